Context: an optimization exercise on an open-source flow, tuned for small area and a short achievable clock period. The choices shown serve that exercise and are no tape-out recipe. At most, simulation tests tie the RTL to the original design; equivalence was not proved. Runs are listed by start time; runs that overlapped did not see each other's results, and the first one shown may already differ from the original design. Not every run is shown, and edits may drop behaviour that the tests do not exercise. No functional check of the RTL was part of runs 3 to 6, 8, 9 and 14 to 17. No driver is modelled on the clock port, so clocking that relies on it looks cheaper here than on a real chip. Power is estimated from default activity; no workload was simulated.

$ cat design/flow/config.mk
export PLATFORM = sky130hd
export DESIGN_NAME = Multiplier_Wrapper
export DESIGN_NICKNAME = Multiplier_Wrapper
export VERILOG_FILES = /design/flow/design.v
export SDC_FILE = /design/flow/constraint.sdc
export NUM_CORES = 4
export LEC_CHECK = 0
export CAP_MARGIN = 20
export CORE_MARGIN = 2
export CORE_UTILIZATION = 40
export SLEW_MARGIN = 20
$ cat design/flow/constraint.sdc
create_clock -name core_clock -period 19.5 [get_ports {clk}]
set_input_delay 3.9000 -clock core_clock [delete_from_list [all_inputs] [get_ports {clk}]]
set_output_delay 3.9000 -clock core_clock [all_outputs]
set_load 0.01 [all_outputs]
$ cat design/flow/design.v
`timescale 1ns / 1ps
module Inter_Prod #(parameter bits = 31)(
    input [bits:0] x, y, z,
    output [bits:0] s, c
    );
    assign s = x ^ y ^ z;
    assign c = (x & y) | (y & z) | (x & z);
endmodule
`timescale 1ns / 1ps
module Multiplier #(parameter N = 32, bits = N-1, prod = 2*bits+1)(
    input [bits:0] a, b,  
    output [prod:0] p  
    );
    wire [bits:0] c [bits:0];  
    wire [bits-1:0] s [bits:0];  
    Inter_Prod #(bits) ip0 (
        b[0] ? a : 0,
        0,
        0,
        {s[0], p[0]},
        c[0]
    );
    genvar i;
    generate
        for(i=1; i<=bits; i=i+1)
            Inter_Prod #(bits) ip (
                b[i] ? a : 0,
                {1'b0, s[i-1]},
                c[i-1],
                {s[i], p[i]},
                c[i]
            );
    endgenerate
    assign p[prod:prod-bits] = s[bits] + c[bits];        
endmodule
`timescale 1ns / 1ps
module Multiplier_Wrapper #(parameter N = 32, bits = N-1, prod = 2*bits+1)(
    input clk, rst,  
    input [bits:0] a_in, b_in,  
    output reg [prod:0] p  
    );
    reg [bits:0] a, b;  
    wire [prod:0] product;  
    always @ (posedge clk) begin 
        if(rst)  
            {a, b} <= {{N{1'b0}}, {N{1'b0}}};
        else begin  
            a <= a_in;
            b <= b_in;
            p <= product;
        end
    end
    Multiplier #(.N(N)) mul (
        .a(a),
        .b(b),
        .p(product)
    );
endmodule
$ cat design/flow/run.sh
#!/bin/bash
# synth_recipe.tcl (not shown) runs the flow's synth.tcl, then flattens the netlist and writes it again
# the make line also repeats each setting of config.mk as NAME=value (left out here)
make -C /OpenROAD-flow-scripts/flow DESIGN_CONFIG=/design/flow/config.mk WORK_HOME=/design/flow/orfs CLKGATE_MAP_FILE= SYNTH_SCRIPT=/design/flow/synth_recipe.tcl finish
==> results of run 1 <==
==> metrics by stage <==
step	hold slack [ps]	instance area, sq um
finish	871	34400
CTS	880	34400
global placement	876	33800
detailed placement	889	33800
floorplan	560	31700
global route	908	34400
==> worst min path at each step <==
stage / start / to / slack, ps / cells past startpoint
5_1_grt: a[0] / p[0] / 910 / 2
2_1_floorplan: a[0] / p[0] / 560 / 1
6_report: a[0] / p[0] / 870 / 2
3_5_place_dp: a[0] / p[0] / 890 / 2
3_3_place_gp: a[0] / p[0] / 880 / 2
4_1_cts: a[0] / p[0] / 880 / 2
==> cells in the mapped netlist (all sizes together) (6+ instances only) <==
master  number
fa         931
and2       919
clkbuf     204
inv        184
nand2      124
nor2b       66
dfxtp       64
edfxtp      64
ha          62
a21oi       33
o21ai       15
xnor2       14
a21o        13
xor2        13
nand3        8
o211ai       7
and3         6
nor2         6
==> repair_timing <==
item                                    4_1_cts  5_1_grt
endpoints found under the setup margin        0       10
gates resized for setup                       0        4
setup buffers                                 0        0
==> final cells by class <==
class,instances,area (sq um)
clock inverters,15,171
inverters,184,691
fillers,7422,44300
repair buffers,162,1540
well taps,1050,1310
clock buffers,17,425
flip-flops and latches,128,3210
multi-input cells,2253,27100
==> worst max-delay path: cells and delay by family, from the launching register on <==
kind,cells,cell delay [ps]
buf+inv,1,280
simple gates,2,270
flops,1,380
compound gates,7,1790
fa+ha+maj,33,15810
==> sequential cells by signal, indices dropped and copies added, names as in the netlist <==
register,cells
a,32
b,32
p,64
==> placed cells by master (no fill, tap or decap), types with 7 or more instances in the layout <==
cell / count
and2_1: 919
dfxtp_1: 60
nand2_1: 124
edfxtp_1: 64
o21ai_0: 7
a21oi_1: 32
xor2_1: 13
buf_4: 34
inv_6: 8
o21ai_1: 8
inv_1: 183
nor2b_1: 66
xnor2_1: 14
a21o_1: 13
nand3_1: 8
fa_1: 931
clkdlybuf4s50_1: 128
clkbuf_16: 17
ha_1: 62
==> logic make-up after synthesis <==
| group | Yosys count |
|---|---|
| flops | 128 |
| fa+ha+maj | 993 |
| buf+inv | 388 |
| xor+xnor | 27 |
| compound gates | 91 |
| simple gates | 1142 |
==> per-layer routing <==
layer  vias to the layer above  wire length (um)  GRT usage (%)
li1                       8210                 -              -
met1                     10200             20800           15.2
met2                       176             29600           26.4
met4                         0               670           3.29
met3                        42              1310           2.03
met5                         -                 0              0
==> results_dict.tcl, run 1 <==
set metrics [dict create \
    gr-total-overflow 0 \
    hp-class "reg2reg" \
    crit_arrival_ps 19040 \
    synth-edff-count 64 \
    synthAdderAreaFrac_pct 61.2 \
    setup.worst_path.start "a[28]" \
    cp-end-kind "flop" \
    synthCells 2769 \
    drt_iter0_drc 374 \
    async_flop_share_pct 0 \
    area_growth_pct 8.48 \
    synth_xor_area_share_pct 0.745 \
    n_antenna_cell 0 \
    synthSimpleGateAreaFrac_pct 21.5 \
    setup_viol 0 \
    ys_seq_area_share_pct 10.1 \
    fin_worst_skew_ps 27.8 \
    period_share_pct 96.5 \
    clock_sinks 128 \
    ys_ff_latch 128 \
    setup_ws_ps 690 \
    start_util_pct 40.3 \
    final_hold_viol_count 0 \
    reg2regPathDepth 43 \
    yosys_warnings 2 \
    worst-path-max-fanout 31 \
    synth_top_area_share_pct 58.7 \
    relSlewSlack_pct 32.4 \
    wire_per_inst_um 13.8 \
    die_h_um 286 \
    final.setup.tns_ps 0 \
    place_inst 3777 \
    postLayoutCoreUtil_pct 43.7 \
    period_needed_ps 18810 \
    grt_pass1_wl_mm 91.8 \
    yosys_most_used_dff "edfxtp_1" \
    dpl.hpwl_mm 47.9 \
    ant_nets 0 \
    htree_levels 4 \
    cpMostUsedCell "fa_1" \
    dpl_worst_slack_ps 166 \
    numPortBuffers 129 \
    antenna_found_initial 1 \
    timing.critical_path.to "p[56]" \
    required_ps 19730 \
    drtPass1Iterations 4 \
    ios 130 \
    path_clk_slew_ps 70 \
    rows 103 \
    cts_tree "yes" \
    syn_area_sq_um 31700 \
    synthTopCellsByArea "fa_1 (59%), and2_1 (18%), edfxtp_1 (6.1%)" \
    r2r-start "a[28]" \
    crit_slowest_cell "fa_1" \
    place.gp.congestion 0.798 \
    core_sq_um 78700 \
    die_w_um 286 \
    fin_nets 3805 \
    netlist-cell-type-count 44 \
    wl_mm 52.5 \
    drcViolationCount 0 \
    avgSynthCellArea_sq_um 11.5 \
    synth.area.mux_share_pct 0 \
    maxCapViolCount 0 \
    grt_max_degree 66 \
    slew_viol_final 0 \
    fmax_mhz 53.2 \
    die-area_sq_um 81600 \
    status "finished clean" \
    r2r_slack_ps 690 \
    insertion_delay_ps 500 \
    grt_usage_pct 13.5 \
    root_buffer "clkbuf_16" \
    yosys.area.top_type "fa_1" \
    layout-drive-gt1-share_pct 2.86 \
    tightest_slew_ps 1010 \
    instances_no_fill 3809 \
    start_kind "flop" \
    via_per_inst 4.89 \
    vias 18600 \
    grt_pass1_vias 21200 \
    synth_compound_area_share_pct 1.95 \
    numCtsBuffers 17 \
    rsz0062_at_grt "no" \
    clock_path_buffers 2 \
    cts_hold_buf 0 \
    reg2reg_to "p[56]" \
    max_stage_delay_ps 590 \
    synth_top_family_by_area "adder cells" \
    critical_path_class "reg2reg" \
]
Power of run 1 is left out: the tool's default activity adds up to more than one toggle a clock period on the data nets, which glitch-free logic cannot reach.
--- run 2: outline of the changes from run 1 ---
design/flow/design.v: 58 -> 4874 lines; modules unchanged: 0
  FA: new, 4 lines
  HA: new, 4 lines
  Multiplier: edited, 26 -> 4844 lines, shown in part
  Multiplier_Wrapper: edited, 22 -> 22 lines
  removed: Inter_Prod
  code outside the modules changed too, not shown
==> module FA as of run 2 <==
module FA (input a, b, ci, output s, co);
    assign s = a ^ b ^ ci;
    assign co = (a & b) | (a & ci) | (b & ci);
endmodule
==> module HA as of run 2 <==
module HA (input a, b, output s, co);
    assign s = a ^ b;
    assign co = a & b;
endmodule
==> module Multiplier, changes in run 2, first 93 of 4870 lines <==
@@ -1,26 +1,4844 @@
-module Multiplier #(parameter N = 32, bits = N-1, prod = 2*bits+1)(
-    input [bits:0] a, b,  
-    output [prod:0] p  
-    );
-    wire [bits:0] c [bits:0];  
-    wire [bits-1:0] s [bits:0];  
-    Inter_Prod #(bits) ip0 (
-        b[0] ? a : 0,
-        0,
-        0,
-        {s[0], p[0]},
-        c[0]
-    );
-    genvar i;
-    generate
-        for(i=1; i<=bits; i=i+1)
-            Inter_Prod #(bits) ip (
-                b[i] ? a : 0,
-                {1'b0, s[i-1]},
-                c[i-1],
-                {s[i], p[i]},
-                c[i]
-            );
-    endgenerate
-    assign p[prod:prod-bits] = s[bits] + c[bits];        
+module Multiplier (input [31:0] a, input [31:0] b, output [63:0] p);
+    wire pp1;
+    wire pp2;
+    wire pp3;
+    wire pp4;
+    wire pp5;
+    wire pp6;
+    wire pp7;
+    wire pp8;
+    wire pp9;
+    wire pp10;
+    wire pp11;
+    wire pp12;
+    wire pp13;
+    wire pp14;
+    wire pp15;
+    wire pp16;
+    wire pp17;
+    wire pp18;
+    wire pp19;
+    wire pp20;
+    wire pp21;
+    wire pp22;
+    wire pp23;
+    wire pp24;
+    wire pp25;
+    wire pp26;
+    wire pp27;
+    wire pp28;
+    wire pp29;
+    wire pp30;
+    wire pp31;
+    wire pp32;
+    wire pp33;
+    wire pp34;
+    wire pp35;
+    wire pp36;
+    wire pp37;
+    wire pp38;
+    wire pp39;
+    wire pp40;
+    wire pp41;
+    wire pp42;
+    wire pp43;
+    wire pp44;
+    wire pp45;
+    wire pp46;
+    wire pp47;
+    wire pp48;
+    wire pp49;
+    wire pp50;
+    wire pp51;
+    wire pp52;
+    wire pp53;
+    wire pp54;
+    wire pp55;
+    wire pp56;
+    wire pp57;
+    wire pp58;
+    wire pp59;
+    wire pp60;
+    wire pp61;
+    wire pp62;
+    wire pp63;
+    wire pp64;
+    wire pp65;
+    wire pp66;
==> module Multiplier_Wrapper as of run 2 <==
module Multiplier_Wrapper #(parameter N = 32, bits = N-1, prod = 2*bits+1)(
    input clk, rst,  
    input [bits:0] a_in, b_in,  
    output reg [prod:0] p  
    );
    reg [bits:0] a, b;  
    wire [prod:0] product;  
    always @ (posedge clk) begin
        if(rst)  
            {a, b} <= {{N{1'b0}}, {N{1'b0}}};
        else begin  
            a <= a_in;
            b <= b_in;
            p <= product;
        end
    end
    Multiplier mul (
        .a(a),
        .b(b),
        .p(product)
    );
endmodule
--- a/design/flow/config.mk
+++ b/design/flow/config.mk
@@ -9,3 +9,5 @@
 export CORE_MARGIN = 2
 export CORE_UTILIZATION = 40
 export SLEW_MARGIN = 20
+export SYNTH_HIERARCHICAL = 1
+export SYNTH_MINIMUM_KEEP_SIZE = 0
==> results_dict.tcl, run 2 <==
set metrics [dict create \
    synth_top_cells_by_count "and2_1 (1024), fa_1 (900), clkbuf_1 (227)" \
    grt_usage_pct 27.4 \
    tightest_slew_ps 1160 \
    dpl_worst_slack_ps 10690 \
    setup_viol 0 \
    fin_nets 3958 \
    cellPowerDensity_nw_per_um2 103 \
    synthTopCellsByArea "fa_1 (54%), and2_1 (19%), edfxtp_1 (5.8%)" \
    async_flop_share_pct 0 \
    dpl.hpwl_mm 77.9 \
    layout-drive-gt1-share_pct 5.43 \
    root_buffer "clkbuf_16" \
    cts_resized 0 \
    ios 130 \
    yosys_most_used_dff "edfxtp_1" \
    insertion_delay_ps 510 \
    worst-path-max-fanout 17 \
    cp-end-kind "flop" \
    setup_ws_ps 10330 \
    rsz0062_at_grt "no" \
    core_sq_um 82100 \
    htree_levels 4 \
    gr-total-overflow 0 \
    yosysMostFrequentCell "and2_1" \
    hp-class "reg2reg" \
    relSlewSlack_pct 21.8 \
    worst_hold_slack_ps 1010 \
    drcViolationCount 0 \
    numCtsBuffers 17 \
    ant_nets 0 \
    synth-edff-count 64 \
    final_common_cell "and2_1" \
    synthCells 2940 \
    yosys_warnings 7 \
    area_growth_pct 8.05 \
    crit_arrival_ps 9410 \
    worst_ir_drop_vdd_v 0.000130 \
    crit_slowest_cell "dfxtp_1" \
    max_stage_delay_ps 970 \
    top_regs "p x64, a x32, b x32" \
    cts_tree "yes" \
    maxCapViolCount 0 \
    cpMostUsedCell "fa_1" \
    via_per_inst 5.81 \
    yosys.area.top_type "fa_1" \
    layout_common_cells "and2_1 (1024), fa_1 (900), clkdlybuf4s50_1 (128)" \
    drtPass1Iterations 5 \
    grt_pass1_vias 27000 \
    clock_sinks 128 \
    final_hold_viol_count 0 \
    wire_per_inst_um 28.3 \
    p_leak_uw 0.0174 \
    ys_ff_latch 128 \
    fin_worst_skew_ps 26.3 \
    status "finished clean" \
    power.total_uw 3710 \
    wl_mm 113 \
    ys_seq_area_share_pct 9.65 \
    postCtsSetupBuffers 0 \
    vias 23200 \
    antenna_found_initial 6 \
    instances_no_fill 3985 \
    required_ps 19730 \
    clock_path_buffers 2 \
    synth_top_area_share_pct 54.3 \
    start_kind "flop" \
    avgSynthCellArea_sq_um 11.3 \
    final.setup.tns_ps 0 \
    place_inst 3950 \
    period_share_pct 47.0 \
    drt_iter0_drc 1994 \
    rows 105 \
    grt_pass1_wl_mm 171 \
    num-fill-cells 7594 \
    die_h_um 292 \
    die-area_sq_um 85300 \
    path_clk_slew_ps 90 \
    grt_max_degree 66 \
    start_util_pct 40.4 \
    syn_area_sq_um 33200 \
    numPortBuffers 129 \
    largest_register_ff_count 64 \
    place.gp.congestion 0.916 \
    top_register "p" \
    fmax_mhz 109 \
    crit_chain "buf_4 -> and2_1 -> fa_1 -> fa_1 -> fa_1 -> fa_1 -> fa_1 -> fa_1 -> fa_1 -> ha_1 -> a21oi_1 -> o21ai_0 -> a221oi_1 -> o31ai_1 -> nor3b_2 -> o21ai_1 -> a311oi_1 -> xnor2_1" \
    netlist-cell-type-count 63 \
    die_w_um 292 \
    cts_hold_buf 0 \
    period_needed_ps 9170 \
    slew_viol_final 0 \
    critical_path_class "reg2reg" \
]
-- run 2: final cells by class --
| cell class | instances | area (sq um) | share of cell area (%) |
|---|---|---|---|
| clock buffers | 18 | 439 | 1.22 |
| clock inverters | 14 | 141 | 0.394 |
| diodes | 3 | 7.51 | 0.0209 |
| inverters | 15 | 57.6 | 0.160 |
| multi-input cells | 2562 | 29000 | 80.9 |
| well taps | 1070 | 1340 | 3.73 |
| repair buffers | 175 | 1630 | 4.56 |
| flip-flops and latches | 128 | 3240 | 9.05 |
-- run 2: final timing paths --
| path | from | endpoint | slack, ps | cells past startpoint |
|---|---|---|---|---|
| hold reg to reg | a[0] | p[0] | 1010 | 2 |
| setup reg to reg | b[10] | p[60] | 10330 | 18 |
| hold / removal | a[0] | p[0] | 1010 | 2 |
| setup / recovery | b[10] | p[60] | 10330 | 18 |
-- run 2: metal layers --
layer	global-route usage, %	wire, um	vias to the layer above
met5	0	13	-
met4	13.5	5920	2
met3	5.09	9250	319
met2	44.4	53500	1309
met1	35.4	44200	12400
li1	-	-	9140
-- run 2: through the flow --
| step | area, sq um | util, % |
|---|---|---|
| final | 35900 | 43.7 |
| after global routing | 35900 | 43.7 |
| after CTS | 35900 | 43.7 |
| after detailed placement | 35300 | 43.0 |
| after global placement | 35300 | 43.0 |
| after floorplan | 33200 | - |
-- run 2: kinds of logic after synthesis --
logic type,synth area share (%)
xor+xnor,1.40
mux,0.0302
fa+ha+maj,57.8
compound gates,4.40
simple gates,23.7
buf+inv,2.98
flops,9.65
-- run 2: critical path, delay by kind of cell, from the launching register on --
| kind | cells | cell delay, ps |
|---|---|---|
| buffers and inverters | 1 | 360 |
| XOR/XNOR | 1 | 130 |
| AND/OR/NAND/NOR | 2 | 910 |
| AO/OA/AOI/OAI | 6 | 2720 |
| adder cells (fa/ha/maj) | 8 | 3780 |
| flip-flops | 1 | 970 |
-- run 2: report_power, final --
group,internal [uW],switching [uW]
clock,183,166
sequential,439,53.4
combinational,1050,1810
total,1670,2030
-- run 2: modules after synthesis (local to each module, per instance) --
module	cells inside	cell area [sq um]	flip-flops and latches
FA	1	20.0	0
HA	1	12.5	0
Multiplier_Wrapper	200	3750	128
Multiplier	1810	11100	0
==> run 3: too many edits to list; what changed since run 2 <==
design/flow/design.v: 4874 -> 2869 lines; modules unchanged: 3
  HAN: new, 4 lines
  BSEL: new, 3 lines
  Multiplier: edited, 4844 -> 2832 lines, shown in part
==> module HAN as of run 3 <==
module HAN (input a, b, output s, co);
    assign s = ~(a ^ b);
    assign co = a | b;
endmodule
==> module BSEL as of run 3 <==
module BSEL (input one, two, neg, x, xl, output pp);
    assign pp = ((one & x) | (two & xl)) ^ neg;
endmodule
==> module Multiplier, changes in run 3, first 102 of 5375 lines <==
@@ -1,7 +1,7 @@
 module Multiplier (input [31:0] a, input [31:0] b, output [63:0] p);
-    wire pp1;
-    wire pp2;
-    wire pp3;
+    wire neg1;
+    wire one2;
+    wire two3;
     wire pp4;
     wire pp5;
     wire pp6;
@@ -35,10 +35,10 @@
     wire pp34;
     wire pp35;
     wire pp36;
-    wire pp37;
-    wire pp38;
-    wire pp39;
-    wire pp40;
+    wire nn37;
+    wire neg38;
+    wire one39;
+    wire two40;
     wire pp41;
     wire pp42;
     wire pp43;
@@ -72,10 +72,10 @@
     wire pp71;
     wire pp72;
     wire pp73;
-    wire pp74;
-    wire pp75;
-    wire pp76;
-    wire pp77;
+    wire nn74;
+    wire neg75;
+    wire one76;
+    wire two77;
     wire pp78;
     wire pp79;
     wire pp80;
@@ -109,10 +109,10 @@
     wire pp108;
     wire pp109;
     wire pp110;
-    wire pp111;
-    wire pp112;
-    wire pp113;
-    wire pp114;
+    wire nn111;
+    wire neg112;
+    wire one113;
+    wire two114;
     wire pp115;
     wire pp116;
     wire pp117;
@@ -146,10 +146,10 @@
     wire pp145;
     wire pp146;
     wire pp147;
-    wire pp148;
-    wire pp149;
-    wire pp150;
-    wire pp151;
+    wire nn148;
+    wire neg149;
+    wire one150;
+    wire two151;
     wire pp152;
     wire pp153;
     wire pp154;
@@ -183,10 +183,10 @@
     wire pp182;
     wire pp183;
     wire pp184;
-    wire pp185;
-    wire pp186;
-    wire pp187;
-    wire pp188;
+    wire nn185;
+    wire neg186;
+    wire one187;
+    wire two188;
     wire pp189;
     wire pp190;
     wire pp191;
@@ -220,10 +220,10 @@
     wire pp219;
     wire pp220;
     wire pp221;
-    wire pp222;
-    wire pp223;
-    wire pp224;
-    wire pp225;
+    wire nn222;
+    wire neg223;
+    wire one224;
+    wire two225;
     wire pp226;
     wire pp227;
     wire pp228;
@@ -257,10 +257,10 @@
removed: design/flow/run.sh
==> design/flow/flow/run.sh (new file) <==
#!/bin/bash
# Standard ORFS layout, with repair_timing aiming for 12 ns of setup slack
# (the clock period and constraints are the design's own).
set -euo pipefail
bash standard.sh SETUP_SLACK_MARGIN=12 finish > standard_flow.log 2>&1
==> design/flow/standard.sh (new file) <==
#!/bin/bash
# synth_recipe.tcl (not shown) runs the flow's synth.tcl, then flattens the netlist and writes it again
# the make line also repeats each setting of config.mk as NAME=value (left out here)
make -C /OpenROAD-flow-scripts/flow DESIGN_CONFIG=/design/flow/config.mk WORK_HOME=/design/flow/orfs CLKGATE_MAP_FILE= SYNTH_SCRIPT=/design/flow/synth_recipe.tcl "${@:-finish}"
==> results_dict.tcl, run 3 <==
set metrics [dict create \
    htree_levels 4 \
    grt_use_met3_pct 5.53 \
    met1_usage_pct 35.1 \
    drcViolationCount 0 \
    grt_use_met2_pct 47.7 \
    required_ps 19730 \
    setup_viol 0 \
    synth_top_area_share_pct 32.4 \
    place.gp.congestion 0.901 \
    r2r-start "b[1]" \
    ant_nets 0 \
    hold_start "b[1]" \
    fmax_mhz 137 \
    rows 99 \
    yosys_warnings 7 \
    path_clk_slew_ps 60 \
    syn_area_sq_um 29600 \
    final_hold_viol_count 0 \
    synth_top_cells_by_count "xnor2_1 (545), a22oi_2 (496), fa_1 (480)" \
    crit_arrival_ps 7520 \
    grt_max_degree 63 \
    cts_tree "yes" \
    die-area_sq_um 76200 \
    grt_pass1_vias 25800 \
    critical_path_class "reg2reg" \
    worst-path-max-fanout 31 \
    rsz0062_at_grt "no" \
    avgSynthCellArea_sq_um 11.8 \
    die_h_um 276 \
    wl_mm 109 \
    grt_usage_pct 28.8 \
    largest_register_ff_count 64 \
    hp-class "reg2reg" \
    synthTopCellsByArea "fa_1 (32%), a22oi_2 (21%), xnor2_1 (16%)" \
    fin_nets 3416 \
    die_w_um 276 \
    fin_worst_skew_ps 15.4 \
    core_sq_um 73100 \
    drtPass1Iterations 19 \
    antenna_found_initial 0 \
    wire_per_inst_um 29.3 \
    ys_seq_area_share_pct 10.8 \
    maxCapViolCount 0 \
    yosys.area.top_type "fa_1" \
    grt_busiest_layer "met2" \
    vias 23400 \
    ys_ff_latch 128 \
    period_share_pct 37.4 \
    layout-drive-gt1-share_pct 29.0 \
    synthCells 2512 \
    final.setup.tns_ps 0 \
    synth-edff-count 64 \
    yosysMostFrequentCell "xnor2_1" \
    dpl_worst_slack_ps 11200 \
    numCtsBuffers 17 \
    insertion_delay_ps 500 \
    async_flop_share_pct 0 \
    period_needed_ps 7290 \
    clock_sinks 128 \
    drt_iter0_drc 1957 \
    netlist-cell-type-count 73 \
    yosys_most_used_dff "edfxtp_1" \
    dpl.hpwl_mm 72.5 \
    tightest_slew_ps 983 \
    final_common_cell "xnor2_1" \
    cts_hold_buf 0 \
    start_kind "flop" \
    status "finished clean" \
    relSlewSlack_pct 34.5 \
    ios 130 \
    setup_ws_ps 12210 \
    setup.worst_path.start "b[1]" \
    place_inst 3639 \
    instances_no_fill 3734 \
    clock_path_buffers 2 \
    cp-end-kind "flop" \
    numPortBuffers 129 \
    area_growth_pct 16.7 \
    grt_pass1_wl_mm 165 \
    gr-total-overflow 0 \
    top_regs "p x64, a x32, b x32" \
    root_buffer "clkbuf_16" \
    top_register "p" \
    via_per_inst 6.27 \
    slew_viol_final 0 \
    layout_common_cells "xnor2_1 (541), a22oi_2 (496), fa_1 (480)" \
    start_util_pct 40.5 \
]
-- run 3: layout make-up --
| cell class | instances | area [sq um] |
|---|---|---|
| Tap cell | 959 | 1200 |
| Multi-Input combinational cell | 2304 | 26600 |
| Fill cell | 6696 | 38500 |
| Sequential cell | 128 | 3290 |
| Antenna cell | 1 | 2.50 |
| Timing Repair Buffer | 269 | 2810 |
| Clock buffer | 18 | 429 |
| Clock inverter | 14 | 113 |
| Inverter | 41 | 158 |
-- run 3: logic make-up after synthesis --
family                   count (synthesis)  share of synthesized area [%]
AND/OR/NAND/NOR                        326                           6.16
buffers and inverters                   95                           1.49
XOR/XNOR                               585                           17.3
adder cells (fa/ha/maj)                589                           37.1
flip-flops                             128                           10.8
other                                    1                         0.0127
AO/OA/AOI/OAI                          788                           27.2
-- run 3: per-stage QoR --
| step | area (sq um) | hold WS (ps) | util (%) |
|---|---|---|---|
| finish | 34600 | 815 | 47.3 |
| global route | 34600 | 840 | 47.3 |
| CTS | 34000 | 738 | 46.6 |
| detailed placement | 33000 | 745 | 45.2 |
| global placement | 33000 | 781 | 45.2 |
| floorplan | 30200 | 941 | - |
-- run 3: timing repair --
item | CTS | global route
setup endpoints to repair | 26 | 18
hold endpoints to repair | 0 | 0
buffers inserted | 19 | 41
gates resized for setup | 32 | 37
cloned | 0 | 2
pin swaps | 3 | 3
-- run 3: critical path, cell delays in order, from the launching register on --
cell,delay [ps]
dfxtp_4,450
buf_12,260
inv_1,170
nor2_4,150
buf_12,260
a22oi_2,90
xnor2_1,200
fa_1,580
fa_1,440
fa_1,400
fa_1,510
fa_1,410
ha_1,420
nand2_1,120
nor4_2,520
o21ai_0,190
a41o_1,330
a21o_1,310
a21oi_2,420
a31oi_1,300
o31ai_1,350
xor2_1,100
-- run 3: routing by layer --
layer,up-vias,share of wire [%],wire length [um]
li1,9634,-,-
met1,12200,39,42100
met2,1196,48,52000
met3,347,7.8,8470
met4,0,6.1,6630
met5,-,0,0
-- run 3: path summary, 6_finish.rpt --
path / cells past startpoint / slack (ps) / end
setup / recovery: 21 / 12210 / p[62]
hold / removal: 2 / 810 / p[0]
setup reg to reg: 21 / 12210 / p[62]
hold reg to reg: 2 / 810 / p[0]
-- run 3: Yosys stat by module, one instance, submodules excluded --
module              copies in the design  cells  cell area (sq um)
FA                                   480      1               20.0
HA                                    46      1               12.5
Multiplier_Wrapper                     1    200               3750
BSEL                                 496      2               21.3
Multiplier                             1    794               5130
Power of run 3 is left out: the tool's default activity adds up to more than one toggle a clock period on the data nets, which glitch-free logic cannot reach.
--- run 4: outline of the changes from run 3 ---
design/flow/design.v: 2869 -> 4878 lines; modules unchanged: 4
  Multiplier: edited, 2832 -> 4844 lines, shown in part
  removed: BSEL
==> module Multiplier, changes in run 4, first 102 of 5376 lines <==
@@ -1,7 +1,7 @@
 module Multiplier (input [31:0] a, input [31:0] b, output [63:0] p);
-    wire neg1;
-    wire one2;
-    wire two3;
+    wire pp1;
+    wire pp2;
+    wire pp3;
     wire pp4;
     wire pp5;
     wire pp6;
@@ -35,10 +35,10 @@
     wire pp34;
     wire pp35;
     wire pp36;
-    wire nn37;
-    wire neg38;
-    wire one39;
-    wire two40;
+    wire pp37;
+    wire pp38;
+    wire pp39;
+    wire pp40;
     wire pp41;
     wire pp42;
     wire pp43;
@@ -72,10 +72,10 @@
     wire pp71;
     wire pp72;
     wire pp73;
-    wire nn74;
-    wire neg75;
-    wire one76;
-    wire two77;
+    wire pp74;
+    wire pp75;
+    wire pp76;
+    wire pp77;
     wire pp78;
     wire pp79;
     wire pp80;
@@ -109,10 +109,10 @@
     wire pp108;
     wire pp109;
     wire pp110;
-    wire nn111;
-    wire neg112;
-    wire one113;
-    wire two114;
+    wire pp111;
+    wire pp112;
+    wire pp113;
+    wire pp114;
     wire pp115;
     wire pp116;
     wire pp117;
@@ -146,10 +146,10 @@
     wire pp145;
     wire pp146;
     wire pp147;
-    wire nn148;
-    wire neg149;
-    wire one150;
-    wire two151;
+    wire pp148;
+    wire pp149;
+    wire pp150;
+    wire pp151;
     wire pp152;
     wire pp153;
     wire pp154;
@@ -183,10 +183,10 @@
     wire pp182;
     wire pp183;
     wire pp184;
-    wire nn185;
-    wire neg186;
-    wire one187;
-    wire two188;
+    wire pp185;
+    wire pp186;
+    wire pp187;
+    wire pp188;
     wire pp189;
     wire pp190;
     wire pp191;
@@ -220,10 +220,10 @@
     wire pp219;
     wire pp220;
     wire pp221;
-    wire nn222;
-    wire neg223;
-    wire one224;
-    wire two225;
+    wire pp222;
+    wire pp223;
+    wire pp224;
+    wire pp225;
     wire pp226;
     wire pp227;
     wire pp228;
@@ -257,10 +257,10 @@
==> results_dict.tcl, run 4 <==
set metrics [dict create \
    status "finished clean" \
    via_per_inst 5.62 \
    grt_usage_pct 26.4 \
    die_w_um 284 \
    yosys_warnings 7 \
    yosysMostFrequentCell "nand2_1" \
    insertion_delay_ps 530 \
    critical_path_class "reg2reg" \
    final_common_cell "nand2_1" \
    r2r_slack_ps 12260 \
    period_needed_ps 7240 \
    clock_path_buffers 2 \
    fin_worst_skew_ps 45.7 \
    layout_common_cells "nand2_1 (1065), fa_1 (900), inv_1 (260)" \
    yosys.area.top_type "fa_1" \
    dpl.hpwl_mm 70.3 \
    postLayoutCoreUtil_pct 44.4 \
    final_hold_viol_count 0 \
    clock_sinks 128 \
    die-area_sq_um 80500 \
    rsz0062_at_grt "yes" \
    syn_area_sq_um 31300 \
    synth_top_area_share_pct 57.5 \
    ant_nets 0 \
    postCtsSetupBuffers 0 \
    fin_area_sq_um 34400 \
    worst_ir_drop_vdd_v 0.000102 \
    grt_pass1_vias 26300 \
    ys_seq_area_share_pct 10.2 \
    layout-drive-gt1-share_pct 5.01 \
    drcViolationCount 0 \
    grt_pass1_wl_mm 159 \
    synthCells 3127 \
    synth-edff-count 64 \
    wire_per_inst_um 24.2 \
    area_growth_pct 9.94 \
    avgSynthCellArea_sq_um 10.0 \
    crit_arrival_ps 7490 \
    cellPowerDensity_nw_per_um2 101 \
    slew_viol_final 0 \
    root_buffer "clkbuf_16" \
    power.total_uw 3490 \
    place_area_sq_um 33500 \
    worst-path-max-fanout 24 \
    p_leak_uw 0.00965 \
    yosys_most_used_dff "edfxtp_1" \
    path_clk_slew_ps 70 \
    n_antenna_cell 0 \
    vias 23500 \
    ys_ff_latch 128 \
    worst_hold_slack_ps 839 \
    setup_viol 0 \
    async_flop_share_pct 0 \
    die_h_um 284 \
    netlist-cell-type-count 61 \
    maxCapViolCount 0 \
    ios 130 \
    place.gp.congestion 0.906 \
    synthTopCellsByArea "fa_1 (58%), nand2_1 (13%), edfxtp_1 (6.1%)" \
    fmax_mhz 138 \
    antenna_found_initial 1 \
    numPortBuffers 129 \
    required_ps 19750 \
    cp-end-kind "flop" \
    synth_top_cells_by_count "nand2_1 (1065), fa_1 (900), inv_1 (261)" \
    core_sq_um 77500 \
    top_register "p" \
    start_kind "flop" \
    period_share_pct 37.1 \
    tightest_slew_ps 974 \
    final.setup.tns_ps 0 \
    largest_register_ff_count 64 \
    fin_nets 4177 \
    gr-total-overflow 0 \
    hp-class "reg2reg" \
    wl_mm 101 \
    cts_tree "yes" \
    drt_iter0_drc 2023 \
    htree_levels 4 \
    rows 102 \
    relSlewSlack_pct 34.5 \
    numCtsBuffers 17 \
    top_regs "p x64, a x32, b x32" \
    start_util_pct 40.4 \
    grt_max_degree 53 \
    drtPass1Iterations 5 \
]
run 4: per-layer routing:
layer | track usage, % | up-vias | wire length [um]
met5 | 0 | - | 30
met4 | 13.9 | 4 | 5850
met3 | 6.31 | 301 | 10000
met2 | 43.0 | 1411 | 48100
met1 | 32.8 | 12300 | 37000
li1 | - | 9456 | -
run 4: Yosys stat by module (local to each module, per instance):
| module | area (sq um) | times used | cells inside |
|---|---|---|---|
| Multiplier_Wrapper | 3750 | 1 | 200 |
| Multiplier | 8710 | 1 | 1873 |
| HAN | 27.5 | 31 | 5 |
| FA | 20.0 | 899 | 1 |
run 4: logic make-up after synthesis:
kind of cell,Yosys count,synth area share [%]
buffers and inverters,485,6.02
adder cells (fa/ha/maj),993,61.3
AO/OA/AOI/OAI,210,4.40
XOR/XNOR,57,1.59
flip-flops,128,10.2
AND/OR/NAND/NOR,1254,16.5
run 4: worst paths after layout:
check / from / to / depth (start not counted)
hold reg to reg: b[0] / p[0] / 2
hold / removal: b[0] / p[0] / 2
setup / recovery: b[3] / p[62] / 20
setup reg to reg: b[3] / p[62] / 20
run 4: cell type report:
class,instances,area [sq um]
timing repair buffer,196,2040
tap,1040,1300
clock buffer,20,472
inverter,261,980
multi-input combinational,2514,26300
fill,7323,43000
clock inverter,12,145
sequential,128,3210
run 4: repair_timing:
| item | CTS | global route |
|---|---|---|
| cloned | 0 | 0 |
| resized for setup | 2 | 80 |
| hold buffers | 0 | 0 |
| setup endpoints to repair | 3 | 18 |
run 4: worst max-delay path, stage by stage, from the launching register on:
cell	delay [ps]
dfxtp_2	420
buf_6	270
nand2_1	120
fa_1	510
fa_1	400
fa_1	420
fa_1	510
fa_1	440
fa_1	390
fa_1	430
fa_1	640
inv_1	70
ha_2	430
nand4_1	150
or3_1	380
or3_1	390
a21oi_2	220
o2111ai_1	230
o211ai_1	270
a31oi_1	140
xnor2_1	140
run 4: where the power goes:
| group | internal [uW] | total (uW) | switching (uW) |
|---|---|---|---|
| registers | 438 | 458 | 19.6 |
| logic | 1030 | 2680 | 1650 |
| clock network | 203 | 357 | 155 |
run 4: stage by stage:
step,setup WS (ps),cells
floorplan,12880,3127
global placement,12060,4139
detailed placement,11920,4139
CTS,12030,4171
global route,12010,4171
finish,12260,4171
==> run 5: changes to the inputs <==
==> design/flow/design.v: back to that of run 3 <==
==> design/flow/flow/run.sh (replaced) <==
#!/bin/bash
# Standard ORFS layout, with repair_timing aiming for 12 ns of setup slack
# (the clock period and constraints are the design's own).
set -euo pipefail
bash standard.sh SETUP_SLACK_MARGIN=12 RECOVER_POWER=100 finish > standard_flow.log 2>&1
==> results_dict.tcl, run 5 <==
set metrics [dict create \
    worst-path-max-fanout 33 \
    rsz0062_at_grt "no" \
    grt_pass1_wl_mm 165 \
    ios 130 \
    top_register "p" \
    top_regs "p x64, a x32, b x32" \
    clock_sinks 128 \
    ys_seq_area_share_pct 10.8 \
    ant_nets 0 \
    core_sq_um 73100 \
    wl_mm 109 \
    insertion_delay_ps 490 \
    crit_slowest_cell "clkbuf_1" \
    synth_top_area_share_pct 32.4 \
    fin_nets 3416 \
    rows 99 \
    maxCapViolCount 3 \
    synth_top_family_by_area "adder cells" \
    die_h_um 276 \
    gr-total-overflow 0 \
    ys_ff_latch 128 \
    numPortBuffers 129 \
    required_ps 19720 \
    vias 23400 \
    place.gp.congestion 0.901 \
    netlist-cell-type-count 73 \
    fin_worst_skew_ps 13.6 \
    avgSynthCellArea_sq_um 11.8 \
    crit_arrival_ps 9150 \
    start_kind "flop" \
    syn_area_sq_um 29600 \
    worst_hold_slack_ps 813 \
    clock_path_buffers 2 \
    wire_per_inst_um 29.3 \
    crit_chain "clkbuf_1 -> a22oi_1 -> xnor2_1 -> fa_1 -> fa_1 -> fa_1 -> fa_1 -> fa_1 -> ha_1 -> nand2_1 -> nor4_1 -> o21ai_0 -> a41o_1 -> a21o_1 -> a21oi_1 -> a31oi_1 -> o31ai_1 -> xor2_1" \
    setup_viol 0 \
    fmax_mhz 112 \
    tightest_slew_ps 3940 \
    hp-class "reg2reg" \
    max_stage_delay_ps 1670 \
    yosysMostFrequentCell "xnor2_1" \
    num-fill-cells 6727 \
    final_common_cell "xnor2_1" \
    synth_compound_area_share_pct 27.2 \
    die-area_sq_um 76200 \
    start_util_pct 40.5 \
    layout-drive-gt1-share_pct 28.0 \
    dpl_worst_slack_ps 11200 \
    synth.area.mux_share_pct 0 \
    n_antenna_cell 0 \
    async_flop_share_pct 0 \
    yosys_warnings 7 \
    period_needed_ps 8930 \
    cts_tree "yes" \
    antenna_found_initial 0 \
    die_w_um 276 \
    setup_ws_ps 10570 \
    final.setup.tns_ps 0 \
    dpl.hpwl_mm 72.5 \
    period_share_pct 45.8 \
    drtPass1Iterations 16 \
    area_growth_pct 16.2 \
    yosys.area.top_type "fa_1" \
    synthCells 2512 \
    synthSimpleGateAreaFrac_pct 6.16 \
    synth_top_cells_by_count "xnor2_1 (545), a22oi_2 (496), fa_1 (480)" \
    postLayoutCoreUtil_pct 47.1 \
    relSlewSlack_pct -162 \
    root_buffer "clkbuf_16" \
    grt_max_degree 63 \
    synthAdderAreaFrac_pct 37.1 \
    check.faults "capacitance limit, slew limit" \
    cpMostUsedCell "fa_1" \
    grt_pass1_vias 25800 \
    numCtsBuffers 17 \
    drt_iter0_drc 1863 \
    largest_register_ff_count 64 \
    grt_usage_pct 28.8 \
    synth-edff-count 64 \
    htree_levels 4 \
    drcViolationCount 0 \
    slew_viol_final 134 \
    yosys_most_used_dff "edfxtp_1" \
    cp-end-kind "flop" \
    synth_xor_area_share_pct 17.3 \
    via_per_inst 6.27 \
    status "failed layout checks" \
    critical_path_class "reg2reg" \
    cts_hold_buf 0 \
    final_hold_viol_count 0 \
    synthTopCellsByArea "fa_1 (32%), a22oi_2 (21%), xnor2_1 (16%)" \
    path_clk_slew_ps 60 \
    layout_common_cells "xnor2_1 (541), a22oi_2 (486), fa_1 (480)" \
]
-- run 5: path summary, 6_finish.rpt --
path	start	endpoint	slack, ps	cells after the start
worst min-delay path	b[1]	p[0]	810	2
worst min register to register	b[1]	p[0]	810	2
worst max register to register	b[0]	p[62]	10570	18
worst max-delay path	b[0]	p[62]	10570	18
-- run 5: repair_timing --
item | CTS | global route
setup buffers | 19 | 41
cloned | 0 | 2
pin swaps | 3 | 3
hold endpoints to repair | 0 | 0
setup endpoints to repair | 26 | 18
resized for setup | 32 | 37
-- run 5: metal layers --
metal  vias to the layer above  track usage (%)  part of all wire (%)
met3                       377             5.53                   7.7
met5                         -                0                     0
met1                     12200             35.1                    39
met4                         0             16.3                   6.2
met2                      1211             47.7                    47
li1                       9639                -                     -
-- run 5: area by class of cell --
class,instances,area (sq um),area share (%)
Multi-Input combinational cell,2304,26400,76.8
Sequential cell,128,3290,9.56
Timing Repair Buffer,269,2790,8.10
Tap cell,959,1200,3.49
Clock buffer,18,429,1.25
Inverter,41,158,0.458
Clock inverter,14,113,0.327
-- run 5: cells by family after synthesis --
kind of cell | count (synthesis)
xor+xnor | 585
simple gates | 326
other cells | 1
flops | 128
buf+inv | 95
compound gates | 788
fa+ha+maj | 589
-- run 5: Yosys stat by module (local to each module, per instance) --
| module | cells inside | flops+latches | area [sq um] |
|---|---|---|---|
| Multiplier_Wrapper | 200 | 128 | 3750 |
| HA | 1 | 0 | 12.5 |
| FA | 1 | 0 | 20.0 |
| BSEL | 2 | 0 | 21.3 |
| Multiplier | 794 | 0 | 5130 |
-- run 5: per-stage QoR --
step | cell area (sq um) | cells
5_1_grt | 34400 | 3733
3_3_place_gp | 33000 | 3639
4_1_cts | 34000 | 3690
3_5_place_dp | 33000 | 3639
6_report | 34400 | 3733
2_1_floorplan | 30200 | 2527
-- run 5: critical path: cells and delay by family, from the launching register on --
family          cells  cell delay, ps
compound gates      7            2590
buf+inv             1            1670
flops               1             480
fa+ha+maj           6            2760
simple gates        2             790
xor+xnor            2             370
Power of run 5 is left out: the tool's default activity adds up to more than one toggle a clock period on the data nets, which glitch-free logic cannot reach.
==> run 6: changes to the inputs <==
==> design/flow/design.v: back to that of run 4 <==
==> design/flow/flow/run.sh (replaced) <==
#!/bin/bash
# Standard ORFS layout, with repair_timing aiming for 14 ns of setup slack
# (the clock period and constraints are the design's own).
set -euo pipefail
bash standard.sh SETUP_SLACK_MARGIN=14 finish > standard_flow.log 2>&1
==> results_dict.tcl, run 6 <==
set metrics [dict create \
    grt_pass1_vias 30000 \
    numPortBuffers 129 \
    syn_area_sq_um 31300 \
    synth-edff-count 64 \
    antenna_found_initial 7 \
    multiInputGateArea_sq_um 27900 \
    layout-drive-gt1-share_pct 27.6 \
    drt_iter0_drc 3283 \
    via_per_inst 5.89 \
    ys_seq_area_share_pct 10.2 \
    start_util_pct 40.4 \
    fin_area_sq_um 42200 \
    switchingPower_uw 2400 \
    tightest_slew_ps 987 \
    switching_share_pct 47.9 \
    worst_hold_path.num_cells 2 \
    insertion_delay_ps 500 \
    synth_top_area_share_pct 57.5 \
    p_int_uw 2610 \
    worst-path-max-fanout 6 \
    path_clk_slew_ps 70 \
    top_regs "p x64, a x32, b x32" \
    core_sq_um 77500 \
    ant_nets 0 \
    cp-end-kind "flop" \
    final_hold_viol_count 0 \
    htree_levels 4 \
    relSlewSlack_pct 34.2 \
    period_needed_ps 6870 \
    vias 27100 \
    yosys_warnings 7 \
    largest_register_ff_count 64 \
    place.gp.congestion 0.906 \
    synth_top_cells_by_count "nand2_1 (1065), fa_1 (900), inv_1 (261)" \
    numCtsBuffers 17 \
    grt_max_degree 64 \
    synthCells 3127 \
    crit_arrival_ps 7120 \
    wl_mm 134 \
    seq_area_sq_um 3420 \
    layout_common_cells "nand2_1 (1037), fa_1 (741), buf_4 (269)" \
    maxCapViolCount 0 \
    async_flop_share_pct 0 \
    dpl.hpwl_mm 70.5 \
    num-fill-cells 6446 \
    start_kind "flop" \
    die-area_sq_um 80500 \
    grt_usage_pct 33.7 \
    fin_worst_skew_ps 20.2 \
    period_share_pct 35.2 \
    drcViolationCount 0 \
    seqPwrFrac_pct 9.4 \
    synthTopCellsByArea "fa_1 (58%), nand2_1 (13%), edfxtp_1 (6.1%)" \
    power.total_uw 5010 \
    top_register "p" \
    rsz0062_at_grt "yes" \
    fmax_mhz 146 \
    final_common_cell "nand2_1" \
    p_leak_uw 0.0131 \
    setup_viol 0 \
    pwr-share-clk_pct 7.3 \
    required_ps 19760 \
    reg2regPathDepth 23 \
    yosysMostFrequentCell "nand2_1" \
    avgSynthCellArea_sq_um 10.0 \
    rows 102 \
    slew_viol_final 0 \
    die_h_um 284 \
    status "finished clean" \
    clock_sinks 128 \
    hp-class "reg2reg" \
    fin_nets 4599 \
    wire_per_inst_um 29.1 \
    worst_ir_drop_vdd_v 0.000179 \
    critical_path_class "reg2reg" \
    gr-total-overflow 0 \
    area_growth_pct 34.7 \
    die_w_um 284 \
    root_buffer "clkbuf_16" \
    place_area_sq_um 33500 \
    yosys.area.top_type "fa_1" \
    yosys_most_used_dff "edfxtp_1" \
    drtPass1Iterations 6 \
    combPwrFrac_pct 83.3 \
    grt_pass1_wl_mm 195 \
    ys_ff_latch 128 \
    clock_path_buffers 2 \
    cellPowerDensity_nw_per_um2 119 \
    ios 130 \
    netlist-cell-type-count 61 \
    final.setup.tns_ps 0 \
    cts_tree "yes" \
]
run 6: path summary, 6_finish.rpt:
kind                            start    end  slack (ps)
worst max-delay path            b[11]  p[62]       12630
worst min-delay path             b[0]   p[0]         950
worst max register to register  b[11]  p[62]       12630
worst min register to register   b[0]   p[0]         950
run 6: timing repair:
action                                 4_1_cts  5_1_grt
cloned                                      54        5
endpoints found under the hold margin        0        0
resized for setup                          558      166
buffers inserted                           316       62
pin swaps                                   95       80
setup endpoints to repair                   49       45
hold buffers                                 0        0
run 6: cell families (layout without fill, tap and decap cells):
family | after synthesis | count (layout) | synth area share (%)
flops | 128 | 128 | 10.2
xor+xnor | 57 | 57 | 1.59
simple gates | 1254 | 1254 | 16.5
buf+inv | 485 | 911 | 6.02
fa+ha+maj | 993 | 993 | 61.3
compound gates | 210 | 210 | 4.40
other cells | 0 | 4 | 0
run 6: final cells by class:
class | instances | share of cell area (%)
diodes | 4 | 0.0237
clock buffers | 22 | 1.23
inverters | 261 | 2.33
clock inverters | 10 | 0.258
flip-flops and latches | 128 | 8.11
multi-input cells | 2514 | 66.1
well taps | 1040 | 3.08
repair buffers | 618 | 18.8
run 6: power groups by stage:
stage / clock network, uW / logic, uW / registers [uW]
2_1_floorplan: 0 / 1830 / 494
3_3_place_gp: 0 / 2650 / 487
3_5_place_dp: 0 / 2650 / 486
4_1_cts: 371 / 3680 / 472
5_1_grt: 379 / 4460 / 478
6_report: 364 / 4180 / 472
run 6: worst max-delay path: stages, from the launching register on:
cell and delay, ps:
dfxtp_4 390, buf_12 160, buf_4 160, nand2_2 80
inv_2 40, ha_4 250, inv_2 40, fa_2 460
fa_2 370, fa_1 520, fa_1 450, fa_2 360
fa_2 450, fa_1 510, inv_2 50, ha_4 350
nand4_1 210, or3_4 420, or3_4 380, a21oi_4 240
o2111ai_4 160, o211ai_1 250, a31oi_1 140, xnor2_1 140
run 6: routing by layer:
layer | wire [um] | GRT usage [%] | part of all wire, %
met2 | 57200 | 49.7 | 43
met5 | 65 | 0.298 | 0.049
met4 | 12300 | 24.2 | 9.2
met3 | 20200 | 15.4 | 15
met1 | 43900 | 38.7 | 33
run 6: per-stage QoR:
stage                     instances  util (%)  setup WS, ps  hold slack, ps
after floorplan                3127         -         13220             548
after global placement         4124      43.3         12090             998
after detailed placement       4124      43.3         12000            1020
after CTS                      4526      52.8         12820             949
after global routing           4594      54.5         12520             964
final                          4597      54.5         12630             951
run 6: modules after synthesis, one instance, submodules excluded:
module              times used  cells  area [sq um]
Multiplier                   1   1873          8710
FA                         899      1          20.0
HAN                         31      5          27.5
Multiplier_Wrapper           1    200          3750
--- run 7: outline of the changes from run 6 ---
design/flow/design.v: 4878 -> 3734 lines; modules unchanged: 2
  BSEL: new, 3 lines
  PG0: new, 4 lines
  BLKP: new, 4 lines
  BLKN: new, 4 lines
  GRYP: new, 3 lines
  GRYN: new, 3 lines
  Multiplier: edited, 4844 -> 3667 lines, shown in part
  Multiplier_Wrapper: edited, 22 -> 38 lines
  removed: HAN
==> module BSEL as of run 7 <==
module BSEL (input one, two, neg, x, xl, output pp);
    assign pp = ((one & x) | (two & xl)) ^ neg;
endmodule
==> module PG0 as of run 7 <==
module PG0 (input x, y, output gn, p);
    assign gn = ~(x & y);
    assign p = x ^ y;
endmodule
==> module BLKP as of run 7 <==
module BLKP (input g, p, gl, pl, output gn, pn);
    assign gn = ~(g | (p & gl));
    assign pn = ~(p & pl);
endmodule
==> module BLKN as of run 7 <==
module BLKN (input gn, pn, gln, pln, output g, p);
    assign g = ~(gn & (pn | gln));
    assign p = ~(pn | pln);
endmodule
==> module GRYP as of run 7 <==
module GRYP (input g, p, gl, output gn);
    assign gn = ~(g | (p & gl));
endmodule
==> module GRYN as of run 7 <==
module GRYN (input gn, pn, gln, output g);
    assign g = ~(gn & (pn | gln));
endmodule
==> module Multiplier as of run 7, first 110 of 3667 lines <==
module Multiplier (input [31:0] a, input [15:0] one, input [15:0] two, input [15:0] neg, output [63:0] p);
    wire pp1;
    wire pp2;
    wire pp4;
    wire pp6;
    wire pp8;
    wire pp10;
    wire pp12;
    wire pp14;
    wire pp16;
    wire pp18;
    wire pp20;
    wire pp22;
    wire pp24;
    wire pp26;
    wire pp28;
    wire pp30;
    wire pp32;
    wire pp34;
    wire pp36;
    wire pp38;
    wire pp40;
    wire pp42;
    wire pp44;
    wire pp46;
    wire pp48;
    wire pp50;
    wire pp52;
    wire pp54;
    wire pp56;
    wire pp58;
    wire pp60;
    wire pp62;
    wire pp64;
    wire nn65;
    wire pp66;
    wire pp67;
    wire pp69;
    wire pp71;
    wire pp73;
    wire pp75;
    wire pp77;
    wire pp79;
    wire pp81;
    wire pp83;
    wire pp85;
    wire pp87;
    wire pp89;
    wire pp91;
    wire pp93;
    wire pp95;
    wire pp97;
    wire pp99;
    wire pp101;
    wire pp103;
    wire pp105;
    wire pp107;
    wire pp109;
    wire pp111;
    wire pp113;
    wire pp115;
    wire pp117;
    wire pp119;
    wire pp121;
    wire pp123;
    wire pp125;
    wire pp127;
    wire pp129;
    wire nn130;
    wire pp131;
    wire pp132;
    wire pp134;
    wire pp136;
    wire pp138;
    wire pp140;
    wire pp142;
    wire pp144;
    wire pp146;
    wire pp148;
    wire pp150;
    wire pp152;
    wire pp154;
    wire pp156;
    wire pp158;
    wire pp160;
    wire pp162;
    wire pp164;
    wire pp166;
    wire pp168;
    wire pp170;
    wire pp172;
    wire pp174;
    wire pp176;
    wire pp178;
    wire pp180;
    wire pp182;
    wire pp184;
    wire pp186;
    wire pp188;
    wire pp190;
    wire pp192;
    wire pp194;
    wire nn195;
    wire pp196;
    wire pp197;
    wire pp199;
    wire pp201;
    wire pp203;
    wire pp205;
    wire pp207;
==> module Multiplier_Wrapper as of run 7 <==
module Multiplier_Wrapper #(parameter N = 32, bits = N-1, prod = 2*bits+1)(
    input clk, rst,  
    input [bits:0] a_in, b_in,  
    output reg [prod:0] p  
    );
    reg [bits:0] a;  
    reg [15:0] one, two, neg;  
    wire [prod:0] product;  
    wire [32:0] bx = {b_in, 1'b0};
    wire [15:0] one_in, two_in, neg_in;
    genvar i;
    generate
        for (i = 0; i < 16; i = i + 1) begin : enc
            assign neg_in[i] = bx[2*i+2];
            assign one_in[i] = bx[2*i+1] ^ bx[2*i];
            assign two_in[i] = (bx[2*i+2] & ~bx[2*i+1] & ~bx[2*i]) | (~bx[2*i+2] & bx[2*i+1] & bx[2*i]);
        end
    endgenerate
    always @ (posedge clk) begin
        if(rst) begin  
            a <= {N{1'b0}};
            {one, two, neg} <= 48'b0;
        end else begin
            a <= a_in;
            one <= one_in;
            two <= two_in;
            neg <= neg_in;
            p <= product;
        end
    end
    Multiplier mul (
        .a(a),
        .one(one),
        .two(two),
        .neg(neg),
        .p(product)
    );
endmodule
==> design/flow/flow/run.sh (replaced) <==
#!/bin/bash
# The standard ORFS layout (standard.sh, unchanged synthesis), with
# repair_timing asked to leave 13 ns of setup slack. The clock period and all
# constraints stay the design's own; the margin only makes the repair work harder.
set -euo pipefail
bash standard.sh SETUP_SLACK_MARGIN=13 finish > standard_flow.log 2>&1
==> results_dict.tcl, run 7 <==
set metrics [dict create \
    status "failed layout checks" \
    start_kind "flop" \
    cts_hold_buf 0 \
    start_util_pct 40.3 \
    final_hold_viol_count 0 \
    hold_start "neg[0]" \
    fmax_mhz 157 \
    grt_max_degree 68 \
    die_h_um 278 \
    drtPass1Iterations 5 \
    dpl.hpwl_mm 68.9 \
    syn_area_sq_um 29900 \
    wl_mm 105 \
    area_growth_pct 14.3 \
    drcViolationCount 0 \
    clock_sinks 144 \
    grt_usage_pct 27.2 \
    rows 100 \
    grt_pass1_vias 24200 \
    reg2reg_to "p[62]" \
    cp-end-kind "flop" \
    fin_nets 3386 \
    antenna_found_initial 0 \
    instances_no_fill 3717 \
    gr-total-overflow 0 \
    die_w_um 278 \
    rsz0062_at_grt "yes" \
    synthCells 2515 \
    vias 22200 \
    cts_tree "yes" \
    ios 130 \
    htree_levels 4 \
    layout-drive-gt1-share_pct 33.1 \
    path_clk_slew_ps 90 \
    final_common_cell "xnor2_1" \
    ant_nets 1 \
    period_share_pct 32.6 \
    setup_viol 0 \
    slew_viol_final 0 \
    top_regs "p x64, a x32" \
    core_sq_um 74300 \
    final.setup.tns_ps 0 \
    required_ps 19790 \
    dpl_worst_slack_ps 12480 \
    numPortBuffers 129 \
    place_inst 3660 \
    whs_endpoint "p[0]" \
    yosys_warnings 7 \
    layout_common_cells "xnor2_1 (545), a22oi_2 (496), fa_1 (469)" \
    critical_path_class "reg2reg" \
    die-area_sq_um 77100 \
    fin_worst_skew_ps 33.2 \
    setup_ws_ps 13140 \
    reg2regPathDepth 18 \
    period_needed_ps 6360 \
    numCtsBuffers 17 \
    avgSynthCellArea_sq_um 11.9 \
    r2r-start "a[22]" \
    tightest_slew_ps 819 \
    check.faults "antenna rules" \
    largest_register_ff_count 64 \
    insertion_delay_ps 520 \
    hp-class "reg2reg" \
    drt_iter0_drc 1871 \
    grt_pass1_wl_mm 155 \
    relSlewSlack_pct 45.4 \
    root_buffer "clkbuf_16" \
    top_register "p" \
    worst-path-max-fanout 33 \
    place.gp.congestion 0.919 \
    worst_hold_path.num_cells 2 \
    crit_arrival_ps 6650 \
    wire_per_inst_um 28.4 \
    r2r_slack_ps 13140 \
    clock_path_buffers 2 \
    via_per_inst 5.98 \
    maxCapViolCount 0 \
]
==> run 7: what timing repair did <==
item                       CTS  global route
resized for setup           37            51
setup endpoints to repair   36            30
gates cloned                 0             0
buffers inserted             4            16
==> run 7: routing by layer <==
metal / GRT usage (%) / share of wire (%) / vias up
met4: 12.8 / 5.0 / 0
met1: 35.2 / 41 / 11500
met2: 43.8 / 46 / 1145
li1: - / - / 9234
met5: 0 / 0 / -
met3: 5.25 / 7.9 / 287
==> run 7: per-stage QoR <==
stage	utilization [%]	cell area, sq um	hold WS, ps
global route	46.0	34200	1220
finish	46.1	34200	1190
detailed placement	44.2	32900	1210
CTS	45.3	33700	1100
global placement	44.2	32900	1210
floorplan	-	30000	1090
==> run 7: worst max-delay path by stage <==
stage	startpoint	end	slack, ps
5_1_grt	a[10]	p[47]	12960
3_5_place_dp	a[28]	p[62]	12480
2_1_floorplan	neg[15]	p[35]	13210
6_report	a[22]	p[62]	13140
4_1_cts	two[8]	p[47]	13000
3_3_place_gp	a[27]	p[63]	12430
==> run 7: worst max-delay path, cell delays in order (launching register included) <==
cell and delay (ps):
dfxtp_2 320, clkbuf_8 400, a22oi_2 100, xnor2_1 170, fa_1 440, fa_1 570, fa_1 490, fa_1 430
fa_1 620, fa_1 450, ha_1 330, inv_1 70, nor2_1 280, nand2_1 180, nor2_1 300, nand2_1 150
o21ai_2 330, a21oi_2 170, xnor2_1 330
==> run 7: area by class of cell <==
type                            count  area (sq um)
Antenna cell                        5          12.5
Clock buffer                       17           425
Clock inverter                     15           185
Fill cell                        6811         40100
Inverter                          178           669
Multi-Input combinational cell   2179         25700
Sequential cell                   144          3680
Tap cell                          969          1210
Timing Repair Buffer              210          2400
Power of run 7 is not shown: default switching activity piles up to over one toggle a cycle in this logic, so the estimate is an artifact.
==> run 8: changes to the inputs <==
--- a/design/flow/design.v
+++ b/design/flow/design.v
@@ -1784,196 +1784,197 @@
     wire pr2827;
     wire gc2829;
     wire ni2830;
-    wire g2831;
-    wire p2832;
-    wire ni2833;
+    wire pc2831;
+    wire g2832;
+    wire p2833;
     wire ni2834;
-    wire g2836;
-    wire p2837;
-    wire ni2838;
+    wire ni2835;
+    wire g2837;
+    wire p2838;
     wire ni2839;
     wire g2841;
     wire p2842;
     wire ni2843;
-    wire ni2844;
-    wire g2846;
-    wire p2847;
-    wire ni2848;
-    wire ni2849;
-    wire g2851;
-    wire p2852;
-    wire ni2853;
-    wire ni2854;
-    wire g2856;
-    wire p2857;
-    wire ni2858;
+    wire g2845;
+    wire p2846;
+    wire ni2847;
+    wire g2849;
+    wire p2850;
+    wire ni2851;
+    wire g2853;
+    wire p2854;
+    wire ni2855;
+    wire g2857;
+    wire p2858;
     wire ni2859;
     wire g2861;
     wire p2862;
     wire ni2863;
-    wire ni2864;
-    wire g2866;
-    wire p2867;
-    wire ni2868;
-    wire ni2869;
-    wire g2871;
-    wire p2872;
-    wire ni2873;
-    wire ni2874;
-    wire g2876;
-    wire p2877;
-    wire ni2878;
+    wire g2865;
+    wire p2866;
+    wire ni2867;
+    wire g2869;
+    wire p2870;
+    wire ni2871;
+    wire g2873;
+    wire p2874;
+    wire ni2875;
+    wire g2877;
+    wire p2878;
     wire ni2879;
     wire g2881;
     wire p2882;
     wire ni2883;
-    wire ni2884;
-    wire g2886;
-    wire p2887;
-    wire ni2888;
-    wire ni2889;
-    wire g2891;
-    wire p2892;
-    wire ni2893;
-    wire ni2894;
-    wire g2896;
-    wire p2897;
-    wire ni2898;
+    wire g2885;
+    wire p2886;
+    wire ni2887;
+    wire g2889;
+    wire p2890;
+    wire ni2891;
+    wire g2893;
+    wire p2894;
+    wire ni2895;
+    wire g2897;
+    wire p2898;
     wire ni2899;
     wire g2901;
     wire p2902;
     wire ni2903;
-    wire ni2904;
-    wire g2906;
-    wire p2907;
-    wire ni2908;
-    wire ni2909;
-    wire g2911;
-    wire p2912;
-    wire ni2913;
-    wire ni2914;
-    wire g2916;
-    wire p2917;
-    wire ni2918;
+    wire g2905;
+    wire p2906;
+    wire ni2907;
+    wire g2909;
+    wire p2910;
+    wire ni2911;
+    wire g2913;
+    wire p2914;
+    wire ni2915;
+    wire g2917;
+    wire p2918;
     wire ni2919;
     wire g2921;
     wire p2922;
     wire ni2923;
-    wire ni2924;
-    wire g2926;
-    wire p2927;
-    wire ni2928;
-    wire ni2929;
-    wire g2931;
-    wire p2932;
-    wire ni2933;
-    wire ni2934;
-    wire g2936;
-    wire p2937;
-    wire ni2938;
+    wire g2925;
+    wire p2926;
+    wire ni2927;
+    wire g2929;
+    wire p2930;
+    wire ni2931;
+    wire g2933;
+    wire p2934;
+    wire ni2935;
+    wire g2937;
+    wire p2938;
     wire ni2939;
     wire g2941;
     wire p2942;
     wire ni2943;
-    wire ni2944;
-    wire g2946;
-    wire p2947;
-    wire ni2948;
-    wire ni2949;
-    wire g2951;
-    wire p2952;
-    wire ni2953;
-    wire ni2954;
-    wire g2956;
-    wire p2957;
-    wire ni2958;
+    wire g2945;
+    wire p2946;
+    wire ni2947;
+    wire g2949;
+    wire p2950;
+    wire ni2951;
+    wire g2953;
+    wire p2954;
+    wire ni2955;
+    wire g2957;
+    wire p2958;
     wire ni2959;
     wire g2961;
     wire p2962;
     wire ni2963;
-    wire ni2964;
-    wire g2966;
-    wire p2967;
-    wire ni2968;
-    wire ni2969;
-    wire g2971;
-    wire p2972;
-    wire ni2973;
-    wire ni2974;
-    wire g2976;
-    wire p2977;
-    wire ni2978;
+    wire g2965;
+    wire p2966;
+    wire ni2967;
+    wire g2969;
+    wire p2970;
+    wire ni2971;
+    wire g2973;
+    wire p2974;
+    wire ni2975;
+    wire g2977;
+    wire p2978;
     wire ni2979;
     wire g2981;
     wire p2982;
     wire ni2983;
-    wire ni2984;
-    wire g2986;
-    wire g2988;
-    wire p2989;
-    wire g2991;
-    wire p2992;
-    wire g2994;
-    wire p2995;
+    wire g2985;
+    wire p2986;
+    wire ni2987;
+    wire g2989;
+    wire p2990;
+    wire ni2991;
+    wire g2993;
+    wire p2994;
+    wire ni2995;
     wire g2997;
     wire p2998;
-    wire g3000;
-    wire p3001;
-    wire g3003;
-    wire p3004;
-    wire g3006;
-    wire p3007;
+    wire ni2999;
+    wire g3001;
+    wire p3002;
+    wire ni3003;
+    wire g3005;
+    wire p3006;
+    wire ni3007;
     wire g3009;
     wire p3010;
-    wire g3012;
-    wire p3013;
-    wire g3015;
-    wire p3016;
-    wire g3018;
-    wire p3019;
+    wire ni3011;
+    wire g3013;
+    wire p3014;
+    wire ni3015;
+    wire g3017;
+    wire p3018;
+    wire ni3019;
     wire g3021;
     wire p3022;
-    wire g3024;
-    wire p3025;
-    wire g3027;
-    wire p3028;
-    wire g3030;
-    wire p3031;
+    wire ni3023;
+    wire g3025;
+    wire p3026;
+    wire ni3027;
+    wire g3029;
+    wire p3030;
+    wire ni3031;
     wire g3033;
     wire p3034;
-    wire g3036;
-    wire p3037;
-    wire g3039;
-    wire p3040;
-    wire g3042;
-    wire p3043;
+    wire ni3035;
+    wire g3037;
+    wire p3038;
+    wire ni3039;
+    wire g3041;
+    wire p3042;
+    wire ni3043;
     wire g3045;
     wire p3046;
-    wire g3048;
-    wire p3049;
-    wire g3051;
-    wire p3052;
-    wire g3054;
-    wire p3055;
+    wire ni3047;
+    wire g3049;
+    wire p3050;
+    wire ni3051;
+    wire g3053;
+    wire p3054;
+    wire ni3055;
     wire g3057;
     wire p3058;
-    wire g3060;
-    wire p3061;
-    wire g3063;
-    wire p3064;
-    wire g3066;
-    wire p3067;
+    wire ni3059;
+    wire g3061;
+    wire p3062;
+    wire ni3063;
+    wire g3065;
+    wire p3066;
+    wire ni3067;
     wire g3069;
     wire p3070;
-    wire g3072;
-    wire p3073;
-    wire g3075;
-    wire p3076;
-    wire g3078;
-    wire ni3079;
-    wire g3081;
-    wire g3083;
-    wire p3084;
+    wire ni3071;
+    wire g3073;
+    wire p3074;
+    wire ni3075;
+    wire g3077;
+    wire ni3078;
+    wire g3080;
+    wire g3082;
+    wire p3083;
+    wire ni3084;
     wire g3086;
     wire p3087;
     wire g3089;
@@ -2029,10 +2030,11 @@
     wire g3164;
     wire p3165;
     wire g3167;
-    wire g3169;
-    wire ni3170;
-    wire g3172;
-    wire g3174;
+    wire p3168;
+    wire g3170;
+    wire p3171;
+    wire g3173;
+    wire p3174;
     wire g3176;
     wire p3177;
     wire g3179;
@@ -2082,106 +2084,362 @@
     wire g3245;
     wire p3246;
     wire g3248;
-    wire g3250;
-    wire g3252;
-    wire ni3253;
-    wire g3255;
-    wire ni3256;
-    wire g3258;
+    wire p3249;
+    wire g3251;
+    wire p3252;
+    wire g3254;
+    wire p3255;
+    wire g3257;
+    wire p3258;
     wire g3260;
-    wire g3262;
-    wire g3264;
-    wire g3266;
-    wire p3267;
-    wire g3269;
-    wire p3270;
-    wire g3272;
-    wire p3273;
-    wire g3275;
-    wire p3276;
-    wire g3278;
-    wire p3279;
-    wire g3281;
-    wire p3282;
-    wire g3284;
-    wire p3285;
-    wire g3287;
-    wire p3288;
-    wire g3290;
-    wire p3291;
-    wire g3293;
-    wire p3294;
-    wire g3296;
-    wire p3297;
-    wire g3299;
-    wire p3300;
-    wire g3302;
-    wire p3303;
-    wire g3305;
-    wire p3306;
-    wire g3308;
-    wire p3309;
-    wire g3311;
-    wire p3312;
-    wire g3314;
-    wire g3316;
+    wire p3261;
+    wire g3263;
+    wire g3265;
+    wire ni3266;
+    wire g3268;
+    wire ni3269;
+    wire g3271;
+    wire g3273;
+    wire p3274;
+    wire g3276;
+    wire p3277;
+    wire g3279;
+    wire p3280;
+    wire g3282;
+    wire p3283;
+    wire g3285;
+    wire p3286;
+    wire g3288;
+    wire p3289;
+    wire g3291;
+    wire p3292;
+    wire g3294;
+    wire p3295;
+    wire g3297;
+    wire p3298;
+    wire g3300;
+    wire p3301;
+    wire g3303;
+    wire p3304;
+    wire g3306;
+    wire p3307;
+    wire g3309;
+    wire p3310;
+    wire g3312;
+    wire p3313;
+    wire g3315;
+    wire p3316;
     wire g3318;
-    wire g3320;
-    wire g3322;
-    wire ni3323;
-    wire g3325;
-    wire ni3326;
-    wire g3328;
-    wire ni3329;
-    wire g3331;
-    wire ni3332;
-    wire g3334;
+    wire p3319;
+    wire g3321;
+    wire p3322;
+    wire g3324;
+    wire p3325;
+    wire g3327;
+    wire p3328;
+    wire g3330;
+    wire p3331;
+    wire g3333;
+    wire p3334;
     wire g3336;
-    wire g3338;
-    wire g3340;
+    wire p3337;
+    wire g3339;
+    wire p3340;
     wire g3342;
-    wire g3344;
-    wire g3346;
+    wire p3343;
+    wire g3345;
+    wire p3346;
     wire g3348;
-    wire g3350;
-    wire g3352;
+    wire p3349;
+    wire g3351;
+    wire p3352;
     wire g3354;
-    wire g3356;
-    wire g3358;
+    wire p3355;
+    wire g3357;
+    wire p3358;
     wire g3360;
-    wire g3362;
-    wire g3364;
+    wire p3361;
+    wire g3363;
+    wire p3364;
     wire g3366;
-    wire ni3367;
+    wire p3367;
     wire g3369;
-    wire ni3370;
+    wire p3370;
     wire g3372;
-    wire ni3373;
+    wire p3373;
     wire g3375;
-    wire ni3376;
+    wire p3376;
     wire g3378;
-    wire ni3379;
+    wire p3379;
     wire g3381;
-    wire ni3382;
+    wire p3382;
     wire g3384;
-    wire ni3385;
+    wire p3385;
     wire g3387;
-    wire ni3388;
+    wire p3388;
     wire g3390;
-    wire g3392;
-    wire g3394;
+    wire p3391;
+    wire g3393;
+    wire p3394;
     wire g3396;
-    wire g3398;
-    wire g3400;
+    wire p3397;
+    wire g3399;
+    wire p3400;
     wire g3402;
-    wire g3404;
-    wire g3406;
+    wire p3403;
+    wire g3405;
+    wire p3406;
     wire g3408;
-    wire g3410;
-    wire g3412;
+    wire p3409;
+    wire g3411;
+    wire p3412;
     wire g3414;
-    wire g3416;
-    wire g3418;
+    wire p3415;
+    wire g3417;
+    wire p3418;
+    wire g3420;
+    wire p3421;
+    wire g3423;
+    wire p3424;
+    wire g3426;
+    wire p3427;
+    wire g3429;
+    wire p3430;
+    wire g3432;
+    wire p3433;
+    wire g3435;
+    wire p3436;
+    wire g3438;
+    wire p3439;
+    wire g3441;
+    wire g3443;
+    wire g3445;
+    wire g3447;
+    wire ni3448;
+    wire g3450;
+    wire g3452;
+    wire g3454;
+    wire g3456;
+    wire g3458;
+    wire p3459;
+    wire g3461;
+    wire p3462;
+    wire g3464;
+    wire p3465;
+    wire g3467;
+    wire p3468;
+    wire g3470;
+    wire p3471;
+    wire g3473;
+    wire p3474;
+    wire g3476;
+    wire p3477;
+    wire g3479;
+    wire p3480;
+    wire g3482;
+    wire p3483;
+    wire g3485;
+    wire p3486;
+    wire g3488;
+    wire p3489;
+    wire g3491;
+    wire p3492;
+    wire g3494;
+    wire p3495;
+    wire g3497;
+    wire p3498;
+    wire g3500;
+    wire p3501;
+    wire g3503;
+    wire p3504;
+    wire g3506;
+    wire p3507;
+    wire g3509;
+    wire p3510;
+    wire g3512;
+    wire p3513;
+    wire g3515;
+    wire p3516;
+    wire g3518;
+    wire p3519;
+    wire g3521;
+    wire p3522;
+    wire g3524;
+    wire p3525;
+    wire g3527;
+    wire p3528;
+    wire g3530;
+    wire p3531;
+    wire g3533;
+    wire p3534;
+    wire g3536;
+    wire p3537;
+    wire g3539;
+    wire p3540;
+    wire g3542;
+    wire p3543;
+    wire g3545;
+    wire p3546;
+    wire g3548;
+    wire p3549;
+    wire g3551;
+    wire p3552;
+    wire g3554;
+    wire p3555;
+    wire g3557;
+    wire p3558;
+    wire g3560;
+    wire p3561;
+    wire g3563;
+    wire p3564;
+    wire g3566;
+    wire p3567;
+    wire g3569;
+    wire p3570;
+    wire g3572;
+    wire p3573;
+    wire g3575;
+    wire p3576;
+    wire g3578;
+    wire p3579;
+    wire g3581;
+    wire p3582;
+    wire g3584;
+    wire p3585;
+    wire g3587;
+    wire p3588;
+    wire g3590;
+    wire p3591;
+    wire g3593;
+    wire p3594;
+    wire g3596;
+    wire p3597;
+    wire g3599;
+    wire p3600;
+    wire g3602;
+    wire g3604;
+    wire g3606;
+    wire g3608;
+    wire g3610;
+    wire ni3611;
+    wire g3613;
+    wire ni3614;
+    wire g3616;
+    wire ni3617;
+    wire g3619;
+    wire ni3620;
+    wire g3622;
+    wire g3624;
+    wire g3626;
+    wire g3628;
+    wire g3630;
+    wire g3632;
+    wire g3634;
+    wire g3636;
+    wire g3638;
+    wire p3639;
+    wire g3641;
+    wire p3642;
+    wire g3644;
+    wire p3645;
+    wire g3647;
+    wire p3648;
+    wire g3650;
+    wire p3651;
+    wire g3653;
+    wire p3654;
+    wire g3656;
+    wire p3657;
+    wire g3659;
+    wire p3660;
+    wire g3662;
+    wire p3663;
+    wire g3665;
+    wire p3666;
+    wire g3668;
+    wire p3669;
+    wire g3671;
+    wire p3672;
+    wire g3674;
+    wire p3675;
+    wire g3677;
+    wire p3678;
+    wire g3680;
+    wire p3681;
+    wire g3683;
+    wire p3684;
+    wire g3686;
+    wire p3687;
+    wire g3689;
+    wire p3690;
+    wire g3692;
+    wire p3693;
+    wire g3695;
+    wire p3696;
+    wire g3698;
+    wire p3699;
+    wire g3701;
+    wire p3702;
+    wire g3704;
+    wire p3705;
+    wire g3707;
+    wire p3708;
+    wire g3710;
+    wire p3711;
+    wire g3713;
+    wire p3714;
+    wire g3716;
+    wire p3717;
+    wire g3719;
+    wire p3720;
+    wire g3722;
+    wire p3723;
+    wire g3725;
+    wire p3726;
+    wire g3728;
+    wire p3729;
+    wire g3731;
+    wire p3732;
+    wire g3734;
+    wire g3736;
+    wire g3738;
+    wire g3740;
+    wire g3742;
+    wire g3744;
+    wire g3746;
+    wire g3748;
+    wire g3750;
+    wire ni3751;
+    wire g3753;
+    wire ni3754;
+    wire g3756;
+    wire ni3757;
+    wire g3759;
+    wire ni3760;
+    wire g3762;
+    wire ni3763;
+    wire g3765;
+    wire ni3766;
+    wire g3768;
+    wire ni3769;
+    wire g3771;
+    wire ni3772;
+    wire g3774;
+    wire g3776;
+    wire g3778;
+    wire g3780;
+    wire g3782;
+    wire g3784;
+    wire g3786;
+    wire g3788;
+    wire g3790;
+    wire g3792;
+    wire g3794;
+    wire g3796;
+    wire g3798;
+    wire g3800;
+    wire g3802;
+    wire g3804;
     assign pp1 = (one[0] & a[0]) ^ neg[0];
     BSEL u3 (.one(one[0]), .two(two[0]), .neg(neg[0]), .x(a[1]), .xl(a[0]), .pp(pp2));
     BSEL u5 (.one(one[0]), .two(two[0]), .neg(neg[0]), .x(a[2]), .xl(a[1]), .pp(pp4));
@@ -3360,339 +3618,469 @@
     PG0 u2828 (.x(c2635), .y(s2637), .gn(gn2826), .p(pr2827));
     assign ni2830 = ~gn2640;
     assign gc2829 = 1'b0 | (pp2 & ni2830);
-    assign ni2833 = ~pr2647;
-    assign ni2834 = ~pr2644;
-    BLKN u2835 (.gn(gn2646), .pn(ni2833), .gln(gn2643), .pln(ni2834), .g(g2831), .p(p2832));
-    assign ni2838 = ~pr2653;
+    assign pc2831 = pr2644 & pp2;
+    assign ni2834 = ~pr2647;
+    assign ni2835 = ~pr2644;
+    BLKN u2836 (.gn(gn2646), .pn(ni2834), .gln(gn2643), .pln(ni2835), .g(g2832), .p(p2833));
     assign ni2839 = ~pr2650;
-    BLKN u2840 (.gn(gn2652), .pn(ni2838), .gln(gn2649), .pln(ni2839), .g(g2836), .p(p2837));
-    assign ni2843 = ~pr2659;
-    assign ni2844 = ~pr2656;
-    BLKN u2845 (.gn(gn2658), .pn(ni2843), .gln(gn2655), .pln(ni2844), .g(g2841), .p(p2842));
-    assign ni2848 = ~pr2665;
-    assign ni2849 = ~pr2662;
-    BLKN u2850 (.gn(gn2664), .pn(ni2848), .gln(gn2661), .pln(ni2849), .g(g2846), .p(p2847));
-    assign ni2853 = ~pr2671;
-    assign ni2854 = ~pr2668;
-    BLKN u2855 (.gn(gn2670), .pn(ni2853), .gln(gn2667), .pln(ni2854), .g(g2851), .p(p2852));
-    assign ni2858 = ~pr2677;
-    assign ni2859 = ~pr2674;
-    BLKN u2860 (.gn(gn2676), .pn(ni2858), .gln(gn2673), .pln(ni2859), .g(g2856), .p(p2857));
-    assign ni2863 = ~pr2683;
-    assign ni2864 = ~pr2680;
-    BLKN u2865 (.gn(gn2682), .pn(ni2863), .gln(gn2679), .pln(ni2864), .g(g2861), .p(p2862));
-    assign ni2868 = ~pr2689;
-    assign ni2869 = ~pr2686;
-    BLKN u2870 (.gn(gn2688), .pn(ni2868), .gln(gn2685), .pln(ni2869), .g(g2866), .p(p2867));
-    assign ni2873 = ~pr2695;
-    assign ni2874 = ~pr2692;
-    BLKN u2875 (.gn(gn2694), .pn(ni2873), .gln(gn2691), .pln(ni2874), .g(g2871), .p(p2872));
-    assign ni2878 = ~pr2701;
-    assign ni2879 = ~pr2698;
-    BLKN u2880 (.gn(gn2700), .pn(ni2878), .gln(gn2697), .pln(ni2879), .g(g2876), .p(p2877));
-    assign ni2883 = ~pr2707;
-    assign ni2884 = ~pr2704;
-    BLKN u2885 (.gn(gn2706), .pn(ni2883), .gln(gn2703), .pln(ni2884), .g(g2881), .p(p2882));
-    assign ni2888 = ~pr2713;
-    assign ni2889 = ~pr2710;
-    BLKN u2890 (.gn(gn2712), .pn(ni2888), .gln(gn2709), .pln(ni2889), .g(g2886), .p(p2887));
-    assign ni2893 = ~pr2719;
-    assign ni2894 = ~pr2716;
-    BLKN u2895 (.gn(gn2718), .pn(ni2893), .gln(gn2715), .pln(ni2894), .g(g2891), .p(p2892));
-    assign ni2898 = ~pr2725;
-    assign ni2899 = ~pr2722;
-    BLKN u2900 (.gn(gn2724), .pn(ni2898), .gln(gn2721), .pln(ni2899), .g(g2896), .p(p2897));
-    assign ni2903 = ~pr2731;
-    assign ni2904 = ~pr2728;
-    BLKN u2905 (.gn(gn2730), .pn(ni2903), .gln(gn2727), .pln(ni2904), .g(g2901), .p(p2902));
-    assign ni2908 = ~pr2737;
-    assign ni2909 = ~pr2734;
-    BLKN u2910 (.gn(gn2736), .pn(ni2908), .gln(gn2733), .pln(ni2909), .g(g2906), .p(p2907));
-    assign ni2913 = ~pr2743;
-    assign ni2914 = ~pr2740;
-    BLKN u2915 (.gn(gn2742), .pn(ni2913), .gln(gn2739), .pln(ni2914), .g(g2911), .p(p2912));
-    assign ni2918 = ~pr2749;
-    assign ni2919 = ~pr2746;
-    BLKN u2920 (.gn(gn2748), .pn(ni2918), .gln(gn2745), .pln(ni2919), .g(g2916), .p(p2917));
-    assign ni2923 = ~pr2755;
-    assign ni2924 = ~pr2752;
-    BLKN u2925 (.gn(gn2754), .pn(ni2923), .gln(gn2751), .pln(ni2924), .g(g2921), .p(p2922));
-    assign ni2928 = ~pr2761;
-    assign ni2929 = ~pr2758;
-    BLKN u2930 (.gn(gn2760), .pn(ni2928), .gln(gn2757), .pln(ni2929), .g(g2926), .p(p2927));
-    assign ni2933 = ~pr2767;
-    assign ni2934 = ~pr2764;
-    BLKN u2935 (.gn(gn2766), .pn(ni2933), .gln(gn2763), .pln(ni2934), .g(g2931), .p(p2932));
-    assign ni2938 = ~pr2773;
-    assign ni2939 = ~pr2770;
-    BLKN u2940 (.gn(gn2772), .pn(ni2938), .gln(gn2769), .pln(ni2939), .g(g2936), .p(p2937));
-    assign ni2943 = ~pr2779;
-    assign ni2944 = ~pr2776;
-    BLKN u2945 (.gn(gn2778), .pn(ni2943), .gln(gn2775), .pln(ni2944), .g(g2941), .p(p2942));
-    assign ni2948 = ~pr2785;
-    assign ni2949 = ~pr2782;
-    BLKN u2950 (.gn(gn2784), .pn(ni2948), .gln(gn2781), .pln(ni2949), .g(g2946), .p(p2947));
-    assign ni2953 = ~pr2791;
-    assign ni2954 = ~pr2788;
-    BLKN u2955 (.gn(gn2790), .pn(ni2953), .gln(gn2787), .pln(ni2954), .g(g2951), .p(p2952));
-    assign ni2958 = ~pr2797;
-    assign ni2959 = ~pr2794;
-    BLKN u2960 (.gn(gn2796), .pn(ni2958), .gln(gn2793), .pln(ni2959), .g(g2956), .p(p2957));
-    assign ni2963 = ~pr2803;
-    assign ni2964 = ~pr2800;
-    BLKN u2965 (.gn(gn2802), .pn(ni2963), .gln(gn2799), .pln(ni2964), .g(g2961), .p(p2962));
-    assign ni2968 = ~pr2809;
-    assign ni2969 = ~pr2806;
-    BLKN u2970 (.gn(gn2808), .pn(ni2968), .gln(gn2805), .pln(ni2969), .g(g2966), .p(p2967));
-    assign ni2973 = ~pr2815;
-    assign ni2974 = ~pr2812;
-    BLKN u2975 (.gn(gn2814), .pn(ni2973), .gln(gn2811), .pln(ni2974), .g(g2971), .p(p2972));
-    assign ni2978 = ~pr2821;
-    assign ni2979 = ~pr2818;
-    BLKN u2980 (.gn(gn2820), .pn(ni2978), .gln(gn2817), .pln(ni2979), .g(g2976), .p(p2977));
-    assign ni2983 = ~pr2827;
-    assign ni2984 = ~pr2824;
-    BLKN u2985 (.gn(gn2826), .pn(ni2983), .gln(gn2823), .pln(ni2984), .g(g2981), .p(p2982));
-    GRYP u2987 (.g(g2831), .p(p2832), .gl(gc2829), .gn(g2986));
-    BLKP u2990 (.g(g2836), .p(p2837), .gl(g2831), .pl(p2832), .gn(g2988), .pn(p2989));
-    BLKP u2993 (.g(g2841), .p(p2842), .gl(g2836), .pl(p2837), .gn(g2991), .pn(p2992));
-    BLKP u2996 (.g(g2846), .p(p2847), .gl(g2841), .pl(p2842), .gn(g2994), .pn(p2995));
-    BLKP u2999 (.g(g2851), .p(p2852), .gl(g2846), .pl(p2847), .gn(g2997), .pn(p2998));
-    BLKP u3002 (.g(g2856), .p(p2857), .gl(g2851), .pl(p2852), .gn(g3000), .pn(p3001));
-    BLKP u3005 (.g(g2861), .p(p2862), .gl(g2856), .pl(p2857), .gn(g3003), .pn(p3004));
-    BLKP u3008 (.g(g2866), .p(p2867), .gl(g2861), .pl(p2862), .gn(g3006), .pn(p3007));
-    BLKP u3011 (.g(g2871), .p(p2872), .gl(g2866), .pl(p2867), .gn(g3009), .pn(p3010));
-    BLKP u3014 (.g(g2876), .p(p2877), .gl(g2871), .pl(p2872), .gn(g3012), .pn(p3013));
-    BLKP u3017 (.g(g2881), .p(p2882), .gl(g2876), .pl(p2877), .gn(g3015), .pn(p3016));
-    BLKP u3020 (.g(g2886), .p(p2887), .gl(g2881), .pl(p2882), .gn(g3018), .pn(p3019));
-    BLKP u3023 (.g(g2891), .p(p2892), .gl(g2886), .pl(p2887), .gn(g3021), .pn(p3022));
-    BLKP u3026 (.g(g2896), .p(p2897), .gl(g2891), .pl(p2892), .gn(g3024), .pn(p3025));
-    BLKP u3029 (.g(g2901), .p(p2902), .gl(g2896), .pl(p2897), .gn(g3027), .pn(p3028));
-    BLKP u3032 (.g(g2906), .p(p2907), .gl(g2901), .pl(p2902), .gn(g3030), .pn(p3031));
-    BLKP u3035 (.g(g2911), .p(p2912), .gl(g2906), .pl(p2907), .gn(g3033), .pn(p3034));
-    BLKP u3038 (.g(g2916), .p(p2917), .gl(g2911), .pl(p2912), .gn(g3036), .pn(p3037));
-    BLKP u3041 (.g(g2921), .p(p2922), .gl(g2916), .pl(p2917), .gn(g3039), .pn(p3040));
-    BLKP u3044 (.g(g2926), .p(p2927), .gl(g2921), .pl(p2922), .gn(g3042), .pn(p3043));
-    BLKP u3047 (.g(g2931), .p(p2932), .gl(g2926), .pl(p2927), .gn(g3045), .pn(p3046));
-    BLKP u3050 (.g(g2936), .p(p2937), .gl(g2931), .pl(p2932), .gn(g3048), .pn(p3049));
-    BLKP u3053 (.g(g2941), .p(p2942), .gl(g2936), .pl(p2937), .gn(g3051), .pn(p3052));
-    BLKP u3056 (.g(g2946), .p(p2947), .gl(g2941), .pl(p2942), .gn(g3054), .pn(p3055));
-    BLKP u3059 (.g(g2951), .p(p2952), .gl(g2946), .pl(p2947), .gn(g3057), .pn(p3058));
-    BLKP u3062 (.g(g2956), .p(p2957), .gl(g2951), .pl(p2952), .gn(g3060), .pn(p3061));
-    BLKP u3065 (.g(g2961), .p(p2962), .gl(g2956), .pl(p2957), .gn(g3063), .pn(p3064));
-    BLKP u3068 (.g(g2966), .p(p2967), .gl(g2961), .pl(p2962), .gn(g3066), .pn(p3067));
-    BLKP u3071 (.g(g2971), .p(p2972), .gl(g2966), .pl(p2967), .gn(g3069), .pn(p3070));
-    BLKP u3074 (.g(g2976), .p(p2977), .gl(g2971), .pl(p2972), .gn(g3072), .pn(p3073));
-    BLKP u3077 (.g(g2981), .p(p2982), .gl(g2976), .pl(p2977), .gn(g3075), .pn(p3076));
-    assign ni3079 = ~gc2829;
-    GRYN u3080 (.gn(g2988), .pn(p2989), .gln(ni3079), .g(g3078));
-    GRYN u3082 (.gn(g2991), .pn(p2992), .gln(g2986), .g(g3081));
-    BLKN u3085 (.gn(g2994), .pn(p2995), .gln(g2988), .pln(p2989), .g(g3083), .p(p3084));
-    BLKN u3088 (.gn(g2997), .pn(p2998), .gln(g2991), .pln(p2992), .g(g3086), .p(p3087));
-    BLKN u3091 (.gn(g3000), .pn(p3001), .gln(g2994), .pln(p2995), .g(g3089), .p(p3090));
-    BLKN u3094 (.gn(g3003), .pn(p3004), .gln(g2997), .pln(p2998), .g(g3092), .p(p3093));
-    BLKN u3097 (.gn(g3006), .pn(p3007), .gln(g3000), .pln(p3001), .g(g3095), .p(p3096));
-    BLKN u3100 (.gn(g3009), .pn(p3010), .gln(g3003), .pln(p3004), .g(g3098), .p(p3099));
-    BLKN u3103 (.gn(g3012), .pn(p3013), .gln(g3006), .pln(p3007), .g(g3101), .p(p3102));
-    BLKN u3106 (.gn(g3015), .pn(p3016), .gln(g3009), .pln(p3010), .g(g3104), .p(p3105));
-    BLKN u3109 (.gn(g3018), .pn(p3019), .gln(g3012), .pln(p3013), .g(g3107), .p(p3108));
-    BLKN u3112 (.gn(g3021), .pn(p3022), .gln(g3015), .pln(p3016), .g(g3110), .p(p3111));
-    BLKN u3115 (.gn(g3024), .pn(p3025), .gln(g3018), .pln(p3019), .g(g3113), .p(p3114));
-    BLKN u3118 (.gn(g3027), .pn(p3028), .gln(g3021), .pln(p3022), .g(g3116), .p(p3117));
-    BLKN u3121 (.gn(g3030), .pn(p3031), .gln(g3024), .pln(p3025), .g(g3119), .p(p3120));
-    BLKN u3124 (.gn(g3033), .pn(p3034), .gln(g3027), .pln(p3028), .g(g3122), .p(p3123));
-    BLKN u3127 (.gn(g3036), .pn(p3037), .gln(g3030), .pln(p3031), .g(g3125), .p(p3126));
-    BLKN u3130 (.gn(g3039), .pn(p3040), .gln(g3033), .pln(p3034), .g(g3128), .p(p3129));
-    BLKN u3133 (.gn(g3042), .pn(p3043), .gln(g3036), .pln(p3037), .g(g3131), .p(p3132));
-    BLKN u3136 (.gn(g3045), .pn(p3046), .gln(g3039), .pln(p3040), .g(g3134), .p(p3135));
-    BLKN u3139 (.gn(g3048), .pn(p3049), .gln(g3042), .pln(p3043), .g(g3137), .p(p3138));
-    BLKN u3142 (.gn(g3051), .pn(p3052), .gln(g3045), .pln(p3046), .g(g3140), .p(p3141));
-    BLKN u3145 (.gn(g3054), .pn(p3055), .gln(g3048), .pln(p3049), .g(g3143), .p(p3144));
-    BLKN u3148 (.gn(g3057), .pn(p3058), .gln(g3051), .pln(p3052), .g(g3146), .p(p3147));
-    BLKN u3151 (.gn(g3060), .pn(p3061), .gln(g3054), .pln(p3055), .g(g3149), .p(p3150));
-    BLKN u3154 (.gn(g3063), .pn(p3064), .gln(g3057), .pln(p3058), .g(g3152), .p(p3153));
-    BLKN u3157 (.gn(g3066), .pn(p3067), .gln(g3060), .pln(p3061), .g(g3155), .p(p3156));
-    BLKN u3160 (.gn(g3069), .pn(p3070), .gln(g3063), .pln(p3064), .g(g3158), .p(p3159));
-    BLKN u3163 (.gn(g3072), .pn(p3073), .gln(g3066), .pln(p3067), .g(g3161), .p(p3162));
-    BLKN u3166 (.gn(g3075), .pn(p3076), .gln(g3069), .pln(p3070), .g(g3164), .p(p3165));
-    GRYP u3168 (.g(g3083), .p(p3084), .gl(gc2829), .gn(g3167));
-    assign ni3170 = ~g2986;
-    GRYP u3171 (.g(g3086), .p(p3087), .gl(ni3170), .gn(g3169));
-    GRYP u3173 (.g(g3089), .p(p3090), .gl(g3078), .gn(g3172));
-    GRYP u3175 (.g(g3092), .p(p3093), .gl(g3081), .gn(g3174));
-    BLKP u3178 (.g(g3095), .p(p3096), .gl(g3083), .pl(p3084), .gn(g3176), .pn(p3177));
-    BLKP u3181 (.g(g3098), .p(p3099), .gl(g3086), .pl(p3087), .gn(g3179), .pn(p3180));
-    BLKP u3184 (.g(g3101), .p(p3102), .gl(g3089), .pl(p3090), .gn(g3182), .pn(p3183));
-    BLKP u3187 (.g(g3104), .p(p3105), .gl(g3092), .pl(p3093), .gn(g3185), .pn(p3186));
-    BLKP u3190 (.g(g3107), .p(p3108), .gl(g3095), .pl(p3096), .gn(g3188), .pn(p3189));
-    BLKP u3193 (.g(g3110), .p(p3111), .gl(g3098), .pl(p3099), .gn(g3191), .pn(p3192));
-    BLKP u3196 (.g(g3113), .p(p3114), .gl(g3101), .pl(p3102), .gn(g3194), .pn(p3195));
-    BLKP u3199 (.g(g3116), .p(p3117), .gl(g3104), .pl(p3105), .gn(g3197), .pn(p3198));
-    BLKP u3202 (.g(g3119), .p(p3120), .gl(g3107), .pl(p3108), .gn(g3200), .pn(p3201));
-    BLKP u3205 (.g(g3122), .p(p3123), .gl(g3110), .pl(p3111), .gn(g3203), .pn(p3204));
-    BLKP u3208 (.g(g3125), .p(p3126), .gl(g3113), .pl(p3114), .gn(g3206), .pn(p3207));
-    BLKP u3211 (.g(g3128), .p(p3129), .gl(g3116), .pl(p3117), .gn(g3209), .pn(p3210));
-    BLKP u3214 (.g(g3131), .p(p3132), .gl(g3119), .pl(p3120), .gn(g3212), .pn(p3213));
-    BLKP u3217 (.g(g3134), .p(p3135), .gl(g3122), .pl(p3123), .gn(g3215), .pn(p3216));
-    BLKP u3220 (.g(g3137), .p(p3138), .gl(g3125), .pl(p3126), .gn(g3218), .pn(p3219));
-    BLKP u3223 (.g(g3140), .p(p3141), .gl(g3128), .pl(p3129), .gn(g3221), .pn(p3222));
-    BLKP u3226 (.g(g3143), .p(p3144), .gl(g3131), .pl(p3132), .gn(g3224), .pn(p3225));
-    BLKP u3229 (.g(g3146), .p(p3147), .gl(g3134), .pl(p3135), .gn(g3227), .pn(p3228));
-    BLKP u3232 (.g(g3149), .p(p3150), .gl(g3137), .pl(p3138), .gn(g3230), .pn(p3231));
-    BLKP u3235 (.g(g3152), .p(p3153), .gl(g3140), .pl(p3141), .gn(g3233), .pn(p3234));
-    BLKP u3238 (.g(g3155), .p(p3156), .gl(g3143), .pl(p3144), .gn(g3236), .pn(p3237));
-    BLKP u3241 (.g(g3158), .p(p3159), .gl(g3146), .pl(p3147), .gn(g3239), .pn(p3240));
-    BLKP u3244 (.g(g3161), .p(p3162), .gl(g3149), .pl(p3150), .gn(g3242), .pn(p3243));
-    BLKP u3247 (.g(g3164), .p(p3165), .gl(g3152), .pl(p3153), .gn(g3245), .pn(p3246));
-    GRYN u3249 (.gn(g3176), .pn(p3177), .gln(ni3079), .g(g3248));
-    GRYN u3251 (.gn(g3179), .pn(p3180), .gln(g2986), .g(g3250));
-    assign ni3253 = ~g3078;
-    GRYN u3254 (.gn(g3182), .pn(p3183), .gln(ni3253), .g(g3252));
-    assign ni3256 = ~g3081;
-    GRYN u3257 (.gn(g3185), .pn(p3186), .gln(ni3256), .g(g3255));
-    GRYN u3259 (.gn(g3188), .pn(p3189), .gln(g3167), .g(g3258));
-    GRYN u3261 (.gn(g3191), .pn(p3192), .gln(g3169), .g(g3260));
-    GRYN u3263 (.gn(g3194), .pn(p3195), .gln(g3172), .g(g3262));
-    GRYN u3265 (.gn(g3197), .pn(p3198), .gln(g3174), .g(g3264));
-    BLKN u3268 (.gn(g3200), .pn(p3201), .gln(g3176), .pln(p3177), .g(g3266), .p(p3267));
-    BLKN u3271 (.gn(g3203), .pn(p3204), .gln(g3179), .pln(p3180), .g(g3269), .p(p3270));
-    BLKN u3274 (.gn(g3206), .pn(p3207), .gln(g3182), .pln(p3183), .g(g3272), .p(p3273));
-    BLKN u3277 (.gn(g3209), .pn(p3210), .gln(g3185), .pln(p3186), .g(g3275), .p(p3276));
-    BLKN u3280 (.gn(g3212), .pn(p3213), .gln(g3188), .pln(p3189), .g(g3278), .p(p3279));
-    BLKN u3283 (.gn(g3215), .pn(p3216), .gln(g3191), .pln(p3192), .g(g3281), .p(p3282));
-    BLKN u3286 (.gn(g3218), .pn(p3219), .gln(g3194), .pln(p3195), .g(g3284), .p(p3285));
-    BLKN u3289 (.gn(g3221), .pn(p3222), .gln(g3197), .pln(p3198), .g(g3287), .p(p3288));
-    BLKN u3292 (.gn(g3224), .pn(p3225), .gln(g3200), .pln(p3201), .g(g3290), .p(p3291));
-    BLKN u3295 (.gn(g3227), .pn(p3228), .gln(g3203), .pln(p3204), .g(g3293), .p(p3294));
-    BLKN u3298 (.gn(g3230), .pn(p3231), .gln(g3206), .pln(p3207), .g(g3296), .p(p3297));
-    BLKN u3301 (.gn(g3233), .pn(p3234), .gln(g3209), .pln(p3210), .g(g3299), .p(p3300));
-    BLKN u3304 (.gn(g3236), .pn(p3237), .gln(g3212), .pln(p3213), .g(g3302), .p(p3303));
-    BLKN u3307 (.gn(g3239), .pn(p3240), .gln(g3215), .pln(p3216), .g(g3305), .p(p3306));
-    BLKN u3310 (.gn(g3242), .pn(p3243), .gln(g3218), .pln(p3219), .g(g3308), .p(p3309));
-    BLKN u3313 (.gn(g3245), .pn(p3246), .gln(g3221), .pln(p3222), .g(g3311), .p(p3312));
-    GRYP u3315 (.g(g3266), .p(p3267), .gl(gc2829), .gn(g3314));
-    GRYP u3317 (.g(g3269), .p(p3270), .gl(ni3170), .gn(g3316));
-    GRYP u3319 (.g(g3272), .p(p3273), .gl(g3078), .gn(g3318));
-    GRYP u3321 (.g(g3275), .p(p3276), .gl(g3081), .gn(g3320));
-    assign ni3323 = ~g3167;
-    GRYP u3324 (.g(g3278), .p(p3279), .gl(ni3323), .gn(g3322));
-    assign ni3326 = ~g3169;
-    GRYP u3327 (.g(g3281), .p(p3282), .gl(ni3326), .gn(g3325));
-    assign ni3329 = ~g3172;
-    GRYP u3330 (.g(g3284), .p(p3285), .gl(ni3329), .gn(g3328));
-    assign ni3332 = ~g3174;
-    GRYP u3333 (.g(g3287), .p(p3288), .gl(ni3332), .gn(g3331));
-    GRYP u3335 (.g(g3290), .p(p3291), .gl(g3248), .gn(g3334));
-    GRYP u3337 (.g(g3293), .p(p3294), .gl(g3250), .gn(g3336));
-    GRYP u3339 (.g(g3296), .p(p3297), .gl(g3252), .gn(g3338));
-    GRYP u3341 (.g(g3299), .p(p3300), .gl(g3255), .gn(g3340));
-    GRYP u3343 (.g(g3302), .p(p3303), .gl(g3258), .gn(g3342));
-    GRYP u3345 (.g(g3305), .p(p3306), .gl(g3260), .gn(g3344));
-    GRYP u3347 (.g(g3308), .p(p3309), .gl(g3262), .gn(g3346));
-    GRYP u3349 (.g(g3311), .p(p3312), .gl(g3264), .gn(g3348));
-    GRYN u3351 (.gn(gn2643), .pn(ni2834), .gln(ni3079), .g(g3350));
-    GRYN u3353 (.gn(gn2649), .pn(ni2839), .gln(g2986), .g(g3352));
-    GRYN u3355 (.gn(gn2655), .pn(ni2844), .gln(ni3253), .g(g3354));
-    GRYN u3357 (.gn(gn2661), .pn(ni2849), .gln(ni3256), .g(g3356));
-    GRYN u3359 (.gn(gn2667), .pn(ni2854), .gln(g3167), .g(g3358));
-    GRYN u3361 (.gn(gn2673), .pn(ni2859), .gln(g3169), .g(g3360));
-    GRYN u3363 (.gn(gn2679), .pn(ni2864), .gln(g3172), .g(g3362));
-    GRYN u3365 (.gn(gn2685), .pn(ni2869), .gln(g3174), .g(g3364));
-    assign ni3367 = ~g3248;
-    GRYN u3368 (.gn(gn2691), .pn(ni2874), .gln(ni3367), .g(g3366));
-    assign ni3370 = ~g3250;
-    GRYN u3371 (.gn(gn2697), .pn(ni2879), .gln(ni3370), .g(g3369));
-    assign ni3373 = ~g3252;
-    GRYN u3374 (.gn(gn2703), .pn(ni2884), .gln(ni3373), .g(g3372));
-    assign ni3376 = ~g3255;
-    GRYN u3377 (.gn(gn2709), .pn(ni2889), .gln(ni3376), .g(g3375));
-    assign ni3379 = ~g3258;
-    GRYN u3380 (.gn(gn2715), .pn(ni2894), .gln(ni3379), .g(g3378));
-    assign ni3382 = ~g3260;
-    GRYN u3383 (.gn(gn2721), .pn(ni2899), .gln(ni3382), .g(g3381));
-    assign ni3385 = ~g3262;
-    GRYN u3386 (.gn(gn2727), .pn(ni2904), .gln(ni3385), .g(g3384));
-    assign ni3388 = ~g3264;
-    GRYN u3389 (.gn(gn2733), .pn(ni2909), .gln(ni3388), .g(g3387));
-    GRYN u3391 (.gn(gn2739), .pn(ni2914), .gln(g3314), .g(g3390));
-    GRYN u3393 (.gn(gn2745), .pn(ni2919), .gln(g3316), .g(g3392));
-    GRYN u3395 (.gn(gn2751), .pn(ni2924), .gln(g3318), .g(g3394));
-    GRYN u3397 (.gn(gn2757), .pn(ni2929), .gln(g3320), .g(g3396));
-    GRYN u3399 (.gn(gn2763), .pn(ni2934), .gln(g3322), .g(g3398));
-    GRYN u3401 (.gn(gn2769), .pn(ni2939), .gln(g3325), .g(g3400));
-    GRYN u3403 (.gn(gn2775), .pn(ni2944), .gln(g3328), .g(g3402));
-    GRYN u3405 (.gn(gn2781), .pn(ni2949), .gln(g3331), .g(g3404));
-    GRYN u3407 (.gn(gn2787), .pn(ni2954), .gln(g3334), .g(g3406));
-    GRYN u3409 (.gn(gn2793), .pn(ni2959), .gln(g3336), .g(g3408));
-    GRYN u3411 (.gn(gn2799), .pn(ni2964), .gln(g3338), .g(g3410));
-    GRYN u3413 (.gn(gn2805), .pn(ni2969), .gln(g3340), .g(g3412));
-    GRYN u3415 (.gn(gn2811), .pn(ni2974), .gln(g3342), .g(g3414));
-    GRYN u3417 (.gn(gn2817), .pn(ni2979), .gln(g3344), .g(g3416));
-    GRYN u3419 (.gn(gn2823), .pn(ni2984), .gln(g3346), .g(g3418));
+    BLKN u2840 (.gn(gn2649), .pn(ni2839), .gln(gn2646), .pln(ni2834), .g(g2837), .p(p2838));
+    assign ni2843 = ~pr2653;
+    BLKN u2844 (.gn(gn2652), .pn(ni2843), .gln(gn2649), .pln(ni2839), .g(g2841), .p(p2842));
+    assign ni2847 = ~pr2656;
+    BLKN u2848 (.gn(gn2655), .pn(ni2847), .gln(gn2652), .pln(ni2843), .g(g2845), .p(p2846));
+    assign ni2851 = ~pr2659;
+    BLKN u2852 (.gn(gn2658), .pn(ni2851), .gln(gn2655), .pln(ni2847), .g(g2849), .p(p2850));
+    assign ni2855 = ~pr2662;
+    BLKN u2856 (.gn(gn2661), .pn(ni2855), .gln(gn2658), .pln(ni2851), .g(g2853), .p(p2854));
+    assign ni2859 = ~pr2665;
+    BLKN u2860 (.gn(gn2664), .pn(ni2859), .gln(gn2661), .pln(ni2855), .g(g2857), .p(p2858));
+    assign ni2863 = ~pr2668;
+    BLKN u2864 (.gn(gn2667), .pn(ni2863), .gln(gn2664), .pln(ni2859), .g(g2861), .p(p2862));
+    assign ni2867 = ~pr2671;
+    BLKN u2868 (.gn(gn2670), .pn(ni2867), .gln(gn2667), .pln(ni2863), .g(g2865), .p(p2866));
+    assign ni2871 = ~pr2674;
+    BLKN u2872 (.gn(gn2673), .pn(ni2871), .gln(gn2670), .pln(ni2867), .g(g2869), .p(p2870));
+    assign ni2875 = ~pr2677;
+    BLKN u2876 (.gn(gn2676), .pn(ni2875), .gln(gn2673), .pln(ni2871), .g(g2873), .p(p2874));
+    assign ni2879 = ~pr2680;
+    BLKN u2880 (.gn(gn2679), .pn(ni2879), .gln(gn2676), .pln(ni2875), .g(g2877), .p(p2878));
+    assign ni2883 = ~pr2683;
+    BLKN u2884 (.gn(gn2682), .pn(ni2883), .gln(gn2679), .pln(ni2879), .g(g2881), .p(p2882));
+    assign ni2887 = ~pr2686;
+    BLKN u2888 (.gn(gn2685), .pn(ni2887), .gln(gn2682), .pln(ni2883), .g(g2885), .p(p2886));
+    assign ni2891 = ~pr2689;
+    BLKN u2892 (.gn(gn2688), .pn(ni2891), .gln(gn2685), .pln(ni2887), .g(g2889), .p(p2890));
+    assign ni2895 = ~pr2692;
+    BLKN u2896 (.gn(gn2691), .pn(ni2895), .gln(gn2688), .pln(ni2891), .g(g2893), .p(p2894));
+    assign ni2899 = ~pr2695;
+    BLKN u2900 (.gn(gn2694), .pn(ni2899), .gln(gn2691), .pln(ni2895), .g(g2897), .p(p2898));
+    assign ni2903 = ~pr2698;
+    BLKN u2904 (.gn(gn2697), .pn(ni2903), .gln(gn2694), .pln(ni2899), .g(g2901), .p(p2902));
+    assign ni2907 = ~pr2701;
+    BLKN u2908 (.gn(gn2700), .pn(ni2907), .gln(gn2697), .pln(ni2903), .g(g2905), .p(p2906));
+    assign ni2911 = ~pr2704;
+    BLKN u2912 (.gn(gn2703), .pn(ni2911), .gln(gn2700), .pln(ni2907), .g(g2909), .p(p2910));
+    assign ni2915 = ~pr2707;
+    BLKN u2916 (.gn(gn2706), .pn(ni2915), .gln(gn2703), .pln(ni2911), .g(g2913), .p(p2914));
+    assign ni2919 = ~pr2710;
+    BLKN u2920 (.gn(gn2709), .pn(ni2919), .gln(gn2706), .pln(ni2915), .g(g2917), .p(p2918));
+    assign ni2923 = ~pr2713;
+    BLKN u2924 (.gn(gn2712), .pn(ni2923), .gln(gn2709), .pln(ni2919), .g(g2921), .p(p2922));
+    assign ni2927 = ~pr2716;
+    BLKN u2928 (.gn(gn2715), .pn(ni2927), .gln(gn2712), .pln(ni2923), .g(g2925), .p(p2926));
+    assign ni2931 = ~pr2719;
+    BLKN u2932 (.gn(gn2718), .pn(ni2931), .gln(gn2715), .pln(ni2927), .g(g2929), .p(p2930));
+    assign ni2935 = ~pr2722;
+    BLKN u2936 (.gn(gn2721), .pn(ni2935), .gln(gn2718), .pln(ni2931), .g(g2933), .p(p2934));
+    assign ni2939 = ~pr2725;
+    BLKN u2940 (.gn(gn2724), .pn(ni2939), .gln(gn2721), .pln(ni2935), .g(g2937), .p(p2938));
+    assign ni2943 = ~pr2728;
+    BLKN u2944 (.gn(gn2727), .pn(ni2943), .gln(gn2724), .pln(ni2939), .g(g2941), .p(p2942));
+    assign ni2947 = ~pr2731;
+    BLKN u2948 (.gn(gn2730), .pn(ni2947), .gln(gn2727), .pln(ni2943), .g(g2945), .p(p2946));
+    assign ni2951 = ~pr2734;
+    BLKN u2952 (.gn(gn2733), .pn(ni2951), .gln(gn2730), .pln(ni2947), .g(g2949), .p(p2950));
+    assign ni2955 = ~pr2737;
+    BLKN u2956 (.gn(gn2736), .pn(ni2955), .gln(gn2733), .pln(ni2951), .g(g2953), .p(p2954));
+    assign ni2959 = ~pr2740;
+    BLKN u2960 (.gn(gn2739), .pn(ni2959), .gln(gn2736), .pln(ni2955), .g(g2957), .p(p2958));
+    assign ni2963 = ~pr2743;
+    BLKN u2964 (.gn(gn2742), .pn(ni2963), .gln(gn2739), .pln(ni2959), .g(g2961), .p(p2962));
+    assign ni2967 = ~pr2746;
+    BLKN u2968 (.gn(gn2745), .pn(ni2967), .gln(gn2742), .pln(ni2963), .g(g2965), .p(p2966));
+    assign ni2971 = ~pr2749;
+    BLKN u2972 (.gn(gn2748), .pn(ni2971), .gln(gn2745), .pln(ni2967), .g(g2969), .p(p2970));
+    assign ni2975 = ~pr2752;
+    BLKN u2976 (.gn(gn2751), .pn(ni2975), .gln(gn2748), .pln(ni2971), .g(g2973), .p(p2974));
+    assign ni2979 = ~pr2755;
+    BLKN u2980 (.gn(gn2754), .pn(ni2979), .gln(gn2751), .pln(ni2975), .g(g2977), .p(p2978));
+    assign ni2983 = ~pr2758;
+    BLKN u2984 (.gn(gn2757), .pn(ni2983), .gln(gn2754), .pln(ni2979), .g(g2981), .p(p2982));
+    assign ni2987 = ~pr2761;
+    BLKN u2988 (.gn(gn2760), .pn(ni2987), .gln(gn2757), .pln(ni2983), .g(g2985), .p(p2986));
+    assign ni2991 = ~pr2764;
+    BLKN u2992 (.gn(gn2763), .pn(ni2991), .gln(gn2760), .pln(ni2987), .g(g2989), .p(p2990));
+    assign ni2995 = ~pr2767;
+    BLKN u2996 (.gn(gn2766), .pn(ni2995), .gln(gn2763), .pln(ni2991), .g(g2993), .p(p2994));
+    assign ni2999 = ~pr2770;
+    BLKN u3000 (.gn(gn2769), .pn(ni2999), .gln(gn2766), .pln(ni2995), .g(g2997), .p(p2998));
+    assign ni3003 = ~pr2773;
+    BLKN u3004 (.gn(gn2772), .pn(ni3003), .gln(gn2769), .pln(ni2999), .g(g3001), .p(p3002));
+    assign ni3007 = ~pr2776;
+    BLKN u3008 (.gn(gn2775), .pn(ni3007), .gln(gn2772), .pln(ni3003), .g(g3005), .p(p3006));
+    assign ni3011 = ~pr2779;
+    BLKN u3012 (.gn(gn2778), .pn(ni3011), .gln(gn2775), .pln(ni3007), .g(g3009), .p(p3010));
+    assign ni3015 = ~pr2782;
+    BLKN u3016 (.gn(gn2781), .pn(ni3015), .gln(gn2778), .pln(ni3011), .g(g3013), .p(p3014));
+    assign ni3019 = ~pr2785;
+    BLKN u3020 (.gn(gn2784), .pn(ni3019), .gln(gn2781), .pln(ni3015), .g(g3017), .p(p3018));
+    assign ni3023 = ~pr2788;
+    BLKN u3024 (.gn(gn2787), .pn(ni3023), .gln(gn2784), .pln(ni3019), .g(g3021), .p(p3022));
+    assign ni3027 = ~pr2791;
+    BLKN u3028 (.gn(gn2790), .pn(ni3027), .gln(gn2787), .pln(ni3023), .g(g3025), .p(p3026));
+    assign ni3031 = ~pr2794;
+    BLKN u3032 (.gn(gn2793), .pn(ni3031), .gln(gn2790), .pln(ni3027), .g(g3029), .p(p3030));
+    assign ni3035 = ~pr2797;
+    BLKN u3036 (.gn(gn2796), .pn(ni3035), .gln(gn2793), .pln(ni3031), .g(g3033), .p(p3034));
+    assign ni3039 = ~pr2800;
+    BLKN u3040 (.gn(gn2799), .pn(ni3039), .gln(gn2796), .pln(ni3035), .g(g3037), .p(p3038));
+    assign ni3043 = ~pr2803;
+    BLKN u3044 (.gn(gn2802), .pn(ni3043), .gln(gn2799), .pln(ni3039), .g(g3041), .p(p3042));
+    assign ni3047 = ~pr2806;
+    BLKN u3048 (.gn(gn2805), .pn(ni3047), .gln(gn2802), .pln(ni3043), .g(g3045), .p(p3046));
+    assign ni3051 = ~pr2809;
+    BLKN u3052 (.gn(gn2808), .pn(ni3051), .gln(gn2805), .pln(ni3047), .g(g3049), .p(p3050));
+    assign ni3055 = ~pr2812;
+    BLKN u3056 (.gn(gn2811), .pn(ni3055), .gln(gn2808), .pln(ni3051), .g(g3053), .p(p3054));
+    assign ni3059 = ~pr2815;
+    BLKN u3060 (.gn(gn2814), .pn(ni3059), .gln(gn2811), .pln(ni3055), .g(g3057), .p(p3058));
+    assign ni3063 = ~pr2818;
+    BLKN u3064 (.gn(gn2817), .pn(ni3063), .gln(gn2814), .pln(ni3059), .g(g3061), .p(p3062));
+    assign ni3067 = ~pr2821;
+    BLKN u3068 (.gn(gn2820), .pn(ni3067), .gln(gn2817), .pln(ni3063), .g(g3065), .p(p3066));
+    assign ni3071 = ~pr2824;
+    BLKN u3072 (.gn(gn2823), .pn(ni3071), .gln(gn2820), .pln(ni3067), .g(g3069), .p(p3070));
+    assign ni3075 = ~pr2827;
+    BLKN u3076 (.gn(gn2826), .pn(ni3075), .gln(gn2823), .pln(ni3071), .g(g3073), .p(p3074));
+    assign ni3078 = ~pc2831;
+    GRYN u3079 (.gn(gn2643), .pn(ni3078), .gln(gn2640), .g(g3077));
+    GRYP u3081 (.g(g2832), .p(p2833), .gl(gc2829), .gn(g3080));
+    assign ni3084 = ~gn2643;
+    BLKP u3085 (.g(g2837), .p(p2838), .gl(ni3084), .pl(pc2831), .gn(g3082), .pn(p3083));
+    BLKP u3088 (.g(g2841), .p(p2842), .gl(g2832), .pl(p2833), .gn(g3086), .pn(p3087));
+    BLKP u3091 (.g(g2845), .p(p2846), .gl(g2837), .pl(p2838), .gn(g3089), .pn(p3090));
+    BLKP u3094 (.g(g2849), .p(p2850), .gl(g2841), .pl(p2842), .gn(g3092), .pn(p3093));
+    BLKP u3097 (.g(g2853), .p(p2854), .gl(g2845), .pl(p2846), .gn(g3095), .pn(p3096));
+    BLKP u3100 (.g(g2857), .p(p2858), .gl(g2849), .pl(p2850), .gn(g3098), .pn(p3099));
+    BLKP u3103 (.g(g2861), .p(p2862), .gl(g2853), .pl(p2854), .gn(g3101), .pn(p3102));
+    BLKP u3106 (.g(g2865), .p(p2866), .gl(g2857), .pl(p2858), .gn(g3104), .pn(p3105));
+    BLKP u3109 (.g(g2869), .p(p2870), .gl(g2861), .pl(p2862), .gn(g3107), .pn(p3108));
+    BLKP u3112 (.g(g2873), .p(p2874), .gl(g2865), .pl(p2866), .gn(g3110), .pn(p3111));
+    BLKP u3115 (.g(g2877), .p(p2878), .gl(g2869), .pl(p2870), .gn(g3113), .pn(p3114));
+    BLKP u3118 (.g(g2881), .p(p2882), .gl(g2873), .pl(p2874), .gn(g3116), .pn(p3117));
+    BLKP u3121 (.g(g2885), .p(p2886), .gl(g2877), .pl(p2878), .gn(g3119), .pn(p3120));
+    BLKP u3124 (.g(g2889), .p(p2890), .gl(g2881), .pl(p2882), .gn(g3122), .pn(p3123));
+    BLKP u3127 (.g(g2893), .p(p2894), .gl(g2885), .pl(p2886), .gn(g3125), .pn(p3126));
+    BLKP u3130 (.g(g2897), .p(p2898), .gl(g2889), .pl(p2890), .gn(g3128), .pn(p3129));
+    BLKP u3133 (.g(g2901), .p(p2902), .gl(g2893), .pl(p2894), .gn(g3131), .pn(p3132));
+    BLKP u3136 (.g(g2905), .p(p2906), .gl(g2897), .pl(p2898), .gn(g3134), .pn(p3135));
+    BLKP u3139 (.g(g2909), .p(p2910), .gl(g2901), .pl(p2902), .gn(g3137), .pn(p3138));
+    BLKP u3142 (.g(g2913), .p(p2914), .gl(g2905), .pl(p2906), .gn(g3140), .pn(p3141));
+    BLKP u3145 (.g(g2917), .p(p2918), .gl(g2909), .pl(p2910), .gn(g3143), .pn(p3144));
+    BLKP u3148 (.g(g2921), .p(p2922), .gl(g2913), .pl(p2914), .gn(g3146), .pn(p3147));
+    BLKP u3151 (.g(g2925), .p(p2926), .gl(g2917), .pl(p2918), .gn(g3149), .pn(p3150));
+    BLKP u3154 (.g(g2929), .p(p2930), .gl(g2921), .pl(p2922), .gn(g3152), .pn(p3153));
+    BLKP u3157 (.g(g2933), .p(p2934), .gl(g2925), .pl(p2926), .gn(g3155), .pn(p3156));
+    BLKP u3160 (.g(g2937), .p(p2938), .gl(g2929), .pl(p2930), .gn(g3158), .pn(p3159));
+    BLKP u3163 (.g(g2941), .p(p2942), .gl(g2933), .pl(p2934), .gn(g3161), .pn(p3162));
+    BLKP u3166 (.g(g2945), .p(p2946), .gl(g2937), .pl(p2938), .gn(g3164), .pn(p3165));
+    BLKP u3169 (.g(g2949), .p(p2950), .gl(g2941), .pl(p2942), .gn(g3167), .pn(p3168));
+    BLKP u3172 (.g(g2953), .p(p2954), .gl(g2945), .pl(p2946), .gn(g3170), .pn(p3171));
+    BLKP u3175 (.g(g2957), .p(p2958), .gl(g2949), .pl(p2950), .gn(g3173), .pn(p3174));
+    BLKP u3178 (.g(g2961), .p(p2962), .gl(g2953), .pl(p2954), .gn(g3176), .pn(p3177));
+    BLKP u3181 (.g(g2965), .p(p2966), .gl(g2957), .pl(p2958), .gn(g3179), .pn(p3180));
+    BLKP u3184 (.g(g2969), .p(p2970), .gl(g2961), .pl(p2962), .gn(g3182), .pn(p3183));
+    BLKP u3187 (.g(g2973), .p(p2974), .gl(g2965), .pl(p2966), .gn(g3185), .pn(p3186));
+    BLKP u3190 (.g(g2977), .p(p2978), .gl(g2969), .pl(p2970), .gn(g3188), .pn(p3189));
+    BLKP u3193 (.g(g2981), .p(p2982), .gl(g2973), .pl(p2974), .gn(g3191), .pn(p3192));
+    BLKP u3196 (.g(g2985), .p(p2986), .gl(g2977), .pl(p2978), .gn(g3194), .pn(p3195));
+    BLKP u3199 (.g(g2989), .p(p2990), .gl(g2981), .pl(p2982), .gn(g3197), .pn(p3198));
+    BLKP u3202 (.g(g2993), .p(p2994), .gl(g2985), .pl(p2986), .gn(g3200), .pn(p3201));
+    BLKP u3205 (.g(g2997), .p(p2998), .gl(g2989), .pl(p2990), .gn(g3203), .pn(p3204));
+    BLKP u3208 (.g(g3001), .p(p3002), .gl(g2993), .pl(p2994), .gn(g3206), .pn(p3207));
+    BLKP u3211 (.g(g3005), .p(p3006), .gl(g2997), .pl(p2998), .gn(g3209), .pn(p3210));
+    BLKP u3214 (.g(g3009), .p(p3010), .gl(g3001), .pl(p3002), .gn(g3212), .pn(p3213));
+    BLKP u3217 (.g(g3013), .p(p3014), .gl(g3005), .pl(p3006), .gn(g3215), .pn(p3216));
+    BLKP u3220 (.g(g3017), .p(p3018), .gl(g3009), .pl(p3010), .gn(g3218), .pn(p3219));
+    BLKP u3223 (.g(g3021), .p(p3022), .gl(g3013), .pl(p3014), .gn(g3221), .pn(p3222));
+    BLKP u3226 (.g(g3025), .p(p3026), .gl(g3017), .pl(p3018), .gn(g3224), .pn(p3225));
+    BLKP u3229 (.g(g3029), .p(p3030), .gl(g3021), .pl(p3022), .gn(g3227), .pn(p3228));
+    BLKP u3232 (.g(g3033), .p(p3034), .gl(g3025), .pl(p3026), .gn(g3230), .pn(p3231));
+    BLKP u3235 (.g(g3037), .p(p3038), .gl(g3029), .pl(p3030), .gn(g3233), .pn(p3234));
+    BLKP u3238 (.g(g3041), .p(p3042), .gl(g3033), .pl(p3034), .gn(g3236), .pn(p3237));
+    BLKP u3241 (.g(g3045), .p(p3046), .gl(g3037), .pl(p3038), .gn(g3239), .pn(p3240));
+    BLKP u3244 (.g(g3049), .p(p3050), .gl(g3041), .pl(p3042), .gn(g3242), .pn(p3243));
+    BLKP u3247 (.g(g3053), .p(p3054), .gl(g3045), .pl(p3046), .gn(g3245), .pn(p3246));
+    BLKP u3250 (.g(g3057), .p(p3058), .gl(g3049), .pl(p3050), .gn(g3248), .pn(p3249));
+    BLKP u3253 (.g(g3061), .p(p3062), .gl(g3053), .pl(p3054), .gn(g3251), .pn(p3252));
+    BLKP u3256 (.g(g3065), .p(p3066), .gl(g3057), .pl(p3058), .gn(g3254), .pn(p3255));
+    BLKP u3259 (.g(g3069), .p(p3070), .gl(g3061), .pl(p3062), .gn(g3257), .pn(p3258));
+    BLKP u3262 (.g(g3073), .p(p3074), .gl(g3065), .pl(p3066), .gn(g3260), .pn(p3261));
+    GRYN u3264 (.gn(g3082), .pn(p3083), .gln(gn2640), .g(g3263));
+    assign ni3266 = ~gc2829;
+    GRYN u3267 (.gn(g3086), .pn(p3087), .gln(ni3266), .g(g3265));
+    assign ni3269 = ~g3077;
+    GRYN u3270 (.gn(g3089), .pn(p3090), .gln(ni3269), .g(g3268));
+    GRYN u3272 (.gn(g3092), .pn(p3093), .gln(g3080), .g(g3271));
+    BLKN u3275 (.gn(g3095), .pn(p3096), .gln(g3082), .pln(p3083), .g(g3273), .p(p3274));
+    BLKN u3278 (.gn(g3098), .pn(p3099), .gln(g3086), .pln(p3087), .g(g3276), .p(p3277));
+    BLKN u3281 (.gn(g3101), .pn(p3102), .gln(g3089), .pln(p3090), .g(g3279), .p(p3280));
+    BLKN u3284 (.gn(g3104), .pn(p3105), .gln(g3092), .pln(p3093), .g(g3282), .p(p3283));
+    BLKN u3287 (.gn(g3107), .pn(p3108), .gln(g3095), .pln(p3096), .g(g3285), .p(p3286));
+    BLKN u3290 (.gn(g3110), .pn(p3111), .gln(g3098), .pln(p3099), .g(g3288), .p(p3289));
+    BLKN u3293 (.gn(g3113), .pn(p3114), .gln(g3101), .pln(p3102), .g(g3291), .p(p3292));
+    BLKN u3296 (.gn(g3116), .pn(p3117), .gln(g3104), .pln(p3105), .g(g3294), .p(p3295));
+    BLKN u3299 (.gn(g3119), .pn(p3120), .gln(g3107), .pln(p3108), .g(g3297), .p(p3298));
+    BLKN u3302 (.gn(g3122), .pn(p3123), .gln(g3110), .pln(p3111), .g(g3300), .p(p3301));
+    BLKN u3305 (.gn(g3125), .pn(p3126), .gln(g3113), .pln(p3114), .g(g3303), .p(p3304));
+    BLKN u3308 (.gn(g3128), .pn(p3129), .gln(g3116), .pln(p3117), .g(g3306), .p(p3307));
+    BLKN u3311 (.gn(g3131), .pn(p3132), .gln(g3119), .pln(p3120), .g(g3309), .p(p3310));
+    BLKN u3314 (.gn(g3134), .pn(p3135), .gln(g3122), .pln(p3123), .g(g3312), .p(p3313));
+    BLKN u3317 (.gn(g3137), .pn(p3138), .gln(g3125), .pln(p3126), .g(g3315), .p(p3316));
+    BLKN u3320 (.gn(g3140), .pn(p3141), .gln(g3128), .pln(p3129), .g(g3318), .p(p3319));
+    BLKN u3323 (.gn(g3143), .pn(p3144), .gln(g3131), .pln(p3132), .g(g3321), .p(p3322));
+    BLKN u3326 (.gn(g3146), .pn(p3147), .gln(g3134), .pln(p3135), .g(g3324), .p(p3325));
+    BLKN u3329 (.gn(g3149), .pn(p3150), .gln(g3137), .pln(p3138), .g(g3327), .p(p3328));
+    BLKN u3332 (.gn(g3152), .pn(p3153), .gln(g3140), .pln(p3141), .g(g3330), .p(p3331));
+    BLKN u3335 (.gn(g3155), .pn(p3156), .gln(g3143), .pln(p3144), .g(g3333), .p(p3334));
+    BLKN u3338 (.gn(g3158), .pn(p3159), .gln(g3146), .pln(p3147), .g(g3336), .p(p3337));
+    BLKN u3341 (.gn(g3161), .pn(p3162), .gln(g3149), .pln(p3150), .g(g3339), .p(p3340));
+    BLKN u3344 (.gn(g3164), .pn(p3165), .gln(g3152), .pln(p3153), .g(g3342), .p(p3343));
+    BLKN u3347 (.gn(g3167), .pn(p3168), .gln(g3155), .pln(p3156), .g(g3345), .p(p3346));
+    BLKN u3350 (.gn(g3170), .pn(p3171), .gln(g3158), .pln(p3159), .g(g3348), .p(p3349));
+    BLKN u3353 (.gn(g3173), .pn(p3174), .gln(g3161), .pln(p3162), .g(g3351), .p(p3352));
+    BLKN u3356 (.gn(g3176), .pn(p3177), .gln(g3164), .pln(p3165), .g(g3354), .p(p3355));
+    BLKN u3359 (.gn(g3179), .pn(p3180), .gln(g3167), .pln(p3168), .g(g3357), .p(p3358));
+    BLKN u3362 (.gn(g3182), .pn(p3183), .gln(g3170), .pln(p3171), .g(g3360), .p(p3361));
+    BLKN u3365 (.gn(g3185), .pn(p3186), .gln(g3173), .pln(p3174), .g(g3363), .p(p3364));
+    BLKN u3368 (.gn(g3188), .pn(p3189), .gln(g3176), .pln(p3177), .g(g3366), .p(p3367));
+    BLKN u3371 (.gn(g3191), .pn(p3192), .gln(g3179), .pln(p3180), .g(g3369), .p(p3370));
+    BLKN u3374 (.gn(g3194), .pn(p3195), .gln(g3182), .pln(p3183), .g(g3372), .p(p3373));
+    BLKN u3377 (.gn(g3197), .pn(p3198), .gln(g3185), .pln(p3186), .g(g3375), .p(p3376));
+    BLKN u3380 (.gn(g3200), .pn(p3201), .gln(g3188), .pln(p3189), .g(g3378), .p(p3379));
+    BLKN u3383 (.gn(g3203), .pn(p3204), .gln(g3191), .pln(p3192), .g(g3381), .p(p3382));
+    BLKN u3386 (.gn(g3206), .pn(p3207), .gln(g3194), .pln(p3195), .g(g3384), .p(p3385));
+    BLKN u3389 (.gn(g3209), .pn(p3210), .gln(g3197), .pln(p3198), .g(g3387), .p(p3388));
+    BLKN u3392 (.gn(g3212), .pn(p3213), .gln(g3200), .pln(p3201), .g(g3390), .p(p3391));
+    BLKN u3395 (.gn(g3215), .pn(p3216), .gln(g3203), .pln(p3204), .g(g3393), .p(p3394));
+    BLKN u3398 (.gn(g3218), .pn(p3219), .gln(g3206), .pln(p3207), .g(g3396), .p(p3397));
+    BLKN u3401 (.gn(g3221), .pn(p3222), .gln(g3209), .pln(p3210), .g(g3399), .p(p3400));
+    BLKN u3404 (.gn(g3224), .pn(p3225), .gln(g3212), .pln(p3213), .g(g3402), .p(p3403));
+    BLKN u3407 (.gn(g3227), .pn(p3228), .gln(g3215), .pln(p3216), .g(g3405), .p(p3406));
+    BLKN u3410 (.gn(g3230), .pn(p3231), .gln(g3218), .pln(p3219), .g(g3408), .p(p3409));
+    BLKN u3413 (.gn(g3233), .pn(p3234), .gln(g3221), .pln(p3222), .g(g3411), .p(p3412));
+    BLKN u3416 (.gn(g3236), .pn(p3237), .gln(g3224), .pln(p3225), .g(g3414), .p(p3415));
+    BLKN u3419 (.gn(g3239), .pn(p3240), .gln(g3227), .pln(p3228), .g(g3417), .p(p3418));
+    BLKN u3422 (.gn(g3242), .pn(p3243), .gln(g3230), .pln(p3231), .g(g3420), .p(p3421));
+    BLKN u3425 (.gn(g3245), .pn(p3246), .gln(g3233), .pln(p3234), .g(g3423), .p(p3424));
+    BLKN u3428 (.gn(g3248), .pn(p3249), .gln(g3236), .pln(p3237), .g(g3426), .p(p3427));
+    BLKN u3431 (.gn(g3251), .pn(p3252), .gln(g3239), .pln(p3240), .g(g3429), .p(p3430));
+    BLKN u3434 (.gn(g3254), .pn(p3255), .gln(g3242), .pln(p3243), .g(g3432), .p(p3433));
+    BLKN u3437 (.gn(g3257), .pn(p3258), .gln(g3245), .pln(p3246), .g(g3435), .p(p3436));
+    BLKN u3440 (.gn(g3260), .pn(p3261), .gln(g3248), .pln(p3249), .g(g3438), .p(p3439));
+    GRYP u3442 (.g(g3273), .p(p3274), .gl(ni2830), .gn(g3441));
+    GRYP u3444 (.g(g3276), .p(p3277), .gl(gc2829), .gn(g3443));
+    GRYP u3446 (.g(g3279), .p(p3280), .gl(g3077), .gn(g3445));
+    assign ni3448 = ~g3080;
+    GRYP u3449 (.g(g3282), .p(p3283), .gl(ni3448), .gn(g3447));
+    GRYP u3451 (.g(g3285), .p(p3286), .gl(g3263), .gn(g3450));
+    GRYP u3453 (.g(g3288), .p(p3289), .gl(g3265), .gn(g3452));
+    GRYP u3455 (.g(g3291), .p(p3292), .gl(g3268), .gn(g3454));
+    GRYP u3457 (.g(g3294), .p(p3295), .gl(g3271), .gn(g3456));
+    BLKP u3460 (.g(g3297), .p(p3298), .gl(g3273), .pl(p3274), .gn(g3458), .pn(p3459));
+    BLKP u3463 (.g(g3300), .p(p3301), .gl(g3276), .pl(p3277), .gn(g3461), .pn(p3462));
+    BLKP u3466 (.g(g3303), .p(p3304), .gl(g3279), .pl(p3280), .gn(g3464), .pn(p3465));
+    BLKP u3469 (.g(g3306), .p(p3307), .gl(g3282), .pl(p3283), .gn(g3467), .pn(p3468));
+    BLKP u3472 (.g(g3309), .p(p3310), .gl(g3285), .pl(p3286), .gn(g3470), .pn(p3471));
+    BLKP u3475 (.g(g3312), .p(p3313), .gl(g3288), .pl(p3289), .gn(g3473), .pn(p3474));
+    BLKP u3478 (.g(g3315), .p(p3316), .gl(g3291), .pl(p3292), .gn(g3476), .pn(p3477));
+    BLKP u3481 (.g(g3318), .p(p3319), .gl(g3294), .pl(p3295), .gn(g3479), .pn(p3480));
+    BLKP u3484 (.g(g3321), .p(p3322), .gl(g3297), .pl(p3298), .gn(g3482), .pn(p3483));
+    BLKP u3487 (.g(g3324), .p(p3325), .gl(g3300), .pl(p3301), .gn(g3485), .pn(p3486));
+    BLKP u3490 (.g(g3327), .p(p3328), .gl(g3303), .pl(p3304), .gn(g3488), .pn(p3489));
+    BLKP u3493 (.g(g3330), .p(p3331), .gl(g3306), .pl(p3307), .gn(g3491), .pn(p3492));
+    BLKP u3496 (.g(g3333), .p(p3334), .gl(g3309), .pl(p3310), .gn(g3494), .pn(p3495));
+    BLKP u3499 (.g(g3336), .p(p3337), .gl(g3312), .pl(p3313), .gn(g3497), .pn(p3498));
+    BLKP u3502 (.g(g3339), .p(p3340), .gl(g3315), .pl(p3316), .gn(g3500), .pn(p3501));
+    BLKP u3505 (.g(g3342), .p(p3343), .gl(g3318), .pl(p3319), .gn(g3503), .pn(p3504));
+    BLKP u3508 (.g(g3345), .p(p3346), .gl(g3321), .pl(p3322), .gn(g3506), .pn(p3507));
+    BLKP u3511 (.g(g3348), .p(p3349), .gl(g3324), .pl(p3325), .gn(g3509), .pn(p3510));
+    BLKP u3514 (.g(g3351), .p(p3352), .gl(g3327), .pl(p3328), .gn(g3512), .pn(p3513));
+    BLKP u3517 (.g(g3354), .p(p3355), .gl(g3330), .pl(p3331), .gn(g3515), .pn(p3516));
+    BLKP u3520 (.g(g3357), .p(p3358), .gl(g3333), .pl(p3334), .gn(g3518), .pn(p3519));
+    BLKP u3523 (.g(g3360), .p(p3361), .gl(g3336), .pl(p3337), .gn(g3521), .pn(p3522));
+    BLKP u3526 (.g(g3363), .p(p3364), .gl(g3339), .pl(p3340), .gn(g3524), .pn(p3525));
+    BLKP u3529 (.g(g3366), .p(p3367), .gl(g3342), .pl(p3343), .gn(g3527), .pn(p3528));
+    BLKP u3532 (.g(g3369), .p(p3370), .gl(g3345), .pl(p3346), .gn(g3530), .pn(p3531));
+    BLKP u3535 (.g(g3372), .p(p3373), .gl(g3348), .pl(p3349), .gn(g3533), .pn(p3534));
+    BLKP u3538 (.g(g3375), .p(p3376), .gl(g3351), .pl(p3352), .gn(g3536), .pn(p3537));
+    BLKP u3541 (.g(g3378), .p(p3379), .gl(g3354), .pl(p3355), .gn(g3539), .pn(p3540));
+    BLKP u3544 (.g(g3381), .p(p3382), .gl(g3357), .pl(p3358), .gn(g3542), .pn(p3543));
+    BLKP u3547 (.g(g3384), .p(p3385), .gl(g3360), .pl(p3361), .gn(g3545), .pn(p3546));
+    BLKP u3550 (.g(g3387), .p(p3388), .gl(g3363), .pl(p3364), .gn(g3548), .pn(p3549));
+    BLKP u3553 (.g(g3390), .p(p3391), .gl(g3366), .pl(p3367), .gn(g3551), .pn(p3552));
+    BLKP u3556 (.g(g3393), .p(p3394), .gl(g3369), .pl(p3370), .gn(g3554), .pn(p3555));
+    BLKP u3559 (.g(g3396), .p(p3397), .gl(g3372), .pl(p3373), .gn(g3557), .pn(p3558));
+    BLKP u3562 (.g(g3399), .p(p3400), .gl(g3375), .pl(p3376), .gn(g3560), .pn(p3561));
+    BLKP u3565 (.g(g3402), .p(p3403), .gl(g3378), .pl(p3379), .gn(g3563), .pn(p3564));
+    BLKP u3568 (.g(g3405), .p(p3406), .gl(g3381), .pl(p3382), .gn(g3566), .pn(p3567));
+    BLKP u3571 (.g(g3408), .p(p3409), .gl(g3384), .pl(p3385), .gn(g3569), .pn(p3570));
+    BLKP u3574 (.g(g3411), .p(p3412), .gl(g3387), .pl(p3388), .gn(g3572), .pn(p3573));
+    BLKP u3577 (.g(g3414), .p(p3415), .gl(g3390), .pl(p3391), .gn(g3575), .pn(p3576));
+    BLKP u3580 (.g(g3417), .p(p3418), .gl(g3393), .pl(p3394), .gn(g3578), .pn(p3579));
+    BLKP u3583 (.g(g3420), .p(p3421), .gl(g3396), .pl(p3397), .gn(g3581), .pn(p3582));
+    BLKP u3586 (.g(g3423), .p(p3424), .gl(g3399), .pl(p3400), .gn(g3584), .pn(p3585));
+    BLKP u3589 (.g(g3426), .p(p3427), .gl(g3402), .pl(p3403), .gn(g3587), .pn(p3588));
+    BLKP u3592 (.g(g3429), .p(p3430), .gl(g3405), .pl(p3406), .gn(g3590), .pn(p3591));
+    BLKP u3595 (.g(g3432), .p(p3433), .gl(g3408), .pl(p3409), .gn(g3593), .pn(p3594));
+    BLKP u3598 (.g(g3435), .p(p3436), .gl(g3411), .pl(p3412), .gn(g3596), .pn(p3597));
+    BLKP u3601 (.g(g3438), .p(p3439), .gl(g3414), .pl(p3415), .gn(g3599), .pn(p3600));
+    GRYN u3603 (.gn(g3458), .pn(p3459), .gln(gn2640), .g(g3602));
+    GRYN u3605 (.gn(g3461), .pn(p3462), .gln(ni3266), .g(g3604));
+    GRYN u3607 (.gn(g3464), .pn(p3465), .gln(ni3269), .g(g3606));
+    GRYN u3609 (.gn(g3467), .pn(p3468), .gln(g3080), .g(g3608));
+    assign ni3611 = ~g3263;
+    GRYN u3612 (.gn(g3470), .pn(p3471), .gln(ni3611), .g(g3610));
+    assign ni3614 = ~g3265;
+    GRYN u3615 (.gn(g3473), .pn(p3474), .gln(ni3614), .g(g3613));
+    assign ni3617 = ~g3268;
+    GRYN u3618 (.gn(g3476), .pn(p3477), .gln(ni3617), .g(g3616));
+    assign ni3620 = ~g3271;
+    GRYN u3621 (.gn(g3479), .pn(p3480), .gln(ni3620), .g(g3619));
+    GRYN u3623 (.gn(g3482), .pn(p3483), .gln(g3441), .g(g3622));
+    GRYN u3625 (.gn(g3485), .pn(p3486), .gln(g3443), .g(g3624));
+    GRYN u3627 (.gn(g3488), .pn(p3489), .gln(g3445), .g(g3626));
+    GRYN u3629 (.gn(g3491), .pn(p3492), .gln(g3447), .g(g3628));
+    GRYN u3631 (.gn(g3494), .pn(p3495), .gln(g3450), .g(g3630));
+    GRYN u3633 (.gn(g3497), .pn(p3498), .gln(g3452), .g(g3632));
+    GRYN u3635 (.gn(g3500), .pn(p3501), .gln(g3454), .g(g3634));
+    GRYN u3637 (.gn(g3503), .pn(p3504), .gln(g3456), .g(g3636));
+    BLKN u3640 (.gn(g3506), .pn(p3507), .gln(g3458), .pln(p3459), .g(g3638), .p(p3639));
+    BLKN u3643 (.gn(g3509), .pn(p3510), .gln(g3461), .pln(p3462), .g(g3641), .p(p3642));
+    BLKN u3646 (.gn(g3512), .pn(p3513), .gln(g3464), .pln(p3465), .g(g3644), .p(p3645));
+    BLKN u3649 (.gn(g3515), .pn(p3516), .gln(g3467), .pln(p3468), .g(g3647), .p(p3648));
+    BLKN u3652 (.gn(g3518), .pn(p3519), .gln(g3470), .pln(p3471), .g(g3650), .p(p3651));
+    BLKN u3655 (.gn(g3521), .pn(p3522), .gln(g3473), .pln(p3474), .g(g3653), .p(p3654));
+    BLKN u3658 (.gn(g3524), .pn(p3525), .gln(g3476), .pln(p3477), .g(g3656), .p(p3657));
+    BLKN u3661 (.gn(g3527), .pn(p3528), .gln(g3479), .pln(p3480), .g(g3659), .p(p3660));
+    BLKN u3664 (.gn(g3530), .pn(p3531), .gln(g3482), .pln(p3483), .g(g3662), .p(p3663));
+    BLKN u3667 (.gn(g3533), .pn(p3534), .gln(g3485), .pln(p3486), .g(g3665), .p(p3666));
+    BLKN u3670 (.gn(g3536), .pn(p3537), .gln(g3488), .pln(p3489), .g(g3668), .p(p3669));
+    BLKN u3673 (.gn(g3539), .pn(p3540), .gln(g3491), .pln(p3492), .g(g3671), .p(p3672));
+    BLKN u3676 (.gn(g3542), .pn(p3543), .gln(g3494), .pln(p3495), .g(g3674), .p(p3675));
+    BLKN u3679 (.gn(g3545), .pn(p3546), .gln(g3497), .pln(p3498), .g(g3677), .p(p3678));
+    BLKN u3682 (.gn(g3548), .pn(p3549), .gln(g3500), .pln(p3501), .g(g3680), .p(p3681));
+    BLKN u3685 (.gn(g3551), .pn(p3552), .gln(g3503), .pln(p3504), .g(g3683), .p(p3684));
+    BLKN u3688 (.gn(g3554), .pn(p3555), .gln(g3506), .pln(p3507), .g(g3686), .p(p3687));
+    BLKN u3691 (.gn(g3557), .pn(p3558), .gln(g3509), .pln(p3510), .g(g3689), .p(p3690));
+    BLKN u3694 (.gn(g3560), .pn(p3561), .gln(g3512), .pln(p3513), .g(g3692), .p(p3693));
+    BLKN u3697 (.gn(g3563), .pn(p3564), .gln(g3515), .pln(p3516), .g(g3695), .p(p3696));
+    BLKN u3700 (.gn(g3566), .pn(p3567), .gln(g3518), .pln(p3519), .g(g3698), .p(p3699));
+    BLKN u3703 (.gn(g3569), .pn(p3570), .gln(g3521), .pln(p3522), .g(g3701), .p(p3702));
+    BLKN u3706 (.gn(g3572), .pn(p3573), .gln(g3524), .pln(p3525), .g(g3704), .p(p3705));
+    BLKN u3709 (.gn(g3575), .pn(p3576), .gln(g3527), .pln(p3528), .g(g3707), .p(p3708));
+    BLKN u3712 (.gn(g3578), .pn(p3579), .gln(g3530), .pln(p3531), .g(g3710), .p(p3711));
+    BLKN u3715 (.gn(g3581), .pn(p3582), .gln(g3533), .pln(p3534), .g(g3713), .p(p3714));
+    BLKN u3718 (.gn(g3584), .pn(p3585), .gln(g3536), .pln(p3537), .g(g3716), .p(p3717));
+    BLKN u3721 (.gn(g3587), .pn(p3588), .gln(g3539), .pln(p3540), .g(g3719), .p(p3720));
+    BLKN u3724 (.gn(g3590), .pn(p3591), .gln(g3542), .pln(p3543), .g(g3722), .p(p3723));
+    BLKN u3727 (.gn(g3593), .pn(p3594), .gln(g3545), .pln(p3546), .g(g3725), .p(p3726));
+    BLKN u3730 (.gn(g3596), .pn(p3597), .gln(g3548), .pln(p3549), .g(g3728), .p(p3729));
+    BLKN u3733 (.gn(g3599), .pn(p3600), .gln(g3551), .pln(p3552), .g(g3731), .p(p3732));
+    GRYP u3735 (.g(g3638), .p(p3639), .gl(ni2830), .gn(g3734));
+    GRYP u3737 (.g(g3641), .p(p3642), .gl(gc2829), .gn(g3736));
+    GRYP u3739 (.g(g3644), .p(p3645), .gl(g3077), .gn(g3738));
+    GRYP u3741 (.g(g3647), .p(p3648), .gl(ni3448), .gn(g3740));
+    GRYP u3743 (.g(g3650), .p(p3651), .gl(g3263), .gn(g3742));
+    GRYP u3745 (.g(g3653), .p(p3654), .gl(g3265), .gn(g3744));
+    GRYP u3747 (.g(g3656), .p(p3657), .gl(g3268), .gn(g3746));
+    GRYP u3749 (.g(g3659), .p(p3660), .gl(g3271), .gn(g3748));
+    assign ni3751 = ~g3441;
+    GRYP u3752 (.g(g3662), .p(p3663), .gl(ni3751), .gn(g3750));
+    assign ni3754 = ~g3443;
+    GRYP u3755 (.g(g3665), .p(p3666), .gl(ni3754), .gn(g3753));
+    assign ni3757 = ~g3445;
+    GRYP u3758 (.g(g3668), .p(p3669), .gl(ni3757), .gn(g3756));
+    assign ni3760 = ~g3447;
+    GRYP u3761 (.g(g3671), .p(p3672), .gl(ni3760), .gn(g3759));
+    assign ni3763 = ~g3450;
+    GRYP u3764 (.g(g3674), .p(p3675), .gl(ni3763), .gn(g3762));
+    assign ni3766 = ~g3452;
+    GRYP u3767 (.g(g3677), .p(p3678), .gl(ni3766), .gn(g3765));
+    assign ni3769 = ~g3454;
+    GRYP u3770 (.g(g3680), .p(p3681), .gl(ni3769), .gn(g3768));
+    assign ni3772 = ~g3456;
+    GRYP u3773 (.g(g3683), .p(p3684), .gl(ni3772), .gn(g3771));
+    GRYP u3775 (.g(g3686), .p(p3687), .gl(g3602), .gn(g3774));
+    GRYP u3777 (.g(g3689), .p(p3690), .gl(g3604), .gn(g3776));
+    GRYP u3779 (.g(g3692), .p(p3693), .gl(g3606), .gn(g3778));
+    GRYP u3781 (.g(g3695), .p(p3696), .gl(g3608), .gn(g3780));
+    GRYP u3783 (.g(g3698), .p(p3699), .gl(g3610), .gn(g3782));
+    GRYP u3785 (.g(g3701), .p(p3702), .gl(g3613), .gn(g3784));
+    GRYP u3787 (.g(g3704), .p(p3705), .gl(g3616), .gn(g3786));
+    GRYP u3789 (.g(g3707), .p(p3708), .gl(g3619), .gn(g3788));
+    GRYP u3791 (.g(g3710), .p(p3711), .gl(g3622), .gn(g3790));
+    GRYP u3793 (.g(g3713), .p(p3714), .gl(g3624), .gn(g3792));
+    GRYP u3795 (.g(g3716), .p(p3717), .gl(g3626), .gn(g3794));
+    GRYP u3797 (.g(g3719), .p(p3720), .gl(g3628), .gn(g3796));
+    GRYP u3799 (.g(g3722), .p(p3723), .gl(g3630), .gn(g3798));
+    GRYP u3801 (.g(g3725), .p(p3726), .gl(g3632), .gn(g3800));
+    GRYP u3803 (.g(g3728), .p(p3729), .gl(g3634), .gn(g3802));
+    GRYP u3805 (.g(g3731), .p(p3732), .gl(g3636), .gn(g3804));
     assign p[0] = pr2641;
     assign p[1] = ~(pp2 ^ gn2640);
     assign p[2] = (pr2644 ^ gc2829);
-    assign p[3] = (pr2647 ^ g3350);
-    assign p[4] = ~(pr2650 ^ g2986);
-    assign p[5] = (pr2653 ^ g3352);
-    assign p[6] = (pr2656 ^ g3078);
-    assign p[7] = (pr2659 ^ g3354);
-    assign p[8] = (pr2662 ^ g3081);
-    assign p[9] = (pr2665 ^ g3356);
-    assign p[10] = ~(pr2668 ^ g3167);
-    assign p[11] = (pr2671 ^ g3358);
-    assign p[12] = ~(pr2674 ^ g3169);
-    assign p[13] = (pr2677 ^ g3360);
-    assign p[14] = ~(pr2680 ^ g3172);
-    assign p[15] = (pr2683 ^ g3362);
-    assign p[16] = ~(pr2686 ^ g3174);
-    assign p[17] = (pr2689 ^ g3364);
-    assign p[18] = (pr2692 ^ g3248);
-    assign p[19] = (pr2695 ^ g3366);
-    assign p[20] = (pr2698 ^ g3250);
-    assign p[21] = (pr2701 ^ g3369);
-    assign p[22] = (pr2704 ^ g3252);
-    assign p[23] = (pr2707 ^ g3372);
-    assign p[24] = (pr2710 ^ g3255);
-    assign p[25] = (pr2713 ^ g3375);
-    assign p[26] = (pr2716 ^ g3258);
-    assign p[27] = (pr2719 ^ g3378);
-    assign p[28] = (pr2722 ^ g3260);
-    assign p[29] = (pr2725 ^ g3381);
-    assign p[30] = (pr2728 ^ g3262);
-    assign p[31] = (pr2731 ^ g3384);
-    assign p[32] = (pr2734 ^ g3264);
-    assign p[33] = (pr2737 ^ g3387);
-    assign p[34] = ~(pr2740 ^ g3314);
-    assign p[35] = (pr2743 ^ g3390);
-    assign p[36] = ~(pr2746 ^ g3316);
-    assign p[37] = (pr2749 ^ g3392);
-    assign p[38] = ~(pr2752 ^ g3318);
-    assign p[39] = (pr2755 ^ g3394);
-    assign p[40] = ~(pr2758 ^ g3320);
-    assign p[41] = (pr2761 ^ g3396);
-    assign p[42] = ~(pr2764 ^ g3322);
-    assign p[43] = (pr2767 ^ g3398);
-    assign p[44] = ~(pr2770 ^ g3325);
-    assign p[45] = (pr2773 ^ g3400);
-    assign p[46] = ~(pr2776 ^ g3328);
-    assign p[47] = (pr2779 ^ g3402);
-    assign p[48] = ~(pr2782 ^ g3331);
-    assign p[49] = (pr2785 ^ g3404);
-    assign p[50] = ~(pr2788 ^ g3334);
-    assign p[51] = (pr2791 ^ g3406);
-    assign p[52] = ~(pr2794 ^ g3336);
-    assign p[53] = (pr2797 ^ g3408);
-    assign p[54] = ~(pr2800 ^ g3338);
-    assign p[55] = (pr2803 ^ g3410);
-    assign p[56] = ~(pr2806 ^ g3340);
-    assign p[57] = (pr2809 ^ g3412);
-    assign p[58] = ~(pr2812 ^ g3342);
-    assign p[59] = (pr2815 ^ g3414);
-    assign p[60] = ~(pr2818 ^ g3344);
-    assign p[61] = (pr2821 ^ g3416);
-    assign p[62] = ~(pr2824 ^ g3346);
-    assign p[63] = (pr2827 ^ g3418);
+    assign p[3] = (pr2647 ^ g3077);
+    assign p[4] = ~(pr2650 ^ g3080);
+    assign p[5] = (pr2653 ^ g3263);
+    assign p[6] = (pr2656 ^ g3265);
+    assign p[7] = (pr2659 ^ g3268);
+    assign p[8] = (pr2662 ^ g3271);
+    assign p[9] = ~(pr2665 ^ g3441);
+    assign p[10] = ~(pr2668 ^ g3443);
+    assign p[11] = ~(pr2671 ^ g3445);
+    assign p[12] = ~(pr2674 ^ g3447);
+    assign p[13] = ~(pr2677 ^ g3450);
+    assign p[14] = ~(pr2680 ^ g3452);
+    assign p[15] = ~(pr2683 ^ g3454);
+    assign p[16] = ~(pr2686 ^ g3456);
+    assign p[17] = (pr2689 ^ g3602);
+    assign p[18] = (pr2692 ^ g3604);
+    assign p[19] = (pr2695 ^ g3606);
+    assign p[20] = (pr2698 ^ g3608);
+    assign p[21] = (pr2701 ^ g3610);
+    assign p[22] = (pr2704 ^ g3613);
+    assign p[23] = (pr2707 ^ g3616);
+    assign p[24] = (pr2710 ^ g3619);
+    assign p[25] = (pr2713 ^ g3622);
+    assign p[26] = (pr2716 ^ g3624);
+    assign p[27] = (pr2719 ^ g3626);
+    assign p[28] = (pr2722 ^ g3628);
+    assign p[29] = (pr2725 ^ g3630);
+    assign p[30] = (pr2728 ^ g3632);
+    assign p[31] = (pr2731 ^ g3634);
+    assign p[32] = (pr2734 ^ g3636);
+    assign p[33] = ~(pr2737 ^ g3734);
+    assign p[34] = ~(pr2740 ^ g3736);
+    assign p[35] = ~(pr2743 ^ g3738);
+    assign p[36] = ~(pr2746 ^ g3740);
+    assign p[37] = ~(pr2749 ^ g3742);
+    assign p[38] = ~(pr2752 ^ g3744);
+    assign p[39] = ~(pr2755 ^ g3746);
+    assign p[40] = ~(pr2758 ^ g3748);
+    assign p[41] = ~(pr2761 ^ g3750);
+    assign p[42] = ~(pr2764 ^ g3753);
+    assign p[43] = ~(pr2767 ^ g3756);
+    assign p[44] = ~(pr2770 ^ g3759);
+    assign p[45] = ~(pr2773 ^ g3762);
+    assign p[46] = ~(pr2776 ^ g3765);
+    assign p[47] = ~(pr2779 ^ g3768);
+    assign p[48] = ~(pr2782 ^ g3771);
+    assign p[49] = ~(pr2785 ^ g3774);
+    assign p[50] = ~(pr2788 ^ g3776);
+    assign p[51] = ~(pr2791 ^ g3778);
+    assign p[52] = ~(pr2794 ^ g3780);
+    assign p[53] = ~(pr2797 ^ g3782);
+    assign p[54] = ~(pr2800 ^ g3784);
+    assign p[55] = ~(pr2803 ^ g3786);
+    assign p[56] = ~(pr2806 ^ g3788);
+    assign p[57] = ~(pr2809 ^ g3790);
+    assign p[58] = ~(pr2812 ^ g3792);
+    assign p[59] = ~(pr2815 ^ g3794);
+    assign p[60] = ~(pr2818 ^ g3796);
+    assign p[61] = ~(pr2821 ^ g3798);
+    assign p[62] = ~(pr2824 ^ g3800);
+    assign p[63] = ~(pr2827 ^ g3802);
 endmodule
 module Multiplier_Wrapper #(parameter N = 32, bits = N-1, prod = 2*bits+1)(
     input clk, rst,  
==> results_dict.tcl, run 8 <==
set metrics [dict create \
    grt_pass1_wl_mm 176 \
    cp-end-kind "flop" \
    numPortBuffers 129 \
    hp-class "reg2reg" \
    die-area_sq_um 81300 \
    final.setup.tns_ps 0 \
    die_h_um 285 \
    r2r-start "one[6]" \
    synthCells 2773 \
    via_per_inst 6.02 \
    slew_viol_final 0 \
    status "finished clean" \
    numCtsBuffers 17 \
    setup_viol 0 \
    rows 103 \
    rsz0062_at_grt "yes" \
    gr-total-overflow 0 \
    setup.worst_path.start "one[6]" \
    timing.critical_path.to "p[39]" \
    drcViolationCount 0 \
    period_needed_ps 6370 \
    place.gp.congestion 0.992 \
    worst-path-max-fanout 32 \
    syn_area_sq_um 31600 \
    htree_levels 4 \
    fmax_mhz 157 \
    relSlewSlack_pct 34.2 \
    avgSynthCellArea_sq_um 11.4 \
    final_common_cell "xnor2_1" \
    area_growth_pct 12.7 \
    insertion_delay_ps 500 \
    clock_sinks 144 \
    layout_common_cells "xnor2_1 (565), a22oi_2 (496), fa_1 (469)" \
    top_register "p" \
    required_ps 19740 \
    wl_mm 118 \
    grt_pass1_vias 27100 \
    yosys_warnings 7 \
    top_regs "p x64, a x32" \
    wire_per_inst_um 29.0 \
    drt_iter0_drc 2051 \
    dpl.hpwl_mm 79.9 \
    largest_register_ff_count 64 \
    crit_arrival_ps 6610 \
    clock_path_buffers 2 \
    grt_usage_pct 29.0 \
    r2r_slack_ps 13130 \
    antenna_found_initial 1 \
    reg2regPathDepth 18 \
    period_share_pct 32.7 \
    cts_tree "yes" \
    die_w_um 285 \
    layout-drive-gt1-share_pct 34.9 \
    critical_path_class "reg2reg" \
    ant_nets 0 \
    path_clk_slew_ps 80 \
    ios 130 \
    start_kind "flop" \
    maxCapViolCount 0 \
    drtPass1Iterations 5 \
    n_antenna_cell 0 \
    tightest_slew_ps 986 \
    worst_hold_slack_ps 1130 \
    root_buffer "clkbuf_16" \
    start_util_pct 40.2 \
    final_hold_viol_count 0 \
    fin_nets 3641 \
    reg2reg_to "p[39]" \
    fin_worst_skew_ps 21.2 \
    grt_max_degree 67 \
    vias 24400 \
    core_sq_um 78600 \
]
-- run 8: how the worst min path moves through the flow --
stage,slack (ps),end,depth (start not counted),from
after floorplan,1110,p[1],3,a[0]
after CTS,1220,p[0],3,neg[0]
after global routing,1150,p[0],3,one[0]
after global placement,1190,p[0],3,neg[0]
final,1130,p[0],3,one[0]
after detailed placement,1180,p[0],3,neg[0]
-- run 8: stage by stage --
stage	setup slack, ps	util, %	std cells	area [sq um]
detailed placement	12820	44.2	4013	34800
global placement	12780	44.2	4013	34800
finish	13130	45.4	4048	35700
floorplan	13310	-	2777	31600
CTS	13000	45.0	4045	35400
global route	12960	45.4	4048	35700
-- run 8: area by class of cell --
type | count | area, sq um
multi-input cells | 2436 | 27300
fillers | 7419 | 42900
flip-flops and latches | 144 | 3640
inverters | 179 | 672
clock buffers | 20 | 479
clock inverters | 12 | 116
repair buffers | 207 | 2130
well taps | 1050 | 1310
-- run 8: worst max-delay path, stage by stage (launching register included) --
cell and delay, ps:
dfxtp_2 320, clkbuf_8 410, a22oi_2 150, xnor2_1 180
fa_1 520, fa_1 580, fa_1 440, fa_1 400
fa_1 510, fa_1 490, ha_1 470, inv_1 130
nor2_1 230, nand2_1 170, nor2_1 340, nand2_1 250
nor2_1 200, a21oi_2 120, xnor2_1 160
-- run 8: metal layers --
metal | GRT usage [%] | routed length, um | vias to the layer above
met1 | 37.5 | 48000 | 12500
li1 | - | - | 10100
met4 | 11.1 | 4710 | 2
met3 | 7.94 | 11300 | 319
met2 | 46.3 | 53500 | 1362
met5 | 0 | 13 | -
-- run 8: repair_timing --
action,4_1_cts,5_1_grt
hold buffers,0,0
setup endpoints to repair,19,35
gates resized for setup,4,65
buffers inserted,0,3
endpoints found under the hold margin,0,0
Power of run 8 is left out for the same reason.
==> run 9: changes to the inputs <==
==> design/flow/flow/run.sh (replaced) <==
#!/bin/bash
# Layout flow: the standard ORFS flow (standard.sh, synthesis unchanged) with
#  - every synthesized cell first set to the smallest size of its family
#    (flow/downsize.tcl), so that the repair steps size up only what timing needs;
#  - repair_timing asked to leave 13 ns of setup slack. The clock period and all
#    constraints stay the design's own; the margin only makes the repair work harder.
# Each tool's output goes to a log file of its own in this folder.
set -euo pipefail
M=13
R=orfs/results/$FLOW_PLATFORM/Multiplier_Wrapper/base
bash standard.sh SETUP_SLACK_MARGIN=$M synth > synth.log 2>&1
RESULTS=$R LIB=$FLOW_HOME/platforms/$FLOW_PLATFORM/lib/sky130_fd_sc_hd__tt_025C_1v80.lib DONT_USE="" \
  openroad -no_init -exit flow/downsize.tcl > downsize.log 2>&1
bash standard.sh SETUP_SLACK_MARGIN=$M finish > finish.log 2>&1
==> design/flow/flow/downsize.tcl (new file) <==
# Set every cell to the smallest-area member of its drive-strength family
# (same cell function, e.g. a22oi_2 -> a22oi_1). The later repair steps of the
# flow size up whatever timing needs.
set results $::env(RESULTS)
read_liberty $::env(LIB)
read_db $results/1_synth.odb
set areas [dict create]
foreach lc [get_lib_cells *] {
  dict set areas [get_name $lc] [get_property $lc area]
}
set dont_use [list]
foreach p $::env(DONT_USE) { lappend dont_use $p }
set n 0
foreach inst [get_cells *] {
  set ref [get_property $inst ref_name]
  if { ![regexp {^(sky130_fd_sc_hd__[a-z0-9]+(?:_[a-z0-9]+)*?)_([0-9]+)$} $ref -> fam drv] } { continue }
  set best $ref
  set best_area [dict get $areas $ref]
  foreach cand [dict keys $areas "${fam}_*"] {
    if { ![regexp "^${fam}_\[0-9\]+\$" $cand] } { continue }
    if { [lsearch -exact $dont_use $cand] >= 0 } { continue }
    set a [dict get $areas $cand]
    if { $a < $best_area } { set best $cand; set best_area $a }
  }
  if { $best ne $ref } {
    replace_cell $inst $best
    incr n
  }
}
puts "downsized $n cells"
write_db $results/1_synth.odb
==> results_dict.tcl, run 9 <==
set metrics [dict create \
    place_inst 3871 \
    whs_endpoint "p[0]" \
    start_kind "flop" \
    period_share_pct 32.8 \
    avgSynthCellArea_sq_um 9.99 \
    ios 130 \
    wl_mm 113 \
    clock_sinks 144 \
    critical_path_class "reg2reg" \
    die-area_sq_um 71300 \
    hold_start "one[0]" \
    largest_register_ff_count 64 \
    rsz0062_at_grt "no" \
    start_util_pct 40.4 \
    required_ps 19730 \
    layout_common_cells "xnor2_1 (583), a22oi_1 (496), fa_1 (469)" \
    synthCells 2773 \
    grt_max_degree 81 \
    htree_levels 4 \
    final_hold_viol_count 0 \
    rows 96 \
    yosys_warnings 7 \
    syn_area_sq_um 27700 \
    numPortBuffers 129 \
    instances_no_fill 3910 \
    final_common_cell "xnor2_1" \
    drcViolationCount 0 \
    cts_hold_buf 0 \
    grt_pass1_wl_mm 168 \
    setup_viol 0 \
    r2r_slack_ps 13100 \
    antenna_found_initial 1 \
    layout-drive-gt1-share_pct 5.07 \
    dpl.hpwl_mm 76.1 \
    insertion_delay_ps 490 \
    fmax_mhz 156 \
    wire_per_inst_um 28.9 \
    die_w_um 267 \
    period_needed_ps 6400 \
    grt_pass1_vias 26600 \
    cp-end-kind "flop" \
    drt_iter0_drc 2906 \
    slew_viol_final 0 \
    tightest_slew_ps 939 \
    relSlewSlack_pct 37.4 \
    reg2regPathDepth 18 \
    ant_nets 0 \
    crit_arrival_ps 6630 \
    final.setup.tns_ps 0 \
    top_regs "p x64, a x32" \
    drtPass1Iterations 7 \
    area_growth_pct 14.2 \
    top_register "p" \
    die_h_um 267 \
    worst_hold_path.num_cells 4 \
    via_per_inst 6.29 \
    path_clk_slew_ps 80 \
    r2r-start "a[29]" \
    status "finished clean" \
    root_buffer "clkbuf_16" \
    clock_path_buffers 2 \
    core_sq_um 68600 \
    maxCapViolCount 0 \
    gr-total-overflow 0 \
    reg2reg_to "p[63]" \
    worst-path-max-fanout 33 \
    place.gp.congestion 1.06 \
    n_antenna_cell 0 \
    numCtsBuffers 17 \
    grt_usage_pct 31.8 \
    fin_nets 3622 \
    cts_tree "yes" \
    hp-class "reg2reg" \
    fin_worst_skew_ps 14.7 \
    vias 24600 \
]
-- run 9: worst max-delay path, stage by stage (launching register included) --
cell and delay (ps):
dfxtp_1 320, clkbuf_8 330, a22oi_1 160, xnor2_1 310, fa_1 470, fa_1 540, fa_1 440, fa_1 390
fa_1 510, fa_1 410, ha_1 460, inv_1 160, nor2_1 240, nand2_1 170, o21ai_1 490, a21oi_1 140
o21ai_2 240, a21oi_1 180, xnor2_1 180
-- run 9: metal layers --
layer	track usage [%]	vias to the layer above	part of all wire, %
met5	0	-	0
met4	17.0	0	6.4
met3	8.27	471	12
met2	50.1	1769	45
met1	40.0	12300	38
li1	-	10100	-
-- run 9: worst max-delay path by stage --
| stage | start | end | slack (ps) |
|---|---|---|---|
| 2_1_floorplan | neg[15] | p[56] | 13300 |
| 3_3_place_gp | a[22] | p[63] | 12460 |
| 3_5_place_dp | a[20] | p[63] | 12510 |
| 4_1_cts | a[24] | p[63] | 12960 |
| 5_1_grt | a[16] | p[37] | 12990 |
| 6_report | a[29] | p[63] | 13100 |
-- run 9: through the flow --
stage,hold WS (ps),utilization (%),worst slack [ps],area (sq um)
final,1050,46.1,13100,31600
after global routing,1090,46.1,12990,31600
after CTS,1070,45.5,12960,31200
after detailed placement,1080,44.5,12510,30500
after global placement,1080,44.5,12460,30500
after floorplan,998,-,13300,27700
-- run 9: area by class of cell --
cell class	count	area (sq um)
repair buffers	188	2030
clock inverters	12	135
clock buffers	20	489
well taps	931	1160
inverters	179	672
multi-input cells	2436	23500
fillers	6542	37000
flip-flops and latches	144	3660
-- run 9: what timing repair did --
action / CTS / global route
resized for setup: 21 / 73
buffers inserted: 0 / 7
pin swaps: 0 / 0
setup endpoints to repair: 19 / 24
cloned: 0 / 0
Power of run 9 is left out for the same reason.
==> run 10: changes to the inputs <==
==> design/flow/design.v: back to that of run 7 <==
==> results_dict.tcl, run 10 <==
set metrics [dict create \
    maxCapViolCount 0 \
    slew_viol_final 0 \
    final_hold_viol_count 0 \
    place_area_sq_um 29300 \
    die_h_um 262 \
    fin_nets 3376 \
    antenna_found_initial 0 \
    gr-total-overflow 0 \
    start_kind "flop" \
    wire_per_inst_um 29.3 \
    fin_worst_skew_ps 38.3 \
    rows 94 \
    drt_iter0_drc 2983 \
    grt_pass1_wl_mm 155 \
    cpMostUsedCell "fa_1" \
    synthCells 2515 \
    r2r_slack_ps 13190 \
    hp-class "reg2reg" \
    die-area_sq_um 68500 \
    period_needed_ps 6310 \
    htree_levels 4 \
    layout_common_cells "xnor2_1 (562), a22oi_1 (496), fa_1 (469)" \
    grt_usage_pct 30.9 \
    vias 22800 \
    avgSynthCellArea_sq_um 10.6 \
    crit_arrival_ps 6560 \
    root_buffer "clkbuf_16" \
    required_ps 19750 \
    grt_pass1_vias 24800 \
    top_regs "p x64, a x32" \
    final.setup.tns_ps 0 \
    drcViolationCount 0 \
    rsz0062_at_grt "no" \
    yosys_warnings 7 \
    ios 130 \
    clock_sinks 144 \
    place.gp.congestion 0.946 \
    max_stage_delay_ps 590 \
    relSlewSlack_pct 29.1 \
    worst-path-max-fanout 32 \
    die_w_um 262 \
    drtPass1Iterations 7 \
    tightest_slew_ps 1060 \
    numCtsBuffers 17 \
    path_clk_slew_ps 80 \
    status "finished clean" \
    start_util_pct 40.4 \
    setup_viol 0 \
    clock_path_buffers 2 \
    cts_hold_buf 0 \
    fmax_mhz 159 \
    crit_slowest_cell "fa_1" \
    insertion_delay_ps 520 \
    ant_nets 0 \
    area_growth_pct 15.2 \
    syn_area_sq_um 26600 \
    final_common_cell "xnor2_1" \
    fin_area_sq_um 30600 \
    period_share_pct 32.3 \
    via_per_inst 6.35 \
    dpl.hpwl_mm 64.9 \
    layout-drive-gt1-share_pct 6.04 \
    num-fill-cells 6094 \
    cp-end-kind "flop" \
    wl_mm 105 \
    grt_max_degree 81 \
    cts_tree "yes" \
    crit_chain "buf_4 -> a22oi_1 -> xnor2_1 -> fa_1 -> fa_1 -> fa_1 -> fa_1 -> fa_1 -> fa_1 -> ha_1 -> inv_1 -> o21ai_0 -> a21oi_1 -> o21ai_0 -> a21oi_1 -> o21ai_0 -> a21oi_2 -> o21ai_1 -> xor2_1" \
    core_sq_um 65700 \
    top_register "p" \
    n_antenna_cell 0 \
    numPortBuffers 129 \
    critical_path_class "reg2reg" \
    largest_register_ff_count 64 \
]
-- run 10: area by class of cell --
| class | count | area [sq um] | share of cell area (%) |
|---|---|---|---|
| Clock buffer | 18 | 439 | 1.44 |
| Clock inverter | 14 | 160 | 0.524 |
| Inverter | 178 | 669 | 2.19 |
| Multi-Input combinational cell | 2179 | 22400 | 73.1 |
| Sequential cell | 144 | 3660 | 12.0 |
| Tap cell | 864 | 1080 | 3.53 |
| Timing Repair Buffer | 200 | 2220 | 7.26 |
-- run 10: timing repair --
item / in CTS / in global routing
gates resized for setup: 38 / 61
buffers inserted: 0 / 18
setup endpoints to repair: 23 / 31
-- run 10: per-stage QoR --
stage,worst slack (ps),hold WS [ps],utilization (%),std cells
after floorplan,13160,971,-,2519
after global placement,12570,1090,44.6,3547
after detailed placement,12570,1070,44.6,3547
after CTS,13000,1100,45.7,3579
after global routing,13000,1090,46.5,3597
final,13190,1080,46.5,3597
-- run 10: path summary, 6_finish.rpt --
| kind | depth (start not counted) | startpoint | endpoint |
|---|---|---|---|
| worst max-delay path | 19 | one[0] | p[39] |
| worst min-delay path | 2 | neg[0] | p[0] |
| worst max register to register | 19 | one[0] | p[39] |
| worst min register to register | 2 | neg[0] | p[0] |
-- run 10: critical path: cells and delay by family (launching register included) --
kind / cells / cell delay [ps]
AO/OA/AOI/OAI: 8 / 1650
XOR/XNOR: 2 / 370
adder cells (fa/ha/maj): 7 / 3220
buffers and inverters: 2 / 460
flip-flops: 1 / 310
-- run 10: per-layer routing --
metal	global-route usage (%)	vias up	part of all wire [%]
met4	14.9	0	5.7
met2	49.0	1804	45
met5	0	-	0
li1	-	9201	-
met3	9.86	442	13
met1	38.1	11400	36
Power of run 10 is left out for the same reason.
==> run 11: changes to the inputs <==
==> design/flow/flow/run.sh (replaced) <==
#!/bin/bash
# Layout flow: the standard ORFS flow (standard.sh, synthesis unchanged) with
#  - every synthesized cell first set to the smallest size of its family
#    (flow/downsize.tcl), so that the repair steps size up only what timing needs;
#  - repair_timing asked to leave 14 ns of setup slack. The clock period and all
#    constraints stay the design's own; the margin only makes the repair work harder.
# Each tool's output goes to a log file of its own in this folder.
set -euo pipefail
M=14
R=orfs/results/$FLOW_PLATFORM/Multiplier_Wrapper/base
bash standard.sh SETUP_SLACK_MARGIN=$M synth > synth.log 2>&1
RESULTS=$R LIB=$FLOW_HOME/platforms/$FLOW_PLATFORM/lib/sky130_fd_sc_hd__tt_025C_1v80.lib DONT_USE="" \
  openroad -no_init -exit flow/downsize.tcl > downsize.log 2>&1
bash standard.sh SETUP_SLACK_MARGIN=$M finish > finish.log 2>&1
==> results_dict.tcl, run 11 <==
set metrics [dict create \
    rsz0062_at_grt "yes" \
    syn_area_sq_um 26600 \
    relSlewSlack_pct 28.6 \
    clock_path_buffers 2 \
    rows 94 \
    die_h_um 262 \
    worst_hold_slack_ps 1020 \
    required_ps 19820 \
    ios 130 \
    gr-total-overflow 0 \
    cts_hold_buf 0 \
    yosys_warnings 7 \
    htree_levels 4 \
    status "finished clean" \
    setup_viol 0 \
    period_share_pct 29.9 \
    ant_nets 0 \
    dpl.hpwl_mm 65.5 \
    top_regs "p x64, a x32" \
    core_sq_um 65700 \
    largest_register_ff_count 64 \
    cp-end-kind "flop" \
    worst-path-max-fanout 6 \
    cts_tree "yes" \
    tightest_slew_ps 1070 \
    path_clk_slew_ps 110 \
    grt_usage_pct 35.8 \
    drt_iter0_drc 3624 \
    drtPass1Iterations 10 \
    grt_pass1_wl_mm 175 \
    slew_viol_final 0 \
    final_hold_viol_count 0 \
    place.gp.congestion 0.944 \
    grt_max_degree 81 \
    vias 25400 \
    crit_arrival_ps 6160 \
    fin_nets 3624 \
    via_per_inst 6.59 \
    final_common_cell "xnor2_1" \
    grt_pass1_vias 26400 \
    fin_worst_skew_ps 47.6 \
    start_kind "flop" \
    synthCells 2515 \
    wire_per_inst_um 32.7 \
    layout-drive-gt1-share_pct 28.7 \
    start_util_pct 40.4 \
    layout_common_cells "xnor2_1 (536), a22oi_1 (423), fa_1 (402)" \
    die_w_um 262 \
    area_growth_pct 37.9 \
    critical_path_class "reg2reg" \
    hold_start "neg[0]" \
    root_buffer "clkbuf_16" \
    clock_sinks 144 \
    fmax_mhz 171 \
    setup.worst_path.start "one[3]" \
    postLayoutCoreUtil_pct 55.7 \
    period_needed_ps 5830 \
    die-area_sq_um 68500 \
    hp-class "reg2reg" \
    final.setup.tns_ps 0 \
    avgSynthCellArea_sq_um 10.6 \
    numPortBuffers 129 \
    maxCapViolCount 0 \
    drcViolationCount 0 \
    wl_mm 126 \
    antenna_found_initial 4 \
    r2r-start "one[3]" \
    numCtsBuffers 17 \
    insertion_delay_ps 540 \
    top_register "p" \
]
run 11: critical path: stages, from the launching register on:
cell and delay, ps:
dfxtp_4 390, buf_6 160, buf_4 160, a22oi_1 310, xnor2_1 230, fa_2 510, fa_1 440, fa_2 560
fa_1 450, fa_2 480, ha_4 310, inv_1 80, nor2_4 200, nand2_1 200, nor2_4 220, nand2_1 140
o21ai_4 240, inv_1 90, o21ai_2 190, xor2_2 270
run 11: stage by stage:
stage | std cells | instance area (sq um) | worst slack [ps]
after floorplan | 2519 | 26700 | 14000
after global placement | 3526 | 29200 | 12470
after detailed placement | 3526 | 29200 | 12510
after CTS | 3770 | 34200 | 13870
after global routing | 3845 | 36600 | 13640
final | 3849 | 36600 | 13670
run 11: cell type report:
| type | count | area, sq um |
|---|---|---|
| flip-flops and latches | 144 | 3780 |
| diodes | 4 | 10.0 |
| repair buffers | 448 | 5730 |
| well taps | 864 | 1080 |
| inverters | 178 | 686 |
| multi-input cells | 2179 | 24700 |
| fillers | 5364 | 29100 |
| clock buffers | 17 | 425 |
| clock inverters | 15 | 183 |
run 11: final timing paths:
path,slack [ps],depth (start not counted),endpoint
max,13670,19,p[27]
min,1020,2,p[0]
max reg2reg,13670,19,p[27]
min reg2reg,1020,2,p[0]
run 11: what timing repair did:
item                                    CTS  global route
gates resized for setup                 424           354
endpoints found under the setup margin   47            46
cloned                                   12             2
pin swaps                                81           151
buffers inserted                        200            73
run 11: per-layer routing:
layer  global-route usage [%]  vias up  routed length [um]
li1                         -     9729                   -
met2                     53.8     2352               53300
met5                     1.04        -                 228
met1                     41.4    12400               41700
met4                     24.8       12               11700
met3                     14.9      847               19000
Power of run 11 is left out for the same reason.
==> run 12: changes to the inputs <==
--- a/design/flow/design.v
+++ b/design/flow/design.v
@@ -9,8 +9,8 @@
 module BSEL (input one, two, neg, x, xl, output pp);
     assign pp = ((one & x) | (two & xl)) ^ neg;
 endmodule
-module PG0 (input x, y, output gn, p);
-    assign gn = ~(x & y);
+module PG0 (input x, y, output g, p);
+    assign g = x & y;
     assign p = x ^ y;
 endmodule
 module BLKP (input g, p, gl, pl, output gn, pn);
@@ -1783,195 +1783,174 @@
     wire gn2826;
     wire pr2827;
     wire gc2829;
-    wire ni2830;
-    wire g2831;
-    wire p2832;
-    wire ni2833;
-    wire ni2834;
+    wire g2830;
+    wire p2831;
+    wire g2833;
+    wire p2834;
     wire g2836;
     wire p2837;
-    wire ni2838;
-    wire ni2839;
-    wire g2841;
-    wire p2842;
-    wire ni2843;
-    wire ni2844;
-    wire g2846;
-    wire p2847;
-    wire ni2848;
-    wire ni2849;
+    wire g2839;
+    wire p2840;
+    wire g2842;
+    wire p2843;
+    wire g2845;
+    wire p2846;
+    wire g2848;
+    wire p2849;
     wire g2851;
     wire p2852;
-    wire ni2853;
-    wire ni2854;
-    wire g2856;
-    wire p2857;
-    wire ni2858;
-    wire ni2859;
-    wire g2861;
-    wire p2862;
-    wire ni2863;
-    wire ni2864;
+    wire g2854;
+    wire p2855;
+    wire g2857;
+    wire p2858;
+    wire g2860;
+    wire p2861;
+    wire g2863;
+    wire p2864;
     wire g2866;
     wire p2867;
-    wire ni2868;
-    wire ni2869;
-    wire g2871;
-    wire p2872;
-    wire ni2873;
-    wire ni2874;
-    wire g2876;
-    wire p2877;
-    wire ni2878;
-    wire ni2879;
+    wire g2869;
+    wire p2870;
+    wire g2872;
+    wire p2873;
+    wire g2875;
+    wire p2876;
+    wire g2878;
+    wire p2879;
     wire g2881;
     wire p2882;
-    wire ni2883;
-    wire ni2884;
-    wire g2886;
-    wire p2887;
-    wire ni2888;
-    wire ni2889;
-    wire g2891;
-    wire p2892;
-    wire ni2893;
-    wire ni2894;
+    wire g2884;
+    wire p2885;
+    wire g2887;
+    wire p2888;
+    wire g2890;
+    wire p2891;
+    wire g2893;
+    wire p2894;
     wire g2896;
     wire p2897;
-    wire ni2898;
-    wire ni2899;
-    wire g2901;
-    wire p2902;
-    wire ni2903;
-    wire ni2904;
-    wire g2906;
-    wire p2907;
-    wire ni2908;
-    wire ni2909;
+    wire g2899;
+    wire p2900;
+    wire g2902;
+    wire p2903;
+    wire g2905;
+    wire p2906;
+    wire g2908;
+    wire p2909;
     wire g2911;
     wire p2912;
-    wire ni2913;
-    wire ni2914;
-    wire g2916;
-    wire p2917;
-    wire ni2918;
-    wire ni2919;
-    wire g2921;
-    wire p2922;
-    wire ni2923;
+    wire g2914;
+    wire p2915;
+    wire g2917;
+    wire p2918;
+    wire g2920;
+    wire p2921;
+    wire g2923;
     wire ni2924;
     wire g2926;
     wire p2927;
-    wire ni2928;
-    wire ni2929;
-    wire g2931;
-    wire p2932;
-    wire ni2933;
-    wire ni2934;
-    wire g2936;
-    wire p2937;
-    wire ni2938;
-    wire ni2939;
+    wire g2929;
+    wire p2930;
+    wire g2932;
+    wire p2933;
+    wire g2935;
+    wire p2936;
+    wire g2938;
+    wire p2939;
     wire g2941;
     wire p2942;
-    wire ni2943;
-    wire ni2944;
-    wire g2946;
-    wire p2947;
-    wire ni2948;
-    wire ni2949;
-    wire g2951;
-    wire p2952;
-    wire ni2953;
-    wire ni2954;
+    wire g2944;
+    wire p2945;
+    wire g2947;
+    wire p2948;
+    wire g2950;
+    wire p2951;
+    wire g2953;
+    wire p2954;
     wire g2956;
     wire p2957;
-    wire ni2958;
-    wire ni2959;
-    wire g2961;
-    wire p2962;
-    wire ni2963;
-    wire ni2964;
-    wire g2966;
-    wire p2967;
-    wire ni2968;
-    wire ni2969;
+    wire g2959;
+    wire p2960;
+    wire g2962;
+    wire p2963;
+    wire g2965;
+    wire p2966;
+    wire g2968;
+    wire p2969;
     wire g2971;
     wire p2972;
-    wire ni2973;
-    wire ni2974;
-    wire g2976;
-    wire p2977;
-    wire ni2978;
-    wire ni2979;
-    wire g2981;
-    wire p2982;
-    wire ni2983;
-    wire ni2984;
+    wire g2974;
+    wire p2975;
+    wire g2977;
+    wire p2978;
+    wire g2980;
+    wire p2981;
+    wire g2983;
+    wire p2984;
     wire g2986;
-    wire g2988;
-    wire p2989;
-    wire g2991;
-    wire p2992;
-    wire g2994;
-    wire p2995;
-    wire g2997;
-    wire p2998;
-    wire g3000;
-    wire p3001;
-    wire g3003;
-    wire p3004;
-    wire g3006;
-    wire p3007;
-    wire g3009;
-    wire p3010;
-    wire g3012;
-    wire p3013;
-    wire g3015;
-    wire p3016;
+    wire p2987;
+    wire g2989;
+    wire p2990;
+    wire g2992;
+    wire p2993;
+    wire g2995;
+    wire p2996;
+    wire g2998;
+    wire p2999;
+    wire g3001;
+    wire p3002;
+    wire g3004;
+    wire p3005;
+    wire g3007;
+    wire p3008;
+    wire g3010;
+    wire p3011;
+    wire g3013;
+    wire p3014;
+    wire g3016;
     wire g3018;
-    wire p3019;
-    wire g3021;
-    wire p3022;
-    wire g3024;
-    wire p3025;
-    wire g3027;
-    wire p3028;
-    wire g3030;
-    wire p3031;
-    wire g3033;
-    wire p3034;
-    wire g3036;
-    wire p3037;
-    wire g3039;
-    wire p3040;
-    wire g3042;
-    wire p3043;
-    wire g3045;
-    wire p3046;
-    wire g3048;
-    wire p3049;
-    wire g3051;
-    wire p3052;
-    wire g3054;
-    wire p3055;
-    wire g3057;
-    wire p3058;
-    wire g3060;
-    wire p3061;
-    wire g3063;
-    wire p3064;
-    wire g3066;
-    wire p3067;
-    wire g3069;
-    wire p3070;
-    wire g3072;
-    wire p3073;
-    wire g3075;
-    wire p3076;
-    wire g3078;
-    wire ni3079;
-    wire g3081;
+    wire g3020;
+    wire p3021;
+    wire g3023;
+    wire p3024;
+    wire g3026;
+    wire p3027;
+    wire g3029;
+    wire p3030;
+    wire g3032;
+    wire p3033;
+    wire g3035;
+    wire p3036;
+    wire g3038;
+    wire p3039;
+    wire g3041;
+    wire p3042;
+    wire g3044;
+    wire p3045;
+    wire g3047;
+    wire p3048;
+    wire g3050;
+    wire p3051;
+    wire g3053;
+    wire p3054;
+    wire g3056;
+    wire p3057;
+    wire g3059;
+    wire p3060;
+    wire g3062;
+    wire p3063;
+    wire g3065;
+    wire p3066;
+    wire g3068;
+    wire p3069;
+    wire g3071;
+    wire p3072;
+    wire g3074;
+    wire p3075;
+    wire g3077;
+    wire p3078;
+    wire g3080;
+    wire p3081;
     wire g3083;
     wire p3084;
     wire g3086;
@@ -1987,11 +1966,10 @@
     wire g3101;
     wire p3102;
     wire g3104;
-    wire p3105;
-    wire g3107;
-    wire p3108;
-    wire g3110;
-    wire p3111;
+    wire g3106;
+    wire ni3107;
+    wire g3109;
+    wire g3111;
     wire g3113;
     wire p3114;
     wire g3116;
@@ -2029,10 +2007,11 @@
     wire g3164;
     wire p3165;
     wire g3167;
-    wire g3169;
-    wire ni3170;
-    wire g3172;
-    wire g3174;
+    wire p3168;
+    wire g3170;
+    wire p3171;
+    wire g3173;
+    wire p3174;
     wire g3176;
     wire p3177;
     wire g3179;
@@ -2040,17 +2019,15 @@
     wire g3182;
     wire p3183;
     wire g3185;
-    wire p3186;
-    wire g3188;
-    wire p3189;
-    wire g3191;
-    wire p3192;
-    wire g3194;
-    wire p3195;
+    wire g3187;
+    wire g3189;
+    wire ni3190;
+    wire g3192;
+    wire ni3193;
+    wire g3195;
     wire g3197;
-    wire p3198;
-    wire g3200;
-    wire p3201;
+    wire g3199;
+    wire g3201;
     wire g3203;
     wire p3204;
     wire g3206;
@@ -2082,106 +2059,66 @@
     wire g3245;
     wire p3246;
     wire g3248;
-    wire g3250;
-    wire g3252;
-    wire ni3253;
+    wire p3249;
+    wire g3251;
+    wire g3253;
     wire g3255;
-    wire ni3256;
-    wire g3258;
-    wire g3260;
+    wire g3257;
+    wire g3259;
+    wire ni3260;
     wire g3262;
-    wire g3264;
-    wire g3266;
-    wire p3267;
-    wire g3269;
-    wire p3270;
-    wire g3272;
-    wire p3273;
+    wire ni3263;
+    wire g3265;
+    wire ni3266;
+    wire g3268;
+    wire ni3269;
+    wire g3271;
+    wire g3273;
     wire g3275;
-    wire p3276;
-    wire g3278;
-    wire p3279;
+    wire g3277;
+    wire g3279;
     wire g3281;
-    wire p3282;
-    wire g3284;
-    wire p3285;
+    wire g3283;
+    wire g3285;
     wire g3287;
-    wire p3288;
-    wire g3290;
-    wire p3291;
+    wire g3289;
+    wire g3291;
     wire g3293;
-    wire p3294;
-    wire g3296;
-    wire p3297;
+    wire g3295;
+    wire g3297;
     wire g3299;
-    wire p3300;
-    wire g3302;
-    wire p3303;
-    wire g3305;
-    wire p3306;
-    wire g3308;
-    wire p3309;
-    wire g3311;
-    wire p3312;
-    wire g3314;
-    wire g3316;
+    wire g3301;
+    wire g3303;
+    wire ni3304;
+    wire g3306;
+    wire ni3307;
+    wire g3309;
+    wire ni3310;
+    wire g3312;
+    wire ni3313;
+    wire g3315;
+    wire ni3316;
     wire g3318;
-    wire g3320;
-    wire g3322;
-    wire ni3323;
-    wire g3325;
-    wire ni3326;
-    wire g3328;
-    wire ni3329;
+    wire ni3319;
+    wire g3321;
+    wire ni3322;
+    wire g3324;
+    wire ni3325;
+    wire g3327;
+    wire g3329;
     wire g3331;
-    wire ni3332;
-    wire g3334;
-    wire g3336;
-    wire g3338;
-    wire g3340;
-    wire g3342;
-    wire g3344;
-    wire g3346;
-    wire g3348;
-    wire g3350;
-    wire g3352;
-    wire g3354;
-    wire g3356;
-    wire g3358;
-    wire g3360;
-    wire g3362;
-    wire g3364;
-    wire g3366;
-    wire ni3367;
-    wire g3369;
-    wire ni3370;
-    wire g3372;
-    wire ni3373;
-    wire g3375;
-    wire ni3376;
-    wire g3378;
-    wire ni3379;
-    wire g3381;
-    wire ni3382;
-    wire g3384;
-    wire ni3385;
-    wire g3387;
-    wire ni3388;
-    wire g3390;
-    wire g3392;
-    wire g3394;
-    wire g3396;
-    wire g3398;
-    wire g3400;
-    wire g3402;
-    wire g3404;
-    wire g3406;
-    wire g3408;
-    wire g3410;
-    wire g3412;
-    wire g3414;
-    wire g3416;
-    wire g3418;
+    wire g3333;
+    wire g3335;
+    wire g3337;
+    wire g3339;
+    wire g3341;
+    wire g3343;
+    wire g3345;
+    wire g3347;
+    wire g3349;
+    wire g3351;
+    wire g3353;
+    wire g3355;
     assign pp1 = (one[0] & a[0]) ^ neg[0];
     BSEL u3 (.one(one[0]), .two(two[0]), .neg(neg[0]), .x(a[1]), .xl(a[0]), .pp(pp2));
     BSEL u5 (.one(one[0]), .two(two[0]), .neg(neg[0]), .x(a[2]), .xl(a[1]), .pp(pp4));
@@ -3295,404 +3232,341 @@
     FA u2633 (.a(pp1037), .b(s2448), .ci(c2446), .s(s2631), .co(c2632));
     FA u2636 (.a(s2451), .b(pp1039), .ci(c2449), .s(s2634), .co(c2635));
     FA u2639 (.a(nn1040), .b(pp1072), .ci(c2452), .s(s2637), .co(c2638));
-    PG0 u2642 (.x(neg[0]), .y(pp1), .gn(gn2640), .p(pr2641));
-    PG0 u2645 (.x(s2454), .y(pp66), .gn(gn2643), .p(pr2644));
-    PG0 u2648 (.x(c2455), .y(s2457), .gn(gn2646), .p(pr2647));
-    PG0 u2651 (.x(c2458), .y(s2460), .gn(gn2649), .p(pr2650));
-    PG0 u2654 (.x(c2461), .y(s2463), .gn(gn2652), .p(pr2653));
-    PG0 u2657 (.x(c2464), .y(s2466), .gn(gn2655), .p(pr2656));
-    PG0 u2660 (.x(c2467), .y(s2469), .gn(gn2658), .p(pr2659));
-    PG0 u2663 (.x(c2470), .y(s2472), .gn(gn2661), .p(pr2662));
-    PG0 u2666 (.x(c2473), .y(s2475), .gn(gn2664), .p(pr2665));
-    PG0 u2669 (.x(c2476), .y(s2478), .gn(gn2667), .p(pr2668));
-    PG0 u2672 (.x(c2479), .y(s2481), .gn(gn2670), .p(pr2671));
-    PG0 u2675 (.x(c2482), .y(s2484), .gn(gn2673), .p(pr2674));
-    PG0 u2678 (.x(c2485), .y(s2487), .gn(gn2676), .p(pr2677));
-    PG0 u2681 (.x(c2488), .y(s2490), .gn(gn2679), .p(pr2680));
-    PG0 u2684 (.x(c2491), .y(s2493), .gn(gn2682), .p(pr2683));
-    PG0 u2687 (.x(c2494), .y(s2496), .gn(gn2685), .p(pr2686));
-    PG0 u2690 (.x(c2497), .y(s2499), .gn(gn2688), .p(pr2689));
-    PG0 u2693 (.x(c2500), .y(s2502), .gn(gn2691), .p(pr2692));
-    PG0 u2696 (.x(c2503), .y(s2505), .gn(gn2694), .p(pr2695));
-    PG0 u2699 (.x(c2506), .y(s2508), .gn(gn2697), .p(pr2698));
-    PG0 u2702 (.x(c2509), .y(s2511), .gn(gn2700), .p(pr2701));
-    PG0 u2705 (.x(c2512), .y(s2514), .gn(gn2703), .p(pr2704));
-    PG0 u2708 (.x(c2515), .y(s2517), .gn(gn2706), .p(pr2707));
-    PG0 u2711 (.x(c2518), .y(s2520), .gn(gn2709), .p(pr2710));
-    PG0 u2714 (.x(c2521), .y(s2523), .gn(gn2712), .p(pr2713));
-    PG0 u2717 (.x(c2524), .y(s2526), .gn(gn2715), .p(pr2716));
-    PG0 u2720 (.x(c2527), .y(s2529), .gn(gn2718), .p(pr2719));
-    PG0 u2723 (.x(c2530), .y(s2532), .gn(gn2721), .p(pr2722));
-    PG0 u2726 (.x(c2533), .y(s2535), .gn(gn2724), .p(pr2725));
-    PG0 u2729 (.x(c2536), .y(s2538), .gn(gn2727), .p(pr2728));
-    PG0 u2732 (.x(c2539), .y(s2541), .gn(gn2730), .p(pr2731));
-    PG0 u2735 (.x(c2542), .y(s2544), .gn(gn2733), .p(pr2734));
-    PG0 u2738 (.x(c2545), .y(s2547), .gn(gn2736), .p(pr2737));
-    PG0 u2741 (.x(c2548), .y(s2550), .gn(gn2739), .p(pr2740));
-    PG0 u2744 (.x(c2551), .y(s2553), .gn(gn2742), .p(pr2743));
-    PG0 u2747 (.x(c2554), .y(s2556), .gn(gn2745), .p(pr2746));
-    PG0 u2750 (.x(c2557), .y(s2559), .gn(gn2748), .p(pr2749));
-    PG0 u2753 (.x(c2560), .y(s2562), .gn(gn2751), .p(pr2752));
-    PG0 u2756 (.x(c2563), .y(s2565), .gn(gn2754), .p(pr2755));
-    PG0 u2759 (.x(c2566), .y(s2568), .gn(gn2757), .p(pr2758));
-    PG0 u2762 (.x(c2569), .y(s2571), .gn(gn2760), .p(pr2761));
-    PG0 u2765 (.x(c2572), .y(s2574), .gn(gn2763), .p(pr2764));
-    PG0 u2768 (.x(c2575), .y(s2577), .gn(gn2766), .p(pr2767));
-    PG0 u2771 (.x(c2578), .y(s2580), .gn(gn2769), .p(pr2770));
-    PG0 u2774 (.x(c2581), .y(s2583), .gn(gn2772), .p(pr2773));
-    PG0 u2777 (.x(c2584), .y(s2586), .gn(gn2775), .p(pr2776));
-    PG0 u2780 (.x(c2587), .y(s2589), .gn(gn2778), .p(pr2779));
-    PG0 u2783 (.x(c2590), .y(s2592), .gn(gn2781), .p(pr2782));
-    PG0 u2786 (.x(c2593), .y(s2595), .gn(gn2784), .p(pr2785));
-    PG0 u2789 (.x(c2596), .y(s2598), .gn(gn2787), .p(pr2788));
-    PG0 u2792 (.x(c2599), .y(s2601), .gn(gn2790), .p(pr2791));
-    PG0 u2795 (.x(c2602), .y(s2604), .gn(gn2793), .p(pr2794));
-    PG0 u2798 (.x(c2605), .y(s2607), .gn(gn2796), .p(pr2797));
-    PG0 u2801 (.x(c2608), .y(s2610), .gn(gn2799), .p(pr2800));
-    PG0 u2804 (.x(c2611), .y(s2613), .gn(gn2802), .p(pr2803));
-    PG0 u2807 (.x(c2614), .y(s2616), .gn(gn2805), .p(pr2806));
-    PG0 u2810 (.x(c2617), .y(s2619), .gn(gn2808), .p(pr2809));
-    PG0 u2813 (.x(c2620), .y(s2622), .gn(gn2811), .p(pr2812));
-    PG0 u2816 (.x(c2623), .y(s2625), .gn(gn2814), .p(pr2815));
-    PG0 u2819 (.x(c2626), .y(s2628), .gn(gn2817), .p(pr2818));
-    PG0 u2822 (.x(c2629), .y(s2631), .gn(gn2820), .p(pr2821));
-    PG0 u2825 (.x(c2632), .y(s2634), .gn(gn2823), .p(pr2824));
-    PG0 u2828 (.x(c2635), .y(s2637), .gn(gn2826), .p(pr2827));
-    assign ni2830 = ~gn2640;
-    assign gc2829 = 1'b0 | (pp2 & ni2830);
-    assign ni2833 = ~pr2647;
-    assign ni2834 = ~pr2644;
-    BLKN u2835 (.gn(gn2646), .pn(ni2833), .gln(gn2643), .pln(ni2834), .g(g2831), .p(p2832));
-    assign ni2838 = ~pr2653;
-    assign ni2839 = ~pr2650;
-    BLKN u2840 (.gn(gn2652), .pn(ni2838), .gln(gn2649), .pln(ni2839), .g(g2836), .p(p2837));
-    assign ni2843 = ~pr2659;
-    assign ni2844 = ~pr2656;
-    BLKN u2845 (.gn(gn2658), .pn(ni2843), .gln(gn2655), .pln(ni2844), .g(g2841), .p(p2842));
-    assign ni2848 = ~pr2665;
-    assign ni2849 = ~pr2662;
-    BLKN u2850 (.gn(gn2664), .pn(ni2848), .gln(gn2661), .pln(ni2849), .g(g2846), .p(p2847));
-    assign ni2853 = ~pr2671;
-    assign ni2854 = ~pr2668;
-    BLKN u2855 (.gn(gn2670), .pn(ni2853), .gln(gn2667), .pln(ni2854), .g(g2851), .p(p2852));
-    assign ni2858 = ~pr2677;
-    assign ni2859 = ~pr2674;
-    BLKN u2860 (.gn(gn2676), .pn(ni2858), .gln(gn2673), .pln(ni2859), .g(g2856), .p(p2857));
-    assign ni2863 = ~pr2683;
-    assign ni2864 = ~pr2680;
-    BLKN u2865 (.gn(gn2682), .pn(ni2863), .gln(gn2679), .pln(ni2864), .g(g2861), .p(p2862));
-    assign ni2868 = ~pr2689;
-    assign ni2869 = ~pr2686;
-    BLKN u2870 (.gn(gn2688), .pn(ni2868), .gln(gn2685), .pln(ni2869), .g(g2866), .p(p2867));
-    assign ni2873 = ~pr2695;
-    assign ni2874 = ~pr2692;
-    BLKN u2875 (.gn(gn2694), .pn(ni2873), .gln(gn2691), .pln(ni2874), .g(g2871), .p(p2872));
-    assign ni2878 = ~pr2701;
-    assign ni2879 = ~pr2698;
-    BLKN u2880 (.gn(gn2700), .pn(ni2878), .gln(gn2697), .pln(ni2879), .g(g2876), .p(p2877));
-    assign ni2883 = ~pr2707;
-    assign ni2884 = ~pr2704;
-    BLKN u2885 (.gn(gn2706), .pn(ni2883), .gln(gn2703), .pln(ni2884), .g(g2881), .p(p2882));
-    assign ni2888 = ~pr2713;
-    assign ni2889 = ~pr2710;
-    BLKN u2890 (.gn(gn2712), .pn(ni2888), .gln(gn2709), .pln(ni2889), .g(g2886), .p(p2887));
-    assign ni2893 = ~pr2719;
-    assign ni2894 = ~pr2716;
-    BLKN u2895 (.gn(gn2718), .pn(ni2893), .gln(gn2715), .pln(ni2894), .g(g2891), .p(p2892));
-    assign ni2898 = ~pr2725;
-    assign ni2899 = ~pr2722;
-    BLKN u2900 (.gn(gn2724), .pn(ni2898), .gln(gn2721), .pln(ni2899), .g(g2896), .p(p2897));
-    assign ni2903 = ~pr2731;
-    assign ni2904 = ~pr2728;
-    BLKN u2905 (.gn(gn2730), .pn(ni2903), .gln(gn2727), .pln(ni2904), .g(g2901), .p(p2902));
-    assign ni2908 = ~pr2737;
-    assign ni2909 = ~pr2734;
-    BLKN u2910 (.gn(gn2736), .pn(ni2908), .gln(gn2733), .pln(ni2909), .g(g2906), .p(p2907));
-    assign ni2913 = ~pr2743;
-    assign ni2914 = ~pr2740;
-    BLKN u2915 (.gn(gn2742), .pn(ni2913), .gln(gn2739), .pln(ni2914), .g(g2911), .p(p2912));
-    assign ni2918 = ~pr2749;
-    assign ni2919 = ~pr2746;
-    BLKN u2920 (.gn(gn2748), .pn(ni2918), .gln(gn2745), .pln(ni2919), .g(g2916), .p(p2917));
-    assign ni2923 = ~pr2755;
-    assign ni2924 = ~pr2752;
-    BLKN u2925 (.gn(gn2754), .pn(ni2923), .gln(gn2751), .pln(ni2924), .g(g2921), .p(p2922));
-    assign ni2928 = ~pr2761;
-    assign ni2929 = ~pr2758;
-    BLKN u2930 (.gn(gn2760), .pn(ni2928), .gln(gn2757), .pln(ni2929), .g(g2926), .p(p2927));
-    assign ni2933 = ~pr2767;
-    assign ni2934 = ~pr2764;
-    BLKN u2935 (.gn(gn2766), .pn(ni2933), .gln(gn2763), .pln(ni2934), .g(g2931), .p(p2932));
-    assign ni2938 = ~pr2773;
-    assign ni2939 = ~pr2770;
-    BLKN u2940 (.gn(gn2772), .pn(ni2938), .gln(gn2769), .pln(ni2939), .g(g2936), .p(p2937));
-    assign ni2943 = ~pr2779;
-    assign ni2944 = ~pr2776;
-    BLKN u2945 (.gn(gn2778), .pn(ni2943), .gln(gn2775), .pln(ni2944), .g(g2941), .p(p2942));
-    assign ni2948 = ~pr2785;
-    assign ni2949 = ~pr2782;
-    BLKN u2950 (.gn(gn2784), .pn(ni2948), .gln(gn2781), .pln(ni2949), .g(g2946), .p(p2947));
-    assign ni2953 = ~pr2791;
-    assign ni2954 = ~pr2788;
-    BLKN u2955 (.gn(gn2790), .pn(ni2953), .gln(gn2787), .pln(ni2954), .g(g2951), .p(p2952));
-    assign ni2958 = ~pr2797;
-    assign ni2959 = ~pr2794;
-    BLKN u2960 (.gn(gn2796), .pn(ni2958), .gln(gn2793), .pln(ni2959), .g(g2956), .p(p2957));
-    assign ni2963 = ~pr2803;
-    assign ni2964 = ~pr2800;
-    BLKN u2965 (.gn(gn2802), .pn(ni2963), .gln(gn2799), .pln(ni2964), .g(g2961), .p(p2962));
-    assign ni2968 = ~pr2809;
-    assign ni2969 = ~pr2806;
-    BLKN u2970 (.gn(gn2808), .pn(ni2968), .gln(gn2805), .pln(ni2969), .g(g2966), .p(p2967));
-    assign ni2973 = ~pr2815;
-    assign ni2974 = ~pr2812;
-    BLKN u2975 (.gn(gn2814), .pn(ni2973), .gln(gn2811), .pln(ni2974), .g(g2971), .p(p2972));
-    assign ni2978 = ~pr2821;
-    assign ni2979 = ~pr2818;
-    BLKN u2980 (.gn(gn2820), .pn(ni2978), .gln(gn2817), .pln(ni2979), .g(g2976), .p(p2977));
-    assign ni2983 = ~pr2827;
-    assign ni2984 = ~pr2824;
-    BLKN u2985 (.gn(gn2826), .pn(ni2983), .gln(gn2823), .pln(ni2984), .g(g2981), .p(p2982));
-    GRYP u2987 (.g(g2831), .p(p2832), .gl(gc2829), .gn(g2986));
-    BLKP u2990 (.g(g2836), .p(p2837), .gl(g2831), .pl(p2832), .gn(g2988), .pn(p2989));
-    BLKP u2993 (.g(g2841), .p(p2842), .gl(g2836), .pl(p2837), .gn(g2991), .pn(p2992));
-    BLKP u2996 (.g(g2846), .p(p2847), .gl(g2841), .pl(p2842), .gn(g2994), .pn(p2995));
-    BLKP u2999 (.g(g2851), .p(p2852), .gl(g2846), .pl(p2847), .gn(g2997), .pn(p2998));
-    BLKP u3002 (.g(g2856), .p(p2857), .gl(g2851), .pl(p2852), .gn(g3000), .pn(p3001));
-    BLKP u3005 (.g(g2861), .p(p2862), .gl(g2856), .pl(p2857), .gn(g3003), .pn(p3004));
-    BLKP u3008 (.g(g2866), .p(p2867), .gl(g2861), .pl(p2862), .gn(g3006), .pn(p3007));
-    BLKP u3011 (.g(g2871), .p(p2872), .gl(g2866), .pl(p2867), .gn(g3009), .pn(p3010));
-    BLKP u3014 (.g(g2876), .p(p2877), .gl(g2871), .pl(p2872), .gn(g3012), .pn(p3013));
-    BLKP u3017 (.g(g2881), .p(p2882), .gl(g2876), .pl(p2877), .gn(g3015), .pn(p3016));
-    BLKP u3020 (.g(g2886), .p(p2887), .gl(g2881), .pl(p2882), .gn(g3018), .pn(p3019));
-    BLKP u3023 (.g(g2891), .p(p2892), .gl(g2886), .pl(p2887), .gn(g3021), .pn(p3022));
-    BLKP u3026 (.g(g2896), .p(p2897), .gl(g2891), .pl(p2892), .gn(g3024), .pn(p3025));
-    BLKP u3029 (.g(g2901), .p(p2902), .gl(g2896), .pl(p2897), .gn(g3027), .pn(p3028));
-    BLKP u3032 (.g(g2906), .p(p2907), .gl(g2901), .pl(p2902), .gn(g3030), .pn(p3031));
-    BLKP u3035 (.g(g2911), .p(p2912), .gl(g2906), .pl(p2907), .gn(g3033), .pn(p3034));
-    BLKP u3038 (.g(g2916), .p(p2917), .gl(g2911), .pl(p2912), .gn(g3036), .pn(p3037));
-    BLKP u3041 (.g(g2921), .p(p2922), .gl(g2916), .pl(p2917), .gn(g3039), .pn(p3040));
-    BLKP u3044 (.g(g2926), .p(p2927), .gl(g2921), .pl(p2922), .gn(g3042), .pn(p3043));
-    BLKP u3047 (.g(g2931), .p(p2932), .gl(g2926), .pl(p2927), .gn(g3045), .pn(p3046));
-    BLKP u3050 (.g(g2936), .p(p2937), .gl(g2931), .pl(p2932), .gn(g3048), .pn(p3049));
-    BLKP u3053 (.g(g2941), .p(p2942), .gl(g2936), .pl(p2937), .gn(g3051), .pn(p3052));
-    BLKP u3056 (.g(g2946), .p(p2947), .gl(g2941), .pl(p2942), .gn(g3054), .pn(p3055));
-    BLKP u3059 (.g(g2951), .p(p2952), .gl(g2946), .pl(p2947), .gn(g3057), .pn(p3058));
-    BLKP u3062 (.g(g2956), .p(p2957), .gl(g2951), .pl(p2952), .gn(g3060), .pn(p3061));
-    BLKP u3065 (.g(g2961), .p(p2962), .gl(g2956), .pl(p2957), .gn(g3063), .pn(p3064));
-    BLKP u3068 (.g(g2966), .p(p2967), .gl(g2961), .pl(p2962), .gn(g3066), .pn(p3067));
-    BLKP u3071 (.g(g2971), .p(p2972), .gl(g2966), .pl(p2967), .gn(g3069), .pn(p3070));
-    BLKP u3074 (.g(g2976), .p(p2977), .gl(g2971), .pl(p2972), .gn(g3072), .pn(p3073));
-    BLKP u3077 (.g(g2981), .p(p2982), .gl(g2976), .pl(p2977), .gn(g3075), .pn(p3076));
-    assign ni3079 = ~gc2829;
-    GRYN u3080 (.gn(g2988), .pn(p2989), .gln(ni3079), .g(g3078));
-    GRYN u3082 (.gn(g2991), .pn(p2992), .gln(g2986), .g(g3081));
-    BLKN u3085 (.gn(g2994), .pn(p2995), .gln(g2988), .pln(p2989), .g(g3083), .p(p3084));
-    BLKN u3088 (.gn(g2997), .pn(p2998), .gln(g2991), .pln(p2992), .g(g3086), .p(p3087));
-    BLKN u3091 (.gn(g3000), .pn(p3001), .gln(g2994), .pln(p2995), .g(g3089), .p(p3090));
-    BLKN u3094 (.gn(g3003), .pn(p3004), .gln(g2997), .pln(p2998), .g(g3092), .p(p3093));
-    BLKN u3097 (.gn(g3006), .pn(p3007), .gln(g3000), .pln(p3001), .g(g3095), .p(p3096));
-    BLKN u3100 (.gn(g3009), .pn(p3010), .gln(g3003), .pln(p3004), .g(g3098), .p(p3099));
-    BLKN u3103 (.gn(g3012), .pn(p3013), .gln(g3006), .pln(p3007), .g(g3101), .p(p3102));
-    BLKN u3106 (.gn(g3015), .pn(p3016), .gln(g3009), .pln(p3010), .g(g3104), .p(p3105));
-    BLKN u3109 (.gn(g3018), .pn(p3019), .gln(g3012), .pln(p3013), .g(g3107), .p(p3108));
-    BLKN u3112 (.gn(g3021), .pn(p3022), .gln(g3015), .pln(p3016), .g(g3110), .p(p3111));
-    BLKN u3115 (.gn(g3024), .pn(p3025), .gln(g3018), .pln(p3019), .g(g3113), .p(p3114));
-    BLKN u3118 (.gn(g3027), .pn(p3028), .gln(g3021), .pln(p3022), .g(g3116), .p(p3117));
-    BLKN u3121 (.gn(g3030), .pn(p3031), .gln(g3024), .pln(p3025), .g(g3119), .p(p3120));
-    BLKN u3124 (.gn(g3033), .pn(p3034), .gln(g3027), .pln(p3028), .g(g3122), .p(p3123));
-    BLKN u3127 (.gn(g3036), .pn(p3037), .gln(g3030), .pln(p3031), .g(g3125), .p(p3126));
-    BLKN u3130 (.gn(g3039), .pn(p3040), .gln(g3033), .pln(p3034), .g(g3128), .p(p3129));
-    BLKN u3133 (.gn(g3042), .pn(p3043), .gln(g3036), .pln(p3037), .g(g3131), .p(p3132));
-    BLKN u3136 (.gn(g3045), .pn(p3046), .gln(g3039), .pln(p3040), .g(g3134), .p(p3135));
-    BLKN u3139 (.gn(g3048), .pn(p3049), .gln(g3042), .pln(p3043), .g(g3137), .p(p3138));
-    BLKN u3142 (.gn(g3051), .pn(p3052), .gln(g3045), .pln(p3046), .g(g3140), .p(p3141));
-    BLKN u3145 (.gn(g3054), .pn(p3055), .gln(g3048), .pln(p3049), .g(g3143), .p(p3144));
-    BLKN u3148 (.gn(g3057), .pn(p3058), .gln(g3051), .pln(p3052), .g(g3146), .p(p3147));
-    BLKN u3151 (.gn(g3060), .pn(p3061), .gln(g3054), .pln(p3055), .g(g3149), .p(p3150));
-    BLKN u3154 (.gn(g3063), .pn(p3064), .gln(g3057), .pln(p3058), .g(g3152), .p(p3153));
-    BLKN u3157 (.gn(g3066), .pn(p3067), .gln(g3060), .pln(p3061), .g(g3155), .p(p3156));
-    BLKN u3160 (.gn(g3069), .pn(p3070), .gln(g3063), .pln(p3064), .g(g3158), .p(p3159));
-    BLKN u3163 (.gn(g3072), .pn(p3073), .gln(g3066), .pln(p3067), .g(g3161), .p(p3162));
-    BLKN u3166 (.gn(g3075), .pn(p3076), .gln(g3069), .pln(p3070), .g(g3164), .p(p3165));
-    GRYP u3168 (.g(g3083), .p(p3084), .gl(gc2829), .gn(g3167));
-    assign ni3170 = ~g2986;
-    GRYP u3171 (.g(g3086), .p(p3087), .gl(ni3170), .gn(g3169));
-    GRYP u3173 (.g(g3089), .p(p3090), .gl(g3078), .gn(g3172));
-    GRYP u3175 (.g(g3092), .p(p3093), .gl(g3081), .gn(g3174));
-    BLKP u3178 (.g(g3095), .p(p3096), .gl(g3083), .pl(p3084), .gn(g3176), .pn(p3177));
-    BLKP u3181 (.g(g3098), .p(p3099), .gl(g3086), .pl(p3087), .gn(g3179), .pn(p3180));
-    BLKP u3184 (.g(g3101), .p(p3102), .gl(g3089), .pl(p3090), .gn(g3182), .pn(p3183));
-    BLKP u3187 (.g(g3104), .p(p3105), .gl(g3092), .pl(p3093), .gn(g3185), .pn(p3186));
-    BLKP u3190 (.g(g3107), .p(p3108), .gl(g3095), .pl(p3096), .gn(g3188), .pn(p3189));
-    BLKP u3193 (.g(g3110), .p(p3111), .gl(g3098), .pl(p3099), .gn(g3191), .pn(p3192));
-    BLKP u3196 (.g(g3113), .p(p3114), .gl(g3101), .pl(p3102), .gn(g3194), .pn(p3195));
-    BLKP u3199 (.g(g3116), .p(p3117), .gl(g3104), .pl(p3105), .gn(g3197), .pn(p3198));
-    BLKP u3202 (.g(g3119), .p(p3120), .gl(g3107), .pl(p3108), .gn(g3200), .pn(p3201));
-    BLKP u3205 (.g(g3122), .p(p3123), .gl(g3110), .pl(p3111), .gn(g3203), .pn(p3204));
-    BLKP u3208 (.g(g3125), .p(p3126), .gl(g3113), .pl(p3114), .gn(g3206), .pn(p3207));
-    BLKP u3211 (.g(g3128), .p(p3129), .gl(g3116), .pl(p3117), .gn(g3209), .pn(p3210));
-    BLKP u3214 (.g(g3131), .p(p3132), .gl(g3119), .pl(p3120), .gn(g3212), .pn(p3213));
-    BLKP u3217 (.g(g3134), .p(p3135), .gl(g3122), .pl(p3123), .gn(g3215), .pn(p3216));
-    BLKP u3220 (.g(g3137), .p(p3138), .gl(g3125), .pl(p3126), .gn(g3218), .pn(p3219));
-    BLKP u3223 (.g(g3140), .p(p3141), .gl(g3128), .pl(p3129), .gn(g3221), .pn(p3222));
-    BLKP u3226 (.g(g3143), .p(p3144), .gl(g3131), .pl(p3132), .gn(g3224), .pn(p3225));
-    BLKP u3229 (.g(g3146), .p(p3147), .gl(g3134), .pl(p3135), .gn(g3227), .pn(p3228));
-    BLKP u3232 (.g(g3149), .p(p3150), .gl(g3137), .pl(p3138), .gn(g3230), .pn(p3231));
-    BLKP u3235 (.g(g3152), .p(p3153), .gl(g3140), .pl(p3141), .gn(g3233), .pn(p3234));
-    BLKP u3238 (.g(g3155), .p(p3156), .gl(g3143), .pl(p3144), .gn(g3236), .pn(p3237));
-    BLKP u3241 (.g(g3158), .p(p3159), .gl(g3146), .pl(p3147), .gn(g3239), .pn(p3240));
-    BLKP u3244 (.g(g3161), .p(p3162), .gl(g3149), .pl(p3150), .gn(g3242), .pn(p3243));
-    BLKP u3247 (.g(g3164), .p(p3165), .gl(g3152), .pl(p3153), .gn(g3245), .pn(p3246));
-    GRYN u3249 (.gn(g3176), .pn(p3177), .gln(ni3079), .g(g3248));
-    GRYN u3251 (.gn(g3179), .pn(p3180), .gln(g2986), .g(g3250));
-    assign ni3253 = ~g3078;
-    GRYN u3254 (.gn(g3182), .pn(p3183), .gln(ni3253), .g(g3252));
-    assign ni3256 = ~g3081;
-    GRYN u3257 (.gn(g3185), .pn(p3186), .gln(ni3256), .g(g3255));
-    GRYN u3259 (.gn(g3188), .pn(p3189), .gln(g3167), .g(g3258));
-    GRYN u3261 (.gn(g3191), .pn(p3192), .gln(g3169), .g(g3260));
-    GRYN u3263 (.gn(g3194), .pn(p3195), .gln(g3172), .g(g3262));
-    GRYN u3265 (.gn(g3197), .pn(p3198), .gln(g3174), .g(g3264));
-    BLKN u3268 (.gn(g3200), .pn(p3201), .gln(g3176), .pln(p3177), .g(g3266), .p(p3267));
-    BLKN u3271 (.gn(g3203), .pn(p3204), .gln(g3179), .pln(p3180), .g(g3269), .p(p3270));
-    BLKN u3274 (.gn(g3206), .pn(p3207), .gln(g3182), .pln(p3183), .g(g3272), .p(p3273));
-    BLKN u3277 (.gn(g3209), .pn(p3210), .gln(g3185), .pln(p3186), .g(g3275), .p(p3276));
-    BLKN u3280 (.gn(g3212), .pn(p3213), .gln(g3188), .pln(p3189), .g(g3278), .p(p3279));
-    BLKN u3283 (.gn(g3215), .pn(p3216), .gln(g3191), .pln(p3192), .g(g3281), .p(p3282));
-    BLKN u3286 (.gn(g3218), .pn(p3219), .gln(g3194), .pln(p3195), .g(g3284), .p(p3285));
-    BLKN u3289 (.gn(g3221), .pn(p3222), .gln(g3197), .pln(p3198), .g(g3287), .p(p3288));
-    BLKN u3292 (.gn(g3224), .pn(p3225), .gln(g3200), .pln(p3201), .g(g3290), .p(p3291));
-    BLKN u3295 (.gn(g3227), .pn(p3228), .gln(g3203), .pln(p3204), .g(g3293), .p(p3294));
-    BLKN u3298 (.gn(g3230), .pn(p3231), .gln(g3206), .pln(p3207), .g(g3296), .p(p3297));
-    BLKN u3301 (.gn(g3233), .pn(p3234), .gln(g3209), .pln(p3210), .g(g3299), .p(p3300));
-    BLKN u3304 (.gn(g3236), .pn(p3237), .gln(g3212), .pln(p3213), .g(g3302), .p(p3303));
-    BLKN u3307 (.gn(g3239), .pn(p3240), .gln(g3215), .pln(p3216), .g(g3305), .p(p3306));
-    BLKN u3310 (.gn(g3242), .pn(p3243), .gln(g3218), .pln(p3219), .g(g3308), .p(p3309));
-    BLKN u3313 (.gn(g3245), .pn(p3246), .gln(g3221), .pln(p3222), .g(g3311), .p(p3312));
-    GRYP u3315 (.g(g3266), .p(p3267), .gl(gc2829), .gn(g3314));
-    GRYP u3317 (.g(g3269), .p(p3270), .gl(ni3170), .gn(g3316));
-    GRYP u3319 (.g(g3272), .p(p3273), .gl(g3078), .gn(g3318));
-    GRYP u3321 (.g(g3275), .p(p3276), .gl(g3081), .gn(g3320));
-    assign ni3323 = ~g3167;
-    GRYP u3324 (.g(g3278), .p(p3279), .gl(ni3323), .gn(g3322));
-    assign ni3326 = ~g3169;
-    GRYP u3327 (.g(g3281), .p(p3282), .gl(ni3326), .gn(g3325));
-    assign ni3329 = ~g3172;
-    GRYP u3330 (.g(g3284), .p(p3285), .gl(ni3329), .gn(g3328));
-    assign ni3332 = ~g3174;
-    GRYP u3333 (.g(g3287), .p(p3288), .gl(ni3332), .gn(g3331));
-    GRYP u3335 (.g(g3290), .p(p3291), .gl(g3248), .gn(g3334));
-    GRYP u3337 (.g(g3293), .p(p3294), .gl(g3250), .gn(g3336));
-    GRYP u3339 (.g(g3296), .p(p3297), .gl(g3252), .gn(g3338));
-    GRYP u3341 (.g(g3299), .p(p3300), .gl(g3255), .gn(g3340));
-    GRYP u3343 (.g(g3302), .p(p3303), .gl(g3258), .gn(g3342));
-    GRYP u3345 (.g(g3305), .p(p3306), .gl(g3260), .gn(g3344));
-    GRYP u3347 (.g(g3308), .p(p3309), .gl(g3262), .gn(g3346));
-    GRYP u3349 (.g(g3311), .p(p3312), .gl(g3264), .gn(g3348));
-    GRYN u3351 (.gn(gn2643), .pn(ni2834), .gln(ni3079), .g(g3350));
-    GRYN u3353 (.gn(gn2649), .pn(ni2839), .gln(g2986), .g(g3352));
-    GRYN u3355 (.gn(gn2655), .pn(ni2844), .gln(ni3253), .g(g3354));
-    GRYN u3357 (.gn(gn2661), .pn(ni2849), .gln(ni3256), .g(g3356));
-    GRYN u3359 (.gn(gn2667), .pn(ni2854), .gln(g3167), .g(g3358));
-    GRYN u3361 (.gn(gn2673), .pn(ni2859), .gln(g3169), .g(g3360));
-    GRYN u3363 (.gn(gn2679), .pn(ni2864), .gln(g3172), .g(g3362));
-    GRYN u3365 (.gn(gn2685), .pn(ni2869), .gln(g3174), .g(g3364));
-    assign ni3367 = ~g3248;
-    GRYN u3368 (.gn(gn2691), .pn(ni2874), .gln(ni3367), .g(g3366));
-    assign ni3370 = ~g3250;
-    GRYN u3371 (.gn(gn2697), .pn(ni2879), .gln(ni3370), .g(g3369));
-    assign ni3373 = ~g3252;
-    GRYN u3374 (.gn(gn2703), .pn(ni2884), .gln(ni3373), .g(g3372));
-    assign ni3376 = ~g3255;
-    GRYN u3377 (.gn(gn2709), .pn(ni2889), .gln(ni3376), .g(g3375));
-    assign ni3379 = ~g3258;
-    GRYN u3380 (.gn(gn2715), .pn(ni2894), .gln(ni3379), .g(g3378));
-    assign ni3382 = ~g3260;
-    GRYN u3383 (.gn(gn2721), .pn(ni2899), .gln(ni3382), .g(g3381));
-    assign ni3385 = ~g3262;
-    GRYN u3386 (.gn(gn2727), .pn(ni2904), .gln(ni3385), .g(g3384));
-    assign ni3388 = ~g3264;
-    GRYN u3389 (.gn(gn2733), .pn(ni2909), .gln(ni3388), .g(g3387));
-    GRYN u3391 (.gn(gn2739), .pn(ni2914), .gln(g3314), .g(g3390));
-    GRYN u3393 (.gn(gn2745), .pn(ni2919), .gln(g3316), .g(g3392));
-    GRYN u3395 (.gn(gn2751), .pn(ni2924), .gln(g3318), .g(g3394));
-    GRYN u3397 (.gn(gn2757), .pn(ni2929), .gln(g3320), .g(g3396));
-    GRYN u3399 (.gn(gn2763), .pn(ni2934), .gln(g3322), .g(g3398));
-    GRYN u3401 (.gn(gn2769), .pn(ni2939), .gln(g3325), .g(g3400));
-    GRYN u3403 (.gn(gn2775), .pn(ni2944), .gln(g3328), .g(g3402));
-    GRYN u3405 (.gn(gn2781), .pn(ni2949), .gln(g3331), .g(g3404));
-    GRYN u3407 (.gn(gn2787), .pn(ni2954), .gln(g3334), .g(g3406));
-    GRYN u3409 (.gn(gn2793), .pn(ni2959), .gln(g3336), .g(g3408));
-    GRYN u3411 (.gn(gn2799), .pn(ni2964), .gln(g3338), .g(g3410));
-    GRYN u3413 (.gn(gn2805), .pn(ni2969), .gln(g3340), .g(g3412));
-    GRYN u3415 (.gn(gn2811), .pn(ni2974), .gln(g3342), .g(g3414));
-    GRYN u3417 (.gn(gn2817), .pn(ni2979), .gln(g3344), .g(g3416));
-    GRYN u3419 (.gn(gn2823), .pn(ni2984), .gln(g3346), .g(g3418));
+    PG0 u2642 (.x(neg[0]), .y(pp1), .g(gn2640), .p(pr2641));
+    PG0 u2645 (.x(s2454), .y(pp66), .g(gn2643), .p(pr2644));
+    PG0 u2648 (.x(c2455), .y(s2457), .g(gn2646), .p(pr2647));
+    PG0 u2651 (.x(c2458), .y(s2460), .g(gn2649), .p(pr2650));
+    PG0 u2654 (.x(c2461), .y(s2463), .g(gn2652), .p(pr2653));
+    PG0 u2657 (.x(c2464), .y(s2466), .g(gn2655), .p(pr2656));
+    PG0 u2660 (.x(c2467), .y(s2469), .g(gn2658), .p(pr2659));
+    PG0 u2663 (.x(c2470), .y(s2472), .g(gn2661), .p(pr2662));
+    PG0 u2666 (.x(c2473), .y(s2475), .g(gn2664), .p(pr2665));
+    PG0 u2669 (.x(c2476), .y(s2478), .g(gn2667), .p(pr2668));
+    PG0 u2672 (.x(c2479), .y(s2481), .g(gn2670), .p(pr2671));
+    PG0 u2675 (.x(c2482), .y(s2484), .g(gn2673), .p(pr2674));
+    PG0 u2678 (.x(c2485), .y(s2487), .g(gn2676), .p(pr2677));
+    PG0 u2681 (.x(c2488), .y(s2490), .g(gn2679), .p(pr2680));
+    PG0 u2684 (.x(c2491), .y(s2493), .g(gn2682), .p(pr2683));
+    PG0 u2687 (.x(c2494), .y(s2496), .g(gn2685), .p(pr2686));
+    PG0 u2690 (.x(c2497), .y(s2499), .g(gn2688), .p(pr2689));
+    PG0 u2693 (.x(c2500), .y(s2502), .g(gn2691), .p(pr2692));
+    PG0 u2696 (.x(c2503), .y(s2505), .g(gn2694), .p(pr2695));
+    PG0 u2699 (.x(c2506), .y(s2508), .g(gn2697), .p(pr2698));
+    PG0 u2702 (.x(c2509), .y(s2511), .g(gn2700), .p(pr2701));
+    PG0 u2705 (.x(c2512), .y(s2514), .g(gn2703), .p(pr2704));
+    PG0 u2708 (.x(c2515), .y(s2517), .g(gn2706), .p(pr2707));
+    PG0 u2711 (.x(c2518), .y(s2520), .g(gn2709), .p(pr2710));
+    PG0 u2714 (.x(c2521), .y(s2523), .g(gn2712), .p(pr2713));
+    PG0 u2717 (.x(c2524), .y(s2526), .g(gn2715), .p(pr2716));
+    PG0 u2720 (.x(c2527), .y(s2529), .g(gn2718), .p(pr2719));
+    PG0 u2723 (.x(c2530), .y(s2532), .g(gn2721), .p(pr2722));
+    PG0 u2726 (.x(c2533), .y(s2535), .g(gn2724), .p(pr2725));
+    PG0 u2729 (.x(c2536), .y(s2538), .g(gn2727), .p(pr2728));
+    PG0 u2732 (.x(c2539), .y(s2541), .g(gn2730), .p(pr2731));
+    PG0 u2735 (.x(c2542), .y(s2544), .g(gn2733), .p(pr2734));
+    PG0 u2738 (.x(c2545), .y(s2547), .g(gn2736), .p(pr2737));
+    PG0 u2741 (.x(c2548), .y(s2550), .g(gn2739), .p(pr2740));
+    PG0 u2744 (.x(c2551), .y(s2553), .g(gn2742), .p(pr2743));
+    PG0 u2747 (.x(c2554), .y(s2556), .g(gn2745), .p(pr2746));
+    PG0 u2750 (.x(c2557), .y(s2559), .g(gn2748), .p(pr2749));
+    PG0 u2753 (.x(c2560), .y(s2562), .g(gn2751), .p(pr2752));
+    PG0 u2756 (.x(c2563), .y(s2565), .g(gn2754), .p(pr2755));
+    PG0 u2759 (.x(c2566), .y(s2568), .g(gn2757), .p(pr2758));
+    PG0 u2762 (.x(c2569), .y(s2571), .g(gn2760), .p(pr2761));
+    PG0 u2765 (.x(c2572), .y(s2574), .g(gn2763), .p(pr2764));
+    PG0 u2768 (.x(c2575), .y(s2577), .g(gn2766), .p(pr2767));
+    PG0 u2771 (.x(c2578), .y(s2580), .g(gn2769), .p(pr2770));
+    PG0 u2774 (.x(c2581), .y(s2583), .g(gn2772), .p(pr2773));
+    PG0 u2777 (.x(c2584), .y(s2586), .g(gn2775), .p(pr2776));
+    PG0 u2780 (.x(c2587), .y(s2589), .g(gn2778), .p(pr2779));
+    PG0 u2783 (.x(c2590), .y(s2592), .g(gn2781), .p(pr2782));
+    PG0 u2786 (.x(c2593), .y(s2595), .g(gn2784), .p(pr2785));
+    PG0 u2789 (.x(c2596), .y(s2598), .g(gn2787), .p(pr2788));
+    PG0 u2792 (.x(c2599), .y(s2601), .g(gn2790), .p(pr2791));
+    PG0 u2795 (.x(c2602), .y(s2604), .g(gn2793), .p(pr2794));
+    PG0 u2798 (.x(c2605), .y(s2607), .g(gn2796), .p(pr2797));
+    PG0 u2801 (.x(c2608), .y(s2610), .g(gn2799), .p(pr2800));
+    PG0 u2804 (.x(c2611), .y(s2613), .g(gn2802), .p(pr2803));
+    PG0 u2807 (.x(c2614), .y(s2616), .g(gn2805), .p(pr2806));
+    PG0 u2810 (.x(c2617), .y(s2619), .g(gn2808), .p(pr2809));
+    PG0 u2813 (.x(c2620), .y(s2622), .g(gn2811), .p(pr2812));
+    PG0 u2816 (.x(c2623), .y(s2625), .g(gn2814), .p(pr2815));
+    PG0 u2819 (.x(c2626), .y(s2628), .g(gn2817), .p(pr2818));
+    PG0 u2822 (.x(c2629), .y(s2631), .g(gn2820), .p(pr2821));
+    PG0 u2825 (.x(c2632), .y(s2634), .g(gn2823), .p(pr2824));
+    PG0 u2828 (.x(c2635), .y(s2637), .g(gn2826), .p(pr2827));
+    assign gc2829 = 1'b0 | (pp2 & gn2640);
+    BLKP u2832 (.g(gn2646), .p(pr2647), .gl(gn2643), .pl(pr2644), .gn(g2830), .pn(p2831));
+    BLKP u2835 (.g(gn2652), .p(pr2653), .gl(gn2649), .pl(pr2650), .gn(g2833), .pn(p2834));
+    BLKP u2838 (.g(gn2658), .p(pr2659), .gl(gn2655), .pl(pr2656), .gn(g2836), .pn(p2837));
+    BLKP u2841 (.g(gn2664), .p(pr2665), .gl(gn2661), .pl(pr2662), .gn(g2839), .pn(p2840));
+    BLKP u2844 (.g(gn2670), .p(pr2671), .gl(gn2667), .pl(pr2668), .gn(g2842), .pn(p2843));
+    BLKP u2847 (.g(gn2676), .p(pr2677), .gl(gn2673), .pl(pr2674), .gn(g2845), .pn(p2846));
+    BLKP u2850 (.g(gn2682), .p(pr2683), .gl(gn2679), .pl(pr2680), .gn(g2848), .pn(p2849));
+    BLKP u2853 (.g(gn2688), .p(pr2689), .gl(gn2685), .pl(pr2686), .gn(g2851), .pn(p2852));
+    BLKP u2856 (.g(gn2694), .p(pr2695), .gl(gn2691), .pl(pr2692), .gn(g2854), .pn(p2855));
+    BLKP u2859 (.g(gn2700), .p(pr2701), .gl(gn2697), .pl(pr2698), .gn(g2857), .pn(p2858));
+    BLKP u2862 (.g(gn2706), .p(pr2707), .gl(gn2703), .pl(pr2704), .gn(g2860), .pn(p2861));
+    BLKP u2865 (.g(gn2712), .p(pr2713), .gl(gn2709), .pl(pr2710), .gn(g2863), .pn(p2864));
+    BLKP u2868 (.g(gn2718), .p(pr2719), .gl(gn2715), .pl(pr2716), .gn(g2866), .pn(p2867));
+    BLKP u2871 (.g(gn2724), .p(pr2725), .gl(gn2721), .pl(pr2722), .gn(g2869), .pn(p2870));
+    BLKP u2874 (.g(gn2730), .p(pr2731), .gl(gn2727), .pl(pr2728), .gn(g2872), .pn(p2873));
+    BLKP u2877 (.g(gn2736), .p(pr2737), .gl(gn2733), .pl(pr2734), .gn(g2875), .pn(p2876));
+    BLKP u2880 (.g(gn2742), .p(pr2743), .gl(gn2739), .pl(pr2740), .gn(g2878), .pn(p2879));
+    BLKP u2883 (.g(gn2748), .p(pr2749), .gl(gn2745), .pl(pr2746), .gn(g2881), .pn(p2882));
+    BLKP u2886 (.g(gn2754), .p(pr2755), .gl(gn2751), .pl(pr2752), .gn(g2884), .pn(p2885));
+    BLKP u2889 (.g(gn2760), .p(pr2761), .gl(gn2757), .pl(pr2758), .gn(g2887), .pn(p2888));
+    BLKP u2892 (.g(gn2766), .p(pr2767), .gl(gn2763), .pl(pr2764), .gn(g2890), .pn(p2891));
+    BLKP u2895 (.g(gn2772), .p(pr2773), .gl(gn2769), .pl(pr2770), .gn(g2893), .pn(p2894));
+    BLKP u2898 (.g(gn2778), .p(pr2779), .gl(gn2775), .pl(pr2776), .gn(g2896), .pn(p2897));
+    BLKP u2901 (.g(gn2784), .p(pr2785), .gl(gn2781), .pl(pr2782), .gn(g2899), .pn(p2900));
+    BLKP u2904 (.g(gn2790), .p(pr2791), .gl(gn2787), .pl(pr2788), .gn(g2902), .pn(p2903));
+    BLKP u2907 (.g(gn2796), .p(pr2797), .gl(gn2793), .pl(pr2794), .gn(g2905), .pn(p2906));
+    BLKP u2910 (.g(gn2802), .p(pr2803), .gl(gn2799), .pl(pr2800), .gn(g2908), .pn(p2909));
+    BLKP u2913 (.g(gn2808), .p(pr2809), .gl(gn2805), .pl(pr2806), .gn(g2911), .pn(p2912));
+    BLKP u2916 (.g(gn2814), .p(pr2815), .gl(gn2811), .pl(pr2812), .gn(g2914), .pn(p2915));
+    BLKP u2919 (.g(gn2820), .p(pr2821), .gl(gn2817), .pl(pr2818), .gn(g2917), .pn(p2918));
+    BLKP u2922 (.g(gn2826), .p(pr2827), .gl(gn2823), .pl(pr2824), .gn(g2920), .pn(p2921));
+    assign ni2924 = ~gc2829;
+    GRYN u2925 (.gn(g2830), .pn(p2831), .gln(ni2924), .g(g2923));
+    BLKN u2928 (.gn(g2833), .pn(p2834), .gln(g2830), .pln(p2831), .g(g2926), .p(p2927));
+    BLKN u2931 (.gn(g2836), .pn(p2837), .gln(g2833), .pln(p2834), .g(g2929), .p(p2930));
+    BLKN u2934 (.gn(g2839), .pn(p2840), .gln(g2836), .pln(p2837), .g(g2932), .p(p2933));
+    BLKN u2937 (.gn(g2842), .pn(p2843), .gln(g2839), .pln(p2840), .g(g2935), .p(p2936));
+    BLKN u2940 (.gn(g2845), .pn(p2846), .gln(g2842), .pln(p2843), .g(g2938), .p(p2939));
+    BLKN u2943 (.gn(g2848), .pn(p2849), .gln(g2845), .pln(p2846), .g(g2941), .p(p2942));
+    BLKN u2946 (.gn(g2851), .pn(p2852), .gln(g2848), .pln(p2849), .g(g2944), .p(p2945));
+    BLKN u2949 (.gn(g2854), .pn(p2855), .gln(g2851), .pln(p2852), .g(g2947), .p(p2948));
+    BLKN u2952 (.gn(g2857), .pn(p2858), .gln(g2854), .pln(p2855), .g(g2950), .p(p2951));
+    BLKN u2955 (.gn(g2860), .pn(p2861), .gln(g2857), .pln(p2858), .g(g2953), .p(p2954));
+    BLKN u2958 (.gn(g2863), .pn(p2864), .gln(g2860), .pln(p2861), .g(g2956), .p(p2957));
+    BLKN u2961 (.gn(g2866), .pn(p2867), .gln(g2863), .pln(p2864), .g(g2959), .p(p2960));
+    BLKN u2964 (.gn(g2869), .pn(p2870), .gln(g2866), .pln(p2867), .g(g2962), .p(p2963));
+    BLKN u2967 (.gn(g2872), .pn(p2873), .gln(g2869), .pln(p2870), .g(g2965), .p(p2966));
+    BLKN u2970 (.gn(g2875), .pn(p2876), .gln(g2872), .pln(p2873), .g(g2968), .p(p2969));
+    BLKN u2973 (.gn(g2878), .pn(p2879), .gln(g2875), .pln(p2876), .g(g2971), .p(p2972));
+    BLKN u2976 (.gn(g2881), .pn(p2882), .gln(g2878), .pln(p2879), .g(g2974), .p(p2975));
+    BLKN u2979 (.gn(g2884), .pn(p2885), .gln(g2881), .pln(p2882), .g(g2977), .p(p2978));
+    BLKN u2982 (.gn(g2887), .pn(p2888), .gln(g2884), .pln(p2885), .g(g2980), .p(p2981));
+    BLKN u2985 (.gn(g2890), .pn(p2891), .gln(g2887), .pln(p2888), .g(g2983), .p(p2984));
+    BLKN u2988 (.gn(g2893), .pn(p2894), .gln(g2890), .pln(p2891), .g(g2986), .p(p2987));
+    BLKN u2991 (.gn(g2896), .pn(p2897), .gln(g2893), .pln(p2894), .g(g2989), .p(p2990));
+    BLKN u2994 (.gn(g2899), .pn(p2900), .gln(g2896), .pln(p2897), .g(g2992), .p(p2993));
+    BLKN u2997 (.gn(g2902), .pn(p2903), .gln(g2899), .pln(p2900), .g(g2995), .p(p2996));
+    BLKN u3000 (.gn(g2905), .pn(p2906), .gln(g2902), .pln(p2903), .g(g2998), .p(p2999));
+    BLKN u3003 (.gn(g2908), .pn(p2909), .gln(g2905), .pln(p2906), .g(g3001), .p(p3002));
+    BLKN u3006 (.gn(g2911), .pn(p2912), .gln(g2908), .pln(p2909), .g(g3004), .p(p3005));
+    BLKN u3009 (.gn(g2914), .pn(p2915), .gln(g2911), .pln(p2912), .g(g3007), .p(p3008));
+    BLKN u3012 (.gn(g2917), .pn(p2918), .gln(g2914), .pln(p2915), .g(g3010), .p(p3011));
+    BLKN u3015 (.gn(g2920), .pn(p2921), .gln(g2917), .pln(p2918), .g(g3013), .p(p3014));
+    GRYP u3017 (.g(g2926), .p(p2927), .gl(gc2829), .gn(g3016));
+    GRYP u3019 (.g(g2929), .p(p2930), .gl(g2923), .gn(g3018));
+    BLKP u3022 (.g(g2932), .p(p2933), .gl(g2926), .pl(p2927), .gn(g3020), .pn(p3021));
+    BLKP u3025 (.g(g2935), .p(p2936), .gl(g2929), .pl(p2930), .gn(g3023), .pn(p3024));
+    BLKP u3028 (.g(g2938), .p(p2939), .gl(g2932), .pl(p2933), .gn(g3026), .pn(p3027));
+    BLKP u3031 (.g(g2941), .p(p2942), .gl(g2935), .pl(p2936), .gn(g3029), .pn(p3030));
+    BLKP u3034 (.g(g2944), .p(p2945), .gl(g2938), .pl(p2939), .gn(g3032), .pn(p3033));
+    BLKP u3037 (.g(g2947), .p(p2948), .gl(g2941), .pl(p2942), .gn(g3035), .pn(p3036));
+    BLKP u3040 (.g(g2950), .p(p2951), .gl(g2944), .pl(p2945), .gn(g3038), .pn(p3039));
+    BLKP u3043 (.g(g2953), .p(p2954), .gl(g2947), .pl(p2948), .gn(g3041), .pn(p3042));
+    BLKP u3046 (.g(g2956), .p(p2957), .gl(g2950), .pl(p2951), .gn(g3044), .pn(p3045));
+    BLKP u3049 (.g(g2959), .p(p2960), .gl(g2953), .pl(p2954), .gn(g3047), .pn(p3048));
+    BLKP u3052 (.g(g2962), .p(p2963), .gl(g2956), .pl(p2957), .gn(g3050), .pn(p3051));
+    BLKP u3055 (.g(g2965), .p(p2966), .gl(g2959), .pl(p2960), .gn(g3053), .pn(p3054));
+    BLKP u3058 (.g(g2968), .p(p2969), .gl(g2962), .pl(p2963), .gn(g3056), .pn(p3057));
+    BLKP u3061 (.g(g2971), .p(p2972), .gl(g2965), .pl(p2966), .gn(g3059), .pn(p3060));
+    BLKP u3064 (.g(g2974), .p(p2975), .gl(g2968), .pl(p2969), .gn(g3062), .pn(p3063));
+    BLKP u3067 (.g(g2977), .p(p2978), .gl(g2971), .pl(p2972), .gn(g3065), .pn(p3066));
+    BLKP u3070 (.g(g2980), .p(p2981), .gl(g2974), .pl(p2975), .gn(g3068), .pn(p3069));
+    BLKP u3073 (.g(g2983), .p(p2984), .gl(g2977), .pl(p2978), .gn(g3071), .pn(p3072));
+    BLKP u3076 (.g(g2986), .p(p2987), .gl(g2980), .pl(p2981), .gn(g3074), .pn(p3075));
+    BLKP u3079 (.g(g2989), .p(p2990), .gl(g2983), .pl(p2984), .gn(g3077), .pn(p3078));
+    BLKP u3082 (.g(g2992), .p(p2993), .gl(g2986), .pl(p2987), .gn(g3080), .pn(p3081));
+    BLKP u3085 (.g(g2995), .p(p2996), .gl(g2989), .pl(p2990), .gn(g3083), .pn(p3084));
+    BLKP u3088 (.g(g2998), .p(p2999), .gl(g2992), .pl(p2993), .gn(g3086), .pn(p3087));
+    BLKP u3091 (.g(g3001), .p(p3002), .gl(g2995), .pl(p2996), .gn(g3089), .pn(p3090));
+    BLKP u3094 (.g(g3004), .p(p3005), .gl(g2998), .pl(p2999), .gn(g3092), .pn(p3093));
+    BLKP u3097 (.g(g3007), .p(p3008), .gl(g3001), .pl(p3002), .gn(g3095), .pn(p3096));
+    BLKP u3100 (.g(g3010), .p(p3011), .gl(g3004), .pl(p3005), .gn(g3098), .pn(p3099));
+    BLKP u3103 (.g(g3013), .p(p3014), .gl(g3007), .pl(p3008), .gn(g3101), .pn(p3102));
+    GRYN u3105 (.gn(g3020), .pn(p3021), .gln(ni2924), .g(g3104));
+    assign ni3107 = ~g2923;
+    GRYN u3108 (.gn(g3023), .pn(p3024), .gln(ni3107), .g(g3106));
+    GRYN u3110 (.gn(g3026), .pn(p3027), .gln(g3016), .g(g3109));
+    GRYN u3112 (.gn(g3029), .pn(p3030), .gln(g3018), .g(g3111));
+    BLKN u3115 (.gn(g3032), .pn(p3033), .gln(g3020), .pln(p3021), .g(g3113), .p(p3114));
+    BLKN u3118 (.gn(g3035), .pn(p3036), .gln(g3023), .pln(p3024), .g(g3116), .p(p3117));
+    BLKN u3121 (.gn(g3038), .pn(p3039), .gln(g3026), .pln(p3027), .g(g3119), .p(p3120));
+    BLKN u3124 (.gn(g3041), .pn(p3042), .gln(g3029), .pln(p3030), .g(g3122), .p(p3123));
+    BLKN u3127 (.gn(g3044), .pn(p3045), .gln(g3032), .pln(p3033), .g(g3125), .p(p3126));
+    BLKN u3130 (.gn(g3047), .pn(p3048), .gln(g3035), .pln(p3036), .g(g3128), .p(p3129));
+    BLKN u3133 (.gn(g3050), .pn(p3051), .gln(g3038), .pln(p3039), .g(g3131), .p(p3132));
+    BLKN u3136 (.gn(g3053), .pn(p3054), .gln(g3041), .pln(p3042), .g(g3134), .p(p3135));
+    BLKN u3139 (.gn(g3056), .pn(p3057), .gln(g3044), .pln(p3045), .g(g3137), .p(p3138));
+    BLKN u3142 (.gn(g3059), .pn(p3060), .gln(g3047), .pln(p3048), .g(g3140), .p(p3141));
+    BLKN u3145 (.gn(g3062), .pn(p3063), .gln(g3050), .pln(p3051), .g(g3143), .p(p3144));
+    BLKN u3148 (.gn(g3065), .pn(p3066), .gln(g3053), .pln(p3054), .g(g3146), .p(p3147));
+    BLKN u3151 (.gn(g3068), .pn(p3069), .gln(g3056), .pln(p3057), .g(g3149), .p(p3150));
+    BLKN u3154 (.gn(g3071), .pn(p3072), .gln(g3059), .pln(p3060), .g(g3152), .p(p3153));
+    BLKN u3157 (.gn(g3074), .pn(p3075), .gln(g3062), .pln(p3063), .g(g3155), .p(p3156));
+    BLKN u3160 (.gn(g3077), .pn(p3078), .gln(g3065), .pln(p3066), .g(g3158), .p(p3159));
+    BLKN u3163 (.gn(g3080), .pn(p3081), .gln(g3068), .pln(p3069), .g(g3161), .p(p3162));
+    BLKN u3166 (.gn(g3083), .pn(p3084), .gln(g3071), .pln(p3072), .g(g3164), .p(p3165));
+    BLKN u3169 (.gn(g3086), .pn(p3087), .gln(g3074), .pln(p3075), .g(g3167), .p(p3168));
+    BLKN u3172 (.gn(g3089), .pn(p3090), .gln(g3077), .pln(p3078), .g(g3170), .p(p3171));
+    BLKN u3175 (.gn(g3092), .pn(p3093), .gln(g3080), .pln(p3081), .g(g3173), .p(p3174));
+    BLKN u3178 (.gn(g3095), .pn(p3096), .gln(g3083), .pln(p3084), .g(g3176), .p(p3177));
+    BLKN u3181 (.gn(g3098), .pn(p3099), .gln(g3086), .pln(p3087), .g(g3179), .p(p3180));
+    BLKN u3184 (.gn(g3101), .pn(p3102), .gln(g3089), .pln(p3090), .g(g3182), .p(p3183));
+    GRYP u3186 (.g(g3113), .p(p3114), .gl(gc2829), .gn(g3185));
+    GRYP u3188 (.g(g3116), .p(p3117), .gl(g2923), .gn(g3187));
+    assign ni3190 = ~g3016;
+    GRYP u3191 (.g(g3119), .p(p3120), .gl(ni3190), .gn(g3189));
+    assign ni3193 = ~g3018;
+    GRYP u3194 (.g(g3122), .p(p3123), .gl(ni3193), .gn(g3192));
+    GRYP u3196 (.g(g3125), .p(p3126), .gl(g3104), .gn(g3195));
+    GRYP u3198 (.g(g3128), .p(p3129), .gl(g3106), .gn(g3197));
+    GRYP u3200 (.g(g3131), .p(p3132), .gl(g3109), .gn(g3199));
+    GRYP u3202 (.g(g3134), .p(p3135), .gl(g3111), .gn(g3201));
+    BLKP u3205 (.g(g3137), .p(p3138), .gl(g3113), .pl(p3114), .gn(g3203), .pn(p3204));
+    BLKP u3208 (.g(g3140), .p(p3141), .gl(g3116), .pl(p3117), .gn(g3206), .pn(p3207));
+    BLKP u3211 (.g(g3143), .p(p3144), .gl(g3119), .pl(p3120), .gn(g3209), .pn(p3210));
+    BLKP u3214 (.g(g3146), .p(p3147), .gl(g3122), .pl(p3123), .gn(g3212), .pn(p3213));
+    BLKP u3217 (.g(g3149), .p(p3150), .gl(g3125), .pl(p3126), .gn(g3215), .pn(p3216));
+    BLKP u3220 (.g(g3152), .p(p3153), .gl(g3128), .pl(p3129), .gn(g3218), .pn(p3219));
+    BLKP u3223 (.g(g3155), .p(p3156), .gl(g3131), .pl(p3132), .gn(g3221), .pn(p3222));
+    BLKP u3226 (.g(g3158), .p(p3159), .gl(g3134), .pl(p3135), .gn(g3224), .pn(p3225));
+    BLKP u3229 (.g(g3161), .p(p3162), .gl(g3137), .pl(p3138), .gn(g3227), .pn(p3228));
+    BLKP u3232 (.g(g3164), .p(p3165), .gl(g3140), .pl(p3141), .gn(g3230), .pn(p3231));
+    BLKP u3235 (.g(g3167), .p(p3168), .gl(g3143), .pl(p3144), .gn(g3233), .pn(p3234));
+    BLKP u3238 (.g(g3170), .p(p3171), .gl(g3146), .pl(p3147), .gn(g3236), .pn(p3237));
+    BLKP u3241 (.g(g3173), .p(p3174), .gl(g3149), .pl(p3150), .gn(g3239), .pn(p3240));
+    BLKP u3244 (.g(g3176), .p(p3177), .gl(g3152), .pl(p3153), .gn(g3242), .pn(p3243));
+    BLKP u3247 (.g(g3179), .p(p3180), .gl(g3155), .pl(p3156), .gn(g3245), .pn(p3246));
+    BLKP u3250 (.g(g3182), .p(p3183), .gl(g3158), .pl(p3159), .gn(g3248), .pn(p3249));
+    GRYN u3252 (.gn(g3203), .pn(p3204), .gln(ni2924), .g(g3251));
+    GRYN u3254 (.gn(g3206), .pn(p3207), .gln(ni3107), .g(g3253));
+    GRYN u3256 (.gn(g3209), .pn(p3210), .gln(g3016), .g(g3255));
+    GRYN u3258 (.gn(g3212), .pn(p3213), .gln(g3018), .g(g3257));
+    assign ni3260 = ~g3104;
+    GRYN u3261 (.gn(g3215), .pn(p3216), .gln(ni3260), .g(g3259));
+    assign ni3263 = ~g3106;
+    GRYN u3264 (.gn(g3218), .pn(p3219), .gln(ni3263), .g(g3262));
+    assign ni3266 = ~g3109;
+    GRYN u3267 (.gn(g3221), .pn(p3222), .gln(ni3266), .g(g3265));
+    assign ni3269 = ~g3111;
+    GRYN u3270 (.gn(g3224), .pn(p3225), .gln(ni3269), .g(g3268));
+    GRYN u3272 (.gn(g3227), .pn(p3228), .gln(g3185), .g(g3271));
+    GRYN u3274 (.gn(g3230), .pn(p3231), .gln(g3187), .g(g3273));
+    GRYN u3276 (.gn(g3233), .pn(p3234), .gln(g3189), .g(g3275));
+    GRYN u3278 (.gn(g3236), .pn(p3237), .gln(g3192), .g(g3277));
+    GRYN u3280 (.gn(g3239), .pn(p3240), .gln(g3195), .g(g3279));
+    GRYN u3282 (.gn(g3242), .pn(p3243), .gln(g3197), .g(g3281));
+    GRYN u3284 (.gn(g3245), .pn(p3246), .gln(g3199), .g(g3283));
+    GRYN u3286 (.gn(g3248), .pn(p3249), .gln(g3201), .g(g3285));
+    GRYP u3288 (.g(gn2643), .p(pr2644), .gl(gc2829), .gn(g3287));
+    GRYP u3290 (.g(gn2649), .p(pr2650), .gl(g2923), .gn(g3289));
+    GRYP u3292 (.g(gn2655), .p(pr2656), .gl(ni3190), .gn(g3291));
+    GRYP u3294 (.g(gn2661), .p(pr2662), .gl(ni3193), .gn(g3293));
+    GRYP u3296 (.g(gn2667), .p(pr2668), .gl(g3104), .gn(g3295));
+    GRYP u3298 (.g(gn2673), .p(pr2674), .gl(g3106), .gn(g3297));
+    GRYP u3300 (.g(gn2679), .p(pr2680), .gl(g3109), .gn(g3299));
+    GRYP u3302 (.g(gn2685), .p(pr2686), .gl(g3111), .gn(g3301));
+    assign ni3304 = ~g3185;
+    GRYP u3305 (.g(gn2691), .p(pr2692), .gl(ni3304), .gn(g3303));
+    assign ni3307 = ~g3187;
+    GRYP u3308 (.g(gn2697), .p(pr2698), .gl(ni3307), .gn(g3306));
+    assign ni3310 = ~g3189;
+    GRYP u3311 (.g(gn2703), .p(pr2704), .gl(ni3310), .gn(g3309));
+    assign ni3313 = ~g3192;
+    GRYP u3314 (.g(gn2709), .p(pr2710), .gl(ni3313), .gn(g3312));
+    assign ni3316 = ~g3195;
+    GRYP u3317 (.g(gn2715), .p(pr2716), .gl(ni3316), .gn(g3315));
+    assign ni3319 = ~g3197;
+    GRYP u3320 (.g(gn2721), .p(pr2722), .gl(ni3319), .gn(g3318));
+    assign ni3322 = ~g3199;
+    GRYP u3323 (.g(gn2727), .p(pr2728), .gl(ni3322), .gn(g3321));
+    assign ni3325 = ~g3201;
+    GRYP u3326 (.g(gn2733), .p(pr2734), .gl(ni3325), .gn(g3324));
+    GRYP u3328 (.g(gn2739), .p(pr2740), .gl(g3251), .gn(g3327));
+    GRYP u3330 (.g(gn2745), .p(pr2746), .gl(g3253), .gn(g3329));
+    GRYP u3332 (.g(gn2751), .p(pr2752), .gl(g3255), .gn(g3331));
+    GRYP u3334 (.g(gn2757), .p(pr2758), .gl(g3257), .gn(g3333));
+    GRYP u3336 (.g(gn2763), .p(pr2764), .gl(g3259), .gn(g3335));
+    GRYP u3338 (.g(gn2769), .p(pr2770), .gl(g3262), .gn(g3337));
+    GRYP u3340 (.g(gn2775), .p(pr2776), .gl(g3265), .gn(g3339));
+    GRYP u3342 (.g(gn2781), .p(pr2782), .gl(g3268), .gn(g3341));
+    GRYP u3344 (.g(gn2787), .p(pr2788), .gl(g3271), .gn(g3343));
+    GRYP u3346 (.g(gn2793), .p(pr2794), .gl(g3273), .gn(g3345));
+    GRYP u3348 (.g(gn2799), .p(pr2800), .gl(g3275), .gn(g3347));
+    GRYP u3350 (.g(gn2805), .p(pr2806), .gl(g3277), .gn(g3349));
+    GRYP u3352 (.g(gn2811), .p(pr2812), .gl(g3279), .gn(g3351));
+    GRYP u3354 (.g(gn2817), .p(pr2818), .gl(g3281), .gn(g3353));
+    GRYP u3356 (.g(gn2823), .p(pr2824), .gl(g3283), .gn(g3355));
     assign p[0] = pr2641;
-    assign p[1] = ~(pp2 ^ gn2640);
+    assign p[1] = (pp2 ^ gn2640);
     assign p[2] = (pr2644 ^ gc2829);
-    assign p[3] = (pr2647 ^ g3350);
-    assign p[4] = ~(pr2650 ^ g2986);
-    assign p[5] = (pr2653 ^ g3352);
-    assign p[6] = (pr2656 ^ g3078);
-    assign p[7] = (pr2659 ^ g3354);
-    assign p[8] = (pr2662 ^ g3081);
-    assign p[9] = (pr2665 ^ g3356);
-    assign p[10] = ~(pr2668 ^ g3167);
-    assign p[11] = (pr2671 ^ g3358);
-    assign p[12] = ~(pr2674 ^ g3169);
-    assign p[13] = (pr2677 ^ g3360);
-    assign p[14] = ~(pr2680 ^ g3172);
-    assign p[15] = (pr2683 ^ g3362);
-    assign p[16] = ~(pr2686 ^ g3174);
-    assign p[17] = (pr2689 ^ g3364);
-    assign p[18] = (pr2692 ^ g3248);
-    assign p[19] = (pr2695 ^ g3366);
-    assign p[20] = (pr2698 ^ g3250);
-    assign p[21] = (pr2701 ^ g3369);
-    assign p[22] = (pr2704 ^ g3252);
-    assign p[23] = (pr2707 ^ g3372);
-    assign p[24] = (pr2710 ^ g3255);
-    assign p[25] = (pr2713 ^ g3375);
-    assign p[26] = (pr2716 ^ g3258);
-    assign p[27] = (pr2719 ^ g3378);
-    assign p[28] = (pr2722 ^ g3260);
-    assign p[29] = (pr2725 ^ g3381);
-    assign p[30] = (pr2728 ^ g3262);
-    assign p[31] = (pr2731 ^ g3384);
-    assign p[32] = (pr2734 ^ g3264);
-    assign p[33] = (pr2737 ^ g3387);
-    assign p[34] = ~(pr2740 ^ g3314);
-    assign p[35] = (pr2743 ^ g3390);
-    assign p[36] = ~(pr2746 ^ g3316);
-    assign p[37] = (pr2749 ^ g3392);
-    assign p[38] = ~(pr2752 ^ g3318);
-    assign p[39] = (pr2755 ^ g3394);
-    assign p[40] = ~(pr2758 ^ g3320);
-    assign p[41] = (pr2761 ^ g3396);
-    assign p[42] = ~(pr2764 ^ g3322);
-    assign p[43] = (pr2767 ^ g3398);
-    assign p[44] = ~(pr2770 ^ g3325);
-    assign p[45] = (pr2773 ^ g3400);
-    assign p[46] = ~(pr2776 ^ g3328);
-    assign p[47] = (pr2779 ^ g3402);
-    assign p[48] = ~(pr2782 ^ g3331);
-    assign p[49] = (pr2785 ^ g3404);
-    assign p[50] = ~(pr2788 ^ g3334);
-    assign p[51] = (pr2791 ^ g3406);
-    assign p[52] = ~(pr2794 ^ g3336);
-    assign p[53] = (pr2797 ^ g3408);
-    assign p[54] = ~(pr2800 ^ g3338);
-    assign p[55] = (pr2803 ^ g3410);
-    assign p[56] = ~(pr2806 ^ g3340);
-    assign p[57] = (pr2809 ^ g3412);
-    assign p[58] = ~(pr2812 ^ g3342);
-    assign p[59] = (pr2815 ^ g3414);
-    assign p[60] = ~(pr2818 ^ g3344);
-    assign p[61] = (pr2821 ^ g3416);
-    assign p[62] = ~(pr2824 ^ g3346);
-    assign p[63] = (pr2827 ^ g3418);
+    assign p[3] = ~(pr2647 ^ g3287);
+    assign p[4] = (pr2650 ^ g2923);
+    assign p[5] = ~(pr2653 ^ g3289);
+    assign p[6] = ~(pr2656 ^ g3016);
+    assign p[7] = ~(pr2659 ^ g3291);
+    assign p[8] = ~(pr2662 ^ g3018);
+    assign p[9] = ~(pr2665 ^ g3293);
+    assign p[10] = (pr2668 ^ g3104);
+    assign p[11] = ~(pr2671 ^ g3295);
+    assign p[12] = (pr2674 ^ g3106);
+    assign p[13] = ~(pr2677 ^ g3297);
+    assign p[14] = (pr2680 ^ g3109);
+    assign p[15] = ~(pr2683 ^ g3299);
+    assign p[16] = (pr2686 ^ g3111);
+    assign p[17] = ~(pr2689 ^ g3301);
+    assign p[18] = ~(pr2692 ^ g3185);
+    assign p[19] = ~(pr2695 ^ g3303);
+    assign p[20] = ~(pr2698 ^ g3187);
+    assign p[21] = ~(pr2701 ^ g3306);
+    assign p[22] = ~(pr2704 ^ g3189);
+    assign p[23] = ~(pr2707 ^ g3309);
+    assign p[24] = ~(pr2710 ^ g3192);
+    assign p[25] = ~(pr2713 ^ g3312);
+    assign p[26] = ~(pr2716 ^ g3195);
+    assign p[27] = ~(pr2719 ^ g3315);
+    assign p[28] = ~(pr2722 ^ g3197);
+    assign p[29] = ~(pr2725 ^ g3318);
+    assign p[30] = ~(pr2728 ^ g3199);
+    assign p[31] = ~(pr2731 ^ g3321);
+    assign p[32] = ~(pr2734 ^ g3201);
+    assign p[33] = ~(pr2737 ^ g3324);
+    assign p[34] = (pr2740 ^ g3251);
+    assign p[35] = ~(pr2743 ^ g3327);
+    assign p[36] = (pr2746 ^ g3253);
+    assign p[37] = ~(pr2749 ^ g3329);
+    assign p[38] = (pr2752 ^ g3255);
+    assign p[39] = ~(pr2755 ^ g3331);
+    assign p[40] = (pr2758 ^ g3257);
+    assign p[41] = ~(pr2761 ^ g3333);
+    assign p[42] = (pr2764 ^ g3259);
+    assign p[43] = ~(pr2767 ^ g3335);
+    assign p[44] = (pr2770 ^ g3262);
+    assign p[45] = ~(pr2773 ^ g3337);
+    assign p[46] = (pr2776 ^ g3265);
+    assign p[47] = ~(pr2779 ^ g3339);
+    assign p[48] = (pr2782 ^ g3268);
+    assign p[49] = ~(pr2785 ^ g3341);
+    assign p[50] = (pr2788 ^ g3271);
+    assign p[51] = ~(pr2791 ^ g3343);
+    assign p[52] = (pr2794 ^ g3273);
+    assign p[53] = ~(pr2797 ^ g3345);
+    assign p[54] = (pr2800 ^ g3275);
+    assign p[55] = ~(pr2803 ^ g3347);
+    assign p[56] = (pr2806 ^ g3277);
+    assign p[57] = ~(pr2809 ^ g3349);
+    assign p[58] = (pr2812 ^ g3279);
+    assign p[59] = ~(pr2815 ^ g3351);
+    assign p[60] = (pr2818 ^ g3281);
+    assign p[61] = ~(pr2821 ^ g3353);
+    assign p[62] = (pr2824 ^ g3283);
+    assign p[63] = ~(pr2827 ^ g3355);
 endmodule
 module Multiplier_Wrapper #(parameter N = 32, bits = N-1, prod = 2*bits+1)(
     input clk, rst,  
==> design/flow/flow/run.sh (replaced) <==
#!/bin/bash
# Layout flow: the standard ORFS flow (standard.sh, synthesis unchanged) with
#  - every synthesized cell first set to the smallest size of its family
#    (flow/downsize.tcl), so that the repair steps size up only what timing needs;
#  - port buffers of the smallest buffer cell (buf_1) instead of the default pick;
#  - repair_timing asked to leave 13 ns of setup slack. The clock period and all
#    constraints stay the design's own; the margin only makes the repair work harder.
# Each tool's output goes to a log file of its own in this folder.
set -euo pipefail
M=13
R=orfs/results/$FLOW_PLATFORM/Multiplier_Wrapper/base
bash standard.sh SETUP_SLACK_MARGIN=$M synth > synth.log 2>&1
RESULTS=$R LIB=$FLOW_HOME/platforms/$FLOW_PLATFORM/lib/sky130_fd_sc_hd__tt_025C_1v80.lib DONT_USE="" \
  openroad -no_init -exit flow/downsize.tcl > downsize.log 2>&1
bash standard.sh SETUP_SLACK_MARGIN=$M "BUFFER_PORTS_ARGS=-buffer_cell sky130_fd_sc_hd__buf_1"  finish > finish.log 2>&1
==> results_dict.tcl, run 12 <==
set metrics [dict create \
    grt_max_degree 80 \
    yosys_warnings 7 \
    dpl.hpwl_mm 62.5 \
    worst_hold_path.num_cells 2 \
    setup_viol 0 \
    r2r_slack_ps 13120 \
    layout-drive-gt1-share_pct 5.57 \
    setup.worst_path.start "a[13]" \
    wire_per_inst_um 29.2 \
    tightest_slew_ps 1050 \
    clock_path_buffers 2 \
    seq_area_sq_um 3690 \
    maxCapViolCount 0 \
    layout_common_cells "xnor2_1 (584), a22oi_1 (496), fa_1 (469)" \
    area_growth_pct 10.5 \
    syn_area_sq_um 26100 \
    final_common_cell "xnor2_1" \
    rows 93 \
    top_regs "p x64, a x32" \
    ant_nets 0 \
    top_register "p" \
    final_hold_viol_count 0 \
    rsz0062_at_grt "yes" \
    cts_tree "yes" \
    drcViolationCount 0 \
    worst_hold_slack_ps 1070 \
    period_share_pct 32.7 \
    avgSynthCellArea_sq_um 10.9 \
    wl_mm 100 \
    gr-total-overflow 0 \
    relSlewSlack_pct 29.8 \
    fin_worst_skew_ps 33.3 \
    numPortBuffers 129 \
    die_w_um 259 \
    clock_sinks 144 \
    start_util_pct 40.5 \
    multiInputGateArea_sq_um 22300 \
    hp-class "reg2reg" \
    grt_usage_pct 30.2 \
    period_needed_ps 6380 \
    num-fill-cells 6133 \
    insertion_delay_ps 520 \
    critical_path_class "reg2reg" \
    root_buffer "clkbuf_16" \
    numCtsBuffers 17 \
    n_antenna_cell 0 \
    fmax_mhz 157 \
    htree_levels 4 \
    slew_viol_final 0 \
    status "finished clean" \
    synthCells 2391 \
    reg2regPathDepth 18 \
    antenna_found_initial 0 \
    drt_iter0_drc 2624 \
    vias 22100 \
    drtPass1Iterations 6 \
    die-area_sq_um 67300 \
    path_clk_slew_ps 100 \
    largest_register_ff_count 64 \
    grt_pass1_vias 24100 \
    r2r-start "a[13]" \
    die_h_um 259 \
    grt_pass1_wl_mm 150 \
    start_kind "flop" \
    hold_start "neg[0]" \
    worst-path-max-fanout 33 \
    ios 130 \
    whs_endpoint "p[0]" \
    fin_nets 3227 \
    via_per_inst 6.44 \
    reg2reg_to "p[41]" \
    cp-end-kind "flop" \
    crit_arrival_ps 6660 \
    final.setup.tns_ps 0 \
    required_ps 19780 \
    place.gp.congestion 0.970 \
    core_sq_um 64500 \
]
## run 12: area by class of cell
cell class	count	area share, %
Clock inverter	14	0.521
Sequential cell	144	12.8
Inverter	54	0.703
Clock buffer	18	1.49
Timing Repair Buffer	175	3.31
Tap cell	855	3.71
Multi-Input combinational cell	2179	77.5
## run 12: per-layer routing
| layer | wire length, um | GRT usage (%) | vias to the layer above |
|---|---|---|---|
| met4 | 6140 | 16.2 | 0 |
| met3 | 13500 | 10.4 | 428 |
| li1 | - | - | 8903 |
| met2 | 43500 | 45.5 | 1748 |
| met5 | 0 | 0 | - |
| met1 | 37300 | 38.0 | 11100 |
## run 12: worst max-delay path, cell delays in order, from the launching register on
cell and delay [ps]:
dfxtp_2 310, buf_4 520, a22oi_1 220, xnor2_1 190, fa_1 450, fa_1 470, fa_1 470, fa_1 420
fa_1 510, fa_1 430, ha_1 360, a21oi_2 300, o21ai_0 250, a21oi_1 250, o21ai_0 260, a21oi_1 230
o21ai_2 170, a21oi_1 240, xnor2_1 100
## run 12: worst max path at each step
stage,endpoint,slack [ps],cells past startpoint
2_1_floorplan,p[57],13230,19
3_3_place_gp,p[41],12700,17
3_5_place_dp,p[63],12710,17
4_1_cts,p[40],13010,17
5_1_grt,p[41],12950,18
6_report,p[41],13120,18
## run 12: per-stage QoR
step	worst slack, ps	util (%)	instance area (sq um)	instances
after global routing	12950	44.7	28800	3439
final	13120	44.7	28800	3439
after floorplan	13230	-	26100	2395
after global placement	12700	43.4	28000	3403
after detailed placement	12710	43.4	28000	3403
after CTS	13010	44.4	28600	3435
## run 12: timing repair
| item | in CTS | in global routing |
|---|---|---|
| hold buffers | 0 | 0 |
| gates resized for setup | 29 | 37 |
| buffers inserted | 0 | 4 |
| setup endpoints to repair | 29 | 33 |
Power of run 12 is left out for the same reason.
==> run 13: changes to the inputs <==
==> design/flow/flow/run.sh (replaced) <==
#!/bin/bash
# Layout flow: the standard ORFS flow (standard.sh, synthesis unchanged) with
#  - every synthesized cell first set to the smallest size of its family
#    (flow/downsize.tcl), so that the repair steps size up only what timing needs;
#  - port buffers of the smallest buffer cell (buf_1) instead of the default pick;
#  - repair_timing asked to leave 13.8 ns of setup slack. The clock period and all
#    constraints stay the design's own; the margin only makes the repair work harder.
# Each tool's output goes to a log file of its own in this folder.
set -euo pipefail
M=13.8
R=orfs/results/$FLOW_PLATFORM/Multiplier_Wrapper/base
bash standard.sh SETUP_SLACK_MARGIN=$M synth > synth.log 2>&1
RESULTS=$R LIB=$FLOW_HOME/platforms/$FLOW_PLATFORM/lib/sky130_fd_sc_hd__tt_025C_1v80.lib DONT_USE="" \
  openroad -no_init -exit flow/downsize.tcl > downsize.log 2>&1
bash standard.sh SETUP_SLACK_MARGIN=$M "BUFFER_PORTS_ARGS=-buffer_cell sky130_fd_sc_hd__buf_1" \
  "POST_CTS_TCL=$PWD/flow/skew.tcl" "SKEW_CHAIN=clkdlybuf4s50_1 clkbuf_8"  finish > finish.log 2>&1
==> design/flow/flow/skew.tcl (new file) <==
set block [ord::get_db_block]
set db [ord::get_db]
set chain $::env(SKEW_CHAIN)
set groups [dict create]
foreach inst [$block getInsts] {
  if { ![regexp {^p\\?\[[0-9]+\\?\]} [$inst getName]] } { continue }
  set it [$inst findITerm CLK]
  if { $it eq "NULL" } { continue }
  set net [$it getNet]
  dict lappend groups [$net getName] $inst
}
set g 0
dict for {netname insts} $groups {
  set net [$block findNet $netname]
  set sx 0
  set sy 0
  foreach inst $insts {
    set bb [$inst getBBox]
    incr sx [expr { ([$bb xMin] + [$bb xMax]) / 2 }]
    incr sy [expr { ([$bb yMin] + [$bb yMax]) / 2 }]
  }
  set n [llength $insts]
  set x [expr { $sx / $n }]
  set y [expr { $sy / $n }]
  set cur $net
  set k 0
  foreach cell $chain {
    set master [$db findMaster sky130_fd_sc_hd__$cell]
    set buf [odb::dbInst_create $block $master "pskew_${g}_${k}"]
    set out [odb::dbNet_create $block "pskew_net_${g}_${k}"]
    $out setSigType CLOCK
    [$buf findITerm A] connect $cur
    [$buf findITerm X] connect $out
    $buf setLocation $x $y
    $buf setPlacementStatus PLACED
    set cur $out
    incr k
  }
  foreach inst $insts {
    set it [$inst findITerm CLK]
    $it disconnect
    $it connect $cur
  }
  puts "skew: leaf net $netname: $n p registers behind [llength $chain] buffers"
  incr g
}
detailed_placement
check_placement -verbose
==> results_dict.tcl, run 13 <==
set metrics [dict create \
    status "finished clean" \
    ios 130 \
    grt_usage_pct 33.3 \
    final_hold_viol_count 0 \
    die_h_um 259 \
    rows 93 \
    fin_worst_skew_ps 694 \
    avgSynthCellArea_sq_um 10.9 \
    antenna_found_initial 2 \
    drt_iter0_drc 3032 \
    drcViolationCount 0 \
    via_per_inst 6.46 \
    setup_viol 0 \
    layout-drive-gt1-share_pct 12.3 \
    cp-end-kind "primary output" \
    die_w_um 259 \
    start_kind "flop" \
    vias 23000 \
    setup.worst_path.start "p[45]" \
    wire_per_inst_um 30.9 \
    clock_sinks 144 \
    grt_pass1_vias 24900 \
    maxCapViolCount 0 \
    timing.critical_path.to "p[45]" \
    start_util_pct 40.5 \
    final.setup.tns_ps 0 \
    die-area_sq_um 67300 \
    num-fill-cells 5961 \
    largest_register_ff_count 64 \
    grt_max_degree 65 \
    core_sq_um 64500 \
    reg2reg_to "p[40]" \
    numPortBuffers 129 \
    crit_chain "clkbuf_2" \
    seq_area_sq_um 3720 \
    path_clk_slew_ps 90 \
    fin_nets 3352 \
    gr-total-overflow 0 \
    insertion_delay_ps 1190 \
    area_growth_pct 20.7 \
    slew_viol_final 0 \
    critical_path_class "reg2out" \
    top_register "p" \
    worst-path-stages 1 \
    ant_nets 0 \
    wl_met2_mm 47.3 \
    wl_mm 110 \
    r2r_slack_ps 14180 \
    rsz0062_at_grt "yes" \
    dpl.hpwl_mm 63.1 \
    met1_length_mm 39.5 \
    n_antenna_cell 0 \
    layout_common_cells "xnor2_1 (578), a22oi_1 (496), fa_1 (468)" \
    required_ps 15600 \
    grt_pass1_wl_mm 163 \
    cts_tree "yes" \
    syn_area_sq_um 26100 \
    final_common_cell "xnor2_1" \
    period_needed_ps 5690 \
    crit_arrival_ps 1790 \
    drtPass1Iterations 9 \
    crit_family "flip-flops" \
    yosys_warnings 7 \
    top_regs "p x64, a x32" \
    crit_buf_inv 1 \
    synthCells 2391 \
    max_stage_delay_ps 440 \
    r2r-start "a[12]" \
    crit_slowest_cell "edfxtp_1" \
    hp-class "reg2reg" \
    worst_hold_path.num_cells 4 \
    relSlewSlack_pct 33.0 \
    period_share_pct 29.2 \
    fmax_mhz 176 \
    multiInputGateArea_sq_um 22700 \
    tightest_slew_ps 1000 \
    reg2regPathDepth 17 \
    maxUsedRoutingLayer "met4" \
    wl_met3_mm 15.8 \
    place.gp.congestion 0.939 \
    worst-path-max-fanout 1 \
]
-- run 13: worst min path at each step --
stage                     endpoint  start  slack (ps)
after detailed placement      p[0]   a[0]        1190
final                         p[0]   a[0]         490
after floorplan               p[1]   a[0]         970
after global routing          p[0]   a[0]         510
after global placement        p[0]   a[0]        1210
-- run 13: layout make-up, clock buffers not listed --
cell class	count	share of cell area, %
clock inverter	15	0.695
buffer	20	0.755
multi-input combinational	2179	72.1
inverter	54	0.644
tap	855	3.40
timing repair buffer	280	9.22
sequential	144	11.8
-- run 13: routing by layer --
layer,GRT usage (%),up-vias
met2,49.9,1880
met3,12.5,474
met4,19.7,0
met1,40.9,11500
li1,-,9171
met5,0,-
-- run 13: stage by stage --
| step | utilization, % | area (sq um) | hold slack (ps) | worst slack [ps] | cells |
|---|---|---|---|---|---|
| 3_3_place_gp | 43.4 | 28000 | 1210 | 12540 | 3406 |
| 2_1_floorplan | - | 26100 | 971 | 13830 | 2395 |
| 3_5_place_dp | 43.4 | 28000 | 1190 | 12670 | 3406 |
| 6_report | 48.8 | 31500 | 495 | 13810 | 3564 |
| 5_1_grt | 48.8 | 31500 | 509 | 13790 | 3564 |
Power of run 13 is left out for the same reason.
==> run 14: changes to the inputs <==
--- a/design/flow/design.v
+++ b/design/flow/design.v
@@ -3588,16 +3588,16 @@
     endgenerate
     always @ (posedge clk) begin
         if(rst) begin  
-            a <= {N{1'b0}};
             {one, two, neg} <= 48'b0;
         end else begin
-            a <= a_in;
             one <= one_in;
             two <= two_in;
             neg <= neg_in;
             p <= product;
         end
     end
+    always @ (posedge clk)
+        a <= a_in;
     Multiplier mul (
         .a(a),
         .one(one),
==> design/flow/flow/run.sh (replaced) <==
#!/bin/bash
# Layout flow: the standard ORFS flow (standard.sh, synthesis unchanged) with
#  - every synthesized cell first set to the smallest size of its family
#    (flow/downsize.tcl), so that the repair steps size up only what timing needs;
#  - port buffers of the smallest buffer cell (buf_1) instead of the default pick;
#  - repair_timing asked to leave 14 ns of setup slack. The clock period and all
#    constraints stay the design's own; the margin only makes the repair work harder.
# Each tool's output goes to a log file of its own in this folder.
set -euo pipefail
M=14
R=orfs/results/$FLOW_PLATFORM/Multiplier_Wrapper/base
bash standard.sh SETUP_SLACK_MARGIN=$M synth > synth.log 2>&1
RESULTS=$R LIB=$FLOW_HOME/platforms/$FLOW_PLATFORM/lib/sky130_fd_sc_hd__tt_025C_1v80.lib DONT_USE="" \
  openroad -no_init -exit flow/downsize.tcl > downsize.log 2>&1
bash standard.sh SETUP_SLACK_MARGIN=$M "BUFFER_PORTS_ARGS=-buffer_cell sky130_fd_sc_hd__buf_1" \
  "POST_CTS_TCL=$PWD/flow/skew.tcl" "SKEW_CHAIN=clkdlybuf4s25_1 clkbuf_8"  finish > finish.log 2>&1
==> results_dict.tcl, run 14 <==
set metrics [dict create \
    layout-drive-gt1-share_pct 17.1 \
    ant_nets 0 \
    die-area_sq_um 66700 \
    top_register "p" \
    cts_tree "yes" \
    wire_per_inst_um 32.8 \
    crit_family "flip-flops" \
    hp-class "reg2reg" \
    required_ps 15600 \
    max_stage_delay_ps 510 \
    insertion_delay_ps 920 \
    relSlewSlack_pct 38.3 \
    final_common_cell "xnor2_1" \
    avgSynthCellArea_sq_um 11.0 \
    period_share_pct 28.2 \
    place_area_sq_um 27800 \
    crit_arrival_ps 1610 \
    die_w_um 258 \
    die_h_um 258 \
    dpl.hpwl_mm 64.8 \
    grt_pass1_wl_mm 171 \
    area_growth_pct 25.1 \
    numPortBuffers 129 \
    period_needed_ps 5510 \
    yosys_warnings 7 \
    grt_pass1_vias 25900 \
    worst_hold_slack_ps 589 \
    largest_register_ff_count 64 \
    place.gp.congestion 0.972 \
    layout_common_cells "xnor2_1 (582), a22oi_1 (484), fa_1 (448)" \
    via_per_inst 6.64 \
    crit_buf_inv 1 \
    tightest_slew_ps 925 \
    grt_usage_pct 35.4 \
    final.setup.tns_ps 0 \
    status "finished clean" \
    clock_sinks 144 \
    core_sq_um 64200 \
    worst-path-max-fanout 1 \
    wl_mm 117 \
    fin_worst_skew_ps 430 \
    antenna_found_initial 3 \
    vias 23700 \
    ios 130 \
    synthCells 2355 \
    setup_viol 0 \
    maxCapViolCount 0 \
    top_regs "p x64, a x32" \
    critical_path_class "reg2out" \
    path_clk_slew_ps 70 \
    rsz0062_at_grt "yes" \
    start_kind "flop" \
    grt_max_degree 60 \
    syn_area_sq_um 25900 \
    drt_iter0_drc 3678 \
    start_util_pct 40.3 \
    slew_viol_final 0 \
    rows 93 \
    fin_area_sq_um 32400 \
    cp-end-kind "primary output" \
    num-fill-cells 5738 \
    gr-total-overflow 0 \
    crit_slowest_cell "edfxtp_1" \
    crit_chain "buf_6" \
    fin_nets 3355 \
    fmax_mhz 182 \
    final_hold_viol_count 0 \
    drcViolationCount 0 \
    drtPass1Iterations 9 \
]
run 14: changes by cell type in the layout (fill, tap and decap cells not counted), moves of 13 or more:
cell | previous run | this run
buf_4 | 60 | 76
nand2_1 | 112 | 99
bufbuf_16 | 8 | 21
a21oi_1 | 100 | 80
nor2b_1 | 50 | 18
fa_2 | 1 | 21
buf_16 | 20 | 6
fa_1 | 468 | 448
run 14: final timing paths:
path / cells past startpoint / from / to / slack [ps]
setup / recovery: 1 / p[36] / p[36] / 13990
hold / removal: 2 / neg[0] / p[0] / 590
setup reg to reg: 17 / a[18] / p[37] / 14070
hold reg to reg: 2 / neg[0] / p[0] / 590
run 14: per-stage QoR:
step	util, %	instances	setup slack, ps
5_1_grt	50.4	3567	13970
3_3_place_gp	43.3	3378	12660
2_1_floorplan	-	2359	14000
6_report	50.4	3570	13990
3_5_place_dp	43.3	3378	12650
run 14: routing by layer:
layer / part of all wire [%] / vias up / GRT usage, %
li1: - / 9155 / -
met1: 35 / 11800 / 41.8
met2: 42 / 2143 / 51.7
met3: 15 / 635 / 14.6
met4: 8.5 / 4 / 25.9
met5: 0.023 / - / 0
run 14: layout make-up, clock buffers not listed:
cell class                      count  area [sq um]  area share (%)
Buffer                             20           238           0.735
Antenna cell                        3          7.51          0.0232
Timing Repair Buffer              315          3420            10.6
Inverter                           54           206           0.638
Sequential cell                   144          3730            11.5
Tap cell                          855          1070            3.31
Clock inverter                     15           186           0.576
Multi-Input combinational cell   2147         23100            71.3
Power of run 14 is left out for the same reason.
==> run 15: changes to the inputs <==
--- a/design/flow/flow/run.sh
+++ b/design/flow/flow/run.sh
@@ -3,11 +3,11 @@
 #  - every synthesized cell first set to the smallest size of its family
 #    (flow/downsize.tcl), so that the repair steps size up only what timing needs;
 #  - port buffers of the smallest buffer cell (buf_1) instead of the default pick;
-#  - repair_timing asked to leave 14 ns of setup slack. The clock period and all
+#  - repair_timing asked to leave 13.5 ns of setup slack. The clock period and all
 #    constraints stay the design's own; the margin only makes the repair work harder.
 # Each tool's output goes to a log file of its own in this folder.
 set -euo pipefail
-M=14
+M=13.5
 R=orfs/results/$FLOW_PLATFORM/Multiplier_Wrapper/base
 bash standard.sh SETUP_SLACK_MARGIN=$M synth > synth.log 2>&1
 RESULTS=$R LIB=$FLOW_HOME/platforms/$FLOW_PLATFORM/lib/sky130_fd_sc_hd__tt_025C_1v80.lib DONT_USE="" \
==> results_dict.tcl, run 15 <==
set metrics [dict create \
    vias 22300 \
    start_kind "flop" \
    via_per_inst 6.45 \
    period_needed_ps 5820 \
    crit_chain "buf_6 -> xnor2_1 -> fa_1 -> fa_1 -> fa_1 -> fa_1 -> fa_1 -> fa_1 -> ha_1 -> a21oi_2 -> o21ai_0 -> a21oi_1 -> o21ai_0 -> a21oi_1 -> o21ai_4 -> a21oi_1 -> xnor2_1" \
    insertion_delay_ps 920 \
    rsz0062_at_grt "no" \
    drt_iter0_drc 2776 \
    ant_nets 0 \
    ios 130 \
    dpl.hpwl_mm 64.8 \
    rows 93 \
    cpMostUsedCell "fa_1" \
    layout_common_cells "xnor2_1 (584), a22oi_1 (496), fa_1 (469)" \
    worst-path-max-fanout 34 \
    drcViolationCount 0 \
    place.gp.congestion 0.981 \
    core_sq_um 64200 \
    grt_max_degree 68 \
    path_clk_slew_ps 80 \
    cts_tree "yes" \
    setup_viol 0 \
    slew_viol_final 0 \
    fin_worst_skew_ps 443 \
    synthCells 2355 \
    largest_register_ff_count 64 \
    max_stage_delay_ps 520 \
    fin_nets 3247 \
    drtPass1Iterations 8 \
    hold_start "neg[0]" \
    final.setup.tns_ps 0 \
    crit_arrival_ps 6460 \
    die_w_um 258 \
    r2r_slack_ps 13680 \
    avgSynthCellArea_sq_um 11.0 \
    instances_no_fill 3460 \
    grt_usage_pct 32.6 \
    status "finished clean" \
    final_hold_viol_count 0 \
    place_inst 3388 \
    reg2regPathDepth 17 \
    die-area_sq_um 66700 \
    final_common_cell "xnor2_1" \
    clock_sinks 144 \
    yosys_warnings 7 \
    wl_mm 108 \
    area_growth_pct 14.8 \
    relSlewSlack_pct 25.3 \
    fmax_mhz 172 \
    numPortBuffers 129 \
    whs_endpoint "p[0]" \
    tightest_slew_ps 1120 \
    gr-total-overflow 0 \
    critical_path_class "reg2reg" \
    worst_hold_path.num_cells 2 \
    crit_slowest_cell "fa_1" \
    cp-end-kind "flop" \
    top_regs "p x64, a x32" \
    wire_per_inst_um 31.2 \
    syn_area_sq_um 25900 \
    layout-drive-gt1-share_pct 6.68 \
    reg2reg_to "p[43]" \
    grt_pass1_vias 24500 \
    start_util_pct 40.3 \
    antenna_found_initial 1 \
    maxCapViolCount 0 \
    grt_pass1_wl_mm 159 \
    required_ps 20140 \
    die_h_um 258 \
    hp-class "reg2reg" \
    period_share_pct 29.8 \
    r2r-start "neg[7]" \
    top_register "p" \
]
run 15: final cells by class, clock buffers not listed:
cell class | instances | area [sq um]
antenna | 1 | 2.50
timing repair buffer | 205 | 1730
sequential | 144 | 3630
fill | 6030 | 34500
inverter | 54 | 204
tap | 855 | 1070
buffer | 22 | 262
multi-input combinational | 2147 | 22200
clock inverter | 15 | 183
run 15: how the worst max path moves through the flow:
stage,from,to,slack [ps],cells after the start
final,neg[7],p[43],13680,17
after global routing,one[2],p[39],13550,18
after detailed placement,one[0],p[63],12550,17
after global placement,one[0],p[63],12610,17
after floorplan,rst,p[0],13520,3
run 15: routing by layer:
metal  wire [um]  vias to the layer above  part of all wire, %  track usage, %
li1            -                     8922                    -               -
met1       39400                    11100                   36            39.7
met2       47500                     1742                   44            50.6
met3       13700                      505                   13            10.5
met4        7320                        0                  6.8            19.7
met5           0                        -                    0               0
run 15: worst max-delay path, delay by kind of cell, from the launching register on:
| family | cells | cell delay (ps) |
|---|---|---|
| flip-flops | 1 | 340 |
| XOR/XNOR | 2 | 320 |
| AO/OA/AOI/OAI | 7 | 1670 |
| buffers and inverters | 1 | 470 |
| adder cells (fa/ha/maj) | 7 | 3120 |
run 15: per-stage QoR:
| stage | setup slack [ps] | hold slack [ps] | util (%) | cell area, sq um |
|---|---|---|---|---|
| floorplan | 13520 | 971 | - | 25900 |
| global placement | 12610 | 1130 | 43.4 | 27900 |
| detailed placement | 12550 | 1130 | 43.4 | 27900 |
| global route | 13550 | 664 | 46.2 | 29700 |
| finish | 13680 | 689 | 46.2 | 29700 |
Power of run 15 is left out for the same reason.
## Run 16: large edit since run 15, in outline
design/flow/design.v: 3608 -> 2672 lines; modules unchanged: 7
  BSEL8: new, 3 lines
  BSEL8P: new, 3 lines
  Multiplier: edited, 3541 -> 2587 lines, shown in part
  Multiplier_Wrapper: edited, 38 -> 53 lines
  removed: BSEL
==> module BSEL8 as of run 16 <==
module BSEL8 (input s1, x1, s2, x2, s3, x3, s4, x4, neg, output pp);
    assign pp = ((s1 & x1) | (s2 & x2) | (s3 & x3) | (s4 & x4)) ^ neg;
endmodule
==> module BSEL8P as of run 16 <==
module BSEL8P (input s1, x1, s2, x2, s3, x3, s4, x4, output pp);
    assign pp = (s1 & x1) | (s2 & x2) | (s3 & x3) | (s4 & x4);
endmodule
==> module Multiplier, changes in run 16, first 97 of 6020 lines <==
@@ -1,630 +1,682 @@
-module Multiplier (input [31:0] a, input [15:0] one, input [15:0] two, input [15:0] neg, output [63:0] p);
+module Multiplier (input [31:0] a, input [33:0] t, input [10:0] s1, input [10:0] s2, input [10:0] s3, input [10:0] s4, input [9:0] neg, output [63:0] p);
     wire pp1;
     wire pp2;
-    wire pp4;
-    wire pp6;
-    wire pp8;
-    wire pp10;
-    wire pp12;
-    wire pp14;
-    wire pp16;
-    wire pp18;
-    wire pp20;
-    wire pp22;
-    wire pp24;
-    wire pp26;
-    wire pp28;
-    wire pp30;
-    wire pp32;
-    wire pp34;
-    wire pp36;
-    wire pp38;
-    wire pp40;
-    wire pp42;
-    wire pp44;
-    wire pp46;
-    wire pp48;
-    wire pp50;
-    wire pp52;
-    wire pp54;
-    wire pp56;
-    wire pp58;
-    wire pp60;
-    wire pp62;
+    wire pp3;
+    wire pp5;
+    wire pp7;
+    wire pp9;
+    wire pp11;
+    wire pp13;
+    wire pp15;
+    wire pp17;
+    wire pp19;
+    wire pp21;
+    wire pp23;
+    wire pp25;
+    wire pp27;
+    wire pp29;
+    wire pp31;
+    wire pp33;
+    wire pp35;
+    wire pp37;
+    wire pp39;
+    wire pp41;
+    wire pp43;
+    wire pp45;
+    wire pp47;
+    wire pp49;
+    wire pp51;
+    wire pp53;
+    wire pp55;
+    wire pp57;
+    wire pp59;
+    wire pp61;
+    wire pp63;
     wire pp64;
     wire nn65;
     wire pp66;
     wire pp67;
-    wire pp69;
-    wire pp71;
-    wire pp73;
-    wire pp75;
-    wire pp77;
-    wire pp79;
-    wire pp81;
-    wire pp83;
-    wire pp85;
-    wire pp87;
-    wire pp89;
-    wire pp91;
-    wire pp93;
-    wire pp95;
-    wire pp97;
-    wire pp99;
-    wire pp101;
-    wire pp103;
-    wire pp105;
-    wire pp107;
-    wire pp109;
-    wire pp111;
-    wire pp113;
-    wire pp115;
-    wire pp117;
-    wire pp119;
-    wire pp121;
==> module Multiplier_Wrapper as of run 16 <==
module Multiplier_Wrapper #(parameter N = 32, bits = N-1, prod = 2*bits+1)(
    input clk, rst,  
    input [bits:0] a_in, b_in,  
    output reg [prod:0] p  
    );
    reg [bits:0] a;  
    reg [33:0] t;  
    reg [10:0] s1, s2, s3, s4;  
    reg [9:0] neg;  
    wire [prod:0] product;  
    wire [35:0] bx = {3'b000, b_in, 1'b0};
    wire [10:0] s1_in, s2_in, s3_in, s4_in, neg_in;
    genvar i;
    generate
        for (i = 0; i < 11; i = i + 1) begin : enc
            wire q3 = bx[3*i+3], q2 = bx[3*i+2], q1 = bx[3*i+1], q0 = bx[3*i];
            wire [2:0] u = {1'b0, q2, 1'b0} + q1 + q0;
            wire [2:0] m = q3 ? 3'd4 - u : u;
            assign s1_in[i] = m == 3'd1;
            assign s2_in[i] = m == 3'd2;
            assign s3_in[i] = m == 3'd3;
            assign s4_in[i] = m == 3'd4;
            assign neg_in[i] = q3;
        end
    endgenerate
    always @ (posedge clk) begin
        if(rst) begin  
            {s1, s2, s3, s4} <= 44'b0;
            neg <= 10'b0;
        end else begin
            s1 <= s1_in;
            s2 <= s2_in;
            s3 <= s3_in;
            s4 <= s4_in;
            neg <= neg_in[9:0];
            p <= product;
        end
    end
    always @ (posedge clk) begin
        a <= a_in;
        t <= {2'b00, a_in} + {1'b0, a_in, 1'b0};
    end
    Multiplier mul (
        .a(a),
        .t(t),
        .s1(s1),
        .s2(s2),
        .s3(s3),
        .s4(s4),
        .neg(neg),
        .p(product)
    );
endmodule
--- a/design/flow/flow/run.sh
+++ b/design/flow/flow/run.sh
@@ -3,11 +3,11 @@
 #  - every synthesized cell first set to the smallest size of its family
 #    (flow/downsize.tcl), so that the repair steps size up only what timing needs;
 #  - port buffers of the smallest buffer cell (buf_1) instead of the default pick;
-#  - repair_timing asked to leave 13.5 ns of setup slack. The clock period and all
+#  - repair_timing asked to leave 14 ns of setup slack. The clock period and all
 #    constraints stay the design's own; the margin only makes the repair work harder.
 # Each tool's output goes to a log file of its own in this folder.
 set -euo pipefail
-M=13.5
+M=14
 R=orfs/results/$FLOW_PLATFORM/Multiplier_Wrapper/base
 bash standard.sh SETUP_SLACK_MARGIN=$M synth > synth.log 2>&1
 RESULTS=$R LIB=$FLOW_HOME/platforms/$FLOW_PLATFORM/lib/sky130_fd_sc_hd__tt_025C_1v80.lib DONT_USE="" \
==> results_dict.tcl, run 16 <==
set metrics [dict create \
    fmax_mhz 177 \
    relSlewSlack_pct 33.1 \
    antenna_found_initial 3 \
    rows 92 \
    start_util_pct 40.5 \
    cp-end-kind "flop" \
    maxCapViolCount 0 \
    worst_hold_path.num_cells 4 \
    largest_register_ff_count 64 \
    crit_family "compound AO/OA/AOI/OAI gates" \
    final_hold_viol_count 0 \
    avgSynthCellArea_sq_um 10.2 \
    vias 25200 \
    grt_usage_pct 33.4 \
    setup_viol 0 \
    via_per_inst 7.01 \
    instances_no_fill 3599 \
    worst-path-max-fanout 4 \
    insertion_delay_ps 920 \
    ant_nets 0 \
    reg2reg_to "p[43]" \
    status "finished clean" \
    place.gp.congestion 0.980 \
    hold_start "s3[0]" \
    drtPass1Iterations 10 \
    rsz0062_at_grt "yes" \
    final.setup.tns_ps 0 \
    die_w_um 257 \
    die-area_sq_um 66200 \
    tightest_slew_ps 1000 \
    drt_iter0_drc 3679 \
    numPortBuffers 129 \
    fin_area_sq_um 29600 \
    crit_arrival_ps 6020 \
    cts_tree "yes" \
    crit_slowest_cell "fa_2" \
    ios 130 \
    fin_nets 3267 \
    grt_pass1_wl_mm 166 \
    crit_chain "buf_8 -> buf_4 -> fa_2 -> a21o_1 -> a221oi_4 -> a211oi_4 -> or2_4 -> o2111ai_4 -> mux2i_1 -> a211oi_2" \
    wl_mm 113 \
    r2r-start "neg[1]" \
    fin_worst_skew_ps 428 \
    synthCells 2514 \
    syn_area_sq_um 25700 \
    place_area_sq_um 27600 \
    start_kind "primary input" \
    grt_pass1_vias 25700 \
    whs_endpoint "p[0]" \
    critical_path_class "in2reg" \
    final_common_cell "xnor2_1" \
    period_share_pct 29.0 \
    dpl.hpwl_mm 71.1 \
    slew_viol_final 0 \
    core_sq_um 63300 \
    worst_hold_slack_ps 839 \
    setup.worst_path.start "a_in[1]" \
    layout-drive-gt1-share_pct 11.3 \
    place_inst 3507 \
    path_clk_slew_ps 70 \
    top_regs "p x64, t x34, a x31" \
    clock_sinks 183 \
    required_ps 19870 \
    max_stage_delay_ps 380 \
    top_register "p" \
    area_growth_pct 15.1 \
    gr-total-overflow 0 \
    period_needed_ps 5650 \
    wire_per_inst_um 31.3 \
    layout_common_cells "xnor2_1 (406), a22o_1 (302), a221oi_1 (296)" \
    reg2regPathDepth 16 \
    crit_buf_inv 2 \
    num-fill-cells 6044 \
    drcViolationCount 0 \
    hp-class "reg2reg" \
    grt_max_degree 65 \
    r2r_slack_ps 14140 \
    die_h_um 257 \
    yosys_warnings 7 \
]
## run 16: area by class of cell, clock buffers not listed
cell class / instances / area [sq um] / area share (%)
plain buffers: 16 / 190 / 0.644
clock inverters: 14 / 158 / 0.533
well taps: 846 / 1060 / 3.58
diodes: 4 / 10.0 / 0.0339
flip-flops and latches: 183 / 4530 / 15.3
repair buffers: 210 / 1290 / 4.38
inverters: 90 / 339 / 1.15
multi-input cells: 2218 / 21500 / 72.9
## run 16: tightest hold or removal path: cells and delay by family (launching register included)
kind            cells  cell delay (ps)
flops               1              310
compound gates      1              240
buf+inv             1              190
fa+ha+maj           1              160
xor+xnor            1              150
## run 16: worst max path at each step
stage,to,slack [ps],cells past startpoint
6_report,t[23],13850,10
5_1_grt,t[23],13770,10
3_5_place_dp,p[57],13030,16
3_3_place_gp,t[25],13040,10
2_1_floorplan,t[23],13600,9
## run 16: layer usage
metal	wire, um	GRT usage, %	vias to the layer above
li1	-	-	10400
met5	54	0	-
met3	16200	13.3	523
met4	6600	18.2	2
met1	42800	42.2	12200
met2	47000	48.5	2128
## run 16: stage by stage
| stage | setup WS [ps] | util, % |
|---|---|---|
| after global placement | 13040 | 43.6 |
| after floorplan | 13600 | - |
| after detailed placement | 13030 | 43.6 |
| final | 13850 | 46.7 |
| after global routing | 13770 | 46.7 |
Power of run 16 is left out for the same reason.
==> run 17: changes to the inputs <==
--- a/design/flow/flow/run.sh
+++ b/design/flow/flow/run.sh
@@ -3,11 +3,11 @@
 #  - every synthesized cell first set to the smallest size of its family
 #    (flow/downsize.tcl), so that the repair steps size up only what timing needs;
 #  - port buffers of the smallest buffer cell (buf_1) instead of the default pick;
-#  - repair_timing asked to leave 14 ns of setup slack. The clock period and all
+#  - repair_timing asked to leave 13.5 ns of setup slack. The clock period and all
 #    constraints stay the design's own; the margin only makes the repair work harder.
 # Each tool's output goes to a log file of its own in this folder.
 set -euo pipefail
-M=14
+M=13.5
 R=orfs/results/$FLOW_PLATFORM/Multiplier_Wrapper/base
 bash standard.sh SETUP_SLACK_MARGIN=$M synth > synth.log 2>&1
 RESULTS=$R LIB=$FLOW_HOME/platforms/$FLOW_PLATFORM/lib/sky130_fd_sc_hd__tt_025C_1v80.lib DONT_USE="" \
==> results_dict.tcl, run 17 <==
set metrics [dict create \
    status "finished clean" \
    die_h_um 257 \
    crit_family "adder cells" \
    gr-total-overflow 0 \
    largest_register_ff_count 64 \
    drtPass1Iterations 9 \
    period_share_pct 30.2 \
    path_clk_slew_ps 70 \
    postLayoutCoreUtil_pct 45.0 \
    max_stage_delay_ps 980 \
    cp-end-kind "flop" \
    worst-path-max-fanout 11 \
    area_growth_pct 11.0 \
    grt_pass1_wl_mm 163 \
    critical_path_class "reg2reg" \
    rsz0062_at_grt "no" \
    avgSynthCellArea_sq_um 10.2 \
    num-fill-cells 6063 \
    syn_area_sq_um 25700 \
    cpMostUsedCell "fa_1" \
    numPortBuffers 129 \
    required_ps 20140 \
    place.gp.congestion 0.941 \
    dpl.hpwl_mm 70.0 \
    core_sq_um 63300 \
    fin_nets 3237 \
    n_antenna_cell 0 \
    drcViolationCount 0 \
    start_kind "flop" \
    final_common_cell "xnor2_1" \
    grt_max_degree 65 \
    synthCells 2514 \
    grt_usage_pct 32.5 \
    final_hold_viol_count 0 \
    crit_chain "a22o_1 -> a221oi_1 -> xnor2_1 -> fa_1 -> fa_1 -> fa_1 -> fa_1 -> fa_1 -> ha_1 -> nand2_1 -> nor2_1 -> nand2_1 -> o21ai_0 -> a21oi_1 -> o21ai_1 -> a21oi_1 -> xnor2_1" \
    antenna_found_initial 0 \
    via_per_inst 6.99 \
    top_regs "p x64, t x34, a x31" \
    hp-class "reg2reg" \
    insertion_delay_ps 930 \
    relSlewSlack_pct 29.6 \
    period_needed_ps 5890 \
    clock_sinks 183 \
    crit_buf_inv 0 \
    wire_per_inst_um 30.6 \
    crit_arrival_ps 6540 \
    instances_no_fill 3565 \
    fmax_mhz 170 \
    drt_iter0_drc 3520 \
    yosys_warnings 7 \
    start_util_pct 40.5 \
    layout-drive-gt1-share_pct 6.03 \
    final.setup.tns_ps 0 \
    layout_common_cells "xnor2_1 (407), a22o_1 (302), a221oi_1 (301)" \
    maxCapViolCount 0 \
    ant_nets 0 \
    rows 92 \
    tightest_slew_ps 1060 \
    top_register "p" \
    setup_viol 0 \
    die_w_um 257 \
    die-area_sq_um 66200 \
    crit_slowest_cell "dfxtp_1" \
    wl_mm 109 \
    cts_tree "yes" \
    place_inst 3515 \
    vias 24900 \
    grt_pass1_vias 25400 \
    ios 130 \
    slew_viol_final 0 \
    fin_worst_skew_ps 436 \
]
## run 17: tightest hold or removal path, delay by kind of cell, from the launching register on
family | cells | cell delay (ps)
buffers and inverters | 1 | 310
flip-flops | 1 | 320
adder cells (fa/ha/maj) | 1 | 440
## run 17: final timing paths
path	slack (ps)	start	end	depth (start not counted)
setup / recovery	13610	t[25]	p[55]	17
hold / removal	870	neg[0]	p[0]	2
setup reg to reg	13610	t[25]	p[55]	17
hold reg to reg	870	neg[0]	p[0]	2
## run 17: layer usage
layer,track usage [%],vias up,wire [um]
met5,1.02,-,35
met4,15.6,2,5850
met3,12.9,509,15700
met2,47.8,2031,45800
met1,41.3,12100,41600
li1,-,10300,-
## run 17: area by class of cell, clock buffers not listed
class                           count  area, sq um  share of cell area, %
Tap cell                          846         1060                   3.72
Multi-Input combinational cell   2218        21000                   73.7
Buffer                             16          190                  0.668
Inverter                           90          339                   1.19
Clock inverter                     15          179                  0.628
Sequential cell                   183         4450                   15.6
Timing Repair Buffer              180          867                   3.04
## run 17: through the flow
stage	setup slack [ps]	hold slack, ps	area (sq um)
3_5_place_dp	12870	1200	27600
5_1_grt	13530	866	28500
2_1_floorplan	13520	1090	25700
6_report	13610	868	28500
3_3_place_gp	12890	1200	27600
Power of run 17 is left out for the same reason.
==> run 18: changes to the inputs <==
--- a/design/flow/design.v
+++ b/design/flow/design.v
@@ -2617,6 +2617,529 @@
     assign p[62] = (pr1893 ^ g2352);
     assign p[63] = ~(pr1896 ^ g2423);
 endmodule
+module Times3 (input [31:0] x, output [33:0] t);
+    wire gn2425;
+    wire pr2426;
+    wire gn2428;
+    wire pr2429;
+    wire gn2431;
+    wire pr2432;
+    wire gn2434;
+    wire pr2435;
+    wire gn2437;
+    wire pr2438;
+    wire gn2440;
+    wire pr2441;
+    wire gn2443;
+    wire pr2444;
+    wire gn2446;
+    wire pr2447;
+    wire gn2449;
+    wire pr2450;
+    wire gn2452;
+    wire pr2453;
+    wire gn2455;
+    wire pr2456;
+    wire gn2458;
+    wire pr2459;
+    wire gn2461;
+    wire pr2462;
+    wire gn2464;
+    wire pr2465;
+    wire gn2467;
+    wire pr2468;
+    wire gn2470;
+    wire pr2471;
+    wire gn2473;
+    wire pr2474;
+    wire gn2476;
+    wire pr2477;
+    wire gn2479;
+    wire pr2480;
+    wire gn2482;
+    wire pr2483;
+    wire gn2485;
+    wire pr2486;
+    wire gn2488;
+    wire pr2489;
+    wire gn2491;
+    wire pr2492;
+    wire gn2494;
+    wire pr2495;
+    wire gn2497;
+    wire pr2498;
+    wire gn2500;
+    wire pr2501;
+    wire gn2503;
+    wire pr2504;
+    wire gn2506;
+    wire pr2507;
+    wire gn2509;
+    wire pr2510;
+    wire gn2512;
+    wire pr2513;
+    wire gn2515;
+    wire pr2516;
+    wire g2518;
+    wire p2519;
+    wire g2521;
+    wire p2522;
+    wire g2524;
+    wire p2525;
+    wire g2527;
+    wire p2528;
+    wire g2530;
+    wire p2531;
+    wire g2533;
+    wire p2534;
+    wire g2536;
+    wire p2537;
+    wire g2539;
+    wire p2540;
+    wire g2542;
+    wire p2543;
+    wire g2545;
+    wire p2546;
+    wire g2548;
+    wire p2549;
+    wire g2551;
+    wire p2552;
+    wire g2554;
+    wire p2555;
+    wire g2557;
+    wire p2558;
+    wire g2560;
+    wire p2561;
+    wire g2563;
+    wire p2564;
+    wire g2566;
+    wire p2567;
+    wire g2569;
+    wire p2570;
+    wire g2572;
+    wire p2573;
+    wire g2575;
+    wire p2576;
+    wire g2578;
+    wire p2579;
+    wire g2581;
+    wire p2582;
+    wire g2584;
+    wire p2585;
+    wire g2587;
+    wire p2588;
+    wire g2590;
+    wire p2591;
+    wire g2593;
+    wire p2594;
+    wire g2596;
+    wire p2597;
+    wire g2599;
+    wire p2600;
+    wire g2602;
+    wire p2603;
+    wire g2605;
+    wire p2606;
+    wire gc2608;
+    wire pc2609;
+    wire g2610;
+    wire ni2611;
+    wire g2613;
+    wire p2614;
+    wire g2616;
+    wire p2617;
+    wire g2619;
+    wire p2620;
+    wire g2622;
+    wire p2623;
+    wire g2625;
+    wire p2626;
+    wire g2628;
+    wire p2629;
+    wire g2631;
+    wire p2632;
+    wire g2634;
+    wire p2635;
+    wire g2637;
+    wire p2638;
+    wire g2640;
+    wire p2641;
+    wire g2643;
+    wire p2644;
+    wire g2646;
+    wire p2647;
+    wire g2649;
+    wire p2650;
+    wire g2652;
+    wire p2653;
+    wire g2655;
+    wire p2656;
+    wire g2658;
+    wire p2659;
+    wire g2661;
+    wire p2662;
+    wire g2664;
+    wire p2665;
+    wire g2667;
+    wire p2668;
+    wire g2670;
+    wire p2671;
+    wire g2673;
+    wire p2674;
+    wire g2676;
+    wire p2677;
+    wire g2679;
+    wire p2680;
+    wire g2682;
+    wire p2683;
+    wire g2685;
+    wire p2686;
+    wire g2688;
+    wire p2689;
+    wire g2691;
+    wire p2692;
+    wire g2694;
+    wire p2695;
+    wire g2697;
+    wire p2698;
+    wire ni2699;
+    wire ni2700;
+    wire g2702;
+    wire g2704;
+    wire ni2705;
+    wire g2707;
+    wire g2709;
+    wire p2710;
+    wire g2712;
+    wire p2713;
+    wire g2715;
+    wire p2716;
+    wire g2718;
+    wire p2719;
+    wire g2721;
+    wire p2722;
+    wire g2724;
+    wire p2725;
+    wire g2727;
+    wire p2728;
+    wire g2730;
+    wire p2731;
+    wire g2733;
+    wire p2734;
+    wire g2736;
+    wire p2737;
+    wire g2739;
+    wire p2740;
+    wire g2742;
+    wire p2743;
+    wire g2745;
+    wire p2746;
+    wire g2748;
+    wire p2749;
+    wire g2751;
+    wire p2752;
+    wire g2754;
+    wire p2755;
+    wire g2757;
+    wire p2758;
+    wire g2760;
+    wire p2761;
+    wire g2763;
+    wire p2764;
+    wire g2766;
+    wire p2767;
+    wire g2769;
+    wire p2770;
+    wire g2772;
+    wire p2773;
+    wire g2775;
+    wire p2776;
+    wire g2778;
+    wire p2779;
+    wire g2781;
+    wire p2782;
+    wire ni2783;
+    wire ni2784;
+    wire g2786;
+    wire g2788;
+    wire g2790;
+    wire ni2791;
+    wire g2793;
+    wire ni2794;
+    wire g2796;
+    wire g2798;
+    wire g2800;
+    wire g2802;
+    wire p2803;
+    wire g2805;
+    wire p2806;
+    wire g2808;
+    wire p2809;
+    wire g2811;
+    wire p2812;
+    wire g2814;
+    wire p2815;
+    wire g2817;
+    wire p2818;
+    wire g2820;
+    wire p2821;
+    wire g2823;
+    wire p2824;
+    wire g2826;
+    wire p2827;
+    wire g2829;
+    wire p2830;
+    wire g2832;
+    wire p2833;
+    wire g2835;
+    wire p2836;
+    wire g2838;
+    wire p2839;
+    wire g2841;
+    wire p2842;
+    wire g2844;
+    wire p2845;
+    wire g2847;
+    wire p2848;
+    wire g2850;
+    wire p2851;
+    wire ni2852;
+    wire ni2853;
+    wire g2855;
+    wire g2857;
+    wire g2859;
+    wire g2861;
+    wire g2863;
+    wire ni2864;
+    wire g2866;
+    wire ni2867;
+    wire g2869;
+    wire ni2870;
+    wire g2872;
+    wire ni2873;
+    wire g2875;
+    wire g2877;
+    wire g2879;
+    wire g2881;
+    wire g2883;
+    wire g2885;
+    wire g2887;
+    wire g2889;
+    wire p2890;
+    wire ni2891;
+    wire ni2892;
+    PG0 u2427 (.x(x[1]), .y(x[0]), .g(gn2425), .p(pr2426));
+    PG0 u2430 (.x(x[2]), .y(x[1]), .g(gn2428), .p(pr2429));
+    PG0 u2433 (.x(x[3]), .y(x[2]), .g(gn2431), .p(pr2432));
+    PG0 u2436 (.x(x[4]), .y(x[3]), .g(gn2434), .p(pr2435));
+    PG0 u2439 (.x(x[5]), .y(x[4]), .g(gn2437), .p(pr2438));
+    PG0 u2442 (.x(x[6]), .y(x[5]), .g(gn2440), .p(pr2441));
+    PG0 u2445 (.x(x[7]), .y(x[6]), .g(gn2443), .p(pr2444));
+    PG0 u2448 (.x(x[8]), .y(x[7]), .g(gn2446), .p(pr2447));
+    PG0 u2451 (.x(x[9]), .y(x[8]), .g(gn2449), .p(pr2450));
+    PG0 u2454 (.x(x[10]), .y(x[9]), .g(gn2452), .p(pr2453));
+    PG0 u2457 (.x(x[11]), .y(x[10]), .g(gn2455), .p(pr2456));
+    PG0 u2460 (.x(x[12]), .y(x[11]), .g(gn2458), .p(pr2459));
+    PG0 u2463 (.x(x[13]), .y(x[12]), .g(gn2461), .p(pr2462));
+    PG0 u2466 (.x(x[14]), .y(x[13]), .g(gn2464), .p(pr2465));
+    PG0 u2469 (.x(x[15]), .y(x[14]), .g(gn2467), .p(pr2468));
+    PG0 u2472 (.x(x[16]), .y(x[15]), .g(gn2470), .p(pr2471));
+    PG0 u2475 (.x(x[17]), .y(x[16]), .g(gn2473), .p(pr2474));
+    PG0 u2478 (.x(x[18]), .y(x[17]), .g(gn2476), .p(pr2477));
+    PG0 u2481 (.x(x[19]), .y(x[18]), .g(gn2479), .p(pr2480));
+    PG0 u2484 (.x(x[20]), .y(x[19]), .g(gn2482), .p(pr2483));
+    PG0 u2487 (.x(x[21]), .y(x[20]), .g(gn2485), .p(pr2486));
+    PG0 u2490 (.x(x[22]), .y(x[21]), .g(gn2488), .p(pr2489));
+    PG0 u2493 (.x(x[23]), .y(x[22]), .g(gn2491), .p(pr2492));
+    PG0 u2496 (.x(x[24]), .y(x[23]), .g(gn2494), .p(pr2495));
+    PG0 u2499 (.x(x[25]), .y(x[24]), .g(gn2497), .p(pr2498));
+    PG0 u2502 (.x(x[26]), .y(x[25]), .g(gn2500), .p(pr2501));
+    PG0 u2505 (.x(x[27]), .y(x[26]), .g(gn2503), .p(pr2504));
+    PG0 u2508 (.x(x[28]), .y(x[27]), .g(gn2506), .p(pr2507));
+    PG0 u2511 (.x(x[29]), .y(x[28]), .g(gn2509), .p(pr2510));
+    PG0 u2514 (.x(x[30]), .y(x[29]), .g(gn2512), .p(pr2513));
+    PG0 u2517 (.x(x[31]), .y(x[30]), .g(gn2515), .p(pr2516));
+    BLKP u2520 (.g(gn2428), .p(pr2429), .gl(gn2425), .pl(pr2426), .gn(g2518), .pn(p2519));
+    BLKP u2523 (.g(gn2431), .p(pr2432), .gl(gn2428), .pl(pr2429), .gn(g2521), .pn(p2522));
+    BLKP u2526 (.g(gn2434), .p(pr2435), .gl(gn2431), .pl(pr2432), .gn(g2524), .pn(p2525));
+    BLKP u2529 (.g(gn2437), .p(pr2438), .gl(gn2434), .pl(pr2435), .gn(g2527), .pn(p2528));
+    BLKP u2532 (.g(gn2440), .p(pr2441), .gl(gn2437), .pl(pr2438), .gn(g2530), .pn(p2531));
+    BLKP u2535 (.g(gn2443), .p(pr2444), .gl(gn2440), .pl(pr2441), .gn(g2533), .pn(p2534));
+    BLKP u2538 (.g(gn2446), .p(pr2447), .gl(gn2443), .pl(pr2444), .gn(g2536), .pn(p2537));
+    BLKP u2541 (.g(gn2449), .p(pr2450), .gl(gn2446), .pl(pr2447), .gn(g2539), .pn(p2540));
+    BLKP u2544 (.g(gn2452), .p(pr2453), .gl(gn2449), .pl(pr2450), .gn(g2542), .pn(p2543));
+    BLKP u2547 (.g(gn2455), .p(pr2456), .gl(gn2452), .pl(pr2453), .gn(g2545), .pn(p2546));
+    BLKP u2550 (.g(gn2458), .p(pr2459), .gl(gn2455), .pl(pr2456), .gn(g2548), .pn(p2549));
+    BLKP u2553 (.g(gn2461), .p(pr2462), .gl(gn2458), .pl(pr2459), .gn(g2551), .pn(p2552));
+    BLKP u2556 (.g(gn2464), .p(pr2465), .gl(gn2461), .pl(pr2462), .gn(g2554), .pn(p2555));
+    BLKP u2559 (.g(gn2467), .p(pr2468), .gl(gn2464), .pl(pr2465), .gn(g2557), .pn(p2558));
+    BLKP u2562 (.g(gn2470), .p(pr2471), .gl(gn2467), .pl(pr2468), .gn(g2560), .pn(p2561));
+    BLKP u2565 (.g(gn2473), .p(pr2474), .gl(gn2470), .pl(pr2471), .gn(g2563), .pn(p2564));
+    BLKP u2568 (.g(gn2476), .p(pr2477), .gl(gn2473), .pl(pr2474), .gn(g2566), .pn(p2567));
+    BLKP u2571 (.g(gn2479), .p(pr2480), .gl(gn2476), .pl(pr2477), .gn(g2569), .pn(p2570));
+    BLKP u2574 (.g(gn2482), .p(pr2483), .gl(gn2479), .pl(pr2480), .gn(g2572), .pn(p2573));
+    BLKP u2577 (.g(gn2485), .p(pr2486), .gl(gn2482), .pl(pr2483), .gn(g2575), .pn(p2576));
+    BLKP u2580 (.g(gn2488), .p(pr2489), .gl(gn2485), .pl(pr2486), .gn(g2578), .pn(p2579));
+    BLKP u2583 (.g(gn2491), .p(pr2492), .gl(gn2488), .pl(pr2489), .gn(g2581), .pn(p2582));
+    BLKP u2586 (.g(gn2494), .p(pr2495), .gl(gn2491), .pl(pr2492), .gn(g2584), .pn(p2585));
+    BLKP u2589 (.g(gn2497), .p(pr2498), .gl(gn2494), .pl(pr2495), .gn(g2587), .pn(p2588));
+    BLKP u2592 (.g(gn2500), .p(pr2501), .gl(gn2497), .pl(pr2498), .gn(g2590), .pn(p2591));
+    BLKP u2595 (.g(gn2503), .p(pr2504), .gl(gn2500), .pl(pr2501), .gn(g2593), .pn(p2594));
+    BLKP u2598 (.g(gn2506), .p(pr2507), .gl(gn2503), .pl(pr2504), .gn(g2596), .pn(p2597));
+    BLKP u2601 (.g(gn2509), .p(pr2510), .gl(gn2506), .pl(pr2507), .gn(g2599), .pn(p2600));
+    BLKP u2604 (.g(gn2512), .p(pr2513), .gl(gn2509), .pl(pr2510), .gn(g2602), .pn(p2603));
+    BLKP u2607 (.g(gn2515), .p(pr2516), .gl(gn2512), .pl(pr2513), .gn(g2605), .pn(p2606));
+    assign gc2608 = 1'b0 | (x[31] & gn2515);
+    assign pc2609 = x[31] & pr2516;
+    assign ni2611 = ~gn2425;
+    GRYN u2612 (.gn(g2521), .pn(p2522), .gln(ni2611), .g(g2610));
+    BLKN u2615 (.gn(g2524), .pn(p2525), .gln(g2518), .pln(p2519), .g(g2613), .p(p2614));
+    BLKN u2618 (.gn(g2527), .pn(p2528), .gln(g2521), .pln(p2522), .g(g2616), .p(p2617));
+    BLKN u2621 (.gn(g2530), .pn(p2531), .gln(g2524), .pln(p2525), .g(g2619), .p(p2620));
+    BLKN u2624 (.gn(g2533), .pn(p2534), .gln(g2527), .pln(p2528), .g(g2622), .p(p2623));
+    BLKN u2627 (.gn(g2536), .pn(p2537), .gln(g2530), .pln(p2531), .g(g2625), .p(p2626));
+    BLKN u2630 (.gn(g2539), .pn(p2540), .gln(g2533), .pln(p2534), .g(g2628), .p(p2629));
+    BLKN u2633 (.gn(g2542), .pn(p2543), .gln(g2536), .pln(p2537), .g(g2631), .p(p2632));
+    BLKN u2636 (.gn(g2545), .pn(p2546), .gln(g2539), .pln(p2540), .g(g2634), .p(p2635));
+    BLKN u2639 (.gn(g2548), .pn(p2549), .gln(g2542), .pln(p2543), .g(g2637), .p(p2638));
+    BLKN u2642 (.gn(g2551), .pn(p2552), .gln(g2545), .pln(p2546), .g(g2640), .p(p2641));
+    BLKN u2645 (.gn(g2554), .pn(p2555), .gln(g2548), .pln(p2549), .g(g2643), .p(p2644));
+    BLKN u2648 (.gn(g2557), .pn(p2558), .gln(g2551), .pln(p2552), .g(g2646), .p(p2647));
+    BLKN u2651 (.gn(g2560), .pn(p2561), .gln(g2554), .pln(p2555), .g(g2649), .p(p2650));
+    BLKN u2654 (.gn(g2563), .pn(p2564), .gln(g2557), .pln(p2558), .g(g2652), .p(p2653));
+    BLKN u2657 (.gn(g2566), .pn(p2567), .gln(g2560), .pln(p2561), .g(g2655), .p(p2656));
+    BLKN u2660 (.gn(g2569), .pn(p2570), .gln(g2563), .pln(p2564), .g(g2658), .p(p2659));
+    BLKN u2663 (.gn(g2572), .pn(p2573), .gln(g2566), .pln(p2567), .g(g2661), .p(p2662));
+    BLKN u2666 (.gn(g2575), .pn(p2576), .gln(g2569), .pln(p2570), .g(g2664), .p(p2665));
+    BLKN u2669 (.gn(g2578), .pn(p2579), .gln(g2572), .pln(p2573), .g(g2667), .p(p2668));
+    BLKN u2672 (.gn(g2581), .pn(p2582), .gln(g2575), .pln(p2576), .g(g2670), .p(p2671));
+    BLKN u2675 (.gn(g2584), .pn(p2585), .gln(g2578), .pln(p2579), .g(g2673), .p(p2674));
+    BLKN u2678 (.gn(g2587), .pn(p2588), .gln(g2581), .pln(p2582), .g(g2676), .p(p2677));
+    BLKN u2681 (.gn(g2590), .pn(p2591), .gln(g2584), .pln(p2585), .g(g2679), .p(p2680));
+    BLKN u2684 (.gn(g2593), .pn(p2594), .gln(g2587), .pln(p2588), .g(g2682), .p(p2683));
+    BLKN u2687 (.gn(g2596), .pn(p2597), .gln(g2590), .pln(p2591), .g(g2685), .p(p2686));
+    BLKN u2690 (.gn(g2599), .pn(p2600), .gln(g2593), .pln(p2594), .g(g2688), .p(p2689));
+    BLKN u2693 (.gn(g2602), .pn(p2603), .gln(g2596), .pln(p2597), .g(g2691), .p(p2692));
+    BLKN u2696 (.gn(g2605), .pn(p2606), .gln(g2599), .pln(p2600), .g(g2694), .p(p2695));
+    assign ni2699 = ~g2602;
+    assign ni2700 = ~p2603;
+    BLKP u2701 (.g(gc2608), .p(pc2609), .gl(ni2699), .pl(ni2700), .gn(g2697), .pn(p2698));
+    GRYP u2703 (.g(g2616), .p(p2617), .gl(gn2425), .gn(g2702));
+    assign ni2705 = ~g2518;
+    GRYP u2706 (.g(g2619), .p(p2620), .gl(ni2705), .gn(g2704));
+    GRYP u2708 (.g(g2622), .p(p2623), .gl(g2610), .gn(g2707));
+    BLKP u2711 (.g(g2625), .p(p2626), .gl(g2613), .pl(p2614), .gn(g2709), .pn(p2710));
+    BLKP u2714 (.g(g2628), .p(p2629), .gl(g2616), .pl(p2617), .gn(g2712), .pn(p2713));
+    BLKP u2717 (.g(g2631), .p(p2632), .gl(g2619), .pl(p2620), .gn(g2715), .pn(p2716));
+    BLKP u2720 (.g(g2634), .p(p2635), .gl(g2622), .pl(p2623), .gn(g2718), .pn(p2719));
+    BLKP u2723 (.g(g2637), .p(p2638), .gl(g2625), .pl(p2626), .gn(g2721), .pn(p2722));
+    BLKP u2726 (.g(g2640), .p(p2641), .gl(g2628), .pl(p2629), .gn(g2724), .pn(p2725));
+    BLKP u2729 (.g(g2643), .p(p2644), .gl(g2631), .pl(p2632), .gn(g2727), .pn(p2728));
+    BLKP u2732 (.g(g2646), .p(p2647), .gl(g2634), .pl(p2635), .gn(g2730), .pn(p2731));
+    BLKP u2735 (.g(g2649), .p(p2650), .gl(g2637), .pl(p2638), .gn(g2733), .pn(p2734));
+    BLKP u2738 (.g(g2652), .p(p2653), .gl(g2640), .pl(p2641), .gn(g2736), .pn(p2737));
+    BLKP u2741 (.g(g2655), .p(p2656), .gl(g2643), .pl(p2644), .gn(g2739), .pn(p2740));
+    BLKP u2744 (.g(g2658), .p(p2659), .gl(g2646), .pl(p2647), .gn(g2742), .pn(p2743));
+    BLKP u2747 (.g(g2661), .p(p2662), .gl(g2649), .pl(p2650), .gn(g2745), .pn(p2746));
+    BLKP u2750 (.g(g2664), .p(p2665), .gl(g2652), .pl(p2653), .gn(g2748), .pn(p2749));
+    BLKP u2753 (.g(g2667), .p(p2668), .gl(g2655), .pl(p2656), .gn(g2751), .pn(p2752));
+    BLKP u2756 (.g(g2670), .p(p2671), .gl(g2658), .pl(p2659), .gn(g2754), .pn(p2755));
+    BLKP u2759 (.g(g2673), .p(p2674), .gl(g2661), .pl(p2662), .gn(g2757), .pn(p2758));
+    BLKP u2762 (.g(g2676), .p(p2677), .gl(g2664), .pl(p2665), .gn(g2760), .pn(p2761));
+    BLKP u2765 (.g(g2679), .p(p2680), .gl(g2667), .pl(p2668), .gn(g2763), .pn(p2764));
+    BLKP u2768 (.g(g2682), .p(p2683), .gl(g2670), .pl(p2671), .gn(g2766), .pn(p2767));
+    BLKP u2771 (.g(g2685), .p(p2686), .gl(g2673), .pl(p2674), .gn(g2769), .pn(p2770));
+    BLKP u2774 (.g(g2688), .p(p2689), .gl(g2676), .pl(p2677), .gn(g2772), .pn(p2773));
+    BLKP u2777 (.g(g2691), .p(p2692), .gl(g2679), .pl(p2680), .gn(g2775), .pn(p2776));
+    BLKP u2780 (.g(g2694), .p(p2695), .gl(g2682), .pl(p2683), .gn(g2778), .pn(p2779));
+    assign ni2783 = ~g2685;
+    assign ni2784 = ~p2686;
+    BLKN u2785 (.gn(g2697), .pn(p2698), .gln(ni2783), .pln(ni2784), .g(g2781), .p(p2782));
+    GRYN u2787 (.gn(g2712), .pn(p2713), .gln(ni2611), .g(g2786));
+    GRYN u2789 (.gn(g2715), .pn(p2716), .gln(g2518), .g(g2788));
+    assign ni2791 = ~g2610;
+    GRYN u2792 (.gn(g2718), .pn(p2719), .gln(ni2791), .g(g2790));
+    assign ni2794 = ~g2613;
+    GRYN u2795 (.gn(g2721), .pn(p2722), .gln(ni2794), .g(g2793));
+    GRYN u2797 (.gn(g2724), .pn(p2725), .gln(g2702), .g(g2796));
+    GRYN u2799 (.gn(g2727), .pn(p2728), .gln(g2704), .g(g2798));
+    GRYN u2801 (.gn(g2730), .pn(p2731), .gln(g2707), .g(g2800));
+    BLKN u2804 (.gn(g2733), .pn(p2734), .gln(g2709), .pln(p2710), .g(g2802), .p(p2803));
+    BLKN u2807 (.gn(g2736), .pn(p2737), .gln(g2712), .pln(p2713), .g(g2805), .p(p2806));
+    BLKN u2810 (.gn(g2739), .pn(p2740), .gln(g2715), .pln(p2716), .g(g2808), .p(p2809));
+    BLKN u2813 (.gn(g2742), .pn(p2743), .gln(g2718), .pln(p2719), .g(g2811), .p(p2812));
+    BLKN u2816 (.gn(g2745), .pn(p2746), .gln(g2721), .pln(p2722), .g(g2814), .p(p2815));
+    BLKN u2819 (.gn(g2748), .pn(p2749), .gln(g2724), .pln(p2725), .g(g2817), .p(p2818));
+    BLKN u2822 (.gn(g2751), .pn(p2752), .gln(g2727), .pln(p2728), .g(g2820), .p(p2821));
+    BLKN u2825 (.gn(g2754), .pn(p2755), .gln(g2730), .pln(p2731), .g(g2823), .p(p2824));
+    BLKN u2828 (.gn(g2757), .pn(p2758), .gln(g2733), .pln(p2734), .g(g2826), .p(p2827));
+    BLKN u2831 (.gn(g2760), .pn(p2761), .gln(g2736), .pln(p2737), .g(g2829), .p(p2830));
+    BLKN u2834 (.gn(g2763), .pn(p2764), .gln(g2739), .pln(p2740), .g(g2832), .p(p2833));
+    BLKN u2837 (.gn(g2766), .pn(p2767), .gln(g2742), .pln(p2743), .g(g2835), .p(p2836));
+    BLKN u2840 (.gn(g2769), .pn(p2770), .gln(g2745), .pln(p2746), .g(g2838), .p(p2839));
+    BLKN u2843 (.gn(g2772), .pn(p2773), .gln(g2748), .pln(p2749), .g(g2841), .p(p2842));
+    BLKN u2846 (.gn(g2775), .pn(p2776), .gln(g2751), .pln(p2752), .g(g2844), .p(p2845));
+    BLKN u2849 (.gn(g2778), .pn(p2779), .gln(g2754), .pln(p2755), .g(g2847), .p(p2848));
+    assign ni2852 = ~g2757;
+    assign ni2853 = ~p2758;
+    BLKP u2854 (.g(g2781), .p(p2782), .gl(ni2852), .pl(ni2853), .gn(g2850), .pn(p2851));
+    GRYP u2856 (.g(g2805), .p(p2806), .gl(gn2425), .gn(g2855));
+    GRYP u2858 (.g(g2808), .p(p2809), .gl(ni2705), .gn(g2857));
+    GRYP u2860 (.g(g2811), .p(p2812), .gl(g2610), .gn(g2859));
+    GRYP u2862 (.g(g2814), .p(p2815), .gl(g2613), .gn(g2861));
+    assign ni2864 = ~g2702;
+    GRYP u2865 (.g(g2817), .p(p2818), .gl(ni2864), .gn(g2863));
+    assign ni2867 = ~g2704;
+    GRYP u2868 (.g(g2820), .p(p2821), .gl(ni2867), .gn(g2866));
+    assign ni2870 = ~g2707;
+    GRYP u2871 (.g(g2823), .p(p2824), .gl(ni2870), .gn(g2869));
+    assign ni2873 = ~g2709;
+    GRYP u2874 (.g(g2826), .p(p2827), .gl(ni2873), .gn(g2872));
+    GRYP u2876 (.g(g2829), .p(p2830), .gl(g2786), .gn(g2875));
+    GRYP u2878 (.g(g2832), .p(p2833), .gl(g2788), .gn(g2877));
+    GRYP u2880 (.g(g2835), .p(p2836), .gl(g2790), .gn(g2879));
+    GRYP u2882 (.g(g2838), .p(p2839), .gl(g2793), .gn(g2881));
+    GRYP u2884 (.g(g2841), .p(p2842), .gl(g2796), .gn(g2883));
+    GRYP u2886 (.g(g2844), .p(p2845), .gl(g2798), .gn(g2885));
+    GRYP u2888 (.g(g2847), .p(p2848), .gl(g2800), .gn(g2887));
+    assign ni2891 = ~g2802;
+    assign ni2892 = ~p2803;
+    BLKN u2893 (.gn(g2850), .pn(p2851), .gln(ni2891), .pln(ni2892), .g(g2889), .p(p2890));
+    assign t[0] = x[0];
+    assign t[1] = pr2426;
+    assign t[2] = (pr2429 ^ gn2425);
+    assign t[3] = ~(pr2432 ^ g2518);
+    assign t[4] = (pr2435 ^ g2610);
+    assign t[5] = (pr2438 ^ g2613);
+    assign t[6] = ~(pr2441 ^ g2702);
+    assign t[7] = ~(pr2444 ^ g2704);
+    assign t[8] = ~(pr2447 ^ g2707);
+    assign t[9] = ~(pr2450 ^ g2709);
+    assign t[10] = (pr2453 ^ g2786);
+    assign t[11] = (pr2456 ^ g2788);
+    assign t[12] = (pr2459 ^ g2790);
+    assign t[13] = (pr2462 ^ g2793);
+    assign t[14] = (pr2465 ^ g2796);
+    assign t[15] = (pr2468 ^ g2798);
+    assign t[16] = (pr2471 ^ g2800);
+    assign t[17] = (pr2474 ^ g2802);
+    assign t[18] = ~(pr2477 ^ g2855);
+    assign t[19] = ~(pr2480 ^ g2857);
+    assign t[20] = ~(pr2483 ^ g2859);
+    assign t[21] = ~(pr2486 ^ g2861);
+    assign t[22] = ~(pr2489 ^ g2863);
+    assign t[23] = ~(pr2492 ^ g2866);
+    assign t[24] = ~(pr2495 ^ g2869);
+    assign t[25] = ~(pr2498 ^ g2872);
+    assign t[26] = ~(pr2501 ^ g2875);
+    assign t[27] = ~(pr2504 ^ g2877);
+    assign t[28] = ~(pr2507 ^ g2879);
+    assign t[29] = ~(pr2510 ^ g2881);
+    assign t[30] = ~(pr2513 ^ g2883);
+    assign t[31] = ~(pr2516 ^ g2885);
+    assign t[32] = ~(x[31] ^ g2887);
+    assign t[33] = g2889;
+endmodule
 module Multiplier_Wrapper #(parameter N = 32, bits = N-1, prod = 2*bits+1)(
     input clk, rst,  
     input [bits:0] a_in, b_in,  
@@ -2627,6 +3150,8 @@
     reg [10:0] s1, s2, s3, s4;  
     reg [9:0] neg;  
     wire [prod:0] product;  
+    wire [33:0] t_in;
+    Times3 times3 (.x(a_in), .t(t_in));
     wire [35:0] bx = {3'b000, b_in, 1'b0};
     wire [10:0] s1_in, s2_in, s3_in, s4_in, neg_in;
     genvar i;
@@ -2657,7 +3182,7 @@
     end
     always @ (posedge clk) begin
         a <= a_in;
-        t <= {2'b00, a_in} + {1'b0, a_in, 1'b0};
+        t <= t_in;
     end
     Multiplier mul (
         .a(a),
--- a/design/flow/flow/run.sh
+++ b/design/flow/flow/run.sh
@@ -3,11 +3,11 @@
 #  - every synthesized cell first set to the smallest size of its family
 #    (flow/downsize.tcl), so that the repair steps size up only what timing needs;
 #  - port buffers of the smallest buffer cell (buf_1) instead of the default pick;
-#  - repair_timing asked to leave 13.5 ns of setup slack. The clock period and all
+#  - repair_timing asked to leave 14 ns of setup slack. The clock period and all
 #    constraints stay the design's own; the margin only makes the repair work harder.
 # Each tool's output goes to a log file of its own in this folder.
 set -euo pipefail
-M=13.5
+M=14
 R=orfs/results/$FLOW_PLATFORM/Multiplier_Wrapper/base
 bash standard.sh SETUP_SLACK_MARGIN=$M synth > synth.log 2>&1
 RESULTS=$R LIB=$FLOW_HOME/platforms/$FLOW_PLATFORM/lib/sky130_fd_sc_hd__tt_025C_1v80.lib DONT_USE="" \
==> results_dict.tcl, run 18 <==
set metrics [dict create \
    worst-path-max-fanout 4 \
    grt_usage_pct 33.9 \
    grt_pass1_wl_mm 170 \
    place.gp.congestion 0.966 \
    final_common_cell "xnor2_1" \
    final.setup.tns_ps 0 \
    avgSynthCellArea_sq_um 9.99 \
    critical_path_class "in2reg" \
    cp-end-kind "flop" \
    layout-drive-gt1-share_pct 10.0 \
    period_share_pct 27.8 \
    cts_tree "yes" \
    rows 93 \
    ant_nets 0 \
    required_ps 19920 \
    crit_buf_inv 1 \
    relSlewSlack_pct 29.3 \
    drtPass1Iterations 7 \
    hold_start "neg[0]" \
    setup_ws_ps 14080 \
    fin_worst_skew_ps 425 \
    drt_iter0_drc 3870 \
    antenna_found_initial 3 \
    core_sq_um 64200 \
    start_util_pct 40.3 \
    via_per_inst 6.91 \
    vias 25400 \
    r2r-start "neg[3]" \
    final_hold_viol_count 0 \
    grt_max_degree 68 \
    max_stage_delay_ps 370 \
    drcViolationCount 0 \
    wire_per_inst_um 31.2 \
    status "finished clean" \
    ios 130 \
    syn_area_sq_um 25900 \
    fmax_mhz 184 \
    top_regs "p x64, t x34, a x32" \
    top_register "p" \
    whs_endpoint "p[0]" \
    fin_nets 3329 \
    die_h_um 258 \
    seq_area_sq_um 4490 \
    insertion_delay_ps 910 \
    worst_hold_slack_ps 847 \
    dpl.hpwl_mm 77.6 \
    crit_family "compound AO/OA/AOI/OAI gates" \
    crit_slowest_cell "ha_1" \
    crit_chain "buf_1 -> ha_1 -> a21oi_1 -> o21ai_1 -> a21oi_2 -> o21ai_1 -> a21oi_1 -> xnor2_1" \
    synthCells 2591 \
    largest_register_ff_count 64 \
    die_w_um 258 \
    area_growth_pct 14.0 \
    hp-class "reg2reg" \
    r2r_slack_ps 14200 \
    reg2regPathDepth 16 \
    period_needed_ps 5420 \
    reg2reg_to "p[37]" \
    setup_viol 0 \
    layout_common_cells "xnor2_1 (402), a22o_1 (302), a221oi_1 (292)" \
    num-fill-cells 6252 \
    worst_hold_path.num_cells 2 \
    maxCapViolCount 0 \
    wl_mm 115 \
    rsz0062_at_grt "no" \
    die-area_sq_um 66800 \
    grt_pass1_vias 25700 \
    multiInputGateArea_sq_um 21700 \
    start_kind "primary input" \
    yosys_warnings 7 \
    dpl_worst_slack_ps 12920 \
    slew_viol_final 0 \
    clock_sinks 184 \
    numPortBuffers 129 \
    gr-total-overflow 0 \
    path_clk_slew_ps 80 \
    tightest_slew_ps 1060 \
    crit_arrival_ps 5840 \
]
-- run 18: changes by cell type in the layout (fill, tap and decap cells not counted), moves of 18 or more --
cell     delta
a21oi_2    +30
buf_6      +18
ha_1       -21
nand2_1    +23
nand3_1    -18
nor4_1     -19
-- run 18: cell type report, clock buffers not listed --
class | instances | share of cell area [%]
timing repair buffer | 202 | 3.78
multi-input combinational | 2307 | 73.6
antenna | 2 | 0.0170
inverter | 84 | 1.07
buffer | 14 | 0.564
clock inverter | 15 | 0.670
tap | 855 | 3.62
sequential | 184 | 15.2
-- run 18: worst max-delay path by stage --
stage	from	end	slack, ps	depth (start not counted)
after detailed placement	s3[3]	p[35]	12920	17
final	a_in[2]	t[32]	14080	8
after global routing	a_in[3]	t[32]	14000	8
after global placement	s2[0]	p[35]	12640	17
after floorplan	neg[1]	p[63]	14020	15
-- run 18: per-stage QoR --
step	cells	instance area (sq um)	util [%]
after global placement	3615	27900	43.4
final	3680	29500	46.0
after floorplan	2600	25900	-
after detailed placement	3615	27900	43.4
after global routing	3678	29500	46.0
-- run 18: worst register-to-register path, cell delays in order, from the launching register on --
cell	delay, ps
dfxtp_2	330
buf_4	600
xnor2_1	250
fa_1	680
fa_1	470
fa_1	400
fa_1	510
fa_1	450
ha_4	320
nand2_1	130
nor2_2	210
nand2_1	170
nor2_2	260
nand2_1	140
o21ai_4	240
a21oi_2	110
xnor2_2	180
-- run 18: metal layers --
layer	track usage [%]	vias to the layer above	share of wire (%)
met4	17.2	4	5.4
met2	49.3	1996	42
met5	0.855	-	0.075
met3	13.4	461	14
met1	43.5	12400	39
li1	-	10600	-
Power of run 18 is left out for the same reason.
==> run 19: changes to the inputs <==
==> design/flow/flow/run.sh (replaced) <==
#!/bin/bash
# Layout flow: the standard ORFS flow (standard.sh, synthesis unchanged) with
#  - every synthesized cell first set to the smallest size of its family
#    (flow/downsize.tcl), so that the repair steps size up only what timing needs;
#  - port buffers of the smallest buffer cell (buf_1) instead of the default pick;
#  - repair_timing asked to leave 14.2 ns of setup slack. The clock period and all
#    constraints stay the design's own; the margin only makes the repair work harder.
# Each tool's output goes to a log file of its own in this folder.
set -euo pipefail
M=14.2
R=orfs/results/$FLOW_PLATFORM/Multiplier_Wrapper/base
bash standard.sh SETUP_SLACK_MARGIN=$M synth > synth.log 2>&1
RESULTS=$R LIB=$FLOW_HOME/platforms/$FLOW_PLATFORM/lib/sky130_fd_sc_hd__tt_025C_1v80.lib DONT_USE="" \
  openroad -no_init -exit flow/downsize.tcl > downsize.log 2>&1
bash standard.sh SETUP_SLACK_MARGIN=$M "BUFFER_PORTS_ARGS=-buffer_cell sky130_fd_sc_hd__buf_1" \
  "POST_CTS_TCL=$PWD/flow/skew.tcl" "SKEW_CHAIN=clkbuf_1 clkbuf_8"  finish > finish.log 2>&1
==> results_dict.tcl, run 19 <==
set metrics [dict create \
    top_register "p" \
    slew_viol_final 0 \
    drcViolationCount 0 \
    dpl.hpwl_mm 75.9 \
    layout_common_cells "xnor2_1 (401), a22o_1 (302), a221oi_1 (263)" \
    grt_max_degree 66 \
    cp-end-kind "flop" \
    insertion_delay_ps 750 \
    fin_worst_skew_ps 252 \
    relSlewSlack_pct 32.7 \
    yosys_warnings 7 \
    final_common_cell "xnor2_1" \
    crit_arrival_ps 5680 \
    wire_per_inst_um 31.7 \
    die-area_sq_um 66800 \
    critical_path_class "in2reg" \
    final_hold_viol_count 0 \
    worst-path-max-fanout 4 \
    ant_nets 0 \
    r2r-start "a[26]" \
    avgSynthCellArea_sq_um 9.99 \
    syn_area_sq_um 25900 \
    layout-drive-gt1-share_pct 15.5 \
    cts_tree "yes" \
    hold_start "neg[0]" \
    period_needed_ps 5270 \
    gr-total-overflow 0 \
    top_regs "p x64, t x34, a x32" \
    numPortBuffers 129 \
    core_sq_um 64200 \
    drt_iter0_drc 3602 \
    period_share_pct 27.0 \
    path_clk_slew_ps 90 \
    hp-class "reg2reg" \
    clock_sinks 184 \
    largest_register_ff_count 64 \
    grt_usage_pct 34.7 \
    num-fill-cells 6099 \
    synthCells 2591 \
    ios 130 \
    grt_pass1_vias 26300 \
    via_per_inst 6.96 \
    fmax_mhz 190 \
    grt_pass1_wl_mm 174 \
    maxCapViolCount 0 \
    die_h_um 258 \
    required_ps 19920 \
    antenna_found_initial 3 \
    area_growth_pct 19.1 \
    wl_mm 118 \
    drtPass1Iterations 9 \
    rows 93 \
    start_util_pct 40.3 \
    setup_viol 0 \
    place.gp.congestion 0.985 \
    rsz0062_at_grt "yes" \
    fin_nets 3361 \
    vias 25800 \
    start_kind "primary input" \
    tightest_slew_ps 1010 \
    status "finished clean" \
    die_w_um 258 \
    final.setup.tns_ps 0 \
    n_antenna_cell 0 \
    setup.worst_path.start "a_in[4]" \
]
## run 19: path summary, 6_finish.rpt
path,endpoint,depth (start not counted),slack (ps)
setup / recovery,t[27],8,14230
hold / removal,p[0],2,1030
setup reg to reg,p[59],18,14240
hold reg to reg,p[0],2,1030
## run 19: area by class of cell, clock buffers not listed
type | instances | area (sq um) | share of cell area [%]
Multi-Input combinational cell | 2307 | 22400 | 72.7
Sequential cell | 184 | 4520 | 14.7
Timing Repair Buffer | 234 | 1730 | 5.61
Tap cell | 855 | 1070 | 3.47
Inverter | 84 | 315 | 1.02
Clock inverter | 15 | 223 | 0.722
Buffer | 14 | 123 | 0.398
## run 19: metrics by stage
step,hold WS [ps],util (%),instances,setup slack (ps),cell area [sq um]
global placement,1210,43.4,3616,13040,27900
detailed placement,1210,43.4,3616,13130,27900
finish,1030,48.0,3710,14230,30800
global route,1020,48.0,3710,14160,30800
floorplan,1050,-,2600,14230,25900
## run 19: worst max-delay path: stages
cell and delay, ps:
buf_1 200, ha_1 330, a21oi_1 250, o21ai_0 210, a21oi_1 200, o21ai_1 160, a21oi_1 250, xnor2_1 170
## run 19: layer usage
| layer | routed length (um) | vias up | GRT usage (%) | part of all wire (%) |
|---|---|---|---|---|
| met4 | 6940 | 6 | 17.7 | 5.9 |
| met2 | 48800 | 2088 | 51.1 | 41 |
| li1 | - | 10600 | - | - |
| met1 | 45100 | 12500 | 43.3 | 38 |
| met5 | 102 | - | 0.783 | 0.087 |
| met3 | 16800 | 579 | 14.5 | 14 |
Power of run 19 is left out for the same reason.
==> run 20: changes to the inputs <==
==> design/flow/flow/run.sh (replaced) <==
#!/bin/bash
# Layout flow: the standard ORFS flow (standard.sh, synthesis unchanged) with
#  - every synthesized cell first set to the smallest size of its family
#    (flow/downsize.tcl), so that the repair steps size up only what timing needs;
#  - port buffers of the smallest buffer cell (buf_1) instead of the default pick;
#  - repair_timing asked to leave 14 ns of setup slack. The clock period and all
#    constraints stay the design's own; the margin only makes the repair work harder.
# Each tool's output goes to a log file of its own in this folder.
set -euo pipefail
M=14
R=orfs/results/$FLOW_PLATFORM/Multiplier_Wrapper/base
bash standard.sh SETUP_SLACK_MARGIN=$M synth > synth.log 2>&1
RESULTS=$R LIB=$FLOW_HOME/platforms/$FLOW_PLATFORM/lib/sky130_fd_sc_hd__tt_025C_1v80.lib DONT_USE="" \
  openroad -no_init -exit flow/downsize.tcl > downsize.log 2>&1
bash standard.sh SETUP_SLACK_MARGIN=$M "BUFFER_PORTS_ARGS=-buffer_cell sky130_fd_sc_hd__buf_1" \
  "POST_CTS_TCL=$PWD/flow/skew.tcl" "SKEW_CHAIN=clkdlybuf4s25_1 clkbuf_8"  finish > finish.log 2>&1
--- a/design/flow/config.mk
+++ b/design/flow/config.mk
@@ -8,6 +8,7 @@
 export CAP_MARGIN = 20
 export CORE_MARGIN = 2
 export CORE_UTILIZATION = 40
+export GPL_TIMING_DRIVEN = 1
 export SLEW_MARGIN = 20
 export SYNTH_HIERARCHICAL = 1
 export SYNTH_MINIMUM_KEEP_SIZE = 0
==> results_dict.tcl, run 20 <==
set metrics [dict create \
    layout_common_cells "xnor2_1 (402), a22o_1 (302), a221oi_1 (292)" \
    slew_viol_final 0 \
    clock_sinks 184 \
    rows 93 \
    place.gp.congestion 0.966 \
    drt_iter0_drc 3870 \
    cp-end-kind "flop" \
    insertion_delay_ps 910 \
    via_per_inst 6.91 \
    ios 130 \
    timing.critical_path.to "t[32]" \
    largest_register_ff_count 64 \
    place_area_sq_um 27900 \
    start_util_pct 40.3 \
    hp-class "reg2reg" \
    ant_nets 0 \
    reg2reg_to "p[37]" \
    numPortBuffers 129 \
    final.setup.tns_ps 0 \
    rsz0062_at_grt "no" \
    wl_mm 115 \
    grt_max_degree 68 \
    r2r_slack_ps 14200 \
    required_ps 19920 \
    drcViolationCount 0 \
    cts_tree "yes" \
    dpl_worst_slack_ps 12920 \
    vias 25400 \
    path_clk_slew_ps 80 \
    die_h_um 258 \
    crit_family "compound AO/OA/AOI/OAI gates" \
    worst-path-stages 8 \
    final_hold_viol_count 0 \
    fin_area_sq_um 29500 \
    crit_buf_inv 1 \
    top_register "p" \
    layout-drive-gt1-share_pct 10.0 \
    setup_viol 0 \
    maxCapViolCount 0 \
    drtPass1Iterations 7 \
    final_common_cell "xnor2_1" \
    grt_usage_pct 33.9 \
    yosys_warnings 7 \
    tightest_slew_ps 1060 \
    fin_nets 3329 \
    synthCells 2591 \
    crit_slowest_cell "ha_1" \
    gr-total-overflow 0 \
    r2r-start "neg[3]" \
    status "finished clean" \
    period_share_pct 27.8 \
    crit_arrival_ps 5840 \
    worst-path-max-fanout 4 \
    max_stage_delay_ps 370 \
    reg2regPathDepth 16 \
    grt_pass1_wl_mm 170 \
    syn_area_sq_um 25900 \
    wire_per_inst_um 31.2 \
    area_growth_pct 14.0 \
    die_w_um 258 \
    core_sq_um 64200 \
    die-area_sq_um 66800 \
    grt_pass1_vias 25700 \
    relSlewSlack_pct 29.3 \
    crit_chain "buf_1 -> ha_1 -> a21oi_1 -> o21ai_1 -> a21oi_2 -> o21ai_1 -> a21oi_1 -> xnor2_1" \
    fin_worst_skew_ps 425 \
    avgSynthCellArea_sq_um 9.99 \
    critical_path_class "in2reg" \
    top_regs "p x64, t x34, a x32" \
    dpl.hpwl_mm 77.6 \
    setup.worst_path.start "a_in[2]" \
    setup_ws_ps 14080 \
    start_kind "primary input" \
    fmax_mhz 184 \
    antenna_found_initial 3 \
    period_needed_ps 5420 \
]
[run 20: cell types whose count changed in the layout (fill, tap and decap cells not counted), moves of 12 or more]
cell	previous run	this run
fa_2	20	1
a221oi_1	263	292
a21oi_1	131	153
fa_1	257	276
buf_8	14	2
a21oi_2	49	33
nor2_1	78	93
nand2_1	140	153
a221oi_2	37	8
o21ai_2	24	11
o21ai_0	64	76
[run 20: metal layers]
layer / GRT usage, % / part of all wire, % / up-vias
li1: - / - / 10600
met1: 43.5 / 39 / 12400
met2: 49.3 / 42 / 1996
met3: 13.4 / 14 / 461
met4: 17.2 / 5.4 / 4
met5: 0.855 / 0.075 / -
[run 20: cell type report, clock buffers not listed]
cell class / instances / area [sq um]
Antenna cell: 2 / 5.00
Buffer: 14 / 166
Clock inverter: 15 / 198
Fill cell: 6252 / 34700
Inverter: 84 / 315
Multi-Input combinational cell: 2307 / 21700
Sequential cell: 184 / 4490
Tap cell: 855 / 1070
Timing Repair Buffer: 202 / 1120
[run 20: metrics by stage]
step                instances  util (%)  hold WS (ps)
floorplan                2600         -          1050
global route             3678      46.0           834
detailed placement       3615      43.4          1180
global placement         3615      43.4          1180
finish                   3680      46.0           847
[run 20: worst min-delay path by stage]
| stage | start | endpoint | slack [ps] | depth (start not counted) |
|---|---|---|---|---|
| final | neg[0] | p[0] | 850 | 2 |
| after global placement | neg[0] | p[0] | 1180 | 2 |
| after floorplan | neg[0] | p[2] | 1050 | 2 |
| after detailed placement | neg[0] | p[0] | 1180 | 2 |
| after global routing | neg[0] | p[0] | 830 | 2 |
[run 20: worst register-to-register path, cell delays in order (launching register included)]
cell     delay [ps]
dfxtp_2         330
buf_4           600
xnor2_1         250
fa_1            680
fa_1            470
fa_1            400
fa_1            510
fa_1            450
ha_4            320
nand2_1         130
nor2_2          210
nand2_1         170
nor2_2          260
nand2_1         140
o21ai_4         240
a21oi_2         110
xnor2_2         180
Power of run 20 is left out for the same reason.
==> run 21: changes to the inputs <==
--- a/design/flow/flow/run.sh
+++ b/design/flow/flow/run.sh
@@ -3,11 +3,11 @@
 #  - every synthesized cell first set to the smallest size of its family
 #    (flow/downsize.tcl), so that the repair steps size up only what timing needs;
 #  - port buffers of the smallest buffer cell (buf_1) instead of the default pick;
-#  - repair_timing asked to leave 14 ns of setup slack. The clock period and all
+#  - repair_timing asked to leave 13.8 ns of setup slack. The clock period and all
 #    constraints stay the design's own; the margin only makes the repair work harder.
 # Each tool's output goes to a log file of its own in this folder.
 set -euo pipefail
-M=14
+M=13.8
 R=orfs/results/$FLOW_PLATFORM/Multiplier_Wrapper/base
 bash standard.sh SETUP_SLACK_MARGIN=$M synth > synth.log 2>&1
 RESULTS=$R LIB=$FLOW_HOME/platforms/$FLOW_PLATFORM/lib/sky130_fd_sc_hd__tt_025C_1v80.lib DONT_USE="" \
--- a/design/flow/config.mk
+++ b/design/flow/config.mk
@@ -8,7 +8,6 @@
 export CAP_MARGIN = 20
 export CORE_MARGIN = 2
 export CORE_UTILIZATION = 40
-export GPL_TIMING_DRIVEN = 1
 export SLEW_MARGIN = 20
 export SYNTH_HIERARCHICAL = 1
 export SYNTH_MINIMUM_KEEP_SIZE = 0
==> results_dict.tcl, run 21 <==
set metrics [dict create \
    fin_worst_skew_ps 428 \
    clock_sinks 184 \
    n_antenna_cell 0 \
    die_w_um 258 \
    largest_register_ff_count 64 \
    final_hold_viol_count 0 \
    fmax_mhz 178 \
    layout_common_cells "xnor2_1 (403), a22o_1 (302), a221oi_1 (297)" \
    vias 25000 \
    insertion_delay_ps 920 \
    drtPass1Iterations 9 \
    core_sq_um 64200 \
    drcViolationCount 0 \
    top_regs "p x64, t x34, a x32" \
    via_per_inst 6.80 \
    rows 93 \
    syn_area_sq_um 25900 \
    worst_hold_slack_ps 833 \
    hp-class "reg2reg" \
    grt_usage_pct 32.8 \
    grt_pass1_vias 25100 \
    critical_path_class "in2reg" \
    slew_viol_final 0 \
    final_common_cell "xnor2_1" \
    yosys_warnings 7 \
    path_clk_slew_ps 90 \
    avgSynthCellArea_sq_um 9.99 \
    numPortBuffers 129 \
    area_growth_pct 11.9 \
    grt_pass1_wl_mm 165 \
    grt_max_degree 71 \
    worst-path-max-fanout 4 \
    cp-end-kind "flop" \
    period_share_pct 28.9 \
    wl_mm 111 \
    tightest_slew_ps 1050 \
    die_h_um 258 \
    top_register "p" \
    ios 130 \
    fin_nets 3328 \
    die-area_sq_um 66800 \
    cts_tree "yes" \
    dpl.hpwl_mm 76.3 \
    dpl_worst_slack_ps 13040 \
    place.gp.congestion 1.03 \
    status "finished clean" \
    synthCells 2591 \
    ant_nets 0 \
    drt_iter0_drc 3712 \
    wire_per_inst_um 30.2 \
    maxCapViolCount 0 \
    antenna_found_initial 0 \
    crit_arrival_ps 6010 \
    rsz0062_at_grt "no" \
    setup_viol 0 \
    final.setup.tns_ps 0 \
    layout-drive-gt1-share_pct 7.34 \
    period_needed_ps 5630 \
    gr-total-overflow 0 \
    start_kind "primary input" \
    start_util_pct 40.3 \
    required_ps 19880 \
    setup_ws_ps 13870 \
    relSlewSlack_pct 30.3 \
]
[run 21: path summary, 6_finish.rpt]
| check | end | depth (start not counted) | slack, ps | start |
|---|---|---|---|---|
| setup reg to reg | p[37] | 17 | 13930 | t[25] |
| hold / removal | p[0] | 2 | 830 | neg[0] |
| hold reg to reg | p[0] | 2 | 830 | neg[0] |
| setup / recovery | t[17] | 7 | 13870 | a_in[2] |
[run 21: through the flow]
stage                     std cells  instance area, sq um  utilization [%]
final                          3677                 29000             45.1
after global routing           3677                 29000             45.1
after detailed placement       3630                 28000             43.6
after global placement         3630                 28000             43.6
after floorplan                2600                 25900                -
[run 21: critical path: stages]
cell     delay (ps)
buf_1           200
ha_1            310
a21oi_1         390
o21ai_1         300
a21oi_2         340
o21ai_0         200
xor2_1          360
[run 21: layer usage]
layer	track usage [%]	wire (um)	vias up
met5	0.499	48	-
met4	14.4	5700	2
met3	12.9	15500	447
met2	48.6	46700	1913
met1	42.1	43200	12100
li1	-	-	10600
[run 21: area by class of cell, clock buffers not listed]
cell class | instances | area, sq um
Multi-Input combinational cell | 2307 | 21400
Fill cell | 6294 | 35300
Clock inverter | 14 | 176
Timing Repair Buffer | 201 | 1040
Sequential cell | 184 | 4400
Inverter | 84 | 315
Buffer | 14 | 166
Tap cell | 855 | 1070
Power of run 21 is left out for the same reason.
==> run 22: changes to the inputs <==
--- a/design/flow/flow/run.sh
+++ b/design/flow/flow/run.sh
@@ -3,11 +3,11 @@
 #  - every synthesized cell first set to the smallest size of its family
 #    (flow/downsize.tcl), so that the repair steps size up only what timing needs;
 #  - port buffers of the smallest buffer cell (buf_1) instead of the default pick;
-#  - repair_timing asked to leave 13.8 ns of setup slack. The clock period and all
+#  - repair_timing asked to leave 14 ns of setup slack. The clock period and all
 #    constraints stay the design's own; the margin only makes the repair work harder.
 # Each tool's output goes to a log file of its own in this folder.
 set -euo pipefail
-M=13.8
+M=14
 R=orfs/results/$FLOW_PLATFORM/Multiplier_Wrapper/base
 bash standard.sh SETUP_SLACK_MARGIN=$M synth > synth.log 2>&1
 RESULTS=$R LIB=$FLOW_HOME/platforms/$FLOW_PLATFORM/lib/sky130_fd_sc_hd__tt_025C_1v80.lib DONT_USE="" \
--- a/design/flow/config.mk
+++ b/design/flow/config.mk
@@ -8,6 +8,7 @@
 export CAP_MARGIN = 20
 export CORE_MARGIN = 2
 export CORE_UTILIZATION = 40
+export PLACE_DENSITY = 0.72
 export SLEW_MARGIN = 20
 export SYNTH_HIERARCHICAL = 1
 export SYNTH_MINIMUM_KEEP_SIZE = 0
==> results_dict.tcl, run 22 <==
set metrics [dict create \
    top_regs "p x64, t x34, a x32" \
    tightest_slew_ps 977 \
    insertion_delay_ps 920 \
    area_growth_pct 12.7 \
    top_register "p" \
    largest_register_ff_count 64 \
    status "finished clean" \
    die_w_um 258 \
    slew_viol_final 0 \
    place_area_sq_um 28000 \
    grt_pass1_wl_mm 156 \
    layout-drive-gt1-share_pct 7.73 \
    met1_length_mm 39.1 \
    cp-end-kind "flop" \
    ant_nets 0 \
    grt_max_degree 67 \
    wl_met3_mm 16.6 \
    die-area_sq_um 66800 \
    cpMostUsedCell "a21oi_1" \
    dpl.hpwl_mm 69.2 \
    final_hold_viol_count 0 \
    numPortBuffers 129 \
    crit_buf_inv 1 \
    start_util_pct 40.3 \
    via_per_inst 6.89 \
    path_clk_slew_ps 80 \
    setup_viol 0 \
    drtPass1Iterations 10 \
    place.gp.congestion 1.01 \
    rsz0062_at_grt "no" \
    clock_sinks 184 \
    gr-total-overflow 0 \
    reg2reg_to "p[61]" \
    crit_chain "buf_1 -> ha_1 -> a21oi_1 -> o21ai_0 -> a21oi_1 -> o21ai_0 -> a21oi_1 -> xnor2_1" \
    relSlewSlack_pct 34.9 \
    num-fill-cells 6232 \
    final_common_cell "xnor2_1" \
    fmax_mhz 186 \
    whs_endpoint "p[0]" \
    final.setup.tns_ps 0 \
    fin_nets 3340 \
    crit_family "compound AO/OA/AOI/OAI gates" \
    maxCapViolCount 0 \
    critical_path_class "in2reg" \
    ios 130 \
    fin_worst_skew_ps 426 \
    rows 93 \
    yosys_warnings 7 \
    grt_pass1_vias 25000 \
    wl_met2_mm 43.2 \
    cts_tree "yes" \
    seq_area_sq_um 4430 \
    hold_start "s3[0]" \
    period_share_pct 27.5 \
    synthCells 2591 \
    drcViolationCount 0 \
    grt_usage_pct 30.5 \
    wire_per_inst_um 28.2 \
    hp-class "reg2reg" \
    layout_common_cells "xnor2_1 (403), a22o_1 (302), a221oi_1 (292)" \
    required_ps 19870 \
    r2r_slack_ps 14160 \
    max_stage_delay_ps 330 \
    r2r-start "t[8]" \
    avgSynthCellArea_sq_um 9.99 \
    syn_area_sq_um 25900 \
    antenna_found_initial 3 \
    crit_slowest_cell "ha_1" \
    die_h_um 258 \
    crit_arrival_ps 5730 \
    worst-path-max-fanout 4 \
    instances_no_fill 3689 \
    fin_area_sq_um 29200 \
    multiInputGateArea_sq_um 21400 \
    wl_mm 104 \
    period_needed_ps 5360 \
    worst_hold_path.num_cells 4 \
    vias 25400 \
    place_inst 3633 \
    start_kind "primary input" \
    maxUsedRoutingLayer "met5" \
    core_sq_um 64200 \
    reg2regPathDepth 16 \
    drt_iter0_drc 4164 \
]
==> run 22: layer usage <==
layer | vias to the layer above | global-route usage [%]
li1 | 10600 | -
met1 | 12100 | 38.7
met2 | 2229 | 45.0
met3 | 494 | 13.4
met4 | 8 | 13.0
met5 | - | 1.14
==> run 22: cell type report, clock buffers not listed <==
type	count	area share (%)
Inverter	84	1.08
Sequential cell	184	15.2
Tap cell	855	3.67
Buffer	16	0.652
Multi-Input combinational cell	2307	73.4
Clock inverter	13	0.455
Timing Repair Buffer	211	4.06
Antenna cell	1	0.00858
==> run 22: metrics by stage <==
stage / worst slack [ps] / hold slack [ps] / utilization [%]
global placement: 13320 / 1210 / 43.6
floorplan: 14020 / 1050 / -
detailed placement: 13350 / 1180 / 43.6
finish: 14140 / 820 / 45.4
global route: 14010 / 800 / 45.4
==> run 22: worst max-delay path by stage <==
stage	startpoint	endpoint	slack, ps	cells after the start
2_1_floorplan	neg[1]	p[63]	14020	15
3_3_place_gp	s3[0]	p[63]	13320	18
3_5_place_dp	s3[0]	p[63]	13350	18
5_1_grt	s3[5]	p[43]	14010	18
6_report	a_in[16]	t[26]	14140	8
==> run 22: worst register-to-register path: cells and delay by family, from the launching register on <==
| family | cells | cell delay [ps] |
|---|---|---|
| flops | 1 | 910 |
| xor+xnor | 2 | 350 |
| simple gates | 3 | 550 |
| compound gates | 6 | 1190 |
| fa+ha+maj | 5 | 2490 |
Power of run 22 is left out for the same reason.
==> run 23: changes to the inputs <==
--- a/design/flow/flow/run.sh
+++ b/design/flow/flow/run.sh
@@ -3,11 +3,11 @@
 #  - every synthesized cell first set to the smallest size of its family
 #    (flow/downsize.tcl), so that the repair steps size up only what timing needs;
 #  - port buffers of the smallest buffer cell (buf_1) instead of the default pick;
-#  - repair_timing asked to leave 14 ns of setup slack. The clock period and all
+#  - repair_timing asked to leave 14.1 ns of setup slack. The clock period and all
 #    constraints stay the design's own; the margin only makes the repair work harder.
 # Each tool's output goes to a log file of its own in this folder.
 set -euo pipefail
-M=14
+M=14.1
 R=orfs/results/$FLOW_PLATFORM/Multiplier_Wrapper/base
 bash standard.sh SETUP_SLACK_MARGIN=$M synth > synth.log 2>&1
 RESULTS=$R LIB=$FLOW_HOME/platforms/$FLOW_PLATFORM/lib/sky130_fd_sc_hd__tt_025C_1v80.lib DONT_USE="" \
==> results_dict.tcl, run 23 <==
set metrics [dict create \
    status "finished clean" \
    layout_common_cells "xnor2_1 (400), a22o_1 (302), a221oi_1 (275), fa_1 (275), ha_1 (165)" \
    vias 25200 \
    top_register "p" \
    whs_endpoint "p[0]" \
    grt_usage_pct 31.0 \
    crit_arrival_ps 1530 \
    period_share_pct 27.9 \
    crit_slowest_cell "edfxtp_1" \
    critical_path_class "reg2out" \
    required_ps 15600 \
    worst-path-max-fanout 1 \
    insertion_delay_ps 950 \
    worst_hold_path.num_cells 2 \
    r2r_slack_ps 14170 \
    yosys_warnings 7 \
    drt_iter0_drc 4143 \
    core_sq_um 64200 \
    r2r-start "t[4]" \
    hp-class "reg2reg" \
    die_h_um 258 \
    antenna_found_initial 0 \
    grt_pass1_wl_mm 158 \
    avgSynthCellArea_sq_um 9.99 \
    largest_register_ff_count 64 \
    period_needed_ps 5430 \
    final_common_cell "xnor2_1" \
    ant_nets 0 \
    gr-total-overflow 0 \
    fin_nets 3338 \
    numPortBuffers 129 \
    n_antenna_cell 0 \
    wl_mm 105 \
    clock_sinks 184 \
    drtPass1Iterations 10 \
    path_clk_slew_ps 80 \
    wire_per_inst_um 28.5 \
    layout-drive-gt1-share_pct 11.2 \
    hold_start "neg[0]" \
    relSlewSlack_pct 27.5 \
    synthCells 2591 \
    final_hold_viol_count 0 \
    place.gp.congestion 0.999 \
    setup_viol 0 \
    via_per_inst 6.84 \
    maxCapViolCount 0 \
    reg2reg_to "p[57]" \
    rsz0062_at_grt "yes" \
    cts_tree "yes" \
    fmax_mhz 184 \
    top_regs "p x64, t x34, a x32" \
    start_util_pct 40.3 \
    final.setup.tns_ps 0 \
    crit_buf_inv 1 \
    tightest_slew_ps 1090 \
    die-area_sq_um 66800 \
    reg2regPathDepth 16 \
    crit_family "flip-flops" \
    crit_chain "clkbuf_2" \
    slew_viol_final 0 \
    fin_worst_skew_ps 450 \
    max_stage_delay_ps 430 \
    drcViolationCount 0 \
    ios 130 \
    grt_max_degree 69 \
    area_growth_pct 14.6 \
    syn_area_sq_um 25900 \
    die_w_um 258 \
    dpl.hpwl_mm 70.4 \
    cp-end-kind "primary output" \
    grt_pass1_vias 24900 \
    rows 93 \
    start_kind "flop" \
]
## run 23: final cells by class, clock buffers not listed
type | count | area [sq um]
fill | 6184 | 34600
multi-input combinational | 2307 | 21800
sequential | 184 | 4450
timing repair buffer | 209 | 1220
tap | 855 | 1070
inverter | 84 | 315
buffer | 16 | 190
clock inverter | 14 | 156
## run 23: worst max path at each step
stage | from | end | slack (ps) | depth (start not counted)
6_report | p[25] | p[25] | 14070 | 1
5_1_grt | a_in[5] | t[31] | 13980 | 8
3_5_place_dp | s3[4] | p[41] | 13370 | 17
3_3_place_gp | t[29] | p[41] | 13290 | 17
2_1_floorplan | a_in[1] | t[33] | 14110 | 8
## run 23: through the flow
step | setup WS, ps | util [%] | cells | cell area [sq um] | hold slack [ps]
floorplan | 14110 | - | 2600 | 25900 | 1050
global placement | 13290 | 43.5 | 3626 | 27900 | 1160
detailed placement | 13370 | 43.5 | 3626 | 27900 | 1160
global route | 13980 | 46.2 | 3687 | 29700 | 682
finish | 14070 | 46.2 | 3687 | 29700 | 701
## run 23: routing by layer
layer / vias up / wire (um) / GRT usage (%) / part of all wire (%)
met2: 2097 / 42400 / 44.4 / 40
met1: 12000 / 39700 / 39.3 / 38
li1: 10600 / - / - / -
met5: - / 82 / 0.641 / 0.078
met3: 531 / 17500 / 15.8 / 17
met4: 4 / 5320 / 12.7 / 5.1
## run 23: tightest hold or removal path, stage by stage, from the launching register on
cell and delay [ps]:
dfxtp_2 320, buf_6 240, ha_1 380
Power of run 23 is left out for the same reason.

afterwards: timing with drivers on the ports:
No port has a modelled driver above. Below, the same layouts with a new extraction and two added sets of constraints.
Step 1 assumes that a clkbuf_16 drives the clock port and a buf_2 every other input.
Step 2, shift: input delay + t, output delay - t, t = (earliest + latest rising clock arrival at the registers) / 2. This alone moves slack from input paths to output paths.
a / b / c = no drivers / after step 1 / after step 2; a / b = the first two.
run | t, ns | setup slack, ns | latest minus earliest clock arrival (ns) | pins driven straight from the clock port
run 1 | 0.546 | 0.690 / 0.690 / 0.690 | 0.028 / 0.028 | 1
run 2 | 0.550 | 10.326 / 10.326 / 10.326 | 0.026 / 0.027 | 1
run 3 | 0.551 | 12.206 / 12.206 / 12.206 | 0.015 / 0.016 | 1
run 4 | 0.579 | 12.256 / 12.256 / 12.256 | 0.046 / 0.045 | 1
run 5 | 0.548 | 10.568 / 10.568 / 10.568 | 0.014 / 0.014 | 1
run 6 | 0.561 | 12.634 / 12.634 / 12.634 | 0.024 / 0.024 | 1
run 7 | 0.572 | 13.137 / 13.137 / 13.137 | 0.036 / 0.035 | 1
run 8 | 0.550 | 13.131 / 13.131 / 13.131 | 0.021 / 0.021 | 1
run 9 | 0.542 | 13.097 / 13.097 / 13.097 | 0.015 / 0.015 | 1
run 10 | 0.566 | 13.192 / 13.192 / 13.192 | 0.038 / 0.038 | 1
run 11 | 0.583 | 13.667 / 13.667 / 13.667 | 0.048 / 0.047 | 1
run 12 | 0.562 | 13.118 / 13.118 / 13.118 | 0.037 / 0.038 | 1
run 13 | 0.907 | 13.814 / 13.752 / 14.076 | 0.694 / 0.694 | 1
run 14 | 0.764 | 13.993 / 13.935 / 13.840 | 0.430 / 0.430 | 1
run 15 | 0.766 | 13.685 / 13.685 / 13.685 | 0.443 / 0.443 | 1
run 16 | 0.762 | 13.851 / 13.868 / 13.107 | 0.428 / 0.427 | 1
run 17 | 0.766 | 13.607 / 13.607 / 12.924 | 0.438 / 0.438 | 1
run 18 | 0.760 | 14.079 / 14.070 / 13.358 | 0.425 / 0.425 | 1
run 19 | 0.681 | 14.233 / 14.237 / 13.592 | 0.252 / 0.252 | 1
run 20 | 0.760 | 14.079 / 14.070 / 13.358 | 0.425 / 0.425 | 1
run 21 | 0.765 | 13.872 / 13.911 / 13.146 | 0.428 / 0.428 | 1
run 22 | 0.764 | 14.135 / 14.077 / 13.408 | 0.425 / 0.426 | 1
run 23 | 0.783 | 14.069 / 14.009 / 13.355 | 0.450 / 0.450 | 1
Clock arrivals are far apart in 10 of these runs, so t is only a midpoint there and step 2 fits no single register. For run 16, which loses most, drivers alone change the setup slack by +0.017 ns; drivers and shift together by -0.744 ns.
